From an optimization exercise on the open Yosys and OpenROAD flow, aimed at small area, a short achievable clock period and few clock cycles per item; shortcuts taken in it are not production practice.
At most, simulation tests tie the RTL to the original design; equivalence was not proved.
Runs are listed by start time; runs that overlapped did not see each other's results, and the first one shown may already differ from the original design.
Some runs may be left out. An edit can pass the tests and still lose a function that they never use.
For runs 3 to 14, 17 and 19 to 24, only the layout was checked, not whether the RTL still works.

[flow/config.mk]
export PLATFORM = sky130hd
export DESIGN_NAME = V_CORDIC_Unit
export DESIGN_NICKNAME = V_CORDIC_Unit
export VERILOG_FILES = /design/flow/design.v
export SDC_FILE = /design/flow/constraint.sdc
export NUM_CORES = 4
export LEC_CHECK = 0
export CAP_MARGIN = 20
export CORE_MARGIN = 2
export CORE_UTILIZATION = 40
export SLEW_MARGIN = 20
[flow/constraint.sdc]
create_clock -name core_clock -period 10.0 [get_ports {clk}]
set_input_delay 2.0000 -clock core_clock [delete_from_list [all_inputs] [get_ports {clk}]]
set_output_delay 2.0000 -clock core_clock [all_outputs]
set_load 0.01 [all_outputs]
[flow/design.v]
module LUT (
    input [3:0]       sel,
    input             en,
    input             clk,
    input             rst,
    output reg [31:0] value
);
    reg [31:0] mem1 [14:0];
    reg ON;
    always@(posedge clk or posedge rst)begin
        if(rst)begin
            mem1[0]<=32'b00101101000000000000000000000000;
            mem1[1]<=32'b00011010100100001111000011110101;
            mem1[2]<=32'b00001110000010010010011010100101;
            mem1[3]<=32'b00000111001000000010001111010000;
            mem1[4]<=32'b00000011100100110111101010111111;
            mem1[5]<=32'b00000001110010010101110010101101;
            mem1[6]<=32'b00000000111001001001001011100101;
            mem1[7]<=32'b00000000011100100010110100010110;
            mem1[8]<=32'b00000000001110010001110100111111;
            mem1[9]<=32'b00000000000111001100001111011101;
            mem1[10]<=32'b00000000000011100010010010000111;
            mem1[11]<=32'b00000000000001110010001010010000;
            mem1[12]<=32'b00000000000000111001000101111100;
            mem1[13]<=32'b00000000000000011110011001101110;
            mem1[14]<=32'b00000000000000001110010101010111;     
        end
    end
    always@(posedge clk or posedge rst)begin
        if(rst)begin
            ON <= 0;
        end
        else begin
            if(en)begin
                ON <= 1;
            end
        end
    end
    always@(*)begin
        if(ON)begin
            value = mem1[sel];
        end
        else 
            value = 0;
    end
endmodule
module V_CORDIC (
    input signed [31:0]      i_data_1, 
    input signed [31:0]      i_data_2,
    input                    en,
    input                    rst,
    input                    clk,
    input signed [31:0]      LUT,
    output reg signed [31:0] o_data_1,
    output reg signed [31:0] o_data_2,
    output reg signed [31:0] angle,
    output reg               done_flag, 
    output [3:0]             sel
);
    localparam signed [31:0] COS_ANG = 32'b00000000100110110111010011101111;  
    reg [3:0] counter;
    reg signed [31:0] buff_data_1;
    reg signed [31:0] buff_data_2;
    reg signed [31:0] buff_angle;
    wire signed [63:0] product1,product2;
    reg                ON;
    always@(posedge clk or posedge rst)begin
        if(rst)begin
            buff_data_1 <= 32'h0;
            buff_data_2 <= 32'h0;
            done_flag   <= 32'h0;
            buff_angle  <= 32'h0;
            angle       <= 32'h0;
            o_data_1    <= 32'h0;
            o_data_2    <= 32'h0;
            ON          <= 0;
            counter     <= 0;
        end
        else begin
            if(ON)begin
                if(counter == 15)begin
                    o_data_1  <= product1[31:0];
                    o_data_2  <= product2[31:0];
                    counter   <= 0;
                    done_flag <= 1;
                    angle     <= buff_angle;
                    ON        <= 0;
                end
                else begin
                    if(counter == 0)begin
                        if(i_data_2[31])begin
                            buff_data_1 <= i_data_1 - (i_data_2>>>(counter));
                            buff_data_2 <= i_data_2 + (i_data_1>>>(counter));
                            buff_angle  <= buff_angle + LUT; 
                        end
                        else begin
                            buff_data_1 <= i_data_1 + (i_data_2>>>(counter));
                            buff_data_2 <= i_data_2 - (i_data_1>>>(counter));
                            buff_angle  <= buff_angle - LUT;  
                        end
                    end
                    else begin
                        if(buff_data_2[31])begin
                            buff_data_1 <= buff_data_1 - (buff_data_2>>>(counter));
                            buff_data_2 <= buff_data_2 + (buff_data_1>>>(counter));
                            buff_angle  <= buff_angle + LUT;
                        end
                        else begin
                            buff_data_1 <= buff_data_1 + (buff_data_2>>>(counter));
                            buff_data_2 <= buff_data_2 - (buff_data_1>>>(counter));
                            buff_angle  <= buff_angle - LUT;
                        end
                    end
                end
                counter <= counter + 1;
            end
            if(en)begin
                ON <= 1;
            end
            if(done_flag)begin
                done_flag <= 0;
                buff_angle<= 0;
                buff_data_1<=0;
                buff_data_2<=0;
            end
        end
    end
    assign sel = counter;
    assign product1 = (COS_ANG*buff_data_1)>>>24;
    assign product2 = (COS_ANG*buff_data_2)>>>24;
endmodule
module V_CORDIC_Unit (
    input signed [31:0]      i_data_1, 
    input signed [31:0]      i_data_2,
    input                    en,
    input                    rst,
    input                    clk,
    output signed [31:0]     o_data_1,
    output signed [31:0]     o_data_2,
    output signed [31:0]     angle,
    output                   done_flag
);
    wire [31:0] LUT;
    wire [3:0]  sel;    
    V_CORDIC veccor (
        .i_data_1(i_data_1),
        .i_data_2(i_data_2),
        .en(en),
        .rst(rst),
        .clk(clk),
        .LUT(LUT),
        .o_data_1(o_data_1),
        .o_data_2(o_data_2),
        .angle(angle),
        .done_flag(done_flag),
        .sel(sel)
    );
    LUT lut (
        .sel(sel),
        .en(en),
        .clk(clk),
        .rst(rst),
        .value(LUT)
    );
endmodule
[flow/run.sh]
#!/bin/bash
# synth_recipe.tcl (not shown) runs the flow's synth.tcl, then flattens the netlist and writes it again
# the make line also repeats each setting of config.mk as NAME=value (left out here)
make -C /OpenROAD-flow-scripts/flow DESIGN_CONFIG=/design/flow/config.mk WORK_HOME=/design/flow/orfs CLKGATE_MAP_FILE= SYNTH_SCRIPT=/design/flow/synth_recipe.tcl finish
==> impl_metrics.json, run 1 <==
{
  "fin_crit_sh": 0.836,
  "holdPathEnd": "veccor.o_data_2[9]",
  "ys.flop_type": "dfrtp_1",
  "clock_path_buffers": 2,
  "nNetsFinal": 8367,
  "startpoint_type": "flip-flop",
  "max_stage_delay_ps": 930,
  "rows": 141,
  "die-width_um": 391,
  "final_layout_size_suffix_gt1_frac": 0.0573,
  "synth-edff-count": 0,
  "worstPathArrival_ps": 8790,
  "synthCells": 6612,
  "ys_seq_area_frac": 0.0833,
  "crit_type": "flip-flop to flip-flop",
  "async_reset_ff_frac": 1.00,
  "crit_required_ps": 10430,
  "cp_top_family": "adder cells",
  "skew_ps": 32.1,
  "ys_ff_latch": 199,
  "vias_per_cell": 5.57,
  "postCtsHoldBufs": 0,
  "drtIter0Drc": 3820,
  "grt_max_degree": 106,
  "rsz0062_at_grt": "no",
  "synth_top_area_share": 0.269,
  "maxCapViolCount": 0,
  "critPathBufInv": 4,
  "path_clk_slew_ps": 110,
  "slew_viol_final": 0,
  "cts_setup_buffers": 0,
  "track_usage": 0.255,
  "cts_tree": "done",
  "avgRoutedWirePerCell_um": 22.4,
  "grt_pass1_wl_um": 299000,
  "dpl.hpwl_um": 159000,
  "path_common_cell": "fa_1",
  "io_pins": 164,
  "start_util": 0.404,
  "min_from": "veccor.o_data_2[9]",
  "utilization": 0.433,
  "final.min_clock_period_ps": 8360,
  "vias": 47839,
  "coreArea_sq_um": 148000,
  "critPathSlowestCell": "dfrtp_1",
  "synth_top_area_cell": "fa_1",
  "drcViolationCount": 0,
  "yosys-top-cells-count": "inv_1, ha_1, fa_1",
  "slew_headroom": 0.247,
  "yosysMostFrequentCell": "inv_1",
  "dieHeight_um": 391,
  "hold_path_depth": 2,
  "fin_area_sq_um": 64100,
  "drt.antenna.violating_nets": 0,
  "antenna_found_initial": 3,
  "reg2reg_from": "veccor.buff_data_2[27]",
  "clock_sinks": 199,
  "wl_um": 193000,
  "drtPass1Iterations": 7,
  "yosysUniqueCellTypes": 100,
  "netlist_area_sq_um": 59800,
  "gp_congestion": 1.00,
  "root_buffer": "clkbuf_16",
  "max_clock_freq_mhz": 120,
  "tns_ps": 0,
  "setup_viol": 0,
  "cp-end-kind": "flip-flop",
  "status": "timing/DRC/antenna clean",
  "hold_path.class": "flip-flop to flip-flop",
  "finalHoldViolCount": 0,
  "io_buffers": 163,
  "ys_top_cells_by_area": "fa_1, ha_1, dfrtp_1, inv_1, mux4_2",
  "worstRegToRegCells": 24,
  "ff2ff_setup_slack_ps": 1640,
  "grt_pass1_vias": 48822,
  "yosysWarnings": 3,
  "htreeDepth": 4,
  "area_growth_pct": 7.25,
  "syn_avg_cell_area_sq_um": 9.04,
  "antenna_cells": 0,
  "dieArea_sq_um": 153000,
  "tightest_slew_ps": 1130,
  "cts_resized": 0,
  "dpl-instance-area_sq_um": 63500,
  "rr_endpoint": "veccor.o_data_2[31]",
  "grt_overflow": 0,
  "crit_chain": "fa_1, fa_1, inv_1, fa_1, inv_1, fa_1, fa_1, fa_1, inv_1, fa_1, inv_1, ha_1, and2_1, a311o_1, a221oi_1, o21ai_0, a21o_1, a211oi_2, o21ai_1, a221o_1, o41a_1, a21oi_1, xnor2_1, o21ai_1",
  "cts_buffers": 17,
  "cp_max_fo": 16,
  "clock_latency_ps": 590
}
-- cell type report --
type	instances	area [sq um]
multi-input cells	4933	49100
clock inverters	15	238
repair buffers	232	2170
well taps	1930	2410
flip-flops and latches	199	5000
inverters	1270	4780
clock buffers	17	425
fillers	14657	83900
-- per-layer routing --
metal / share of wire / global-route usage / wire length, um / up-vias
li1: - / - / - / 22029
met1: 0.43 / 0.346 / 83400 / 23902
met2: 0.47 / 0.422 / 91300 / 1655
met3: 0.062 / 0.0360 / 12000 / 251
met4: 0.032 / 0.0743 / 6110 / 2
met5: 0.000067 / 0 / 13 / -
-- kinds of logic after synthesis --
family | Yosys count | synth area share
buf+inv | 1480 | 0.0961
flops | 199 | 0.0833
mux | 326 | 0.0836
compound gates | 1288 | 0.134
simple gates | 1250 | 0.0955
fa+ha+maj | 1648 | 0.446
xor+xnor | 421 | 0.0617
-- sequential cells by signal, summed over array words and instances, names as in the netlist, 4 cells and up --
signal,flops
veccor.counter,4
veccor.o_data_1,32
veccor.buff_angle,32
veccor.angle,32
veccor.o_data_2,32
veccor.buff_data_1,32
veccor.buff_data_2,32
-- cells in the final DEF, fill, tap and decap left out, types with 11 or more instances in the layout --
master and instances:
a22oi_1 13, a211oi_1 81, mux2i_1 106, o211ai_1 35, nand2_1 464, inv_1 1261
o21ai_1 21, a21oi_1 377, nor2_1 362, mux2_2 83, o22ai_1 28, nand3_1 62
o21a_1 34, nand2b_1 40, a311oi_1 13, a21o_1 133, o31ai_1 22, a31o_2 11
and3_1 36, a31oi_1 56, xor2_1 181, nand4_1 17, nor3_1 82, or2_2 15
clkbuf_16 17, ha_1 844, and4_1 14, mux4_2 124, dfrtp_1 192, and2_1 32
nor2b_1 48, or3_1 17, o21bai_1 33, fa_1 803, buf_4 67, clkdlybuf4s50_1 162
xnor2_1 240, o21ai_0 312
-- worst max path at each step --
stage	startpoint	end	slack, ps	cells after the start
after floorplan	veccor.buff_data_2[31]	veccor.o_data_2[31]	1740	24
after global placement	veccor.buff_data_2[27]	veccor.o_data_2[31]	1720	24
after detailed placement	veccor.buff_data_2[27]	veccor.o_data_2[31]	1640	24
after CTS	veccor.buff_data_1[13]	veccor.o_data_1[27]	1610	24
after global routing	veccor.buff_data_1[13]	veccor.o_data_1[31]	1190	24
final	veccor.buff_data_2[27]	veccor.o_data_2[31]	1640	24
-- worst reg2reg max path, cell delays in order, from the launching register on --
cell,delay [ps]
dfrtp_1,930
fa_1,580
fa_1,560
inv_1,60
fa_1,620
inv_1,80
fa_1,490
fa_1,500
fa_1,490
inv_1,50
fa_1,480
inv_1,50
ha_1,340
and2_1,170
a311o_1,350
a221oi_1,280
o21ai_0,130
a21o_1,270
a211oi_2,390
o21ai_1,230
a221o_1,400
o41a_1,370
a21oi_1,190
xnor2_1,140
o21ai_1,70
-- metrics by stage --
step | setup slack, ps | instances | hold slack (ps)
6_report | 1640 | 8596 | 478
4_1_cts | 1610 | 8596 | 489
2_1_floorplan | 1740 | 6612 | 501
3_5_place_dp | 1640 | 8564 | 468
5_1_grt | 1190 | 8596 | 501
3_3_place_gp | 1720 | 8564 | 461
Testbench counts, summed over its fixed seeds: cycles 8,712, items 512.
Power of run 1 is not shown: default switching activity piles up to over one toggle a cycle in this logic, so the estimate is an artifact.
==> run 2, diff against run 1 <==
==> flow/design.v (replaced) <==
module LUT (
    input      [3:0]  sel,
    output reg [31:0] value
);
    always @(*) begin
        case (sel)
        4'd0:  value = 32'h5A000000;
        4'd1:  value = 32'h3521E1EA;
        4'd2:  value = 32'h1C124D4A;
        4'd3:  value = 32'h0E4047A0;
        4'd4:  value = 32'h0726F57E;
        4'd5:  value = 32'h0392B95A;
        4'd6:  value = 32'h01C925CA;
        4'd7:  value = 32'h00E45A2C;
        4'd8:  value = 32'h00723A7E;
        4'd9:  value = 32'h003987BA;
        4'd10: value = 32'h001C490E;
        4'd11: value = 32'h000E4520;
        4'd12: value = 32'h000722F8;
        4'd13: value = 32'h0003CCDC;
        4'd14: value = 32'h0001CAAE;
        default: value = 32'h0;
        endcase
    end
endmodule
module V_CORDIC (
    input  signed [31:0] i_data_1,
    input  signed [31:0] i_data_2,
    input                en,
    input                rst,
    input                clk,
    input         [31:0] LUT,
    output        [31:0] o_data_1,
    output        [31:0] o_data_2,
    output        [31:0] angle,
    output reg           done_flag,
    output        [3:0]  sel
);
    localparam [31:0] ANG0 = 32'h9C20A7BB;    
    reg        busy;
    reg [4:0]  cnt;           
    reg [31:0] x, y, a;
    reg [32:0] t1, t2;
    wire iter = (cnt < 5'd15);
    wire last = (cnt == 5'd23);
    reg [3:0] msh;
    reg       minv;
    always @(*) begin
        case (cnt)
        5'd15: begin msh = 4'd1; minv = 1'b1; end
        5'd16: begin msh = 4'd3; minv = 1'b0; end
        5'd17: begin msh = 4'd4; minv = 1'b1; end
        5'd18: begin msh = 4'd2; minv = 1'b0; end
        5'd19: begin msh = 4'd2; minv = 1'b1; end
        5'd20: begin msh = 4'd3; minv = 1'b0; end
        5'd21: begin msh = 4'd3; minv = 1'b0; end
        5'd22: begin msh = 4'd3; minv = 1'b1; end
        5'd23: begin msh = 4'd2; minv = 1'b0; end
        default: begin msh = 4'd0; minv = 1'b0; end
        endcase
    end
    wire [3:0] sh  = iter ? cnt[3:0] : msh;
    wire       neg = y[31];
    wire signed [32:0] srcx = iter ? {y[31], y} : t1;
    wire signed [32:0] srcy = iter ? {x[31], x} : t2;
    wire        [32:0] shx  = srcx >>> sh;
    wire        [32:0] shy  = srcy >>> sh;
    wire invx = iter ? neg  : minv;
    wire invy = iter ? ~neg : minv;
    wire cix  = iter & neg;
    wire ciy  = iter & ~neg;
    wire [32:0] sumx = {x[31], x} + (shx ^ {33{invx}}) + {32'd0, cix};
    wire [32:0] sumy = {y[31], y} + (shy ^ {33{invy}}) + {32'd0, ciy};
    wire [31:0] suma = a + (LUT & {32{neg}});
    always @(posedge clk or posedge rst) begin
        if (rst) begin
            busy      <= 1'b0;
            cnt       <= 5'd0;
            done_flag <= 1'b0;
        end else begin
            done_flag <= busy & last;
            if (busy) begin
                cnt  <= cnt + 5'd1;
                busy <= ~last;
            end else begin
                cnt  <= 5'd0;
                busy <= en;
            end
        end
    end
    always @(posedge clk) begin
        if (!busy) begin
            x <= i_data_1;
            y <= i_data_2;
            a <= ANG0;
        end else if (iter) begin
            x <= sumx[31:0];
            y <= sumy[31:0];
            a <= suma;
        end
        if (busy) begin
            t1 <= {iter ? sumx[31] : sumx[32], sumx[31:0]};
            t2 <= {iter ? sumy[31] : sumy[32], sumy[31:0]};
        end
    end
    assign sel      = cnt[3:0];
    assign o_data_1 = t1[32:1];
    assign o_data_2 = t2[32:1];
    assign angle    = a;
endmodule
module V_CORDIC_Unit (
    input signed [31:0]      i_data_1, 
    input signed [31:0]      i_data_2,
    input                    en,
    input                    rst,
    input                    clk,
    output signed [31:0]     o_data_1,
    output signed [31:0]     o_data_2,
    output signed [31:0]     angle,
    output                   done_flag
);
    wire [31:0] LUT;
    wire [3:0]  sel;    
    V_CORDIC veccor (
        .i_data_1(i_data_1),
        .i_data_2(i_data_2),
        .en(en),
        .rst(rst),
        .clk(clk),
        .LUT(LUT),
        .o_data_1(o_data_1),
        .o_data_2(o_data_2),
        .angle(angle),
        .done_flag(done_flag),
        .sel(sel)
    );
    LUT lut (
        .sel(sel),
        .value(LUT)
    );
endmodule
==> impl_metrics.json, run 2 <==
{
  "grt_pass1_vias": 13274,
  "final_layout_size_suffix_gt1_frac": 0.115,
  "die-width_um": 209,
  "synth_top_area_share": 0.231,
  "postCtsHoldBufs": 0,
  "start_util": 0.404,
  "dieHeight_um": 209,
  "fin_crit_sh": 0.782,
  "cts_setup_buffers": 0,
  "worstRegToRegCells": 22,
  "tightest_slew_ps": 1060,
  "finalHoldViolCount": 0,
  "root_buffer": "clkbuf_16",
  "setup_viol": 0,
  "maxCapViolCount": 0,
  "syn_avg_cell_area_sq_um": 9.72,
  "grt_max_degree": 68,
  "yosys-top-cells-count": "mux2i_1, edfxtp_1, mux2_2",
  "synth_top_area_cell": "edfxtp_1",
  "cts_resized": 0,
  "io_pins": 164,
  "hold_path.class": "flip-flop to flip-flop",
  "critPathBufInv": 3,
  "drtIter0Drc": 1127,
  "reg2reg_from": "veccor.cnt[0]",
  "worstPathArrival_ps": 8170,
  "yosysWarnings": 2,
  "async_reset_ff_frac": 0.0417,
  "final.min_clock_period_ps": 7820,
  "vias": 13402,
  "final_cell_mix": "mux2i_1, clkdlybuf4s50_1, edfxtp_1, mux2_2, nand2_1",
  "ys_top_cells_by_area": "edfxtp_1, mux2i_1, mux2_2, ha_1, xnor2_1",
  "path_common_cell": "mux2i_1",
  "rr_endpoint": "veccor.y[25]",
  "ff2ff_setup_slack_ps": 2180,
  "fin_area_sq_um": 18900,
  "drcViolationCount": 0,
  "ys_seq_area_frac": 0.279,
  "cp-end-kind": "flip-flop",
  "startpoint_type": "flip-flop",
  "max_clock_freq_mhz": 128,
  "tns_ps": 0,
  "dpl.hpwl_um": 40100,
  "synthCells": 1736,
  "clock_path_buffers": 2,
  "cp_max_fo": 47,
  "netlist_area_sq_um": 16900,
  "max_stage_delay_ps": 840,
  "drt.antenna.violating_nets": 0,
  "utilization": 0.453,
  "drtPass1Iterations": 5,
  "reg_top3": "veccor.t1: 33 flops, veccor.t2: 33 flops",
  "status": "timing/DRC/antenna clean",
  "yosysMostFrequentCell": "mux2i_1",
  "min_from": "veccor.a[22]",
  "holdPathEnd": "veccor.a[22]",
  "path_clk_slew_ps": 70,
  "area_growth_pct": 12.2,
  "antenna_cells": 0,
  "grt_pass1_wl_um": 78700,
  "ys_ff_latch": 168,
  "crit_chain": "clkinv_1, ha_1, nor2b_1, o21ai_1, o21a_4, buf_12, buf_4, mux2i_1, mux2_2, mux2i_1, mux2i_1, mux2i_1, xnor2_1, ha_1, o21ai_0, nor3_1, a21boi_0, nor2_1, o21a_1, o21a_1, o311ai_0, mux2_2",
  "clock_sinks": 168,
  "cts_buffers": 17,
  "nNetsFinal": 1951,
  "crit_required_ps": 10350,
  "synth-edff-count": 130,
  "wl_um": 51700,
  "clock_latency_ps": 490,
  "ys.flop_type": "edfxtp_1",
  "filler_cell_count": 3970,
  "grt_overflow": 0,
  "slew_headroom": 0.289,
  "skew_ps": 12.6,
  "final_common_cell": "mux2i_1",
  "crit_type": "flip-flop to flip-flop",
  "cp_top_family": "compound AO/OA/AOI/OAI gates",
  "coreArea_sq_um": 41800,
  "hold_path_depth": 2,
  "htreeDepth": 4,
  "cts_tree": "done",
  "track_usage": 0.236,
  "io_buffers": 162,
  "antenna_found_initial": 0,
  "dieArea_sq_um": 43800,
  "critPathSlowestCell": "a21boi_0",
  "rows": 75,
  "yosysUniqueCellTypes": 88,
  "avgRoutedWirePerCell_um": 22.2,
  "dpl-instance-area_sq_um": 18400,
  "slew_viol_final": 0,
  "vias_per_cell": 5.75,
  "gp_congestion": 0.948,
  "rsz0062_at_grt": "no"
}
==> run 2: cell types whose count changed after synthesis, moves of 241 or more <==
| cell | before | now |
|---|---|---|
| inv_1 | 1262 | 40 |
| a21oi_1 | 378 | 99 |
| ha_1 | 844 | 101 |
| fa_1 | 803 | 5 |
| nor2_1 | 365 | 82 |
| o21ai_0 | 312 | 71 |
| nand2_1 | 466 | 118 |
==> run 2: cells by family after synthesis <==
kind of cell | Yosys count | synth area share
flops | 168 | 0.279
simple gates | 333 | 0.0938
other cells | 1 | 0.000222
mux | 409 | 0.253
compound gates | 367 | 0.146
xor+xnor | 149 | 0.0774
fa+ha+maj | 106 | 0.0809
buf+inv | 203 | 0.0699
==> run 2: final cells by class <==
type | count | area (sq um) | area share
clock buffers | 20 | 447 | 0.0236
clock inverters | 12 | 126 | 0.00668
inverters | 43 | 161 | 0.00853
multi-input cells | 1365 | 11000 | 0.582
flip-flops and latches | 168 | 4700 | 0.248
well taps | 539 | 674 | 0.0356
repair buffers | 183 | 1790 | 0.0947
==> run 2: worst reg2reg max path: cells and delay by family (launching register included) <==
family | cells | cell delay (ps)
compound gates | 7 | 3030
mux | 6 | 1340
buf+inv | 3 | 1090
fa+ha+maj | 2 | 810
flops | 1 | 660
simple gates | 3 | 660
xor+xnor | 1 | 120
==> run 2: worst max-delay path by stage <==
stage | from | endpoint | slack, ps | depth (start not counted)
5_1_grt | veccor.cnt[0] | veccor.y[25] | 1800 | 22
4_1_cts | veccor.cnt[0] | veccor.y[25] | 2350 | 22
3_3_place_gp | veccor.cnt[0] | veccor.y[25] | 2400 | 22
2_1_floorplan | veccor.cnt[1] | veccor.x[26] | 4310 | 27
6_report | veccor.cnt[0] | veccor.y[25] | 2180 | 22
3_5_place_dp | veccor.cnt[0] | veccor.y[25] | 2370 | 22
==> run 2: stage by stage <==
step	setup WS, ps	hold WS (ps)	instances
2_1_floorplan	4310	492	1736
3_5_place_dp	2370	472	2298
5_1_grt	1800	501	2330
3_3_place_gp	2400	470	2298
4_1_cts	2350	484	2330
6_report	2180	482	2330
==> run 2: metal layers <==
| metal | track usage | part of all wire | vias to the layer above |
|---|---|---|---|
| met5 | 0 | 0 | - |
| met4 | 0.0933 | 0.029 | 0 |
| met3 | 0.0449 | 0.049 | 75 |
| met2 | 0.383 | 0.47 | 352 |
| met1 | 0.310 | 0.45 | 6527 |
| li1 | - | - | 6448 |
Testbench counts for the RTL of run 2, summed over its fixed seeds: cycles 12,808, items 512.
Power of run 2 is left out for the same reason.
==> run 3, diff against run 2 <==
==> flow/design.v (replaced) <==
module LUT (
    input      [3:0]  sel,
    output reg [31:0] value
);
    always @(*) begin
        case (sel)
        4'd0:  value = 32'h5A000000;
        4'd1:  value = 32'h3521E1EA;
        4'd2:  value = 32'h1C124D4A;
        4'd3:  value = 32'h0E4047A0;
        4'd4:  value = 32'h0726F57E;
        4'd5:  value = 32'h0392B95A;
        4'd6:  value = 32'h01C925CA;
        4'd7:  value = 32'h00E45A2C;
        4'd8:  value = 32'h00723A7E;
        4'd9:  value = 32'h003987BA;
        4'd10: value = 32'h001C490E;
        4'd11: value = 32'h000E4520;
        4'd12: value = 32'h000722F8;
        4'd13: value = 32'h0003CCDC;
        4'd14: value = 32'h0001CAAE;
        default: value = 32'h0;
        endcase
    end
endmodule
module V_CORDIC (
    input signed [31:0]      i_data_1,
    input signed [31:0]      i_data_2,
    input                    en,
    input                    rst,
    input                    clk,
    input         [31:0]     LUT,
    output        [31:0]     o_data_1,
    output        [31:0]     o_data_2,
    output        [31:0]     angle,
    output reg               done_flag,
    output        [3:0]      sel
);
    localparam [31:0] ANG0 = 32'h9C20A7BB;    
    reg        busy;
    reg [4:0]  cnt;           
    reg [32:0] x, y;          
    reg [31:0] a;
    reg [32:0] hx, hy;
    reg        iter, swp, last, minv;
    reg [3:0]  sh;
    wire [4:0] cnt_n = busy ? cnt + 5'd1 : 5'd0;
    reg  [3:0] sh_n;
    reg        minv_n;
    always @(*) begin
        minv_n = 1'b0;
        case (cnt_n)
        5'd15: begin sh_n = 4'd1; minv_n = 1'b1; end
        5'd16: begin sh_n = 4'd3; end
        5'd17: begin sh_n = 4'd4; minv_n = 1'b1; end
        5'd18: begin sh_n = 4'd2; end
        5'd19: begin sh_n = 4'd2; minv_n = 1'b1; end
        5'd20: begin sh_n = 4'd3; end
        5'd21: begin sh_n = 4'd3; end
        5'd22: begin sh_n = 4'd3; minv_n = 1'b1; end
        5'd23: begin sh_n = 4'd2; end
        default: sh_n = cnt_n[3:0];
        endcase
    end
    wire neg = y[31];
    wire signed [32:0] shx = $signed(y) >>> sh;
    wire signed [32:0] shy = $signed(x) >>> sh;
    wire invx = iter ? neg  : minv;
    wire invy = iter ? ~neg : minv;
    wire cix  = iter & neg;
    wire ciy  = iter & ~neg;
    wire [32:0] ax = iter ? x : hx;
    wire [32:0] ay = iter ? y : hy;
    wire [32:0] sumx = ax + (shx ^ {33{invx}}) + {32'd0, cix};
    wire [32:0] sumy = ay + (shy ^ {33{invy}}) + {32'd0, ciy};
    wire [31:0] suma = a + (LUT & {32{neg}});
    wire [32:0] rx = iter ? {sumx[31], sumx[31:0]} : sumx;
    wire [32:0] ry = iter ? {sumy[31], sumy[31:0]} : sumy;
    always @(posedge clk or posedge rst) begin
        if (rst) begin
            busy      <= 1'b0;
            cnt       <= 5'd0;
            done_flag <= 1'b0;
            iter      <= 1'b1;
            swp     <= 1'b0;
            last      <= 1'b0;
            minv      <= 1'b0;
            sh        <= 4'd0;
        end else begin
            done_flag <= busy & last;
            busy      <= busy ? ~last : en;
            cnt       <= cnt_n;
            iter      <= (cnt_n < 5'd15);
            swp     <= (cnt_n >= 5'd14);
            last      <= (cnt_n == 5'd23);
            minv      <= minv_n;
            sh        <= sh_n;
        end
    end
    always @(posedge clk) begin
        if (!busy) begin
            x <= {i_data_1[31], i_data_1};
            y <= {i_data_2[31], i_data_2};
            a <= ANG0;
        end else begin
            x <= swp ? ry : rx;
            y <= swp ? rx : ry;
            if (iter)
                a <= suma;
        end
        if (iter) begin
            hx <= rx;
            hy <= ry;
        end
    end
    assign sel      = cnt[3:0];
    assign o_data_1 = y[32:1];
    assign o_data_2 = x[32:1];
    assign angle    = a;
endmodule
module V_CORDIC_Unit (
    input signed [31:0]      i_data_1, 
    input signed [31:0]      i_data_2,
    input                    en,
    input                    rst,
    input                    clk,
    output signed [31:0]     o_data_1,
    output signed [31:0]     o_data_2,
    output signed [31:0]     angle,
    output                   done_flag
);
    wire [31:0] LUT;
    wire [3:0]  sel;    
    V_CORDIC veccor (
        .i_data_1(i_data_1),
        .i_data_2(i_data_2),
        .en(en),
        .rst(rst),
        .clk(clk),
        .LUT(LUT),
        .o_data_1(o_data_1),
        .o_data_2(o_data_2),
        .angle(angle),
        .done_flag(done_flag),
        .sel(sel)
    );
    LUT lut (
        .sel(sel),
        .value(LUT)
    );
endmodule
--- a/flow/config.mk
+++ b/flow/config.mk
@@ -8,4 +8,5 @@
 export CAP_MARGIN = 20
 export CORE_MARGIN = 2
 export CORE_UTILIZATION = 40
+export SETUP_SLACK_MARGIN = 5
 export SLEW_MARGIN = 20
==> impl_metrics.json, run 3 <==
{
  "cp.depth": 19,
  "postCtsHoldBufs": 0,
  "synth_top_area_share": 0.119,
  "synth-edff-count": 66,
  "min_from": "veccor.a[25]",
  "critPathBufInv": 3,
  "io_pins": 164,
  "maxCapViolCount": 0,
  "fin_crit_sh": 0.477,
  "slew_headroom": 0.368,
  "crit_type": "flip-flop to flip-flop",
  "filler_cell_count": 3954,
  "yosysUniqueCellTypes": 100,
  "hold_path.class": "flip-flop to flip-flop",
  "coreArea_sq_um": 41000,
  "yosysMostFrequentCell": "a21oi_1",
  "synth_top_area_cell": "edfxtp_1",
  "root_buffer": "clkbuf_16",
  "ys_ff_latch": 178,
  "slew_viol_final": 0,
  "rr_endpoint": "veccor.y[32]",
  "final_cell_mix": "a21oi_1, nor2_1, clkdlybuf4s50_1, nand2_1, mux2i_1",
  "grt_pass1_wl_um": 80000,
  "dieHeight_um": 208,
  "netlist_area_sq_um": 16700,
  "die-width_um": 208,
  "finalHoldViolCount": 0,
  "drtPass1Iterations": 5,
  "cp-end-kind": "flip-flop",
  "antenna_found_initial": 0,
  "reg2reg_from": "veccor.sh[2]",
  "crit_chain": "buf_12, inv_4, buf_12, mux4_2, nor2_1, a21oi_1, xor2_1, fa_2, fa_2, a21oi_2, o221ai_4, a31oi_4, o31a_4, o21ai_2, a31o_1, a2111o_1, nand4_1, o21ai_2, o221ai_1",
  "gp_congestion": 0.932,
  "htreeDepth": 4,
  "register_area_sq_um": 4320,
  "skew_ps": 17.7,
  "startpoint_type": "flip-flop",
  "grt_max_degree": 90,
  "clock_sinks": 178,
  "wl_um": 51700,
  "drt.antenna.violating_nets": 0,
  "drtIter0Drc": 1285,
  "path_clk_slew_ps": 80,
  "dpl-instance-area_sq_um": 18200,
  "avgRoutedWirePerCell_um": 21.0,
  "track_usage": 0.235,
  "synthCells": 1886,
  "ff2ff_setup_slack_ps": 5230,
  "worstPathArrival_ps": 5140,
  "rows": 74,
  "drcViolationCount": 0,
  "antenna_cells": 0,
  "fin_hold_ws_ps": 498,
  "cp_top_family": "compound AO/OA/AOI/OAI gates",
  "ys_seq_area_frac": 0.257,
  "hold_path_depth": 2,
  "critPathSlowestCell": "mux4_2",
  "worstRegToRegCells": 19,
  "async_reset_ff_frac": 0.0843,
  "multi_input_area_sq_um": 11400,
  "nNetsFinal": 2092,
  "dieArea_sq_um": 43400,
  "holdPathEnd": "veccor.a[25]",
  "vias": 14290,
  "grt_overflow": 0,
  "final_layout_size_suffix_gt1_frac": 0.137,
  "tightest_slew_ps": 948,
  "ys.flop_type": "dfxtp_1",
  "clock_path_buffers": 2,
  "start_util": 0.408,
  "cp_max_fo": 52,
  "rsz0062_at_grt": "yes",
  "crit_required_ps": 10370,
  "final_common_cell": "a21oi_1",
  "io_buffers": 162,
  "grt_pass1_vias": 13829,
  "fin_area_sq_um": 19200,
  "yosys-top-cells-count": "a21oi_1, nor2_1, nand2_1",
  "area_growth_pct": 14.7,
  "max_stage_delay_ps": 520,
  "cts_tree": "done",
  "yosysWarnings": 2,
  "tns_ps": 0,
  "status": "timing/DRC/antenna clean",
  "setup_viol": 0,
  "vias_per_cell": 5.80,
  "cts_buffers": 17,
  "clock_latency_ps": 460,
  "syn_avg_cell_area_sq_um": 8.86,
  "ys_top_cells_by_area": "edfxtp_1, dfxtp_1, ha_1, mux2i_1, mux2_2",
  "dpl.hpwl_um": 37800,
  "max_clock_freq_mhz": 210,
  "final.min_clock_period_ps": 4770
}
-- run 3: cell count changes in the layout (fill, tap and decap cells not counted), sizes merged, moves of 18 or more --
cell	delta
a21oi	+90
a31oi	+19
dfxtp	+66
edfxtp	-64
mux2	-41
mux2i	-162
mux4	+29
nand2	+34
nand2b	+18
nor2	+83
o21ai	+37
-- run 3: layout make-up --
type	count	area share
clock inverter	13	0.00555
multi-input combinational	1482	0.594
timing repair buffer	194	0.107
tap	532	0.0347
clock buffer	19	0.0248
sequential	178	0.226
inverter	44	0.00875
-- run 3: worst max-delay path by stage --
stage	startpoint	end	slack [ps]
floorplan	veccor.iter	veccor.x[32]	5100
global placement	veccor.iter	veccor.hy[32]	4110
detailed placement	veccor.iter	veccor.hy[32]	4090
CTS	veccor.iter	veccor.hy[32]	4990
global route	veccor.cnt[0]	veccor.a[25]	4950
finish	veccor.sh[2]	veccor.y[32]	5230
-- run 3: through the flow --
step                      utilization  setup WS, ps  std cells
final                           0.467          5230       2462
after global routing            0.467          4950       2462
after CTS                       0.464          4990       2458
after detailed placement        0.443          4090       2414
after global placement          0.443          4110       2414
after floorplan                     -          5100       1886
-- run 3: cell families after synthesis --
kind of cell    Yosys count  synth area share
buf+inv                 226            0.0680
xor+xnor                151            0.0834
mux                     235             0.170
other cells               1          0.000224
flops                   178             0.257
fa+ha+maj               108            0.0831
simple gates            463             0.124
compound gates          524             0.214
-- run 3: worst reg2reg max path, stage by stage, from the launching register on --
cell and delay (ps):
dfrtp_2 420, buf_12 210, inv_4 140, buf_12 170, mux4_2 520, nor2_1 100, a21oi_1 60, xor2_1 190
fa_2 410, fa_2 420, a21oi_2 220, o221ai_4 180, a31oi_4 240, o31a_4 220, o21ai_2 80, a31o_1 290
a2111o_1 430, nand4_1 110, o21ai_2 80, o221ai_1 180
-- run 3: metal layers --
metal / share of wire / up-vias / routed length (um) / global-route usage
met5: 0 / - / 0 / 0
met4: 0.021 / 0 / 1090 / 0.0719
met3: 0.055 / 47 / 2850 / 0.0391
met2: 0.46 / 450 / 23900 / 0.376
met1: 0.46 / 6916 / 23900 / 0.325
li1: - / 6877 / - / -
-- run 3: timing repair --
| item | 4_1_cts | 5_1_grt |
|---|---|---|
| pin swaps | 2 | 11 |
| cloned | 2 | 1 |
| setup buffers | 10 | 3 |
| endpoints found under the hold margin | 0 | 0 |
| resized for setup | 23 | 20 |
| endpoints found under the setup margin | 68 | 40 |
Power of run 3 is left out for the same reason.
==> run 4, diff against run 3 <==
--- a/flow/config.mk
+++ b/flow/config.mk
@@ -8,5 +8,4 @@
 export CAP_MARGIN = 20
 export CORE_MARGIN = 2
 export CORE_UTILIZATION = 40
-export SETUP_SLACK_MARGIN = 5
 export SLEW_MARGIN = 20
==> impl_metrics.json, run 4 <==
{
  "status": "timing/DRC/antenna clean",
  "io_buffers": 162,
  "clock_latency_ps": 470,
  "yosysUniqueCellTypes": 100,
  "final.min_clock_period_ps": 6250,
  "antenna_cells": 0,
  "crit_type": "flip-flop to flip-flop",
  "cp_max_fo": 71,
  "cts_resized": 0,
  "postCtsHoldBufs": 0,
  "die-width_um": 208,
  "yosysMostFrequentCell": "a21oi_1",
  "coreArea_sq_um": 41000,
  "finalHoldViolCount": 0,
  "maxCapViolCount": 0,
  "syn_avg_cell_area_sq_um": 8.86,
  "cts_buffers": 17,
  "setup_viol": 0,
  "tns_ps": 0,
  "clock_path_buffers": 2,
  "filler_cell_count": 3971,
  "crit_required_ps": 10210,
  "slew_headroom": 0.400,
  "worstPathArrival_ps": 6460,
  "cp-end-kind": "flip-flop",
  "ys_seq_area_frac": 0.257,
  "crit_chain": "inv_1, nor2_1, a21o_1, buf_4, xnor2_1, fa_1, fa_1, a211oi_2, o21ai_2, o2111ai_2, a21oi_2, a21boi_4, o21bai_2, a311oi_1, xnor2_1, mux2i_4, inv_1",
  "ys_top_cells_by_area": "edfxtp_1, dfxtp_1, ha_1, mux2i_1, mux2_2",
  "synth_top_family_by_area": "compound AO/OA/AOI/OAI gates",
  "gp_congestion": 0.881,
  "synthAdderAreaFrac": 0.0831,
  "critPathSlowestCell": "dfstp_4",
  "skew_ps": 14.0,
  "drt.antenna.violating_nets": 0,
  "dpl-instance-area_sq_um": 18200,
  "vias": 14105,
  "nNetsFinal": 2076,
  "synth_compound_area_frac": 0.214,
  "fin_area_sq_um": 18800,
  "synthMuxAreaShare": 0.170,
  "root_buffer": "clkbuf_16",
  "avgRoutedWirePerCell_um": 20.3,
  "dieHeight_um": 208,
  "cts_tree": "done",
  "slew_viol_final": 0,
  "dieArea_sq_um": 43400,
  "netlist_area_sq_um": 16700,
  "path_clk_slew_ps": 70,
  "synthCells": 1886,
  "grt_pass1_wl_um": 77000,
  "synthXorXnorAreaFrac": 0.0834,
  "hold_path.class": "flip-flop to flip-flop",
  "cts_setup_buffers": 0,
  "drtIter0Drc": 1187,
  "grt_overflow": 0,
  "track_usage": 0.225,
  "utilization": 0.457,
  "synth_top_area_cell": "edfxtp_1",
  "grt_pass1_vias": 13498,
  "clock_sinks": 178,
  "synth_top_area_share": 0.119,
  "yosysWarnings": 2,
  "max_stage_delay_ps": 1180,
  "final_layout_size_suffix_gt1_frac": 0.121,
  "async_reset_ff_frac": 0.0843,
  "ys_ff_latch": 178,
  "io_pins": 164,
  "synth-edff-count": 66,
  "drcViolationCount": 0,
  "fin_crit_sh": 0.625,
  "final_common_cell": "a21oi_1",
  "antenna_found_initial": 1,
  "startpoint_type": "flip-flop",
  "final_cell_mix": "a21oi_1, nor2_1, clkdlybuf4s50_1, nand2_1, mux2i_1",
  "vias_per_cell": 5.77,
  "area_growth_pct": 12.2,
  "wl_um": 49600,
  "start_util": 0.408,
  "ys.flop_type": "dfxtp_1",
  "drtPass1Iterations": 6,
  "rows": 74,
  "synthSimpleGateAreaFrac": 0.124,
  "dpl.hpwl_um": 37400,
  "grt_max_degree": 72,
  "htreeDepth": 4,
  "fin_hold_ws_ps": 502,
  "yosys-top-cells-count": "a21oi_1, nor2_1, nand2_1",
  "max_clock_freq_mhz": 160,
  "tightest_slew_ps": 894,
  "rsz0062_at_grt": "no"
}
-- run 4: layout make-up --
cell class | instances | area (sq um) | area share
Sequential cell | 178 | 4320 | 0.230
Clock buffer | 22 | 485 | 0.0259
Multi-Input combinational cell | 1482 | 11300 | 0.602
Clock inverter | 10 | 92.6 | 0.00494
Timing Repair Buffer | 178 | 1740 | 0.0928
Tap cell | 532 | 666 | 0.0355
Inverter | 44 | 165 | 0.00880
-- run 4: kinds of logic after synthesis --
logic type,Yosys count
buffers and inverters,226
adder cells (fa/ha/maj),108
AO/OA/AOI/OAI,524
other,1
flip-flops,178
multiplexers,235
AND/OR/NAND/NOR,463
XOR/XNOR,151
-- run 4: final timing paths --
kind / slack [ps] / startpoint / cells past startpoint / endpoint
max: 3750 / veccor.iter / 17 / veccor.hy[32]
min: 500 / veccor.last / 1 / veccor.busy
max reg2reg: 3750 / veccor.iter / 17 / veccor.hy[32]
min reg2reg: 500 / veccor.last / 1 / veccor.busy
max in group asynchronous: 7670 / rst / 2 / veccor.sh[1]
min in group asynchronous: 1890 / rst / 2 / veccor.cnt[3]
-- run 4: critical path: cells and delay by family (launching register included) --
family          cells  cell delay (ps)
compound gates      8             1950
simple gates        1              300
xor+xnor            2              390
flops               1             1180
fa+ha+maj           2             1010
mux                 1              200
buf+inv             3              960
-- run 4: routing by layer --
layer  global-route usage  part of all wire  vias to the layer above  routed length, um
met1                0.310              0.46                     6730              23000
met2                0.365              0.46                      489              22700
met3               0.0344             0.058                       55               2870
met4               0.0655             0.021                        0               1030
li1                     -                 -                     6831                  -
met5                    0                 0                        -                  0
-- run 4: per-stage QoR --
| step | setup WS [ps] | instances |
|---|---|---|
| after floorplan | 4650 | 1886 |
| after global placement | 3830 | 2414 |
| after detailed placement | 3780 | 2414 |
| after CTS | 3740 | 2446 |
| after global routing | 3400 | 2446 |
| final | 3750 | 2446 |
Power of run 4 is left out for the same reason.
==> run 5, diff against run 4 <==
--- a/flow/design.v
+++ b/flow/design.v
@@ -71,8 +71,9 @@
     wire ciy  = iter & ~neg;
     wire [32:0] ax = iter ? x : hx;
     wire [32:0] ay = iter ? y : hy;
-    wire [32:0] sumx = ax + (shx ^ {33{invx}}) + {32'd0, cix};
-    wire [32:0] sumy = ay + (shy ^ {33{invy}}) + {32'd0, ciy};
+    wire [32:0] sumx, sumy;
+    cordic_add33 addx (.a(ax), .b(shx ^ {33{invx}}), .ci(cix), .s(sumx));
+    cordic_add33 addy (.a(ay), .b(shy ^ {33{invy}}), .ci(ciy), .s(sumy));
     wire [31:0] suma = a + (LUT & {32{neg}});
     wire [32:0] rx = iter ? {sumx[31], sumx[31:0]} : sumx;
     wire [32:0] ry = iter ? {sumy[31], sumy[31:0]} : sumy;
@@ -118,6 +119,179 @@
     assign o_data_2 = x[32:1];
     assign angle    = a;
 endmodule
+module cordic_add33(input [32:0] a, input [32:0] b, input ci, output [32:0] s);
+  wire [33:0] g0, p0;
+  assign g0 = {a & b, ci};
+  assign p0 = {a ^ b, 1'b0};
+  wire g1_1 = g0[1] | (p0[1] & g0[0]);
+  wire p1_1 = p0[1] & p0[0];
+  wire g1_3 = g0[3] | (p0[3] & g0[2]);
+  wire p1_3 = p0[3] & p0[2];
+  wire g1_5 = g0[5] | (p0[5] & g0[4]);
+  wire p1_5 = p0[5] & p0[4];
+  wire g1_7 = g0[7] | (p0[7] & g0[6]);
+  wire p1_7 = p0[7] & p0[6];
+  wire g1_9 = g0[9] | (p0[9] & g0[8]);
+  wire p1_9 = p0[9] & p0[8];
+  wire g1_11 = g0[11] | (p0[11] & g0[10]);
+  wire p1_11 = p0[11] & p0[10];
+  wire g1_13 = g0[13] | (p0[13] & g0[12]);
+  wire p1_13 = p0[13] & p0[12];
+  wire g1_15 = g0[15] | (p0[15] & g0[14]);
+  wire p1_15 = p0[15] & p0[14];
+  wire g1_17 = g0[17] | (p0[17] & g0[16]);
+  wire p1_17 = p0[17] & p0[16];
+  wire g1_19 = g0[19] | (p0[19] & g0[18]);
+  wire p1_19 = p0[19] & p0[18];
+  wire g1_21 = g0[21] | (p0[21] & g0[20]);
+  wire p1_21 = p0[21] & p0[20];
+  wire g1_23 = g0[23] | (p0[23] & g0[22]);
+  wire p1_23 = p0[23] & p0[22];
+  wire g1_25 = g0[25] | (p0[25] & g0[24]);
+  wire p1_25 = p0[25] & p0[24];
+  wire g1_27 = g0[27] | (p0[27] & g0[26]);
+  wire p1_27 = p0[27] & p0[26];
+  wire g1_29 = g0[29] | (p0[29] & g0[28]);
+  wire p1_29 = p0[29] & p0[28];
+  wire g1_31 = g0[31] | (p0[31] & g0[30]);
+  wire p1_31 = p0[31] & p0[30];
+  wire g1_33 = g0[33] | (p0[33] & g0[32]);
+  wire p1_33 = p0[33] & p0[32];
+  wire g2_2 = g0[2] | (p0[2] & g1_1);
+  wire p2_2 = p0[2] & p1_1;
+  wire g2_3 = g1_3 | (p1_3 & g1_1);
+  wire p2_3 = p1_3 & p1_1;
+  wire g2_6 = g0[6] | (p0[6] & g1_5);
+  wire p2_6 = p0[6] & p1_5;
+  wire g2_7 = g1_7 | (p1_7 & g1_5);
+  wire p2_7 = p1_7 & p1_5;
+  wire g2_10 = g0[10] | (p0[10] & g1_9);
+  wire p2_10 = p0[10] & p1_9;
+  wire g2_11 = g1_11 | (p1_11 & g1_9);
+  wire p2_11 = p1_11 & p1_9;
+  wire g2_14 = g0[14] | (p0[14] & g1_13);
+  wire p2_14 = p0[14] & p1_13;
+  wire g2_15 = g1_15 | (p1_15 & g1_13);
+  wire p2_15 = p1_15 & p1_13;
+  wire g2_18 = g0[18] | (p0[18] & g1_17);
+  wire p2_18 = p0[18] & p1_17;
+  wire g2_19 = g1_19 | (p1_19 & g1_17);
+  wire p2_19 = p1_19 & p1_17;
+  wire g2_22 = g0[22] | (p0[22] & g1_21);
+  wire p2_22 = p0[22] & p1_21;
+  wire g2_23 = g1_23 | (p1_23 & g1_21);
+  wire p2_23 = p1_23 & p1_21;
+  wire g2_26 = g0[26] | (p0[26] & g1_25);
+  wire p2_26 = p0[26] & p1_25;
+  wire g2_27 = g1_27 | (p1_27 & g1_25);
+  wire p2_27 = p1_27 & p1_25;
+  wire g2_30 = g0[30] | (p0[30] & g1_29);
+  wire p2_30 = p0[30] & p1_29;
+  wire g2_31 = g1_31 | (p1_31 & g1_29);
+  wire p2_31 = p1_31 & p1_29;
+  wire g3_4 = g0[4] | (p0[4] & g2_3);
+  wire p3_4 = p0[4] & p2_3;
+  wire g3_5 = g1_5 | (p1_5 & g2_3);
+  wire p3_5 = p1_5 & p2_3;
+  wire g3_6 = g2_6 | (p2_6 & g2_3);
+  wire p3_6 = p2_6 & p2_3;
+  wire g3_7 = g2_7 | (p2_7 & g2_3);
+  wire p3_7 = p2_7 & p2_3;
+  wire g3_12 = g0[12] | (p0[12] & g2_11);
+  wire p3_12 = p0[12] & p2_11;
+  wire g3_13 = g1_13 | (p1_13 & g2_11);
+  wire p3_13 = p1_13 & p2_11;
+  wire g3_14 = g2_14 | (p2_14 & g2_11);
+  wire p3_14 = p2_14 & p2_11;
+  wire g3_15 = g2_15 | (p2_15 & g2_11);
+  wire p3_15 = p2_15 & p2_11;
+  wire g3_20 = g0[20] | (p0[20] & g2_19);
+  wire p3_20 = p0[20] & p2_19;
+  wire g3_21 = g1_21 | (p1_21 & g2_19);
+  wire p3_21 = p1_21 & p2_19;
+  wire g3_22 = g2_22 | (p2_22 & g2_19);
+  wire p3_22 = p2_22 & p2_19;
+  wire g3_23 = g2_23 | (p2_23 & g2_19);
+  wire p3_23 = p2_23 & p2_19;
+  wire g3_28 = g0[28] | (p0[28] & g2_27);
+  wire p3_28 = p0[28] & p2_27;
+  wire g3_29 = g1_29 | (p1_29 & g2_27);
+  wire p3_29 = p1_29 & p2_27;
+  wire g3_30 = g2_30 | (p2_30 & g2_27);
+  wire p3_30 = p2_30 & p2_27;
+  wire g3_31 = g2_31 | (p2_31 & g2_27);
+  wire p3_31 = p2_31 & p2_27;
+  wire g4_8 = g0[8] | (p0[8] & g3_7);
+  wire p4_8 = p0[8] & p3_7;
+  wire g4_9 = g1_9 | (p1_9 & g3_7);
+  wire p4_9 = p1_9 & p3_7;
+  wire g4_10 = g2_10 | (p2_10 & g3_7);
+  wire p4_10 = p2_10 & p3_7;
+  wire g4_11 = g2_11 | (p2_11 & g3_7);
+  wire p4_11 = p2_11 & p3_7;
+  wire g4_12 = g3_12 | (p3_12 & g3_7);
+  wire p4_12 = p3_12 & p3_7;
+  wire g4_13 = g3_13 | (p3_13 & g3_7);
+  wire p4_13 = p3_13 & p3_7;
+  wire g4_14 = g3_14 | (p3_14 & g3_7);
+  wire p4_14 = p3_14 & p3_7;
+  wire g4_15 = g3_15 | (p3_15 & g3_7);
+  wire p4_15 = p3_15 & p3_7;
+  wire g4_24 = g0[24] | (p0[24] & g3_23);
+  wire p4_24 = p0[24] & p3_23;
+  wire g4_25 = g1_25 | (p1_25 & g3_23);
+  wire p4_25 = p1_25 & p3_23;
+  wire g4_26 = g2_26 | (p2_26 & g3_23);
+  wire p4_26 = p2_26 & p3_23;
+  wire g4_27 = g2_27 | (p2_27 & g3_23);
+  wire p4_27 = p2_27 & p3_23;
+  wire g4_28 = g3_28 | (p3_28 & g3_23);
+  wire p4_28 = p3_28 & p3_23;
+  wire g4_29 = g3_29 | (p3_29 & g3_23);
+  wire p4_29 = p3_29 & p3_23;
+  wire g4_30 = g3_30 | (p3_30 & g3_23);
+  wire p4_30 = p3_30 & p3_23;
+  wire g4_31 = g3_31 | (p3_31 & g3_23);
+  wire p4_31 = p3_31 & p3_23;
+  wire g5_16 = g0[16] | (p0[16] & g4_15);
+  wire p5_16 = p0[16] & p4_15;
+  wire g5_17 = g1_17 | (p1_17 & g4_15);
+  wire p5_17 = p1_17 & p4_15;
+  wire g5_18 = g2_18 | (p2_18 & g4_15);
+  wire p5_18 = p2_18 & p4_15;
+  wire g5_19 = g2_19 | (p2_19 & g4_15);
+  wire p5_19 = p2_19 & p4_15;
+  wire g5_20 = g3_20 | (p3_20 & g4_15);
+  wire p5_20 = p3_20 & p4_15;
+  wire g5_21 = g3_21 | (p3_21 & g4_15);
+  wire p5_21 = p3_21 & p4_15;
+  wire g5_22 = g3_22 | (p3_22 & g4_15);
+  wire p5_22 = p3_22 & p4_15;
+  wire g5_23 = g3_23 | (p3_23 & g4_15);
+  wire p5_23 = p3_23 & p4_15;
+  wire g5_24 = g4_24 | (p4_24 & g4_15);
+  wire p5_24 = p4_24 & p4_15;
+  wire g5_25 = g4_25 | (p4_25 & g4_15);
+  wire p5_25 = p4_25 & p4_15;
+  wire g5_26 = g4_26 | (p4_26 & g4_15);
+  wire p5_26 = p4_26 & p4_15;
+  wire g5_27 = g4_27 | (p4_27 & g4_15);
+  wire p5_27 = p4_27 & p4_15;
+  wire g5_28 = g4_28 | (p4_28 & g4_15);
+  wire p5_28 = p4_28 & p4_15;
+  wire g5_29 = g4_29 | (p4_29 & g4_15);
+  wire p5_29 = p4_29 & p4_15;
+  wire g5_30 = g4_30 | (p4_30 & g4_15);
+  wire p5_30 = p4_30 & p4_15;
+  wire g5_31 = g4_31 | (p4_31 & g4_15);
+  wire p5_31 = p4_31 & p4_15;
+  wire g6_32 = g0[32] | (p0[32] & g5_31);
+  wire p6_32 = p0[32] & p5_31;
+  wire g6_33 = g1_33 | (p1_33 & g5_31);
+  wire p6_33 = p1_33 & p5_31;
+  wire [32:0] c = {g6_32, g5_31, g5_30, g5_29, g5_28, g5_27, g5_26, g5_25, g5_24, g5_23, g5_22, g5_21, g5_20, g5_19, g5_18, g5_17, g5_16, g4_15, g4_14, g4_13, g4_12, g4_11, g4_10, g4_9, g4_8, g3_7, g3_6, g3_5, g3_4, g2_3, g2_2, g1_1, g0[0]};
+  assign s = p0[33:1] ^ c;
+endmodule
 module V_CORDIC_Unit (
     input signed [31:0]      i_data_1, 
     input signed [31:0]      i_data_2,
--- a/flow/config.mk
+++ b/flow/config.mk
@@ -8,4 +8,5 @@
 export CAP_MARGIN = 20
 export CORE_MARGIN = 2
 export CORE_UTILIZATION = 40
+export SETUP_SLACK_MARGIN = 5
 export SLEW_MARGIN = 20
==> impl_metrics.json, run 5 <==
{
  "yosysMostFrequentCell": "nand2_1",
  "slew_viol_final": 0,
  "synth_top_family_by_area": "multiplexers",
  "skew_ps": 14.7,
  "grt_pass1_wl_um": 74500,
  "io_pins": 164,
  "drt.antenna.violating_nets": 0,
  "cp-end-kind": "flip-flop",
  "grt_max_degree": 75,
  "synth_top_area_cell": "edfxtp_1",
  "finalHoldViolCount": 0,
  "cp_max_fo": 8,
  "maxCapViolCount": 0,
  "area_growth_pct": 20.0,
  "crit_required_ps": 10390,
  "ys_top_cells_by_area": "edfxtp_1, dfxtp_1, ha_1, mux2i_1, mux2_2",
  "clock_latency_ps": 460,
  "nNetsFinal": 2014,
  "critPathSlowestCell": "dfrtp_4",
  "slew_headroom": 0.339,
  "gp_congestion": 0.911,
  "worstPathArrival_ps": 5380,
  "start_util": 0.404,
  "synth-edff-count": 66,
  "syn_avg_cell_area_sq_um": 8.88,
  "dieArea_sq_um": 40600,
  "final.min_clock_period_ps": 4980,
  "cts_buffers": 17,
  "critPathBufInv": 3,
  "htreeDepth": 4,
  "final_cell_mix": "nand2_1, clkdlybuf4s50_1, nor2_1, a21oi_1",
  "synthXorXnorAreaFrac": 0.0792,
  "ys_seq_area_frac": 0.276,
  "vias": 13334,
  "antenna_cells": 0,
  "clock_sinks": 178,
  "yosys-top-cells-count": "nand2_1, nor2_1, a21oi_1",
  "register_area_sq_um": 4320,
  "drtIter0Drc": 810,
  "startpoint_type": "flip-flop",
  "avgRoutedWirePerCell_um": 20.4,
  "drcViolationCount": 0,
  "die-width_um": 201,
  "cp_top_family": "compound AO/OA/AOI/OAI gates",
  "root_buffer": "clkbuf_16",
  "tightest_slew_ps": 987,
  "max_stage_delay_ps": 570,
  "synth_compound_area_frac": 0.165,
  "wl_um": 48300,
  "rsz0062_at_grt": "yes",
  "antenna_found_initial": 0,
  "max_clock_freq_mhz": 201,
  "vias_per_cell": 5.64,
  "setup_viol": 0,
  "clock_path_buffers": 2,
  "fin_crit_sh": 0.498,
  "synthSimpleGateAreaFrac": 0.136,
  "final_common_cell": "nand2_1",
  "multi_input_area_sq_um": 10600,
  "ys.flop_type": "dfxtp_1",
  "tns_ps": 0,
  "ff2ff_setup_slack_ps": 5020,
  "synthCells": 1756,
  "io_buffers": 162,
  "cts_tree": "done",
  "coreArea_sq_um": 38600,
  "drtPass1Iterations": 5,
  "synthAdderAreaFrac": 0.0961,
  "filler_cell_count": 3740,
  "ys_ff_latch": 178,
  "synth_top_area_share": 0.127,
  "status": "timing/DRC/antenna clean",
  "postCtsHoldBufs": 0,
  "final_layout_size_suffix_gt1_frac": 0.169,
  "synthMuxAreaShare": 0.179,
  "rows": 72,
  "netlist_area_sq_um": 15600,
  "async_reset_ff_frac": 0.0843,
  "grt_pass1_vias": 13162,
  "yosysUniqueCellTypes": 77,
  "dpl.hpwl_um": 34600,
  "yosysWarnings": 2,
  "dieHeight_um": 201,
  "track_usage": 0.235,
  "crit_type": "flip-flop to flip-flop",
  "hold_path.class": "flip-flop to flip-flop",
  "path_clk_slew_ps": 70,
  "grt_overflow": 0
}
[run 5: cells by family (layout without fill, tap and decap cells)]
logic type      count (synthesis)  in the layout
simple gates                  478            478
compound gates                408            408
mux                           224            224
buf+inv                       214            306
flops                         178            178
xor+xnor                      141            141
fa+ha+maj                     112            112
other cells                     1              1
[run 5: cell type report]
cell class,instances,share of cell area
clock inverters,14,0.00682
inverters,49,0.0116
flip-flops and latches,178,0.231
clock buffers,18,0.0235
repair buffers,224,0.125
multi-input cells,1364,0.567
repair inverters,1,0.000267
well taps,518,0.0346
[run 5: per-layer routing]
layer  GRT usage  vias up  wire length (um)
met5           0        -                 0
met4      0.0672        0               991
met3      0.0394       52              2510
met2       0.392      410             23100
met1       0.313     6458             21600
li1            -     6414                 -
[run 5: what timing repair did]
item,in CTS,in global routing
hold endpoints to repair,0,0
cloned,5,3
buffers inserted,26,13
pin swaps,27,30
resized for setup,86,33
setup endpoints to repair,88,11
[run 5: worst paths after layout]
path / from / end / cells after the start
setup / recovery: veccor.sh[1] / veccor.y[32] / 29
hold / removal: veccor.last / veccor.busy / 1
setup reg to reg: veccor.sh[1] / veccor.y[32] / 29
hold reg to reg: veccor.last / veccor.busy / 1
max in group asynchronous: rst / veccor.sh[1] / 2
min in group asynchronous: rst / veccor.done_flag / 2
[run 5: per-stage QoR]
| stage | utilization | setup slack (ps) | hold slack [ps] | instances | area (sq um) |
|---|---|---|---|---|---|
| detailed placement | 0.444 | 3550 | 441 | 2287 | 17100 |
| floorplan | - | 5000 | 416 | 1756 | 15600 |
| global route | 0.485 | 4730 | 487 | 2366 | 18700 |
| CTS | 0.477 | 4990 | 449 | 2350 | 18400 |
| finish | 0.485 | 5020 | 449 | 2366 | 18700 |
| global placement | 0.444 | 3660 | 432 | 2287 | 17100 |
Power of run 5 is left out for the same reason.
==> run 6, diff against run 5 <==
==> flow/flow/run.sh (new file) <==
#!/bin/bash
# Standard ORFS layout, with repair_timing aiming at a larger setup margin.
set -o pipefail
bash standard.sh SETUP_SLACK_MARGIN=6.5 finish > standard.log 2>&1
==> flow/standard.sh (new file) <==
#!/bin/bash
# synth_recipe.tcl (not shown) runs the flow's synth.tcl, then flattens the netlist and writes it again
# the make line also repeats each setting of config.mk as NAME=value (left out here)
make -C /OpenROAD-flow-scripts/flow DESIGN_CONFIG=/design/flow/config.mk WORK_HOME=/design/flow/orfs CLKGATE_MAP_FILE= SYNTH_SCRIPT=/design/flow/synth_recipe.tcl "${@:-finish}"
--- a/flow/config.mk
+++ b/flow/config.mk
@@ -8,5 +8,4 @@
 export CAP_MARGIN = 20
 export CORE_MARGIN = 2
 export CORE_UTILIZATION = 40
-export SETUP_SLACK_MARGIN = 5
 export SLEW_MARGIN = 20
removed: flow/run.sh
==> impl_metrics.json, run 6 <==
{
  "status": "timing/DRC/antenna clean",
  "yosysMostFrequentCell": "nand2_1",
  "fin_crit_sh": 0.501,
  "avgRoutedWirePerCell_um": 21.2,
  "io_pins": 164,
  "ys_seq_area_frac": 0.276,
  "start_util": 0.404,
  "synth_top_area_share": 0.127,
  "dieHeight_um": 201,
  "dieArea_sq_um": 40600,
  "tns_ps": 0,
  "yosysUniqueCellTypes": 77,
  "die-width_um": 201,
  "cts_buffers": 17,
  "max_clock_freq_mhz": 200,
  "antenna_cells": 0,
  "ys_ff_latch": 178,
  "dp.cells": 2284,
  "slew_viol_final": 0,
  "filler_cell_count": 3460,
  "crit_required_ps": 10380,
  "crit_path_start": "veccor.sh[1]",
  "hold_path_depth": 1,
  "ys_top_cells_by_area": "edfxtp_1, dfxtp_1, ha_1, mux2i_1, mux2_2",
  "rsz0062_at_grt": "yes",
  "utilization": 0.552,
  "maxCapViolCount": 0,
  "synth-edff-count": 66,
  "area_growth_pct": 36.4,
  "final_layout_size_suffix_gt1_frac": 0.347,
  "tightest_slew_ps": 1140,
  "clock_path_buffers": 2,
  "postCtsHoldBufs": 0,
  "skew_ps": 14.6,
  "dp_worst_setup_slack_ps": 3390,
  "startpoint_type": "flip-flop",
  "cts_tree": "done",
  "cp-end-kind": "flip-flop",
  "final_common_cell": "nand2_1",
  "async_reset_ff_frac": 0.0843,
  "worst_slack_ps": 4990,
  "worstPathArrival_ps": 5390,
  "crit_type": "flip-flop to flip-flop",
  "drcViolationCount": 0,
  "grt_overflow": 0,
  "clock_latency_ps": 460,
  "drtIter0Drc": 913,
  "worstRegToRegCells": 27,
  "cp_max_fo": 6,
  "ff2ff_setup_slack_ps": 4990,
  "finalHoldViolCount": 0,
  "clock_sinks": 178,
  "synth_top_area_cell": "edfxtp_1",
  "root_buffer": "clkbuf_16",
  "final_cell_mix": "nand2_1, clkdlybuf4s50_1, nor2_1, buf_4, a21oi_1",
  "wl_um": 52100,
  "ys.flop_type": "dfxtp_1",
  "track_usage": 0.250,
  "stdcell_count": 2462,
  "htreeDepth": 4,
  "grt_pass1_vias": 13666,
  "vias": 13929,
  "rr_endpoint": "veccor.x[32]",
  "dpl.hpwl_um": 34800,
  "yosysWarnings": 2,
  "drt.antenna.violating_nets": 0,
  "min_from": "veccor.last",
  "rows": 72,
  "coreArea_sq_um": 38600,
  "final.min_clock_period_ps": 5010,
  "hold_path.class": "flip-flop to flip-flop",
  "io_buffers": 162,
  "setup_viol": 0,
  "slew_headroom": 0.235,
  "register_area_sq_um": 4410,
  "nNetsFinal": 2110,
  "path_clk_slew_ps": 70,
  "reg2reg_from": "veccor.sh[1]",
  "syn_avg_cell_area_sq_um": 8.88,
  "drtPass1Iterations": 5,
  "holdPathEnd": "veccor.busy",
  "synthCells": 1756,
  "vias_per_cell": 5.66,
  "antenna_found_initial": 0,
  "grt_max_degree": 77,
  "multi_input_area_sq_um": 12100,
  "gp_congestion": 0.906,
  "yosys-top-cells-count": "nand2_1, nor2_1, a21oi_1",
  "grt_pass1_wl_um": 79300,
  "netlist_area_sq_um": 15600
}
## run 6: through the flow
stage / instance area (sq um) / hold slack [ps]
after global routing: 21300 / 490
after CTS: 20100 / 455
after detailed placement: 17700 / 440
after global placement: 17700 / 440
final: 21300 / 450
after floorplan: 16400 / 416
## run 6: timing repair
item / in CTS / in global routing
endpoints found under the setup margin: 212 / 153
gates resized for setup: 244 / 154
gates cloned: 7 / 1
buffers inserted: 79 / 59
pin swaps: 77 / 91
hold endpoints to repair: 0 / 0
## run 6: area by class of cell
type | count | share of cell area
multi-input cells | 1364 | 0.570
flip-flops and latches | 178 | 0.207
repair buffers | 321 | 0.155
well taps | 518 | 0.0305
clock buffers | 21 | 0.0217
inverters | 49 | 0.0108
clock inverters | 11 | 0.00482
## run 6: worst max path at each step
stage	end	slack, ps
after global placement	veccor.y[32]	3540
final	veccor.x[32]	4990
after floorplan	veccor.y[32]	5370
after global routing	veccor.x[32]	4770
after CTS	veccor.x[32]	5060
after detailed placement	veccor.x[32]	3390
## run 6: metal layers
layer  global-route usage  wire (um)  vias to the layer above
met3               0.0379       2750                       62
met5                    0          0                        -
li1                     -          -                     6592
met2                0.404      24500                      455
met1                0.348      23700                     6820
met4               0.0717       1220                        0
## run 6: kinds of logic (layout without fill, tap and decap cells)
| group | Yosys count | after routing | synth area share |
|---|---|---|---|
| AO/OA/AOI/OAI | 408 | 408 | 0.165 |
| XOR/XNOR | 141 | 141 | 0.0792 |
| adder cells (fa/ha/maj) | 112 | 112 | 0.0961 |
| buffers and inverters | 214 | 402 | 0.0681 |
| flip-flops | 178 | 178 | 0.276 |
| multiplexers | 224 | 224 | 0.179 |
| other | 1 | 1 | 0.000241 |
| AND/OR/NAND/NOR | 478 | 478 | 0.136 |
## run 6: critical path: stages, from the launching register on
cell	delay [ps]
dfrtp_4	510
buf_12	150
buf_16	140
buf_12	150
buf_6	120
mux4_2	330
nand2_1	120
o21ai_2	80
a21oi_2	220
xnor2_2	100
ha_1	340
o211ai_1	100
buf_4	150
nor3_4	160
o21ai_4	120
o211ai_4	290
a21oi_4	120
o21ai_2	170
o41a_1	190
a21oi_2	80
fa_2	370
xnor2_2	150
xnor2_1	200
xnor2_1	140
nand2_1	80
o21ai_2	100
mux2i_1	90
a21oi_1	140
Power of run 6 is left out for the same reason.
==> run 7, diff against run 6 <==
==> flow/design.v: back to that of run 3 <==
==> impl_metrics.json, run 7 <==
{
  "synth_top_family_by_area": "compound AO/OA/AOI/OAI gates",
  "crit_chain": "buf_12, mux4_2, mux2_2, a21oi_1, xnor2_1, ha_2, o211ai_1, o21ai_2, o2111ai_4, a21oi_4, a21boi_4, buf_6, o31ai_2, a31oi_2, mux2i_2, or2_4",
  "gp_congestion": 0.918,
  "die-width_um": 208,
  "wl_um": 57100,
  "area_growth_pct": 34.9,
  "setup_viol": 0,
  "rsz0062_at_grt": "yes",
  "netlist_area_sq_um": 16700,
  "finalHoldViolCount": 0,
  "path_clk_slew_ps": 80,
  "final_common_cell": "clkdlybuf4s50_1",
  "ys.flop_type": "dfxtp_1",
  "slew_headroom": 0.475,
  "slew_viol_final": 0,
  "drt.antenna.violating_nets": 0,
  "cts_buffers": 17,
  "clock_path_buffers": 2,
  "io_pins": 164,
  "ys_top_cells_by_area": "edfxtp_1, dfxtp_1, ha_1, mux2i_1, mux2_2",
  "dieHeight_um": 208,
  "syn_avg_cell_area_sq_um": 8.86,
  "grt_max_degree": 79,
  "io_buffers": 162,
  "fin_crit_sh": 0.460,
  "synth_top_area_share": 0.119,
  "crit_type": "flip-flop to flip-flop",
  "yosysWarnings": 2,
  "hold_path.class": "flip-flop to flip-flop",
  "rows": 74,
  "drtPass1Iterations": 6,
  "worstPathArrival_ps": 4820,
  "grt_pass1_vias": 15066,
  "synth_top_area_cell": "edfxtp_1",
  "clock_latency_ps": 460,
  "grt_pass1_wl_um": 85700,
  "track_usage": 0.252,
  "startpoint_type": "flip-flop",
  "clock_sinks": 178,
  "yosysMostFrequentCell": "a21oi_1",
  "antenna_cells": 0,
  "synthXorXnorAreaFrac": 0.0834,
  "critPathSlowestCell": "mux4_2",
  "cp_top_family": "compound AO/OA/AOI/OAI gates",
  "htreeDepth": 4,
  "antenna_found_initial": 1,
  "tightest_slew_ps": 787,
  "ys_seq_area_frac": 0.257,
  "nNetsFinal": 2251,
  "vias": 15438,
  "synthCells": 1886,
  "final.min_clock_period_ps": 4600,
  "ys_ff_latch": 178,
  "skew_ps": 14.3,
  "drcViolationCount": 0,
  "cp-end-kind": "flip-flop",
  "avgRoutedWirePerCell_um": 21.8,
  "synth_compound_area_frac": 0.214,
  "synthSimpleGateAreaFrac": 0.124,
  "synthAdderAreaFrac": 0.0831,
  "yosys-top-cells-count": "a21oi_1, nor2_1, nand2_1",
  "cts_tree": "done",
  "final_cell_mix": "clkdlybuf4s50_1, a21oi_1, nand2_1, nor2_1, buf_4",
  "async_reset_ff_frac": 0.0843,
  "dieArea_sq_um": 43400,
  "drtIter0Drc": 1318,
  "maxCapViolCount": 0,
  "root_buffer": "clkbuf_16",
  "status": "timing/DRC/antenna clean",
  "critPathBufInv": 2,
  "tns_ps": 0,
  "coreArea_sq_um": 41000,
  "start_util": 0.408,
  "max_stage_delay_ps": 560,
  "crit_required_ps": 10220,
  "synth-edff-count": 66,
  "filler_cell_count": 3626,
  "vias_per_cell": 5.89,
  "grt_overflow": 0,
  "max_clock_freq_mhz": 217,
  "cp_max_fo": 7,
  "dpl.hpwl_um": 38200,
  "final_layout_size_suffix_gt1_frac": 0.339,
  "synthMuxAreaShare": 0.170,
  "postCtsHoldBufs": 0,
  "yosysUniqueCellTypes": 100
}
==> run 7: changes by cell type after synthesis, moves of 9 or more <==
cell	delta
o21ai_0	+49
nand2_1	-33
nor2b_1	-18
o21ai_1	-35
nand2b_1	+11
a21oi_1	+46
nor3_1	+9
nor2_1	+11
a221o_1	-9
a21o_1	+23
mux2i_1	+17
==> run 7: layer usage <==
| metal | track usage | part of all wire | up-vias |
|---|---|---|---|
| met2 | 0.426 | 0.48 | 614 |
| li1 | - | - | 7182 |
| met1 | 0.319 | 0.42 | 7525 |
| met3 | 0.0527 | 0.065 | 115 |
| met4 | 0.0829 | 0.030 | 2 |
| met5 | 0 | 0.00023 | - |
==> run 7: path summary, 6_finish.rpt <==
| kind | start | endpoint | slack, ps | depth (start not counted) |
|---|---|---|---|---|
| max | veccor.sh[0] | veccor.hy[30] | 5400 | 16 |
| min | veccor.last | veccor.busy | 440 | 1 |
| max reg2reg | veccor.sh[0] | veccor.hy[30] | 5400 | 16 |
| min reg2reg | veccor.last | veccor.busy | 440 | 1 |
| max in group asynchronous | rst | veccor.sh[2] | 7600 | 2 |
| min in group asynchronous | rst | veccor.done_flag | 1920 | 2 |
==> run 7: metrics by stage <==
step            util  setup slack [ps]  hold WS [ps]  instance area (sq um)  std cells
2_1_floorplan      -              5610           416                  17000       1886
5_1_grt        0.550              5240           473                  22600       2621
3_3_place_gp   0.447              4490           417                  18300       2411
6_report       0.550              5400           436                  22600       2621
3_5_place_dp   0.447              4390           431                  18300       2411
4_1_cts        0.519              5450           444                  21300       2561
==> run 7: area by class of cell <==
class	count	area, sq um	area share
clock inverters	14	191	0.00849
repair buffers	351	3550	0.158
repair inverters	2	15.0	0.000666
well taps	532	666	0.0295
flip-flops and latches	178	4420	0.196
clock buffers	18	429	0.0190
inverters	44	206	0.00915
multi-input cells	1482	13100	0.580
==> run 7: cell families (layout without fill, tap and decap cells) <==
group | Yosys count | after routing
XOR/XNOR | 151 | 151
adder cells (fa/ha/maj) | 108 | 108
buffers and inverters | 226 | 429
AND/OR/NAND/NOR | 463 | 463
multiplexers | 235 | 235
other | 1 | 1
AO/OA/AOI/OAI | 524 | 524
flip-flops | 178 | 178
==> run 7: timing repair <==
| item | CTS | global route |
|---|---|---|
| setup endpoints to repair | 205 | 149 |
| gates resized for setup | 292 | 182 |
| setup buffers | 112 | 58 |
| endpoints found under the hold margin | 0 | 0 |
| cloned | 6 | 2 |
| pin swaps | 104 | 115 |
==> run 7: worst register-to-register path, delay by kind of cell, from the launching register on <==
family | cells | cell delay, ps
mux | 3 | 1090
compound gates | 8 | 1680
fa+ha+maj | 1 | 430
buf+inv | 2 | 300
simple gates | 1 | 230
flops | 1 | 540
xor+xnor | 1 | 100
Power of run 7 is left out for the same reason.
==> run 8, diff against run 7 <==
==> flow/design.v (replaced) <==
module LUT (
    input      [4:0]  sel,
    output reg [31:0] value
);
    always @(*) begin
        case (sel)
        5'd0:  value = 32'h5A000000;
        5'd1:  value = 32'h3521E1EA;
        5'd2:  value = 32'h1C124D4A;
        5'd3:  value = 32'h0E4047A0;
        5'd4:  value = 32'h0726F57E;
        5'd5:  value = 32'h0392B95A;
        5'd6:  value = 32'h01C925CA;
        5'd7:  value = 32'h00E45A2C;
        5'd8:  value = 32'h00723A7E;
        5'd9:  value = 32'h003987BA;
        5'd10: value = 32'h001C490E;
        5'd11: value = 32'h000E4520;
        5'd12: value = 32'h000722F8;
        5'd13: value = 32'h0003CCDC;
        5'd14: value = 32'h0001CAAE;
        default: value = 32'h0;
        endcase
    end
endmodule
module V_CORDIC (
    input signed [31:0]      i_data_1,
    input signed [31:0]      i_data_2,
    input                    en,
    input                    rst,
    input                    clk,
    input         [31:0]     LUT,
    output        [31:0]     o_data_1,
    output        [31:0]     o_data_2,
    output        [31:0]     angle,
    output reg               done_flag,
    output        [4:0]      sel
);
    localparam [31:0] ANG0 = 32'h9C20A7BB;    
    reg        busy;
    reg [4:0]  cnt;           
    reg [32:0] x, y;
    reg [31:0] a;
    reg [32:0] hx, hy;
    reg        iter, mul, usehi, swp, last, minv;
    reg [3:0]  shx_a, shy_a;
    wire [4:0] cnt_n = busy ? cnt + 5'd1 : 5'd0;
    reg  [3:0] sh_n;
    reg        minv_n;
    always @(*) begin
        minv_n = 1'b0;
        case (cnt_n)
        5'd15: begin sh_n = 4'd1; minv_n = 1'b1; end
        5'd16: begin sh_n = 4'd3; end
        5'd17: begin sh_n = 4'd4; minv_n = 1'b1; end
        5'd18: begin sh_n = 4'd2; end
        5'd19: begin sh_n = 4'd2; minv_n = 1'b1; end
        5'd20: begin sh_n = 4'd3; end
        5'd21: begin sh_n = 4'd3; end
        5'd22: begin sh_n = 4'd3; minv_n = 1'b1; end
        5'd23: begin sh_n = 4'd2; end
        default: sh_n = cnt_n[3:0];
        endcase
    end
    wire neg = y[31];
    wire xs = usehi ? x[32] : x[31];
    wire ys = usehi ? y[32] : y[31];
    wire signed [32:0] shx = $signed({ys, y[31:0]}) >>> shx_a;
    wire signed [32:0] shy = $signed({xs, x[31:0]}) >>> (~shy_a);
    wire invx = (iter & neg)  | minv;
    wire invy = (iter & ~neg) | minv;
    wire cix  = iter & neg;
    wire ciy  = iter & ~neg;
    wire [32:0] ax = mul ? hx : {x[31], x[31:0]};
    wire [32:0] ay = mul ? hy : {y[31], y[31:0]};
    wire [32:0] sumx, sumy;
    cordic_add33 addx (.a(ax), .b(shx ^ {33{invx}}), .ci(cix), .s(sumx));
    cordic_add33 addy (.a(ay), .b(shy ^ {33{invy}}), .ci(ciy), .s(sumy));
    wire [31:0] suma = a + (LUT & {32{neg}});
    always @(posedge clk or posedge rst) begin
        if (rst) begin
            busy      <= 1'b0;
            cnt       <= 5'd0;
            done_flag <= 1'b0;
            iter      <= 1'b1;
            mul       <= 1'b0;
            usehi     <= 1'b0;
            swp       <= 1'b0;
            last      <= 1'b0;
            minv      <= 1'b0;
            shx_a     <= 4'd0;
            shy_a     <= 4'hF;
        end else begin
            done_flag <= busy & last;
            busy      <= busy ? ~last : en;
            cnt       <= cnt_n;
            iter      <= (cnt_n < 5'd15);
            mul       <= (cnt_n >= 5'd15);
            usehi     <= (cnt_n >= 5'd16);
            swp       <= (cnt_n >= 5'd14);
            last      <= (cnt_n == 5'd23);
            minv      <= minv_n;
            shx_a     <= sh_n;
            shy_a     <= ~sh_n;
        end
    end
    always @(posedge clk) begin
        if (!busy) begin
            x <= {i_data_1[31], i_data_1};
            y <= {i_data_2[31], i_data_2};
            a <= ANG0;
        end else begin
            x <= swp ? sumy : sumx;
            y <= swp ? sumx : sumy;
            a <= suma;
        end
        if (!mul) begin
            hx <= {sumx[31], sumx[31:0]};
            hy <= {sumy[31], sumy[31:0]};
        end
    end
    assign sel      = cnt;
    assign o_data_1 = y[32:1];
    assign o_data_2 = x[32:1];
    assign angle    = a;
endmodule
module cordic_add33(input [32:0] a, input [32:0] b, input ci, output [32:0] s);
  wire [33:0] g0, p0;
  assign g0 = {a & b, ci};
  assign p0 = {a ^ b, 1'b0};
  wire g1_1 = g0[1] | (p0[1] & g0[0]);
  wire p1_1 = p0[1] & p0[0];
  wire g1_3 = g0[3] | (p0[3] & g0[2]);
  wire p1_3 = p0[3] & p0[2];
  wire g1_5 = g0[5] | (p0[5] & g0[4]);
  wire p1_5 = p0[5] & p0[4];
  wire g1_7 = g0[7] | (p0[7] & g0[6]);
  wire p1_7 = p0[7] & p0[6];
  wire g1_9 = g0[9] | (p0[9] & g0[8]);
  wire p1_9 = p0[9] & p0[8];
  wire g1_11 = g0[11] | (p0[11] & g0[10]);
  wire p1_11 = p0[11] & p0[10];
  wire g1_13 = g0[13] | (p0[13] & g0[12]);
  wire p1_13 = p0[13] & p0[12];
  wire g1_15 = g0[15] | (p0[15] & g0[14]);
  wire p1_15 = p0[15] & p0[14];
  wire g1_17 = g0[17] | (p0[17] & g0[16]);
  wire p1_17 = p0[17] & p0[16];
  wire g1_19 = g0[19] | (p0[19] & g0[18]);
  wire p1_19 = p0[19] & p0[18];
  wire g1_21 = g0[21] | (p0[21] & g0[20]);
  wire p1_21 = p0[21] & p0[20];
  wire g1_23 = g0[23] | (p0[23] & g0[22]);
  wire p1_23 = p0[23] & p0[22];
  wire g1_25 = g0[25] | (p0[25] & g0[24]);
  wire p1_25 = p0[25] & p0[24];
  wire g1_27 = g0[27] | (p0[27] & g0[26]);
  wire p1_27 = p0[27] & p0[26];
  wire g1_29 = g0[29] | (p0[29] & g0[28]);
  wire p1_29 = p0[29] & p0[28];
  wire g1_31 = g0[31] | (p0[31] & g0[30]);
  wire p1_31 = p0[31] & p0[30];
  wire g1_33 = g0[33] | (p0[33] & g0[32]);
  wire p1_33 = p0[33] & p0[32];
  wire g2_3 = g1_3 | (p1_3 & g1_1);
  wire p2_3 = p1_3 & p1_1;
  wire g2_7 = g1_7 | (p1_7 & g1_5);
  wire p2_7 = p1_7 & p1_5;
  wire g2_11 = g1_11 | (p1_11 & g1_9);
  wire p2_11 = p1_11 & p1_9;
  wire g2_15 = g1_15 | (p1_15 & g1_13);
  wire p2_15 = p1_15 & p1_13;
  wire g2_19 = g1_19 | (p1_19 & g1_17);
  wire p2_19 = p1_19 & p1_17;
  wire g2_23 = g1_23 | (p1_23 & g1_21);
  wire p2_23 = p1_23 & p1_21;
  wire g2_27 = g1_27 | (p1_27 & g1_25);
  wire p2_27 = p1_27 & p1_25;
  wire g2_31 = g1_31 | (p1_31 & g1_29);
  wire p2_31 = p1_31 & p1_29;
  wire g3_7 = g2_7 | (p2_7 & g2_3);
  wire p3_7 = p2_7 & p2_3;
  wire g3_15 = g2_15 | (p2_15 & g2_11);
  wire p3_15 = p2_15 & p2_11;
  wire g3_23 = g2_23 | (p2_23 & g2_19);
  wire p3_23 = p2_23 & p2_19;
  wire g3_31 = g2_31 | (p2_31 & g2_27);
  wire p3_31 = p2_31 & p2_27;
  wire g4_15 = g3_15 | (p3_15 & g3_7);
  wire p4_15 = p3_15 & p3_7;
  wire g4_31 = g3_31 | (p3_31 & g3_23);
  wire p4_31 = p3_31 & p3_23;
  wire g5_31 = g4_31 | (p4_31 & g4_15);
  wire p5_31 = p4_31 & p4_15;
  wire g9_23 = g3_23 | (p3_23 & g4_15);
  wire p9_23 = p3_23 & p4_15;
  wire g10_11 = g2_11 | (p2_11 & g3_7);
  wire p10_11 = p2_11 & p3_7;
  wire g10_19 = g2_19 | (p2_19 & g4_15);
  wire p10_19 = p2_19 & p4_15;
  wire g10_27 = g2_27 | (p2_27 & g9_23);
  wire p10_27 = p2_27 & p9_23;
  wire g11_5 = g1_5 | (p1_5 & g2_3);
  wire p11_5 = p1_5 & p2_3;
  wire g11_9 = g1_9 | (p1_9 & g3_7);
  wire p11_9 = p1_9 & p3_7;
  wire g11_13 = g1_13 | (p1_13 & g10_11);
  wire p11_13 = p1_13 & p10_11;
  wire g11_17 = g1_17 | (p1_17 & g4_15);
  wire p11_17 = p1_17 & p4_15;
  wire g11_21 = g1_21 | (p1_21 & g10_19);
  wire p11_21 = p1_21 & p10_19;
  wire g11_25 = g1_25 | (p1_25 & g9_23);
  wire p11_25 = p1_25 & p9_23;
  wire g11_29 = g1_29 | (p1_29 & g10_27);
  wire p11_29 = p1_29 & p10_27;
  wire g11_33 = g1_33 | (p1_33 & g5_31);
  wire p11_33 = p1_33 & p5_31;
  wire g12_2 = g0[2] | (p0[2] & g1_1);
  wire p12_2 = p0[2] & p1_1;
  wire g12_4 = g0[4] | (p0[4] & g2_3);
  wire p12_4 = p0[4] & p2_3;
  wire g12_6 = g0[6] | (p0[6] & g11_5);
  wire p12_6 = p0[6] & p11_5;
  wire g12_8 = g0[8] | (p0[8] & g3_7);
  wire p12_8 = p0[8] & p3_7;
  wire g12_10 = g0[10] | (p0[10] & g11_9);
  wire p12_10 = p0[10] & p11_9;
  wire g12_12 = g0[12] | (p0[12] & g10_11);
  wire p12_12 = p0[12] & p10_11;
  wire g12_14 = g0[14] | (p0[14] & g11_13);
  wire p12_14 = p0[14] & p11_13;
  wire g12_16 = g0[16] | (p0[16] & g4_15);
  wire p12_16 = p0[16] & p4_15;
  wire g12_18 = g0[18] | (p0[18] & g11_17);
  wire p12_18 = p0[18] & p11_17;
  wire g12_20 = g0[20] | (p0[20] & g10_19);
  wire p12_20 = p0[20] & p10_19;
  wire g12_22 = g0[22] | (p0[22] & g11_21);
  wire p12_22 = p0[22] & p11_21;
  wire g12_24 = g0[24] | (p0[24] & g9_23);
  wire p12_24 = p0[24] & p9_23;
  wire g12_26 = g0[26] | (p0[26] & g11_25);
  wire p12_26 = p0[26] & p11_25;
  wire g12_28 = g0[28] | (p0[28] & g10_27);
  wire p12_28 = p0[28] & p10_27;
  wire g12_30 = g0[30] | (p0[30] & g11_29);
  wire p12_30 = p0[30] & p11_29;
  wire g12_32 = g0[32] | (p0[32] & g5_31);
  wire p12_32 = p0[32] & p5_31;
  wire [32:0] c = {g12_32, g5_31, g12_30, g11_29, g12_28, g10_27, g12_26, g11_25, g12_24, g9_23, g12_22, g11_21, g12_20, g10_19, g12_18, g11_17, g12_16, g4_15, g12_14, g11_13, g12_12, g10_11, g12_10, g11_9, g12_8, g3_7, g12_6, g11_5, g12_4, g2_3, g12_2, g1_1, g0[0]};
  assign s = p0[33:1] ^ c;
endmodule
module V_CORDIC_Unit (
    input signed [31:0]      i_data_1, 
    input signed [31:0]      i_data_2,
    input                    en,
    input                    rst,
    input                    clk,
    output signed [31:0]     o_data_1,
    output signed [31:0]     o_data_2,
    output signed [31:0]     angle,
    output                   done_flag
);
    wire [31:0] LUT;
    wire [4:0]  sel;    
    V_CORDIC veccor (
        .i_data_1(i_data_1),
        .i_data_2(i_data_2),
        .en(en),
        .rst(rst),
        .clk(clk),
        .LUT(LUT),
        .o_data_1(o_data_1),
        .o_data_2(o_data_2),
        .angle(angle),
        .done_flag(done_flag),
        .sel(sel)
    );
    LUT lut (
        .sel(sel),
        .value(LUT)
    );
endmodule
==> flow/run.sh (new file) <==
#!/bin/bash
# synth_recipe.tcl (not shown) runs the flow's synth.tcl, then flattens the netlist and writes it again
# the make line also repeats each setting of config.mk as NAME=value (left out here)
make -C /OpenROAD-flow-scripts/flow DESIGN_CONFIG=/design/flow/config.mk WORK_HOME=/design/flow/orfs CLKGATE_MAP_FILE= SYNTH_SCRIPT=/design/flow/synth_recipe.tcl finish
--- a/flow/config.mk
+++ b/flow/config.mk
@@ -8,4 +8,5 @@
 export CAP_MARGIN = 20
 export CORE_MARGIN = 2
 export CORE_UTILIZATION = 40
+export SETUP_SLACK_MARGIN = 5
 export SLEW_MARGIN = 20
removed: flow/flow/run.sh
removed: flow/standard.sh
==> impl_metrics.json, run 8 <==
{
  "status": "timing/DRC/antenna clean",
  "yosysMostFrequentCell": "mux2i_1",
  "cts_tree": "done",
  "postCtsHoldBufs": 0,
  "synthAdderAreaFrac": 0.123,
  "final_common_cell": "clkdlybuf4s50_1",
  "reg_top3": "veccor.x: 33 flops, veccor.y: 33 flops",
  "yosys-top-cells-count": "mux2i_1, nand2_1, a21oi_1",
  "max_clock_freq_mhz": 207,
  "setup_viol": 0,
  "top_layer": "met5",
  "syn_avg_cell_area_sq_um": 9.45,
  "crit_required_ps": 10410,
  "coreArea_sq_um": 38800,
  "cp_top_family": "compound AO/OA/AOI/OAI gates",
  "grt_max_degree": 54,
  "startpoint_type": "flip-flop",
  "critPathSlowestCell": "dfstp_4",
  "dieHeight_um": 203,
  "ys_seq_area_frac": 0.278,
  "grt_overflow": 0,
  "nNetsFinal": 1947,
  "drcViolationCount": 0,
  "antenna_found_initial": 1,
  "final_layout_size_suffix_gt1_frac": 0.161,
  "routed-wl-met2_um": 21800,
  "worstPathArrival_ps": 5250,
  "root_buffer": "clkbuf_16",
  "synthMuxAreaShare": 0.221,
  "rsz0062_at_grt": "yes",
  "max_stage_delay_ps": 660,
  "avgRoutedWirePerCell_um": 20.0,
  "synthSimpleGateAreaFrac": 0.0998,
  "stdcell_count": 2277,
  "dp.cells": 2204,
  "hold_path.class": "flip-flop to flip-flop",
  "m1WireLength_um": 20300,
  "yosysWarnings": 2,
  "gp_congestion": 0.901,
  "synth-edff-count": 64,
  "io_buffers": 162,
  "fin_area_sq_um": 18600,
  "yosysUniqueCellTypes": 80,
  "async_reset_ff_frac": 0.115,
  "route.met3.wl_um": 2320,
  "wl_um": 45500,
  "path_common_cell": "mux2i_1",
  "skew_ps": 12.3,
  "worst_slack_ps": 5160,
  "crit_type": "flip-flop to flip-flop",
  "dieArea_sq_um": 41200,
  "dpl-instance-area_sq_um": 17300,
  "clock_path_buffers": 2,
  "rows": 72,
  "grt_pass1_wl_um": 70500,
  "vias": 12627,
  "crit_chain": "buf_4, mux4_2, mux2i_2, mux2i_1, xnor2_1, ha_1, a21oi_1, nor3_1, a2111oi_2, o21ai_4, a21oi_4, nor2_1, a41oi_2, fa_1, mux2i_1, mux2_2",
  "cts_buffers": 17,
  "track_usage": 0.219,
  "io_pins": 164,
  "start_util": 0.407,
  "dpl.hpwl_um": 34400,
  "synth_top_area_cell": "dfxtp_1",
  "ys_top_cells_by_area": "dfxtp_1, edfxtp_1, mux2i_1, ha_1, mux2_2",
  "htreeDepth": 4,
  "path_clk_slew_ps": 70,
  "clock_latency_ps": 460,
  "final_cell_mix": "clkdlybuf4s50_1, mux2i_1, nand2_1, a21oi_1, nor2_1",
  "ys_ff_latch": 182,
  "area_growth_pct": 17.5,
  "slew_headroom": 0.371,
  "vias_per_cell": 5.55,
  "critPathBufInv": 1,
  "synth_top_family_by_area": "multiplexers",
  "die-width_um": 203,
  "synth_top_area_share": 0.123,
  "slew_viol_final": 0,
  "filler_cell_count": 3676,
  "drtPass1Iterations": 5,
  "maxCapViolCount": 0,
  "drt.antenna.violating_nets": 0,
  "dp_worst_setup_slack_ps": 4230,
  "drtIter0Drc": 992,
  "tns_ps": 0,
  "antenna_cells": 0,
  "final.min_clock_period_ps": 4840,
  "finalHoldViolCount": 0,
  "synth_compound_area_frac": 0.137,
  "fin_crit_sh": 0.484,
  "synthXorXnorAreaFrac": 0.0664,
  "netlist_area_sq_um": 15800,
  "cp_max_fo": 6,
  "tightest_slew_ps": 944,
  "cp-end-kind": "flip-flop",
  "clock_sinks": 182,
  "grt_pass1_vias": 12609,
  "ys.flop_type": "dfxtp_1",
  "synthCells": 1674
}
[run 8: logic make-up (layout without fill, tap and decap cells)]
family | Yosys count | after routing
mux | 290 | 290
other cells | 1 | 1
flops | 182 | 182
buf+inv | 235 | 320
simple gates | 360 | 360
compound gates | 352 | 352
xor+xnor | 120 | 120
fa+ha+maj | 134 | 134
[run 8: through the flow]
step                      hold WS (ps)  utilization
after floorplan                    416            -
after global placement             448        0.445
after detailed placement           451        0.445
after CTS                          456        0.465
after global routing               495        0.479
final                              448        0.479
[run 8: area by class of cell]
cell class | count | area, sq um | share of cell area
Tap cell | 518 | 648 | 0.0349
Timing Repair Buffer | 214 | 2160 | 0.116
Sequential cell | 182 | 4430 | 0.238
Inverter | 74 | 283 | 0.0152
Multi-Input combinational cell | 1257 | 10500 | 0.564
Clock buffer | 19 | 433 | 0.0233
Clock inverter | 13 | 145 | 0.00781
[run 8: repair_timing]
action	CTS	global route
gates resized for setup	19	65
setup endpoints to repair	57	48
endpoints found under the hold margin	0	0
pin swaps	2	32
cloned	1	1
setup buffers	10	29
[run 8: routing by layer]
layer  vias up  track usage
li1       6083            -
met1      6120        0.287
met2       362        0.370
met3        60       0.0368
met4         2       0.0688
met5         -            0
[run 8: final timing paths]
check	slack (ps)	endpoint	startpoint	depth (start not counted)
min	450	veccor.busy	veccor.last	1
max reg2reg	5160	veccor.x[29]	veccor.shy_a[0]	16
min in group asynchronous	2030	veccor.busy	rst	2
max in group asynchronous	7320	veccor.swp	rst	2
min reg2reg	450	veccor.busy	veccor.last	1
max	5160	veccor.x[29]	veccor.shy_a[0]	16
Power of run 8 is left out for the same reason.
==> run 9, diff against run 8 <==
--- a/flow/design.v
+++ b/flow/design.v
@@ -43,8 +43,10 @@
     reg [31:0] a;
     reg [32:0] hx, hy;
     reg        iter, mul, usehi, swp, last, minv;
+    reg        invx, invy, cix, ciy;
     reg [3:0]  shx_a, shy_a;
     wire [4:0] cnt_n = busy ? cnt + 5'd1 : 5'd0;
+    wire       iter_n = (cnt_n < 5'd15);
     reg  [3:0] sh_n;
     reg        minv_n;
     always @(*) begin
@@ -67,53 +69,41 @@
     wire ys = usehi ? y[32] : y[31];
     wire signed [32:0] shx = $signed({ys, y[31:0]}) >>> shx_a;
     wire signed [32:0] shy = $signed({xs, x[31:0]}) >>> (~shy_a);
-    wire invx = (iter & neg)  | minv;
-    wire invy = (iter & ~neg) | minv;
-    wire cix  = iter & neg;
-    wire ciy  = iter & ~neg;
     wire [32:0] ax = mul ? hx : {x[31], x[31:0]};
     wire [32:0] ay = mul ? hy : {y[31], y[31:0]};
     wire [32:0] sumx, sumy;
     cordic_add33 addx (.a(ax), .b(shx ^ {33{invx}}), .ci(cix), .s(sumx));
     cordic_add33 addy (.a(ay), .b(shy ^ {33{invy}}), .ci(ciy), .s(sumy));
     wire [31:0] suma = a + (LUT & {32{neg}});
+    wire [32:0] x_n = !busy ? {i_data_1[31], i_data_1} : (swp ? sumy : sumx);
+    wire [32:0] y_n = !busy ? {i_data_2[31], i_data_2} : (swp ? sumx : sumy);
     always @(posedge clk or posedge rst) begin
         if (rst) begin
             busy      <= 1'b0;
             cnt       <= 5'd0;
             done_flag <= 1'b0;
-            iter      <= 1'b1;
-            mul       <= 1'b0;
-            usehi     <= 1'b0;
-            swp       <= 1'b0;
-            last      <= 1'b0;
-            minv      <= 1'b0;
-            shx_a     <= 4'd0;
-            shy_a     <= 4'hF;
         end else begin
             done_flag <= busy & last;
             busy      <= busy ? ~last : en;
             cnt       <= cnt_n;
-            iter      <= (cnt_n < 5'd15);
-            mul       <= (cnt_n >= 5'd15);
-            usehi     <= (cnt_n >= 5'd16);
-            swp       <= (cnt_n >= 5'd14);
-            last      <= (cnt_n == 5'd23);
-            minv      <= minv_n;
-            shx_a     <= sh_n;
-            shy_a     <= ~sh_n;
         end
     end
     always @(posedge clk) begin
-        if (!busy) begin
-            x <= {i_data_1[31], i_data_1};
-            y <= {i_data_2[31], i_data_2};
-            a <= ANG0;
-        end else begin
-            x <= swp ? sumy : sumx;
-            y <= swp ? sumx : sumy;
-            a <= suma;
-        end
+        iter  <= iter_n;
+        mul   <= (cnt_n >= 5'd15);
+        usehi <= (cnt_n >= 5'd16);
+        swp   <= (cnt_n >= 5'd14);
+        last  <= (cnt_n == 5'd23);
+        minv  <= minv_n;
+        shx_a <= sh_n;
+        shy_a <= ~sh_n;
+        invx  <= iter_n ? y_n[31]  : minv_n;
+        invy  <= iter_n ? ~y_n[31] : minv_n;
+        cix   <= iter_n & y_n[31];
+        ciy   <= iter_n & ~y_n[31];
+        x     <= x_n;
+        y     <= y_n;
+        a     <= busy ? suma : ANG0;
         if (!mul) begin
             hx <= {sumx[31], sumx[31:0]};
             hy <= {sumy[31], sumy[31:0]};
==> impl_metrics.json, run 9 <==
{
  "status": "timing/DRC/antenna clean",
  "final_cell_mix": "nand2_1, clkdlybuf4s50_1, mux2i_1, nor2_1, a21oi_1",
  "worstPathArrival_ps": 5420,
  "async_reset_ff_frac": 0.0380,
  "dpl.hpwl_um": 34800,
  "grt_pass1_wl_um": 74100,
  "ys.flop_type": "dfxtp_1",
  "yosys-top-cells-count": "nand2_1, mux2i_1, nor2_1",
  "register_area_sq_um": 4390,
  "netlist_area_sq_um": 15600,
  "path_common_cell": "mux2_4",
  "grt.busiest_layer": "met2",
  "grt_max_degree": 65,
  "io_pins": 164,
  "io_buffers": 162,
  "rsz0062_at_grt": "yes",
  "ys_seq_area_frac": 0.279,
  "final.min_clock_period_ps": 5080,
  "antenna_cells": 0,
  "final_layout_size_suffix_gt1_frac": 0.148,
  "rr_endpoint": "veccor.invx",
  "cp_max_fo": 5,
  "cp-end-kind": "flip-flop",
  "antenna_found_initial": 0,
  "htreeDepth": 4,
  "start_util": 0.405,
  "cts_buffers": 17,
  "postCtsHoldBufs": 0,
  "stdcell_count": 2341,
  "die-width_um": 202,
  "skew_ps": 12.7,
  "synth_top_area_share": 0.145,
  "cp-endpoint": "veccor.invx",
  "max_clock_freq_mhz": 197,
  "yosysUniqueCellTypes": 69,
  "clock_latency_ps": 460,
  "track_usage": 0.235,
  "use_met1": 0.307,
  "filler_cell_count": 3670,
  "clock_path_buffers": 2,
  "finalHoldViolCount": 0,
  "worstRegToRegCells": 19,
  "cp_top_family": "compound AO/OA/AOI/OAI gates",
  "slew_viol_final": 0,
  "multi_input_area_sq_um": 10400,
  "drtPass1Iterations": 5,
  "crit_path_start": "veccor.shy_a[0]",
  "drt.antenna.violating_nets": 0,
  "maxCapViolCount": 0,
  "cp.depth": 19,
  "use_met2": 0.393,
  "use_met3": 0.0465,
  "dp.cells": 2262,
  "ys_ff_latch": 184,
  "dieHeight_um": 202,
  "root_buffer": "clkbuf_16",
  "reg2reg_from": "veccor.shy_a[0]",
  "critPathSlowestCell": "mux4_2",
  "slew_headroom": 0.319,
  "synth-edff-count": 64,
  "area_growth_pct": 18.6,
  "synthCells": 1734,
  "avgRoutedWirePerCell_um": 20.5,
  "ff2ff_setup_slack_ps": 4920,
  "dieArea_sq_um": 40700,
  "tightest_slew_ps": 1020,
  "crit_required_ps": 10340,
  "utilization": 0.480,
  "setup_viol": 0,
  "grt_pass1_vias": 12923,
  "crit_chain": "buf_12, mux4_2, mux2_4, o21ai_4, xnor2_2, ha_1, a211oi_2, o21ai_2, nand4_1, o21a_2, o31a_4, nor3_4, o41ai_4, o21a_1, fa_2, mux2i_1, mux2_4, nor2b_4, nand2b_1",
  "synth_top_area_cell": "dfxtp_1",
  "max_stage_delay_ps": 570,
  "syn_avg_cell_area_sq_um": 9.02,
  "hold_path.class": "flip-flop to flip-flop",
  "path_clk_slew_ps": 70,
  "wl_um": 47900,
  "coreArea_sq_um": 38600,
  "yosysMostFrequentCell": "nand2_1",
  "yosysWarnings": 2,
  "tns_ps": 0,
  "grt_overflow": 0,
  "rows": 72,
  "drcViolationCount": 0,
  "crit_type": "flip-flop to flip-flop",
  "critPathBufInv": 1,
  "fin_crit_sh": 0.508,
  "vias": 12961,
  "reg_top3": "veccor.x: 33 flops, veccor.y: 33 flops",
  "final_common_cell": "nand2_1",
  "cts_tree": "done",
  "startpoint_type": "flip-flop",
  "gp_congestion": 0.906,
  "nNetsFinal": 2011,
  "clock_sinks": 184,
  "vias_per_cell": 5.54,
  "drtIter0Drc": 888,
  "ys_top_cells_by_area": "dfxtp_1, edfxtp_1, mux2i_1, ha_1, mux2_2"
}
run 9: metal layers:
layer  vias to the layer above  part of all wire
li1                       6243                 -
met1                      6306              0.45
met2                       347              0.47
met3                        65             0.051
met4                         0             0.024
met5                         -                 0
run 9: worst min-delay path by stage:
stage,from,to,slack [ps],cells past startpoint
finish,veccor.last,veccor.busy,450,1
global route,veccor.last,veccor.busy,500,1
CTS,veccor.last,veccor.busy,480,1
detailed placement,veccor.last,veccor.busy,470,1
global placement,veccor.last,veccor.busy,460,1
floorplan,veccor.last,veccor.busy,400,1
run 9: repair_timing:
item / in CTS / in global routing
setup endpoints to repair: 89 / 24
pin swaps: 28 / 12
resized for setup: 67 / 23
setup buffers: 36 / 7
gates cloned: 4 / 0
run 9: cell families after synthesis:
kind of cell / count (synthesis) / share of synthesized area
compound gates: 383 / 0.148
mux: 252 / 0.190
fa+ha+maj: 134 / 0.124
xor+xnor: 120 / 0.0672
flops: 184 / 0.279
other cells: 1 / 0.000240
buf+inv: 247 / 0.0762
simple gates: 413 / 0.115
run 9: final cells by class:
class	instances	area share
multi-input cells	1303	0.559
flip-flops and latches	184	0.237
repair buffers	218	0.119
well taps	518	0.0350
clock buffers	22	0.0262
inverters	85	0.0180
clock inverters	10	0.00567
repair inverters	1	0.000405
run 9: through the flow:
stage	instance area, sq um	hold slack (ps)	setup slack, ps
final	18500	453	4920
after global routing	18500	499	4680
after CTS	18400	482	4910
after detailed placement	17100	472	3690
after global placement	17100	459	3780
after floorplan	15600	400	5120
Power of run 9 is left out for the same reason.
==> run 10, diff against run 9 <==
--- a/flow/design.v
+++ b/flow/design.v
@@ -43,7 +43,6 @@
     reg [31:0] a;
     reg [32:0] hx, hy;
     reg        iter, mul, usehi, swp, last, minv;
-    reg        invx, invy, cix, ciy;
     reg [3:0]  shx_a, shy_a;
     wire [4:0] cnt_n = busy ? cnt + 5'd1 : 5'd0;
     wire       iter_n = (cnt_n < 5'd15);
@@ -69,6 +68,10 @@
     wire ys = usehi ? y[32] : y[31];
     wire signed [32:0] shx = $signed({ys, y[31:0]}) >>> shx_a;
     wire signed [32:0] shy = $signed({xs, x[31:0]}) >>> (~shy_a);
+    wire invx = (iter & neg)  | minv;
+    wire invy = (iter & ~neg) | minv;
+    wire cix  = iter & neg;
+    wire ciy  = iter & ~neg;
     wire [32:0] ax = mul ? hx : {x[31], x[31:0]};
     wire [32:0] ay = mul ? hy : {y[31], y[31:0]};
     wire [32:0] sumx, sumy;
@@ -97,10 +100,6 @@
         minv  <= minv_n;
         shx_a <= sh_n;
         shy_a <= ~sh_n;
-        invx  <= iter_n ? y_n[31]  : minv_n;
-        invy  <= iter_n ? ~y_n[31] : minv_n;
-        cix   <= iter_n & y_n[31];
-        ciy   <= iter_n & ~y_n[31];
         x     <= x_n;
         y     <= y_n;
         a     <= busy ? suma : ANG0;
@@ -119,126 +118,282 @@
   assign g0 = {a & b, ci};
   assign p0 = {a ^ b, 1'b0};
   wire g1_1 = g0[1] | (p0[1] & g0[0]);
-  wire p1_1 = p0[1] & p0[0];
+  wire g1_2 = g0[2] | (p0[2] & g0[1]);
+  wire p1_2 = p0[2] & p0[1];
   wire g1_3 = g0[3] | (p0[3] & g0[2]);
   wire p1_3 = p0[3] & p0[2];
+  wire g1_4 = g0[4] | (p0[4] & g0[3]);
+  wire p1_4 = p0[4] & p0[3];
   wire g1_5 = g0[5] | (p0[5] & g0[4]);
   wire p1_5 = p0[5] & p0[4];
+  wire g1_6 = g0[6] | (p0[6] & g0[5]);
+  wire p1_6 = p0[6] & p0[5];
   wire g1_7 = g0[7] | (p0[7] & g0[6]);
   wire p1_7 = p0[7] & p0[6];
+  wire g1_8 = g0[8] | (p0[8] & g0[7]);
+  wire p1_8 = p0[8] & p0[7];
   wire g1_9 = g0[9] | (p0[9] & g0[8]);
   wire p1_9 = p0[9] & p0[8];
+  wire g1_10 = g0[10] | (p0[10] & g0[9]);
+  wire p1_10 = p0[10] & p0[9];
   wire g1_11 = g0[11] | (p0[11] & g0[10]);
   wire p1_11 = p0[11] & p0[10];
+  wire g1_12 = g0[12] | (p0[12] & g0[11]);
+  wire p1_12 = p0[12] & p0[11];
   wire g1_13 = g0[13] | (p0[13] & g0[12]);
   wire p1_13 = p0[13] & p0[12];
+  wire g1_14 = g0[14] | (p0[14] & g0[13]);
+  wire p1_14 = p0[14] & p0[13];
   wire g1_15 = g0[15] | (p0[15] & g0[14]);
   wire p1_15 = p0[15] & p0[14];
+  wire g1_16 = g0[16] | (p0[16] & g0[15]);
+  wire p1_16 = p0[16] & p0[15];
   wire g1_17 = g0[17] | (p0[17] & g0[16]);
   wire p1_17 = p0[17] & p0[16];
+  wire g1_18 = g0[18] | (p0[18] & g0[17]);
+  wire p1_18 = p0[18] & p0[17];
   wire g1_19 = g0[19] | (p0[19] & g0[18]);
   wire p1_19 = p0[19] & p0[18];
+  wire g1_20 = g0[20] | (p0[20] & g0[19]);
+  wire p1_20 = p0[20] & p0[19];
   wire g1_21 = g0[21] | (p0[21] & g0[20]);
   wire p1_21 = p0[21] & p0[20];
+  wire g1_22 = g0[22] | (p0[22] & g0[21]);
+  wire p1_22 = p0[22] & p0[21];
   wire g1_23 = g0[23] | (p0[23] & g0[22]);
   wire p1_23 = p0[23] & p0[22];
+  wire g1_24 = g0[24] | (p0[24] & g0[23]);
+  wire p1_24 = p0[24] & p0[23];
   wire g1_25 = g0[25] | (p0[25] & g0[24]);
   wire p1_25 = p0[25] & p0[24];
+  wire g1_26 = g0[26] | (p0[26] & g0[25]);
+  wire p1_26 = p0[26] & p0[25];
   wire g1_27 = g0[27] | (p0[27] & g0[26]);
   wire p1_27 = p0[27] & p0[26];
+  wire g1_28 = g0[28] | (p0[28] & g0[27]);
+  wire p1_28 = p0[28] & p0[27];
   wire g1_29 = g0[29] | (p0[29] & g0[28]);
   wire p1_29 = p0[29] & p0[28];
+  wire g1_30 = g0[30] | (p0[30] & g0[29]);
+  wire p1_30 = p0[30] & p0[29];
   wire g1_31 = g0[31] | (p0[31] & g0[30]);
   wire p1_31 = p0[31] & p0[30];
+  wire g1_32 = g0[32] | (p0[32] & g0[31]);
+  wire p1_32 = p0[32] & p0[31];
   wire g1_33 = g0[33] | (p0[33] & g0[32]);
   wire p1_33 = p0[33] & p0[32];
+  wire g2_2 = g1_2 | (p1_2 & g0[0]);
   wire g2_3 = g1_3 | (p1_3 & g1_1);
-  wire p2_3 = p1_3 & p1_1;
+  wire p2_3 = p1_3 & p0[1];
+  wire g2_4 = g1_4 | (p1_4 & g1_2);
+  wire p2_4 = p1_4 & p1_2;
+  wire g2_5 = g1_5 | (p1_5 & g1_3);
+  wire p2_5 = p1_5 & p1_3;
+  wire g2_6 = g1_6 | (p1_6 & g1_4);
+  wire p2_6 = p1_6 & p1_4;
   wire g2_7 = g1_7 | (p1_7 & g1_5);
   wire p2_7 = p1_7 & p1_5;
+  wire g2_8 = g1_8 | (p1_8 & g1_6);
+  wire p2_8 = p1_8 & p1_6;
+  wire g2_9 = g1_9 | (p1_9 & g1_7);
+  wire p2_9 = p1_9 & p1_7;
+  wire g2_10 = g1_10 | (p1_10 & g1_8);
+  wire p2_10 = p1_10 & p1_8;
   wire g2_11 = g1_11 | (p1_11 & g1_9);
   wire p2_11 = p1_11 & p1_9;
+  wire g2_12 = g1_12 | (p1_12 & g1_10);
+  wire p2_12 = p1_12 & p1_10;
+  wire g2_13 = g1_13 | (p1_13 & g1_11);
+  wire p2_13 = p1_13 & p1_11;
+  wire g2_14 = g1_14 | (p1_14 & g1_12);
+  wire p2_14 = p1_14 & p1_12;
   wire g2_15 = g1_15 | (p1_15 & g1_13);
   wire p2_15 = p1_15 & p1_13;
+  wire g2_16 = g1_16 | (p1_16 & g1_14);
+  wire p2_16 = p1_16 & p1_14;
+  wire g2_17 = g1_17 | (p1_17 & g1_15);
+  wire p2_17 = p1_17 & p1_15;
+  wire g2_18 = g1_18 | (p1_18 & g1_16);
+  wire p2_18 = p1_18 & p1_16;
   wire g2_19 = g1_19 | (p1_19 & g1_17);
   wire p2_19 = p1_19 & p1_17;
+  wire g2_20 = g1_20 | (p1_20 & g1_18);
+  wire p2_20 = p1_20 & p1_18;
+  wire g2_21 = g1_21 | (p1_21 & g1_19);
+  wire p2_21 = p1_21 & p1_19;
+  wire g2_22 = g1_22 | (p1_22 & g1_20);
+  wire p2_22 = p1_22 & p1_20;
   wire g2_23 = g1_23 | (p1_23 & g1_21);
   wire p2_23 = p1_23 & p1_21;
+  wire g2_24 = g1_24 | (p1_24 & g1_22);
+  wire p2_24 = p1_24 & p1_22;
+  wire g2_25 = g1_25 | (p1_25 & g1_23);
+  wire p2_25 = p1_25 & p1_23;
+  wire g2_26 = g1_26 | (p1_26 & g1_24);
+  wire p2_26 = p1_26 & p1_24;
   wire g2_27 = g1_27 | (p1_27 & g1_25);
   wire p2_27 = p1_27 & p1_25;
+  wire g2_28 = g1_28 | (p1_28 & g1_26);
+  wire p2_28 = p1_28 & p1_26;
+  wire g2_29 = g1_29 | (p1_29 & g1_27);
+  wire p2_29 = p1_29 & p1_27;
+  wire g2_30 = g1_30 | (p1_30 & g1_28);
+  wire p2_30 = p1_30 & p1_28;
   wire g2_31 = g1_31 | (p1_31 & g1_29);
   wire p2_31 = p1_31 & p1_29;
+  wire g2_32 = g1_32 | (p1_32 & g1_30);
+  wire p2_32 = p1_32 & p1_30;
+  wire g2_33 = g1_33 | (p1_33 & g1_31);
+  wire p2_33 = p1_33 & p1_31;
+  wire g3_4 = g2_4 | (p2_4 & g0[0]);
+  wire g3_5 = g2_5 | (p2_5 & g1_1);
+  wire p3_5 = p2_5 & p0[1];
+  wire g3_6 = g2_6 | (p2_6 & g2_2);
+  wire p3_6 = p2_6 & p1_2;
   wire g3_7 = g2_7 | (p2_7 & g2_3);
   wire p3_7 = p2_7 & p2_3;
+  wire g3_8 = g2_8 | (p2_8 & g2_4);
+  wire p3_8 = p2_8 & p2_4;
+  wire g3_9 = g2_9 | (p2_9 & g2_5);
+  wire p3_9 = p2_9 & p2_5;
+  wire g3_10 = g2_10 | (p2_10 & g2_6);
+  wire p3_10 = p2_10 & p2_6;
+  wire g3_11 = g2_11 | (p2_11 & g2_7);
+  wire p3_11 = p2_11 & p2_7;
+  wire g3_12 = g2_12 | (p2_12 & g2_8);
+  wire p3_12 = p2_12 & p2_8;
+  wire g3_13 = g2_13 | (p2_13 & g2_9);
+  wire p3_13 = p2_13 & p2_9;
+  wire g3_14 = g2_14 | (p2_14 & g2_10);
+  wire p3_14 = p2_14 & p2_10;
   wire g3_15 = g2_15 | (p2_15 & g2_11);
   wire p3_15 = p2_15 & p2_11;
+  wire g3_16 = g2_16 | (p2_16 & g2_12);
+  wire p3_16 = p2_16 & p2_12;
+  wire g3_17 = g2_17 | (p2_17 & g2_13);
+  wire p3_17 = p2_17 & p2_13;
+  wire g3_18 = g2_18 | (p2_18 & g2_14);
+  wire p3_18 = p2_18 & p2_14;
+  wire g3_19 = g2_19 | (p2_19 & g2_15);
+  wire p3_19 = p2_19 & p2_15;
+  wire g3_20 = g2_20 | (p2_20 & g2_16);
+  wire p3_20 = p2_20 & p2_16;
+  wire g3_21 = g2_21 | (p2_21 & g2_17);
+  wire p3_21 = p2_21 & p2_17;
+  wire g3_22 = g2_22 | (p2_22 & g2_18);
+  wire p3_22 = p2_22 & p2_18;
   wire g3_23 = g2_23 | (p2_23 & g2_19);
   wire p3_23 = p2_23 & p2_19;
+  wire g3_24 = g2_24 | (p2_24 & g2_20);
+  wire p3_24 = p2_24 & p2_20;
+  wire g3_25 = g2_25 | (p2_25 & g2_21);
+  wire p3_25 = p2_25 & p2_21;
+  wire g3_26 = g2_26 | (p2_26 & g2_22);
+  wire p3_26 = p2_26 & p2_22;
+  wire g3_27 = g2_27 | (p2_27 & g2_23);
+  wire p3_27 = p2_27 & p2_23;
+  wire g3_28 = g2_28 | (p2_28 & g2_24);
+  wire p3_28 = p2_28 & p2_24;
+  wire g3_29 = g2_29 | (p2_29 & g2_25);
+  wire p3_29 = p2_29 & p2_25;
+  wire g3_30 = g2_30 | (p2_30 & g2_26);
+  wire p3_30 = p2_30 & p2_26;
   wire g3_31 = g2_31 | (p2_31 & g2_27);
   wire p3_31 = p2_31 & p2_27;
+  wire g3_32 = g2_32 | (p2_32 & g2_28);
+  wire p3_32 = p2_32 & p2_28;
+  wire g3_33 = g2_33 | (p2_33 & g2_29);
+  wire p3_33 = p2_33 & p2_29;
+  wire g4_8 = g3_8 | (p3_8 & g0[0]);
+  wire g4_9 = g3_9 | (p3_9 & g1_1);
+  wire p4_9 = p3_9 & p0[1];
+  wire g4_10 = g3_10 | (p3_10 & g2_2);
+  wire p4_10 = p3_10 & p1_2;
+  wire g4_11 = g3_11 | (p3_11 & g2_3);
+  wire p4_11 = p3_11 & p2_3;
+  wire g4_12 = g3_12 | (p3_12 & g3_4);
+  wire p4_12 = p3_12 & p2_4;
+  wire g4_13 = g3_13 | (p3_13 & g3_5);
+  wire p4_13 = p3_13 & p3_5;
+  wire g4_14 = g3_14 | (p3_14 & g3_6);
+  wire p4_14 = p3_14 & p3_6;
   wire g4_15 = g3_15 | (p3_15 & g3_7);
   wire p4_15 = p3_15 & p3_7;
+  wire g4_16 = g3_16 | (p3_16 & g3_8);
+  wire p4_16 = p3_16 & p3_8;
+  wire g4_17 = g3_17 | (p3_17 & g3_9);
+  wire p4_17 = p3_17 & p3_9;
+  wire g4_18 = g3_18 | (p3_18 & g3_10);
+  wire p4_18 = p3_18 & p3_10;
+  wire g4_19 = g3_19 | (p3_19 & g3_11);
+  wire p4_19 = p3_19 & p3_11;
+  wire g4_20 = g3_20 | (p3_20 & g3_12);
+  wire p4_20 = p3_20 & p3_12;
+  wire g4_21 = g3_21 | (p3_21 & g3_13);
+  wire p4_21 = p3_21 & p3_13;
+  wire g4_22 = g3_22 | (p3_22 & g3_14);
+  wire p4_22 = p3_22 & p3_14;
+  wire g4_23 = g3_23 | (p3_23 & g3_15);
+  wire p4_23 = p3_23 & p3_15;
+  wire g4_24 = g3_24 | (p3_24 & g3_16);
+  wire p4_24 = p3_24 & p3_16;
+  wire g4_25 = g3_25 | (p3_25 & g3_17);
+  wire p4_25 = p3_25 & p3_17;
+  wire g4_26 = g3_26 | (p3_26 & g3_18);
+  wire p4_26 = p3_26 & p3_18;
+  wire g4_27 = g3_27 | (p3_27 & g3_19);
+  wire p4_27 = p3_27 & p3_19;
+  wire g4_28 = g3_28 | (p3_28 & g3_20);
+  wire p4_28 = p3_28 & p3_20;
+  wire g4_29 = g3_29 | (p3_29 & g3_21);
+  wire p4_29 = p3_29 & p3_21;
+  wire g4_30 = g3_30 | (p3_30 & g3_22);
+  wire p4_30 = p3_30 & p3_22;
   wire g4_31 = g3_31 | (p3_31 & g3_23);
   wire p4_31 = p3_31 & p3_23;
+  wire g4_32 = g3_32 | (p3_32 & g3_24);
+  wire p4_32 = p3_32 & p3_24;
+  wire g4_33 = g3_33 | (p3_33 & g3_25);
+  wire p4_33 = p3_33 & p3_25;
+  wire g5_16 = g4_16 | (p4_16 & g0[0]);
+  wire g5_17 = g4_17 | (p4_17 & g1_1);
+  wire p5_17 = p4_17 & p0[1];
+  wire g5_18 = g4_18 | (p4_18 & g2_2);
+  wire p5_18 = p4_18 & p1_2;
+  wire g5_19 = g4_19 | (p4_19 & g2_3);
+  wire p5_19 = p4_19 & p2_3;
+  wire g5_20 = g4_20 | (p4_20 & g3_4);
+  wire p5_20 = p4_20 & p2_4;
+  wire g5_21 = g4_21 | (p4_21 & g3_5);
+  wire p5_21 = p4_21 & p3_5;
+  wire g5_22 = g4_22 | (p4_22 & g3_6);
+  wire p5_22 = p4_22 & p3_6;
+  wire g5_23 = g4_23 | (p4_23 & g3_7);
+  wire p5_23 = p4_23 & p3_7;
+  wire g5_24 = g4_24 | (p4_24 & g4_8);
+  wire p5_24 = p4_24 & p3_8;
+  wire g5_25 = g4_25 | (p4_25 & g4_9);
+  wire p5_25 = p4_25 & p4_9;
+  wire g5_26 = g4_26 | (p4_26 & g4_10);
+  wire p5_26 = p4_26 & p4_10;
+  wire g5_27 = g4_27 | (p4_27 & g4_11);
+  wire p5_27 = p4_27 & p4_11;
+  wire g5_28 = g4_28 | (p4_28 & g4_12);
+  wire p5_28 = p4_28 & p4_12;
+  wire g5_29 = g4_29 | (p4_29 & g4_13);
+  wire p5_29 = p4_29 & p4_13;
+  wire g5_30 = g4_30 | (p4_30 & g4_14);
+  wire p5_30 = p4_30 & p4_14;
   wire g5_31 = g4_31 | (p4_31 & g4_15);
   wire p5_31 = p4_31 & p4_15;
-  wire g9_23 = g3_23 | (p3_23 & g4_15);
-  wire p9_23 = p3_23 & p4_15;
-  wire g10_11 = g2_11 | (p2_11 & g3_7);
-  wire p10_11 = p2_11 & p3_7;
-  wire g10_19 = g2_19 | (p2_19 & g4_15);
-  wire p10_19 = p2_19 & p4_15;
-  wire g10_27 = g2_27 | (p2_27 & g9_23);
-  wire p10_27 = p2_27 & p9_23;
-  wire g11_5 = g1_5 | (p1_5 & g2_3);
-  wire p11_5 = p1_5 & p2_3;
-  wire g11_9 = g1_9 | (p1_9 & g3_7);
-  wire p11_9 = p1_9 & p3_7;
-  wire g11_13 = g1_13 | (p1_13 & g10_11);
-  wire p11_13 = p1_13 & p10_11;
-  wire g11_17 = g1_17 | (p1_17 & g4_15);
-  wire p11_17 = p1_17 & p4_15;
-  wire g11_21 = g1_21 | (p1_21 & g10_19);
-  wire p11_21 = p1_21 & p10_19;
-  wire g11_25 = g1_25 | (p1_25 & g9_23);
-  wire p11_25 = p1_25 & p9_23;
-  wire g11_29 = g1_29 | (p1_29 & g10_27);
-  wire p11_29 = p1_29 & p10_27;
-  wire g11_33 = g1_33 | (p1_33 & g5_31);
-  wire p11_33 = p1_33 & p5_31;
-  wire g12_2 = g0[2] | (p0[2] & g1_1);
-  wire p12_2 = p0[2] & p1_1;
-  wire g12_4 = g0[4] | (p0[4] & g2_3);
-  wire p12_4 = p0[4] & p2_3;
-  wire g12_6 = g0[6] | (p0[6] & g11_5);
-  wire p12_6 = p0[6] & p11_5;
-  wire g12_8 = g0[8] | (p0[8] & g3_7);
-  wire p12_8 = p0[8] & p3_7;
-  wire g12_10 = g0[10] | (p0[10] & g11_9);
-  wire p12_10 = p0[10] & p11_9;
-  wire g12_12 = g0[12] | (p0[12] & g10_11);
-  wire p12_12 = p0[12] & p10_11;
-  wire g12_14 = g0[14] | (p0[14] & g11_13);
-  wire p12_14 = p0[14] & p11_13;
-  wire g12_16 = g0[16] | (p0[16] & g4_15);
-  wire p12_16 = p0[16] & p4_15;
-  wire g12_18 = g0[18] | (p0[18] & g11_17);
-  wire p12_18 = p0[18] & p11_17;
-  wire g12_20 = g0[20] | (p0[20] & g10_19);
-  wire p12_20 = p0[20] & p10_19;
-  wire g12_22 = g0[22] | (p0[22] & g11_21);
-  wire p12_22 = p0[22] & p11_21;
-  wire g12_24 = g0[24] | (p0[24] & g9_23);
-  wire p12_24 = p0[24] & p9_23;
-  wire g12_26 = g0[26] | (p0[26] & g11_25);
-  wire p12_26 = p0[26] & p11_25;
-  wire g12_28 = g0[28] | (p0[28] & g10_27);
-  wire p12_28 = p0[28] & p10_27;
-  wire g12_30 = g0[30] | (p0[30] & g11_29);
-  wire p12_30 = p0[30] & p11_29;
-  wire g12_32 = g0[32] | (p0[32] & g5_31);
-  wire p12_32 = p0[32] & p5_31;
-  wire [32:0] c = {g12_32, g5_31, g12_30, g11_29, g12_28, g10_27, g12_26, g11_25, g12_24, g9_23, g12_22, g11_21, g12_20, g10_19, g12_18, g11_17, g12_16, g4_15, g12_14, g11_13, g12_12, g10_11, g12_10, g11_9, g12_8, g3_7, g12_6, g11_5, g12_4, g2_3, g12_2, g1_1, g0[0]};
+  wire g5_32 = g4_32 | (p4_32 & g4_16);
+  wire p5_32 = p4_32 & p4_16;
+  wire g5_33 = g4_33 | (p4_33 & g4_17);
+  wire p5_33 = p4_33 & p4_17;
+  wire g6_32 = g5_32 | (p5_32 & g0[0]);
+  wire g6_33 = g5_33 | (p5_33 & g1_1);
+  wire p6_33 = p5_33 & p0[1];
+  wire [32:0] c = {g6_32, g5_31, g5_30, g5_29, g5_28, g5_27, g5_26, g5_25, g5_24, g5_23, g5_22, g5_21, g5_20, g5_19, g5_18, g5_17, g5_16, g4_15, g4_14, g4_13, g4_12, g4_11, g4_10, g4_9, g4_8, g3_7, g3_6, g3_5, g3_4, g2_3, g2_2, g1_1, g0[0]};
   assign s = p0[33:1] ^ c;
 endmodule
 module V_CORDIC_Unit (
==> flow/flow/run.sh (new file) <==
#!/bin/bash
# Standard ORFS layout; port buffers use buf_2 instead of the default choice.
set -o pipefail
bash standard.sh 'BUFFER_PORTS_ARGS=-buffer_cell sky130_fd_sc_hd__buf_2' finish > standard.log 2>&1
==> flow/standard.sh (new file) <==
#!/bin/bash
# synth_recipe.tcl (not shown) runs the flow's synth.tcl, then flattens the netlist and writes it again
# the make line also repeats each setting of config.mk as NAME=value (left out here)
make -C /OpenROAD-flow-scripts/flow DESIGN_CONFIG=/design/flow/config.mk WORK_HOME=/design/flow/orfs CLKGATE_MAP_FILE= SYNTH_SCRIPT=/design/flow/synth_recipe.tcl "${@:-finish}"
removed: flow/run.sh
==> impl_metrics.json, run 10 <==
{
  "synth-edff-count": 64,
  "synth_top_area_share": 0.135,
  "path_clk_slew_ps": 70,
  "final_cell_mix": "nand2_1, a21oi_1, buf_2, nor2_1, dfxtp_1",
  "clock_path_buffers": 2,
  "max_clock_freq_mhz": 209,
  "syn_avg_cell_area_sq_um": 8.47,
  "yosys-top-cells-count": "nand2_1, a21oi_1, nor2_1",
  "antenna_found_initial": 0,
  "crit_type": "flip-flop to flip-flop",
  "clock_sinks": 182,
  "io_buffers": 162,
  "rsz0062_at_grt": "yes",
  "dieArea_sq_um": 42700,
  "final.min_clock_period_ps": 4770,
  "critPathSlowestCell": "dfxtp_2",
  "yosysUniqueCellTypes": 84,
  "ys.flop_type": "dfxtp_1",
  "reg2reg_from": "veccor.y[31]",
  "status": "timing/DRC/antenna clean",
  "yosysWarnings": 2,
  "crit_path_start": "veccor.y[31]",
  "drt.antenna.violating_nets": 0,
  "grt_pass1_vias": 13975,
  "setup_viol": 0,
  "htreeDepth": 4,
  "slew_viol_final": 0,
  "maxCapViolCount": 0,
  "grt_overflow": 0,
  "start_util": 0.404,
  "yosysMostFrequentCell": "nand2_1",
  "ys_ff_latch": 182,
  "synth_top_area_cell": "dfxtp_1",
  "gp_congestion": 0.953,
  "grt_pass1_wl_um": 84900,
  "cp_max_fo": 11,
  "fin_crit_sh": 0.477,
  "avgRoutedWirePerCell_um": 22.9,
  "vias": 14891,
  "antenna_cells": 0,
  "final_layout_size_suffix_gt1_frac": 0.191,
  "cts_tree": "done",
  "tns_ps": 0,
  "grt_max_degree": 81,
  "synthCells": 1937,
  "final_common_cell": "nand2_1",
  "area_growth_pct": 8.85,
  "coreArea_sq_um": 40600,
  "nNetsFinal": 2139,
  "die-width_um": 207,
  "ys_seq_area_frac": 0.263,
  "vias_per_cell": 5.93,
  "cp-end-kind": "flip-flop",
  "slew_headroom": 0.329,
  "root_buffer": "clkbuf_16",
  "worstRegToRegCells": 16,
  "track_usage": 0.269,
  "worstPathArrival_ps": 5160,
  "crit_required_ps": 10390,
  "drcViolationCount": 0,
  "finalHoldViolCount": 0,
  "cts_buffers": 17,
  "drtIter0Drc": 1504,
  "clock_latency_ps": 500,
  "startpoint_type": "flip-flop",
  "cp-endpoint": "veccor.x[32]",
  "reg_top3": "veccor.x: 33 flops, veccor.y: 33 flops",
  "ff2ff_setup_slack_ps": 5230,
  "tightest_slew_ps": 1010,
  "netlist_area_sq_um": 16400,
  "drtPass1Iterations": 5,
  "dpl.hpwl_um": 44500,
  "ys_top_cells_by_area": "dfxtp_1, edfxtp_1, ha_1, mux2_2, mux2i_1",
  "rr_endpoint": "veccor.x[32]",
  "max_stage_delay_ps": 650,
  "rows": 74,
  "postCtsHoldBufs": 0,
  "wl_um": 57400,
  "async_reset_ff_frac": 0.0385,
  "filler_cell_count": 4066,
  "crit_chain": "clkinvlp_4, o21ai_2, mux4_2, mux2i_1, a21oi_1, xnor2_1, ha_1, nor2_1, a211oi_1, nor2_1, nor4b_1, a2111oi_2, a211oi_1, xnor2_1, mux2i_1, mux2_2",
  "io_pins": 164,
  "dieHeight_um": 207,
  "hold_path.class": "flip-flop to flip-flop",
  "skew_ps": 12.7
}
-- run 10: cell types whose count changed after synthesis, moves of 27 or more --
cell / delta
inv_1: -27
a21oi_1: +40
mux2i_1: -48
xnor2_1: +32
fa_1: -32
nor2_1: +27
nand2_1: +32
-- run 10: cells by family (layout without fill, tap and decap cells) --
logic type	after synthesis	after routing	synth area share
other	1	1	0.000228
XOR/XNOR	149	149	0.0795
AO/OA/AOI/OAI	524	524	0.204
adder cells (fa/ha/maj)	107	107	0.0829
flip-flops	182	182	0.263
AND/OR/NAND/NOR	548	548	0.152
multiplexers	196	196	0.149
buffers and inverters	230	271	0.0691
-- run 10: worst max-delay path, delay by kind of cell (launching register included) --
family          cells  cell delay (ps)
compound gates      5             1310
xor+xnor            2              310
fa+ha+maj           1              430
buf+inv             1              420
flops               1              650
mux                 4              850
simple gates        3              660
-- run 10: what timing repair did --
action / in CTS / in global routing
endpoints found under the setup margin: 11 / 25
buffers inserted: 0 / 4
gates cloned: 1 / 0
gates resized for setup: 7 / 20
-- run 10: how the worst min path moves through the flow --
stage | startpoint | to | slack, ps | depth (start not counted)
finish | veccor.a[31] | veccor.a[31] | 530 | 2
global route | veccor.a[31] | veccor.a[31] | 570 | 2
CTS | veccor.a[31] | veccor.a[31] | 530 | 2
detailed placement | veccor.a[31] | veccor.a[31] | 510 | 2
global placement | veccor.a[31] | veccor.a[31] | 480 | 2
floorplan | veccor.last | veccor.busy | 400 | 1
-- run 10: layout make-up --
| class | instances | area, sq um | area share |
|---|---|---|---|
| clock buffers | 19 | 454 | 0.0254 |
| repair inverters | 1 | 7.51 | 0.000420 |
| multi-input cells | 1525 | 11000 | 0.617 |
| well taps | 532 | 666 | 0.0373 |
| clock inverters | 13 | 164 | 0.00917 |
| flip-flops and latches | 182 | 4340 | 0.243 |
| repair buffers | 181 | 982 | 0.0550 |
| inverters | 57 | 231 | 0.0130 |
-- run 10: layer usage --
layer,track usage,share of wire,wire length (um),vias up
li1,-,-,-,7052
met3,0.0424,0.063,3590,114
met4,0.141,0.050,2860,0
met2,0.443,0.47,26700,631
met5,0,0,0,-
met1,0.339,0.42,24200,7094
-- run 10: through the flow --
| stage | cell area, sq um | std cells | worst slack [ps] | hold slack (ps) | util |
|---|---|---|---|---|---|
| detailed placement | 17100 | 2473 | 4540 | 509 | 0.421 |
| CTS | 17800 | 2506 | 5020 | 534 | 0.437 |
| global route | 17900 | 2510 | 4930 | 570 | 0.440 |
| global placement | 17100 | 2473 | 4360 | 480 | 0.421 |
| finish | 17900 | 2510 | 5230 | 531 | 0.440 |
| floorplan | 16400 | 1937 | 5850 | 400 | - |
Power of run 10 is left out for the same reason.
==> run 11, diff against run 10 <==
==> flow/run.sh (new file) <==
#!/bin/bash
# synth_recipe.tcl (not shown) runs the flow's synth.tcl, then flattens the netlist and writes it again
# the make line also repeats each setting of config.mk as NAME=value (left out here)
make -C /OpenROAD-flow-scripts/flow DESIGN_CONFIG=/design/flow/config.mk WORK_HOME=/design/flow/orfs CLKGATE_MAP_FILE= SYNTH_SCRIPT=/design/flow/synth_recipe.tcl finish
removed: flow/flow/run.sh
removed: flow/standard.sh
==> impl_metrics.json, run 11 <==
{
  "status": "timing/DRC/antenna clean",
  "tightest_slew_ps": 1050,
  "startpoint_type": "flip-flop",
  "wl_um": 58900,
  "nNetsFinal": 2137,
  "cp-end-kind": "flip-flop",
  "holdPathEnd": "veccor.a[31]",
  "drtIter0Drc": 1384,
  "synth_top_area_cell": "dfxtp_1",
  "die-width_um": 207,
  "finalHoldViolCount": 0,
  "postCtsHoldBufs": 0,
  "synthCells": 1937,
  "path_common_cell": "nand4_1",
  "gp_congestion": 0.974,
  "yosysMostFrequentCell": "nand2_1",
  "slew_viol_final": 0,
  "ys_ff_latch": 182,
  "reg2reg_from": "veccor.usehi",
  "multi_input_area_sq_um": 11000,
  "synth-edff-count": 64,
  "synth_compound_area_frac": 0.204,
  "slew_headroom": 0.292,
  "fin_area_sq_um": 18700,
  "synth_top_area_share": 0.135,
  "yosysUniqueCellTypes": 84,
  "track_usage": 0.274,
  "ff2ff_setup_slack_ps": 5200,
  "hold_path.class": "flip-flop to flip-flop",
  "avgRoutedWirePerCell_um": 23.5,
  "worstPathArrival_ps": 5120,
  "grt_overflow": 0,
  "max_stage_delay_ps": 510,
  "vias": 14860,
  "critPathSlowestCell": "dfxtp_1",
  "path_clk_slew_ps": 80,
  "setup_viol": 0,
  "coreArea_sq_um": 40600,
  "tns_ps": 0,
  "hold_path_depth": 2,
  "clock_latency_ps": 480,
  "reg_top3": "veccor.x: 33 flops, veccor.y: 33 flops",
  "rr_endpoint": "veccor.x[28]",
  "synthAdderAreaFrac": 0.0829,
  "cp_max_fo": 10,
  "htreeDepth": 4,
  "filler_cell_count": 3958,
  "ys_seq_area_frac": 0.263,
  "final.min_clock_period_ps": 4800,
  "critPathBufInv": 0,
  "skew_ps": 18.4,
  "worstRegToRegCells": 15,
  "synth_top_family_by_area": "compound AO/OA/AOI/OAI gates",
  "min_from": "veccor.a[31]",
  "final_cell_mix": "nand2_1, a21oi_1, clkdlybuf4s50_1, nor2_1",
  "grt_pass1_vias": 13982,
  "dp_worst_setup_slack_ps": 4200,
  "crit_required_ps": 10330,
  "max_clock_freq_mhz": 209,
  "root_buffer": "clkbuf_16",
  "fin_hold_ws_ps": 505,
  "cts_buffers": 17,
  "worst_slack_ps": 5200,
  "grt_pass1_wl_um": 86500,
  "yosysWarnings": 2,
  "grt_max_degree": 77,
  "netlist_area_sq_um": 16400,
  "synthXorXnorAreaFrac": 0.0795,
  "clock_sinks": 182,
  "clock_path_buffers": 2,
  "fin_crit_sh": 0.480,
  "drcViolationCount": 0,
  "synthMuxAreaShare": 0.149,
  "cp_top_family": "compound AO/OA/AOI/OAI gates",
  "rows": 74,
  "antenna_found_initial": 0,
  "io_buffers": 162,
  "dpl-instance-area_sq_um": 17900,
  "drtPass1Iterations": 5,
  "dieArea_sq_um": 42700,
  "dieHeight_um": 207,
  "final_common_cell": "nand2_1",
  "crit_chain": "mux2_2, mux4_2, o21ai_1, mux2i_1, xnor2_1, ha_1, nand4_1, nor2_1, nand4_1, a211oi_4, nor3_1, o21bai_1, a21oi_1, xor2_1, o221ai_1",
  "antenna_cells": 0,
  "register_area_sq_um": 4340,
  "async_reset_ff_frac": 0.0385,
  "start_util": 0.404,
  "ys.flop_type": "dfxtp_1",
  "maxCapViolCount": 0,
  "crit_type": "flip-flop to flip-flop",
  "area_growth_pct": 13.7,
  "vias_per_cell": 5.93,
  "dpl.hpwl_um": 45600,
  "final_layout_size_suffix_gt1_frac": 0.107,
  "synthSimpleGateAreaFrac": 0.152,
  "yosys-top-cells-count": "nand2_1, a21oi_1, nor2_1",
  "io_pins": 164,
  "rsz0062_at_grt": "yes",
  "drt.antenna.violating_nets": 0,
  "cts_tree": "done",
  "ys_top_cells_by_area": "dfxtp_1, edfxtp_1, ha_1, mux2_2, mux2i_1",
  "syn_avg_cell_area_sq_um": 8.47
}
run 11: layout make-up:
class	instances	share of cell area
clock buffer	19	0.0255
clock inverter	13	0.00718
inverter	57	0.0118
multi-input combinational	1525	0.592
sequential	182	0.233
tap	532	0.0357
timing repair buffer	180	0.0953
run 11: layer usage:
layer | track usage | up-vias | share of wire
li1 | - | 7037 | -
met1 | 0.350 | 7052 | 0.42
met2 | 0.447 | 666 | 0.46
met3 | 0.0432 | 105 | 0.069
met4 | 0.139 | 0 | 0.051
met5 | 0 | - | 0
run 11: cell families (layout without fill, tap and decap cells):
group                      after synthesis  in the layout
and+or+nand+nor                        548            548
AOI/OAI and AO/OA                      524            524
buffers and inverters                  230            269
muxes                                  196            196
DFF                                    182            182
xor gates and xnor gates               149            149
adders and majority gates              107            107
other                                    1              1
run 11: tightest hold or removal path, stage by stage, from the launching register on:
cell	delay (ps)
dfxtp_1	350
xnor2_1	70
nand2_1	50
run 11: worst max-delay path by stage:
| stage | start | slack [ps] | endpoint | cells past startpoint |
|---|---|---|---|---|
| 6_report | veccor.usehi | 5200 | veccor.x[28] | 15 |
| 5_1_grt | veccor.shy_a[0] | 4990 | veccor.hy[28] | 16 |
| 4_1_cts | veccor.shy_a[0] | 5050 | veccor.x[28] | 15 |
| 3_5_place_dp | veccor.y[31] | 4200 | veccor.x[32] | 17 |
| 3_3_place_gp | veccor.y[31] | 4040 | veccor.x[32] | 17 |
| 2_1_floorplan | veccor.cnt[1] | 5850 | veccor.a[17] | 19 |
run 11: timing repair:
action	CTS	global route
hold endpoints to repair	0	0
buffers inserted	0	3
resized for setup	8	17
setup endpoints to repair	23	46
run 11: through the flow:
step	util	instances
3_5_place_dp	0.441	2473
4_1_cts	0.457	2505
2_1_floorplan	-	1937
3_3_place_gp	0.441	2473
6_report	0.459	2508
5_1_grt	0.459	2508
Power of run 11 is left out for the same reason.
==> run 12, diff against run 11 <==
--- a/flow/design.v
+++ b/flow/design.v
@@ -66,8 +66,9 @@
     wire neg = y[31];
     wire xs = usehi ? x[32] : x[31];
     wire ys = usehi ? y[32] : y[31];
-    wire signed [32:0] shx = $signed({ys, y[31:0]}) >>> shx_a;
-    wire signed [32:0] shy = $signed({xs, x[31:0]}) >>> (~shy_a);
+    wire [32:0] shx, shy;
+    cordic_sra33 srx (.d({ys, y[31:0]}), .sh(shx_a), .q(shx));
+    cordic_sra33 sry (.d({xs, x[31:0]}), .sh(~shy_a), .q(shy));
     wire invx = (iter & neg)  | minv;
     wire invy = (iter & ~neg) | minv;
     wire cix  = iter & neg;
@@ -75,8 +76,8 @@
     wire [32:0] ax = mul ? hx : {x[31], x[31:0]};
     wire [32:0] ay = mul ? hy : {y[31], y[31:0]};
     wire [32:0] sumx, sumy;
-    cordic_add33 addx (.a(ax), .b(shx ^ {33{invx}}), .ci(cix), .s(sumx));
-    cordic_add33 addy (.a(ay), .b(shy ^ {33{invy}}), .ci(ciy), .s(sumy));
+    cordic_addsub33 addx (.a(ax), .b(shx), .inv(invx), .ci(cix), .s(sumx));
+    cordic_addsub33 addy (.a(ay), .b(shy), .inv(invy), .ci(ciy), .s(sumy));
     wire [31:0] suma = a + (LUT & {32{neg}});
     wire [32:0] x_n = !busy ? {i_data_1[31], i_data_1} : (swp ? sumy : sumx);
     wire [32:0] y_n = !busy ? {i_data_2[31], i_data_2} : (swp ? sumx : sumy);
@@ -113,6 +114,22 @@
     assign o_data_2 = x[32:1];
     assign angle    = a;
 endmodule
+module cordic_sra33 (
+    input  [32:0] d,
+    input  [3:0]  sh,
+    output [32:0] q
+);
+    assign q = $signed(d) >>> sh;
+endmodule
+module cordic_addsub33 (
+    input  [32:0] a,
+    input  [32:0] b,
+    input         inv,
+    input         ci,
+    output [32:0] s
+);
+    cordic_add33 add (.a(a), .b(b ^ {33{inv}}), .ci(ci), .s(s));
+endmodule
 module cordic_add33(input [32:0] a, input [32:0] b, input ci, output [32:0] s);
   wire [33:0] g0, p0;
   assign g0 = {a & b, ci};
--- a/flow/config.mk
+++ b/flow/config.mk
@@ -10,3 +10,4 @@
 export CORE_UTILIZATION = 40
 export SETUP_SLACK_MARGIN = 5
 export SLEW_MARGIN = 20
+export SYNTH_HIERARCHICAL = 1
==> impl_metrics.json, run 12 <==
{
  "dieArea_sq_um": 46700,
  "dpl.hpwl_um": 45900,
  "syn_avg_cell_area_sq_um": 8.53,
  "ys_top_cells_by_area": "dfxtp_1, edfxtp_1, mux2i_1, ha_1, a21oi_1",
  "yosysMostFrequentCell": "a21oi_1",
  "final_common_cell": "a21oi_1",
  "rsz0062_at_grt": "yes",
  "async_reset_ff_frac": 0.0383,
  "path_clk_slew_ps": 70,
  "htreeDepth": 4,
  "synthSimpleGateAreaFrac": 0.156,
  "tightest_slew_ps": 999,
  "ys_seq_area_frac": 0.241,
  "crit_chain": "buf_4, mux4_2, mux2_2, nor2_1, nor2_1, xor2_1, fa_1, a211oi_1, nor3_2, o2111ai_1, a2111oi_2, o31ai_1, nand4b_1, o311ai_2, mux2i_1, a21oi_1",
  "slew_headroom": 0.334,
  "antenna_cells": 0,
  "grt_max_degree": 84,
  "startpoint_type": "flip-flop",
  "drtIter0Drc": 1235,
  "clock_latency_ps": 520,
  "synthAdderAreaFrac": 0.0756,
  "register_area_sq_um": 4350,
  "cp-endpoint": "veccor.x[25]",
  "grt_overflow": 0,
  "synthCells": 2110,
  "worstRegToRegCells": 16,
  "utilization": 0.448,
  "clock_path_buffers": 2,
  "io_buffers": 163,
  "cp-end-kind": "flip-flop",
  "nNetsFinal": 2285,
  "cp.depth": 16,
  "synth-edff-count": 64,
  "ys.flop_type": "dfxtp_1",
  "cp_max_fo": 36,
  "reg_top3": "veccor.x: 33 flops, veccor.y: 33 flops",
  "synthMuxAreaShare": 0.167,
  "crit_type": "flip-flop to flip-flop",
  "ys_ff_latch": 183,
  "track_usage": 0.251,
  "vias_per_cell": 5.84,
  "antenna_found_initial": 0,
  "skew_ps": 13.5,
  "critPathSlowestCell": "mux4_2",
  "crit_path_start": "veccor.shx_a[3]",
  "max_stage_delay_ps": 570,
  "coreArea_sq_um": 44300,
  "grt_pass1_wl_um": 90900,
  "avgRoutedWirePerCell_um": 21.8,
  "ff2ff_setup_slack_ps": 5280,
  "drt.antenna.violating_nets": 0,
  "final_layout_size_suffix_gt1_frac": 0.106,
  "critPathBufInv": 1,
  "final_cell_mix": "a21oi_1, mux2i_1, nor2_1, clkdlybuf4s50_1, nand2_1",
  "dieHeight_um": 216,
  "yosys-top-cells-count": "a21oi_1, mux2i_1, nor2_1",
  "synthXorXnorAreaFrac": 0.0681,
  "fin_crit_sh": 0.472,
  "synth_compound_area_frac": 0.207,
  "max_clock_freq_mhz": 212,
  "yosysWarnings": 8,
  "tns_ps": 0,
  "rows": 77,
  "postCtsHoldBufs": 0,
  "crit_required_ps": 10440,
  "root_buffer": "clkbuf_16",
  "filler_cell_count": 4389,
  "hold_path.class": "flip-flop to flip-flop",
  "reg2reg_from": "veccor.shx_a[3]",
  "drcViolationCount": 0,
  "drtPass1Iterations": 6,
  "synth_top_area_cell": "dfxtp_1",
  "slew_viol_final": 0,
  "synth_top_family_by_area": "compound AO/OA/AOI/OAI gates",
  "worstPathArrival_ps": 5170,
  "rr_endpoint": "veccor.x[25]",
  "io_pins": 164,
  "area_growth_pct": 10.2,
  "multi_input_area_sq_um": 12200,
  "finalHoldViolCount": 0,
  "netlist_area_sq_um": 18000,
  "gp_congestion": 0.947,
  "clock_sinks": 183,
  "status": "timing/DRC/antenna clean",
  "cts_tree": "done",
  "setup_viol": 0,
  "final.min_clock_period_ps": 4720,
  "maxCapViolCount": 0,
  "cts_buffers": 17,
  "yosysUniqueCellTypes": 95,
  "wl_um": 59300,
  "vias": 15873,
  "cp_top_family": "compound AO/OA/AOI/OAI gates",
  "synth_top_area_share": 0.125,
  "path_common_cell": "nor2_1",
  "start_util": 0.406,
  "grt_pass1_vias": 15353,
  "die-width_um": 216
}
==> run 12: area by class of cell <==
| type | count | area share |
|---|---|---|
| clock inverters | 11 | 0.00498 |
| clock buffers | 21 | 0.0222 |
| repair inverters | 1 | 0.000252 |
| repair buffers | 184 | 0.0906 |
| inverters | 54 | 0.0109 |
| well taps | 592 | 0.0373 |
| multi-input cells | 1670 | 0.614 |
| flip-flops and latches | 183 | 0.219 |
==> run 12: layer usage <==
metal / vias to the layer above / part of all wire / global-route usage
li1: 7670 / - / -
met3: 60 / 0.050 / 0.0428
met4: 0 / 0.021 / 0.0726
met1: 7690 / 0.47 / 0.345
met2: 453 / 0.46 / 0.405
met5: - / 0 / 0
==> run 12: how the worst min path moves through the flow <==
| stage | start | endpoint | slack [ps] | cells after the start |
|---|---|---|---|---|
| after floorplan | veccor.last | veccor.busy | 400 | 1 |
| after global placement | veccor.last | veccor.busy | 420 | 1 |
| after detailed placement | veccor.last | veccor.busy | 420 | 1 |
| after CTS | veccor.last | veccor.busy | 450 | 1 |
| after global routing | veccor.last | veccor.busy | 470 | 1 |
| final | veccor.last | veccor.busy | 440 | 1 |
==> run 12: metrics by stage <==
stage	area, sq um	cells	hold slack, ps	setup slack (ps)
detailed placement	19200	2679	424	4490
floorplan	18000	2111	400	6310
global placement	19200	2679	423	4510
global route	19800	2716	474	4960
CTS	19700	2711	446	5120
finish	19800	2716	436	5280
==> run 12: timing repair <==
action	in CTS	in global routing
endpoints found under the setup margin	32	34
buffers inserted	0	4
gates resized for setup	6	18
pin swaps	0	2
cloned	0	1
==> run 12: per-module statistics from Yosys, one instance, submodules excluded, excerpt <==
module / area [sq um] / copies in the design / flops+latches / cells inside
cordic_addsub33: 360 / 2 / 0 / 37
cordic_sra33: 1570 / 2 / 0 / 212
LUT: 743 / 1 / 0 / 116
V_CORDIC: 9700 / 1 / 183 / 976
cordic_add33: 1850 / 2 / 0 / 260
==> run 12: cells by family (layout without fill, tap and decap cells) <==
family | after synthesis | after routing
AND/OR/NAND/NOR | 582 | 582
AO/OA/AOI/OAI | 560 | 560
multiplexers | 279 | 279
buffers and inverters | 258 | 271
flip-flops | 183 | 183
XOR/XNOR | 140 | 140
adder cells (fa/ha/maj) | 107 | 107
other | 1 | 2
Power of run 12 is left out for the same reason.
==> run 13, diff against run 12 <==
==> flow/flow/run.sh (new file) <==
#!/bin/bash
# Standard ORFS layout with two changes: port buffers are buf_1 cells, and
# repair_timing aims at a setup margin of 7 ns.
set -o pipefail
bash standard.sh 'BUFFER_PORTS_ARGS=-buffer_cell sky130_fd_sc_hd__buf_1' SETUP_SLACK_MARGIN=7 finish > standard.log 2>&1
==> flow/standard.sh (new file) <==
#!/bin/bash
# synth_recipe.tcl (not shown) runs the flow's synth.tcl, then flattens the netlist and writes it again
# the make line also repeats each setting of config.mk as NAME=value (left out here)
make -C /OpenROAD-flow-scripts/flow DESIGN_CONFIG=/design/flow/config.mk WORK_HOME=/design/flow/orfs CLKGATE_MAP_FILE= SYNTH_SCRIPT=/design/flow/synth_recipe.tcl "${@:-finish}"
--- a/flow/config.mk
+++ b/flow/config.mk
@@ -8,6 +8,5 @@
 export CAP_MARGIN = 20
 export CORE_MARGIN = 2
 export CORE_UTILIZATION = 40
-export SETUP_SLACK_MARGIN = 5
 export SLEW_MARGIN = 20
 export SYNTH_HIERARCHICAL = 1
removed: flow/run.sh
==> impl_metrics.json, run 13 <==
{
  "antenna_cells": 0,
  "cp_top_family": "compound AO/OA/AOI/OAI gates",
  "clock_latency_ps": 510,
  "critPathSlowestCell": "mux4_2",
  "syn_avg_cell_area_sq_um": 8.53,
  "postCtsHoldBufs": 0,
  "cp-end-kind": "flip-flop",
  "crit_path_start": "veccor.shy_a[2]",
  "track_usage": 0.268,
  "max_stage_delay_ps": 530,
  "ys_top_cells_by_area": "dfxtp_1, edfxtp_1, mux2i_1, ha_1, a21oi_1",
  "dieArea_sq_um": 46700,
  "final_common_cell": "a21oi_1",
  "start_util": 0.406,
  "worst_slack_ps": 5800,
  "drtIter0Drc": 1505,
  "startpoint_type": "flip-flop",
  "drcViolationCount": 0,
  "hold_path.class": "flip-flop to flip-flop",
  "fin_hold_ws_ps": 433,
  "dpl-instance-area_sq_um": 18300,
  "path_clk_slew_ps": 70,
  "grt_max_degree": 98,
  "worstRegToRegCells": 17,
  "status": "timing/DRC/antenna clean",
  "filler_cell_count": 3936,
  "gp_congestion": 0.946,
  "yosys-top-cells-count": "a21oi_1, mux2i_1, nor2_1",
  "max_clock_freq_mhz": 238,
  "rsz0062_at_grt": "yes",
  "hold_path_depth": 1,
  "tightest_slew_ps": 977,
  "clock_sinks": 183,
  "final.min_clock_period_ps": 4200,
  "vias_per_cell": 5.90,
  "dp_worst_setup_slack_ps": 4600,
  "crit_chain": "buf_12, inv_16, mux4_2, mux2_4, nor2_2, a21oi_2, xor2_1, ha_1, o211a_4, a211o_4, a221oi_4, or3_4, nand3_4, mux2i_2, nor3_2, mux2i_1, a21oi_1",
  "skew_ps": 10.4,
  "grt_pass1_vias": 16453,
  "reg_top3": "veccor.x: 33 flops, veccor.y: 33 flops",
  "ys.flop_type": "dfxtp_1",
  "min_from": "veccor.last",
  "slew_headroom": 0.348,
  "yosysMostFrequentCell": "a21oi_1",
  "htreeDepth": 4,
  "synth_top_area_share": 0.125,
  "cts_buffers": 17,
  "cp_max_fo": 6,
  "final_layout_size_suffix_gt1_frac": 0.400,
  "io_buffers": 163,
  "vias": 17194,
  "final_cell_mix": "a21oi_1, nor2_1, mux2i_1, buf_4, nand2_1",
  "rows": 77,
  "cts_tree": "done",
  "multi_input_area_sq_um": 14900,
  "root_buffer": "clkbuf_16",
  "die-width_um": 216,
  "register_area_sq_um": 4640,
  "clock_path_buffers": 2,
  "grt_pass1_wl_um": 96900,
  "crit_type": "flip-flop to flip-flop",
  "netlist_area_sq_um": 18000,
  "fin_crit_sh": 0.420,
  "worstPathArrival_ps": 4640,
  "synth_top_area_cell": "dfxtp_1",
  "critPathBufInv": 2,
  "wl_um": 65400,
  "reg2reg_from": "veccor.shy_a[2]",
  "grt_overflow": 0,
  "yosysWarnings": 8,
  "setup_viol": 0,
  "maxCapViolCount": 0,
  "yosysUniqueCellTypes": 95,
  "ys_seq_area_frac": 0.241,
  "synthCells": 2110,
  "finalHoldViolCount": 0,
  "nNetsFinal": 2483,
  "cp.depth": 17,
  "fin_area_sq_um": 24100,
  "io_pins": 164,
  "drtPass1Iterations": 5,
  "avgRoutedWirePerCell_um": 22.4,
  "ys_ff_latch": 183,
  "async_reset_ff_frac": 0.0383,
  "crit_required_ps": 10440,
  "drt.antenna.violating_nets": 0,
  "slew_viol_final": 0,
  "antenna_found_initial": 0,
  "tns_ps": 0,
  "coreArea_sq_um": 44300,
  "dpl.hpwl_um": 45000,
  "area_growth_pct": 34.0,
  "dieHeight_um": 216,
  "synth-edff-count": 64
}
==> run 13: area by class of cell <==
| class | instances | share of cell area |
|---|---|---|
| clock buffer | 18 | 0.0178 |
| inverter | 54 | 0.0106 |
| timing repair inverter | 4 | 0.00140 |
| clock inverter | 14 | 0.00513 |
| timing repair buffer | 378 | 0.126 |
| tap | 592 | 0.0307 |
| multi-input combinational | 1671 | 0.617 |
| sequential | 183 | 0.192 |
==> run 13: cells by family (layout without fill, tap and decap cells) <==
group,Yosys count,in the layout,share of synthesized area
XOR/XNOR,140,140,0.0681
AO/OA/AOI/OAI,560,560,0.207
AND/OR/NAND/NOR,582,583,0.156
flip-flops,183,183,0.241
other,1,2,0.000208
adder cells (fa/ha/maj),107,107,0.0756
buffers and inverters,258,468,0.0853
multiplexers,279,279,0.167
==> run 13: repair_timing <==
item / 4_1_cts / 5_1_grt
setup endpoints to repair: 254 / 222
cloned: 6 / 0
setup buffers: 135 / 68
pin swaps: 139 / 130
resized for setup: 624 / 219
==> run 13: per-stage QoR <==
stage / instances / utilization
after floorplan: 2111 / -
after global placement: 2673 / 0.413
after detailed placement: 2673 / 0.413
after CTS: 2846 / 0.507
after global routing: 2914 / 0.545
final: 2914 / 0.545
==> run 13: final timing paths <==
check                                    to  slack [ps]
max reg2reg                    veccor.x[32]        5800
min reg2reg                     veccor.busy         430
max in group asynchronous     veccor.cnt[0]        8370
min in group asynchronous  veccor.done_flag        1390
max                            veccor.x[32]        5800
min                             veccor.busy         430
==> run 13: routing by layer <==
metal  global-route usage  share of wire  vias to the layer above
met4               0.0968          0.030                        0
li1                     -              -                     8093
met2                0.434           0.47                      607
met1                0.366           0.44                     8402
met5                    0              0                        -
met3               0.0351          0.052                       92
==> run 13: Yosys stat by module, one instance, submodules excluded, a selection <==
| module | flip-flops and latches | cells | cell area [sq um] |
|---|---|---|---|
| cordic_addsub33 | 0 | 37 | 360 |
| cordic_add33 | 0 | 260 | 1850 |
| LUT | 0 | 116 | 743 |
| cordic_sra33 | 0 | 212 | 1570 |
| V_CORDIC | 183 | 976 | 9700 |
==> run 13: worst register-to-register path, stage by stage, from the launching register on <==
cell and delay (ps):
dfxtp_4 370, buf_12 130, inv_16 70, mux4_2 530, mux2_4 300, nor2_2 110, a21oi_2 70, xor2_1 170
ha_1 370, o211a_4 180, a211o_4 370, a221oi_4 460, or3_4 230, nand3_4 100, mux2i_2 180, nor3_2 230
mux2i_1 110, a21oi_1 150
Power of run 13 is left out for the same reason.
==> run 14, diff against run 13 <==
--- a/flow/design.v
+++ b/flow/design.v
@@ -66,9 +66,8 @@
     wire neg = y[31];
     wire xs = usehi ? x[32] : x[31];
     wire ys = usehi ? y[32] : y[31];
-    wire [32:0] shx, shy;
-    cordic_sra33 srx (.d({ys, y[31:0]}), .sh(shx_a), .q(shx));
-    cordic_sra33 sry (.d({xs, x[31:0]}), .sh(~shy_a), .q(shy));
+    wire signed [32:0] shx = $signed({ys, y[31:0]}) >>> shx_a;
+    wire signed [32:0] shy = $signed({xs, x[31:0]}) >>> (~shy_a);
     wire invx = (iter & neg)  | minv;
     wire invy = (iter & ~neg) | minv;
     wire cix  = iter & neg;
@@ -76,8 +75,8 @@
     wire [32:0] ax = mul ? hx : {x[31], x[31:0]};
     wire [32:0] ay = mul ? hy : {y[31], y[31:0]};
     wire [32:0] sumx, sumy;
-    cordic_addsub33 addx (.a(ax), .b(shx), .inv(invx), .ci(cix), .s(sumx));
-    cordic_addsub33 addy (.a(ay), .b(shy), .inv(invy), .ci(ciy), .s(sumy));
+    cordic_add33 addx (.a(ax), .b(shx ^ {33{invx}}), .ci(cix), .s(sumx));
+    cordic_add33 addy (.a(ay), .b(shy ^ {33{invy}}), .ci(ciy), .s(sumy));
     wire [31:0] suma = a + (LUT & {32{neg}});
     wire [32:0] x_n = !busy ? {i_data_1[31], i_data_1} : (swp ? sumy : sumx);
     wire [32:0] y_n = !busy ? {i_data_2[31], i_data_2} : (swp ? sumx : sumy);
@@ -114,22 +113,6 @@
     assign o_data_2 = x[32:1];
     assign angle    = a;
 endmodule
-module cordic_sra33 (
-    input  [32:0] d,
-    input  [3:0]  sh,
-    output [32:0] q
-);
-    assign q = $signed(d) >>> sh;
-endmodule
-module cordic_addsub33 (
-    input  [32:0] a,
-    input  [32:0] b,
-    input         inv,
-    input         ci,
-    output [32:0] s
-);
-    cordic_add33 add (.a(a), .b(b ^ {33{inv}}), .ci(ci), .s(s));
-endmodule
 module cordic_add33(input [32:0] a, input [32:0] b, input ci, output [32:0] s);
   wire [33:0] g0, p0;
   assign g0 = {a & b, ci};
--- a/flow/config.mk
+++ b/flow/config.mk
@@ -9,4 +9,3 @@
 export CORE_MARGIN = 2
 export CORE_UTILIZATION = 40
 export SLEW_MARGIN = 20
-export SYNTH_HIERARCHICAL = 1
==> impl_metrics.json, run 14 <==
{
  "maxCapViolCount": 0,
  "netlist_area_sq_um": 16400,
  "reg_top3": "veccor.x: 33 flops, veccor.y: 33 flops",
  "yosysMostFrequentCell": "nand2_1",
  "yosys-top-cells-count": "nand2_1, a21oi_1, nor2_1",
  "cp-end-kind": "flip-flop",
  "start_util": 0.404,
  "ys_top_cells_by_area": "dfxtp_1, edfxtp_1, ha_1, mux2_2, mux2i_1",
  "ys_seq_area_frac": 0.263,
  "vias_per_cell": 6.19,
  "dp.cells": 2468,
  "grt_overflow": 0,
  "ys.flop_type": "dfxtp_1",
  "final.min_clock_period_ps": 4140,
  "crit_chain": "buf_12, clkinvlp_4, buf_4, a211o_1, o211ai_1, o21ai_4, xor2_2, ha_1, nand4b_1, a211oi_4, nor3_4, a211oi_4, buf_6, nor3_2, o211ai_1, xnor2_1, mux2i_1, mux2_2",
  "drtPass1Iterations": 7,
  "syn_avg_cell_area_sq_um": 8.47,
  "multi_input_area_sq_um": 14200,
  "clock_sinks": 182,
  "cts_buffers": 17,
  "fin_hold_ws_ps": 441,
  "critPathSlowestCell": "dfxtp_4",
  "coreArea_sq_um": 40600,
  "cp_max_fo": 21,
  "hold_path_depth": 1,
  "path_clk_slew_ps": 70,
  "startpoint_type": "flip-flop",
  "avgRoutedWirePerCell_um": 24.1,
  "grt_pass1_vias": 15835,
  "dieHeight_um": 207,
  "finalHoldViolCount": 0,
  "root_buffer": "clkbuf_16",
  "filler_cell_count": 3221,
  "cts_tree": "done",
  "worstRegToRegCells": 18,
  "vias": 17500,
  "max_clock_freq_mhz": 242,
  "register_area_sq_um": 4620,
  "drcViolationCount": 0,
  "setup_viol": 0,
  "slew_headroom": 0.317,
  "worstPathArrival_ps": 4500,
  "worst_slack_ps": 5860,
  "final_cell_mix": "buf_4, nand2_1, nor2_1, a21oi_1, buf_6",
  "synth_top_area_cell": "dfxtp_1",
  "clock_path_buffers": 2,
  "antenna_cells": 0,
  "async_reset_ff_frac": 0.0385,
  "die-width_um": 207,
  "final_layout_size_suffix_gt1_frac": 0.494,
  "htreeDepth": 4,
  "postCtsHoldBufs": 0,
  "antenna_found_initial": 1,
  "clock_latency_ps": 480,
  "grt_max_degree": 78,
  "yosysUniqueCellTypes": 84,
  "dpl.hpwl_um": 42900,
  "drt.antenna.violating_nets": 0,
  "rsz0062_at_grt": "yes",
  "skew_ps": 10.7,
  "io_buffers": 162,
  "fin_crit_sh": 0.414,
  "yosysWarnings": 2,
  "synthCells": 1937,
  "ys_ff_latch": 182,
  "dp_worst_setup_slack_ps": 5060,
  "io_pins": 164,
  "tightest_slew_ps": 1020,
  "slew_viol_final": 0,
  "hold_path.class": "flip-flop to flip-flop",
  "final_common_cell": "buf_4",
  "stdcell_count": 2829,
  "wl_um": 68300,
  "drtIter0Drc": 2104,
  "max_stage_delay_ps": 400,
  "track_usage": 0.292,
  "tns_ps": 0,
  "grt_pass1_wl_um": 94000,
  "dieArea_sq_um": 42700,
  "nNetsFinal": 2458,
  "rows": 74,
  "area_growth_pct": 48.5,
  "gp_congestion": 1.00,
  "status": "timing/DRC/antenna clean",
  "synth_top_area_share": 0.135,
  "crit_type": "flip-flop to flip-flop",
  "synth-edff-count": 64,
  "crit_required_ps": 10360
}
-- run 14: cell types whose count changed after synthesis, moves of 17 or more --
cell and delta:
nand2_1 +66, mux2i_1 -98, buf_2 -25, o21ai_0 +43, a21oi_1 -24, o22ai_1 -23
nor2_1 -17, mux4_2 +25, nand3_1 -22, xor2_1 -42, and2_1 -29, xnor2_1 +51
clkbuf_1 +22, a31oi_1 +21
-- run 14: cell families after synthesis --
kind of cell / Yosys count / share of synthesized area
DFF: 182 / 0.263
adders and majority gates: 107 / 0.0829
and+or+nand+nor: 548 / 0.152
other: 1 / 0.000228
AOI/OAI and AO/OA: 524 / 0.204
muxes: 196 / 0.149
buffers and inverters: 230 / 0.0691
xor gates and xnor gates: 149 / 0.0795
-- run 14: path summary, 6_finish.rpt --
path                            startpoint                to  slack (ps)
hold reg to reg                veccor.last       veccor.busy         440
setup / recovery           veccor.shy_a[2]      veccor.x[32]        5860
max in group asynchronous              rst     veccor.cnt[2]        8280
min in group asynchronous              rst  veccor.done_flag        1430
setup reg to reg           veccor.shy_a[2]      veccor.x[32]        5860
hold / removal                 veccor.last       veccor.busy         440
-- run 14: final cells by class --
class | instances | share of cell area
Multi-Input combinational cell | 1525 | 0.582
Sequential cell | 182 | 0.190
Timing Repair Buffer | 498 | 0.163
Tap cell | 532 | 0.0273
Clock buffer | 23 | 0.0227
Inverter | 57 | 0.0112
Clock inverter | 9 | 0.00380
Timing Repair inverter | 3 | 0.000924
-- run 14: routing by layer --
| layer | global-route usage | wire length (um) | vias to the layer above |
|---|---|---|---|
| met3 | 0.0576 | 6160 | 239 |
| met5 | 0 | 13 | - |
| met4 | 0.119 | 3300 | 2 |
| met2 | 0.476 | 32100 | 1006 |
| met1 | 0.377 | 26700 | 8550 |
| li1 | - | - | 7703 |
-- run 14: what timing repair did --
item | CTS | global route
buffers inserted | 198 | 123
cloned | 6 | 2
pin swaps | 163 | 185
endpoints found under the setup margin | 250 | 226
gates resized for setup | 594 | 343
-- run 14: through the flow --
stage	cell area (sq um)	util
floorplan	16900	-
global placement	17300	0.424
detailed placement	17300	0.425
CTS	21800	0.535
global route	24400	0.600
finish	24400	0.600
-- run 14: critical path, delay by kind of cell (launching register included) --
| kind | cells | cell delay (ps) |
|---|---|---|
| AO/OA/AOI/OAI | 6 | 1460 |
| XOR/XNOR | 2 | 340 |
| adder cells (fa/ha/maj) | 1 | 310 |
| buffers and inverters | 4 | 680 |
| flip-flops | 1 | 400 |
| multiplexers | 2 | 410 |
| AND/OR/NAND/NOR | 3 | 380 |
Power of run 14 is left out for the same reason.
==> run 15, diff against run 14 <==
--- a/flow/design.v
+++ b/flow/design.v
@@ -66,8 +66,10 @@
     wire neg = y[31];
     wire xs = usehi ? x[32] : x[31];
     wire ys = usehi ? y[32] : y[31];
-    wire signed [32:0] shx = $signed({ys, y[31:0]}) >>> shx_a;
-    wire signed [32:0] shy = $signed({xs, x[31:0]}) >>> (~shy_a);
+    wire signed [32:0] srcx = {ys, y[31:0]};
+    wire signed [32:0] srcy = {xs, x[31:0]};
+    wire signed [32:0] shx  = srcx >>> shx_a;
+    wire signed [32:0] shy  = srcy >>> (~shy_a);
     wire invx = (iter & neg)  | minv;
     wire invy = (iter & ~neg) | minv;
     wire cix  = iter & neg;
==> flow/flow/run.sh (replaced) <==
#!/bin/bash
# Standard ORFS layout; port buffers use buf_2 instead of the default choice.
set -o pipefail
bash standard.sh 'BUFFER_PORTS_ARGS=-buffer_cell sky130_fd_sc_hd__buf_2' finish > standard.log 2>&1
--- a/flow/config.mk
+++ b/flow/config.mk
@@ -8,4 +8,5 @@
 export CAP_MARGIN = 20
 export CORE_MARGIN = 2
 export CORE_UTILIZATION = 40
+export SETUP_SLACK_MARGIN = 5
 export SLEW_MARGIN = 20
==> impl_metrics.json, run 15 <==
{
  "status": "timing/DRC/antenna clean",
  "path_common_cell": "o21ai_1",
  "yosys-top-cells-count": "a21oi_1, nand2_1, nor2_1",
  "htreeDepth": 4,
  "tightest_slew_ps": 934,
  "io_pins": 164,
  "tns_ps": 0,
  "track_usage": 0.272,
  "netlist_area_sq_um": 16400,
  "slew_viol_final": 0,
  "cp.depth": 15,
  "coreArea_sq_um": 40600,
  "path_clk_slew_ps": 80,
  "ys_ff_latch": 182,
  "worstRegToRegCells": 15,
  "crit_path_start": "veccor.usehi",
  "drtPass1Iterations": 5,
  "skew_ps": 17.5,
  "rsz0062_at_grt": "no",
  "avgRoutedWirePerCell_um": 23.5,
  "grt_pass1_wl_um": 85900,
  "cts_tree": "done",
  "ys.flop_type": "dfxtp_1",
  "dieArea_sq_um": 42700,
  "final_layout_size_suffix_gt1_frac": 0.195,
  "fin_crit_sh": 0.483,
  "crit_chain": "mux2_2, mux4_2, o21ai_1, mux2i_1, xnor2_1, ha_1, nand2_1, o21ai_1, a221oi_2, o21ai_0, a2111oi_1, o21bai_1, a41oi_1, xor2_1, inv_1",
  "drt.antenna.violating_nets": 0,
  "yosysMostFrequentCell": "a21oi_1",
  "startpoint_type": "flip-flop",
  "yosysWarnings": 2,
  "critPathBufInv": 1,
  "drcViolationCount": 0,
  "maxCapViolCount": 0,
  "ff2ff_setup_slack_ps": 5170,
  "cp_max_fo": 6,
  "grt_overflow": 0,
  "cp_top_family": "compound AO/OA/AOI/OAI gates",
  "synth-edff-count": 64,
  "worstPathArrival_ps": 5080,
  "ys_seq_area_frac": 0.263,
  "nNetsFinal": 2105,
  "clock_sinks": 182,
  "clock_path_buffers": 2,
  "syn_avg_cell_area_sq_um": 8.63,
  "gp_congestion": 0.941,
  "start_util": 0.404,
  "crit_required_ps": 10250,
  "crit_type": "flip-flop to flip-flop",
  "die-width_um": 207,
  "async_reset_ff_frac": 0.0385,
  "antenna_found_initial": 3,
  "final.min_clock_period_ps": 4830,
  "slew_headroom": 0.377,
  "synth_top_area_cell": "dfxtp_1",
  "postCtsHoldBufs": 0,
  "cts_buffers": 17,
  "wl_um": 58300,
  "hold_path.class": "flip-flop to flip-flop",
  "vias_per_cell": 5.91,
  "hold_path_depth": 1,
  "rows": 74,
  "max_clock_freq_mhz": 207,
  "clock_latency_ps": 510,
  "setup_viol": 0,
  "max_stage_delay_ps": 530,
  "final_common_cell": "a21oi_1",
  "critPathSlowestCell": "mux4_2",
  "area_growth_pct": 8.97,
  "io_buffers": 162,
  "grt_max_degree": 78,
  "reg_top3": "veccor.x: 33 flops, veccor.y: 33 flops",
  "root_buffer": "clkbuf_16",
  "yosysUniqueCellTypes": 85,
  "ys_top_cells_by_area": "dfxtp_1, edfxtp_1, ha_1, mux2i_1, a21oi_1",
  "vias": 14655,
  "synth_top_area_share": 0.135,
  "dpl.hpwl_um": 45700,
  "grt_pass1_vias": 14047,
  "dieHeight_um": 207,
  "min_from": "veccor.last",
  "finalHoldViolCount": 0,
  "final_cell_mix": "a21oi_1, nand2_1, nor2_1, buf_2, mux2i_1",
  "drtIter0Drc": 1201,
  "reg2reg_from": "veccor.usehi",
  "synthCells": 1903,
  "cp-end-kind": "flip-flop"
}
run 15: final timing paths:
path	endpoint
max in group asynchronous	veccor.busy
hold reg to reg	veccor.busy
setup reg to reg	veccor.hy[30]
hold / removal	veccor.busy
min in group asynchronous	veccor.busy
setup / recovery	veccor.hy[30]
run 15: logic make-up (layout without fill, tap and decap cells):
logic type,after synthesis,count (layout),synth area share
buf+inv,228,270,0.0679
mux,229,229,0.172
flops,182,182,0.263
compound gates,514,514,0.199
other cells,1,2,0.000228
fa+ha+maj,106,106,0.0821
xor+xnor,151,151,0.0805
simple gates,492,492,0.134
run 15: final cells by class:
cell class / instances / area [sq um]
fillers: 4034 / 22800
multi-input cells: 1493 / 11000
flip-flops and latches: 182 / 4350
repair buffers: 181 / 978
well taps: 532 / 666
clock buffers: 17 / 425
inverters: 56 / 224
clock inverters: 15 / 194
repair inverters: 1 / 7.51
diodes: 1 / 2.50
run 15: repair_timing:
item                       in CTS  in global routing
cloned                          1                  0
setup buffers                   0                  7
pin swaps                       0                  0
resized for setup               5                 24
setup endpoints to repair      32                 53
run 15: per-stage QoR:
| stage | instances | instance area, sq um | worst slack (ps) | utilization | hold slack, ps |
|---|---|---|---|---|---|
| 2_1_floorplan | 1903 | 16400 | 5860 | - | 400 |
| 3_3_place_gp | 2437 | 17100 | 4880 | 0.421 | 484 |
| 3_5_place_dp | 2437 | 17100 | 4840 | 0.421 | 478 |
| 4_1_cts | 2470 | 17800 | 4980 | 0.437 | 501 |
| 5_1_grt | 2478 | 17900 | 5000 | 0.440 | 509 |
| 6_report | 2478 | 17900 | 5170 | 0.440 | 486 |
run 15: routing by layer:
layer | up-vias | global-route usage | part of all wire
met1 | 7004 | 0.316 | 0.40
met3 | 137 | 0.0440 | 0.055
li1 | 6928 | - | -
met4 | 4 | 0.185 | 0.071
met2 | 582 | 0.462 | 0.48
met5 | - | 0 | 0.00039
Testbench counts for the RTL of run 15, summed over its fixed seeds: cycles 12,808, items 512.
Power of run 15 is left out for the same reason.
==> run 16, diff against run 15 <==
==> flow/flow/run.sh (replaced) <==
#!/bin/bash
# Standard ORFS layout; port buffers use buf_1 instead of the default choice.
set -o pipefail
bash standard.sh 'BUFFER_PORTS_ARGS=-buffer_cell sky130_fd_sc_hd__buf_1' finish > standard.log 2>&1
--- a/flow/config.mk
+++ b/flow/config.mk
@@ -7,6 +7,7 @@
 export LEC_CHECK = 0
 export CAP_MARGIN = 20
 export CORE_MARGIN = 2
-export CORE_UTILIZATION = 40
+export CORE_UTILIZATION = 65
+export PLACE_DENSITY = 0.8
 export SETUP_SLACK_MARGIN = 5
 export SLEW_MARGIN = 20
==> impl_metrics.json, run 16 <==
{
  "max_clock_freq_mhz": 209,
  "clock_sinks": 182,
  "avgRoutedWirePerCell_um": 23.8,
  "cts_buffers": 17,
  "gp_congestion": 1.01,
  "yosysUniqueCellTypes": 85,
  "cts_tree": "done",
  "synthCells": 1903,
  "async_reset_ff_frac": 0.0385,
  "ff2ff_setup_slack_ps": 5220,
  "fin_area_sq_um": 17300,
  "fin_crit_sh": 0.478,
  "io_buffers": 162,
  "antenna_found_initial": 0,
  "path_clk_slew_ps": 80,
  "dpl-instance-area_sq_um": 16700,
  "stdcell_count": 2273,
  "grt_pass1_wl_um": 79900,
  "final_common_cell": "a21oi_1",
  "reg2reg_from": "veccor.shy_a[0]",
  "track_usage": 0.397,
  "synth_top_area_share": 0.135,
  "worstRegToRegCells": 14,
  "drt.antenna.violating_nets": 0,
  "hold_path.class": "flip-flop to flip-flop",
  "tns_ps": 0,
  "dieHeight_um": 163,
  "grt_pass1_vias": 13857,
  "worstPathArrival_ps": 5140,
  "critPathBufInv": 1,
  "die-width_um": 163,
  "vias": 15202,
  "htreeDepth": 4,
  "nNetsFinal": 2103,
  "final.min_clock_period_ps": 4780,
  "maxCapViolCount": 0,
  "cp.depth": 14,
  "rr_endpoint": "veccor.y[16]",
  "ys_ff_latch": 182,
  "skew_ps": 17.4,
  "final_layout_size_suffix_gt1_frac": 0.106,
  "crit_type": "flip-flop to flip-flop",
  "cp-endpoint": "veccor.y[16]",
  "grt_max_degree": 76,
  "dieArea_sq_um": 26600,
  "dp.cells": 2234,
  "yosysWarnings": 2,
  "final_cell_mix": "a21oi_1, nand2_1, nor2_1, buf_1, mux2i_1",
  "cp_max_fo": 33,
  "grt_overflow": 0,
  "rsz0062_at_grt": "no",
  "synth_top_area_cell": "dfxtp_1",
  "ys_top_cells_by_area": "dfxtp_1, edfxtp_1, ha_1, mux2i_1, a21oi_1",
  "reg_top3": "veccor.x: 33 flops, veccor.y: 33 flops",
  "ys.flop_type": "dfxtp_1",
  "drcViolationCount": 0,
  "status": "timing/DRC/antenna clean",
  "vias_per_cell": 6.69,
  "slew_viol_final": 0,
  "tightest_slew_ps": 1060,
  "cp-end-kind": "flip-flop",
  "synth-edff-count": 64,
  "crit_required_ps": 10350,
  "crit_chain": "buf_6, mux4_2, mux2i_1, mux2i_1, xnor2_1, ha_1, nand4b_1, a21oi_1, o21ai_1, a21oi_1, a21boi_1, xnor2_1, mux2i_1, a21oi_1",
  "drtPass1Iterations": 6,
  "coreArea_sq_um": 25000,
  "clock_path_buffers": 2,
  "yosys-top-cells-count": "a21oi_1, nand2_1, nor2_1",
  "cp_top_family": "multiplexers",
  "netlist_area_sq_um": 16400,
  "clock_latency_ps": 450,
  "start_util": 0.658,
  "dpl.hpwl_um": 41000,
  "wl_um": 54200,
  "critPathSlowestCell": "xnor2_1",
  "root_buffer": "clkbuf_16",
  "setup_viol": 0,
  "antenna_cells": 0,
  "rows": 58,
  "max_stage_delay_ps": 650,
  "filler_cell_count": 2029,
  "syn_avg_cell_area_sq_um": 8.63,
  "yosysMostFrequentCell": "a21oi_1",
  "startpoint_type": "flip-flop",
  "drtIter0Drc": 2066,
  "crit_path_start": "veccor.shy_a[0]",
  "slew_headroom": 0.290,
  "area_growth_pct": 5.49,
  "finalHoldViolCount": 0,
  "min_from": "veccor.last",
  "io_pins": 164,
  "ys_seq_area_frac": 0.263
}
run 16: cell counts after synthesis:
Identical to the previous run, type by type.
run 16: stage by stage:
step,worst slack [ps],hold WS (ps),util
after CTS,5050,451,0.689
after detailed placement,4970,433,0.667
after global routing,5020,484,0.694
after global placement,4980,429,0.667
final,5220,467,0.694
after floorplan,5860,400,-
run 16: what timing repair did:
| item | 4_1_cts | 5_1_grt |
|---|---|---|
| endpoints found under the setup margin | 2 | 65 |
| hold buffers | 0 | 0 |
| buffers inserted | 0 | 6 |
| gates resized for setup | 2 | 13 |
| gates cloned | 0 | 1 |
| hold endpoints to repair | 0 | 0 |
| pin swaps | 0 | 0 |
run 16: per-layer routing:
layer	track usage	up-vias	wire (um)
met3	0.0609	237	4670
met1	0.495	7092	20800
met2	0.637	961	24500
met4	0.265	0	4220
met5	0	-	0
li1	-	6912	-
run 16: cells by family after synthesis:
family / Yosys count / synth area share
flip-flops: 182 / 0.263
multiplexers: 229 / 0.172
adder cells (fa/ha/maj): 106 / 0.0821
AO/OA/AOI/OAI: 514 / 0.199
XOR/XNOR: 151 / 0.0805
buffers and inverters: 228 / 0.0679
AND/OR/NAND/NOR: 492 / 0.134
other: 1 / 0.000228
run 16: cell type report:
type / instances / area [sq um] / share of cell area
repair buffers: 179 / 759 / 0.0438
flip-flops and latches: 182 / 4340 / 0.250
clock inverters: 10 / 95.1 / 0.00549
well taps: 330 / 413 / 0.0238
repair inverters: 1 / 7.51 / 0.000433
inverters: 56 / 220 / 0.0127
multi-input cells: 1493 / 11000 / 0.637
clock buffers: 22 / 454 / 0.0262
run 16: worst register-to-register path, cell delays in order (launching register included):
cell,delay (ps)
dfxtp_1,320
buf_6,300
mux4_2,650
mux2i_1,250
mux2i_1,140
xnor2_1,180
ha_1,400
nand4b_1,210
a21oi_1,320
o21ai_1,170
a21oi_1,350
a21boi_1,200
xnor2_1,650
mux2i_1,290
a21oi_1,270
run 16: worst min-delay path by stage:
stage | to | slack (ps) | depth (start not counted)
after floorplan | veccor.busy | 400 | 1
after global placement | veccor.busy | 430 | 1
after detailed placement | veccor.busy | 430 | 1
after CTS | veccor.busy | 450 | 1
after global routing | veccor.busy | 480 | 1
final | veccor.busy | 470 | 1
Power of run 16 is left out for the same reason.
==> run 17, diff against run 16 <==
--- a/flow/design.v
+++ b/flow/design.v
@@ -66,19 +66,19 @@
     wire neg = y[31];
     wire xs = usehi ? x[32] : x[31];
     wire ys = usehi ? y[32] : y[31];
-    wire signed [32:0] srcx = {ys, y[31:0]};
-    wire signed [32:0] srcy = {xs, x[31:0]};
-    wire signed [32:0] shx  = srcx >>> shx_a;
-    wire signed [32:0] shy  = srcy >>> (~shy_a);
     wire invx = (iter & neg)  | minv;
     wire invy = (iter & ~neg) | minv;
     wire cix  = iter & neg;
     wire ciy  = iter & ~neg;
     wire [32:0] ax = mul ? hx : {x[31], x[31:0]};
     wire [32:0] ay = mul ? hy : {y[31], y[31:0]};
+    wire signed [32:0] srcx = {ys, y[31:0]} ^ {33{invx}};
+    wire signed [32:0] srcy = {xs, x[31:0]} ^ {33{invy}};
+    wire signed [32:0] shx  = srcx >>> shx_a;
+    wire signed [32:0] shy  = srcy >>> (~shy_a);
     wire [32:0] sumx, sumy;
-    cordic_add33 addx (.a(ax), .b(shx ^ {33{invx}}), .ci(cix), .s(sumx));
-    cordic_add33 addy (.a(ay), .b(shy ^ {33{invy}}), .ci(ciy), .s(sumy));
+    cordic_add33 addx (.a(ax), .b(shx), .ci(cix), .s(sumx));
+    cordic_add33 addy (.a(ay), .b(shy), .ci(ciy), .s(sumy));
     wire [31:0] suma = a + (LUT & {32{neg}});
     wire [32:0] x_n = !busy ? {i_data_1[31], i_data_1} : (swp ? sumy : sumx);
     wire [32:0] y_n = !busy ? {i_data_2[31], i_data_2} : (swp ? sumx : sumy);
==> impl_metrics.json, run 17 <==
{
  "cts_tree": "done",
  "netlist_area_sq_um": 16600,
  "ys_ff_latch": 182,
  "htreeDepth": 4,
  "cp-end-kind": "flip-flop",
  "dieHeight_um": 164,
  "rsz0062_at_grt": "yes",
  "yosysWarnings": 2,
  "path_clk_slew_ps": 80,
  "coreArea_sq_um": 25100,
  "fin_crit_sh": 0.494,
  "cts_buffers": 17,
  "cp_max_fo": 13,
  "max_stage_delay_ps": 460,
  "dieArea_sq_um": 26800,
  "vias_per_cell": 6.79,
  "io_buffers": 162,
  "yosysMostFrequentCell": "nor2_1",
  "track_usage": 0.408,
  "die-width_um": 164,
  "drtPass1Iterations": 6,
  "synthCells": 1883,
  "ys.flop_type": "dfxtp_1",
  "final_common_cell": "nor2_1",
  "crit_type": "flip-flop to flip-flop",
  "async_reset_ff_frac": 0.0385,
  "worstPathArrival_ps": 5270,
  "syn_avg_cell_area_sq_um": 8.80,
  "tns_ps": 0,
  "clock_latency_ps": 450,
  "startpoint_type": "flip-flop",
  "clock_sinks": 182,
  "drcViolationCount": 0,
  "postCtsHoldBufs": 0,
  "final.min_clock_period_ps": 4940,
  "grt_pass1_wl_um": 82800,
  "ys_top_cells_by_area": "dfxtp_1, edfxtp_1, ha_1, mux4_2, mux2i_1",
  "slew_headroom": 0.289,
  "synth-edff-count": 64,
  "area_growth_pct": 7.99,
  "max_clock_freq_mhz": 203,
  "vias": 15419,
  "grt_pass1_vias": 14286,
  "gp_congestion": 1.04,
  "ys_seq_area_frac": 0.261,
  "skew_ps": 15.9,
  "root_buffer": "clkbuf_16",
  "dpl.hpwl_um": 41500,
  "slew_viol_final": 0,
  "antenna_found_initial": 0,
  "yosysUniqueCellTypes": 83,
  "tightest_slew_ps": 1070,
  "critPathSlowestCell": "dfxtp_4",
  "nNetsFinal": 2099,
  "status": "timing/DRC/antenna clean",
  "synth_top_area_share": 0.134,
  "maxCapViolCount": 0,
  "yosys-top-cells-count": "nor2_1, a21oi_1, nand2_1",
  "io_pins": 164,
  "final_layout_size_suffix_gt1_frac": 0.136,
  "finalHoldViolCount": 0,
  "avgRoutedWirePerCell_um": 24.6,
  "drtIter0Drc": 2066,
  "clock_path_buffers": 2,
  "setup_viol": 0,
  "filler_cell_count": 1977,
  "reg_top3": "veccor.x: 33 flops, veccor.y: 33 flops",
  "wl_um": 55900,
  "grt_overflow": 0,
  "hold_path.class": "flip-flop to flip-flop",
  "crit_chain": "clkinvlp_4, a21oi_4, buf_12, buf_12, xnor2_1, mux2i_1, mux2i_1, ha_1, nor2b_4, o31ai_2, a21oi_2, a211oi_2, o21ai_2, a31o_2, a311o_1, mux2_4, a311o_1",
  "grt_max_degree": 96,
  "drt.antenna.violating_nets": 0,
  "final_cell_mix": "nor2_1, a21oi_1, buf_1, nand2_1, mux2i_1",
  "crit_required_ps": 10340,
  "synth_top_area_cell": "dfxtp_1",
  "rows": 58,
  "start_util": 0.660
}
run 17: repair_timing:
action                                  in CTS  in global routing
endpoints found under the setup margin      62                 35
pin swaps                                    0                  2
setup buffers                                4                 23
cloned                                       0                  1
resized for setup                           18                 26
run 17: metrics by stage:
step                      cell area, sq um  std cells  hold slack, ps  utilization  worst slack [ps]
after floorplan                      16600       1883             400            -              5170
after global placement               16800       2209             407        0.670              4410
after detailed placement             16800       2209             429        0.670              4280
after CTS                            17600       2245             449        0.700              5000
after global routing                 17900       2269             496        0.713              4860
final                                17900       2270             450        0.713              5060
run 17: worst paths after layout:
check | startpoint | end | slack, ps | depth (start not counted)
setup reg to reg | veccor.y[31] | veccor.y[31] | 5060 | 17
setup / recovery | veccor.y[31] | veccor.y[31] | 5060 | 17
hold reg to reg | veccor.last | veccor.busy | 450 | 1
min in group asynchronous | rst | veccor.done_flag | 1470 | 2
max in group asynchronous | rst | veccor.cnt[2] | 8240 | 2
hold / removal | veccor.last | veccor.busy | 450 | 1
run 17: per-layer routing:
metal  wire [um]  GRT usage
met1       20200      0.474
met2       25800      0.670
met3        4690     0.0581
met4        5290      0.336
met5           0          0
run 17: critical path, delay by kind of cell, from the launching register on:
kind	cells	cell delay, ps
compound gates	8	2250
xor+xnor	1	200
fa+ha+maj	1	350
buf+inv	3	500
flops	1	460
mux	3	880
simple gates	1	150
run 17: cell families after synthesis:
family,count (synthesis),share of synthesized area
AO/OA/AOI/OAI,475,0.183
XOR/XNOR,148,0.0790
adder cells (fa/ha/maj),106,0.0814
buffers and inverters,243,0.0702
flip-flops,182,0.261
multiplexers,242,0.192
other,1,0.000226
AND/OR/NAND/NOR,486,0.133
run 17: layout make-up:
type / count / area, sq um / area share
clock buffers: 20 / 478 / 0.0267
multi-input cells: 1458 / 11200 / 0.627
repair buffers: 206 / 1050 / 0.0589
inverters: 61 / 235 / 0.0131
diodes: 1 / 2.50 / 0.000140
flip-flops and latches: 182 / 4350 / 0.243
clock inverters: 12 / 153 / 0.00853
well taps: 330 / 413 / 0.0231
Power of run 17 is left out for the same reason.
==> run 18, diff against run 17 <==
--- a/flow/design.v
+++ b/flow/design.v
@@ -66,19 +66,19 @@
     wire neg = y[31];
     wire xs = usehi ? x[32] : x[31];
     wire ys = usehi ? y[32] : y[31];
+    wire signed [32:0] srcx = {ys, y[31:0]};
+    wire signed [32:0] srcy = {xs, x[31:0]};
+    wire signed [32:0] shx  = srcx >>> shx_a;
+    wire signed [32:0] shy  = srcy >>> (~shy_a);
     wire invx = (iter & neg)  | minv;
     wire invy = (iter & ~neg) | minv;
     wire cix  = iter & neg;
     wire ciy  = iter & ~neg;
     wire [32:0] ax = mul ? hx : {x[31], x[31:0]};
     wire [32:0] ay = mul ? hy : {y[31], y[31:0]};
-    wire signed [32:0] srcx = {ys, y[31:0]} ^ {33{invx}};
-    wire signed [32:0] srcy = {xs, x[31:0]} ^ {33{invy}};
-    wire signed [32:0] shx  = srcx >>> shx_a;
-    wire signed [32:0] shy  = srcy >>> (~shy_a);
     wire [32:0] sumx, sumy;
-    cordic_add33 addx (.a(ax), .b(shx), .ci(cix), .s(sumx));
-    cordic_add33 addy (.a(ay), .b(shy), .ci(ciy), .s(sumy));
+    cordic_add33 addx (.a(ax), .b(shx ^ {33{invx}}), .ci(cix), .s(sumx));
+    cordic_add33 addy (.a(ay), .b(shy ^ {33{invy}}), .ci(ciy), .s(sumy));
     wire [31:0] suma = a + (LUT & {32{neg}});
     wire [32:0] x_n = !busy ? {i_data_1[31], i_data_1} : (swp ? sumy : sumx);
     wire [32:0] y_n = !busy ? {i_data_2[31], i_data_2} : (swp ? sumx : sumy);
==> flow/flow/run.sh (replaced) <==
#!/bin/bash
# Standard ORFS layout with two changes: port buffers are buf_1 cells, and
# repair_timing aims at a setup margin of 5.5 ns.
set -o pipefail
bash standard.sh 'BUFFER_PORTS_ARGS=-buffer_cell sky130_fd_sc_hd__buf_1' SETUP_SLACK_MARGIN=5.5 finish > standard.log 2>&1
--- a/flow/config.mk
+++ b/flow/config.mk
@@ -9,5 +9,4 @@
 export CORE_MARGIN = 2
 export CORE_UTILIZATION = 65
 export PLACE_DENSITY = 0.8
-export SETUP_SLACK_MARGIN = 5
 export SLEW_MARGIN = 20
==> impl_metrics.json, run 18 <==
{
  "max_stage_delay_ps": 550,
  "synthXorXnorAreaFrac": 0.0805,
  "critPathBufInv": 2,
  "synth_top_area_cell": "dfxtp_1",
  "vias_per_cell": 6.71,
  "dieArea_sq_um": 26600,
  "hold_path_depth": 1,
  "finalHoldViolCount": 0,
  "synthAdderAreaFrac": 0.0821,
  "nNetsFinal": 2138,
  "drt.antenna.violating_nets": 0,
  "final_cell_mix": "a21oi_1, nand2_1, nor2_1, buf_1, mux2i_1",
  "drtPass1Iterations": 6,
  "yosysUniqueCellTypes": 85,
  "final_layout_size_suffix_gt1_frac": 0.152,
  "grt_pass1_wl_um": 81000,
  "setup_viol": 0,
  "grt_pass1_vias": 13967,
  "vias": 15483,
  "netlist_area_sq_um": 16400,
  "holdPathEnd": "veccor.busy",
  "htreeDepth": 4,
  "worstPathArrival_ps": 4860,
  "async_reset_ff_frac": 0.0385,
  "cts_buffers": 17,
  "ys_seq_area_frac": 0.263,
  "ys.flop_type": "dfxtp_1",
  "rows": 58,
  "ys_ff_latch": 182,
  "critPathSlowestCell": "or4_1",
  "ys_top_cells_by_area": "dfxtp_1, edfxtp_1, ha_1, mux2i_1, a21oi_1",
  "coreArea_sq_um": 25000,
  "crit_required_ps": 10370,
  "dieHeight_um": 163,
  "slew_viol_final": 0,
  "clock_sinks": 182,
  "yosys-top-cells-count": "a21oi_1, nand2_1, nor2_1",
  "dpl.hpwl_um": 41000,
  "synthSimpleGateAreaFrac": 0.134,
  "yosysWarnings": 2,
  "postCtsHoldBufs": 0,
  "min_from": "veccor.last",
  "synth_compound_area_frac": 0.199,
  "synth_top_area_share": 0.135,
  "fin_crit_sh": 0.449,
  "io_buffers": 162,
  "synthMuxAreaShare": 0.172,
  "grt_max_degree": 76,
  "reg2reg_from": "veccor.shy_a[0]",
  "start_util": 0.658,
  "synth-edff-count": 64,
  "crit_type": "flip-flop to flip-flop",
  "crit_chain": "buf_12, buf_12, mux4_2, mux2i_1, a21oi_1, xnor2_1, ha_2, nand2_1, o31ai_2, a41oi_1, a41oi_2, nor4_2, or4_1, o211ai_2, mux2i_1, a21oi_1",
  "cp-end-kind": "flip-flop",
  "tightest_slew_ps": 1040,
  "rsz0062_at_grt": "yes",
  "clock_latency_ps": 450,
  "antenna_cells": 0,
  "area_growth_pct": 9.53,
  "reg_top3": "veccor.x: 33 flops, veccor.y: 33 flops",
  "cts_tree": "done",
  "final.min_clock_period_ps": 4490,
  "worstRegToRegCells": 16,
  "antenna_found_initial": 0,
  "rr_endpoint": "veccor.x[31]",
  "path_clk_slew_ps": 80,
  "avgRoutedWirePerCell_um": 24.3,
  "startpoint_type": "flip-flop",
  "maxCapViolCount": 0,
  "cp_max_fo": 15,
  "final_common_cell": "a21oi_1",
  "status": "timing/DRC/antenna clean",
  "ff2ff_setup_slack_ps": 5510,
  "cp_top_family": "compound AO/OA/AOI/OAI gates",
  "max_clock_freq_mhz": 223,
  "yosysMostFrequentCell": "a21oi_1",
  "root_buffer": "clkbuf_16",
  "synthCells": 1903,
  "io_pins": 164,
  "gp_congestion": 1.01,
  "tns_ps": 0,
  "slew_headroom": 0.305,
  "drcViolationCount": 0,
  "wl_um": 56000,
  "track_usage": 0.403,
  "hold_path.class": "flip-flop to flip-flop",
  "clock_path_buffers": 2,
  "die-width_um": 163,
  "grt_overflow": 0,
  "syn_avg_cell_area_sq_um": 8.63,
  "skew_ps": 17.1,
  "drtIter0Drc": 2309,
  "synth_top_family_by_area": "compound AO/OA/AOI/OAI gates"
}
-- run 18: cells by family (layout without fill, tap and decap cells) --
group / count (synthesis) / in the layout
AO/OA/AOI/OAI: 514 / 514
AND/OR/NAND/NOR: 492 / 492
multiplexers: 229 / 229
buffers and inverters: 228 / 303
flip-flops: 182 / 182
XOR/XNOR: 151 / 151
adder cells (fa/ha/maj): 106 / 106
other: 1 / 1
-- run 18: area by class of cell --
| cell class | instances | area [sq um] |
|---|---|---|
| Clock buffer | 22 | 454 |
| Clock inverter | 10 | 95.1 |
| Fill cell | 1959 | 6980 |
| Inverter | 56 | 238 |
| Multi-Input combinational cell | 1493 | 11300 |
| Sequential cell | 182 | 4360 |
| Tap cell | 330 | 413 |
| Timing Repair Buffer | 214 | 1130 |
| Timing Repair inverter | 1 | 7.51 |
-- run 18: metal layers --
layer  vias up  share of wire  global-route usage
met5         -              0                   0
met4         0          0.088               0.277
met3       275          0.088              0.0616
met2      1060           0.44               0.643
met1      7161           0.38               0.503
li1       6987              -                   -
-- run 18: how the worst max path moves through the flow --
| stage | slack [ps] | startpoint | cells after the start | end |
|---|---|---|---|---|
| final | 5510 | veccor.shy_a[0] | 16 | veccor.x[31] |
| after global routing | 5330 | veccor.shy_a[0] | 15 | veccor.hy[30] |
| after CTS | 5460 | veccor.shy_a[0] | 16 | veccor.x[31] |
| after detailed placement | 4970 | veccor.shy_a[1] | 17 | veccor.x[31] |
| after global placement | 4980 | veccor.shy_a[1] | 16 | veccor.y[31] |
| after floorplan | 5860 | veccor.shy_a[1] | 16 | veccor.hy[30] |
-- run 18: through the flow --
step	hold WS [ps]	area, sq um	setup WS (ps)	cells	util
floorplan	400	16400	5860	1903	-
global placement	429	16700	4980	2234	0.667
detailed placement	433	16700	4970	2234	0.667
CTS	451	17400	5460	2275	0.696
global route	484	18000	5330	2308	0.721
finish	464	18000	5510	2308	0.721
-- run 18: timing repair --
action / 4_1_cts / 5_1_grt
buffers inserted: 8 / 31
pin swaps: 2 / 17
resized for setup: 21 / 87
cloned: 1 / 2
setup endpoints to repair: 93 / 83
Testbench counts for the RTL of run 18, summed over its fixed seeds: cycles 12,808, items 512.
Power of run 18 is left out for the same reason.
==> run 19, diff against run 18 <==
--- a/flow/design.v
+++ b/flow/design.v
@@ -43,7 +43,8 @@
     reg [31:0] a;
     reg [32:0] hx, hy;
     reg        iter, mul, usehi, swp, last, minv;
-    reg [3:0]  shx_a, shy_a;
+    reg [3:0]  shx_lo, shx_hi;      
+    reg [3:0]  shy_lo_n, shy_hi_n;  
     wire [4:0] cnt_n = busy ? cnt + 5'd1 : 5'd0;
     wire       iter_n = (cnt_n < 5'd15);
     reg  [3:0] sh_n;
@@ -68,8 +69,9 @@
     wire ys = usehi ? y[32] : y[31];
     wire signed [32:0] srcx = {ys, y[31:0]};
     wire signed [32:0] srcy = {xs, x[31:0]};
-    wire signed [32:0] shx  = srcx >>> shx_a;
-    wire signed [32:0] shy  = srcy >>> (~shy_a);
+    wire [32:0] shx, shy;
+    cordic_sra33 srx (.d(srcx), .s_lo(shx_lo), .s_hi(shx_hi), .q(shx));
+    cordic_sra33 sry (.d(srcy), .s_lo(~shy_lo_n), .s_hi(~shy_hi_n), .q(shy));
     wire invx = (iter & neg)  | minv;
     wire invy = (iter & ~neg) | minv;
     wire cix  = iter & neg;
@@ -100,8 +102,10 @@
         swp   <= (cnt_n >= 5'd14);
         last  <= (cnt_n == 5'd23);
         minv  <= minv_n;
-        shx_a <= sh_n;
-        shy_a <= ~sh_n;
+        shx_lo   <= 4'b0001 << sh_n[1:0];
+        shx_hi   <= 4'b0001 << sh_n[3:2];
+        shy_lo_n <= ~(4'b0001 << sh_n[1:0]);
+        shy_hi_n <= ~(4'b0001 << sh_n[3:2]);
         x     <= x_n;
         y     <= y_n;
         a     <= busy ? suma : ANG0;
@@ -115,6 +119,25 @@
     assign o_data_2 = x[32:1];
     assign angle    = a;
 endmodule
+module cordic_sra33 (
+    input  [32:0] d,
+    input  [3:0]  s_lo,
+    input  [3:0]  s_hi,
+    output [32:0] q
+);
+    wire [44:0] de = {{12{d[32]}}, d};
+    wire [32:0] t;
+    wire [35:0] te = {{3{t[32]}}, t};
+    genvar j;
+    generate
+        for (j = 0; j < 33; j = j + 1) begin : g
+            assign t[j] = (s_hi[0] & de[j])     | (s_hi[1] & de[j + 4]) |
+                          (s_hi[2] & de[j + 8]) | (s_hi[3] & de[j + 12]);
+            assign q[j] = (s_lo[0] & te[j])     | (s_lo[1] & te[j + 1]) |
+                          (s_lo[2] & te[j + 2]) | (s_lo[3] & te[j + 3]);
+        end
+    endgenerate
+endmodule
 module cordic_add33(input [32:0] a, input [32:0] b, input ci, output [32:0] s);
   wire [33:0] g0, p0;
   assign g0 = {a & b, ci};
==> flow/flow/run.sh (replaced) <==
#!/bin/bash
# Standard ORFS layout; port buffers use buf_1 instead of the default choice.
set -o pipefail
bash standard.sh 'BUFFER_PORTS_ARGS=-buffer_cell sky130_fd_sc_hd__buf_1' finish > standard.log 2>&1
--- a/flow/config.mk
+++ b/flow/config.mk
@@ -9,4 +9,5 @@
 export CORE_MARGIN = 2
 export CORE_UTILIZATION = 65
 export PLACE_DENSITY = 0.8
+export SETUP_SLACK_MARGIN = 5
 export SLEW_MARGIN = 20
==> impl_metrics.json, run 19 <==
{
  "holdPathEnd": "veccor.busy",
  "syn_avg_cell_area_sq_um": 8.36,
  "skew_ps": 22.6,
  "max_clock_freq_mhz": 208,
  "path_common_cell": "o21ai_1",
  "synth_top_area_cell": "dfxtp_1",
  "die-width_um": 161,
  "slew_headroom": 0.263,
  "coreArea_sq_um": 24200,
  "dpl.hpwl_um": 37500,
  "vias": 15156,
  "vias_per_cell": 6.70,
  "netlist_area_sq_um": 15900,
  "crit_path_start": "veccor.shy_hi_n[0]",
  "final_layout_size_suffix_gt1_frac": 0.0831,
  "synthCells": 1905,
  "io_buffers": 162,
  "drtIter0Drc": 1921,
  "rows": 57,
  "tightest_slew_ps": 1100,
  "slew_viol_final": 0,
  "max_stage_delay_ps": 490,
  "antenna_cells": 0,
  "worst_slack_ps": 5190,
  "drcViolationCount": 0,
  "finalHoldViolCount": 0,
  "track_usage": 0.376,
  "worstPathArrival_ps": 5150,
  "hold_path_depth": 1,
  "min_from": "veccor.last",
  "synth_top_area_share": 0.150,
  "grt_max_degree": 88,
  "clock_path_buffers": 2,
  "dieHeight_um": 161,
  "root_buffer": "clkbuf_16",
  "synth-edff-count": 64,
  "drtPass1Iterations": 9,
  "cts_tree": "done",
  "synthMuxAreaShare": 0.0702,
  "io_pins": 164,
  "grt_pass1_wl_um": 75800,
  "drt.antenna.violating_nets": 0,
  "filler_cell_count": 2010,
  "yosysWarnings": 2,
  "htreeDepth": 4,
  "ys_top_cells_by_area": "dfxtp_1, edfxtp_1, ha_1, a21oi_1, xor2_1",
  "fin_crit_sh": 0.481,
  "postCtsHoldBufs": 0,
  "yosysUniqueCellTypes": 79,
  "synth_compound_area_frac": 0.272,
  "worstRegToRegCells": 16,
  "crit_required_ps": 10340,
  "nNetsFinal": 2100,
  "wl_um": 50300,
  "rsz0062_at_grt": "yes",
  "cp_max_fo": 17,
  "ys_ff_latch": 190,
  "avgRoutedWirePerCell_um": 22.2,
  "maxCapViolCount": 0,
  "synthAdderAreaFrac": 0.0863,
  "dp_worst_setup_slack_ps": 4510,
  "reg_top3": "veccor.x: 33 flops, veccor.y: 33 flops",
  "clock_latency_ps": 450,
  "critPathSlowestCell": "dfxtp_4",
  "area_growth_pct": 6.32,
  "yosys-top-cells-count": "nor2_1, a21oi_1, nand2_1",
  "cp-end-kind": "flip-flop",
  "ys_seq_area_frac": 0.281,
  "final.min_clock_period_ps": 4810,
  "cts_buffers": 17,
  "synthXorXnorAreaFrac": 0.0814,
  "reg2reg_from": "veccor.shy_hi_n[0]",
  "start_util": 0.659,
  "utilization": 0.700,
  "synthSimpleGateAreaFrac": 0.128,
  "grt_overflow": 0,
  "ff2ff_setup_slack_ps": 5190,
  "ys.flop_type": "dfxtp_1",
  "hold_path.class": "flip-flop to flip-flop",
  "rr_endpoint": "veccor.x[18]",
  "antenna_found_initial": 1,
  "crit_type": "flip-flop to flip-flop",
  "gp_congestion": 1.00,
  "setup_viol": 0,
  "synth_top_family_by_area": "compound AO/OA/AOI/OAI gates",
  "async_reset_ff_frac": 0.0368,
  "crit_chain": "clkinvlp_4, a221oi_1, o22ai_1, nor2_1, xor2_1, ha_1, and3b_1, o21ai_1, a21boi_1, o21ai_1, nand3_1, a211o_1, a31o_1, a21oi_1, xnor2_1, a221o_1",
  "startpoint_type": "flip-flop",
  "final_cell_mix": "nor2_1, buf_1, a21oi_1, nand2_1, dfxtp_1",
  "status": "timing/DRC/antenna clean",
  "tns_ps": 0,
  "path_clk_slew_ps": 80,
  "clock_sinks": 190,
  "dieArea_sq_um": 25800,
  "yosysMostFrequentCell": "nor2_1",
  "grt_pass1_vias": 13979
}
[run 19: through the flow]
| stage | cell area [sq um] | std cells | hold WS, ps |
|---|---|---|---|
| final | 16900 | 2262 | 429 |
| after floorplan | 15900 | 1905 | 401 |
| after detailed placement | 16100 | 2218 | 425 |
| after global routing | 16900 | 2262 | 462 |
| after CTS | 16700 | 2251 | 436 |
| after global placement | 16100 | 2218 | 421 |
[run 19: repair_timing]
item | 4_1_cts | 5_1_grt
gates resized for setup | 9 | 30
pin swaps | 0 | 1
setup endpoints to repair | 21 | 50
gates cloned | 1 | 1
buffers inserted | 0 | 10
[run 19: cell type report]
class	count	area, sq um	area share
clock buffers	19	443	0.0262
clock inverters	13	161	0.00953
inverters	84	330	0.0195
multi-input cells	1448	10300	0.608
flip-flops and latches	190	4510	0.266
well taps	324	405	0.0239
repair buffers	182	771	0.0455
repair inverters	2	10.0	0.000591
[run 19: worst max-delay path by stage]
stage | endpoint | slack, ps | cells after the start
finish | veccor.x[18] | 5190 | 16
global route | veccor.hy[31] | 4960 | 18
CTS | veccor.a[29] | 4990 | 18
detailed placement | veccor.a[29] | 4510 | 18
global placement | veccor.a[29] | 4740 | 18
floorplan | veccor.a[24] | 5830 | 20
[run 19: cell families (layout without fill, tap and decap cells)]
| logic type | after synthesis | in the layout |
|---|---|---|
| and+or+nand+nor | 445 | 445 |
| DFF | 190 | 190 |
| xor gates and xnor gates | 148 | 148 |
| muxes | 105 | 105 |
| adders and majority gates | 108 | 108 |
| buffers and inverters | 267 | 300 |
| AOI/OAI and AO/OA | 641 | 641 |
| other | 1 | 1 |
[run 19: worst max-delay path, delay by kind of cell, from the launching register on]
kind	cells	cell delay (ps)
AOI/OAI and AO/OA	9	2300
xor gates and xnor gates	2	610
buffers and inverters	1	270
adders and majority gates	1	300
and+or+nand+nor	3	740
DFF	1	490
[run 19: routing by layer]
metal / GRT usage / part of all wire
met5: 0 / 0.00026
met1: 0.493 / 0.40
met3: 0.0981 / 0.11
met2: 0.587 / 0.44
met4: 0.165 / 0.043
Power of run 19 is left out for the same reason.
==> run 20, diff against run 19 <==
==> flow/design.v (replaced) <==
module LUT (
    input      [4:0]  sel,
    output reg [31:0] value
);
    always @(*) begin
        case (sel)
        5'd0:  value = 32'h5A000000;
        5'd1:  value = 32'h3521E1EA;
        5'd2:  value = 32'h1C124D4A;
        5'd3:  value = 32'h0E4047A0;
        5'd4:  value = 32'h0726F57E;
        5'd5:  value = 32'h0392B95A;
        5'd6:  value = 32'h01C925CA;
        5'd7:  value = 32'h00E45A2C;
        5'd8:  value = 32'h00723A7E;
        5'd9:  value = 32'h003987BA;
        5'd10: value = 32'h001C490E;
        5'd11: value = 32'h000E4520;
        5'd12: value = 32'h000722F8;
        5'd13: value = 32'h0003CCDC;
        5'd14: value = 32'h0001CAAE;
        default: value = 32'h0;
        endcase
    end
endmodule
module V_CORDIC (
    input signed [31:0]      i_data_1,
    input signed [31:0]      i_data_2,
    input                    en,
    input                    rst,
    input                    clk,
    input         [31:0]     LUT,
    output        [31:0]     o_data_1,
    output        [31:0]     o_data_2,
    output        [31:0]     angle,
    output reg               done_flag,
    output        [4:0]      sel
);
    localparam [31:0] ANG0 = 32'h9C20A7BB;    
    reg        busy;
    reg [4:0]  cnt;           
    reg [32:0] x, y;
    reg [31:1] a;             
    reg [31:0] hx, hy;
    reg        iter, mul, usehi, last, minv;
    reg [3:0]  shx_lo, shx_hr, shy_lo_n, shy_hr_n;    
    reg [1:0]  shx_hm, shy_hm_n;                      
    wire [4:0] cnt_n  = busy ? cnt + 5'd1 : 5'd0;
    wire       iter_n = (cnt_n < 5'd15);
    reg  [3:0] sh_n;
    reg        minv_n;
    always @(*) begin
        minv_n = 1'b0;
        case (cnt_n)
        5'd15: begin sh_n = 4'd1; minv_n = 1'b1; end
        5'd16: begin sh_n = 4'd3; end
        5'd17: begin sh_n = 4'd4; minv_n = 1'b1; end
        5'd18: begin sh_n = 4'd2; end
        5'd19: begin sh_n = 4'd2; minv_n = 1'b1; end
        5'd20: begin sh_n = 4'd3; end
        5'd21: begin sh_n = 4'd3; end
        5'd22: begin sh_n = 4'd3; minv_n = 1'b1; end
        5'd23: begin sh_n = 4'd2; end
        default: sh_n = cnt_n[3:0];
        endcase
    end
    wire [3:0] lo_n = 4'b0001 << sh_n[1:0];
    wire [3:0] hi_n = 4'b0001 << sh_n[3:2];
    wire [3:0] hr_n = iter_n ? hi_n : 4'b0000;
    wire [1:0] hm_n = iter_n ? 2'b00 : hi_n[1:0];
    wire neg = y[31];
    wire xs = usehi ? x[32] : x[31];
    wire ys = usehi ? y[32] : y[31];
    wire [32:0] shx, shy;
    cordic_sra33 srx (.r({y[31], y[31:0]}), .m({xs, x[31:0]}),
                      .s_lo(shx_lo), .s_hr(shx_hr), .s_hm(shx_hm), .q(shx));
    cordic_sra33 sry (.r({x[31], x[31:0]}), .m({ys, y[31:0]}),
                      .s_lo(~shy_lo_n), .s_hr(~shy_hr_n), .s_hm(~shy_hm_n), .q(shy));
    wire invx = (iter & neg)  | minv;
    wire invy = (iter & ~neg) | minv;
    wire cix  = iter & neg;
    wire ciy  = iter & ~neg;
    wire [32:0] ax = mul ? {hx[31], hx} : {x[31], x[31:0]};
    wire [32:0] ay = mul ? {hy[31], hy} : {y[31], y[31:0]};
    wire [32:0] sumx, sumy;
    cordic_add33 addx (.a(ax), .b(shx ^ {33{invx}}), .ci(cix), .s(sumx));
    cordic_add33 addy (.a(ay), .b(shy ^ {33{invy}}), .ci(ciy), .s(sumy));
    wire [31:1] suma = a + (LUT[31:1] & {31{neg}});
    always @(posedge clk or posedge rst) begin
        if (rst) begin
            busy      <= 1'b0;
            cnt       <= 5'd0;
            done_flag <= 1'b0;
        end else begin
            done_flag <= busy & last;
            busy      <= busy ? ~last : en;
            cnt       <= cnt_n;
        end
    end
    always @(posedge clk) begin
        iter     <= iter_n;
        mul      <= ~iter_n;
        usehi    <= (cnt_n >= 5'd16);
        last     <= (cnt_n == 5'd23);
        minv     <= minv_n;
        shx_lo   <= lo_n;
        shx_hr   <= hr_n;
        shx_hm   <= hm_n;
        shy_lo_n <= ~lo_n;
        shy_hr_n <= ~hr_n;
        shy_hm_n <= ~hm_n;
        x        <= busy ? sumx : {i_data_1[31], i_data_1};
        y        <= busy ? sumy : {i_data_2[31], i_data_2};
        a        <= busy ? suma : ANG0[31:1];
        if (!mul) begin
            hx <= sumx[31:0];
            hy <= sumy[31:0];
        end
    end
    assign sel      = cnt;
    assign o_data_1 = x[32:1];
    assign o_data_2 = y[32:1];
    assign angle    = {a, 1'b1};
endmodule
module cordic_sra33 (
    input  [32:0] r,
    input  [32:0] m,
    input  [3:0]  s_lo,
    input  [3:0]  s_hr,
    input  [1:0]  s_hm,
    output [32:0] q
);
    wire [44:0] re = {{12{r[32]}}, r};
    wire [36:0] me = {{4{m[32]}}, m};
    wire [32:0] t;
    wire [35:0] te = {{3{t[32]}}, t};
    genvar j;
    generate
        for (j = 0; j < 33; j = j + 1) begin : g
            assign t[j] = (s_hr[0] & re[j])     | (s_hr[1] & re[j + 4]) |
                          (s_hr[2] & re[j + 8]) | (s_hr[3] & re[j + 12]) |
                          (s_hm[0] & me[j])     | (s_hm[1] & me[j + 4]);
            assign q[j] = (s_lo[0] & te[j])     | (s_lo[1] & te[j + 1]) |
                          (s_lo[2] & te[j + 2]) | (s_lo[3] & te[j + 3]);
        end
    endgenerate
endmodule
module cordic_add33(input [32:0] a, input [32:0] b, input ci, output [32:0] s);
  wire [33:0] g0, p0;
  assign g0 = {a & b, ci};
  assign p0 = {a ^ b, 1'b0};
  wire g1_1 = g0[1] | (p0[1] & g0[0]);
  wire p1_1 = p0[1] & p0[0];
  wire g1_3 = g0[3] | (p0[3] & g0[2]);
  wire p1_3 = p0[3] & p0[2];
  wire g1_5 = g0[5] | (p0[5] & g0[4]);
  wire p1_5 = p0[5] & p0[4];
  wire g1_7 = g0[7] | (p0[7] & g0[6]);
  wire p1_7 = p0[7] & p0[6];
  wire g1_9 = g0[9] | (p0[9] & g0[8]);
  wire p1_9 = p0[9] & p0[8];
  wire g1_11 = g0[11] | (p0[11] & g0[10]);
  wire p1_11 = p0[11] & p0[10];
  wire g1_13 = g0[13] | (p0[13] & g0[12]);
  wire p1_13 = p0[13] & p0[12];
  wire g1_15 = g0[15] | (p0[15] & g0[14]);
  wire p1_15 = p0[15] & p0[14];
  wire g1_17 = g0[17] | (p0[17] & g0[16]);
  wire p1_17 = p0[17] & p0[16];
  wire g1_19 = g0[19] | (p0[19] & g0[18]);
  wire p1_19 = p0[19] & p0[18];
  wire g1_21 = g0[21] | (p0[21] & g0[20]);
  wire p1_21 = p0[21] & p0[20];
  wire g1_23 = g0[23] | (p0[23] & g0[22]);
  wire p1_23 = p0[23] & p0[22];
  wire g1_25 = g0[25] | (p0[25] & g0[24]);
  wire p1_25 = p0[25] & p0[24];
  wire g1_27 = g0[27] | (p0[27] & g0[26]);
  wire p1_27 = p0[27] & p0[26];
  wire g1_29 = g0[29] | (p0[29] & g0[28]);
  wire p1_29 = p0[29] & p0[28];
  wire g1_31 = g0[31] | (p0[31] & g0[30]);
  wire p1_31 = p0[31] & p0[30];
  wire g1_33 = g0[33] | (p0[33] & g0[32]);
  wire p1_33 = p0[33] & p0[32];
  wire g2_2 = g0[2] | (p0[2] & g1_1);
  wire p2_2 = p0[2] & p1_1;
  wire g2_3 = g1_3 | (p1_3 & g1_1);
  wire p2_3 = p1_3 & p1_1;
  wire g2_6 = g0[6] | (p0[6] & g1_5);
  wire p2_6 = p0[6] & p1_5;
  wire g2_7 = g1_7 | (p1_7 & g1_5);
  wire p2_7 = p1_7 & p1_5;
  wire g2_10 = g0[10] | (p0[10] & g1_9);
  wire p2_10 = p0[10] & p1_9;
  wire g2_11 = g1_11 | (p1_11 & g1_9);
  wire p2_11 = p1_11 & p1_9;
  wire g2_14 = g0[14] | (p0[14] & g1_13);
  wire p2_14 = p0[14] & p1_13;
  wire g2_15 = g1_15 | (p1_15 & g1_13);
  wire p2_15 = p1_15 & p1_13;
  wire g2_18 = g0[18] | (p0[18] & g1_17);
  wire p2_18 = p0[18] & p1_17;
  wire g2_19 = g1_19 | (p1_19 & g1_17);
  wire p2_19 = p1_19 & p1_17;
  wire g2_22 = g0[22] | (p0[22] & g1_21);
  wire p2_22 = p0[22] & p1_21;
  wire g2_23 = g1_23 | (p1_23 & g1_21);
  wire p2_23 = p1_23 & p1_21;
  wire g2_26 = g0[26] | (p0[26] & g1_25);
  wire p2_26 = p0[26] & p1_25;
  wire g2_27 = g1_27 | (p1_27 & g1_25);
  wire p2_27 = p1_27 & p1_25;
  wire g2_30 = g0[30] | (p0[30] & g1_29);
  wire p2_30 = p0[30] & p1_29;
  wire g2_31 = g1_31 | (p1_31 & g1_29);
  wire p2_31 = p1_31 & p1_29;
  wire g3_4 = g0[4] | (p0[4] & g2_3);
  wire p3_4 = p0[4] & p2_3;
  wire g3_5 = g1_5 | (p1_5 & g2_3);
  wire p3_5 = p1_5 & p2_3;
  wire g3_6 = g2_6 | (p2_6 & g2_3);
  wire p3_6 = p2_6 & p2_3;
  wire g3_7 = g2_7 | (p2_7 & g2_3);
  wire p3_7 = p2_7 & p2_3;
  wire g3_12 = g0[12] | (p0[12] & g2_11);
  wire p3_12 = p0[12] & p2_11;
  wire g3_13 = g1_13 | (p1_13 & g2_11);
  wire p3_13 = p1_13 & p2_11;
  wire g3_14 = g2_14 | (p2_14 & g2_11);
  wire p3_14 = p2_14 & p2_11;
  wire g3_15 = g2_15 | (p2_15 & g2_11);
  wire p3_15 = p2_15 & p2_11;
  wire g3_20 = g0[20] | (p0[20] & g2_19);
  wire p3_20 = p0[20] & p2_19;
  wire g3_21 = g1_21 | (p1_21 & g2_19);
  wire p3_21 = p1_21 & p2_19;
  wire g3_22 = g2_22 | (p2_22 & g2_19);
  wire p3_22 = p2_22 & p2_19;
  wire g3_23 = g2_23 | (p2_23 & g2_19);
  wire p3_23 = p2_23 & p2_19;
  wire g3_28 = g0[28] | (p0[28] & g2_27);
  wire p3_28 = p0[28] & p2_27;
  wire g3_29 = g1_29 | (p1_29 & g2_27);
  wire p3_29 = p1_29 & p2_27;
  wire g3_30 = g2_30 | (p2_30 & g2_27);
  wire p3_30 = p2_30 & p2_27;
  wire g3_31 = g2_31 | (p2_31 & g2_27);
  wire p3_31 = p2_31 & p2_27;
  wire g4_8 = g0[8] | (p0[8] & g3_7);
  wire p4_8 = p0[8] & p3_7;
  wire g4_9 = g1_9 | (p1_9 & g3_7);
  wire p4_9 = p1_9 & p3_7;
  wire g4_10 = g2_10 | (p2_10 & g3_7);
  wire p4_10 = p2_10 & p3_7;
  wire g4_11 = g2_11 | (p2_11 & g3_7);
  wire p4_11 = p2_11 & p3_7;
  wire g4_12 = g3_12 | (p3_12 & g3_7);
  wire p4_12 = p3_12 & p3_7;
  wire g4_13 = g3_13 | (p3_13 & g3_7);
  wire p4_13 = p3_13 & p3_7;
  wire g4_14 = g3_14 | (p3_14 & g3_7);
  wire p4_14 = p3_14 & p3_7;
  wire g4_15 = g3_15 | (p3_15 & g3_7);
  wire p4_15 = p3_15 & p3_7;
  wire g4_24 = g0[24] | (p0[24] & g3_23);
  wire p4_24 = p0[24] & p3_23;
  wire g4_25 = g1_25 | (p1_25 & g3_23);
  wire p4_25 = p1_25 & p3_23;
  wire g4_26 = g2_26 | (p2_26 & g3_23);
  wire p4_26 = p2_26 & p3_23;
  wire g4_27 = g2_27 | (p2_27 & g3_23);
  wire p4_27 = p2_27 & p3_23;
  wire g4_28 = g3_28 | (p3_28 & g3_23);
  wire p4_28 = p3_28 & p3_23;
  wire g4_29 = g3_29 | (p3_29 & g3_23);
  wire p4_29 = p3_29 & p3_23;
  wire g4_30 = g3_30 | (p3_30 & g3_23);
  wire p4_30 = p3_30 & p3_23;
  wire g4_31 = g3_31 | (p3_31 & g3_23);
  wire p4_31 = p3_31 & p3_23;
  wire g5_16 = g0[16] | (p0[16] & g4_15);
  wire p5_16 = p0[16] & p4_15;
  wire g5_17 = g1_17 | (p1_17 & g4_15);
  wire p5_17 = p1_17 & p4_15;
  wire g5_18 = g2_18 | (p2_18 & g4_15);
  wire p5_18 = p2_18 & p4_15;
  wire g5_19 = g2_19 | (p2_19 & g4_15);
  wire p5_19 = p2_19 & p4_15;
  wire g5_20 = g3_20 | (p3_20 & g4_15);
  wire p5_20 = p3_20 & p4_15;
  wire g5_21 = g3_21 | (p3_21 & g4_15);
  wire p5_21 = p3_21 & p4_15;
  wire g5_22 = g3_22 | (p3_22 & g4_15);
  wire p5_22 = p3_22 & p4_15;
  wire g5_23 = g3_23 | (p3_23 & g4_15);
  wire p5_23 = p3_23 & p4_15;
  wire g5_24 = g4_24 | (p4_24 & g4_15);
  wire p5_24 = p4_24 & p4_15;
  wire g5_25 = g4_25 | (p4_25 & g4_15);
  wire p5_25 = p4_25 & p4_15;
  wire g5_26 = g4_26 | (p4_26 & g4_15);
  wire p5_26 = p4_26 & p4_15;
  wire g5_27 = g4_27 | (p4_27 & g4_15);
  wire p5_27 = p4_27 & p4_15;
  wire g5_28 = g4_28 | (p4_28 & g4_15);
  wire p5_28 = p4_28 & p4_15;
  wire g5_29 = g4_29 | (p4_29 & g4_15);
  wire p5_29 = p4_29 & p4_15;
  wire g5_30 = g4_30 | (p4_30 & g4_15);
  wire p5_30 = p4_30 & p4_15;
  wire g5_31 = g4_31 | (p4_31 & g4_15);
  wire p5_31 = p4_31 & p4_15;
  wire g6_32 = g0[32] | (p0[32] & g5_31);
  wire p6_32 = p0[32] & p5_31;
  wire g6_33 = g1_33 | (p1_33 & g5_31);
  wire p6_33 = p1_33 & p5_31;
  wire [32:0] c = {g6_32, g5_31, g5_30, g5_29, g5_28, g5_27, g5_26, g5_25, g5_24, g5_23, g5_22, g5_21, g5_20, g5_19, g5_18, g5_17, g5_16, g4_15, g4_14, g4_13, g4_12, g4_11, g4_10, g4_9, g4_8, g3_7, g3_6, g3_5, g3_4, g2_3, g2_2, g1_1, g0[0]};
  assign s = p0[33:1] ^ c;
endmodule
module V_CORDIC_Unit (
    input signed [31:0]      i_data_1, 
    input signed [31:0]      i_data_2,
    input                    en,
    input                    rst,
    input                    clk,
    output signed [31:0]     o_data_1,
    output signed [31:0]     o_data_2,
    output signed [31:0]     angle,
    output                   done_flag
);
    wire [31:0] LUT;
    wire [4:0]  sel;    
    V_CORDIC veccor (
        .i_data_1(i_data_1),
        .i_data_2(i_data_2),
        .en(en),
        .rst(rst),
        .clk(clk),
        .LUT(LUT),
        .o_data_1(o_data_1),
        .o_data_2(o_data_2),
        .angle(angle),
        .done_flag(done_flag),
        .sel(sel)
    );
    LUT lut (
        .sel(sel),
        .value(LUT)
    );
endmodule
==> flow/flow/run.sh (replaced) <==
#!/bin/bash
# Standard ORFS layout with two changes: port buffers are buf_1 cells, and
# repair_timing aims at a setup margin of 5.5 ns.
set -o pipefail
bash standard.sh 'BUFFER_PORTS_ARGS=-buffer_cell sky130_fd_sc_hd__buf_1' SETUP_SLACK_MARGIN=5.5 finish > standard.log 2>&1
--- a/flow/config.mk
+++ b/flow/config.mk
@@ -9,5 +9,4 @@
 export CORE_MARGIN = 2
 export CORE_UTILIZATION = 65
 export PLACE_DENSITY = 0.8
-export SETUP_SLACK_MARGIN = 5
 export SLEW_MARGIN = 20
==> impl_metrics.json, run 20 <==
{
  "drtPass1Iterations": 10,
  "fin_area_sq_um": 17300,
  "syn_avg_cell_area_sq_um": 8.28,
  "drtIter0Drc": 1993,
  "clock_sinks": 193,
  "final_layout_size_suffix_gt1_frac": 0.156,
  "finalHoldViolCount": 0,
  "crit_type": "flip-flop to flip-flop",
  "avgRoutedWirePerCell_um": 21.6,
  "hold_path.class": "flip-flop to flip-flop",
  "cp.depth": 19,
  "async_reset_ff_frac": 0.0363,
  "worstPathArrival_ps": 4740,
  "maxCapViolCount": 0,
  "crit_chain": "buf_6, a22oi_1, nand3_2, a22o_1, a221oi_2, xor2_1, fa_2, a211oi_2, o21ai_2, o2111ai_4, a21o_1, a211oi_4, o211ai_1, a21oi_2, a21oi_2, fa_2, xnor2_1, xnor2_1, mux2_2",
  "drt.antenna.violating_nets": 0,
  "ff2ff_setup_slack_ps": 5600,
  "critPathSlowestCell": "fa_2",
  "grt_pass1_wl_um": 73000,
  "ys.flop_type": "dfxtp_1",
  "yosys-top-cells-count": "nand2_1, o22ai_1, inv_1",
  "dieHeight_um": 159,
  "yosysMostFrequentCell": "nand2_1",
  "synth_top_area_share": 0.157,
  "utilization": 0.736,
  "clock_path_buffers": 2,
  "path_clk_slew_ps": 80,
  "fin_hold_ws_ps": 452,
  "final_cell_mix": "nand2_1, buf_1, o22ai_1, nor2_1, o21ai_0",
  "yosysWarnings": 2,
  "grt_overflow": 0,
  "fin_crit_sh": 0.440,
  "cp_top_family": "compound AO/OA/AOI/OAI gates",
  "netlist_area_sq_um": 15500,
  "die-width_um": 159,
  "yosysUniqueCellTypes": 82,
  "htreeDepth": 4,
  "track_usage": 0.370,
  "clock_latency_ps": 460,
  "max_stage_delay_ps": 340,
  "startpoint_type": "flip-flop",
  "io_pins": 164,
  "vias_per_cell": 6.72,
  "reg_top3": "veccor.x: 33 flops, veccor.y: 33 flops",
  "start_util": 0.661,
  "ys_ff_latch": 193,
  "cts_tree": "done",
  "dpl-instance-area_sq_um": 15700,
  "skew_ps": 15.2,
  "synthMuxAreaShare": 0.0436,
  "critPathBufInv": 1,
  "vias": 15229,
  "slew_headroom": 0.490,
  "root_buffer": "clkbuf_16",
  "dieArea_sq_um": 25100,
  "worstRegToRegCells": 19,
  "drcViolationCount": 0,
  "synthXorXnorAreaFrac": 0.0722,
  "synthCells": 1874,
  "synthSimpleGateAreaFrac": 0.130,
  "synth_top_family_by_area": "compound AO/OA/AOI/OAI gates",
  "synthAdderAreaFrac": 0.0966,
  "synth_compound_area_frac": 0.276,
  "grt_max_degree": 69,
  "wl_um": 49000,
  "area_growth_pct": 11.3,
  "hold_path_depth": 1,
  "final_common_cell": "nand2_1",
  "max_clock_freq_mhz": 227,
  "rsz0062_at_grt": "yes",
  "grt_pass1_vias": 14068,
  "gp_congestion": 0.985,
  "status": "timing/DRC/antenna clean",
  "io_buffers": 162,
  "slew_viol_final": 0,
  "synth-edff-count": 64,
  "cp-end-kind": "flip-flop",
  "cts_buffers": 17,
  "synth_top_area_cell": "dfxtp_1",
  "final.min_clock_period_ps": 4400,
  "tns_ps": 0,
  "setup_viol": 0,
  "ys_top_cells_by_area": "dfxtp_1, edfxtp_1, ha_1, o22ai_1, xor2_1",
  "antenna_found_initial": 0,
  "nNetsFinal": 2113,
  "tightest_slew_ps": 764,
  "ys_seq_area_frac": 0.292,
  "cp_max_fo": 33,
  "rows": 56,
  "crit_required_ps": 10340,
  "dpl.hpwl_um": 34400,
  "coreArea_sq_um": 23500
}
[run 20: metrics by stage]
step | std cells | setup WS (ps)
2_1_floorplan | 1874 | 5440
3_3_place_gp | 2188 | 5000
5_1_grt | 2266 | 5400
4_1_cts | 2226 | 5420
6_report | 2267 | 5600
3_5_place_dp | 2188 | 4860
[run 20: path summary, 6_finish.rpt]
check                                 start            end
max                        veccor.shx_hm[0]   veccor.x[32]
min                             veccor.last    veccor.busy
max reg2reg                veccor.shx_hm[0]   veccor.x[32]
min reg2reg                     veccor.last    veccor.busy
max in group asynchronous               rst  veccor.cnt[0]
min in group asynchronous               rst    veccor.busy
[run 20: per-layer routing]
layer	wire, um	vias up	global-route usage
li1	-	6924	-
met1	18200	7021	0.434
met5	0	-	0
met3	4880	272	0.0844
met4	3770	0	0.249
met2	22200	1012	0.607
[run 20: repair_timing]
item | CTS | global route
resized for setup | 36 | 121
buffers inserted | 5 | 40
hold buffers | 0 | 0
endpoints found under the setup margin | 26 | 20
endpoints found under the hold margin | 0 | 0
cloned | 1 | 0
pin swaps | 3 | 30
[run 20: cell type report]
cell class                 count  area, sq um
tap                          319          399
antenna                        1         2.50
clock inverter                15          179
clock buffer                  17          425
timing repair buffer         216         1120
inverter                     126          480
multi-input combinational   1380        10000
fill                        1831         6190
sequential                   193         4620
[run 20: worst register-to-register path, stage by stage, from the launching register on]
cell       delay, ps
dfxtp_1          310
buf_6            190
a22oi_1          260
nand3_2          160
a22o_1           270
a221oi_2         190
xor2_1           250
fa_2             280
a211oi_2          80
o21ai_2          210
o2111ai_4        160
a21o_1           240
a211oi_4         320
o211ai_1         200
a21oi_2          210
a21oi_2           80
fa_2             340
xnor2_1          140
xnor2_1          130
mux2_2           260
[run 20: cell families (layout without fill, tap and decap cells)]
kind of cell	Yosys count	in the layout
muxes	60	60
xor gates and xnor gates	128	128
adders and majority gates	112	112
other	1	2
DFF	193	193
buffers and inverters	302	374
AOI/OAI and AO/OA	625	625
and+or+nand+nor	453	454
Power of run 20 is left out for the same reason.
==> run 21, diff against run 20 <==
--- a/flow/design.v
+++ b/flow/design.v
@@ -76,16 +76,16 @@
                       .s_lo(shx_lo), .s_hr(shx_hr), .s_hm(shx_hm), .q(shx));
     cordic_sra33 sry (.r({x[31], x[31:0]}), .m({ys, y[31:0]}),
                       .s_lo(~shy_lo_n), .s_hr(~shy_hr_n), .s_hm(~shy_hm_n), .q(shy));
-    wire invx = (iter & neg)  | minv;
-    wire invy = (iter & ~neg) | minv;
-    wire cix  = iter & neg;
-    wire ciy  = iter & ~neg;
+    reg  invx_l, invx_hn, invy_l, invy_hn, cix, ciy;
+    wire [32:0] invxv = {{16{~invx_hn}}, {17{invx_l}}};
+    wire [32:0] invyv = {{16{~invy_hn}}, {17{invy_l}}};
     wire [32:0] ax = mul ? {hx[31], hx} : {x[31], x[31:0]};
     wire [32:0] ay = mul ? {hy[31], hy} : {y[31], y[31:0]};
     wire [32:0] sumx, sumy;
-    cordic_add33 addx (.a(ax), .b(shx ^ {33{invx}}), .ci(cix), .s(sumx));
-    cordic_add33 addy (.a(ay), .b(shy ^ {33{invy}}), .ci(ciy), .s(sumy));
+    cordic_add33 addx (.a(ax), .b(shx ^ invxv), .ci(cix), .s(sumx));
+    cordic_add33 addy (.a(ay), .b(shy ^ invyv), .ci(ciy), .s(sumy));
     wire [31:1] suma = a + (LUT[31:1] & {31{neg}});
+    wire [32:0] y_n = busy ? sumy : {i_data_2[31], i_data_2};
     always @(posedge clk or posedge rst) begin
         if (rst) begin
             busy      <= 1'b0;
@@ -110,7 +110,13 @@
         shy_hr_n <= ~hr_n;
         shy_hm_n <= ~hm_n;
         x        <= busy ? sumx : {i_data_1[31], i_data_1};
-        y        <= busy ? sumy : {i_data_2[31], i_data_2};
+        y        <= y_n;
+        invx_l   <= iter_n ? y_n[31]  : minv_n;
+        invx_hn  <= ~(iter_n ? y_n[31]  : minv_n);
+        invy_l   <= iter_n ? ~y_n[31] : minv_n;
+        invy_hn  <= ~(iter_n ? ~y_n[31] : minv_n);
+        cix      <= iter_n & y_n[31];
+        ciy      <= iter_n & ~y_n[31];
         a        <= busy ? suma : ANG0[31:1];
         if (!mul) begin
             hx <= sumx[31:0];
@@ -150,171 +156,281 @@
   assign g0 = {a & b, ci};
   assign p0 = {a ^ b, 1'b0};
   wire g1_1 = g0[1] | (p0[1] & g0[0]);
-  wire p1_1 = p0[1] & p0[0];
+  wire g1_2 = g0[2] | (p0[2] & g0[1]);
+  wire p1_2 = p0[2] & p0[1];
   wire g1_3 = g0[3] | (p0[3] & g0[2]);
   wire p1_3 = p0[3] & p0[2];
+  wire g1_4 = g0[4] | (p0[4] & g0[3]);
+  wire p1_4 = p0[4] & p0[3];
   wire g1_5 = g0[5] | (p0[5] & g0[4]);
   wire p1_5 = p0[5] & p0[4];
+  wire g1_6 = g0[6] | (p0[6] & g0[5]);
+  wire p1_6 = p0[6] & p0[5];
   wire g1_7 = g0[7] | (p0[7] & g0[6]);
   wire p1_7 = p0[7] & p0[6];
+  wire g1_8 = g0[8] | (p0[8] & g0[7]);
+  wire p1_8 = p0[8] & p0[7];
   wire g1_9 = g0[9] | (p0[9] & g0[8]);
   wire p1_9 = p0[9] & p0[8];
+  wire g1_10 = g0[10] | (p0[10] & g0[9]);
+  wire p1_10 = p0[10] & p0[9];
   wire g1_11 = g0[11] | (p0[11] & g0[10]);
   wire p1_11 = p0[11] & p0[10];
+  wire g1_12 = g0[12] | (p0[12] & g0[11]);
+  wire p1_12 = p0[12] & p0[11];
   wire g1_13 = g0[13] | (p0[13] & g0[12]);
   wire p1_13 = p0[13] & p0[12];
+  wire g1_14 = g0[14] | (p0[14] & g0[13]);
+  wire p1_14 = p0[14] & p0[13];
   wire g1_15 = g0[15] | (p0[15] & g0[14]);
   wire p1_15 = p0[15] & p0[14];
+  wire g1_16 = g0[16] | (p0[16] & g0[15]);
+  wire p1_16 = p0[16] & p0[15];
   wire g1_17 = g0[17] | (p0[17] & g0[16]);
   wire p1_17 = p0[17] & p0[16];
+  wire g1_18 = g0[18] | (p0[18] & g0[17]);
+  wire p1_18 = p0[18] & p0[17];
   wire g1_19 = g0[19] | (p0[19] & g0[18]);
   wire p1_19 = p0[19] & p0[18];
+  wire g1_20 = g0[20] | (p0[20] & g0[19]);
+  wire p1_20 = p0[20] & p0[19];
   wire g1_21 = g0[21] | (p0[21] & g0[20]);
   wire p1_21 = p0[21] & p0[20];
+  wire g1_22 = g0[22] | (p0[22] & g0[21]);
+  wire p1_22 = p0[22] & p0[21];
   wire g1_23 = g0[23] | (p0[23] & g0[22]);
   wire p1_23 = p0[23] & p0[22];
+  wire g1_24 = g0[24] | (p0[24] & g0[23]);
+  wire p1_24 = p0[24] & p0[23];
   wire g1_25 = g0[25] | (p0[25] & g0[24]);
   wire p1_25 = p0[25] & p0[24];
+  wire g1_26 = g0[26] | (p0[26] & g0[25]);
+  wire p1_26 = p0[26] & p0[25];
   wire g1_27 = g0[27] | (p0[27] & g0[26]);
   wire p1_27 = p0[27] & p0[26];
+  wire g1_28 = g0[28] | (p0[28] & g0[27]);
+  wire p1_28 = p0[28] & p0[27];
   wire g1_29 = g0[29] | (p0[29] & g0[28]);
   wire p1_29 = p0[29] & p0[28];
+  wire g1_30 = g0[30] | (p0[30] & g0[29]);
+  wire p1_30 = p0[30] & p0[29];
   wire g1_31 = g0[31] | (p0[31] & g0[30]);
   wire p1_31 = p0[31] & p0[30];
+  wire g1_32 = g0[32] | (p0[32] & g0[31]);
+  wire p1_32 = p0[32] & p0[31];
   wire g1_33 = g0[33] | (p0[33] & g0[32]);
   wire p1_33 = p0[33] & p0[32];
-  wire g2_2 = g0[2] | (p0[2] & g1_1);
-  wire p2_2 = p0[2] & p1_1;
+  wire g2_2 = g1_2 | (p1_2 & g0[0]);
   wire g2_3 = g1_3 | (p1_3 & g1_1);
-  wire p2_3 = p1_3 & p1_1;
-  wire g2_6 = g0[6] | (p0[6] & g1_5);
-  wire p2_6 = p0[6] & p1_5;
+  wire p2_3 = p1_3 & p0[1];
+  wire g2_4 = g1_4 | (p1_4 & g1_2);
+  wire p2_4 = p1_4 & p1_2;
+  wire g2_5 = g1_5 | (p1_5 & g1_3);
+  wire p2_5 = p1_5 & p1_3;
+  wire g2_6 = g1_6 | (p1_6 & g1_4);
+  wire p2_6 = p1_6 & p1_4;
   wire g2_7 = g1_7 | (p1_7 & g1_5);
   wire p2_7 = p1_7 & p1_5;
-  wire g2_10 = g0[10] | (p0[10] & g1_9);
-  wire p2_10 = p0[10] & p1_9;
+  wire g2_8 = g1_8 | (p1_8 & g1_6);
+  wire p2_8 = p1_8 & p1_6;
+  wire g2_9 = g1_9 | (p1_9 & g1_7);
+  wire p2_9 = p1_9 & p1_7;
+  wire g2_10 = g1_10 | (p1_10 & g1_8);
+  wire p2_10 = p1_10 & p1_8;
   wire g2_11 = g1_11 | (p1_11 & g1_9);
   wire p2_11 = p1_11 & p1_9;
-  wire g2_14 = g0[14] | (p0[14] & g1_13);
-  wire p2_14 = p0[14] & p1_13;
+  wire g2_12 = g1_12 | (p1_12 & g1_10);
+  wire p2_12 = p1_12 & p1_10;
+  wire g2_13 = g1_13 | (p1_13 & g1_11);
+  wire p2_13 = p1_13 & p1_11;
+  wire g2_14 = g1_14 | (p1_14 & g1_12);
+  wire p2_14 = p1_14 & p1_12;
   wire g2_15 = g1_15 | (p1_15 & g1_13);
   wire p2_15 = p1_15 & p1_13;
-  wire g2_18 = g0[18] | (p0[18] & g1_17);
-  wire p2_18 = p0[18] & p1_17;
+  wire g2_16 = g1_16 | (p1_16 & g1_14);
+  wire p2_16 = p1_16 & p1_14;
+  wire g2_17 = g1_17 | (p1_17 & g1_15);
+  wire p2_17 = p1_17 & p1_15;
+  wire g2_18 = g1_18 | (p1_18 & g1_16);
+  wire p2_18 = p1_18 & p1_16;
   wire g2_19 = g1_19 | (p1_19 & g1_17);
   wire p2_19 = p1_19 & p1_17;
-  wire g2_22 = g0[22] | (p0[22] & g1_21);
-  wire p2_22 = p0[22] & p1_21;
+  wire g2_20 = g1_20 | (p1_20 & g1_18);
+  wire p2_20 = p1_20 & p1_18;
+  wire g2_21 = g1_21 | (p1_21 & g1_19);
+  wire p2_21 = p1_21 & p1_19;
+  wire g2_22 = g1_22 | (p1_22 & g1_20);
+  wire p2_22 = p1_22 & p1_20;
   wire g2_23 = g1_23 | (p1_23 & g1_21);
   wire p2_23 = p1_23 & p1_21;
-  wire g2_26 = g0[26] | (p0[26] & g1_25);
-  wire p2_26 = p0[26] & p1_25;
+  wire g2_24 = g1_24 | (p1_24 & g1_22);
+  wire p2_24 = p1_24 & p1_22;
+  wire g2_25 = g1_25 | (p1_25 & g1_23);
+  wire p2_25 = p1_25 & p1_23;
+  wire g2_26 = g1_26 | (p1_26 & g1_24);
+  wire p2_26 = p1_26 & p1_24;
   wire g2_27 = g1_27 | (p1_27 & g1_25);
   wire p2_27 = p1_27 & p1_25;
-  wire g2_30 = g0[30] | (p0[30] & g1_29);
-  wire p2_30 = p0[30] & p1_29;
+  wire g2_28 = g1_28 | (p1_28 & g1_26);
+  wire p2_28 = p1_28 & p1_26;
+  wire g2_29 = g1_29 | (p1_29 & g1_27);
+  wire p2_29 = p1_29 & p1_27;
+  wire g2_30 = g1_30 | (p1_30 & g1_28);
+  wire p2_30 = p1_30 & p1_28;
   wire g2_31 = g1_31 | (p1_31 & g1_29);
   wire p2_31 = p1_31 & p1_29;
-  wire g3_4 = g0[4] | (p0[4] & g2_3);
-  wire p3_4 = p0[4] & p2_3;
-  wire g3_5 = g1_5 | (p1_5 & g2_3);
-  wire p3_5 = p1_5 & p2_3;
-  wire g3_6 = g2_6 | (p2_6 & g2_3);
-  wire p3_6 = p2_6 & p2_3;
+  wire g2_32 = g1_32 | (p1_32 & g1_30);
+  wire p2_32 = p1_32 & p1_30;
+  wire g2_33 = g1_33 | (p1_33 & g1_31);
+  wire p2_33 = p1_33 & p1_31;
+  wire g3_4 = g2_4 | (p2_4 & g0[0]);
+  wire g3_5 = g2_5 | (p2_5 & g1_1);
+  wire p3_5 = p2_5 & p0[1];
+  wire g3_6 = g2_6 | (p2_6 & g2_2);
+  wire p3_6 = p2_6 & p1_2;
   wire g3_7 = g2_7 | (p2_7 & g2_3);
   wire p3_7 = p2_7 & p2_3;
-  wire g3_12 = g0[12] | (p0[12] & g2_11);
-  wire p3_12 = p0[12] & p2_11;
-  wire g3_13 = g1_13 | (p1_13 & g2_11);
-  wire p3_13 = p1_13 & p2_11;
-  wire g3_14 = g2_14 | (p2_14 & g2_11);
-  wire p3_14 = p2_14 & p2_11;
+  wire g3_8 = g2_8 | (p2_8 & g2_4);
+  wire p3_8 = p2_8 & p2_4;
+  wire g3_9 = g2_9 | (p2_9 & g2_5);
+  wire p3_9 = p2_9 & p2_5;
+  wire g3_10 = g2_10 | (p2_10 & g2_6);
+  wire p3_10 = p2_10 & p2_6;
+  wire g3_11 = g2_11 | (p2_11 & g2_7);
+  wire p3_11 = p2_11 & p2_7;
+  wire g3_12 = g2_12 | (p2_12 & g2_8);
+  wire p3_12 = p2_12 & p2_8;
+  wire g3_13 = g2_13 | (p2_13 & g2_9);
+  wire p3_13 = p2_13 & p2_9;
+  wire g3_14 = g2_14 | (p2_14 & g2_10);
+  wire p3_14 = p2_14 & p2_10;
   wire g3_15 = g2_15 | (p2_15 & g2_11);
   wire p3_15 = p2_15 & p2_11;
-  wire g3_20 = g0[20] | (p0[20] & g2_19);
-  wire p3_20 = p0[20] & p2_19;
-  wire g3_21 = g1_21 | (p1_21 & g2_19);
-  wire p3_21 = p1_21 & p2_19;
-  wire g3_22 = g2_22 | (p2_22 & g2_19);
-  wire p3_22 = p2_22 & p2_19;
+  wire g3_16 = g2_16 | (p2_16 & g2_12);
+  wire p3_16 = p2_16 & p2_12;
+  wire g3_17 = g2_17 | (p2_17 & g2_13);
+  wire p3_17 = p2_17 & p2_13;
+  wire g3_18 = g2_18 | (p2_18 & g2_14);
+  wire p3_18 = p2_18 & p2_14;
+  wire g3_19 = g2_19 | (p2_19 & g2_15);
+  wire p3_19 = p2_19 & p2_15;
+  wire g3_20 = g2_20 | (p2_20 & g2_16);
+  wire p3_20 = p2_20 & p2_16;
+  wire g3_21 = g2_21 | (p2_21 & g2_17);
+  wire p3_21 = p2_21 & p2_17;
+  wire g3_22 = g2_22 | (p2_22 & g2_18);
+  wire p3_22 = p2_22 & p2_18;
   wire g3_23 = g2_23 | (p2_23 & g2_19);
   wire p3_23 = p2_23 & p2_19;
-  wire g3_28 = g0[28] | (p0[28] & g2_27);
-  wire p3_28 = p0[28] & p2_27;
-  wire g3_29 = g1_29 | (p1_29 & g2_27);
-  wire p3_29 = p1_29 & p2_27;
-  wire g3_30 = g2_30 | (p2_30 & g2_27);
-  wire p3_30 = p2_30 & p2_27;
+  wire g3_24 = g2_24 | (p2_24 & g2_20);
+  wire p3_24 = p2_24 & p2_20;
+  wire g3_25 = g2_25 | (p2_25 & g2_21);
+  wire p3_25 = p2_25 & p2_21;
+  wire g3_26 = g2_26 | (p2_26 & g2_22);
+  wire p3_26 = p2_26 & p2_22;
+  wire g3_27 = g2_27 | (p2_27 & g2_23);
+  wire p3_27 = p2_27 & p2_23;
+  wire g3_28 = g2_28 | (p2_28 & g2_24);
+  wire p3_28 = p2_28 & p2_24;
+  wire g3_29 = g2_29 | (p2_29 & g2_25);
+  wire p3_29 = p2_29 & p2_25;
+  wire g3_30 = g2_30 | (p2_30 & g2_26);
+  wire p3_30 = p2_30 & p2_26;
   wire g3_31 = g2_31 | (p2_31 & g2_27);
   wire p3_31 = p2_31 & p2_27;
-  wire g4_8 = g0[8] | (p0[8] & g3_7);
-  wire p4_8 = p0[8] & p3_7;
-  wire g4_9 = g1_9 | (p1_9 & g3_7);
-  wire p4_9 = p1_9 & p3_7;
-  wire g4_10 = g2_10 | (p2_10 & g3_7);
-  wire p4_10 = p2_10 & p3_7;
-  wire g4_11 = g2_11 | (p2_11 & g3_7);
-  wire p4_11 = p2_11 & p3_7;
-  wire g4_12 = g3_12 | (p3_12 & g3_7);
-  wire p4_12 = p3_12 & p3_7;
-  wire g4_13 = g3_13 | (p3_13 & g3_7);
-  wire p4_13 = p3_13 & p3_7;
-  wire g4_14 = g3_14 | (p3_14 & g3_7);
-  wire p4_14 = p3_14 & p3_7;
+  wire g3_32 = g2_32 | (p2_32 & g2_28);
+  wire p3_32 = p2_32 & p2_28;
+  wire g3_33 = g2_33 | (p2_33 & g2_29);
+  wire p3_33 = p2_33 & p2_29;
+  wire g4_8 = g3_8 | (p3_8 & g0[0]);
+  wire g4_9 = g3_9 | (p3_9 & g1_1);
+  wire p4_9 = p3_9 & p0[1];
+  wire g4_10 = g3_10 | (p3_10 & g2_2);
+  wire p4_10 = p3_10 & p1_2;
+  wire g4_11 = g3_11 | (p3_11 & g2_3);
+  wire p4_11 = p3_11 & p2_3;
+  wire g4_12 = g3_12 | (p3_12 & g3_4);
+  wire p4_12 = p3_12 & p2_4;
+  wire g4_13 = g3_13 | (p3_13 & g3_5);
+  wire p4_13 = p3_13 & p3_5;
+  wire g4_14 = g3_14 | (p3_14 & g3_6);
+  wire p4_14 = p3_14 & p3_6;
   wire g4_15 = g3_15 | (p3_15 & g3_7);
   wire p4_15 = p3_15 & p3_7;
-  wire g4_24 = g0[24] | (p0[24] & g3_23);
-  wire p4_24 = p0[24] & p3_23;
-  wire g4_25 = g1_25 | (p1_25 & g3_23);
-  wire p4_25 = p1_25 & p3_23;
-  wire g4_26 = g2_26 | (p2_26 & g3_23);
-  wire p4_26 = p2_26 & p3_23;
-  wire g4_27 = g2_27 | (p2_27 & g3_23);
-  wire p4_27 = p2_27 & p3_23;
-  wire g4_28 = g3_28 | (p3_28 & g3_23);
-  wire p4_28 = p3_28 & p3_23;
-  wire g4_29 = g3_29 | (p3_29 & g3_23);
-  wire p4_29 = p3_29 & p3_23;
-  wire g4_30 = g3_30 | (p3_30 & g3_23);
-  wire p4_30 = p3_30 & p3_23;
+  wire g4_16 = g3_16 | (p3_16 & g3_8);
+  wire p4_16 = p3_16 & p3_8;
+  wire g4_17 = g3_17 | (p3_17 & g3_9);
+  wire p4_17 = p3_17 & p3_9;
+  wire g4_18 = g3_18 | (p3_18 & g3_10);
+  wire p4_18 = p3_18 & p3_10;
+  wire g4_19 = g3_19 | (p3_19 & g3_11);
+  wire p4_19 = p3_19 & p3_11;
+  wire g4_20 = g3_20 | (p3_20 & g3_12);
+  wire p4_20 = p3_20 & p3_12;
+  wire g4_21 = g3_21 | (p3_21 & g3_13);
+  wire p4_21 = p3_21 & p3_13;
+  wire g4_22 = g3_22 | (p3_22 & g3_14);
+  wire p4_22 = p3_22 & p3_14;
+  wire g4_23 = g3_23 | (p3_23 & g3_15);
+  wire p4_23 = p3_23 & p3_15;
+  wire g4_24 = g3_24 | (p3_24 & g3_16);
+  wire p4_24 = p3_24 & p3_16;
+  wire g4_25 = g3_25 | (p3_25 & g3_17);
+  wire p4_25 = p3_25 & p3_17;
+  wire g4_26 = g3_26 | (p3_26 & g3_18);
+  wire p4_26 = p3_26 & p3_18;
+  wire g4_27 = g3_27 | (p3_27 & g3_19);
+  wire p4_27 = p3_27 & p3_19;
+  wire g4_28 = g3_28 | (p3_28 & g3_20);
+  wire p4_28 = p3_28 & p3_20;
+  wire g4_29 = g3_29 | (p3_29 & g3_21);
+  wire p4_29 = p3_29 & p3_21;
+  wire g4_30 = g3_30 | (p3_30 & g3_22);
+  wire p4_30 = p3_30 & p3_22;
   wire g4_31 = g3_31 | (p3_31 & g3_23);
   wire p4_31 = p3_31 & p3_23;
-  wire g5_16 = g0[16] | (p0[16] & g4_15);
-  wire p5_16 = p0[16] & p4_15;
-  wire g5_17 = g1_17 | (p1_17 & g4_15);
-  wire p5_17 = p1_17 & p4_15;
-  wire g5_18 = g2_18 | (p2_18 & g4_15);
-  wire p5_18 = p2_18 & p4_15;
-  wire g5_19 = g2_19 | (p2_19 & g4_15);
-  wire p5_19 = p2_19 & p4_15;
-  wire g5_20 = g3_20 | (p3_20 & g4_15);
-  wire p5_20 = p3_20 & p4_15;
-  wire g5_21 = g3_21 | (p3_21 & g4_15);
-  wire p5_21 = p3_21 & p4_15;
-  wire g5_22 = g3_22 | (p3_22 & g4_15);
-  wire p5_22 = p3_22 & p4_15;
-  wire g5_23 = g3_23 | (p3_23 & g4_15);
-  wire p5_23 = p3_23 & p4_15;
-  wire g5_24 = g4_24 | (p4_24 & g4_15);
-  wire p5_24 = p4_24 & p4_15;
-  wire g5_25 = g4_25 | (p4_25 & g4_15);
-  wire p5_25 = p4_25 & p4_15;
-  wire g5_26 = g4_26 | (p4_26 & g4_15);
-  wire p5_26 = p4_26 & p4_15;
-  wire g5_27 = g4_27 | (p4_27 & g4_15);
-  wire p5_27 = p4_27 & p4_15;
-  wire g5_28 = g4_28 | (p4_28 & g4_15);
-  wire p5_28 = p4_28 & p4_15;
-  wire g5_29 = g4_29 | (p4_29 & g4_15);
-  wire p5_29 = p4_29 & p4_15;
-  wire g5_30 = g4_30 | (p4_30 & g4_15);
-  wire p5_30 = p4_30 & p4_15;
+  wire g4_32 = g3_32 | (p3_32 & g3_24);
+  wire p4_32 = p3_32 & p3_24;
+  wire g4_33 = g3_33 | (p3_33 & g3_25);
+  wire p4_33 = p3_33 & p3_25;
+  wire g5_16 = g4_16 | (p4_16 & g0[0]);
+  wire g5_17 = g4_17 | (p4_17 & g1_1);
+  wire p5_17 = p4_17 & p0[1];
+  wire g5_18 = g4_18 | (p4_18 & g2_2);
+  wire p5_18 = p4_18 & p1_2;
+  wire g5_19 = g4_19 | (p4_19 & g2_3);
+  wire p5_19 = p4_19 & p2_3;
+  wire g5_20 = g4_20 | (p4_20 & g3_4);
+  wire p5_20 = p4_20 & p2_4;
+  wire g5_21 = g4_21 | (p4_21 & g3_5);
+  wire p5_21 = p4_21 & p3_5;
+  wire g5_22 = g4_22 | (p4_22 & g3_6);
+  wire p5_22 = p4_22 & p3_6;
+  wire g5_23 = g4_23 | (p4_23 & g3_7);
+  wire p5_23 = p4_23 & p3_7;
+  wire g5_24 = g4_24 | (p4_24 & g4_8);
+  wire p5_24 = p4_24 & p3_8;
+  wire g5_25 = g4_25 | (p4_25 & g4_9);
+  wire p5_25 = p4_25 & p4_9;
+  wire g5_26 = g4_26 | (p4_26 & g4_10);
+  wire p5_26 = p4_26 & p4_10;
+  wire g5_27 = g4_27 | (p4_27 & g4_11);
+  wire p5_27 = p4_27 & p4_11;
+  wire g5_28 = g4_28 | (p4_28 & g4_12);
+  wire p5_28 = p4_28 & p4_12;
+  wire g5_29 = g4_29 | (p4_29 & g4_13);
+  wire p5_29 = p4_29 & p4_13;
+  wire g5_30 = g4_30 | (p4_30 & g4_14);
+  wire p5_30 = p4_30 & p4_14;
   wire g5_31 = g4_31 | (p4_31 & g4_15);
   wire p5_31 = p4_31 & p4_15;
-  wire g6_32 = g0[32] | (p0[32] & g5_31);
-  wire p6_32 = p0[32] & p5_31;
-  wire g6_33 = g1_33 | (p1_33 & g5_31);
-  wire p6_33 = p1_33 & p5_31;
+  wire g5_32 = g4_32 | (p4_32 & g4_16);
+  wire p5_32 = p4_32 & p4_16;
+  wire g5_33 = g4_33 | (p4_33 & g4_17);
+  wire p5_33 = p4_33 & p4_17;
+  wire g6_32 = g5_32 | (p5_32 & g0[0]);
+  wire g6_33 = g5_33 | (p5_33 & g1_1);
+  wire p6_33 = p5_33 & p0[1];
   wire [32:0] c = {g6_32, g5_31, g5_30, g5_29, g5_28, g5_27, g5_26, g5_25, g5_24, g5_23, g5_22, g5_21, g5_20, g5_19, g5_18, g5_17, g5_16, g4_15, g4_14, g4_13, g4_12, g4_11, g4_10, g4_9, g4_8, g3_7, g3_6, g3_5, g3_4, g2_3, g2_2, g1_1, g0[0]};
   assign s = p0[33:1] ^ c;
 endmodule
==> impl_metrics.json, run 21 <==
{
  "status": "timing/DRC/antenna clean",
  "yosysMostFrequentCell": "nand2_1",
  "grt_overflow": 0,
  "synthXorXnorAreaFrac": 0.0812,
  "setup_viol": 0,
  "grt_pass1_vias": 14404,
  "skew_ps": 18.3,
  "synth-edff-count": 64,
  "cp_top_family": "compound AO/OA/AOI/OAI gates",
  "final.min_clock_period_ps": 4380,
  "synth_compound_area_frac": 0.279,
  "postCtsHoldBufs": 0,
  "io_pins": 164,
  "clock_path_buffers": 2,
  "cp-end-kind": "flip-flop",
  "startpoint_type": "flip-flop",
  "synth_top_area_share": 0.157,
  "clock_latency_ps": 450,
  "antenna_cells": 0,
  "ys_top_cells_by_area": "dfxtp_1, edfxtp_1, ha_1, xnor2_1, o22ai_1",
  "coreArea_sq_um": 24300,
  "dpl.hpwl_um": 38900,
  "drt.antenna.violating_nets": 0,
  "root_buffer": "clkbuf_16",
  "async_reset_ff_frac": 0.0355,
  "final_common_cell": "buf_1",
  "critPathSlowestCell": "dfxtp_1",
  "fin_hold_ws_ps": 460,
  "slew_headroom": 0.335,
  "rsz0062_at_grt": "no",
  "worstPathArrival_ps": 4760,
  "cp_max_fo": 16,
  "die-width_um": 161,
  "final_layout_size_suffix_gt1_frac": 0.101,
  "synthMuxAreaShare": 0.0477,
  "synth_top_area_cell": "dfxtp_1",
  "finalHoldViolCount": 0,
  "maxCapViolCount": 0,
  "max_clock_freq_mhz": 228,
  "antenna_found_initial": 0,
  "synthCells": 1977,
  "drtPass1Iterations": 10,
  "crit_required_ps": 10380,
  "path_clk_slew_ps": 80,
  "final_cell_mix": "buf_1, nand2_1, nor2_1, o21ai_0, o22ai_1",
  "drtIter0Drc": 1983,
  "ys_ff_latch": 197,
  "syn_avg_cell_area_sq_um": 8.13,
  "io_buffers": 162,
  "yosysUniqueCellTypes": 73,
  "ys.flop_type": "dfxtp_1",
  "grt_max_degree": 72,
  "tightest_slew_ps": 996,
  "yosys-top-cells-count": "nand2_1, nor2_1, o21ai_0",
  "ys_seq_area_frac": 0.287,
  "reg_top3": "veccor.x: 33 flops, veccor.y: 33 flops",
  "vias_per_cell": 6.83,
  "max_stage_delay_ps": 700,
  "cts_tree": "done",
  "wl_um": 52500,
  "fin_crit_sh": 0.438,
  "yosysWarnings": 2,
  "grt_pass1_wl_um": 78700,
  "crit_type": "flip-flop to flip-flop",
  "clock_sinks": 197,
  "tns_ps": 0,
  "nNetsFinal": 2174,
  "start_util": 0.661,
  "crit_chain": "nand2b_1, a211oi_1, ha_1, a21oi_1, nand3_1, or2_0, o211a_1, a211o_1, a211o_1, or3_1, a31oi_1, mux2i_1",
  "dieHeight_um": 161,
  "rows": 57,
  "synthAdderAreaFrac": 0.0839,
  "avgRoutedWirePerCell_um": 22.5,
  "dieArea_sq_um": 26000,
  "critPathBufInv": 0,
  "track_usage": 0.383,
  "vias": 15964,
  "path_common_cell": "a211o_1",
  "cts_buffers": 17,
  "slew_viol_final": 0,
  "gp_congestion": 1.04,
  "area_growth_pct": 7.16,
  "drcViolationCount": 0,
  "netlist_area_sq_um": 16100,
  "hold_path.class": "flip-flop to flip-flop",
  "htreeDepth": 4,
  "synthSimpleGateAreaFrac": 0.135,
  "synth_top_family_by_area": "compound AO/OA/AOI/OAI gates"
}
[run 21: changes by cell type after synthesis, moves of 17 or more]
| cell | before | now |
|---|---|---|
| xnor2_1 | 48 | 93 |
| nand3_1 | 35 | 60 |
| nor2_1 | 121 | 144 |
| clkbuf_1 | 90 | 107 |
| xor2_1 | 80 | 51 |
| o21ai_0 | 107 | 131 |
[run 21: path summary, 6_finish.rpt]
check                              from            end  slack [ps]  cells past startpoint
max reg2reg                veccor.y[31]   veccor.a[29]        5620                     12
min reg2reg                 veccor.last    veccor.busy         460                      1
max                        veccor.y[31]   veccor.a[29]        5620                     12
min                         veccor.last    veccor.busy         460                      1
max in group asynchronous           rst  veccor.cnt[2]        8250                      2
min in group asynchronous           rst    veccor.busy        1470                      2
[run 21: kinds of logic (layout without fill, tap and decap cells)]
group,count (synthesis),count (layout)
compound gates,668,668
simple gates,489,489
buf+inv,301,338
flops,197,197
xor+xnor,146,146
fa+ha+maj,106,106
mux,69,69
other cells,1,1
[run 21: worst reg2reg max path, stage by stage, from the launching register on]
cell and delay [ps]:
dfxtp_1 700, nand2b_1 490, a211oi_1 420, ha_1 370, a21oi_1 270, nand3_1 130
or2_0 220, o211a_1 280, a211o_1 410, a211o_1 320, or3_1 310, a31oi_1 210
mux2i_1 200
[run 21: layout make-up]
| class | count | area, sq um |
|---|---|---|
| multi-input cells | 1479 | 10300 |
| fillers | 2013 | 7090 |
| flip-flops and latches | 197 | 4680 |
| repair buffers | 191 | 841 |
| inverters | 115 | 450 |
| clock buffers | 17 | 425 |
| well taps | 324 | 405 |
| clock inverters | 15 | 154 |
[run 21: per-stage QoR]
step	std cells	setup WS, ps	util	area, sq um
floorplan	1977	5790	-	16100
global placement	2286	5010	0.667	16200
detailed placement	2286	5050	0.667	16200
CTS	2319	5470	0.693	16800
global route	2338	5480	0.708	17200
finish	2338	5620	0.708	17200
[run 21: per-layer routing]
metal,vias to the layer above,share of wire,track usage,wire [um]
li1,7277,-,-,-
met1,7589,0.40,0.508,21200
met2,924,0.45,0.599,23600
met3,174,0.10,0.0873,5340
met4,0,0.046,0.168,2410
met5,-,0,0,0
[run 21: what timing repair did]
| item | 4_1_cts | 5_1_grt |
|---|---|---|
| setup buffers | 1 | 19 |
| cloned | 0 | 0 |
| gates resized for setup | 20 | 63 |
| pin swaps | 0 | 4 |
| endpoints found under the setup margin | 60 | 55 |
Power of run 21 is left out for the same reason.
==> run 22, diff against run 21 <==
--- a/flow/config.mk
+++ b/flow/config.mk
@@ -7,6 +7,6 @@
 export LEC_CHECK = 0
 export CAP_MARGIN = 20
 export CORE_MARGIN = 2
-export CORE_UTILIZATION = 65
-export PLACE_DENSITY = 0.8
+export CORE_UTILIZATION = 55
+export PLACE_DENSITY = 0.7
 export SLEW_MARGIN = 20
==> impl_metrics.json, run 22 <==
{
  "status": "timing/DRC/antenna clean",
  "avgRoutedWirePerCell_um": 21.9,
  "ys_seq_area_frac": 0.287,
  "track_usage": 0.333,
  "vias_per_cell": 6.43,
  "cts_buffers": 17,
  "dpl.hpwl_um": 39300,
  "worstPathArrival_ps": 4790,
  "antenna_found_initial": 1,
  "async_reset_ff_frac": 0.0355,
  "grt_overflow": 0,
  "die-width_um": 175,
  "io_buffers": 162,
  "multi_input_area_sq_um": 10300,
  "syn_avg_cell_area_sq_um": 8.13,
  "postCtsHoldBufs": 0,
  "hold_path.class": "flip-flop to flip-flop",
  "nNetsFinal": 2177,
  "cp_max_fo": 5,
  "drt.antenna.violating_nets": 0,
  "yosysMostFrequentCell": "nand2_1",
  "cts_tree": "done",
  "clock_latency_ps": 470,
  "final_layout_size_suffix_gt1_frac": 0.0992,
  "wl_um": 52600,
  "htreeDepth": 4,
  "synth_top_area_share": 0.157,
  "synth-edff-count": 64,
  "netlist_area_sq_um": 16100,
  "cp-end-kind": "flip-flop",
  "crit_required_ps": 10360,
  "setup_viol": 0,
  "slew_viol_final": 0,
  "slew_headroom": 0.271,
  "root_buffer": "clkbuf_16",
  "crit_path_start": "veccor.x[15]",
  "finalHoldViolCount": 0,
  "coreArea_sq_um": 28800,
  "startpoint_type": "flip-flop",
  "crit_type": "flip-flop to flip-flop",
  "final_cell_mix": "buf_1, nand2_1, nor2_1, o21ai_0, o22ai_1",
  "final.min_clock_period_ps": 4430,
  "fin_crit_sh": 0.443,
  "clock_sinks": 197,
  "yosys-top-cells-count": "nand2_1, nor2_1, o21ai_0",
  "dpl-instance-area_sq_um": 16300,
  "grt_pass1_wl_um": 80200,
  "min_from": "veccor.last",
  "ys_ff_latch": 197,
  "gp_congestion": 1.00,
  "start_util": 0.559,
  "clock_path_buffers": 2,
  "utilization": 0.603,
  "ys.flop_type": "dfxtp_1",
  "max_clock_freq_mhz": 226,
  "grt_max_degree": 72,
  "dieHeight_um": 175,
  "rsz0062_at_grt": "yes",
  "path_clk_slew_ps": 90,
  "synth_top_area_cell": "dfxtp_1",
  "drtPass1Iterations": 7,
  "vias": 15444,
  "dieArea_sq_um": 30600,
  "area_growth_pct": 8.00,
  "filler_cell_count": 2634,
  "maxCapViolCount": 0,
  "reg2reg_from": "veccor.x[15]",
  "reg_top3": "veccor.x: 33 flops, veccor.y: 33 flops",
  "fin_area_sq_um": 17400,
  "tightest_slew_ps": 1090,
  "antenna_cells": 0,
  "rows": 62,
  "synthCells": 1977,
  "tns_ps": 0,
  "register_area_sq_um": 4670,
  "skew_ps": 16.8,
  "drtIter0Drc": 1776,
  "drcViolationCount": 0,
  "yosysWarnings": 2,
  "yosysUniqueCellTypes": 73,
  "io_pins": 164,
  "grt_pass1_vias": 14030,
  "final_common_cell": "buf_1",
  "ys_top_cells_by_area": "dfxtp_1, edfxtp_1, ha_1, xnor2_1, o22ai_1"
}
==> run 22: logic make-up after synthesis <==
group                      share of synthesized area
xor gates and xnor gates                      0.0812
AOI/OAI and AO/OA                              0.279
and+or+nand+nor                                0.135
other                                       0.000233
DFF                                            0.287
adders and majority gates                     0.0839
buffers and inverters                         0.0853
muxes                                         0.0477
==> run 22: final timing paths <==
| path | slack [ps] | cells past startpoint | endpoint |
|---|---|---|---|
| max in group asynchronous | 8300 | 2 | veccor.cnt[0] |
| max reg2reg | 5570 | 17 | veccor.invx_hn |
| max | 5570 | 17 | veccor.invx_hn |
| min reg2reg | 460 | 1 | veccor.busy |
| min in group asynchronous | 1430 | 2 | veccor.busy |
| min | 460 | 1 | veccor.busy |
==> run 22: layout make-up <==
type	count	share of cell area
timing repair buffer	194	0.0494
clock inverter	15	0.0110
clock buffer	17	0.0245
multi-input combinational	1479	0.592
tap	384	0.0277
inverter	115	0.0262
sequential	197	0.269
==> run 22: per-stage QoR <==
step,hold WS (ps),worst slack [ps],std cells
floorplan,400,5790,1977
CTS,477,5520,2380
finish,464,5570,2401
global route,488,5420,2401
global placement,442,4930,2347
detailed placement,461,4850,2347
==> run 22: layer usage <==
metal,up-vias,track usage,share of wire
li1,7281,-,-
met1,7400,0.463,0.44
met2,673,0.528,0.46
met3,90,0.0618,0.075
met4,0,0.101,0.026
met5,-,0,0
==> run 22: critical path, stage by stage (launching register included) <==
cell and delay, ps:
dfxtp_1 370, inv_1 320, o22ai_1 170, nor3_2 320, o22ai_1 130, nor2_1 160, xnor2_1 160, inv_1 90
fa_1 440, nor2b_1 170, o31a_1 290, o211ai_1 140, nand3_1 250, a41oi_2 230, or3_1 430, o311ai_2 290
nor2_1 110, or2_1 240
==> run 22: what timing repair did <==
item                       4_1_cts  5_1_grt
resized for setup               26       52
setup endpoints to repair       70       53
buffers inserted                 1       21
pin swaps                        0        1
Power of run 22 is left out for the same reason.
==> run 23, diff against run 22 <==
--- a/flow/design.v
+++ b/flow/design.v
@@ -84,7 +84,8 @@
     wire [32:0] sumx, sumy;
     cordic_add33 addx (.a(ax), .b(shx ^ invxv), .ci(cix), .s(sumx));
     cordic_add33 addy (.a(ay), .b(shy ^ invyv), .ci(ciy), .s(sumy));
-    wire [31:1] suma = a + (LUT[31:1] & {31{neg}});
+    wire [31:1] adda = a + LUT[31:1];
+    wire [31:1] suma = neg ? adda : a;
     wire [32:0] y_n = busy ? sumy : {i_data_2[31], i_data_2};
     always @(posedge clk or posedge rst) begin
         if (rst) begin
--- a/flow/config.mk
+++ b/flow/config.mk
@@ -7,6 +7,6 @@
 export LEC_CHECK = 0
 export CAP_MARGIN = 20
 export CORE_MARGIN = 2
-export CORE_UTILIZATION = 55
-export PLACE_DENSITY = 0.7
+export CORE_UTILIZATION = 65
+export PLACE_DENSITY = 0.8
 export SLEW_MARGIN = 20
==> impl_metrics.json, run 23 <==
{
  "skew_ps": 21.8,
  "cts_tree": "done",
  "vias_per_cell": 6.69,
  "synthXorXnorAreaFrac": 0.0752,
  "synthSimpleGateAreaFrac": 0.134,
  "ys.flop_type": "dfxtp_1",
  "use_met1": 0.471,
  "crit_chain": "clkinvlp_4, ha_4, nor2b_2, o31ai_1, a21oi_2, ha_1, inv_1, fa_1, nand2b_1, a21oi_2, o31ai_1, a21bo_2, a2111oi_4, o2111ai_2, a21boi_0, o221a_2, mux2_2",
  "clock_latency_ps": 460,
  "io_pins": 164,
  "ff2ff_setup_slack_ps": 5690,
  "fin_area_sq_um": 17800,
  "rsz0062_at_grt": "yes",
  "tns_ps": 0,
  "fin_hold_ws_ps": 485,
  "vias": 16220,
  "ys_seq_area_frac": 0.279,
  "max_clock_freq_mhz": 232,
  "rows": 58,
  "track_usage": 0.388,
  "final_cell_mix": "nand2_1, buf_1, nor2_1, o21ai_0, o22ai_1",
  "cp-end-kind": "flip-flop",
  "drtIter0Drc": 2246,
  "dieHeight_um": 164,
  "start_util": 0.659,
  "grt_max_degree": 63,
  "use_met2": 0.649,
  "avgRoutedWirePerCell_um": 22.0,
  "crit_required_ps": 10350,
  "netlist_area_sq_um": 16600,
  "cts_buffers": 17,
  "drcViolationCount": 0,
  "rr_endpoint": "veccor.a[31]",
  "ys_top_cells_by_area": "dfxtp_1, edfxtp_1, ha_1, o22ai_1, xnor2_1",
  "worstRegToRegCells": 17,
  "setup_viol": 0,
  "fin_crit_sh": 0.431,
  "die-width_um": 164,
  "htreeDepth": 4,
  "drtPass1Iterations": 8,
  "synthAdderAreaFrac": 0.0815,
  "gp_congestion": 0.979,
  "yosysMostFrequentCell": "nand2_1",
  "final.min_clock_period_ps": 4310,
  "clock_path_buffers": 2,
  "reg2reg_from": "veccor.cnt[0]",
  "critPathSlowestCell": "dfrtp_4",
  "status": "timing/DRC/antenna clean",
  "yosysWarnings": 2,
  "hold_path.class": "flip-flop to flip-flop",
  "crit_type": "flip-flop to flip-flop",
  "area_growth_pct": 7.29,
  "syn_avg_cell_area_sq_um": 8.05,
  "coreArea_sq_um": 25100,
  "antenna_cells": 0,
  "grt_pass1_wl_um": 81600,
  "dpl-instance-area_sq_um": 16700,
  "synth_top_area_cell": "dfxtp_1",
  "maxCapViolCount": 0,
  "worstPathArrival_ps": 4660,
  "finalHoldViolCount": 0,
  "synthMuxAreaShare": 0.0525,
  "drt.antenna.violating_nets": 0,
  "clock_sinks": 197,
  "nNetsFinal": 2256,
  "grt_overflow": 0,
  "dpl.hpwl_um": 38900,
  "holdPathEnd": "veccor.a[23]",
  "async_reset_ff_frac": 0.0355,
  "utilization": 0.707,
  "wl_um": 53400,
  "slew_viol_final": 0,
  "slew_headroom": 0.318,
  "final_layout_size_suffix_gt1_frac": 0.0954,
  "startpoint_type": "flip-flop",
  "antenna_found_initial": 1,
  "synthCells": 2055,
  "max_stage_delay_ps": 460,
  "io_buffers": 162,
  "synth_top_family_by_area": "compound AO/OA/AOI/OAI gates",
  "final_common_cell": "nand2_1",
  "postCtsHoldBufs": 0,
  "min_from": "veccor.a[23]",
  "yosys-top-cells-count": "nand2_1, nor2_1, o21ai_0",
  "synth-edff-count": 64,
  "use_met3": 0.0678,
  "grt_pass1_vias": 15112,
  "path_clk_slew_ps": 80,
  "synth_top_area_share": 0.152,
  "root_buffer": "clkbuf_16",
  "hold_path_depth": 2,
  "reg_top3": "veccor.x: 33 flops, veccor.y: 33 flops",
  "grt.busiest_layer": "met2",
  "yosysUniqueCellTypes": 80,
  "ys_ff_latch": 197,
  "tightest_slew_ps": 1020,
  "dieArea_sq_um": 26800,
  "synth_compound_area_frac": 0.290,
  "cp_max_fo": 13
}
run 23: cell count changes after synthesis, moves of 5 or more:
cell      change
nand3_1      -13
nor2_1        -7
a21oi_1       +5
o21ai_0       +5
nor3_1        +6
a211o_1       +5
nand2_1      +34
inv_1        +14
nand2b_1      -6
a21o_1       +13
mux2i_1      +11
clkbuf_1      +9
run 23: cell families after synthesis:
logic type,Yosys count
flops,197
mux,78
buf+inv,323
compound gates,706
fa+ha+maj,106
simple gates,505
other cells,1
xor+xnor,139
run 23: timing repair:
action,4_1_cts,5_1_grt
setup endpoints to repair,52,53
pin swaps,0,13
resized for setup,23,36
setup buffers,3,19
run 23: critical path: cells and delay by family, from the launching register on:
family | cells | cell delay, ps
compound gates | 9 | 1850
fa+ha+maj | 3 | 960
flops | 1 | 460
simple gates | 2 | 390
mux | 1 | 320
buf+inv | 2 | 220
run 23: per-stage QoR:
stage	setup WS, ps	std cells
6_report	5690	2426
5_1_grt	5450	2426
4_1_cts	5500	2406
3_5_place_dp	4720	2371
3_3_place_gp	4820	2371
2_1_floorplan	5600	2055
run 23: layer usage:
metal / share of wire / routed length [um]
met5: 0.00024 / 13
met4: 0.060 / 3210
met3: 0.083 / 4440
met2: 0.47 / 25200
met1: 0.39 / 20600
run 23: final cells by class:
type	instances	area, sq um
clock buffer	18	439
tap	330	413
multi-input combinational	1535	10700
sequential	197	4660
inverter	130	495
fill	2066	7350
timing repair buffer	202	930
clock inverter	14	161
run 23: how the worst max path moves through the flow:
stage	startpoint	depth (start not counted)	to
4_1_cts	veccor.y[31]	14	veccor.y[32]
5_1_grt	veccor.y[12]	17	veccor.y[30]
6_report	veccor.cnt[0]	17	veccor.a[31]
3_3_place_gp	veccor.cnt[0]	17	veccor.a[31]
3_5_place_dp	veccor.cnt[0]	17	veccor.a[31]
2_1_floorplan	veccor.cnt[0]	19	veccor.a[31]
Power of run 23 is left out for the same reason.
==> run 24, diff against run 23 <==
==> flow/flow/run.sh (replaced) <==
#!/bin/bash
# Standard ORFS layout with two changes: port buffers are buf_1 cells, and
# repair_timing aims at a setup margin of 6 ns.
set -o pipefail
bash standard.sh 'BUFFER_PORTS_ARGS=-buffer_cell sky130_fd_sc_hd__buf_1' SETUP_SLACK_MARGIN=6 finish > standard.log 2>&1
--- a/flow/config.mk
+++ b/flow/config.mk
@@ -7,6 +7,6 @@
 export LEC_CHECK = 0
 export CAP_MARGIN = 20
 export CORE_MARGIN = 2
-export CORE_UTILIZATION = 65
-export PLACE_DENSITY = 0.8
+export CORE_UTILIZATION = 55
+export PLACE_DENSITY = 0.7
 export SLEW_MARGIN = 20
==> impl_metrics.json, run 24 <==
{
  "ys.flop_type": "dfxtp_1",
  "track_usage": 0.343,
  "io_pins": 164,
  "area_growth_pct": 16.7,
  "yosys-top-cells-count": "nand2_1, nor2_1, o21ai_0",
  "slew_viol_final": 0,
  "nNetsFinal": 2329,
  "finalHoldViolCount": 0,
  "maxCapViolCount": 0,
  "filler_cell_count": 2605,
  "cp-end-kind": "flip-flop",
  "final_layout_size_suffix_gt1_frac": 0.209,
  "dieHeight_um": 177,
  "grt_pass1_vias": 15319,
  "fin_crit_sh": 0.411,
  "final_cell_mix": "nand2_1, buf_1, nor2_1, o21ai_0, o22ai_1",
  "crit_required_ps": 10360,
  "grt_max_degree": 67,
  "drcViolationCount": 0,
  "dieArea_sq_um": 31500,
  "vias": 16742,
  "crit_type": "flip-flop to flip-flop",
  "clock_latency_ps": 470,
  "ys_ff_latch": 197,
  "ys_top_cells_by_area": "dfxtp_1, edfxtp_1, ha_1, o22ai_1, xnor2_1",
  "gp_congestion": 1.00,
  "die-width_um": 177,
  "tns_ps": 0,
  "synth_top_area_share": 0.152,
  "clock_sinks": 197,
  "antenna_found_initial": 1,
  "synth_top_area_cell": "dfxtp_1",
  "syn_avg_cell_area_sq_um": 8.05,
  "ys_seq_area_frac": 0.279,
  "netlist_area_sq_um": 16600,
  "skew_ps": 15.2,
  "async_reset_ff_frac": 0.0355,
  "htreeDepth": 4,
  "yosysMostFrequentCell": "nand2_1",
  "postCtsHoldBufs": 0,
  "final_common_cell": "nand2_1",
  "vias_per_cell": 6.54,
  "clock_path_buffers": 2,
  "cts_tree": "done",
  "cts_buffers": 17,
  "yosysUniqueCellTypes": 80,
  "status": "timing/DRC/antenna clean",
  "synthCells": 2055,
  "dpl.hpwl_um": 39800,
  "io_buffers": 162,
  "max_clock_freq_mhz": 243,
  "slew_headroom": 0.307,
  "path_clk_slew_ps": 80,
  "coreArea_sq_um": 29600,
  "hold_path.class": "flip-flop to flip-flop",
  "setup_viol": 0,
  "grt_pass1_wl_um": 84700,
  "avgRoutedWirePerCell_um": 22.2,
  "reg_top3": "veccor.x: 33 flops, veccor.y: 33 flops",
  "root_buffer": "clkbuf_16",
  "rows": 63,
  "ff2ff_setup_slack_ps": 5890,
  "tightest_slew_ps": 1040,
  "rsz0062_at_grt": "yes",
  "final.min_clock_period_ps": 4110,
  "startpoint_type": "flip-flop",
  "drtIter0Drc": 1806,
  "wl_um": 56900,
  "yosysWarnings": 2,
  "synth-edff-count": 64,
  "grt_overflow": 0,
  "worstPathArrival_ps": 4470,
  "start_util": 0.558,
  "drtPass1Iterations": 8,
  "drt.antenna.violating_nets": 0,
  "cp_max_fo": 8
}
[run 24: cell types whose count changed in the layout (fill, tap and decap cells not counted), sizes merged]
cell      previous run  this run
buf                202       271
bufinv               2         0
clkbuf              18        23
clkinv               5         2
clkinvlp             2         7
diode                0         1
inv                135       134
[run 24: path summary, 6_finish.rpt]
path	startpoint	end	depth (start not counted)
max in group asynchronous	rst	veccor.busy	2
worst max register to register	veccor.shy_hr_n[3]	veccor.y[26]	16
worst min register to register	veccor.last	veccor.busy	1
min in group asynchronous	rst	veccor.cnt[2]	2
worst max-delay path	veccor.shy_hr_n[3]	veccor.y[26]	16
worst min-delay path	veccor.last	veccor.busy	1
[run 24: through the flow]
stage	setup WS (ps)	hold WS [ps]	utilization	cells	cell area, sq um
finish	5890	454	0.652	2560	19300
global route	5810	494	0.652	2559	19300
CTS	5970	437	0.611	2502	18100
detailed placement	5080	423	0.570	2429	16900
global placement	5200	423	0.570	2429	16900
floorplan	6000	400	-	2055	16700
[run 24: routing by layer]
metal,part of all wire,GRT usage,vias up
met5,0,0,-
met4,0.043,0.140,0
met3,0.080,0.0630,160
met2,0.47,0.579,938
met1,0.40,0.431,7933
li1,-,-,7711
[run 24: final cells by class]
| class | count | area (sq um) | area share |
|---|---|---|---|
| Antenna cell | 1 | 2.50 | 0.000130 |
| Clock buffer | 20 | 489 | 0.0253 |
| Clock inverter | 12 | 101 | 0.00525 |
| Inverter | 130 | 519 | 0.0269 |
| Multi-Input combinational cell | 1535 | 11400 | 0.588 |
| Sequential cell | 197 | 4720 | 0.244 |
| Tap cell | 390 | 488 | 0.0253 |
| Timing Repair Buffer | 274 | 1640 | 0.0848 |
| Timing Repair inverter | 1 | 5.00 | 0.000259 |
[run 24: cell families (layout without fill, tap and decap cells)]
group                    count (synthesis)  count (layout)  share of synthesized area
AO/OA/AOI/OAI                          706             706                      0.290
AND/OR/NAND/NOR                        505             505                      0.134
buffers and inverters                  323             437                     0.0875
flip-flops                             197             197                      0.279
XOR/XNOR                               139             139                     0.0752
adder cells (fa/ha/maj)                106             106                     0.0815
multiplexers                            78              78                     0.0525
other                                    1               2                   0.000227
[run 24: repair_timing]
item                       CTS  global route
gates cloned                 1             3
resized for setup          120           176
buffers inserted            40            54
setup endpoints to repair   98            70
pin swaps                   21            78
[run 24: critical path, cell delays in order (launching register included)]
cell	delay [ps]
dfxtp_4	430
buf_6	160
o22ai_1	100
nor3_2	270
o22ai_1	130
nor2_1	170
xnor2_1	90
ha_1	420
o21ai_1	180
o21bai_1	110
a21o_1	220
a221o_1	410
o311a_4	450
o41ai_4	270
o21bai_1	130
xor2_1	170
mux2_4	260
Power of run 24 is left out for the same reason.
==> run 25, diff against run 24 <==
--- a/flow/design.v
+++ b/flow/design.v
@@ -76,17 +76,16 @@
                       .s_lo(shx_lo), .s_hr(shx_hr), .s_hm(shx_hm), .q(shx));
     cordic_sra33 sry (.r({x[31], x[31:0]}), .m({ys, y[31:0]}),
                       .s_lo(~shy_lo_n), .s_hr(~shy_hr_n), .s_hm(~shy_hm_n), .q(shy));
-    reg  invx_l, invx_hn, invy_l, invy_hn, cix, ciy;
-    wire [32:0] invxv = {{16{~invx_hn}}, {17{invx_l}}};
-    wire [32:0] invyv = {{16{~invy_hn}}, {17{invy_l}}};
+    wire invx = (iter & neg)  | minv;
+    wire invy = (iter & ~neg) | minv;
+    wire cix  = iter & neg;
+    wire ciy  = iter & ~neg;
     wire [32:0] ax = mul ? {hx[31], hx} : {x[31], x[31:0]};
     wire [32:0] ay = mul ? {hy[31], hy} : {y[31], y[31:0]};
     wire [32:0] sumx, sumy;
-    cordic_add33 addx (.a(ax), .b(shx ^ invxv), .ci(cix), .s(sumx));
-    cordic_add33 addy (.a(ay), .b(shy ^ invyv), .ci(ciy), .s(sumy));
-    wire [31:1] adda = a + LUT[31:1];
-    wire [31:1] suma = neg ? adda : a;
-    wire [32:0] y_n = busy ? sumy : {i_data_2[31], i_data_2};
+    cordic_add33 addx (.a(ax), .b(shx ^ {33{invx}}), .ci(cix), .s(sumx));
+    cordic_add33 addy (.a(ay), .b(shy ^ {33{invy}}), .ci(ciy), .s(sumy));
+    wire [31:1] suma = a + (LUT[31:1] & {31{neg}});
     always @(posedge clk or posedge rst) begin
         if (rst) begin
             busy      <= 1'b0;
@@ -111,13 +110,7 @@
         shy_hr_n <= ~hr_n;
         shy_hm_n <= ~hm_n;
         x        <= busy ? sumx : {i_data_1[31], i_data_1};
-        y        <= y_n;
-        invx_l   <= iter_n ? y_n[31]  : minv_n;
-        invx_hn  <= ~(iter_n ? y_n[31]  : minv_n);
-        invy_l   <= iter_n ? ~y_n[31] : minv_n;
-        invy_hn  <= ~(iter_n ? ~y_n[31] : minv_n);
-        cix      <= iter_n & y_n[31];
-        ciy      <= iter_n & ~y_n[31];
+        y        <= busy ? sumy : {i_data_2[31], i_data_2};
         a        <= busy ? suma : ANG0[31:1];
         if (!mul) begin
             hx <= sumx[31:0];
==> flow/flow/run.sh (replaced) <==
#!/bin/bash
# Standard ORFS layout with two changes: port buffers are buf_1 cells, and
# repair_timing aims at a setup margin of 5.5 ns.
set -o pipefail
bash standard.sh 'BUFFER_PORTS_ARGS=-buffer_cell sky130_fd_sc_hd__buf_1' SETUP_SLACK_MARGIN=5.5 finish > standard.log 2>&1
--- a/flow/config.mk
+++ b/flow/config.mk
@@ -7,6 +7,6 @@
 export LEC_CHECK = 0
 export CAP_MARGIN = 20
 export CORE_MARGIN = 2
-export CORE_UTILIZATION = 55
-export PLACE_DENSITY = 0.7
+export CORE_UTILIZATION = 65
+export PLACE_DENSITY = 0.8
 export SLEW_MARGIN = 20
==> impl_metrics.json, run 25 <==
{
  "status": "timing/DRC/antenna clean",
  "clock_path_buffers": 2,
  "crit_chain": "inv_1, a21oi_4, buf_4, xor2_1, inv_1, fa_1, nand2b_1, a2111oi_2, o311ai_2, a31oi_4, a311o_1, a31oi_1, xnor2_1, mux2_4",
  "dieArea_sq_um": 26300,
  "area_growth_pct": 6.01,
  "ys_seq_area_frac": 0.279,
  "wl_um": 52000,
  "cts_tree": "done",
  "dieHeight_um": 162,
  "vias_per_cell": 6.81,
  "multi_input_area_sq_um": 10500,
  "io_buffers": 162,
  "final_layout_size_suffix_gt1_frac": 0.0857,
  "startpoint_type": "flip-flop",
  "synth-edff-count": 64,
  "fin_crit_sh": 0.432,
  "cts_buffers": 17,
  "dpl.hpwl_um": 38200,
  "io_pins": 164,
  "maxCapViolCount": 0,
  "synthCells": 2000,
  "finalHoldViolCount": 0,
  "syn_avg_cell_area_sq_um": 8.14,
  "async_reset_ff_frac": 0.0363,
  "ys_ff_latch": 193,
  "ys_top_cells_by_area": "dfxtp_1, edfxtp_1, ha_1, o22ai_1, xor2_1",
  "drtIter0Drc": 2154,
  "cp_max_fo": 33,
  "register_area_sq_um": 4580,
  "slew_viol_final": 0,
  "rows": 57,
  "fin_hold_ws_ps": 447,
  "cp_top_family": "compound AO/OA/AOI/OAI gates",
  "cp-end-kind": "flip-flop",
  "yosysMostFrequentCell": "nand2_1",
  "coreArea_sq_um": 24500,
  "final.min_clock_period_ps": 4320,
  "yosys-top-cells-count": "nand2_1, o22ai_1, o21ai_0",
  "final_cell_mix": "nand2_1, buf_1, o22ai_1, o21ai_0",
  "hold_path.class": "flip-flop to flip-flop",
  "rsz0062_at_grt": "no",
  "path_common_cell": "inv_1",
  "dp_worst_setup_slack_ps": 5110,
  "critPathBufInv": 3,
  "grt_pass1_wl_um": 80100,
  "max_clock_freq_mhz": 231,
  "grt_overflow": 0,
  "setup_viol": 0,
  "reg_top3": "veccor.x: 33 flops, veccor.y: 33 flops",
  "clock_sinks": 193,
  "worstPathArrival_ps": 4650,
  "crit_type": "flip-flop to flip-flop",
  "final_common_cell": "nand2_1",
  "synth_top_area_cell": "dfxtp_1",
  "critPathSlowestCell": "dfxtp_2",
  "htreeDepth": 4,
  "avgRoutedWirePerCell_um": 22.1,
  "drcViolationCount": 0,
  "yosysWarnings": 2,
  "path_clk_slew_ps": 80,
  "drt.antenna.violating_nets": 0,
  "skew_ps": 18.6,
  "grt_pass1_vias": 14968,
  "worst_slack_ps": 5680,
  "grt_max_degree": 68,
  "yosysUniqueCellTypes": 88,
  "antenna_found_initial": 1,
  "netlist_area_sq_um": 16300,
  "start_util": 0.666,
  "tns_ps": 0,
  "ys.flop_type": "dfxtp_1",
  "max_stage_delay_ps": 600,
  "synth_top_area_share": 0.150,
  "slew_headroom": 0.245,
  "track_usage": 0.382,
  "crit_required_ps": 10330,
  "die-width_um": 162,
  "nNetsFinal": 2190,
  "clock_latency_ps": 450,
  "gp_congestion": 0.989,
  "drtPass1Iterations": 12,
  "filler_cell_count": 2032,
  "root_buffer": "clkbuf_16",
  "tightest_slew_ps": 1130,
  "vias": 16045
}
[run 25: cell count changes after synthesis, sizes merged, moves of 7 or more]
cell,previous run,this run
a21o,46,39
inv,129,121
mux2i,19,10
nand2,195,184
nand2b,11,22
nor2,137,117
o21ai,140,124
xnor2,89,53
xor2,48,88
[run 25: final cells by class]
class	count	share of cell area
multi-input combinational	1500	0.606
inverter	122	0.0270
timing repair buffer	183	0.0447
clock buffer	17	0.0246
clock inverter	15	0.00899
sequential	193	0.266
antenna	1	0.000145
tap	324	0.0235
[run 25: final timing paths]
check | from | end | slack (ps) | cells after the start
worst max register to register | veccor.y[31] | veccor.y[29] | 5680 | 14
worst min register to register | veccor.last | veccor.busy | 450 | 1
worst max-delay path | veccor.y[31] | veccor.y[29] | 5680 | 14
max in group asynchronous | rst | veccor.busy | 8250 | 2
min in group asynchronous | rst | veccor.done_flag | 1470 | 2
worst min-delay path | veccor.last | veccor.busy | 450 | 1
[run 25: logic make-up (layout without fill, tap and decap cells)]
kind of cell    Yosys count  after routing  share of synthesized area
compound gates          680            680                      0.286
xor+xnor                141            141                     0.0758
fa+ha+maj               106            106                     0.0828
buf+inv                 307            337                     0.0870
flops                   193            193                      0.279
mux                      71             71                     0.0486
other cells               1              2                   0.000230
simple gates            501            501                      0.141
[run 25: what timing repair did]
action	CTS	global route
pin swaps	0	1
resized for setup	10	37
setup endpoints to repair	24	46
setup buffers	1	8
cloned	0	0
hold buffers	0	0
[run 25: routing by layer]
metal  part of all wire  vias up  global-route usage
met2               0.46      983               0.624
met5                  0        -                   0
met3              0.094      193              0.0710
met4              0.056        0               0.200
met1               0.39     7481               0.481
li1                   -     7388                   -
[run 25: worst register-to-register path, stage by stage (launching register included)]
cell and delay [ps]:
dfxtp_2 600, inv_1 250, a21oi_4 160, buf_4 440, xor2_1 290, inv_1 80, fa_1 400, nand2b_1 230
a2111oi_2 430, o311ai_2 230, a31oi_4 280, a311o_1 270, a31oi_1 120, xnor2_1 170, mux2_4 270
[run 25: metrics by stage]
step                      std cells  utilization  instance area, sq um
after CTS                      2346        0.697                 17100
after floorplan                2000            -                 16300
after global routing           2354        0.706                 17300
after detailed placement       2313        0.673                 16500
after global placement         2313        0.673                 16500
final                          2355        0.706                 17300
Testbench counts for the RTL of run 25, summed over its fixed seeds: cycles 12,808, items 512.
Power of run 25 is left out for the same reason.
==> run 26, diff against run 25 <==
--- a/flow/design.v
+++ b/flow/design.v
@@ -85,7 +85,8 @@
     wire [32:0] sumx, sumy;
     cordic_add33 addx (.a(ax), .b(shx ^ {33{invx}}), .ci(cix), .s(sumx));
     cordic_add33 addy (.a(ay), .b(shy ^ {33{invy}}), .ci(ciy), .s(sumy));
-    wire [31:1] suma = a + (LUT[31:1] & {31{neg}});
+    wire [31:1] adda = a + LUT[31:1];
+    wire [31:1] suma = neg ? adda : a;
     always @(posedge clk or posedge rst) begin
         if (rst) begin
             busy      <= 1'b0;
--- a/flow/config.mk
+++ b/flow/config.mk
@@ -8,5 +8,7 @@
 export CAP_MARGIN = 20
 export CORE_MARGIN = 2
 export CORE_UTILIZATION = 65
+export CTS_BUF_LIST = sky130_fd_sc_hd__clkbuf_4 sky130_fd_sc_hd__clkbuf_8
+export CTS_CLUSTER_SIZE = 30
 export PLACE_DENSITY = 0.8
 export SLEW_MARGIN = 20
==> impl_metrics.json, run 26 <==
{
  "max_clock_freq_mhz": 235,
  "syn_avg_cell_area_sq_um": 8.10,
  "hold_path.class": "flip-flop to flip-flop",
  "dieArea_sq_um": 26600,
  "final.min_clock_period_ps": 4260,
  "yosys-top-cells-count": "nand2_1, o21ai_0, o22ai_1",
  "cp_max_fo": 22,
  "filler_cell_count": 2144,
  "vias": 16086,
  "gp_congestion": 0.946,
  "cp-end-kind": "flip-flop",
  "skew_ps": 27.7,
  "final_common_cell": "nand2_1",
  "grt_max_degree": 69,
  "startpoint_type": "flip-flop",
  "synth-edff-count": 64,
  "dpl.hpwl_um": 37900,
  "crit_required_ps": 10390,
  "synth_top_area_cell": "dfxtp_1",
  "async_reset_ff_frac": 0.0363,
  "dieHeight_um": 163,
  "finalHoldViolCount": 0,
  "yosysUniqueCellTypes": 87,
  "io_buffers": 162,
  "m1WireLength_um": 21500,
  "clock_sinks": 193,
  "nNetsFinal": 2206,
  "clock_path_buffers": 2,
  "drcViolationCount": 0,
  "top_layer": "met4",
  "route.met3.wl_um": 4810,
  "coreArea_sq_um": 25000,
  "netlist_area_sq_um": 16500,
  "htreeDepth": 4,
  "antenna_found_initial": 1,
  "ys.flop_type": "dfxtp_1",
  "drt.antenna.violating_nets": 0,
  "reg2reg_from": "veccor.shy_hr_n[3]",
  "crit_type": "flip-flop to flip-flop",
  "wl_um": 51200,
  "worstPathArrival_ps": 4660,
  "io_pins": 164,
  "drtIter0Drc": 2415,
  "clock_latency_ps": 490,
  "ys_ff_latch": 193,
  "rows": 58,
  "start_util": 0.658,
  "crit_path_start": "veccor.shy_hr_n[3]",
  "vias_per_cell": 6.77,
  "synth_top_area_share": 0.148,
  "area_growth_pct": 4.09,
  "grt_pass1_vias": 14803,
  "status": "timing/DRC/antenna clean",
  "synthCells": 2033,
  "grt_pass1_wl_um": 80300,
  "drtPass1Iterations": 8,
  "slew_headroom": 0.219,
  "yosysWarnings": 2,
  "track_usage": 0.380,
  "cts_tree": "done",
  "rsz0062_at_grt": "yes",
  "root_buffer": "clkbuf_8",
  "die-width_um": 163,
  "cts_buffers": 17,
  "final_layout_size_suffix_gt1_frac": 0.0850,
  "fin_hold_ws_ps": 461,
  "final_cell_mix": "nand2_1, buf_1, o21ai_0, o22ai_1, nor2_1",
  "setup_viol": 0,
  "avgRoutedWirePerCell_um": 21.5,
  "grt_overflow": 0,
  "slew_viol_final": 0,
  "fin_crit_sh": 0.426,
  "reg_top3": "veccor.x: 33 flops, veccor.y: 33 flops",
  "routed-wl-met2_um": 22800,
  "yosysMostFrequentCell": "nand2_1",
  "tns_ps": 0,
  "tightest_slew_ps": 1170,
  "ys_top_cells_by_area": "dfxtp_1, edfxtp_1, ha_1, o22ai_1, xor2_1",
  "path_clk_slew_ps": 120,
  "maxCapViolCount": 0,
  "min_from": "veccor.last",
  "ys_seq_area_frac": 0.276
}
==> run 26: changes by cell type after synthesis, sizes merged, moves of 10 or more <==
cell / delta
o21ai: +18
o31ai: -10
buf: +12
xnor2: +15
a21oi: +14
inv: -11
nor2b: +10
==> run 26: layout make-up <==
| class | count | area [sq um] | share of cell area |
|---|---|---|---|
| Timing Repair Buffer | 180 | 747 | 0.0436 |
| Multi-Input combinational cell | 1530 | 10600 | 0.618 |
| Antenna cell | 1 | 2.50 | 0.000146 |
| Sequential cell | 193 | 4580 | 0.267 |
| Inverter | 111 | 418 | 0.0244 |
| Tap cell | 330 | 413 | 0.0241 |
| Clock inverter | 9 | 72.6 | 0.00423 |
| Clock buffer | 23 | 304 | 0.0177 |
==> run 26: repair_timing <==
item | CTS | global route
setup buffers | 0 | 7
gates resized for setup | 14 | 21
gates cloned | 0 | 0
hold buffers | 0 | 0
pin swaps | 0 | 1
setup endpoints to repair | 26 | 49
==> run 26: cell families (layout without fill, tap and decap cells) <==
| kind of cell | Yosys count | in the layout | share of synthesized area |
|---|---|---|---|
| XOR/XNOR | 148 | 148 | 0.0787 |
| flip-flops | 193 | 193 | 0.276 |
| AO/OA/AOI/OAI | 691 | 691 | 0.283 |
| multiplexers | 82 | 82 | 0.0556 |
| adder cells (fa/ha/maj) | 106 | 106 | 0.0819 |
| other | 1 | 2 | 0.000228 |
| buffers and inverters | 310 | 323 | 0.0859 |
| AND/OR/NAND/NOR | 502 | 502 | 0.139 |
==> run 26: routing by layer <==
metal,vias up,global-route usage
met4,0,0.162
met5,-,0
met2,1007,0.593
met1,7498,0.518
met3,151,0.0648
li1,7430,-
==> run 26: worst paths after layout <==
path	slack [ps]	endpoint	cells past startpoint
min in group asynchronous	1430	veccor.cnt[3]	2
max in group asynchronous	8300	veccor.busy	2
max reg2reg	5740	veccor.y[20]	15
min reg2reg	460	veccor.busy	1
min	460	veccor.busy	1
max	5740	veccor.y[20]	15
==> run 26: per-stage QoR <==
stage / util / setup slack (ps) / instances / area [sq um]
5_1_grt: 0.685 / 5500 / 2376 / 17100
3_3_place_gp: 0.663 / 5210 / 2337 / 16600
6_report: 0.685 / 5740 / 2377 / 17100
3_5_place_dp: 0.663 / 5010 / 2337 / 16600
2_1_floorplan: - / 5890 / 2033 / 16500
4_1_cts: 0.679 / 5470 / 2369 / 17000
==> run 26: worst max-delay path: stages (launching register included) <==
cell      delay (ps)
dfxtp_2          620
o22ai_1          170
nor3_1           460
o22ai_1          140
nor2_1           210
xor2_1           170
ha_1             300
a21oi_1          220
a21oi_1          140
o211ai_2         290
nand3_1          240
a211oi_1         460
o21ai_1          180
a21oi_1          200
xnor2_1          100
mux2_2           270
Testbench counts for the RTL of run 26, summed over its fixed seeds: cycles 12,808, items 512.
Power of run 26 is left out for the same reason.
==> run 27, diff against run 26 <==
--- a/flow/config.mk
+++ b/flow/config.mk
@@ -10,5 +10,6 @@
 export CORE_UTILIZATION = 65
 export CTS_BUF_LIST = sky130_fd_sc_hd__clkbuf_4 sky130_fd_sc_hd__clkbuf_8
 export CTS_CLUSTER_SIZE = 30
+export GPL_ROUTABILITY_DRIVEN = 0
 export PLACE_DENSITY = 0.8
 export SLEW_MARGIN = 20
==> impl_metrics.json, run 27 <==
{
  "antenna_found_initial": 0,
  "ys_seq_area_frac": 0.276,
  "async_reset_ff_frac": 0.0363,
  "dp_worst_setup_slack_ps": 5060,
  "synth_top_area_share": 0.148,
  "cts_buffers": 17,
  "crit_required_ps": 10390,
  "grt_overflow": 0,
  "syn_avg_cell_area_sq_um": 8.10,
  "grt_max_degree": 93,
  "wl_um": 49500,
  "final.min_clock_period_ps": 4290,
  "avgRoutedWirePerCell_um": 20.9,
  "coreArea_sq_um": 25000,
  "final_cell_mix": "nand2_1, buf_1, o21ai_0, o22ai_1, nor2_1",
  "rsz0062_at_grt": "yes",
  "synthCells": 2033,
  "dpl.hpwl_um": 36700,
  "cp_max_fo": 22,
  "finalHoldViolCount": 0,
  "netlist_area_sq_um": 16500,
  "slew_headroom": 0.219,
  "worstPathArrival_ps": 4680,
  "drtIter0Drc": 2761,
  "final_layout_size_suffix_gt1_frac": 0.0780,
  "skew_ps": 26.6,
  "holdPathEnd": "veccor.busy",
  "antenna_cells": 0,
  "clock_sinks": 193,
  "clock_path_buffers": 2,
  "setup_viol": 0,
  "cts_setup_buffers": 0,
  "drtPass1Iterations": 9,
  "dieHeight_um": 163,
  "fin_crit_sh": 0.429,
  "tns_ps": 0,
  "track_usage": 0.363,
  "slew_viol_final": 0,
  "htreeDepth": 4,
  "io_pins": 164,
  "postCtsHoldBufs": 0,
  "fin_area_sq_um": 17100,
  "utilization": 0.684,
  "ys_top_cells_by_area": "dfxtp_1, edfxtp_1, ha_1, o22ai_1, xor2_1",
  "area_growth_pct": 3.94,
  "grt_pass1_wl_um": 77100,
  "dpl-instance-area_sq_um": 16600,
  "grt_pass1_vias": 14624,
  "path_clk_slew_ps": 110,
  "max_clock_freq_mhz": 233,
  "vias": 16153,
  "drt.antenna.violating_nets": 0,
  "root_buffer": "clkbuf_8",
  "vias_per_cell": 6.82,
  "filler_cell_count": 2084,
  "cp-end-kind": "flip-flop",
  "synth_top_area_cell": "dfxtp_1",
  "min_from": "veccor.last",
  "nNetsFinal": 2198,
  "rr_endpoint": "veccor.x[29]",
  "hold_path.class": "flip-flop to flip-flop",
  "ys.flop_type": "dfxtp_1",
  "reg_top3": "veccor.x: 33 flops, veccor.y: 33 flops",
  "yosysUniqueCellTypes": 87,
  "status": "timing/DRC/antenna clean",
  "startpoint_type": "flip-flop",
  "maxCapViolCount": 0,
  "ys_ff_latch": 193,
  "drcViolationCount": 0,
  "cts_tree": "done",
  "ff2ff_setup_slack_ps": 5710,
  "hold_path_depth": 1,
  "die-width_um": 163,
  "yosys-top-cells-count": "nand2_1, o21ai_0, o22ai_1",
  "use_met3": 0.0726,
  "final_common_cell": "nand2_1",
  "yosysWarnings": 2,
  "use_met1": 0.478,
  "yosysMostFrequentCell": "nand2_1",
  "rows": 58,
  "dieArea_sq_um": 26600,
  "reg2reg_from": "veccor.shx_hr[3]",
  "clock_latency_ps": 510,
  "tightest_slew_ps": 1170,
  "start_util": 0.658,
  "crit_type": "flip-flop to flip-flop",
  "worstRegToRegCells": 15,
  "worst_slack_ps": 5710,
  "synth-edff-count": 64,
  "grt.busiest_layer": "met2",
  "use_met2": 0.576,
  "io_buffers": 162
}
## run 27: cell families (layout without fill, tap and decap cells)
logic type      count (synthesis)  in the layout  share of synthesized area
buf+inv                       310            315                     0.0859
flops                         193            193                      0.276
fa+ha+maj                     106            106                     0.0819
other cells                     1              1                   0.000228
mux                            82             82                     0.0556
simple gates                  502            502                      0.139
xor+xnor                      148            148                     0.0787
compound gates                691            691                      0.283
## run 27: how the worst max path moves through the flow
| stage | end | slack, ps | cells after the start | from |
|---|---|---|---|---|
| floorplan | veccor.a[31] | 5890 | 19 | veccor.cnt[1] |
| global placement | veccor.a[31] | 5310 | 17 | veccor.cnt[0] |
| detailed placement | veccor.a[31] | 5060 | 17 | veccor.cnt[0] |
| CTS | veccor.a[31] | 5490 | 17 | veccor.cnt[1] |
| global route | veccor.a[31] | 5460 | 17 | veccor.cnt[0] |
| finish | veccor.x[29] | 5710 | 15 | veccor.shx_hr[3] |
## run 27: metal layers
metal | routed length, um | part of all wire | up-vias
met2 | 22100 | 0.45 | 1092
met3 | 5290 | 0.11 | 195
met5 | 0 | 0 | -
met4 | 2220 | 0.045 | 0
li1 | - | - | 7420
met1 | 19900 | 0.40 | 7446
## run 27: layout make-up
| type | count | area [sq um] | share of cell area |
|---|---|---|---|
| inverter | 111 | 418 | 0.0244 |
| tap | 330 | 413 | 0.0241 |
| clock buffer | 18 | 241 | 0.0141 |
| clock inverter | 14 | 203 | 0.0118 |
| timing repair buffer | 172 | 683 | 0.0399 |
| sequential | 193 | 4580 | 0.268 |
| multi-input combinational | 1530 | 10600 | 0.618 |
## run 27: worst max-delay path, cell delays in order (launching register included)
cell and delay [ps]:
dfxtp_1 880, a22oi_1 200, nand3_1 210, a22o_1 170, a221oi_1 50, xor2_1 210
ha_1 380, nand2_1 190, nor3_4 380, o311ai_2 260, a31oi_1 340, o21a_1 210
a21oi_1 100, and2_1 180, xnor2_1 140, mux2_2 270
## run 27: through the flow
| step | hold slack [ps] | instances |
|---|---|---|
| 3_5_place_dp | 419 | 2336 |
| 4_1_cts | 427 | 2368 |
| 6_report | 436 | 2368 |
| 3_3_place_gp | 418 | 2336 |
| 2_1_floorplan | 400 | 2033 |
| 5_1_grt | 474 | 2368 |
## run 27: repair_timing
| action | CTS | global route |
|---|---|---|
| setup endpoints to repair | 20 | 53 |
| resized for setup | 8 | 20 |
| endpoints found under the hold margin | 0 | 0 |
Power of run 27 is left out for the same reason.
==> run 28, diff against run 27 <==
==> flow/flow/run.sh (replaced) <==
#!/bin/bash
# Standard ORFS layout with two changes: port buffers are buf_1 cells, and
# repair_timing aims at a setup margin of 5.75 ns.
set -o pipefail
bash standard.sh 'BUFFER_PORTS_ARGS=-buffer_cell sky130_fd_sc_hd__buf_1' SETUP_SLACK_MARGIN=5.75 finish > standard.log 2>&1
--- a/flow/config.mk
+++ b/flow/config.mk
@@ -10,6 +10,5 @@
 export CORE_UTILIZATION = 65
 export CTS_BUF_LIST = sky130_fd_sc_hd__clkbuf_4 sky130_fd_sc_hd__clkbuf_8
 export CTS_CLUSTER_SIZE = 30
-export GPL_ROUTABILITY_DRIVEN = 0
 export PLACE_DENSITY = 0.8
 export SLEW_MARGIN = 20
==> impl_metrics.json, run 28 <==
{
  "vias": 16324,
  "skew_ps": 31.8,
  "drcViolationCount": 0,
  "startpoint_type": "flip-flop",
  "status": "timing/DRC/antenna clean",
  "netlist_area_sq_um": 16500,
  "yosysWarnings": 2,
  "grt_pass1_wl_um": 80400,
  "dpl.hpwl_um": 37900,
  "clock_sinks": 193,
  "synth-edff-count": 64,
  "path_clk_slew_ps": 110,
  "antenna_cells": 0,
  "tightest_slew_ps": 1140,
  "ff2ff_setup_slack_ps": 5910,
  "htreeDepth": 4,
  "crit_type": "flip-flop to flip-flop",
  "worstPathArrival_ps": 4530,
  "async_reset_ff_frac": 0.0363,
  "clock_path_buffers": 2,
  "reg_top3": "veccor.x: 33 flops, veccor.y: 33 flops",
  "grt_overflow": 0,
  "final_common_cell": "nand2_1",
  "maxCapViolCount": 0,
  "drtIter0Drc": 2526,
  "cts_tree": "done",
  "vias_per_cell": 6.83,
  "crit_required_ps": 10440,
  "slew_headroom": 0.236,
  "finalHoldViolCount": 0,
  "drtPass1Iterations": 10,
  "grt_pass1_vias": 14823,
  "dieHeight_um": 163,
  "gp_congestion": 0.946,
  "area_growth_pct": 5.93,
  "io_buffers": 162,
  "synth_top_area_share": 0.148,
  "final_layout_size_suffix_gt1_frac": 0.111,
  "rsz0062_at_grt": "yes",
  "rr_endpoint": "veccor.x[31]",
  "ys_ff_latch": 193,
  "yosys-top-cells-count": "nand2_1, o21ai_0, o22ai_1",
  "clock_latency_ps": 500,
  "synthCells": 2033,
  "rows": 58,
  "crit_path_start": "veccor.y[25]",
  "reg2reg_from": "veccor.y[25]",
  "ys.flop_type": "dfxtp_1",
  "io_pins": 164,
  "cts_buffers": 17,
  "max_clock_freq_mhz": 245,
  "start_util": 0.658,
  "setup_viol": 0,
  "slew_viol_final": 0,
  "root_buffer": "clkbuf_8",
  "dieArea_sq_um": 26600,
  "syn_avg_cell_area_sq_um": 8.10,
  "grt_max_degree": 69,
  "drt.antenna.violating_nets": 0,
  "ys_seq_area_frac": 0.276,
  "tns_ps": 0,
  "hold_path.class": "flip-flop to flip-flop",
  "synth_top_area_cell": "dfxtp_1",
  "cp_max_fo": 7,
  "antenna_found_initial": 1,
  "postCtsHoldBufs": 0,
  "yosysUniqueCellTypes": 87,
  "nNetsFinal": 2219,
  "cp-endpoint": "veccor.x[31]",
  "final.min_clock_period_ps": 4090,
  "avgRoutedWirePerCell_um": 21.9,
  "final_cell_mix": "nand2_1, buf_1, o21ai_0, o22ai_1, nor2_1",
  "ys_top_cells_by_area": "dfxtp_1, edfxtp_1, ha_1, o22ai_1, xor2_1",
  "fin_crit_sh": 0.409,
  "yosysMostFrequentCell": "nand2_1",
  "wl_um": 52400,
  "worstRegToRegCells": 15,
  "track_usage": 0.380,
  "die-width_um": 163,
  "cp-end-kind": "flip-flop",
  "coreArea_sq_um": 25000
}
## run 28: logic make-up (layout without fill, tap and decap cells)
group | after synthesis | after routing | share of synthesized area
AOI/OAI and AO/OA | 691 | 691 | 0.283
xor gates and xnor gates | 148 | 148 | 0.0787
adders and majority gates | 106 | 106 | 0.0819
buffers and inverters | 310 | 336 | 0.0859
DFF | 193 | 193 | 0.276
muxes | 82 | 82 | 0.0556
other | 1 | 1 | 0.000228
and+or+nand+nor | 502 | 502 | 0.139
## run 28: worst min path at each step
stage / start / endpoint / cells after the start
global route: veccor.last / veccor.busy / 1
CTS: veccor.last / veccor.busy / 1
finish: veccor.last / veccor.busy / 1
detailed placement: veccor.last / veccor.busy / 1
floorplan: veccor.last / veccor.busy / 1
global placement: veccor.last / veccor.busy / 1
## run 28: timing repair
action,in CTS,in global routing
cloned,0,1
buffers inserted,0,19
pin swaps,0,7
endpoints found under the setup margin,59,63
gates resized for setup,26,66
## run 28: cell type report
type                    instances  area, sq um
clock buffers                  23          304
clock inverters                 9         72.6
fillers                      2126         7590
inverters                     111          423
multi-input cells            1530        10800
flip-flops and latches        193         4610
well taps                     330          413
repair buffers                192          866
repair inverters                1         5.00
## run 28: worst max-delay path: stages (launching register included)
cell and delay [ps]:
dfxtp_1 500, a22oi_1 250, nand3_1 190, a22o_1 270
a221oi_1 260, xor2_1 120, ha_2 420, nand3_1 160
nor3_4 340, nand3_1 290, nand4_1 320, a21boi_1 120
o21ba_2 230, o21ai_1 180, xor2_1 240, a21o_1 140
## run 28: metrics by stage
step / setup WS, ps / hold WS [ps] / instances / instance area [sq um] / utilization
final: 5910 / 453 / 2389 / 17400 / 0.697
after global routing: 5740 / 476 / 2389 / 17400 / 0.697
after CTS: 5640 / 460 / 2369 / 17000 / 0.681
after detailed placement: 5010 / 437 / 2337 / 16600 / 0.663
after global placement: 5210 / 413 / 2337 / 16600 / 0.663
after floorplan: 5890 / 400 / 2033 / 16500 / -
## run 28: routing by layer
| metal | GRT usage | share of wire | vias up |
|---|---|---|---|
| met5 | 0 | 0 | - |
| met4 | 0.161 | 0.044 | 0 |
| met3 | 0.0627 | 0.099 | 186 |
| met2 | 0.594 | 0.44 | 1042 |
| met1 | 0.519 | 0.41 | 7648 |
| li1 | - | - | 7448 |
Power of run 28 is left out for the same reason.
==> run 29, diff against run 28 <==
==> flow/flow/run.sh (replaced) <==
#!/bin/bash
# Standard ORFS layout with two changes: port buffers are buf_1 cells, and
# repair_timing aims at a setup margin of 5.9 ns.
set -o pipefail
bash standard.sh 'BUFFER_PORTS_ARGS=-buffer_cell sky130_fd_sc_hd__buf_1' SETUP_SLACK_MARGIN=5.9 finish > standard.log 2>&1
==> impl_metrics.json, run 29 <==
{
  "status": "timing/DRC/antenna clean",
  "grt_max_degree": 72,
  "die-width_um": 163,
  "rsz0062_at_grt": "yes",
  "dieArea_sq_um": 26600,
  "ys.flop_type": "dfxtp_1",
  "grt_pass1_wl_um": 78400,
  "dpl.hpwl_um": 37700,
  "max_clock_freq_mhz": 248,
  "hold_path.class": "flip-flop to flip-flop",
  "slew_viol_final": 0,
  "coreArea_sq_um": 25000,
  "clock_sinks": 193,
  "grt_pass1_vias": 14575,
  "filler_cell_count": 2027,
  "nNetsFinal": 2225,
  "cts_tree": "done",
  "synth_top_area_share": 0.148,
  "avgRoutedWirePerCell_um": 21.9,
  "root_buffer": "clkbuf_8",
  "ys_ff_latch": 193,
  "io_pins": 164,
  "wl_um": 52400,
  "drtIter0Drc": 2333,
  "area_growth_pct": 8.52,
  "vias_per_cell": 6.79,
  "skew_ps": 19.3,
  "final_common_cell": "nand2_1",
  "cp-end-kind": "flip-flop",
  "tightest_slew_ps": 735,
  "drtPass1Iterations": 8,
  "final_cell_mix": "nand2_1, buf_1, o22ai_1, o21ai_0, nor2_1",
  "track_usage": 0.372,
  "maxCapViolCount": 0,
  "yosysUniqueCellTypes": 87,
  "vias": 16266,
  "antenna_cells": 0,
  "crit_required_ps": 10390,
  "antenna_found_initial": 0,
  "startpoint_type": "flip-flop",
  "final.min_clock_period_ps": 4030,
  "htreeDepth": 4,
  "worstPathArrival_ps": 4410,
  "ys_seq_area_frac": 0.276,
  "dieHeight_um": 163,
  "rows": 58,
  "yosys-top-cells-count": "nand2_1, o21ai_0, o22ai_1",
  "final_layout_size_suffix_gt1_frac": 0.138,
  "synthCells": 2033,
  "io_buffers": 162,
  "drt.antenna.violating_nets": 0,
  "ys_top_cells_by_area": "dfxtp_1, edfxtp_1, ha_1, o22ai_1, xor2_1",
  "cts_buffers": 17,
  "finalHoldViolCount": 0,
  "grt_overflow": 0,
  "yosysWarnings": 2,
  "clock_path_buffers": 2,
  "netlist_area_sq_um": 16500,
  "gp_congestion": 0.985,
  "start_util": 0.658,
  "clock_latency_ps": 490,
  "yosysMostFrequentCell": "nand2_1",
  "setup_viol": 0,
  "fin_crit_sh": 0.403,
  "crit_type": "flip-flop to flip-flop",
  "slew_headroom": 0.509,
  "tns_ps": 0,
  "cp_max_fo": 33,
  "synth_top_area_cell": "dfxtp_1",
  "reg_top3": "veccor.x: 33 flops, veccor.y: 33 flops",
  "syn_avg_cell_area_sq_um": 8.10,
  "synth-edff-count": 64,
  "drcViolationCount": 0,
  "path_clk_slew_ps": 110,
  "async_reset_ff_frac": 0.0363
}
run 29: cell counts after synthesis:
Identical to the previous run, type by type.
run 29: repair_timing:
item,CTS,global route
cloned,0,2
pin swaps,2,26
endpoints found under the hold margin,0,0
hold buffers,0,0
resized for setup,32,129
buffers inserted,3,15
endpoints found under the setup margin,82,61
run 29: logic make-up (layout without fill, tap and decap cells):
group                    after synthesis  after routing  synth area share
multiplexers                          82             82            0.0556
AND/OR/NAND/NOR                      502            502             0.139
flip-flops                           193            193             0.276
adder cells (fa/ha/maj)              106            106            0.0819
XOR/XNOR                             148            148            0.0787
buffers and inverters                310            342            0.0859
AO/OA/AOI/OAI                        691            691             0.283
other                                  1              1          0.000228
run 29: worst max-delay path, stage by stage (launching register included):
cell	delay [ps]
dfxtp_1	310
buf_4	230
a22oi_1	190
nand3_1	200
a22o_1	230
a221oi_1	270
xor2_1	220
ha_1	350
o21a_1	220
o31a_1	150
o311ai_4	410
nand4_1	200
buf_4	210
a21boi_1	140
o21ba_2	180
o21ai_1	80
xor2_1	160
a21o_1	180
run 29: through the flow:
stage / hold slack [ps] / std cells / util / area, sq um / setup slack, ps
floorplan: 400 / 2033 / - / 16500 / 5900
global placement: 403 / 2343 / 0.665 / 16700 / 5330
detailed placement: 412 / 2343 / 0.665 / 16700 / 5090
CTS: 431 / 2378 / 0.686 / 17200 / 5900
global route: 450 / 2395 / 0.714 / 17900 / 5870
finish: 431 / 2395 / 0.714 / 17900 / 5970
run 29: area by class of cell:
class | instances | area [sq um] | area share
Sequential cell | 193 | 4600 | 0.257
Timing Repair Buffer | 198 | 966 | 0.0540
Clock inverter | 15 | 179 | 0.0100
Inverter | 111 | 422 | 0.0236
Clock buffer | 17 | 234 | 0.0131
Timing Repair inverter | 1 | 5.00 | 0.000280
Tap cell | 330 | 413 | 0.0231
Multi-Input combinational cell | 1530 | 11100 | 0.619
run 29: metal layers:
layer  wire (um)  GRT usage
met2       23100      0.582
met3        5120     0.0521
met5           0          0
met4        2750      0.177
met1       21500      0.505
run 29: worst paths after layout:
kind / startpoint / endpoint / slack (ps) / cells after the start
setup reg to reg: veccor.shx_hr[0] / veccor.x[31] / 5970 / 17
max in group asynchronous: rst / veccor.cnt[2] / 8290 / 2
min in group asynchronous: rst / veccor.done_flag / 1420 / 2
setup / recovery: veccor.shx_hr[0] / veccor.x[31] / 5970 / 17
hold reg to reg: veccor.last / veccor.busy / 430 / 1
hold / removal: veccor.last / veccor.busy / 430 / 1
Power of run 29 is left out for the same reason.

==> static timing again, ports no longer ideal <==
In the flow no input, the clock included, has a driving cell. The finished layouts below were timed again as built, in two steps. Step 1 sets driving cells, clkbuf_16 on the clock port and buf_2 on the other inputs (assumed; they add their load-dependent delay and slew). Step 2 times the ports against the registers' clock, not the clock port: input delays grow and output delays shrink by t, the midpoint of the rising clock arrivals with the driver on. a / b / c = ideal / step 1 / step 2; a / b = the first two.
| run | shift t [ns] | setup slack, ns | worst hold slack (ns) | worst setup path at the end | latest minus earliest clock arrival (ns) |
|---|---|---|---|---|---|
| run 1 | 0.644 | 1.642 / 1.642 / 1.642 | 0.478 / 0.478 / 0.478 | register to register | 0.038 / 0.038 |
| run 2 | 0.538 | 2.180 / 2.180 / 2.180 | 0.482 / 0.482 / 0.482 | register to register | 0.015 / 0.015 |
| run 3 | 0.510 | 5.228 / 5.228 / 5.228 | 0.498 / 0.498 / 0.498 | register to register | 0.018 / 0.017 |
| run 4 | 0.513 | 3.745 / 3.745 / 3.745 | 0.502 / 0.502 / 0.502 | register to register | 0.016 / 0.016 |
| run 5 | 0.508 | 5.015 / 5.015 / 5.015 | 0.449 / 0.449 / 0.449 | register to register | 0.014 / 0.015 |
| run 6 | 0.507 | 4.992 / 4.992 / 4.992 | 0.450 / 0.450 / 0.450 | register to register | 0.015 / 0.014 |
| run 7 | 0.506 | 5.397 / 5.397 / 5.397 | 0.436 / 0.436 / 0.436 | register to register | 0.014 / 0.014 |
| run 8 | 0.509 | 5.161 / 5.161 / 5.161 | 0.448 / 0.448 / 0.448 | register to register | 0.012 / 0.012 |
| run 9 | 0.508 | 4.922 / 4.922 / 4.922 | 0.453 / 0.453 / 0.453 | register to register | 0.014 / 0.015 |
| run 10 | 0.552 | 5.226 / 5.226 / 5.226 | 0.531 / 0.531 / 0.531 | register to register | 0.013 / 0.013 |
| run 11 | 0.526 | 5.204 / 5.204 / 5.204 | 0.505 / 0.505 / 0.505 | register to register | 0.019 / 0.019 |
| run 12 | 0.569 | 5.277 / 5.277 / 5.277 | 0.436 / 0.436 / 0.436 | register to register | 0.013 / 0.013 |
| run 13 | 0.568 | 5.798 / 5.798 / 5.798 | 0.433 / 0.433 / 0.433 | register to register | 0.013 / 0.013 |
| run 14 | 0.534 | 5.859 / 5.859 / 5.859 | 0.441 / 0.441 / 0.441 | register to register | 0.011 / 0.011 |
| run 15 | 0.554 | 5.174 / 5.174 / 5.174 | 0.486 / 0.486 / 0.486 | register to register | 0.018 / 0.017 |
| run 16 | 0.484 | 5.216 / 5.216 / 5.216 | 0.467 / 0.467 / 0.467 | register to register | 0.017 / 0.017 |
| run 17 | 0.492 | 5.064 / 5.064 / 5.064 | 0.450 / 0.450 / 0.450 | register to register | 0.016 / 0.016 |
| run 18 | 0.486 | 5.511 / 5.511 / 5.511 | 0.464 / 0.464 / 0.464 | register to register | 0.019 / 0.019 |
| run 19 | 0.493 | 5.195 / 5.195 / 5.195 | 0.429 / 0.429 / 0.429 | register to register | 0.023 / 0.022 |
| run 20 | 0.502 | 5.599 / 5.599 / 5.599 | 0.452 / 0.452 / 0.452 | register to register | 0.015 / 0.015 |
| run 21 | 0.494 | 5.618 / 5.618 / 5.618 | 0.460 / 0.460 / 0.460 | register to register | 0.018 / 0.018 |
| run 22 | 0.519 | 5.573 / 5.573 / 5.573 | 0.464 / 0.464 / 0.464 | register to register | 0.017 / 0.018 |
| run 23 | 0.506 | 5.686 / 5.686 / 5.686 | 0.485 / 0.485 / 0.485 | register to register | 0.022 / 0.022 |
| run 24 | 0.518 | 5.887 / 5.887 / 5.887 | 0.454 / 0.454 / 0.454 | register to register | 0.015 / 0.015 |
| run 25 | 0.498 | 5.679 / 5.679 / 5.679 | 0.447 / 0.447 / 0.447 | register to register | 0.018 / 0.019 |
| run 26 | 0.529 | 5.739 / 5.739 / 5.739 | 0.461 / 0.461 / 0.461 | register to register | 0.027 / 0.028 |
| run 27 | 0.542 | 5.706 / 5.707 / 5.707 | 0.436 / 0.436 / 0.436 | register to register | 0.027 / 0.027 |
| run 28 | 0.541 | 5.911 / 5.911 / 5.911 | 0.453 / 0.453 / 0.453 | register to register | 0.032 / 0.032 |
| run 29 | 0.532 | 5.974 / 5.974 / 5.974 | 0.430 / 0.430 / 0.430 | register to register | 0.020 / 0.019 |
After both steps every run listed still meets setup and hold.
